What follows belongs to an exercise in optimizing a design on an open flow for small area, a short achievable clock period and few clock cycles per item; a production flow would make more cautious choices.
Where RTL was checked, it was by simulation tests only, not by an equivalence proof against the original.
Runs are listed by start time; runs that overlapped did not see each other's results, and the first one shown may already differ from the original design.
The series may have gaps, and a smaller design here may also do less where the tests do not look.
The RTL of runs 1 to 17, 20, 21, 27, 29, 33, 38 and 39 was laid out without a check of its function.

`design/flow/config.mk`:
```
export PLATFORM = sky130hd
export DESIGN_NAME = multiplier
export DESIGN_NICKNAME = multiplier
export VERILOG_FILES = /design/flow/design.v
export SDC_FILE = /design/flow/constraint.sdc
export NUM_CORES = 4
export LEC_CHECK = 0
export CAP_MARGIN = 20
export CORE_MARGIN = 2
export CORE_UTILIZATION = 40
export SLEW_MARGIN = 20
```
`design/flow/constraint.sdc`:
```
create_clock -name core_clock -period 4.0 [get_ports {clk}]
set_input_delay 0.8000 -clock core_clock [delete_from_list [all_inputs] [get_ports {clk}]]
set_output_delay 0.8000 -clock core_clock [all_outputs]
set_load 0.01 [all_outputs]
```
`design/flow/design.v`:
```
module multiplier(
	input logic clk,
	input logic rst,
	input logic start_flag,
	input logic[15:0] a,
	input logic[15:0] b,
	output logic[31:0] result,
	output logic status
	);
	logic signed[15:0] sa, sb;
	logic[31:0] prod;
	logic done;
	assign sa = a;
	assign sb = b;
	always_ff @(posedge clk) begin
		prod <= sa * sb;
	end
	always_ff @(posedge clk or negedge rst) begin
		if(~rst) done <= 1'b0;
		else done <= start_flag;
	end
	assign result = prod;
	assign status = done;
endmodule
```
`design/flow/run.sh`:
```
#!/bin/bash
# synth_recipe.tcl (not shown) runs the flow's synth.tcl, then flattens the netlist and writes it again
# the make line also repeats each setting of config.mk as NAME=value (left out here)
make -C /OpenROAD-flow-scripts/flow DESIGN_CONFIG=/design/flow/config.mk WORK_HOME=/design/flow/orfs CLKGATE_MAP_FILE= SYNTH_SCRIPT=/design/flow/synth_recipe.tcl finish
```
==> results of run 1 <==
-- through the flow --
| stage | hold WS, ns | instances | cell area (um2) | TNS [ns] |
|---|---|---|---|---|
| global route | 0.6567 | 1738 | 14840 | -42.86 |
| detailed placement | 0.9537 | 1659 | 13070 | -62.73 |
| global placement | 0.9502 | 1659 | 13070 | -61.71 |
| CTS | 0.6501 | 1720 | 14260 | -38.82 |
| finish | 0.6531 | 1738 | 14840 | -39.41 |
| floorplan | 0.5044 | 1128 | 11050 | -32.96 |
-- area by class of cell --
class	instances	area, um2	share of cell area
Multi-Input combinational cell	767	9664	0.6514
Timing Repair Buffer	303	2843	0.1916
Inverter	292	1101	0.07422
Sequential cell	33	665.6	0.04487
Tap cell	335	419.2	0.02825
Clock buffer	5	125.1	0.008434
Clock inverter	3	17.52	0.001181
-- state kept, by name, summed over array words and instances (netlist names) --
name / cells
prod: 32
done: 1
-- worst max-delay path by stage --
stage                     start                to  cells after the start
after floorplan            a[3]  prod[28]$_DFF_P_                     21
after global placement     b[4]  prod[28]$_DFF_P_                     22
after detailed placement   b[4]  prod[30]$_DFF_P_                     21
after CTS                  a[5]  prod[30]$_DFF_P_                     20
after global routing      a[15]  prod[30]$_DFF_P_                     22
final                     a[15]  prod[30]$_DFF_P_                     22
-- metal layers --
metal  wire (um)  GRT usage  share of wire  vias up
li1            -          -              -     3849
met1       11190     0.2609           0.39     4333
met2       15990     0.4060           0.56      124
met3         828    0.02186          0.029       32
met4         512    0.03786          0.018        0
met5           0          0              0        -
-- cells by family after synthesis --
kind of cell	Yosys count	share of synthesized area
adder cells (fa/ha/maj)	344	0.5926
buffers and inverters	328	0.1176
AND/OR/NAND/NOR	311	0.1474
AO/OA/AOI/OAI	77	0.05049
XOR/XNOR	35	0.02897
flip-flops	33	0.06290
-- cell usage after synthesis, types with 3 or more instances --
master	instances
nand3_1	8
ha_1	82
clkbuf_1	31
o21bai_1	4
a21o_1	6
nand2b_1	4
xor2_1	4
a21oi_1	26
nor2_1	25
o21a_1	4
dfxtp_1	32
and2_1	123
nand2_1	132
o211ai_1	6
inv_1	292
o31ai_1	3
nor3_1	4
fa_1	262
o21ai_0	12
xnor2_1	31
-- what timing repair did --
item | 4_1_cts | 5_1_grt
setup endpoints to repair | 27 | 26
pin swaps | 131 | 148
buffers inserted | 57 | 34
cloned | 1 | 1
resized for setup | 304 | 154
==> flow_summary.ini, run 1 <==
[clock_tree]
cts_root_buf = clkbuf_16
cts_tree = built
clock_sinks = 33
path_clk_slew_ns = 0.06
h-tree-depth = 2
cts_hold_buf = 0
cts_buffers = 5
cts_buffer_depth = 2

[critical_path]
cp_num_buf_inv = 7
crit_path_frequent_cell = fa_1
cp-start-kind = input port
worstPathCellList = buf_6 > buf_8 > buf_4 > nand2_4 > inv_2 > fa_2 > buf_12 > fa_2 > fa_1 > fa_1 > fa_1 > inv_2 > fa_1 > inv_2 > ha_4 > and3_4 > and2_4 > nand3_4 > a2bb2oi_4 > o211a_1 > or3_4 > o211ai_1
worstSetupPathType = in2reg
crit_path_top_delay_cell = fa_2
arrival_ns = 6.28
critPathTopFamily = adder cells
cpPeakStageDelay_ns = 0.59
cp.required_ns = 4.20
cp_max_fo = 6
crit_path_end_kind = flip-flop

[sta]
setup_viol = 25
fmax_mhz = 164.4
period_minus_slack_ns = 6.081
grt_setup_unrepaired = yes
setup_ws_ns = -2.081
period_share = 1.520
relSlewSlack = 0.7018
tightest_slew_ns = 0.4439
finalMaxSlewViolations = 0
finalHoldViolCount = 0

[synthesis]
synthTopCellsByArea = fa_1 50%, inv_1 10%, ha_1 9.7%
ys_seq_area_frac = 0.06290
yosysWarningCount = 1
synth.distinct_cells = 50
async_reset_ff_frac = 0.03030
yosysTopAreaCellShare = 0.4956
synth_top_area_cell = fa_1
synth-edff-count = 0
syn_area_um2 = 10580
synth_seq_cells = 33
avgSynthCellArea_um2 = 9.382
synthCells = 1128
synth-main-ff-cell = dfxtp_1

[placed_design]
post-place-ws_ns = -2.926
place_congestion = 0.8380
dp_hpwl_mm = 22.88
portBuffers = 67

[drt]
num_vias = 8338
wire_per_inst_um = 16.41
firstDrtPassIters = 4
wl_mm = 28.53
drt_iter0_drc = 315
via_per_inst = 4.797
antenna_left = 0
drcViolationCount = 0

[run_status]
so_faults = setup timing
outcome = failed layout checks

[floorplanning]
rows = 59
die_w_um = 166.7
die_area_um2 = 27770
core_area_um2 = 25980
die_h_um = 166.7
pin_count = 68
initial_core_util = 0.4073

[layout]
final_nets = 1781
area_delta_synth_final_pct = 40.19
fill_cells = 2297
insertedDiodeCount = 0
post-route-util = 0.5709
drive_gt1_frac = 0.3500
layout_common_cells = 254 x inv_1, 239 x fa_1, 162 x buf_4
mostFrequentLayoutCell = inv_1

[hold_path]
hold_class = in2async

[global_routing]
grt_usage = 0.2125
antenna_found_initial = 0
grt_start_max_net_pins = 14
grt_pass1_vias = 9397
globalRouteOverflowTotal = 0
grt_pass1_wl_mm = 46.84

[flow_run]
drv_cap = 0
Power of run 1 is not shown: default switching activity piles up to over one toggle a cycle in this logic, so the estimate is an artifact.
==> run 2: changes to the inputs <==
==> design/flow/design.v (replaced) <==
module multiplier(
	input logic clk,
	input logic rst,
	input logic start_flag,
	input logic[15:0] a,
	input logic[15:0] b,
	output logic[31:0] result,
	output logic status
	);
	logic one1;
	logic two2;
	logic neg3;
	logic pp4;
	logic pp5;
	logic pp6;
	logic pp7;
	logic pp8;
	logic pp9;
	logic pp10;
	logic pp11;
	logic pp12;
	logic pp13;
	logic pp14;
	logic pp15;
	logic pp16;
	logic pp17;
	logic pp18;
	logic pp19;
	logic pp20;
	logic one21;
	logic two22;
	logic neg23;
	logic pp24;
	logic pp25;
	logic pp26;
	logic pp27;
	logic pp28;
	logic pp29;
	logic pp30;
	logic pp31;
	logic pp32;
	logic pp33;
	logic pp34;
	logic pp35;
	logic pp36;
	logic pp37;
	logic pp38;
	logic pp39;
	logic pp40;
	logic one41;
	logic two42;
	logic neg43;
	logic pp44;
	logic pp45;
	logic pp46;
	logic pp47;
	logic pp48;
	logic pp49;
	logic pp50;
	logic pp51;
	logic pp52;
	logic pp53;
	logic pp54;
	logic pp55;
	logic pp56;
	logic pp57;
	logic pp58;
	logic pp59;
	logic pp60;
	logic one61;
	logic two62;
	logic neg63;
	logic pp64;
	logic pp65;
	logic pp66;
	logic pp67;
	logic pp68;
	logic pp69;
	logic pp70;
	logic pp71;
	logic pp72;
	logic pp73;
	logic pp74;
	logic pp75;
	logic pp76;
	logic pp77;
	logic pp78;
	logic pp79;
	logic pp80;
	logic one81;
	logic two82;
	logic neg83;
	logic pp84;
	logic pp85;
	logic pp86;
	logic pp87;
	logic pp88;
	logic pp89;
	logic pp90;
	logic pp91;
	logic pp92;
	logic pp93;
	logic pp94;
	logic pp95;
	logic pp96;
	logic pp97;
	logic pp98;
	logic pp99;
	logic pp100;
	logic one101;
	logic two102;
	logic neg103;
	logic pp104;
	logic pp105;
	logic pp106;
	logic pp107;
	logic pp108;
	logic pp109;
	logic pp110;
	logic pp111;
	logic pp112;
	logic pp113;
	logic pp114;
	logic pp115;
	logic pp116;
	logic pp117;
	logic pp118;
	logic pp119;
	logic pp120;
	logic one121;
	logic two122;
	logic neg123;
	logic pp124;
	logic pp125;
	logic pp126;
	logic pp127;
	logic pp128;
	logic pp129;
	logic pp130;
	logic pp131;
	logic pp132;
	logic pp133;
	logic pp134;
	logic pp135;
	logic pp136;
	logic pp137;
	logic pp138;
	logic pp139;
	logic pp140;
	logic one141;
	logic two142;
	logic neg143;
	logic pp144;
	logic pp145;
	logic pp146;
	logic pp147;
	logic pp148;
	logic pp149;
	logic pp150;
	logic pp151;
	logic pp152;
	logic pp153;
	logic pp154;
	logic pp155;
	logic pp156;
	logic pp157;
	logic pp158;
	logic pp159;
	logic pp160;
	logic s161;
	logic c162;
	logic s163;
	logic c164;
	logic s165;
	logic c166;
	logic s167;
	logic c168;
	logic s169;
	logic c170;
	logic s171;
	logic c172;
	logic s173;
	logic c174;
	logic s175;
	logic c176;
	logic s177;
	logic c178;
	logic s179;
	logic c180;
	logic s181;
	logic c182;
	logic s183;
	logic c184;
	logic s185;
	logic c186;
	logic s187;
	logic c188;
	logic s189;
	logic c190;
	logic s191;
	logic c192;
	logic s193;
	logic c194;
	logic s195;
	logic c196;
	logic s197;
	logic c198;
	logic s199;
	logic c200;
	logic s201;
	logic c202;
	logic s203;
	logic c204;
	logic s205;
	logic c206;
	logic s207;
	logic c208;
	logic s209;
	logic c210;
	logic s211;
	logic c212;
	logic s213;
	logic c214;
	logic s215;
	logic c216;
	logic s217;
	logic c218;
	logic s219;
	logic c220;
	logic s221;
	logic c222;
	logic s223;
	logic c224;
	logic s225;
	logic c226;
	logic s227;
	logic c228;
	logic s229;
	logic c230;
	logic s231;
	logic c232;
	logic s233;
	logic c234;
	logic s235;
	logic c236;
	logic s237;
	logic c238;
	logic s239;
	logic c240;
	logic s241;
	logic c242;
	logic s243;
	logic c244;
	logic s245;
	logic c246;
	logic s247;
	logic c248;
	logic s249;
	logic c250;
	logic s251;
	logic c252;
	logic s253;
	logic c254;
	logic s255;
	logic c256;
	logic s257;
	logic c258;
	logic s259;
	logic c260;
	logic s261;
	logic c262;
	logic s263;
	logic c264;
	logic s265;
	logic c266;
	logic s267;
	logic c268;
	logic s269;
	logic c270;
	logic s271;
	logic c272;
	logic s273;
	logic c274;
	logic s275;
	logic c276;
	logic s277;
	logic c278;
	logic s279;
	logic c280;
	logic s281;
	logic c282;
	logic s283;
	logic c284;
	logic s285;
	logic c286;
	logic s287;
	logic c288;
	logic s289;
	logic c290;
	logic s291;
	logic c292;
	logic s293;
	logic c294;
	logic s295;
	logic c296;
	logic s297;
	logic c298;
	logic s299;
	logic c300;
	logic s301;
	logic c302;
	logic s303;
	logic c304;
	logic s305;
	logic c306;
	logic s307;
	logic c308;
	logic s309;
	logic c310;
	logic s311;
	logic c312;
	logic s313;
	logic c314;
	logic s315;
	logic c316;
	logic s317;
	logic c318;
	logic s319;
	logic c320;
	logic s321;
	logic c322;
	logic s323;
	logic c324;
	logic s325;
	logic c326;
	logic s327;
	logic c328;
	logic s329;
	logic c330;
	logic s331;
	logic c332;
	logic s333;
	logic c334;
	logic s335;
	logic c336;
	logic s337;
	logic c338;
	logic s339;
	logic c340;
	logic s341;
	logic c342;
	logic s343;
	logic c344;
	logic s345;
	logic c346;
	logic s347;
	logic c348;
	logic s349;
	logic c350;
	logic s351;
	logic c352;
	logic s353;
	logic c354;
	logic s355;
	logic c356;
	logic s357;
	logic c358;
	logic s359;
	logic c360;
	logic s361;
	logic c362;
	logic s363;
	logic c364;
	logic s365;
	logic c366;
	logic s367;
	logic c368;
	logic s369;
	logic c370;
	logic s371;
	logic c372;
	logic s373;
	logic c374;
	logic s375;
	logic c376;
	logic s377;
	logic c378;
	logic s379;
	logic c380;
	logic s381;
	logic c382;
	logic s383;
	logic c384;
	assign one1 = b[0];
	assign two2 = b[1] & ~b[0];
	assign neg3 = b[1];
	assign pp4 = ((one1 & a[0])) ^ neg3;
	assign pp5 = ((one1 & a[1]) | (two2 & a[0])) ^ neg3;
	assign pp6 = ((one1 & a[2]) | (two2 & a[1])) ^ neg3;
	assign pp7 = ((one1 & a[3]) | (two2 & a[2])) ^ neg3;
	assign pp8 = ((one1 & a[4]) | (two2 & a[3])) ^ neg3;
	assign pp9 = ((one1 & a[5]) | (two2 & a[4])) ^ neg3;
	assign pp10 = ((one1 & a[6]) | (two2 & a[5])) ^ neg3;
	assign pp11 = ((one1 & a[7]) | (two2 & a[6])) ^ neg3;
	assign pp12 = ((one1 & a[8]) | (two2 & a[7])) ^ neg3;
	assign pp13 = ((one1 & a[9]) | (two2 & a[8])) ^ neg3;
	assign pp14 = ((one1 & a[10]) | (two2 & a[9])) ^ neg3;
	assign pp15 = ((one1 & a[11]) | (two2 & a[10])) ^ neg3;
	assign pp16 = ((one1 & a[12]) | (two2 & a[11])) ^ neg3;
	assign pp17 = ((one1 & a[13]) | (two2 & a[12])) ^ neg3;
	assign pp18 = ((one1 & a[14]) | (two2 & a[13])) ^ neg3;
	assign pp19 = ((one1 & a[15]) | (two2 & a[14])) ^ neg3;
	assign pp20 = ~((one1 | two2) & a[15]) ^ neg3;
	assign one21 = b[2] ^ b[1];
	assign two22 = (b[3] & ~b[2] & ~b[1]) | (~b[3] & b[2] & b[1]);
	assign neg23 = b[3];
	assign pp24 = ((one21 & a[0])) ^ neg23;
	assign pp25 = ((one21 & a[1]) | (two22 & a[0])) ^ neg23;
	assign pp26 = ((one21 & a[2]) | (two22 & a[1])) ^ neg23;
	assign pp27 = ((one21 & a[3]) | (two22 & a[2])) ^ neg23;
	assign pp28 = ((one21 & a[4]) | (two22 & a[3])) ^ neg23;
	assign pp29 = ((one21 & a[5]) | (two22 & a[4])) ^ neg23;
	assign pp30 = ((one21 & a[6]) | (two22 & a[5])) ^ neg23;
	assign pp31 = ((one21 & a[7]) | (two22 & a[6])) ^ neg23;
	assign pp32 = ((one21 & a[8]) | (two22 & a[7])) ^ neg23;
	assign pp33 = ((one21 & a[9]) | (two22 & a[8])) ^ neg23;
	assign pp34 = ((one21 & a[10]) | (two22 & a[9])) ^ neg23;
	assign pp35 = ((one21 & a[11]) | (two22 & a[10])) ^ neg23;
	assign pp36 = ((one21 & a[12]) | (two22 & a[11])) ^ neg23;
	assign pp37 = ((one21 & a[13]) | (two22 & a[12])) ^ neg23;
	assign pp38 = ((one21 & a[14]) | (two22 & a[13])) ^ neg23;
	assign pp39 = ((one21 & a[15]) | (two22 & a[14])) ^ neg23;
	assign pp40 = ~((one21 | two22) & a[15]) ^ neg23;
	assign one41 = b[4] ^ b[3];
	assign two42 = (b[5] & ~b[4] & ~b[3]) | (~b[5] & b[4] & b[3]);
	assign neg43 = b[5];
	assign pp44 = ((one41 & a[0])) ^ neg43;
	assign pp45 = ((one41 & a[1]) | (two42 & a[0])) ^ neg43;
	assign pp46 = ((one41 & a[2]) | (two42 & a[1])) ^ neg43;
	assign pp47 = ((one41 & a[3]) | (two42 & a[2])) ^ neg43;
	assign pp48 = ((one41 & a[4]) | (two42 & a[3])) ^ neg43;
	assign pp49 = ((one41 & a[5]) | (two42 & a[4])) ^ neg43;
	assign pp50 = ((one41 & a[6]) | (two42 & a[5])) ^ neg43;
	assign pp51 = ((one41 & a[7]) | (two42 & a[6])) ^ neg43;
	assign pp52 = ((one41 & a[8]) | (two42 & a[7])) ^ neg43;
	assign pp53 = ((one41 & a[9]) | (two42 & a[8])) ^ neg43;
	assign pp54 = ((one41 & a[10]) | (two42 & a[9])) ^ neg43;
	assign pp55 = ((one41 & a[11]) | (two42 & a[10])) ^ neg43;
	assign pp56 = ((one41 & a[12]) | (two42 & a[11])) ^ neg43;
	assign pp57 = ((one41 & a[13]) | (two42 & a[12])) ^ neg43;
	assign pp58 = ((one41 & a[14]) | (two42 & a[13])) ^ neg43;
	assign pp59 = ((one41 & a[15]) | (two42 & a[14])) ^ neg43;
	assign pp60 = ~((one41 | two42) & a[15]) ^ neg43;
	assign one61 = b[6] ^ b[5];
	assign two62 = (b[7] & ~b[6] & ~b[5]) | (~b[7] & b[6] & b[5]);
	assign neg63 = b[7];
	assign pp64 = ((one61 & a[0])) ^ neg63;
	assign pp65 = ((one61 & a[1]) | (two62 & a[0])) ^ neg63;
	assign pp66 = ((one61 & a[2]) | (two62 & a[1])) ^ neg63;
	assign pp67 = ((one61 & a[3]) | (two62 & a[2])) ^ neg63;
	assign pp68 = ((one61 & a[4]) | (two62 & a[3])) ^ neg63;
	assign pp69 = ((one61 & a[5]) | (two62 & a[4])) ^ neg63;
	assign pp70 = ((one61 & a[6]) | (two62 & a[5])) ^ neg63;
	assign pp71 = ((one61 & a[7]) | (two62 & a[6])) ^ neg63;
	assign pp72 = ((one61 & a[8]) | (two62 & a[7])) ^ neg63;
	assign pp73 = ((one61 & a[9]) | (two62 & a[8])) ^ neg63;
	assign pp74 = ((one61 & a[10]) | (two62 & a[9])) ^ neg63;
	assign pp75 = ((one61 & a[11]) | (two62 & a[10])) ^ neg63;
	assign pp76 = ((one61 & a[12]) | (two62 & a[11])) ^ neg63;
	assign pp77 = ((one61 & a[13]) | (two62 & a[12])) ^ neg63;
	assign pp78 = ((one61 & a[14]) | (two62 & a[13])) ^ neg63;
	assign pp79 = ((one61 & a[15]) | (two62 & a[14])) ^ neg63;
	assign pp80 = ~((one61 | two62) & a[15]) ^ neg63;
	assign one81 = b[8] ^ b[7];
	assign two82 = (b[9] & ~b[8] & ~b[7]) | (~b[9] & b[8] & b[7]);
	assign neg83 = b[9];
	assign pp84 = ((one81 & a[0])) ^ neg83;
	assign pp85 = ((one81 & a[1]) | (two82 & a[0])) ^ neg83;
	assign pp86 = ((one81 & a[2]) | (two82 & a[1])) ^ neg83;
	assign pp87 = ((one81 & a[3]) | (two82 & a[2])) ^ neg83;
	assign pp88 = ((one81 & a[4]) | (two82 & a[3])) ^ neg83;
	assign pp89 = ((one81 & a[5]) | (two82 & a[4])) ^ neg83;
	assign pp90 = ((one81 & a[6]) | (two82 & a[5])) ^ neg83;
	assign pp91 = ((one81 & a[7]) | (two82 & a[6])) ^ neg83;
	assign pp92 = ((one81 & a[8]) | (two82 & a[7])) ^ neg83;
	assign pp93 = ((one81 & a[9]) | (two82 & a[8])) ^ neg83;
	assign pp94 = ((one81 & a[10]) | (two82 & a[9])) ^ neg83;
	assign pp95 = ((one81 & a[11]) | (two82 & a[10])) ^ neg83;
	assign pp96 = ((one81 & a[12]) | (two82 & a[11])) ^ neg83;
	assign pp97 = ((one81 & a[13]) | (two82 & a[12])) ^ neg83;
	assign pp98 = ((one81 & a[14]) | (two82 & a[13])) ^ neg83;
	assign pp99 = ((one81 & a[15]) | (two82 & a[14])) ^ neg83;
	assign pp100 = ~((one81 | two82) & a[15]) ^ neg83;
	assign one101 = b[10] ^ b[9];
	assign two102 = (b[11] & ~b[10] & ~b[9]) | (~b[11] & b[10] & b[9]);
	assign neg103 = b[11];
	assign pp104 = ((one101 & a[0])) ^ neg103;
	assign pp105 = ((one101 & a[1]) | (two102 & a[0])) ^ neg103;
	assign pp106 = ((one101 & a[2]) | (two102 & a[1])) ^ neg103;
	assign pp107 = ((one101 & a[3]) | (two102 & a[2])) ^ neg103;
	assign pp108 = ((one101 & a[4]) | (two102 & a[3])) ^ neg103;
	assign pp109 = ((one101 & a[5]) | (two102 & a[4])) ^ neg103;
	assign pp110 = ((one101 & a[6]) | (two102 & a[5])) ^ neg103;
	assign pp111 = ((one101 & a[7]) | (two102 & a[6])) ^ neg103;
	assign pp112 = ((one101 & a[8]) | (two102 & a[7])) ^ neg103;
	assign pp113 = ((one101 & a[9]) | (two102 & a[8])) ^ neg103;
	assign pp114 = ((one101 & a[10]) | (two102 & a[9])) ^ neg103;
	assign pp115 = ((one101 & a[11]) | (two102 & a[10])) ^ neg103;
	assign pp116 = ((one101 & a[12]) | (two102 & a[11])) ^ neg103;
	assign pp117 = ((one101 & a[13]) | (two102 & a[12])) ^ neg103;
	assign pp118 = ((one101 & a[14]) | (two102 & a[13])) ^ neg103;
	assign pp119 = ((one101 & a[15]) | (two102 & a[14])) ^ neg103;
	assign pp120 = ~((one101 | two102) & a[15]) ^ neg103;
	assign one121 = b[12] ^ b[11];
	assign two122 = (b[13] & ~b[12] & ~b[11]) | (~b[13] & b[12] & b[11]);
	assign neg123 = b[13];
	assign pp124 = ((one121 & a[0])) ^ neg123;
	assign pp125 = ((one121 & a[1]) | (two122 & a[0])) ^ neg123;
	assign pp126 = ((one121 & a[2]) | (two122 & a[1])) ^ neg123;
	assign pp127 = ((one121 & a[3]) | (two122 & a[2])) ^ neg123;
	assign pp128 = ((one121 & a[4]) | (two122 & a[3])) ^ neg123;
	assign pp129 = ((one121 & a[5]) | (two122 & a[4])) ^ neg123;
	assign pp130 = ((one121 & a[6]) | (two122 & a[5])) ^ neg123;
	assign pp131 = ((one121 & a[7]) | (two122 & a[6])) ^ neg123;
	assign pp132 = ((one121 & a[8]) | (two122 & a[7])) ^ neg123;
	assign pp133 = ((one121 & a[9]) | (two122 & a[8])) ^ neg123;
	assign pp134 = ((one121 & a[10]) | (two122 & a[9])) ^ neg123;
	assign pp135 = ((one121 & a[11]) | (two122 & a[10])) ^ neg123;
	assign pp136 = ((one121 & a[12]) | (two122 & a[11])) ^ neg123;
	assign pp137 = ((one121 & a[13]) | (two122 & a[12])) ^ neg123;
	assign pp138 = ((one121 & a[14]) | (two122 & a[13])) ^ neg123;
	assign pp139 = ((one121 & a[15]) | (two122 & a[14])) ^ neg123;
	assign pp140 = ~((one121 | two122) & a[15]) ^ neg123;
	assign one141 = b[14] ^ b[13];
	assign two142 = (b[15] & ~b[14] & ~b[13]) | (~b[15] & b[14] & b[13]);
	assign neg143 = b[15];
	assign pp144 = ((one141 & a[0])) ^ neg143;
	assign pp145 = ((one141 & a[1]) | (two142 & a[0])) ^ neg143;
	assign pp146 = ((one141 & a[2]) | (two142 & a[1])) ^ neg143;
	assign pp147 = ((one141 & a[3]) | (two142 & a[2])) ^ neg143;
	assign pp148 = ((one141 & a[4]) | (two142 & a[3])) ^ neg143;
	assign pp149 = ((one141 & a[5]) | (two142 & a[4])) ^ neg143;
	assign pp150 = ((one141 & a[6]) | (two142 & a[5])) ^ neg143;
	assign pp151 = ((one141 & a[7]) | (two142 & a[6])) ^ neg143;
	assign pp152 = ((one141 & a[8]) | (two142 & a[7])) ^ neg143;
	assign pp153 = ((one141 & a[9]) | (two142 & a[8])) ^ neg143;
	assign pp154 = ((one141 & a[10]) | (two142 & a[9])) ^ neg143;
	assign pp155 = ((one141 & a[11]) | (two142 & a[10])) ^ neg143;
	assign pp156 = ((one141 & a[12]) | (two142 & a[11])) ^ neg143;
	assign pp157 = ((one141 & a[13]) | (two142 & a[12])) ^ neg143;
	assign pp158 = ((one141 & a[14]) | (two142 & a[13])) ^ neg143;
	assign pp159 = ((one141 & a[15]) | (two142 & a[14])) ^ neg143;
	assign pp160 = ~((one141 | two142) & a[15]) ^ neg143;
	assign s161 = neg23 ^ pp6;
	assign c162 = neg23 & pp6;
	assign s163 = pp7 ^ pp25;
	assign c164 = pp7 & pp25;
	assign s165 = neg43 ^ pp8 ^ pp26;
	assign c166 = (neg43 & pp8) | (neg43 & pp26) | (pp8 & pp26);
	assign s167 = pp44 ^ c164;
	assign c168 = pp44 & c164;
	assign s169 = pp9 ^ pp27 ^ pp45;
	assign c170 = (pp9 & pp27) | (pp9 & pp45) | (pp27 & pp45);
	assign s171 = c168 ^ c166;
	assign c172 = c168 & c166;
	assign s173 = neg63 ^ pp10 ^ pp28;
	assign c174 = (neg63 & pp10) | (neg63 & pp28) | (pp10 & pp28);
	assign s175 = pp46 ^ pp64 ^ c170;
	assign c176 = (pp46 & pp64) | (pp46 & c170) | (pp64 & c170);
	assign s177 = s173 ^ c172;
	assign c178 = s173 & c172;
	assign s179 = pp11 ^ pp29 ^ pp47;
	assign c180 = (pp11 & pp29) | (pp11 & pp47) | (pp29 & pp47);
	assign s181 = pp65 ^ c174 ^ s179;
	assign c182 = (pp65 & c174) | (pp65 & s179) | (c174 & s179);
	assign s183 = c176 ^ c178;
	assign c184 = c176 & c178;
	assign s185 = neg83 ^ pp12 ^ pp30;
	assign c186 = (neg83 & pp12) | (neg83 & pp30) | (pp12 & pp30);
	assign s187 = pp48 ^ pp66 ^ pp84;
	assign c188 = (pp48 & pp66) | (pp48 & pp84) | (pp66 & pp84);
	assign s189 = c180 ^ s185 ^ s187;
	assign c190 = (c180 & s185) | (c180 & s187) | (s185 & s187);
	assign s191 = c182 ^ c184;
	assign c192 = c182 & c184;
	assign s193 = pp13 ^ pp31 ^ pp49;
	assign c194 = (pp13 & pp31) | (pp13 & pp49) | (pp31 & pp49);
	assign s195 = pp67 ^ pp85 ^ c186;
	assign c196 = (pp67 & pp85) | (pp67 & c186) | (pp85 & c186);
	assign s197 = c188 ^ s193 ^ c190;
	assign c198 = (c188 & s193) | (c188 & c190) | (s193 & c190);
	assign s199 = s195 ^ c192;
	assign c200 = s195 & c192;
	assign s201 = neg103 ^ pp14 ^ pp32;
	assign c202 = (neg103 & pp14) | (neg103 & pp32) | (pp14 & pp32);
	assign s203 = pp50 ^ pp68 ^ pp86;
	assign c204 = (pp50 & pp68) | (pp50 & pp86) | (pp68 & pp86);
	assign s205 = pp104 ^ c194 ^ s201;
	assign c206 = (pp104 & c194) | (pp104 & s201) | (c194 & s201);
	assign s207 = s203 ^ c196 ^ s205;
	assign c208 = (s203 & c196) | (s203 & s205) | (c196 & s205);
	assign s209 = c198 ^ c200;
	assign c210 = c198 & c200;
	assign s211 = pp15 ^ pp33 ^ pp51;
	assign c212 = (pp15 & pp33) | (pp15 & pp51) | (pp33 & pp51);
	assign s213 = pp69 ^ pp87 ^ pp105;
	assign c214 = (pp69 & pp87) | (pp69 & pp105) | (pp87 & pp105);
	assign s215 = c202 ^ c204 ^ s211;
	assign c216 = (c202 & c204) | (c202 & s211) | (c204 & s211);
	assign s217 = s213 ^ c206 ^ s215;
	assign c218 = (s213 & c206) | (s213 & s215) | (c206 & s215);
	assign s219 = c208 ^ s217;
	assign c220 = c208 & s217;
	assign s221 = neg123 ^ pp16 ^ pp34;
	assign c222 = (neg123 & pp16) | (neg123 & pp34) | (pp16 & pp34);
	assign s223 = pp52 ^ pp70 ^ pp88;
	assign c224 = (pp52 & pp70) | (pp52 & pp88) | (pp70 & pp88);
	assign s225 = pp106 ^ pp124 ^ c212;
	assign c226 = (pp106 & pp124) | (pp106 & c212) | (pp124 & c212);
	assign s227 = c214 ^ s221 ^ s223;
	assign c228 = (c214 & s221) | (c214 & s223) | (s221 & s223);
	assign s229 = c216 ^ s225 ^ s227;
	assign c230 = (c216 & s225) | (c216 & s227) | (s225 & s227);
	assign s231 = c218 ^ s229;
	assign c232 = c218 & s229;
	assign s233 = pp17 ^ pp35 ^ pp53;
	assign c234 = (pp17 & pp35) | (pp17 & pp53) | (pp35 & pp53);
	assign s235 = pp71 ^ pp89 ^ pp107;
	assign c236 = (pp71 & pp89) | (pp71 & pp107) | (pp89 & pp107);
	assign s237 = pp125 ^ c222 ^ c224;
	assign c238 = (pp125 & c222) | (pp125 & c224) | (c222 & c224);
	assign s239 = s233 ^ s235 ^ c226;
	assign c240 = (s233 & s235) | (s233 & c226) | (s235 & c226);
	assign s241 = c228 ^ s237 ^ s239;
	assign c242 = (c228 & s237) | (c228 & s239) | (s237 & s239);
	assign s243 = c230 ^ c232;
	assign c244 = c230 & c232;
	assign s245 = neg143 ^ pp18 ^ pp36;
	assign c246 = (neg143 & pp18) | (neg143 & pp36) | (pp18 & pp36);
	assign s247 = pp54 ^ pp72 ^ pp90;
	assign c248 = (pp54 & pp72) | (pp54 & pp90) | (pp72 & pp90);
	assign s249 = pp108 ^ pp126 ^ pp144;
	assign c250 = (pp108 & pp126) | (pp108 & pp144) | (pp126 & pp144);
	assign s251 = c234 ^ c236 ^ s245;
	assign c252 = (c234 & c236) | (c234 & s245) | (c236 & s245);
	assign s253 = s247 ^ s249 ^ c238;
	assign c254 = (s247 & s249) | (s247 & c238) | (s249 & c238);
	assign s255 = s251 ^ c240 ^ s253;
	assign c256 = (s251 & c240) | (s251 & s253) | (c240 & s253);
	assign s257 = c242 ^ s255;
	assign c258 = c242 & s255;
	assign s259 = pp19 ^ pp37 ^ pp55;
	assign c260 = (pp19 & pp37) | (pp19 & pp55) | (pp37 & pp55);
	assign s261 = pp73 ^ pp91 ^ pp109;
	assign c262 = (pp73 & pp91) | (pp73 & pp109) | (pp91 & pp109);
	assign s263 = pp127 ^ pp145 ^ c246;
	assign c264 = (pp127 & pp145) | (pp127 & c246) | (pp145 & c246);
	assign s265 = c248 ^ c250 ^ s259;
	assign c266 = (c248 & c250) | (c248 & s259) | (c250 & s259);
	assign s267 = s261 ^ c252 ^ s263;
	assign c268 = (s261 & c252) | (s261 & s263) | (c252 & s263);
	assign s269 = s265 ^ c254 ^ s267;
	assign c270 = (s265 & c254) | (s265 & s267) | (c254 & s267);
	assign s271 = c256 ^ s269;
	assign c272 = c256 & s269;
	assign s273 = ~(pp20 ^ pp38);
	assign c274 = pp20 | pp38;
	assign s275 = pp56 ^ pp74 ^ pp92;
	assign c276 = (pp56 & pp74) | (pp56 & pp92) | (pp74 & pp92);
	assign s277 = pp110 ^ pp128 ^ pp146;
	assign c278 = (pp110 & pp128) | (pp110 & pp146) | (pp128 & pp146);
	assign s279 = c260 ^ c262 ^ s273;
	assign c280 = (c260 & c262) | (c260 & s273) | (c262 & s273);
	assign s281 = s275 ^ s277 ^ c264;
	assign c282 = (s275 & s277) | (s275 & c264) | (s277 & c264);
	assign s283 = c266 ^ s279 ^ c268;
	assign c284 = (c266 & s279) | (c266 & c268) | (s279 & c268);
	assign s285 = s281 ^ c270 ^ s283;
	assign c286 = (s281 & c270) | (s281 & s283) | (c270 & s283);
	assign s287 = ~(pp39 ^ pp57);
	assign c288 = pp39 | pp57;
	assign s289 = pp75 ^ pp93 ^ pp111;
	assign c290 = (pp75 & pp93) | (pp75 & pp111) | (pp93 & pp111);
	assign s291 = pp129 ^ pp147 ^ c274;
	assign c292 = (pp129 & pp147) | (pp129 & c274) | (pp147 & c274);
	assign s293 = c276 ^ c278 ^ s287;
	assign c294 = (c276 & c278) | (c276 & s287) | (c278 & s287);
	assign s295 = s289 ^ c280 ^ s291;
	assign c296 = (s289 & c280) | (s289 & s291) | (c280 & s291);
	assign s297 = s293 ^ c282 ^ s295;
	assign c298 = (s293 & c282) | (s293 & s295) | (c282 & s295);
	assign s299 = c284 ^ s297;
	assign c300 = c284 & s297;
	assign s301 = pp40 ^ pp58 ^ pp76;
	assign c302 = (pp40 & pp58) | (pp40 & pp76) | (pp58 & pp76);
	assign s303 = pp94 ^ pp112 ^ pp130;
	assign c304 = (pp94 & pp112) | (pp94 & pp130) | (pp112 & pp130);
	assign s305 = pp148 ^ c288 ^ c290;
	assign c306 = (pp148 & c288) | (pp148 & c290) | (c288 & c290);
	assign s307 = s301 ^ s303 ^ c292;
	assign c308 = (s301 & s303) | (s301 & c292) | (s303 & c292);
	assign s309 = c294 ^ s305 ^ c296;
	assign c310 = (c294 & s305) | (c294 & c296) | (s305 & c296);
	assign s311 = s307 ^ c298 ^ s309;
	assign c312 = (s307 & c298) | (s307 & s309) | (c298 & s309);
	assign s313 = ~(pp59 ^ pp77);
	assign c314 = pp59 | pp77;
	assign s315 = pp95 ^ pp113 ^ pp131;
	assign c316 = (pp95 & pp113) | (pp95 & pp131) | (pp113 & pp131);
	assign s317 = pp149 ^ c302 ^ c304;
	assign c318 = (pp149 & c302) | (pp149 & c304) | (c302 & c304);
	assign s319 = s313 ^ s315 ^ c306;
	assign c320 = (s313 & s315) | (s313 & c306) | (s315 & c306);
	assign s321 = s317 ^ c308 ^ s319;
	assign c322 = (s317 & c308) | (s317 & s319) | (c308 & s319);
	assign s323 = c310 ^ s321;
	assign c324 = c310 & s321;
	assign s325 = pp60 ^ pp78 ^ pp96;
	assign c326 = (pp60 & pp78) | (pp60 & pp96) | (pp78 & pp96);
	assign s327 = pp114 ^ pp132 ^ pp150;
	assign c328 = (pp114 & pp132) | (pp114 & pp150) | (pp132 & pp150);
	assign s329 = c314 ^ c316 ^ s325;
	assign c330 = (c314 & c316) | (c314 & s325) | (c316 & s325);
	assign s331 = s327 ^ c318 ^ s329;
	assign c332 = (s327 & c318) | (s327 & s329) | (c318 & s329);
	assign s333 = c320 ^ s331 ^ c322;
	assign c334 = (c320 & s331) | (c320 & c322) | (s331 & c322);
	assign s335 = ~(pp79 ^ pp97);
	assign c336 = pp79 | pp97;
	assign s337 = pp115 ^ pp133 ^ pp151;
	assign c338 = (pp115 & pp133) | (pp115 & pp151) | (pp133 & pp151);
	assign s339 = c326 ^ c328 ^ s335;
	assign c340 = (c326 & c328) | (c326 & s335) | (c328 & s335);
	assign s341 = s337 ^ c330 ^ s339;
	assign c342 = (s337 & c330) | (s337 & s339) | (c330 & s339);
	assign s343 = c332 ^ s341;
	assign c344 = c332 & s341;
	assign s345 = pp80 ^ pp98 ^ pp116;
	assign c346 = (pp80 & pp98) | (pp80 & pp116) | (pp98 & pp116);
	assign s347 = pp134 ^ pp152 ^ c336;
	assign c348 = (pp134 & pp152) | (pp134 & c336) | (pp152 & c336);
	assign s349 = c338 ^ s345 ^ c340;
	assign c350 = (c338 & s345) | (c338 & c340) | (s345 & c340);
	assign s351 = s347 ^ c342 ^ s349;
	assign c352 = (s347 & c342) | (s347 & s349) | (c342 & s349);
	assign s353 = ~(pp99 ^ pp117);
	assign c354 = pp99 | pp117;
	assign s355 = pp135 ^ pp153 ^ c346;
	assign c356 = (pp135 & pp153) | (pp135 & c346) | (pp153 & c346);
	assign s357 = s353 ^ c348 ^ s355;
	assign c358 = (s353 & c348) | (s353 & s355) | (c348 & s355);
	assign s359 = c350 ^ s357;
	assign c360 = c350 & s357;
	assign s361 = pp100 ^ pp118 ^ pp136;
	assign c362 = (pp100 & pp118) | (pp100 & pp136) | (pp118 & pp136);
	assign s363 = pp154 ^ c354 ^ s361;
	assign c364 = (pp154 & c354) | (pp154 & s361) | (c354 & s361);
	assign s365 = c356 ^ s363 ^ c358;
	assign c366 = (c356 & s363) | (c356 & c358) | (s363 & c358);
	assign s367 = ~(pp119 ^ pp137);
	assign c368 = pp119 | pp137;
	assign s369 = pp155 ^ c362 ^ s367;
	assign c370 = (pp155 & c362) | (pp155 & s367) | (c362 & s367);
	assign s371 = c364 ^ s369;
	assign c372 = c364 & s369;
	assign s373 = pp120 ^ pp138 ^ pp156;
	assign c374 = (pp120 & pp138) | (pp120 & pp156) | (pp138 & pp156);
	assign s375 = c368 ^ s373 ^ c370;
	assign c376 = (c368 & s373) | (c368 & c370) | (s373 & c370);
	assign s377 = ~(pp139 ^ pp157);
	assign c378 = pp139 | pp157;
	assign s379 = c374 ^ s377;
	assign c380 = c374 & s377;
	assign s381 = pp140 ^ pp158 ^ c378;
	assign c382 = (pp140 & pp158) | (pp140 & c378) | (pp158 & c378);
	assign s383 = ~pp159;
	assign c384 = pp159;
	logic[31:0] rs, rc;
	assign rs = {1'b1, pp160, c382, c380, c376, c372, c366, c360, c352, c344, c334, c324, c312, c300, c286, c272, c258, c244, s241, c220, c210, s207, s197, s189, s181, s175, s169, s165, c162, pp24, pp5, pp4};
	assign rc = {1'b0, c384, s383, s381, s379, s375, s371, s365, s359, s351, s343, s333, s323, s311, s299, s285, s271, s257, s243, s231, s219, s209, s199, s191, s183, s177, s171, s167, s163, s161, 1'b0, neg3};
	logic[31:0] hs_q, hc_q;
	logic done;
	always_ff @(posedge clk) begin
		hs_q <= rs[31:0];
		hc_q <= rc[31:0];
	end
	always_ff @(posedge clk or negedge rst) begin
		if(~rst) done <= 1'b0;
		else done <= start_flag;
	end
	logic[32:0] hi;
	assign hi = {hs_q, 1'b0} + {hc_q, 1'b0};
	assign result = hi[32:1];
	assign status = done;
endmodule
==> flow_summary.ini, run 2 <==
[run_status]
outcome = no timing/DRC/antenna violations

[clock_tree]
cts_buffer_depth = 2
path_clk_slew_ns = 0.06
cts_root_buf = clkbuf_16
cts_buffers = 9
cts_tree = built
clock_sinks = 62
cts_hold_buf = 0
h-tree-depth = 3

[hold_path]
hold_class = in2async

[sta]
period_minus_slack_ns = 3.869
fmax_mhz = 258.5
holdWs_ns = 0.6179
period_share = 0.9672
finalMaxSlewViolations = 0
finalHoldViolCount = 0
setup_viol = 0
relSlewSlack = 0.7214
grt_setup_unrepaired = yes
tightest_slew_ns = 0.4151

[global_routing]
antenna_found_initial = 0
grt_pass1_wl_mm = 52.63
globalRouteOverflowTotal = 0
grt_start_max_net_pins = 47
grt_pass1_vias = 10003
grt_usage = 0.2280

[layout]
largest_registers = hs_q: 31 flops, hc_q: 30 flops, done: 1 flops
mostFrequentLayoutCell = buf_4
fill_cells = 2523
multi_input_area_um2 = 8476
layout_common_cells = 195 x buf_4, 168 x nand2_1, 157 x a21oi_1
final_nets = 1772
seq_area_um2 = 1246
largest-register = hs_q
largest_reg_flops = 31
insertedDiodeCount = 0
area_delta_synth_final_pct = 25.47
drive_gt1_frac = 0.1781

[placed_design]
place_congestion = 0.8966
portBuffers = 67
dp_hpwl_mm = 25.55

[synthesis]
syn_area_um2 = 10640
synth-edff-count = 0
yosysWarningCount = 1
synthCells = 1470
synth-main-ff-cell = dfxtp_1
ys_seq_area_frac = 0.1171
ys_top_cells_by_count = 168 x nand2_1, 162 x a21oi_1, 126 x clkbuf_1, 103 x nor2_1, 103 x o21ai_0
yosysTopAreaCellShare = 0.1581
synth_top_area_cell = fa_1
synth_seq_cells = 62
async_reset_ff_frac = 0.01613
avgSynthCellArea_um2 = 7.237
yosysMostFrequentCell = nand2_1
synth.distinct_cells = 64
synthTopCellsByArea = fa_1 16%, dfxtp_1 11%, a21oi_1 7.6%

[floorplanning]
die_h_um = 167.1
die_area_um2 = 27910
initial_core_util = 0.4082
pin_count = 68
die_w_um = 167.1
core_area_um2 = 26060
rows = 59

[drt]
firstDrtPassIters = 5
drcViolationCount = 0
num_vias = 10975
wire_per_inst_um = 16.74
via_per_inst = 5.672
wl_mm = 32.40
drt_iter0_drc = 999
antenna_left = 0

[critical_path]
worstSetupPathType = in2reg
cp-start-kind = input port
critical_path.startpoint = a[10]
arrival_ns = 4.07
cp.required_ns = 4.20
crit_path_end_kind = flip-flop
cp_max_fo = 9

[flow_run]
drv_cap = 0
[run 2: critical path: stages]
cell and delay [ns]:
clkdlybuf4s50_1 0.39, buf_4 0.17, buf_4 0.17, maj3_1 0.36, o22ai_2 0.18, a21oi_2 0.08, fa_1 0.56, inv_1 0.06
fa_1 0.42, fa_1 0.41, inv_1 0.07, fa_1 0.40
[run 2: metrics by stage]
| step | setup slack, ns | cell area (um2) | instances | utilization | TNS (ns) |
|---|---|---|---|---|---|
| after floorplan | -0.02470 | 10670 | 1470 | - | -0.02470 |
| after global placement | -0.4466 | 12790 | 1913 | 0.4909 | -6.986 |
| after detailed placement | -0.4655 | 12790 | 1913 | 0.4909 | -7.824 |
| after CTS | 0.003401 | 13150 | 1929 | 0.5044 | 0 |
| after global routing | -0.01018 | 13350 | 1935 | 0.5122 | -0.01865 |
| final | 0.1311 | 13350 | 1935 | 0.5122 | 0 |
[run 2: final timing paths]
check	endpoint	slack (ns)	depth (start not counted)
max	hc_q[20]$_DFF_P_	0.13	12
min	done$_DFF_PN0_	0.62	1
max in group asynchronous	done$_DFF_PN0_	3.28	1
min in group core_clock	done$_DFF_PN0_	0.92	1
[run 2: layout make-up]
cell class              instances  share of cell area
well taps                     335             0.03141
repair buffers                280              0.1859
clock buffers                  11             0.01894
inverters                     103             0.02925
flip-flops and latches         62             0.09337
clock inverters                 5            0.006094
multi-input cells            1139              0.6350
[run 2: layer usage]
layer  GRT usage  routed length (um)  vias to the layer above
met5           0                   0                        -
met3     0.01545                1669                       34
met4     0.06109                 647                        0
li1            -                   -                     5406
met1      0.3414               15690                     5169
met2      0.3543               14390                      366
[run 2: kinds of logic (layout without fill, tap and decap cells)]
family | Yosys count | count (layout) | share of synthesized area
AND/OR/NAND/NOR | 375 | 375 | 0.1560
flip-flops | 62 | 62 | 0.1171
XOR/XNOR | 57 | 57 | 0.04693
adder cells (fa/ha/maj) | 188 | 188 | 0.2696
AO/OA/AOI/OAI | 519 | 519 | 0.3124
buffers and inverters | 269 | 399 | 0.09798
[run 2: timing repair]
item / in CTS / in global routing
gates cloned: 0 / 1
pin swaps: 2 / 10
endpoints found under the setup margin: 13 / 24
gates resized for setup: 10 / 52
setup buffers: 0 / 5
Power of run 2 is not shown: the default activity estimate is doubtful for this run.
==> run 3: changes to the inputs <==
--- a/design/flow/design.v
+++ b/design/flow/design.v
@@ -778,18 +778,24 @@
 	logic[31:0] rs, rc;
 	assign rs = {1'b1, pp160, c382, c380, c376, c372, c366, c360, c352, c344, c334, c324, c312, c300, c286, c272, c258, c244, s241, c220, c210, s207, s197, s189, s181, s175, s169, s165, c162, pp24, pp5, pp4};
 	assign rc = {1'b0, c384, s383, s381, s379, s375, s371, s365, s359, s351, s343, s333, s323, s311, s299, s285, s271, s257, s243, s231, s219, s209, s199, s191, s183, s177, s171, s167, s163, s161, 1'b0, neg3};
-	logic[31:0] hs_q, hc_q;
+	logic[23:0] hs_q, hc_q;
+	logic[8:0] lo;
+	logic[7:0] lo_q;
+	logic cin_q;
+	assign lo = {1'b0, rs[7:0]} + {1'b0, rc[7:0]};
 	logic done;
 	always_ff @(posedge clk) begin
-		hs_q <= rs[31:0];
-		hc_q <= rc[31:0];
+		hs_q <= rs[31:8];
+		hc_q <= rc[31:8];
+		lo_q <= lo[7:0];
+		cin_q <= lo[8];
 	end
 	always_ff @(posedge clk or negedge rst) begin
 		if(~rst) done <= 1'b0;
 		else done <= start_flag;
 	end
-	logic[32:0] hi;
-	assign hi = {hs_q, 1'b0} + {hc_q, 1'b0};
-	assign result = hi[32:1];
+	logic[24:0] hi;
+	assign hi = {hs_q, 1'b1} + {hc_q, cin_q};
+	assign result = {hi[24:1], lo_q};
 	assign status = done;
 endmodule
==> flow_summary.ini, run 3 <==
[critical_path]
cp-start-kind = input port
crit_path_end_kind = flip-flop
cp_max_fo = 4
critical_path.startpoint = b[4]
cp.required_ns = 4.18
worstSetupPathType = in2reg
arrival_ns = 4.10
setup.worst_path.end = hc_q[5]$_DFF_P_

[sta]
period_minus_slack_ns = 3.923
grt_setup_unrepaired = yes
tightest_slew_ns = 0.5415
fmax_mhz = 254.9
finalHoldViolCount = 0
period_share = 0.9809
relSlewSlack = 0.6381
setup_viol = 0
finalMaxSlewViolations = 0

[global_routing]
grt_pass1_vias = 9299
grt_usage = 0.2366
antenna_found_initial = 0
grt_start_max_net_pins = 34
grt_pass1_wl_mm = 50.25
globalRouteOverflowTotal = 0

[placed_design]
portBuffers = 67
dpl_cell_area_um2 = 12170
place_congestion = 0.8869
dp_hpwl_mm = 25.04

[layout]
largest_registers = hc_q: 23 flops, hs_q: 23 flops, lo_q: 8 flops
area_delta_synth_final_pct = 25.39
fill_cells = 2369
insertedDiodeCount = 0
layout_common_cells = 190 x buf_4, 152 x a21oi_1, 132 x nand2_1
mostFrequentLayoutCell = buf_4
final_nets = 1666
final_area_um2 = 12560
drive_gt1_frac = 0.1948

[floorplanning]
initial_core_util = 0.4093
rows = 57
pin_count = 68
die_h_um = 162.2
die_w_um = 162.2
core_area_um2 = 24460
die_area_um2 = 26320

[synthesis]
async_reset_ff_frac = 0.01786
synth_seq_cells = 56
avgSynthCellArea_um2 = 7.352
synth_top_area_cell = fa_1
synth.distinct_cells = 61
synth-main-ff-cell = dfxtp_1
muxShareOfSynthArea = 0.002124
synth_compound_area_frac = 0.3173
ys_top_cells_by_count = 160 x a21oi_1, 132 x nand2_1, 118 x clkbuf_1, 113 x inv_1, 88 x nor2_1
synthTopCellsByArea = fa_1 17%, dfxtp_1 11%, a21oi_1 8.0%
yosysWarningCount = 1
syn_area_um2 = 10010
synthXorXnorAreaFrac = 0.04811
synthCells = 1362
yosys.area_share.simple = 0.1359
yosysTopAreaCellShare = 0.1699
synth-adder-area-share = 0.2814
yosysMostFrequentCell = a21oi_1
synth_top_family_by_area = compound AO/OA/AOI/OAI gates
ys_seq_area_frac = 0.1125
synth-edff-count = 0

[drt]
drt_iter0_drc = 1111
via_per_inst = 5.724
wl_mm = 31.29
antenna_left = 0
drcViolationCount = 0
num_vias = 10378
wire_per_inst_um = 17.26
firstDrtPassIters = 5

[clock_tree]
clock_sinks = 56
h-tree-depth = 2
cts_buffers = 5
cts_tree = built
cts_buffer_depth = 2
path_clk_slew_ns = 0.07
cts_root_buf = clkbuf_16

[flow_run]
drv_cap = 0

[run_status]
outcome = no timing/DRC/antenna violations

[hold_path]
hold_class = in2async
==> run 3: cell count changes in the layout (fill, tap and decap cells not counted), sizes merged, moves of 7 or more <==
cell           previous run  this run
clkbuf                   14         7
o22ai                    42        55
nor2                    104        89
o21ai                   110        65
nand2                   168       132
o211ai                   16         4
inv                     101       113
maj3                     46        39
clkdlybuf4s50            41        51
a22oi                    34        43
dlymetal6s2s             15         7
==> run 3: per-stage QoR <==
stage	instances	hold slack, ns	worst slack, ns	util	setup TNS, ns
finish	1813	0.6358	0.07658	0.5133	0
global route	1813	0.6382	-0.01896	0.5133	-0.03076
CTS	1814	0.6294	0.0007572	0.5063	0
detailed placement	1805	0.9512	-0.5299	0.4976	-8.059
global placement	1805	0.9485	-0.4338	0.4976	-6.857
floorplan	1362	0.5044	0.004008	-	0
==> run 3: worst min path at each step <==
stage / startpoint / endpoint / slack (ns) / cells past startpoint
floorplan: rst / done$_DFF_PN0_ / 0.50 / 0
global placement: rst / done$_DFF_PN0_ / 0.95 / 1
detailed placement: rst / done$_DFF_PN0_ / 0.95 / 1
CTS: rst / done$_DFF_PN0_ / 0.63 / 1
global route: rst / done$_DFF_PN0_ / 0.64 / 1
finish: rst / done$_DFF_PN0_ / 0.64 / 1
==> run 3: critical path, cell delays in order <==
cell             delay, ns
clkdlybuf4s50_1       0.52
clkinv_1              0.13
buf_4                 0.17
o311a_1               0.31
o22ai_2               0.18
fa_1                  0.46
fa_1                  0.52
fa_1                  0.54
inv_1                 0.04
ha_1                  0.17
ha_1                  0.27
==> run 3: cell families (layout without fill, tap and decap cells) <==
logic type / after synthesis / after routing
muxes: 2 / 2
AOI/OAI and AO/OA: 487 / 487
DFF: 56 / 56
adders and majority gates: 182 / 182
and+or+nand+nor: 310 / 310
xor gates and xnor gates: 55 / 55
buffers and inverters: 270 / 397
==> run 3: timing repair <==
action / 4_1_cts / 5_1_grt
setup buffers: 2 / 0
endpoints found under the setup margin: 13 / 22
hold buffers: 0 / 0
pin swaps: 8 / 12
gates resized for setup: 26 / 48
==> run 3: metal layers <==
layer  vias up  GRT usage  share of wire
li1       5052          -              -
met1      4893     0.3606           0.48
met2       410     0.3632           0.43
met3        23    0.02400          0.074
met4         0    0.04505          0.013
met5         -          0              0
==> run 3: area by class of cell <==
class / count / area (um2) / share of cell area
flip-flops and latches: 56 / 1126 / 0.08969
clock buffers: 6 / 128.9 / 0.01026
well taps: 324 / 405.4 / 0.03229
repair buffers: 274 / 2374 / 0.1890
clock inverters: 2 / 16.27 / 0.001295
multi-input cells: 1036 / 8074 / 0.6430
inverters: 115 / 431.7 / 0.03438
Power of run 3 is not shown: the default activity estimate is doubtful for this run.
==> run 4: changes to the inputs <==
--- a/design/flow/design.v
+++ b/design/flow/design.v
@@ -778,24 +778,18 @@
 	logic[31:0] rs, rc;
 	assign rs = {1'b1, pp160, c382, c380, c376, c372, c366, c360, c352, c344, c334, c324, c312, c300, c286, c272, c258, c244, s241, c220, c210, s207, s197, s189, s181, s175, s169, s165, c162, pp24, pp5, pp4};
 	assign rc = {1'b0, c384, s383, s381, s379, s375, s371, s365, s359, s351, s343, s333, s323, s311, s299, s285, s271, s257, s243, s231, s219, s209, s199, s191, s183, s177, s171, s167, s163, s161, 1'b0, neg3};
-	logic[23:0] hs_q, hc_q;
-	logic[8:0] lo;
-	logic[7:0] lo_q;
-	logic cin_q;
-	assign lo = {1'b0, rs[7:0]} + {1'b0, rc[7:0]};
+	logic[31:0] hs_q, hc_q;
 	logic done;
 	always_ff @(posedge clk) begin
-		hs_q <= rs[31:8];
-		hc_q <= rc[31:8];
-		lo_q <= lo[7:0];
-		cin_q <= lo[8];
+		hs_q <= rs[31:0];
+		hc_q <= rc[31:0];
 	end
 	always_ff @(posedge clk or negedge rst) begin
 		if(~rst) done <= 1'b0;
 		else done <= start_flag;
 	end
-	logic[24:0] hi;
-	assign hi = {hs_q, 1'b1} + {hc_q, cin_q};
-	assign result = {hi[24:1], lo_q};
+	logic[32:0] hi;
+	assign hi = {hs_q, 1'b0} + {hc_q, 1'b0};
+	assign result = hi[32:1];
 	assign status = done;
 endmodule
--- a/design/flow/config.mk
+++ b/design/flow/config.mk
@@ -5,6 +5,7 @@
 export SDC_FILE = /design/flow/constraint.sdc
 export NUM_CORES = 4
 export LEC_CHECK = 0
+export ABC_CLOCK_PERIOD_IN_PS = 2500
 export CAP_MARGIN = 20
 export CORE_MARGIN = 2
 export CORE_UTILIZATION = 40
==> flow_summary.ini, run 4 <==
[critical_path]
worstPathCellList = clkdlybuf4s50_1 > buf_4 > buf_4 > maj3_1 > o22ai_2 > a21oi_2 > fa_1 > inv_1 > fa_1 > fa_1 > inv_1 > fa_1
cp-start-kind = input port
crit_path_top_delay_cell = fa_1
cp_num_buf_inv = 5
worstSetupPathType = in2reg
cpPeakStageDelay_ns = 0.56
cp_max_fo = 9
crit_path_frequent_cell = fa_1
arrival_ns = 4.07
cp.required_ns = 4.20
critPathTopFamily = adder cells
crit_path_end_kind = flip-flop

[clock_tree]
clock_sinks = 62
cts_root_buf = clkbuf_16
path_clk_slew_ns = 0.06
cts_buffers = 9
h-tree-depth = 3
cts_tree = built
cts_buffer_depth = 2
cts_hold_buf = 0

[layout]
post-route-util = 0.5122
drive_gt1_frac = 0.1781
largest_reg_flops = 31
multi_input_area_um2 = 8476
area_delta_synth_final_pct = 25.47
mostFrequentLayoutCell = buf_4
largest_registers = hs_q: 31 flops, hc_q: 30 flops, done: 1 flops
final_area_um2 = 13350
insertedDiodeCount = 0
seq_area_um2 = 1246
fill_cells = 2523
final_nets = 1772
largest-register = hs_q
layout_common_cells = 195 x buf_4, 168 x nand2_1, 157 x a21oi_1

[sta]
period_share = 0.9672
tightest_slew_ns = 0.4151
grt_setup_unrepaired = yes
finalSetupTns_ns = 0
relSlewSlack = 0.7214
period_minus_slack_ns = 3.869
setup_viol = 0
finalMaxSlewViolations = 0
fmax_mhz = 258.5
finalHoldViolCount = 0
setup_ws_ns = 0.1311

[drt]
antenna_left = 0
wl_mm = 32.40
via_per_inst = 5.672
wire_per_inst_um = 16.74
drt_iter0_drc = 999
drcViolationCount = 0
firstDrtPassIters = 5
num_vias = 10975

[synthesis]
ys_seq_area_frac = 0.1171
synth-edff-count = 0
synth_top_area_cell = fa_1
async_reset_ff_frac = 0.01613
yosysTopAreaCellShare = 0.1581
synth_seq_cells = 62
synth.distinct_cells = 64
syn_area_um2 = 10640
ys_top_cells_by_count = 168 x nand2_1, 162 x a21oi_1, 126 x clkbuf_1, 103 x nor2_1, 103 x o21ai_0
yosysWarningCount = 1
synth-main-ff-cell = dfxtp_1
yosysMostFrequentCell = nand2_1
synthCells = 1470
synthTopCellsByArea = fa_1 16%, dfxtp_1 11%, a21oi_1 7.6%
avgSynthCellArea_um2 = 7.237

[global_routing]
met2_usage = 0.3543
busiest_layer = met2
globalRouteOverflowTotal = 0
grt.met3_usage = 0.01545
grt_usage = 0.2280
antenna_found_initial = 0
globalRouteMet1Util = 0.3414
grt_start_max_net_pins = 47
grt_pass1_vias = 10003
grt_pass1_wl_mm = 52.63

[run_status]
outcome = no timing/DRC/antenna violations

[floorplanning]
die_w_um = 167.1
rows = 59
die_area_um2 = 27910
core_area_um2 = 26060
die_h_um = 167.1
pin_count = 68
initial_core_util = 0.4082

[placed_design]
dp_hpwl_mm = 25.55
post-place-ws_ns = -0.4655
portBuffers = 67
place_congestion = 0.8966
dpl_cell_area_um2 = 12790

[hold_path]
hold_class = in2async

[flow_run]
drv_cap = 0
[run 4: changes by cell type after synthesis, sizes merged, moves of 7 or more]
cell,previous run,this run
a22oi,43,34
clkbuf,118,127
inv,113,100
maj3,39,46
nand2,132,168
nor2,89,104
o211ai,4,16
o21ai,65,110
o22ai,55,42
[run 4: worst max-delay path by stage]
stage / start / endpoint / slack [ns] / depth (start not counted)
4_1_cts: a[9] / hc_q[20]$_DFF_P_ / 0.003 / 13
3_3_place_gp: b[2] / hc_q[16]$_DFF_P_ / -0.45 / 12
2_1_floorplan: b[9] / hc_q[18]$_DFF_P_ / -0.02 / 11
6_report: a[10] / hc_q[20]$_DFF_P_ / 0.13 / 12
3_5_place_dp: b[2] / hc_q[16]$_DFF_P_ / -0.47 / 12
5_1_grt: a[14] / hc_q[18]$_DFF_P_ / -0.01 / 13
[run 4: what timing repair did]
item	in CTS	in global routing
gates cloned	0	1
pin swaps	2	10
endpoints found under the setup margin	13	24
gates resized for setup	10	52
setup buffers	0	5
[run 4: logic make-up (layout without fill, tap and decap cells)]
family                     count (synthesis)  after routing  synth area share
AOI/OAI and AO/OA                        519            519            0.3124
buffers and inverters                    269            399           0.09798
and+or+nand+nor                          375            375            0.1560
xor gates and xnor gates                  57             57           0.04693
adders and majority gates                188            188            0.2696
DFF                                       62             62            0.1171
[run 4: through the flow]
stage               hold slack (ns)  instances
floorplan                    0.5044       1470
global placement             0.9493       1913
detailed placement           0.9539       1913
CTS                          0.6115       1929
global route                 0.6112       1935
finish                       0.6179       1935
[run 4: final cells by class]
| cell class | count | share of cell area |
|---|---|---|
| clock buffers | 11 | 0.01894 |
| clock inverters | 5 | 0.006094 |
| inverters | 103 | 0.02925 |
| multi-input cells | 1139 | 0.6350 |
| flip-flops and latches | 62 | 0.09337 |
| well taps | 335 | 0.03141 |
| repair buffers | 280 | 0.1859 |
[run 4: metal layers]
layer  vias up  share of wire
li1       5406              -
met1      5169           0.48
met2       366           0.44
met3        34          0.052
met4         0          0.020
met5         -              0
Power of run 4 is not shown: the default activity estimate is doubtful for this run.
==> run 5: changes to the inputs <==
--- a/design/flow/config.mk
+++ b/design/flow/config.mk
@@ -5,7 +5,7 @@
 export SDC_FILE = /design/flow/constraint.sdc
 export NUM_CORES = 4
 export LEC_CHECK = 0
-export ABC_CLOCK_PERIOD_IN_PS = 2500
+export ABC_AREA = 1
 export CAP_MARGIN = 20
 export CORE_MARGIN = 2
 export CORE_UTILIZATION = 40
==> flow_summary.ini, run 5 <==
[sta]
period_share = 0.9813
finalSetupTns_ns = 0
finalHoldViolCount = 0
setup_ws_ns = 0.07469
relSlewSlack = 0.6512
setup_viol = 0
tightest_slew_ns = 0.5227
fmax_mhz = 254.8
period_minus_slack_ns = 3.925
finalMaxSlewViolations = 0
grt_setup_unrepaired = yes

[critical_path]
crit_path_end_kind = flip-flop
cp.required_ns = 4.18
cp-start-kind = input port
crit_path_frequent_cell = fa_1
cpPeakStageDelay_ns = 0.54
worstSetupPathType = in2reg
arrival_ns = 4.11
worstPathCellList = clkdlybuf4s50_1 > nand2_2 > inv_1 > o21ai_4 > buf_6 > o22ai_2 > xor2_1 > fa_1 > inv_1 > fa_1 > fa_1 > fa_1
cp_max_fo = 6
crit_path_top_delay_cell = fa_1

[run_status]
outcome = no timing/DRC/antenna violations

[placed_design]
post-place-ws_ns = -0.4612
dp_hpwl_mm = 20.27
place_congestion = 0.9070
dp.cells = 1543
portBuffers = 67

[floorplanning]
die_w_um = 151.2
initial_core_util = 0.4098
pin_count = 68
die_h_um = 151.2
die_area_um2 = 22860
rows = 53
core_area_um2 = 21150

[drt]
drt_iter0_drc = 448
drcViolationCount = 0
antenna_left = 0
via_per_inst = 4.886
wl_mm = 23.65
wire_per_inst_um = 15.17
firstDrtPassIters = 5
num_vias = 7617

[synthesis]
synth-main-ff-cell = dfxtp_1
yosysMostFrequentCell = nand2_1
synthCells = 1119
synth_top_area_cell = fa_1
synth_seq_cells = 62
syn_area_um2 = 8668
synth.distinct_cells = 34
avgSynthCellArea_um2 = 7.746
ys_seq_area_frac = 0.1438
yosysWarningCount = 1
async_reset_ff_frac = 0.01613
ys_top_cells_by_count = 240 x nand2_1, 217 x inv_1, 143 x xor2_1, 84 x fa_1, 79 x o22ai_1
synthTopCellsByArea = fa_1 19%, xor2_1 14%, dfxtp_1 14%
synth-edff-count = 0
yosysTopAreaCellShare = 0.1940

[global_routing]
grt_start_max_net_pins = 14
grt_usage = 0.2128
grt_pass1_wl_mm = 37.95
globalRouteOverflowTotal = 0
grt_pass1_vias = 7421
antenna_found_initial = 0

[layout]
area_delta_synth_final_pct = 26.89
insertedDiodeCount = 0
largest_registers = hs_q: 31 flops, hc_q: 30 flops, done: 1 flops
largest-register = hs_q
final_nets = 1457
multi_input_area_um2 = 6565
largest_reg_flops = 31
layout.cells.non_filler = 1559
mostFrequentLayoutCell = nand2_1
seq_area_um2 = 1246
fill_cells = 2028
drive_gt1_frac = 0.1893
layout_common_cells = 232 x nand2_1, 215 x inv_1, 134 x xor2_1

[clock_tree]
clock_sinks = 62
cts_buffers = 9
cts_root_buf = clkbuf_16
path_clk_slew_ns = 0.06
cts_buffer_depth = 2
h-tree-depth = 3
cts_tree = built

[flow_run]
drv_cap = 0

[hold_path]
hold_class = in2async
==> run 5: cell families after synthesis <==
family	synth area share
xor+xnor	0.1445
buf+inv	0.1277
fa+ha+maj	0.2777
compound gates	0.1478
flops	0.1438
simple gates	0.1585
==> run 5: final timing paths <==
path | slack, ns | from | end | depth (start not counted)
max in group asynchronous | 3.30 | rst | done$_DFF_PN0_ | 1
worst max-delay path | 0.07 | b[6] | hs_q[21]$_DFF_P_ | 12
worst min-delay path | 0.61 | rst | done$_DFF_PN0_ | 1
min in group core_clock | 0.91 | start_flag | done$_DFF_PN0_ | 1
==> run 5: layer usage <==
layer,vias up,global-route usage,part of all wire
met5,-,0,0
met1,3533,0.2922,0.46
met4,0,0.06589,0.026
li1,3836,-,-
met3,37,0.01386,0.043
met2,211,0.3590,0.47
==> run 5: what timing repair did <==
| action | 4_1_cts | 5_1_grt |
|---|---|---|
| pin swaps | 8 | 21 |
| resized for setup | 18 | 47 |
| setup endpoints to repair | 7 | 18 |
| hold buffers | 0 | 0 |
| buffers inserted | 0 | 1 |
==> run 5: critical path: cells and delay by family <==
| kind | cells | cell delay (ns) |
|---|---|---|
| AOI/OAI and AO/OA | 2 | 0.34 |
| xor gates and xnor gates | 1 | 0.18 |
| adders and majority gates | 4 | 1.94 |
| buffers and inverters | 4 | 0.74 |
| and+or+nand+nor | 1 | 0.10 |
==> run 5: final cells by class <==
| cell class | count | share of cell area |
|---|---|---|
| tap | 275 | 0.03128 |
| clock buffer | 11 | 0.02207 |
| inverter | 222 | 0.07576 |
| clock inverter | 4 | 0.004323 |
| timing repair buffer | 195 | 0.1564 |
| multi-input combinational | 790 | 0.5969 |
| sequential | 62 | 0.1133 |
==> run 5: stage by stage <==
stage / utilization / hold WS [ns] / instance area, um2
after floorplan: - / 0.5044 / 8675
after global placement: 0.4929 / 0.9491 / 10430
after detailed placement: 0.4929 / 0.9514 / 10430
after CTS: 0.5103 / 0.5949 / 10790
after global routing: 0.5200 / 0.6105 / 11000
final: 0.5200 / 0.6083 / 11000
Power of run 5 is not shown: the default activity estimate is doubtful for this run.
==> run 6: changes to the inputs <==
==> design/flow/design.v (replaced) <==
module multiplier(
	input logic clk,
	input logic rst,
	input logic start_flag,
	input logic[15:0] a,
	input logic[15:0] b,
	output logic[31:0] result,
	output logic status
	);
	localparam n = 16;
	typedef enum logic [2:0] {IDLE, CHECK, SHIFT, COUNT_CHECK, DONE} state_t;
	logic[15:0] M;
	logic[15:0] Q;
	logic[16:0] regA;	 
	logic c0;
	logic[7:0] counter;
	state_t state;
	logic[34:0] organizer;
	assign organizer = {regA[16], regA, Q, c0};
	always@(posedge clk or negedge rst) begin
		if(~rst) begin
			state <= IDLE;
			M <= 0;
			Q <= 0;
			regA <= 0;
			c0 <= 0;
			counter <= 0;
		end
		else begin
			case(state)
				IDLE, DONE: begin
					if(start_flag) begin
						counter <= n;
						M <= a;
						Q <= b;
						regA <= 0;
						c0 <= 0;
						state <= CHECK;
					end
					else begin
						state <= IDLE;
					end
				end
				CHECK: begin
					if({Q[0], c0} == 2'b10) begin
						regA <= regA - {M[15], M};
					end
					else if({Q[0], c0} == 2'b01) begin
						regA <= regA + {M[15], M};
					end
					state <= SHIFT;
				end
				SHIFT: begin
					{regA, Q, c0} <= organizer[34:1];
					counter <= counter - 1;
					state <= COUNT_CHECK;
				end
				COUNT_CHECK: begin
					if(counter == 0) begin
						state <= DONE;
					end
					else begin
						state <= CHECK;
					end
				end
				default: begin
					state <= IDLE;
				end
			endcase
		end
	end
	assign status = (state == DONE);
	assign result = {regA[15:0], Q};
endmodule
--- a/design/flow/config.mk
+++ b/design/flow/config.mk
@@ -5,7 +5,6 @@
 export SDC_FILE = /design/flow/constraint.sdc
 export NUM_CORES = 4
 export LEC_CHECK = 0
-export ABC_AREA = 1
 export CAP_MARGIN = 20
 export CORE_MARGIN = 2
 export CORE_UTILIZATION = 40
==> flow_summary.ini, run 6 <==
[critical_path]
reg2reg_slack_ns = 0.63
cp-start-kind = flip-flop
crit_path_end_kind = flip-flop
worstSetupPathType = reg2reg
rr_startpoint = c0$_DFFE_PN0P_
reg2reg_to = regA[13]$_DFFE_PN0P_
cp_max_fo = 17
arrival_ns = 3.66
reg2reg_depth = 12
cp.required_ns = 4.28

[clock_tree]
post_cts_buffers = 0
clock_sinks = 61
cts_hold_buf = 0
cts_buffer_depth = 2
path_clk_slew_ns = 0.07
cts_root_buf = clkbuf_8
post_cts_resized = 0
clkLatencyLatePin_ns = 0.35
cts_buffers = 9
cts_tree = built
h-tree-depth = 3

[synthesis]
synth_seq_cells = 61
yosysWarningCount = 1
synth_top_area_cell = dfrtp_1
synth-adder-area-share = 0.06634
synth-main-ff-cell = dfrtp_1
yosys.area_share.simple = 0.2058
muxShareOfSynthArea = 0.002899
synth_top_family_by_area = simple AND/OR/NAND/NOR gates
synthXorXnorAreaFrac = 0.05411
synth.distinct_cells = 55
synthTopCellsByArea = dfrtp_1 39%, nand2_1 8.9%, buf_4 6.2%
ys_seq_area_frac = 0.3929
synth_compound_area_frac = 0.1865
synthCells = 459
async_reset_ff_frac = 1.000
ys_top_cells_by_count = 92 x nand2_1, 61 x dfrtp_1, 42 x nor2_1, 32 x buf_4, 24 x o21ai_0
yosysTopAreaCellShare = 0.3929
syn_area_um2 = 3885
avgSynthCellArea_um2 = 8.464
synth-edff-count = 0
yosysMostFrequentCell = nand2_1

[layout]
largest-register = regA
layout_common_cells = 92 x nand2_1, 66 x clkdlybuf4s50_1, 61 x dfrtp_1
largest_reg_flops = 17
drive_gt1_frac = 0.05400
fill_cells = 923
mostFrequentLayoutCell = nand2_1
area_delta_synth_final_pct = 19.71
final_area_um2 = 4651
insertedDiodeCount = 0
final_nets = 550
largest_registers = regA: 17 flops, M: 16 flops, Q: 16 flops
layout.cells.non_filler = 629

[floorplanning]
initial_core_util = 0.4165
die_w_um = 102.6
rows = 35
die_area_um2 = 10520
core_area_um2 = 9328
die_h_um = 102.6
pin_count = 68

[drt]
met2_wirelength_mm = 3.849
num_vias = 3262
wl_mm = 9.151
via_per_inst = 5.186
antenna_left = 0
drcViolationCount = 0
drt-met1-wl_mm = 4.703
wire_per_inst_um = 14.55
drt_iter0_drc = 169
top_layer = met4
wl_met3_um = 395
firstDrtPassIters = 5

[placed_design]
dp_hpwl_mm = 6.876
dp.cells = 613
place_congestion = 0.8595
portBuffers = 67
dpl_cell_area_um2 = 4458

[global_routing]
grt_start_max_net_pins = 30
grt_pass1_vias = 2980
grt_pass1_wl_mm = 14.86
globalRouteOverflowTotal = 0
grt_usage = 0.1812
antenna_found_initial = 0

[sta]
finalMaxSlewViolations = 0
period_minus_slack_ns = 3.372
tightest_slew_ns = 0.8659
finalSetupTns_ns = 0
setup_viol = 0
finalHoldViolCount = 0
fmax_mhz = 296.6
grt_setup_unrepaired = no
finClkSkew_ns = 0.01227
period_share = 0.8430
relSlewSlack = 0.4206

[hold_path]
hold_class = in2async

[flow_run]
drv_cap = 0

[run_status]
outcome = no timing/DRC/antenna violations
## run 6: cell types whose count changed in the layout (fill, tap and decap cells not counted), sizes merged, moves of 18 or more
cell	change
dfrtp	+60
ha	-39
a22oi	+18
nand3	-18
nand2	-153
o22ai	-118
xor2	-141
fa	-83
inv	-209
dfxtp	-61
xnor2	+22
buf	-120
## run 6: area by class of cell
cell class	count	area, um2	area share
flip-flops and latches	61	1526	0.3282
inverters	13	48.80	0.01049
clock inverters	4	47.55	0.01022
clock buffers	12	145.1	0.03121
well taps	129	161.4	0.03471
multi-input cells	336	2003	0.4307
repair buffers	74	718.2	0.1544
## run 6: per-layer routing
| metal | global-route usage | vias to the layer above |
|---|---|---|
| li1 | - | 1646 |
| met1 | 0.2738 | 1514 |
| met2 | 0.2589 | 87 |
| met3 | 0.02983 | 15 |
| met4 | 0.06974 | 0 |
| met5 | 0 | - |
## run 6: kinds of logic after synthesis
family / after synthesis
adders and majority gates: 20
AOI/OAI and AO/OA: 110
muxes: 1
buffers and inverters: 62
xor gates and xnor gates: 24
DFF: 61
and+or+nand+nor: 181
## run 6: how the worst max path moves through the flow
stage / start / to / slack [ns] / depth (start not counted)
6_report: c0$_DFFE_PN0P_ / regA[13]$_DFFE_PN0P_ / 0.63 / 12
5_1_grt: c0$_DFFE_PN0P_ / regA[13]$_DFFE_PN0P_ / 0.32 / 12
4_1_cts: c0$_DFFE_PN0P_ / regA[13]$_DFFE_PN0P_ / 0.64 / 12
3_5_place_dp: c0$_DFFE_PN0P_ / regA[13]$_DFFE_PN0P_ / 0.65 / 12
3_3_place_gp: c0$_DFFE_PN0P_ / regA[16]$_DFFE_PN0P_ / 0.76 / 12
2_1_floorplan: M[4]$_DFFE_PN0P_ / regA[14]$_DFFE_PN0P_ / 1.12 / 13
## run 6: through the flow
step           hold WS, ns    util  worst slack [ns]
2_1_floorplan       0.4507       -             1.122
3_3_place_gp        0.4644  0.4779            0.7624
3_5_place_dp        0.4775  0.4779            0.6541
4_1_cts             0.3066  0.4986            0.6418
5_1_grt             0.3137  0.4986            0.3226
6_report            0.3045  0.4986            0.6280
## run 6: critical path, cell delays in order, from the launching register on
cell and delay, ns:
dfrtp_1 0.39, inv_1 0.06, ha_1 0.49, mux2_2 0.43
inv_1 0.07, ha_1 0.12, nor2b_1 0.16, o2111ai_1 0.14
a311oi_1 0.39, nor2_1 0.14, o21ai_0 0.41, nor4b_1 0.32
o22a_1 0.19
Power of run 6 is not shown: the default activity estimate is doubtful for this run.
==> run 7: too many edits to list; what changed since run 6 <==
design/flow/design.v: 74 -> 1116 lines; modules unchanged: 0
  multiplier: edited, 74 -> 1105 lines, shown in part
  mult_fa: new, 4 lines, not shown
  mult_pp: new, 3 lines
  mult_ha: new, 4 lines
==> module multiplier, changes in run 7, first 19 of 1163 lines <==
@@ -7,68 +7,1099 @@
 	output logic[31:0] result,
 	output logic status
 	);
-	localparam n = 16;
-	typedef enum logic [2:0] {IDLE, CHECK, SHIFT, COUNT_CHECK, DONE} state_t;
-	logic[15:0] M;
-	logic[15:0] Q;
-	logic[16:0] regA;	 
-	logic c0;
-	logic[7:0] counter;
-	state_t state;
-	logic[34:0] organizer;
-	assign organizer = {regA[16], regA, Q, c0};
-	always@(posedge clk or negedge rst) begin
-		if(~rst) begin
-			state <= IDLE;
-			M <= 0;
-			Q <= 0;
==> module mult_pp as of run 7 <==
module mult_pp(input logic one, input logic two, input logic y0, input logic y1, output logic p);
	assign p = ~((one & y0) | (two & y1));
endmodule
==> module mult_ha as of run 7 <==
module mult_ha(input logic x, input logic y, output logic s, output logic c);
	assign s = x ^ y;
	assign c = x & y;
endmodule
--- a/design/flow/config.mk
+++ b/design/flow/config.mk
@@ -9,3 +9,4 @@
 export CORE_MARGIN = 2
 export CORE_UTILIZATION = 40
 export SLEW_MARGIN = 20
+export SYNTH_HIERARCHICAL = 1
==> flow_summary.ini, run 7 <==
[floorplanning]
initial_core_util = 0.4105
die_w_um = 148.8
die_h_um = 148.8
core_area_um2 = 20430
die_area_um2 = 22140
pin_count = 68
rows = 52

[run_status]
outcome = failed layout checks
so_faults = setup timing

[layout]
largest-register = lo_q
mostFrequentLayoutCell = xnor2_1
insertedDiodeCount = 0
largest_reg_flops = 6
area_delta_synth_final_pct = 25.71
layout_common_cells = 147 x xnor2_1, 128 x a22oi_2, 111 x buf_4
drive_gt1_frac = 0.3308
layout.cells.non_filler = 1201
final_nets = 1110
post-route-util = 0.5160

[clock_tree]
cts_root_buf = clkbuf_16
path_clk_slew_ns = 0.06
cts_buffers = 9
clock_sinks = 79
h-tree-depth = 3
cts_tree = built
cts_buffer_depth = 2

[synthesis]
muxShareOfSynthArea = 0.001194
yosys.area_share.simple = 0.05148
synthTopCellsByArea = fa_1 21%, a22oi_2 19%, dfxtp_1 19%
synth_top_area_cell = fa_1
synth_compound_area_frac = 0.2596
ys_seq_area_frac = 0.1892
synth.distinct_cells = 52
avgSynthCellArea_um2 = 10.93
synth-adder-area-share = 0.3002
async_reset_ff_frac = 0.01266
synth-main-ff-cell = dfxtp_1
synthCells = 767
synthXorXnorAreaFrac = 0.1598
yosysMostFrequentCell = xnor2_1
ys_top_cells_by_count = 147 x xnor2_1, 128 x a22oi_2, 87 x fa_1, 78 x dfxtp_1, 62 x ha_1
yosysTopAreaCellShare = 0.2077
yosysWarningCount = 7
syn_area_um2 = 8386
synth_seq_cells = 79
synth_top_family_by_area = adder cells
synth-edff-count = 0

[sta]
period_share = 1.050
setup_viol = 4
setup_ws_ns = -0.1988
fmax_mhz = 238.2
period_minus_slack_ns = 4.199
tightest_slew_ns = 0.4470
finalHoldViolCount = 0
grt_setup_unrepaired = yes
relSlewSlack = 0.7020
finalMaxSlewViolations = 0

[drt]
wl_mm = 21.52
drt_iter0_drc = 449
wire_per_inst_um = 17.92
via_per_inst = 5.147
num_vias = 6181
firstDrtPassIters = 4
drcViolationCount = 0
antenna_left = 0

[critical_path]
worstPathCellList = fa_1 > ha_2 > inv_2 > fa_2 > nor2b_2 > o211ai_1 > a211o_1 > a21oi_4 > a41o_1 > buf_4 > buf_4 > a311o_1 > o311ai_1 > buf_2
cp.required_ns = 3.20
cpPeakStageDelay_ns = 0.53
crit_path_frequent_cell = buf_4
arrival_ns = 3.40
cp-start-kind = flip-flop
cp_max_fo = 2
worstSetupPathType = reg2out
crit_path_end_kind = output pin
crit_path_top_delay_cell = fa_1

[global_routing]
grt_usage = 0.2041
grt_pass1_wl_mm = 34.78
grt_pass1_vias = 6377
grt_start_max_net_pins = 21
globalRouteOverflowTotal = 0
antenna_found_initial = 0

[hold_path]
hold_class = in2async

[placed_design]
post-place-ws_ns = -0.3503
dp.cells = 1176
place_congestion = 0.9061
portBuffers = 67
dp_hpwl_mm = 18.00

[flow_run]
drv_cap = 0
-- run 7: layout make-up --
type                            count  area, um2
Fill cell                        1876       9888
Clock inverter                      5      81.33
Tap cell                          270      337.8
Sequential cell                    79       1589
Timing Repair Buffer              183       1531
Inverter                           49      183.9
Multi-Input combinational cell    604       6575
Clock buffer                       11      242.7
-- run 7: what timing repair did --
item | in CTS | in global routing
gates resized for setup | 57 | 16
setup endpoints to repair | 17 | 15
buffers inserted | 7 | 2
pin swaps | 11 | 11
hold buffers | 0 | 0
-- run 7: logic make-up (layout without fill, tap and decap cells) --
group           Yosys count  count (layout)
mux                       1               1
compound gates          214             214
fa+ha+maj               149             149
xor+xnor                153             153
buf+inv                  84             248
flops                    79              79
simple gates             87              87
-- run 7: critical path: cells and delay by family (launching register included) --
family	cells	cell delay (ns)
adder cells (fa/ha/maj)	3	1.06
buffers and inverters	4	0.41
AND/OR/NAND/NOR	1	0.14
flip-flops	1	0.32
AO/OA/AOI/OAI	6	1.11
-- run 7: path summary, 6_finish.rpt --
| path | cells past startpoint | from | end | slack, ns |
|---|---|---|---|---|
| max in group asynchronous | 1 | rst | done$_DFF_PN0_ | 3.31 |
| min | 1 | rst | done$_DFF_PN0_ | 0.59 |
| max | 14 | q6_1$_DFF_P_ | result[28] | -0.20 |
| min in group core_clock | 1 | start_flag | done$_DFF_PN0_ | 0.89 |
-- run 7: Yosys stat by module (local to each module, per instance) --
module | times used | cells inside | flip-flops and latches | cell area, um2
mult_fa | 86 | 1 | 0 | 20.02
mult_ha | 18 | 1 | 0 | 12.51
mult_pp | 128 | 1 | 0 | 12.51
multiplier | 1 | 535 | 79 | 4837
-- run 7: per-stage QoR --
stage / cell area (um2) / setup TNS (ns) / hold WS [ns]
floorplan: 8424 / 0 / 0.5044
global placement: 10140 / -1.094 / 0.9486
detailed placement: 10140 / -1.181 / 0.9501
CTS: 10510 / -1.086 / 0.5813
global route: 10540 / -1.503 / 0.5896
finish: 10540 / -0.6225 / 0.5931
-- run 7: metal layers --
| layer | share of wire | GRT usage | vias up |
|---|---|---|---|
| met5 | 0 | 0 | - |
| met4 | 0.011 | 0.05000 | 0 |
| met3 | 0.051 | 0.03914 | 14 |
| met2 | 0.44 | 0.3100 | 133 |
| met1 | 0.50 | 0.3002 | 3013 |
| li1 | - | - | 3021 |
Power of run 7 is not shown: the default activity estimate is doubtful for this run.
--- run 8: outline of the changes from run 7 ---
design/flow/design.v: 1116 -> 1090 lines; modules unchanged: 3
  multiplier: edited, 1105 -> 1079 lines, not shown
==> flow_summary.ini, run 8 <==
[layout]
post-route-util = 0.5451
fill_cells = 1784
seq_area_um2 = 1246
area_delta_synth_final_pct = 34.42
layout.cells.non_filler = 1253
layout_common_cells = 157 x buf_4, 139 x xnor2_1, 128 x a22oi_2
mostFrequentLayoutCell = buf_4
final_nets = 1162
drive_gt1_frac = 0.3835
insertedDiodeCount = 0
multi_input_area_um2 = 6884

[floorplanning]
core_area_um2 = 20100
initial_core_util = 0.4055
die_h_um = 146.8
die_area_um2 = 21540
rows = 52
die_w_um = 146.8
pin_count = 68

[placed_design]
place_congestion = 0.8733
dp_hpwl_mm = 18.94
portBuffers = 67
dp.cells = 1227

[drt]
via_per_inst = 5.178
wl_mm = 22.21
antenna_left = 0
wire_per_inst_um = 17.73
drt_iter0_drc = 416
drcViolationCount = 0
firstDrtPassIters = 5
num_vias = 6488

[critical_path]
worstPathCellList = clkdlybuf4s50_1 > inv_1 > ha_4 > a22oi_2 > fa_1 > fa_2 > fa_2 > fa_1 > fa_1
worst-path-stages = 9
cp.required_ns = 4.20
cp-start-kind = input port
crit_path_end_kind = flip-flop
arrival_ns = 4.12
crit_path_top_delay_cell = fa_1
crit_path_frequent_cell = fa_1
cpPeakStageDelay_ns = 0.54
cp_max_fo = 6
critPathTopFamily = adder cells
worstSetupPathType = in2reg
cp_num_buf_inv = 2

[clock_tree]
cts_tree = built
cts_root_buf = clkbuf_16
clock_sinks = 62
cts_hold_buf = 0
cts_buffers = 9
path_clk_slew_ns = 0.06
cts_buffer_depth = 2
h-tree-depth = 3

[global_routing]
grt_start_max_net_pins = 21
antenna_found_initial = 0
grt_usage = 0.2097
grt_pass1_wl_mm = 35.43
grt_pass1_vias = 6418
globalRouteOverflowTotal = 0

[hold_path]
hold_class = in2async

[sta]
tightest_slew_ns = 0.4080
period_minus_slack_ns = 3.915
relSlewSlack = 0.7252
finalHoldViolCount = 0
finalMaxSlewViolations = 0
period_share = 0.9789
fmax_mhz = 255.4
setup_viol = 0

[synthesis]
synthTopCellsByArea = fa_1 21%, a22oi_2 20%, xnor2_1 16%
synth-edff-count = 0
synth-main-ff-cell = dfxtp_1
ys_top_cells_by_count = 146 x xnor2_1, 128 x a22oi_2, 84 x fa_1, 65 x ha_1, 61 x dfxtp_1
async_reset_ff_frac = 0.01613
synthCells = 767
yosysWarningCount = 7
synth_seq_cells = 62
yosysMostFrequentCell = xnor2_1
synth_top_area_cell = fa_1
ys_seq_area_frac = 0.1529
yosysTopAreaCellShare = 0.2063
syn_area_um2 = 8153
avgSynthCellArea_um2 = 10.63
synth.distinct_cells = 56

[run_status]
outcome = no timing/DRC/antenna violations

[flow_run]
drv_cap = 0
==> run 8: final timing paths <==
check                            from              to  slack, ns
max in group asynchronous         rst  done$_DFF_PN0_       3.29
min in group core_clock    start_flag  done$_DFF_PN0_       0.91
hold / removal                    rst  done$_DFF_PN0_       0.61
setup / recovery                 b[8]   q16_1$_DFF_P_       0.08
==> run 8: routing by layer <==
layer	track usage	share of wire	up-vias	wire, um
met1	0.3127	0.50	3153	11090
met2	0.3183	0.43	145	9655
met5	0	0	-	0
li1	-	-	3166	-
met3	0.03137	0.050	24	1101
met4	0.05388	0.016	0	365
==> run 8: kinds of logic (layout without fill, tap and decap cells) <==
logic type	count (synthesis)	count (layout)	share of synthesized area
adders and majority gates	149	149	0.3060
DFF	62	62	0.1529
and+or+nand+nor	83	83	0.05095
buffers and inverters	82	298	0.03791
xor gates and xnor gates	155	155	0.1665
AOI/OAI and AO/OA	236	236	0.2858
==> run 8: cell type report <==
type / count / share of cell area
clock inverter: 6 / 0.005708
timing repair buffer: 235 / 0.1846
multi-input combinational: 623 / 0.6282
clock buffer: 10 / 0.02089
inverter: 47 / 0.01610
sequential: 62 / 0.1137
tap: 270 / 0.03083
==> run 8: modules after synthesis, one instance, submodules excluded <==
module | flip-flops and latches | cells inside | area (um2) | copies in the design
mult_ha | 0 | 1 | 12.51 | 20
mult_fa | 0 | 1 | 20.02 | 84
mult_pp | 0 | 1 | 12.51 | 128
multiplier | 62 | 535 | 4619 | 1
==> run 8: repair_timing <==
item,CTS,global route
hold endpoints to repair,0,0
pin swaps,5,13
setup endpoints to repair,17,17
resized for setup,30,25
buffers inserted,4,6
==> run 8: through the flow <==
step,cell area (um2),worst slack (ns),setup TNS (ns),hold slack (ns)
after floorplan,8323,-0.04125,-0.04125,0.5044
after global placement,10390,-0.4649,-6.696,0.9489
after detailed placement,10390,-0.5513,-7.747,0.9506
after CTS,10840,0.0003126,0,0.5990
after global routing,10960,-0.006116,-0.006116,0.6072
final,10960,0.08450,0,0.6094
Power of run 8 is not shown: the default activity estimate is doubtful for this run.
==> run 9: changes to the inputs <==
--- a/design/flow/config.mk
+++ b/design/flow/config.mk
@@ -8,5 +8,6 @@
 export CAP_MARGIN = 20
 export CORE_MARGIN = 2
 export CORE_UTILIZATION = 40
+export GPL_TIMING_DRIVEN = 0
 export SLEW_MARGIN = 20
 export SYNTH_HIERARCHICAL = 1
==> flow_summary.ini, run 9 <==
[critical_path]
cp_max_fo = 5
arrival_ns = 4.14
crit_path_end_kind = flip-flop
worstSetupPathType = in2reg
cp-start-kind = input port
cp.required_ns = 4.20

[run_status]
outcome = no timing/DRC/antenna violations

[layout]
multi_input_area_um2 = 7064
insertedDiodeCount = 0
seq_area_um2 = 1246
layout_common_cells = 129 x xnor2_1, 128 x a22oi_2, 68 x fa_1
final_area_um2 = 10470
mostFrequentLayoutCell = xnor2_1
final_nets = 1073
area_delta_synth_final_pct = 28.41
drive_gt1_frac = 0.3415
fill_cells = 1782

[synthesis]
synth_top_area_cell = fa_1
async_reset_ff_frac = 0.01613
yosysTopAreaCellShare = 0.2063
avgSynthCellArea_um2 = 10.63
synth.distinct_cells = 56
yosysWarningCount = 7
synth_seq_cells = 62
ys_top_cells_by_count = 146 x xnor2_1, 128 x a22oi_2, 84 x fa_1, 65 x ha_1, 61 x dfxtp_1
ys_seq_area_frac = 0.1529
synth-edff-count = 0
synthCells = 767
synthTopCellsByArea = fa_1 21%, a22oi_2 20%, xnor2_1 16%
syn_area_um2 = 8153
synth-main-ff-cell = dfxtp_1
yosysMostFrequentCell = xnor2_1

[sta]
period_minus_slack_ns = 3.944
holdWs_ns = 0.6187
grt_setup_unrepaired = yes
relSlewSlack = 0.2949
tightest_slew_ns = 1.058
finalMaxSlewViolations = 0
setup_viol = 0
finalHoldViolCount = 0
period_share = 0.9860
fmax_mhz = 253.6

[floorplanning]
core_area_um2 = 20100
die_w_um = 146.8
pin_count = 68
die_h_um = 146.8
die_area_um2 = 21540
initial_core_util = 0.4055
rows = 52

[flow_run]
drv_cap = 0

[drt]
num_vias = 6206
drt_iter0_drc = 326
antenna_left = 0
drcViolationCount = 0
via_per_inst = 5.336
wire_per_inst_um = 18.70
firstDrtPassIters = 5
wl_mm = 21.75

[placed_design]
portBuffers = 49
dpl_cell_area_um2 = 9163
dp_hpwl_mm = 16.65
place_congestion = 0.8311

[global_routing]
grt_pass1_wl_mm = 34.35
grt_start_max_net_pins = 19
grt_pass1_vias = 6231
globalRouteOverflowTotal = 0
antenna_found_initial = 0
grt_usage = 0.2040

[clock_tree]
h-tree-depth = 3
cts_buffers = 9
path_clk_slew_ns = 0.05
cts_tree = built
cts_root_buf = clkbuf_16
cts_hold_buf = 0
cts_buffer_depth = 2
clock_sinks = 62

[hold_path]
hold_class = in2async
run 9: cell counts after synthesis:
No cell type changed its count.
run 9: modules after synthesis (local to each module, per instance):
module	flip-flops and latches	cells inside
mult_fa	0	1
mult_pp	0	1
mult_ha	0	1
multiplier	62	535
run 9: repair_timing:
action                     CTS  global route
buffers inserted            31            29
setup endpoints to repair   40            25
gates resized for setup     77            40
pin swaps                   15            21
gates cloned                 1             0
run 9: metrics by stage:
step	TNS (ns)	instances	utilization	setup WS, ns
6_report	0	1163	0.5207	0.05615
5_1_grt	-0.05135	1163	0.5207	-0.03101
4_1_cts	0	1134	0.5027	0.005059
3_5_place_dp	-25.40	1087	0.4558	-1.232
3_3_place_gp	-25.13	1086	0.4552	-1.209
2_1_floorplan	-0.04125	767	-	-0.04125
run 9: cells by family after synthesis:
group,count (synthesis),synth area share
adder cells (fa/ha/maj),149,0.3060
AO/OA/AOI/OAI,236,0.2858
buffers and inverters,82,0.03791
XOR/XNOR,155,0.1665
AND/OR/NAND/NOR,83,0.05095
flip-flops,62,0.1529
run 9: routing by layer:
| layer | vias to the layer above | track usage | part of all wire |
|---|---|---|---|
| met4 | 0 | 0.04563 | 0.016 |
| met3 | 22 | 0.03913 | 0.067 |
| met2 | 182 | 0.3127 | 0.43 |
| met1 | 3016 | 0.2989 | 0.48 |
| met5 | - | 0 | 0 |
| li1 | 2986 | - | - |
run 9: area by class of cell:
class | count | share of cell area
tap | 270 | 0.03227
clock inverter | 4 | 0.004542
sequential | 62 | 0.1190
multi-input combinational | 623 | 0.6748
buffer | 35 | 0.02845
clock buffer | 11 | 0.02319
inverter | 47 | 0.01685
timing repair buffer | 111 | 0.1009
run 9: path summary, 6_finish.rpt:
check	slack, ns	cells past startpoint	endpoint	start
max	0.06	10	q19_1$_DFF_P_	b[7]
max in group asynchronous	3.29	1	done$_DFF_PN0_	rst
min	0.62	1	done$_DFF_PN0_	rst
min in group core_clock	0.89	3	q0_0$_DFF_P_	b[1]
run 9: critical path, stage by stage:
cell and delay [ns]:
clkdlybuf4s50_1 0.53, inv_2 0.10, ha_4 0.35, buf_12 0.12
a22oi_2 0.08, fa_2 0.40, fa_1 0.42, fa_2 0.58
fa_2 0.44, ha_1 0.31
Power of run 9 is not shown: the default activity estimate is doubtful for this run.
--- run 10: outline of the changes from run 9 ---
design/flow/design.v: 1090 -> 1183 lines; modules unchanged: 0
  multiplier: edited, 1079 -> 1183 lines, not shown
  removed: mult_fa, mult_pp, mult_ha
--- a/design/flow/config.mk
+++ b/design/flow/config.mk
@@ -10,4 +10,3 @@
 export CORE_UTILIZATION = 40
 export GPL_TIMING_DRIVEN = 0
 export SLEW_MARGIN = 20
-export SYNTH_HIERARCHICAL = 1
==> flow_summary.ini, run 10 <==
[run_status]
outcome = no timing/DRC/antenna violations

[placed_design]
portBuffers = 47
post-place-ws_ns = -1.284
dp_hpwl_mm = 25.78
dpl_cell_area_um2 = 9982
place_congestion = 1.009

[floorplanning]
die_w_um = 152.7
core_area_um2 = 21760
pin_count = 68
die_h_um = 152.7
initial_core_util = 0.4065
rows = 54
die_area_um2 = 23310

[synthesis]
synthTopCellsByArea = fa_1 19%, dfxtp_1 14%, ha_1 9.2%
yosysTopAreaCellShare = 0.1902
synth_top_area_cell = fa_1
synth.distinct_cells = 58
avgSynthCellArea_um2 = 7.882
async_reset_ff_frac = 0.01613
ys_seq_area_frac = 0.1409
yosysWarningCount = 1
yosysMostFrequentCell = nor2_1
synthCells = 1122
ys_top_cells_by_count = 138 x nor2_1, 112 x inv_1, 107 x o22ai_1, 106 x clkbuf_1, 84 x fa_1
synth-main-ff-cell = dfxtp_1
syn_area_um2 = 8843
synth-edff-count = 0
synth_seq_cells = 62

[clock_tree]
clock_sinks = 62
path_clk_slew_ns = 0.05
cts_buffer_depth = 2
cts_root_buf = clkbuf_16
cts_hold_buf = 0
cts_tree = built
h-tree-depth = 3
cts_buffers = 9

[drt]
firstDrtPassIters = 6
wire_per_inst_um = 23.71
wl_mm = 35.04
antenna_left = 0
via_per_inst = 6.332
drt_iter0_drc = 1288
num_vias = 9359
drcViolationCount = 0

[layout]
insertedDiodeCount = 0
final_area_um2 = 10910
seq_area_um2 = 1246
final_nets = 1377
layout_common_cells = 133 x nor2_1, 103 x o22ai_1, 96 x inv_1
fill_cells = 2152
multi_input_area_um2 = 7128
mostFrequentLayoutCell = nor2_1
area_delta_synth_final_pct = 23.33
drive_gt1_frac = 0.1669

[critical_path]
worstSetupPathType = in2reg
cp_max_fo = 10
crit_path_frequent_cell = fa_1
cp-start-kind = input port
critical_path.startpoint = b[11]
cp.required_ns = 4.20
crit_path_top_delay_cell = fa_1
worstPathCellList = buf_4 > inv_8 > clkbuf_8 > ha_1 > clkbuf_8 > inv_2 > buf_6 > o22ai_1 > nor2_1 > nor2_1 > fa_1 > inv_1 > fa_1 > fa_1 > fa_1
cpPeakStageDelay_ns = 0.56
critPathTopFamily = adder cells
cp_num_buf_inv = 7
arrival_ns = 4.13
crit_path_end_kind = flip-flop

[global_routing]
grt_usage = 0.2926
grt_pass1_vias = 9042
antenna_found_initial = 0
globalRouteOverflowTotal = 0
grt_pass1_wl_mm = 52.81
grt_start_max_net_pins = 17

[sta]
setup_ws_ns = 0.06710
holdWs_ns = 0.6104
setup_viol = 0
finalHoldViolCount = 0
relSlewSlack = 0.3531
fmax_mhz = 254.3
period_minus_slack_ns = 3.933
finalMaxSlewViolations = 0
period_share = 0.9832
tightest_slew_ns = 0.9703

[hold_path]
hold_class = in2async

[flow_run]
drv_cap = 0
[run 10: per-stage QoR]
stage                      TNS, ns  instances    util
after detailed placement    -34.98       1449  0.4588
after CTS                        0       1470  0.4884
final                            0       1478  0.5013
after global placement      -33.98       1449  0.4588
after floorplan            -0.5727       1122       -
after global routing      -0.03502       1478  0.5013
[run 10: layout make-up]
| type | instances | area share |
|---|---|---|
| Sequential cell | 62 | 0.1143 |
| Tap cell | 280 | 0.03212 |
| Buffer | 110 | 0.06826 |
| Clock buffer | 9 | 0.02065 |
| Timing Repair Buffer | 68 | 0.05724 |
| Multi-Input combinational cell | 825 | 0.6536 |
| Clock inverter | 7 | 0.006768 |
| Inverter | 117 | 0.04715 |
[run 10: logic make-up (layout without fill, tap and decap cells)]
kind of cell             after synthesis  after routing  share of synthesized area
AO/OA/AOI/OAI                        405            405                     0.3212
XOR/XNOR                              49             49                    0.04853
buffers and inverters                235            311                     0.1003
adder cells (fa/ha/maj)              149            149                     0.2821
flip-flops                            62             62                     0.1409
AND/OR/NAND/NOR                      222            222                     0.1070
[run 10: layer usage]
layer,vias up,share of wire,global-route usage
li1,4200,-,-
met1,4367,0.40,0.3961
met2,652,0.41,0.4367
met3,140,0.13,0.06911
met4,0,0.057,0.1477
met5,-,0,0
[run 10: how the worst max path moves through the flow]
stage	to	slack, ns	depth (start not counted)
3_5_place_dp	q18_1$_DFF_P_	-1.28	15
6_report	q20_1$_DFF_P_	0.07	15
3_3_place_gp	q18_1$_DFF_P_	-1.27	15
2_1_floorplan	q18_1$_DFF_P_	-0.11	14
5_1_grt	q14_1$_DFF_P_	-0.02	15
4_1_cts	q16_1$_DFF_P_	0.0001	15
[run 10: timing repair]
item,4_1_cts,5_1_grt
gates resized for setup,124,93
buffers inserted,8,13
pin swaps,18,29
endpoints found under the setup margin,43,26
Power of run 10 is not shown: the default activity estimate is doubtful for this run.
==> run 11: changes to the inputs <==
==> design/flow/design.v: back to that of run 8 <==
==> design/flow/flow/run.sh (new file) <==
#!/bin/bash
set -euo pipefail
cd "$(dirname "$0")/.."
export BUFFER_PORTS_ARGS="-buffer_cell sky130_fd_sc_hd__buf_2"
bash standard.sh > make.log 2>&1
==> design/flow/standard.sh (new file) <==
#!/bin/bash
# synth_recipe.tcl (not shown) runs the flow's synth.tcl, then flattens the netlist and writes it again
# the make line also repeats each setting of config.mk as NAME=value (left out here)
make -C /OpenROAD-flow-scripts/flow DESIGN_CONFIG=/design/flow/config.mk WORK_HOME=/design/flow/orfs CLKGATE_MAP_FILE= SYNTH_SCRIPT=/design/flow/synth_recipe.tcl "${@:-finish}"
--- a/design/flow/config.mk
+++ b/design/flow/config.mk
@@ -10,3 +10,4 @@
 export CORE_UTILIZATION = 40
 export GPL_TIMING_DRIVEN = 0
 export SLEW_MARGIN = 20
+export SYNTH_HIERARCHICAL = 1
removed: design/flow/run.sh
==> flow_summary.ini, run 11 <==
[run_status]
outcome = no timing/DRC/antenna violations

[clock_tree]
clock_sinks = 62
cts_buffers = 9
h-tree-depth = 3
cts_root_buf = clkbuf_16
cts_tree = built
cts_buffer_depth = 2
path_clk_slew_ns = 0.05

[sta]
setup_ws_ns = 0.05300
finalMaxSlewViolations = 0
finalHoldViolCount = 0
fmax_mhz = 253.4
grt_setup_unrepaired = yes
period_minus_slack_ns = 3.947
relSlewSlack = 0.4220
tightest_slew_ns = 0.8670
setup_viol = 0
period_share = 0.9868
holdWs_ns = 0.2436

[global_routing]
antenna_found_initial = 0
grt_start_max_net_pins = 19
grt_usage = 0.1956
grt_pass1_vias = 6126
globalRouteOverflowTotal = 0
grt_pass1_wl_mm = 33.32

[layout]
area_delta_synth_final_pct = 17.57
mostFrequentLayoutCell = xnor2_1
drive_gt1_frac = 0.3337
insertedDiodeCount = 0
final_area_um2 = 9585
layout_common_cells = 134 x xnor2_1, 128 x a22oi_2, 82 x fa_1
final_nets = 1037

[critical_path]
arrival_ns = 4.14
cp_max_fo = 10
worstSetupPathType = in2reg
worstPathCellList = buf_2 > clkbuf_4 > clkbuf_8 > xnor2_1 > a22oi_2 > fa_1 > fa_1 > fa_1 > fa_1 > fa_1
cp.required_ns = 4.19
crit_path_frequent_cell = fa_1
cp-start-kind = input port
crit_path_end_kind = flip-flop
cpPeakStageDelay_ns = 0.54
crit_path_top_delay_cell = fa_1
critical_path.startpoint = b[9]

[placed_design]
dp_hpwl_mm = 16.70
place_congestion = 0.8581
portBuffers = 49
post-place-ws_ns = -0.5704
dpl_cell_area_um2 = 8917

[synthesis]
synth-edff-count = 0
synth_seq_cells = 62
ys_top_cells_by_count = 146 x xnor2_1, 128 x a22oi_2, 84 x fa_1, 65 x ha_1, 61 x dfxtp_1
synth-main-ff-cell = dfxtp_1
synthTopCellsByArea = fa_1 21%, a22oi_2 20%, xnor2_1 16%
syn_area_um2 = 8153
avgSynthCellArea_um2 = 10.63
synth_top_area_cell = fa_1
synth.distinct_cells = 56
yosysMostFrequentCell = xnor2_1
yosysTopAreaCellShare = 0.2063
ys_seq_area_frac = 0.1529
synthCells = 767
async_reset_ff_frac = 0.01613
yosysWarningCount = 7

[drt]
drt_iter0_drc = 360
num_vias = 5972
wl_mm = 20.62
wire_per_inst_um = 18.30
firstDrtPassIters = 7
drcViolationCount = 0
antenna_left = 0
via_per_inst = 5.299

[floorplanning]
initial_core_util = 0.4055
core_area_um2 = 20100
die_area_um2 = 21540
pin_count = 68
die_h_um = 146.8
rows = 52
die_w_um = 146.8

[hold_path]
hold_class = in2async

[flow_run]
drv_cap = 0
==> run 11: area by class of cell <==
type,instances,area [um2]
fillers,1899,10520
multi-input cells,623,6868
flip-flops and latches,62,1246
repair buffers,75,456.7
well taps,270,337.8
clock buffers,11,242.7
plain buffers,35,210.2
inverters,47,176.4
clock inverters,4,47.55
==> run 11: worst max-delay path: cells and delay by family <==
kind                       cells  cell delay, ns
buffers and inverters          3            0.56
xor gates and xnor gates       1            0.29
adders and majority gates      5            2.38
AOI/OAI and AO/OA              1            0.10
==> run 11: repair_timing <==
item | in CTS | in global routing
endpoints found under the setup margin | 11 | 9
buffers inserted | 14 | 11
gates resized for setup | 19 | 18
pin swaps | 5 | 1
hold buffers | 0 | 0
==> run 11: cell families (layout without fill, tap and decap cells) <==
group,Yosys count,count (layout),share of synthesized area
AO/OA/AOI/OAI,236,236,0.2858
XOR/XNOR,155,155,0.1665
adder cells (fa/ha/maj),149,149,0.3060
AND/OR/NAND/NOR,83,83,0.05095
buffers and inverters,82,172,0.03791
flip-flops,62,62,0.1529
==> run 11: stage by stage <==
stage           TNS, ns    util  instances
2_1_floorplan  -0.04125       -        767
3_3_place_gp     -7.020  0.4430       1086
3_5_place_dp     -7.357  0.4436       1087
4_1_cts               0  0.4697       1116
5_1_grt         -0.1030  0.4768       1127
6_report              0  0.4768       1127
==> run 11: worst max-delay path by stage <==
stage / endpoint / slack, ns / cells past startpoint
floorplan: q16_1$_DFF_P_ / -0.04 / 10
global placement: q16_1$_DFF_P_ / -0.53 / 11
detailed placement: q16_1$_DFF_P_ / -0.57 / 11
CTS: q18_1$_DFF_P_ / 0.01 / 9
global route: q20_1$_DFF_P_ / -0.04 / 10
finish: q16_1$_DFF_P_ / 0.05 / 10
==> run 11: layer usage <==
| layer | global-route usage | routed length, um | vias to the layer above |
|---|---|---|---|
| met5 | 0 | 0 | - |
| met4 | 0.05000 | 264 | 0 |
| met3 | 0.03043 | 1072 | 20 |
| met2 | 0.2958 | 8819 | 153 |
| met1 | 0.2921 | 10470 | 2883 |
| li1 | - | - | 2916 |
==> run 11: per-module statistics from Yosys, one instance, submodules excluded <==
module	cell area [um2]	copies in the design
multiplier	4619	1
mult_ha	12.51	20
mult_pp	12.51	128
mult_fa	20.02	84
Power of run 11 is not shown: the default activity estimate is doubtful for this run.
==> run 12: too many edits to list; what changed since run 11 <==
design/flow/design.v: 1090 -> 1090 lines; modules unchanged: 3
  multiplier: edited, 1079 -> 1079 lines, shown in part
==> module multiplier, changes in run 12, first 15 of 362 lines <==
@@ -885,188 +885,188 @@
 	mult_pp u_pp294 (.one(one260), .two(two261), .y0(y277), .y1(y276), .p(pp294));
 	mult_pp u_pp295 (.one(one260), .two(two261), .y0(y278), .y1(y277), .p(pp295));
 	assign pp296 = (one260 | two261) & y278;
-	mult_ha u_s297 (.x(cb40), .y(pp23), .s(s297), .c(c298));
-	mult_ha u_s299 (.x(pp24), .y(pp59), .s(s299), .c(c300));
-	mult_fa u_s301 (.x(cb77), .y(pp25), .z(pp60), .s(s301), .c(c302));
-	mult_ha u_s303 (.x(pp95), .y(c300), .s(s303), .c(c304));
-	mult_fa u_s305 (.x(pp26), .y(pp61), .z(pp96), .s(s305), .c(c306));
-	mult_ha u_s307 (.x(c304), .y(c302), .s(s307), .c(c308));
-	mult_fa u_s309 (.x(cb114), .y(pp27), .z(pp62), .s(s309), .c(c310));
-	mult_fa u_s311 (.x(pp97), .y(pp132), .z(c306), .s(s311), .c(c312));
-	mult_ha u_s313 (.x(s309), .y(c308), .s(s313), .c(c314));
-	mult_fa u_s315 (.x(pp28), .y(pp63), .z(pp98), .s(s315), .c(c316));
-	mult_fa u_s317 (.x(pp133), .y(c310), .z(s315), .s(s317), .c(c318));
==> flow_summary.ini, run 12 <==
[floorplanning]
core_area_um2 = 20300
die_h_um = 148.2
initial_core_util = 0.4099
pin_count = 68
die_w_um = 148.2
die_area_um2 = 21970
rows = 52

[critical_path]
critical_path.startpoint = b[7]
cp_max_fo = 10
arrival_ns = 4.10
critPathTopFamily = adder cells
cpPeakStageDelay_ns = 0.58
cp-start-kind = input port
cp.required_ns = 4.19
crit_path_top_delay_cell = fa_1
cp_num_buf_inv = 6
crit_path_frequent_cell = fa_1
crit_path_end_kind = flip-flop
worstPathCellList = buf_2 > buf_4 > buf_6 > inv_1 > ha_4 > clkbuf_4 > buf_4 > a22oi_2 > ha_1 > fa_1 > fa_1 > fa_1
worstSetupPathType = in2reg

[sta]
finalHoldViolCount = 0
tightest_slew_ns = 0.8628
setup_ws_ns = 0.09065
holdWs_ns = 0.2410
grt_setup_unrepaired = no
finalMaxSlewViolations = 0
fmax_mhz = 255.8
period_minus_slack_ns = 3.909
relSlewSlack = 0.4248
period_share = 0.9773
setup_viol = 0

[drt]
drcViolationCount = 0
wire_per_inst_um = 17.91
wl_mm = 20.76
num_vias = 6259
antenna_left = 0
via_per_inst = 5.400
drt_iter0_drc = 298
firstDrtPassIters = 4

[global_routing]
antenna_found_initial = 0
grt_pass1_vias = 6153
grt_start_max_net_pins = 19
grt_usage = 0.1909
globalRouteOverflowTotal = 0
grt_pass1_wl_mm = 33.27

[clock_tree]
clock_sinks = 62
cts_root_buf = clkbuf_16
cts_tree = built
cts_hold_buf = 0
path_clk_slew_ns = 0.05
h-tree-depth = 3
cts_buffers = 9
cts_buffer_depth = 2

[placed_design]
dp_hpwl_mm = 17.18
dp.cells = 1127
portBuffers = 50
post-place-ws_ns = -0.5005
place_congestion = 0.9007

[synthesis]
avgSynthCellArea_um2 = 10.31
synth-edff-count = 0
synth.distinct_cells = 57
ys_seq_area_frac = 0.1498
synth_top_area_cell = fa_1
synth-main-ff-cell = dfxtp_1
synthCells = 807
yosysTopAreaCellShare = 0.2093
synth_seq_cells = 62
yosysMostFrequentCell = xnor2_1
syn_area_um2 = 8320
async_reset_ff_frac = 0.01613
ys_top_cells_by_count = 139 x xnor2_1, 128 x a22oi_2, 87 x fa_1, 61 x dfxtp_1, 59 x ha_1
synthTopCellsByArea = fa_1 21%, a22oi_2 19%, dfxtp_1 15%
yosysWarningCount = 7

[layout]
layout.cells.non_filler = 1159
post-route-util = 0.4716
layout_common_cells = 139 x xnor2_1, 128 x a22oi_2, 87 x fa_1
drive_gt1_frac = 0.2891
area_delta_synth_final_pct = 15.07
insertedDiodeCount = 0
final_nets = 1065
mostFrequentLayoutCell = xnor2_1

[flow_run]
drv_cap = 0

[hold_path]
hold_class = in2async

[run_status]
outcome = no timing/DRC/antenna violations
==> run 12: changes by cell type in the layout (fill, tap and decap cells not counted), sizes merged, moves of 5 or more <==
cell | before | now
xnor2 | 146 | 139
ha | 65 | 59
nor3 | 3 | 10
o21ai | 25 | 30
a21o | 15 | 8
nor2 | 13 | 30
buf | 86 | 80
==> run 12: what timing repair did <==
item	CTS	global route
hold endpoints to repair	0	0
gates resized for setup	11	9
pin swaps	2	2
buffers inserted	4	12
cloned	0	0
setup endpoints to repair	17	14
==> run 12: layout make-up <==
class / count / area, um2
Clock inverter: 3 / 90.09
Fill cell: 1973 / 10730
Multi-Input combinational cell: 660 / 6904
Timing Repair Buffer: 66 / 370.4
Buffer: 38 / 188.9
Inverter: 47 / 176.4
Clock buffer: 13 / 260.3
Tap cell: 270 / 337.8
Sequential cell: 62 / 1246
==> run 12: logic make-up after synthesis <==
| logic type | after synthesis | share of synthesized area |
|---|---|---|
| muxes | 1 | 0.001203 |
| and+or+nand+nor | 117 | 0.06752 |
| buffers and inverters | 85 | 0.03895 |
| AOI/OAI and AO/OA | 247 | 0.2877 |
| DFF | 62 | 0.1498 |
| xor gates and xnor gates | 149 | 0.1568 |
| adders and majority gates | 146 | 0.2980 |
==> run 12: Yosys stat by module, one instance, submodules excluded <==
module      cell area, um2  flip-flops and latches
mult_ha              12.51                       0
mult_fa              20.02                       0
multiplier            4765                      62
mult_pp              12.51                       0
==> run 12: per-layer routing <==
layer / global-route usage / wire, um / vias up
li1: - / - / 3061
met1: 0.2920 / 10780 / 3051
met2: 0.2875 / 8770 / 133
met3: 0.02454 / 957 / 14
met4: 0.04143 / 243 / 0
met5: 0 / 0 / -
==> run 12: worst max-delay path by stage <==
stage                         end  slack [ns]  cells past startpoint
CTS                 q17_1$_DFF_P_       0.005                     10
detailed placement  q17_1$_DFF_P_       -0.50                     10
global route        q16_1$_DFF_P_       0.003                      9
global placement    q17_1$_DFF_P_       -0.48                     10
floorplan           q17_1$_DFF_P_       0.001                      8
finish              q14_1$_DFF_P_        0.09                     12
==> run 12: metrics by stage <==
| step | TNS, ns | area (um2) |
|---|---|---|
| floorplan | 0 | 8439 |
| global placement | -7.726 | 9027 |
| detailed placement | -8.189 | 9027 |
| CTS | 0 | 9460 |
| global route | 0 | 9574 |
| finish | 0 | 9574 |
Power of run 12 is not shown: the default activity estimate is doubtful for this run.
--- run 13: outline of the changes from run 12 ---
design/flow/design.v: 1090 -> 1466 lines; modules unchanged: 3
  multiplier: edited, 1079 -> 1431 lines, not shown
  mult_and2: new, 3 lines
  mult_enc: new, 5 lines, not shown
  mult_fa1: new, 4 lines, not shown
  mult_gc: new, 3 lines, not shown
  mult_pps: new, 3 lines
  mult_xor: new, 3 lines
  mult_y: new, 3 lines
==> module mult_and2 as of run 13 <==
module mult_and2(input logic a, input logic b, output logic y);
	assign y = a & b;
endmodule
==> module mult_pps as of run 13 <==
module mult_pps(input logic one, input logic two, input logic y0, output logic p);
	assign p = (one | two) & y0;
endmodule
==> module mult_xor as of run 13 <==
module mult_xor(input logic a, input logic b, output logic y);
	assign y = a ^ b;
endmodule
==> module mult_y as of run 13 <==
module mult_y(input logic a, input logic n, output logic y);
	assign y = ~(a ^ n);
endmodule
==> flow_summary.ini, run 13 <==
[run_status]
outcome = no timing/DRC/antenna violations

[global_routing]
grt_usage = 0.1885
grt_pass1_wl_mm = 30.42
antenna_found_initial = 0
globalRouteOverflowTotal = 0
grt_pass1_vias = 5818
grt_start_max_net_pins = 24

[layout]
multi_input_area_um2 = 6392
final_nets = 959
area_delta_synth_final_pct = 15.60
layout_common_cells = 128 x xnor2_1, 128 x a22oi_2, 87 x fa_1
drive_gt1_frac = 0.3461
fill_cells = 1819
seq_area_um2 = 1246
insertedDiodeCount = 0

[synthesis]
async_reset_ff_frac = 0.01613
avgSynthCellArea_um2 = 11.58
synthTopCellsByArea = fa_1 22%, a22oi_2 20%, dfxtp_1 15%
yosysTopAreaCellShare = 0.2195
synth.distinct_cells = 17
synth-edff-count = 0
ys_top_cells_by_count = 128 x a22oi_2, 128 x xnor2_1, 87 x fa_1, 61 x dfxtp_1, 59 x ha_1
syn_area_um2 = 7934
synth_seq_cells = 62
synth_top_area_cell = fa_1
synthCells = 685
yosysWarningCount = 7
synth-main-ff-cell = dfxtp_1
ys_seq_area_frac = 0.1571

[drt]
antenna_left = 0
drcViolationCount = 0
firstDrtPassIters = 4
wire_per_inst_um = 17.46
num_vias = 5429
via_per_inst = 5.180
wl_mm = 18.30
drt_iter0_drc = 210

[critical_path]
cp_max_fo = 5
worstSetupPathType = reg2out
cp-start-kind = flip-flop
crit_path_end_kind = output pin
cp.required_ns = 3.20
arrival_ns = 3.05

[placed_design]
dp_hpwl_mm = 14.35
portBuffers = 67
post-place-ws_ns = -0.7462
place_congestion = 0.8625

[floorplanning]
die_w_um = 144.8
core_area_um2 = 19460
pin_count = 68
die_h_um = 144.8
die_area_um2 = 20980
rows = 51
initial_core_util = 0.4077

[clock_tree]
cts_root_buf = clkbuf_16
path_clk_slew_ns = 0.06
cts_tree = built
clock_sinks = 62
cts_buffer_depth = 2
cts_hold_buf = 0
cts_buffers = 9
h-tree-depth = 3

[sta]
setup_viol = 0
finalMaxSlewViolations = 0
relSlewSlack = 0.4444
tightest_slew_ns = 0.8334
fmax_mhz = 259.8
period_share = 0.9624
grt_setup_unrepaired = no
setup_ws_ns = 0.1504
finalHoldViolCount = 0
period_minus_slack_ns = 3.850

[flow_run]
drv_cap = 0

[hold_path]
hold_class = in2async
run 13: cell types whose count changed in the layout (fill, tap and decap cells not counted), sizes merged, moves of 6 or more:
| cell | previous run | this run |
|---|---|---|
| xor2 | 10 | 30 |
| o21ai | 30 | 0 |
| xnor2 | 139 | 128 |
| nand3 | 14 | 0 |
| buf | 80 | 111 |
| and2 | 2 | 23 |
| clkbuf | 37 | 9 |
| nor3 | 10 | 0 |
| nand2b | 2 | 8 |
| nor2 | 30 | 0 |
| nand2 | 31 | 8 |
| a21oi | 31 | 0 |
| a21o | 8 | 51 |
run 13: per-layer routing:
| metal | global-route usage | part of all wire |
|---|---|---|
| met1 | 0.2541 | 0.46 |
| met2 | 0.3103 | 0.49 |
| met3 | 0.02336 | 0.036 |
| met4 | 0.07052 | 0.014 |
| met5 | 0 | 0 |
run 13: metrics by stage:
| step | hold slack (ns) | util | std cells | TNS, ns | area, um2 |
|---|---|---|---|---|---|
| floorplan | 0.5044 | - | 687 | 0 | 7941 |
| detailed placement | 0.5761 | 0.4431 | 1019 | -14.83 | 8623 |
| global route | 0.2072 | 0.4712 | 1048 | 0 | 9171 |
| CTS | 0.1972 | 0.4686 | 1044 | -0.001489 | 9120 |
| finish | 0.2094 | 0.4712 | 1048 | 0 | 9171 |
| global placement | 0.5744 | 0.4423 | 1019 | -13.07 | 8608 |
run 13: final timing paths:
check	from	to	slack (ns)
hold / removal	rst	done$_DFF_PN0_	0.21
max in group asynchronous	rst	done$_DFF_PN0_	3.71
setup / recovery	q3_1$_DFF_P_	result[30]	0.15
min in group core_clock	start_flag	done$_DFF_PN0_	0.55
run 13: Yosys stat by module, one instance, submodules excluded, excerpt:
module | cells | area (um2)
mult_ha | 1 | 12.51
mult_fa | 1 | 20.02
mult_and2 | 1 | 6.256
mult_fa1 | 5 | 27.53
mult_gc | 1 | 7.507
multiplier | 107 | 1531
mult_enc | 7 | 48.80
mult_xor | 1 | 8.758
run 13: worst max-delay path: stages, from the launching register on:
cell and delay (ns):
dfxtp_1 0.30, ha_1 0.32, and2_1 0.17, a21o_1 0.24, a21o_1 0.25, a21o_1 0.27
a21o_2 0.28, a21o_1 0.23, a21o_1 0.20, xor2_1 0.16, buf_4 0.13, buf_2 0.13
run 13: cells by family after synthesis:
| group | count (synthesis) | share of synthesized area |
|---|---|---|
| adder cells (fa/ha/maj) | 146 | 0.3126 |
| buffers and inverters | 76 | 0.05062 |
| AO/OA/AOI/OAI | 195 | 0.2703 |
| AND/OR/NAND/NOR | 47 | 0.03454 |
| other | 1 | 0.0004727 |
| flip-flops | 62 | 0.1571 |
| XOR/XNOR | 158 | 0.1744 |
run 13: timing repair:
item | in CTS | in global routing
setup buffers | 9 | 4
gates resized for setup | 20 | 3
pin swaps | 3 | 1
gates cloned | 0 | 0
endpoints found under the setup margin | 20 | 8
run 13: final cells by class:
| type | count | share of cell area |
|---|---|---|
| Clock inverter | 7 | 0.01078 |
| Buffer | 31 | 0.02538 |
| Clock buffer | 9 | 0.02456 |
| Multi-Input combinational cell | 549 | 0.6970 |
| Tap cell | 265 | 0.03615 |
| Sequential cell | 62 | 0.1359 |
| Timing Repair Buffer | 80 | 0.05184 |
| Inverter | 45 | 0.01842 |
Power of run 13 is not shown: the default activity estimate is doubtful for this run.
## Run 14: large edit since run 13, in outline
design/flow/design.v: 1466 -> 1558 lines; modules unchanged: 10
  multiplier: edited, 1431 -> 1523 lines, shown in part
==> module multiplier, changes in run 14, first 57 of 398 lines <==
@@ -699,36 +699,82 @@
 	logic pp21208;
 	logic pg1211;
 	logic pp21212;
-	logic sum1215;
-	logic sum1217;
-	logic sum1219;
-	logic sum1221;
-	logic sum1223;
-	logic sum1225;
-	logic sum1227;
-	logic sum1229;
-	logic sum1231;
-	logic sum1233;
-	logic sum1235;
-	logic sum1237;
-	logic sum1239;
-	logic sum1241;
-	logic sum1243;
-	logic sum1245;
-	logic sum1247;
-	logic sum1249;
-	logic sum1251;
-	logic sum1253;
-	logic sum1255;
-	logic sum1257;
-	logic sum1259;
-	logic sum1261;
-	logic sum1263;
-	logic sum1265;
-	logic sum1267;
-	logic sum1269;
-	logic sum1271;
-	logic sum1273;
+	logic pg1215;
+	logic pp21216;
+	logic pg1219;
+	logic pp21220;
+	logic pg1223;
+	logic pp21224;
+	logic pg1227;
+	logic pp21228;
+	logic pg1231;
+	logic pp21232;
+	logic pg1235;
+	logic pp21236;
+	logic pg1239;
+	logic pp21240;
+	logic pg1243;
+	logic pp21244;
+	logic pg1247;
+	logic pp21248;
+	logic pg1251;
+	logic pp21252;
+	logic pg1255;
+	logic pp21256;
+	logic pg1259;
==> flow_summary.ini, run 14 <==
[run_status]
outcome = no timing/DRC/antenna violations

[layout]
final_nets = 1010
area_delta_synth_final_pct = 15.53
drive_gt1_frac = 0.3309
seq_area_um2 = 1246
final_area_um2 = 9532
multi_input_area_um2 = 6709
layout_common_cells = 128 x xnor2_1, 128 x a22oi_2, 87 x fa_1
fill_cells = 1922
insertedDiodeCount = 0

[drt]
via_per_inst = 5.178
drt_iter0_drc = 218
wl_mm = 19.61
antenna_left = 0
num_vias = 5716
wire_per_inst_um = 17.76
drcViolationCount = 0
firstDrtPassIters = 4

[sta]
setup_viol = 0
relSlewSlack = 0.4249
grt_setup_unrepaired = no
period_share = 0.9722
finalMaxSlewViolations = 0
period_minus_slack_ns = 3.889
finalHoldViolCount = 0
fmax_mhz = 257.1
tightest_slew_ns = 0.8627

[synthesis]
async_reset_ff_frac = 0.01613
ys_top_cells_by_count = 128 x a22oi_2, 128 x xnor2_1, 87 x fa_1, 74 x a21o_1, 61 x dfxtp_1
yosysTopAreaCellShare = 0.2111
syn_area_um2 = 8250
synthCells = 731
synth.distinct_cells = 17
ys_seq_area_frac = 0.1510
synth-edff-count = 0
synth-main-ff-cell = dfxtp_1
synth_top_area_cell = fa_1
avgSynthCellArea_um2 = 11.29
synth_seq_cells = 62
yosysWarningCount = 7
synthTopCellsByArea = fa_1 21%, a22oi_2 19%, dfxtp_1 15%

[global_routing]
globalRouteOverflowTotal = 0
grt_pass1_vias = 6061
grt_usage = 0.1908
antenna_found_initial = 0
grt_pass1_wl_mm = 32.59
grt_start_max_net_pins = 24

[placed_design]
dpl_cell_area_um2 = 8954
dp_hpwl_mm = 15.09
place_congestion = 0.8351
portBuffers = 67

[floorplanning]
rows = 52
die_area_um2 = 21790
core_area_um2 = 20230
initial_core_util = 0.4077
pin_count = 68
die_h_um = 147.6
die_w_um = 147.6

[clock_tree]
h-tree-depth = 3
clock_sinks = 62
cts_hold_buf = 0
path_clk_slew_ns = 0.06
cts_buffer_depth = 2
cts_buffers = 9
cts_root_buf = clkbuf_16
cts_tree = built

[critical_path]
crit_path_end_kind = flip-flop
crit_path_top_delay_cell = o22ai_4
cp_max_fo = 23
cp-start-kind = input port
critPathTopFamily = adder cells
arrival_ns = 4.11
cp.required_ns = 4.22
worstSetupPathType = in2reg
worstPathCellList = buf_4 > nand2_1 > o22ai_4 > a22oi_2 > fa_1 > fa_1 > fa_1 > fa_1
cpPeakStageDelay_ns = 0.67
cp_num_buf_inv = 1
crit_path_frequent_cell = fa_1

[flow_run]
drv_cap = 0

[hold_path]
hold_class = in2async
==> run 14: routing by layer <==
metal / track usage / routed length, um / vias to the layer above
li1: - / - / 2760
met3: 0.02593 / 529 / 22
met5: 0 / 0 / -
met4: 0.05433 / 370 / 0
met1: 0.2520 / 9141 / 2836
met2: 0.3274 / 9570 / 98
==> run 14: repair_timing <==
item / CTS / global route
gates resized for setup: 19 / 3
cloned: 0 / 0
setup endpoints to repair: 21 / 17
setup buffers: 8 / 10
pin swaps: 4 / 1
==> run 14: layout make-up <==
type | instances | share of cell area
Multi-Input combinational cell | 595 | 0.7039
Sequential cell | 62 | 0.1307
Timing Repair Buffer | 85 | 0.05382
Tap cell | 270 | 0.03544
Buffer | 31 | 0.02442
Clock buffer | 9 | 0.02363
Inverter | 45 | 0.01772
Clock inverter | 7 | 0.01037
==> run 14: worst paths after layout <==
path,start,endpoint,slack [ns],depth (start not counted)
max,b[9],q18_1$_DFF_P_,0.11,8
min,rst,done$_DFF_PN0_,0.22,1
max in group asynchronous,rst,done$_DFF_PN0_,3.69,1
min in group core_clock,start_flag,done$_DFF_PN0_,0.57,1
==> run 14: cell families after synthesis <==
| group | Yosys count | share of synthesized area |
|---|---|---|
| AOI/OAI and AO/OA | 218 | 0.2809 |
| xor gates and xnor gates | 158 | 0.1677 |
| adders and majority gates | 146 | 0.3006 |
| buffers and inverters | 76 | 0.04868 |
| DFF | 62 | 0.1510 |
| other | 1 | 0.0004545 |
| and+or+nand+nor | 70 | 0.05065 |
==> run 14: modules after synthesis (local to each module, per instance) <==
module / area, um2 / flops+latches / cells / times used
multiplier: 1531 / 62 / 107 / 1
mult_enc: 48.80 / 0 / 7 / 8
mult_fa1: 27.53 / 0 / 5 / 4
mult_fa: 20.02 / 0 / 1 / 87
mult_ha: 12.51 / 0 / 1 / 47
mult_pp: 12.51 / 0 / 1 / 128
mult_xor: 8.758 / 0 / 1 / 30
mult_y: 8.758 / 0 / 1 / 128
mult_gc: 7.507 / 0 / 1 / 74
mult_pps: 7.507 / 0 / 1 / 8
mult_and2: 6.256 / 0 / 1 / 46
==> run 14: through the flow <==
stage                     std cells  hold WS, ns  TNS [ns]  utilization  setup WS (ns)
after floorplan                 733       0.5044         0            -         0.1820
after global placement         1070       0.5742    -13.79       0.4414        -0.7125
after detailed placement       1070       0.5757    -15.01       0.4425        -0.7732
after CTS                      1094       0.2111         0       0.4657        0.05570
after global routing           1104       0.2081         0       0.4711       0.001493
final                          1104       0.2234         0       0.4711         0.1111
Power of run 14 is not shown: the default activity estimate is doubtful for this run.
--- run 15: outline of the changes from run 14 ---
design/flow/design.v: 1558 -> 1486 lines; modules unchanged: 9
  multiplier: edited, 1523 -> 1447 lines, not shown
  mult_cb: new, 3 lines
  mult_one: new, 3 lines
  mult_two: new, 3 lines
  removed: mult_enc
==> module mult_cb as of run 15 <==
module mult_cb(input logic b1, input logic b0, input logic bm, output logic cb);
	assign cb = b1 | ~(b0 | bm);
endmodule
==> module mult_one as of run 15 <==
module mult_one(input logic b0, input logic bm, output logic one);
	assign one = b0 ^ bm;
endmodule
==> module mult_two as of run 15 <==
module mult_two(input logic b1, input logic b0, input logic bm, output logic two);
	assign two = (b1 & ~b0 & ~bm) | (~b1 & b0 & bm);
endmodule
==> flow_summary.ini, run 15 <==
[sta]
period_minus_slack_ns = 3.851
tightest_slew_ns = 0.7924
finalSetupTns_ns = 0
period_share = 0.9627
relSlewSlack = 0.4717
fmax_mhz = 259.7
setup_viol = 0
finalMaxSlewViolations = 0
finalHoldViolCount = 0
grt_setup_unrepaired = no
holdWs_ns = 0.2133

[critical_path]
arrival_ns = 3.05
worstSetupPathType = reg2out
critPathTopFamily = compound AO/OA/AOI/OAI gates
cpPeakStageDelay_ns = 0.32
cp-start-kind = flip-flop
cp_max_fo = 5
cp_num_buf_inv = 2
crit_path_top_delay_cell = ha_1
crit_path_frequent_cell = a21o_1
crit_path_end_kind = output pin
cp.required_ns = 3.20
worstPathCellList = ha_1 > a21o_1 > a21o_1 > a21o_1 > a21o_2 > a21o_2 > a21o_1 > a21o_1 > xor2_1 > buf_4 > buf_2

[synthesis]
synth-edff-count = 0
synth_top_area_cell = fa_1
ys_top_cells_by_count = 128 x a22oi_2, 128 x xnor2_1, 87 x fa_1, 61 x dfxtp_1
ys_seq_area_frac = 0.1587
async_reset_ff_frac = 0.01613
avgSynthCellArea_um2 = 11.74
yosysWarningCount = 7
synth-main-ff-cell = dfxtp_1
synthCells = 669
syn_area_um2 = 7854
synthTopCellsByArea = fa_1 22%, a22oi_2 20%, dfxtp_1 16%
synth_seq_cells = 62
yosysTopAreaCellShare = 0.2218
synth.distinct_cells = 17

[hold_path]
hold_class = in2async

[drt]
wire_per_inst_um = 17.41
drt_iter0_drc = 182
firstDrtPassIters = 4
num_vias = 5457
via_per_inst = 5.134
antenna_left = 0
drcViolationCount = 0
wl_mm = 18.51

[global_routing]
globalRouteOverflowTotal = 0
met2_usage = 0.3073
busiest_layer = met2
grt_usage = 0.1896
grt_start_max_net_pins = 25
grt.met3_usage = 0.02914
grt_pass1_vias = 5833
globalRouteMet1Util = 0.2549
antenna_found_initial = 0
grt_pass1_wl_mm = 30.28

[layout]
final_nets = 966
drive_gt1_frac = 0.3797
layout.cells.non_filler = 1063
area_delta_synth_final_pct = 20.46
fill_cells = 1756
final_area_um2 = 9460
layout_common_cells = 128 x xnor2_1, 128 x a22oi_2, 87 x fa_1
insertedDiodeCount = 0

[flow_run]
drv_cap = 0

[floorplanning]
die_area_um2 = 20770
die_w_um = 144.1
core_area_um2 = 19330
rows = 51
pin_count = 68
die_h_um = 144.1
initial_core_util = 0.4062

[clock_tree]
cts_tree = built
cts_buffers = 9
clock_sinks = 62
cts_buffer_depth = 2
path_clk_slew_ns = 0.06
cts_root_buf = clkbuf_16
h-tree-depth = 3

[placed_design]
dp.cells = 1004
dp_hpwl_mm = 14.48
place_congestion = 0.8866
portBuffers = 67
dpl_cell_area_um2 = 8633

[run_status]
outcome = no timing/DRC/antenna violations
[run 15: logic make-up after synthesis]
logic type,count (synthesis),synth area share
AOI/OAI and AO/OA,203,0.2807
xor gates and xnor gates,166,0.1851
adders and majority gates,138,0.3030
buffers and inverters,60,0.04349
DFF,62,0.1587
other,1,0.0004775
and+or+nand+nor,39,0.02852
[run 15: worst max path at each step]
| stage | startpoint | to | depth (start not counted) |
|---|---|---|---|
| after floorplan | b[2] | q16_1$_DFF_P_ | 7 |
| after global placement | b[13] | q17_1$_DFF_P_ | 7 |
| after detailed placement | b[11] | q18_1$_DFF_P_ | 8 |
| after CTS | b[15] | q17_1$_DFF_P_ | 8 |
| after global routing | b[7] | q17_1$_DFF_P_ | 8 |
| final | q3_1$_DFF_P_ | result[30] | 11 |
[run 15: per-stage QoR]
stage,utilization,setup slack [ns]
after floorplan,-,0.1820
after global placement,0.4444,-0.7377
after detailed placement,0.4465,-0.8195
after CTS,0.4778,0.01522
after global routing,0.4893,0.01632
final,0.4893,0.1491
[run 15: layout make-up]
cell class	instances	area, um2	area share
multi-input combinational	550	6490	0.6860
tap	265	331.6	0.03505
clock inverter	7	65.06	0.006877
timing repair buffer	110	760.7	0.08041
clock buffer	9	225.2	0.02381
buffer	31	232.7	0.02460
sequential	62	1246	0.1317
inverter	29	108.9	0.01151
[run 15: repair_timing]
item,CTS,global route
gates resized for setup,16,4
hold buffers,0,0
pin swaps,8,3
buffers inserted,19,24
endpoints found under the hold margin,0,0
cloned,0,0
endpoints found under the setup margin,21,14
[run 15: modules after synthesis (local to each module, per instance), excerpt]
| module | times used | cells |
|---|---|---|
| mult_cb | 8 | 1 |
| mult_fa1 | 4 | 5 |
| mult_ha | 47 | 1 |
| mult_one | 8 | 1 |
| mult_pp | 128 | 1 |
| mult_pps | 8 | 1 |
| mult_two | 8 | 3 |
| mult_xor | 30 | 1 |
| mult_y | 128 | 1 |
| multiplier | 1 | 107 |
[run 15: layer usage]
layer / vias up / wire, um
met5: - / 0
met4: 0 / 374
met3: 25 / 691
met2: 91 / 8889
met1: 2737 / 8550
li1: 2604 / -
Power of run 15 is not shown: the default activity estimate is doubtful for this run.
--- run 16: outline of the changes from run 15 ---
design/flow/design.v: 1486 -> 1578 lines; modules unchanged: 12
  multiplier: edited, 1447 -> 1539 lines, shown in part
==> module multiplier, changes in run 16, first 57 of 398 lines <==
@@ -699,36 +699,82 @@
 	logic pp21224;
 	logic pg1227;
 	logic pp21228;
-	logic sum1231;
-	logic sum1233;
-	logic sum1235;
-	logic sum1237;
-	logic sum1239;
-	logic sum1241;
-	logic sum1243;
-	logic sum1245;
-	logic sum1247;
-	logic sum1249;
-	logic sum1251;
-	logic sum1253;
-	logic sum1255;
-	logic sum1257;
-	logic sum1259;
-	logic sum1261;
-	logic sum1263;
-	logic sum1265;
-	logic sum1267;
-	logic sum1269;
-	logic sum1271;
-	logic sum1273;
-	logic sum1275;
-	logic sum1277;
-	logic sum1279;
-	logic sum1281;
-	logic sum1283;
-	logic sum1285;
-	logic sum1287;
-	logic sum1289;
+	logic pg1231;
+	logic pp21232;
+	logic pg1235;
+	logic pp21236;
+	logic pg1239;
+	logic pp21240;
+	logic pg1243;
+	logic pp21244;
+	logic pg1247;
+	logic pp21248;
+	logic pg1251;
+	logic pp21252;
+	logic pg1255;
+	logic pp21256;
+	logic pg1259;
+	logic pp21260;
+	logic pg1263;
+	logic pp21264;
+	logic pg1267;
+	logic pp21268;
+	logic pg1271;
+	logic pp21272;
+	logic pg1275;
==> flow_summary.ini, run 16 <==
[drt]
wire_per_inst_um = 17.87
num_vias = 5775
drt_iter0_drc = 253
firstDrtPassIters = 4
antenna_left = 0
drcViolationCount = 0
wl_mm = 19.90
via_per_inst = 5.184

[sta]
relSlewSlack = 0.2904
fmax_mhz = 258.0
setup_viol = 0
tightest_slew_ns = 1.064
finalMaxSlewViolations = 0
period_share = 0.9691
period_minus_slack_ns = 3.876
setup_ws_ns = 0.1235
finalHoldViolCount = 0

[global_routing]
antenna_found_initial = 0
globalRouteOverflowTotal = 0
grt_pass1_vias = 5999
grt_usage = 0.1909
grt_pass1_wl_mm = 32.31
grt_start_max_net_pins = 25

[synthesis]
synthTopCellsByArea = fa_1 21%, a22oi_2 20%, dfxtp_1 15%
synth-adder-area-share = 0.2913
yosysTopAreaCellShare = 0.2132
synth_top_family_by_area = adder cells
synthCells = 715
yosysWarningCount = 7
synth-main-ff-cell = dfxtp_1
yosys.area_share.simple = 0.04502
syn_area_um2 = 8170
synthXorXnorAreaFrac = 0.1779
ys_seq_area_frac = 0.1525
async_reset_ff_frac = 0.01613
ys_top_cells_by_count = 128 x a22oi_2, 128 x xnor2_1, 87 x fa_1, 74 x a21o_1, 61 x dfxtp_1
synth_top_area_cell = fa_1
avgSynthCellArea_um2 = 11.43
synth_compound_area_frac = 0.2910
synth_seq_cells = 62
synth-edff-count = 0
muxShareOfSynthArea = 0
synth.distinct_cells = 17

[critical_path]
crit_path_top_delay_cell = fa_1
worstSetupPathType = in2reg
crit_path_frequent_cell = fa_1
cp.required_ns = 4.22
cp_num_buf_inv = 1
arrival_ns = 4.10
worstPathCellList = buf_4 > nand2b_1 > o22ai_4 > a22oi_2 > fa_1 > fa_1 > fa_1 > fa_1
cp-start-kind = input port
crit_path_end_kind = flip-flop
critPathTopFamily = adder cells
cp_max_fo = 24
cpPeakStageDelay_ns = 0.60

[layout]
insertedDiodeCount = 0
drive_gt1_frac = 0.3578
layout_common_cells = 128 x xnor2_1, 128 x a22oi_2, 87 x fa_1
area_delta_synth_final_pct = 20.34
multi_input_area_um2 = 6794
final_nets = 1012
layout.cells.non_filler = 1114
fill_cells = 1875
seq_area_um2 = 1246
post-route-util = 0.4875

[clock_tree]
clock_sinks = 62
cts_buffer_depth = 2
cts_root_buf = clkbuf_16
cts_tree = built
h-tree-depth = 3
cts_buffers = 9
path_clk_slew_ns = 0.06
cts_hold_buf = 0

[placed_design]
dp_hpwl_mm = 14.78
post-place-ws_ns = -0.7655
place_congestion = 0.7951
dp.cells = 1055
portBuffers = 67

[floorplanning]
die_h_um = 146.9
die_w_um = 146.9
pin_count = 68
die_area_um2 = 21590
initial_core_util = 0.4051
core_area_um2 = 20170
rows = 52

[run_status]
outcome = no timing/DRC/antenna violations

[hold_path]
hold_class = in2async

[flow_run]
drv_cap = 0
[run 16: layout make-up]
class	count	area share
multi-input cells	596	0.6910
flip-flops and latches	62	0.1268
repair buffers	110	0.08170
well taps	270	0.03436
clock buffers	10	0.02431
plain buffers	31	0.02367
inverters	29	0.01107
clock inverters	6	0.007126
[run 16: Yosys stat by module (local to each module, per instance), excerpt]
module	cell area, um2	flops+latches	times used	cells
mult_and2	6.256	0	46	1
mult_fa	20.02	0	87	1
mult_fa1	27.53	0	4	5
mult_gc	7.507	0	74	1
mult_ha	12.51	0	47	1
mult_one	8.758	0	8	1
mult_xor	8.758	0	30	1
mult_y	8.758	0	128	1
multiplier	1531	62	1	107
[run 16: cell families (layout without fill, tap and decap cells)]
| family | after synthesis | after routing |
|---|---|---|
| AO/OA/AOI/OAI | 226 | 226 |
| XOR/XNOR | 166 | 166 |
| adder cells (fa/ha/maj) | 138 | 138 |
| buffers and inverters | 60 | 186 |
| flip-flops | 62 | 62 |
| other | 1 | 4 |
| AND/OR/NAND/NOR | 62 | 62 |
[run 16: layer usage]
| layer | GRT usage | wire length [um] |
|---|---|---|
| met4 | 0.04471 | 255 |
| met1 | 0.2605 | 9311 |
| met5 | 0 | 0 |
| met3 | 0.02764 | 729 |
| met2 | 0.3221 | 9608 |
[run 16: what timing repair did]
item,in CTS,in global routing
gates resized for setup,11,1
pin swaps,8,3
buffers inserted,18,25
endpoints found under the setup margin,20,17
[run 16: path summary, 6_finish.rpt]
kind,from,endpoint,depth (start not counted)
min in group core_clock,start_flag,done$_DFF_PN0_,1
min,rst,done$_DFF_PN0_,1
max,b[1],q15_1$_DFF_P_,8
max in group asynchronous,rst,done$_DFF_PN0_,1
[run 16: metrics by stage]
stage               setup TNS [ns]  hold slack (ns)  instance area (um2)
detailed placement          -15.42           0.5765                 8986
floorplan                        0           0.5044                 8242
global placement            -14.72           0.5743                 8915
global route             -0.008189           0.2092                 9832
finish                           0           0.2170                 9832
CTS                              0           0.2007                 9593
Power of run 16 is not shown: the default activity estimate is doubtful for this run.
## Run 17: large edit since run 16, in outline
design/flow/design.v: 1578 -> 1568 lines; modules unchanged: 7
  multiplier: edited, 1539 -> 1527 lines, not shown
  mult_cb: edited, 3 -> 3 lines
  mult_or2: new, 3 lines
  mult_pp: edited, 3 -> 3 lines, not shown
  mult_pps: edited, 3 -> 3 lines, not shown
  mult_xnor: new, 3 lines
  mult_y: edited, 3 -> 3 lines
  removed: mult_fa1
==> module mult_cb as of run 17 <==
module mult_cb(input logic b1, input logic b0, input logic bm, output logic cb);
	assign cb = b1 & ~(b0 & bm);
endmodule
==> module mult_or2 as of run 17 <==
module mult_or2(input logic a, input logic b, output logic y);
	assign y = a | b;
endmodule
==> module mult_xnor as of run 17 <==
module mult_xnor(input logic a, input logic b, output logic y);
	assign y = ~(a ^ b);
endmodule
==> module mult_y as of run 17 <==
module mult_y(input logic a, input logic n, output logic y);
	assign y = a ^ n;
endmodule
==> flow_summary.ini, run 17 <==
[drt]
drcViolationCount = 0
via_per_inst = 5.507
wire_per_inst_um = 17.89
num_vias = 5595
wl_mm = 18.18
firstDrtPassIters = 5
antenna_left = 0
drt_iter0_drc = 243

[synthesis]
synthXorXnorAreaFrac = 0.1954
synthCells = 695
synth_compound_area_frac = 0.2502
ys_top_cells_by_count = 166 x xor2_1, 128 x a22o_1, 87 x fa_1, 74 x a21o_1, 61 x dfxtp_1
synth-edff-count = 0
synth_top_area_cell = fa_1
yosysWarningCount = 7
yosysTopAreaCellShare = 0.2286
yosysMostFrequentCell = xor2_1
yosys.area_share.simple = 0.05156
synth-adder-area-share = 0.3057
synth_top_family_by_area = adder cells
synth-main-ff-cell = dfxtp_1
syn_area_um2 = 7620
async_reset_ff_frac = 0.01613
synth.distinct_cells = 18
muxShareOfSynthArea = 0
avgSynthCellArea_um2 = 10.96
synthTopCellsByArea = fa_1 23%, xor2_1 19%, dfxtp_1 16%
synth_seq_cells = 62
ys_seq_area_frac = 0.1635

[global_routing]
busiest_layer = met2
globalRouteOverflowTotal = 0
grt_start_max_net_pins = 25
grt_usage = 0.1893
antenna_found_initial = 0
grt.met3_usage = 0.03499
met2_usage = 0.3107
grt_pass1_vias = 5916
globalRouteMet1Util = 0.2530
grt_pass1_wl_mm = 30.30

[sta]
period_minus_slack_ns = 3.830
setup_viol = 0
fmax_mhz = 261.1
period_share = 0.9576
setup_ws_ns = 0.1696
finalHoldViolCount = 0
finalMaxSlewViolations = 0
grt_setup_unrepaired = no
tightest_slew_ns = 0.7303
relSlewSlack = 0.5127

[critical_path]
crit_path_frequent_cell = fa_1
worstSetupPathType = in2reg
crit_path_end_kind = flip-flop
cp_max_fo = 24
arrival_ns = 4.04
cp.required_ns = 4.21
cpPeakStageDelay_ns = 0.59
crit_path_top_delay_cell = fa_1
worstPathCellList = clkbuf_4 > xor2_1 > buf_4 > a22o_1 > fa_1 > fa_1 > fa_1 > fa_1
cp_num_buf_inv = 2
critPathTopFamily = adder cells
cp-start-kind = input port

[layout]
layout.cells.non_filler = 1016
area_delta_synth_final_pct = 14.89
layout_common_cells = 159 x xor2_1, 128 x a22o_1, 87 x fa_1
insertedDiodeCount = 0
drive_gt1_frac = 0.1752
final_nets = 946
fill_cells = 1742
mostFrequentLayoutCell = xor2_1

[clock_tree]
cts_tree = built
clock_sinks = 62
cts_hold_buf = 0
cts_buffer_depth = 2
cts_root_buf = clkbuf_16
h-tree-depth = 3
cts_buffers = 9
path_clk_slew_ns = 0.05

[flow_run]
drv_cap = 0

[placed_design]
place_congestion = 0.8778
post-place-ws_ns = -0.6652
portBuffers = 67
dp_hpwl_mm = 14.54
dp.cells = 1000

[floorplanning]
rows = 50
die_w_um = 142.0
die_h_um = 142.0
initial_core_util = 0.4074
die_area_um2 = 20170
pin_count = 68
core_area_um2 = 18710

[run_status]
outcome = no timing/DRC/antenna violations

[hold_path]
hold_class = in2async
==> run 17: cell types whose count changed in the layout (fill, tap and decap cells not counted), sizes merged, moves of 25 or more <==
cell / previous run / this run
a22oi: 128 / 0
buf: 141 / 95
inv: 30 / 5
xnor2: 128 / 4
xor2: 38 / 166
a22o: 0 / 128
==> run 17: timing repair <==
| action | CTS | global route |
|---|---|---|
| resized for setup | 18 | 5 |
| setup endpoints to repair | 19 | 16 |
| buffers inserted | 0 | 0 |
==> run 17: routing by layer <==
layer / routed length [um] / up-vias
met4: 310 / 0
li1: - / 2633
met1: 8378 / 2817
met3: 852 / 23
met2: 8634 / 122
met5: 0 / -
==> run 17: cell type report <==
cell class / instances / area, um2 / share of cell area
repair buffers: 68 / 362.8 / 0.04145
flip-flops and latches: 62 / 1246 / 0.1423
clock inverters: 3 / 17.52 / 0.002001
inverters: 5 / 18.77 / 0.002144
clock buffers: 13 / 270.3 / 0.03087
multi-input cells: 600 / 6314 / 0.7212
plain buffers: 31 / 232.7 / 0.02658
well taps: 234 / 292.8 / 0.03344
==> run 17: cell families (layout without fill, tap and decap cells) <==
logic type	Yosys count	in the layout
AOI/OAI and AO/OA	226	226
and+or+nand+nor	66	66
other	1	4
DFF	62	62
xor gates and xnor gates	170	170
buffers and inverters	36	120
adders and majority gates	134	134
==> run 17: how the worst max path moves through the flow <==
stage	startpoint	to	slack (ns)	depth (start not counted)
CTS	b[3]	q17_1$_DFF_P_	0.03	7
floorplan	b[1]	q15_1$_DFF_P_	0.26	6
detailed placement	b[3]	q17_1$_DFF_P_	-0.67	7
global route	b[5]	q18_1$_DFF_P_	0.04	8
finish	b[5]	q18_1$_DFF_P_	0.17	8
global placement	b[13]	q17_1$_DFF_P_	-0.77	7
==> run 17: per-stage QoR <==
| stage | TNS, ns | area (um2) | hold slack (ns) | util |
|---|---|---|---|---|
| floorplan | 0 | 7631 | 0.5044 | - |
| global placement | -14.53 | 8259 | 0.5743 | 0.4415 |
| detailed placement | -11.28 | 8304 | 0.5749 | 0.4439 |
| CTS | 0 | 8726 | 0.2091 | 0.4665 |
| global route | 0 | 8755 | 0.2148 | 0.4680 |
| finish | 0 | 8755 | 0.2199 | 0.4680 |
==> run 17: Yosys stat by module, one instance, submodules excluded, excerpt <==
module | copies in the design | cell area, um2
mult_two | 8 | 22.52
mult_fa | 87 | 20.02
mult_xor | 30 | 8.758
mult_one | 8 | 8.758
mult_pp | 128 | 8.758
mult_xnor | 4 | 8.758
mult_gc | 74 | 7.507
mult_pps | 8 | 5.005
Power of run 17 is not shown: the default activity estimate is doubtful for this run.
==> run 18: too many edits to list; what changed since run 17 <==
design/flow/design.v: 1568 -> 1476 lines; modules unchanged: 13
  multiplier: edited, 1527 -> 1435 lines, shown in part
==> module multiplier, changes in run 18, first 58 of 398 lines <==
@@ -691,82 +691,36 @@
 	logic pp21220;
 	logic pg1223;
 	logic pp21224;
-	logic pg1227;
-	logic pp21228;
-	logic pg1231;
-	logic pp21232;
-	logic pg1235;
-	logic pp21236;
-	logic pg1239;
-	logic pp21240;
-	logic pg1243;
-	logic pp21244;
-	logic pg1247;
-	logic pp21248;
-	logic pg1251;
-	logic pp21252;
-	logic pg1255;
-	logic pp21256;
-	logic pg1259;
-	logic pp21260;
-	logic pg1263;
-	logic pp21264;
-	logic pg1267;
-	logic pp21268;
-	logic pg1271;
-	logic pp21272;
-	logic pg1275;
-	logic pp21276;
-	logic pg1279;
-	logic pp21280;
-	logic pg1283;
-	logic pp21284;
-	logic pg1287;
-	logic pp21288;
-	logic pg1291;
-	logic pp21292;
-	logic pg1295;
-	logic pp21296;
-	logic pg1299;
-	logic pp21300;
-	logic pg1303;
-	logic pp21304;
-	logic pg1307;
-	logic pp21308;
-	logic pg1311;
-	logic pp21312;
-	logic pg1315;
-	logic pp21316;
-	logic sum1319;
-	logic sum1321;
-	logic sum1323;
-	logic sum1325;
-	logic sum1327;
-	logic sum1329;
-	logic sum1331;
-	logic sum1333;
==> flow_summary.ini, run 18 <==
[synthesis]
synth_compound_area_frac = 0.2375
synthTopCellsByArea = fa_1 24%, xor2_1 20%, dfxtp_1 17%
synth_seq_cells = 62
muxShareOfSynthArea = 0
synth_top_area_cell = fa_1
synth-edff-count = 0
yosysTopAreaCellShare = 0.2385
synth.distinct_cells = 18
synth-adder-area-share = 0.3190
synth-main-ff-cell = dfxtp_1
ys_seq_area_frac = 0.1706
yosys.area_share.simple = 0.03409
ys_top_cells_by_count = 166 x xor2_1, 128 x a22o_1, 87 x fa_1, 61 x dfxtp_1, 51 x a21o_1
avgSynthCellArea_um2 = 11.25
synthXorXnorAreaFrac = 0.2039
synth_top_family_by_area = adder cells
yosysWarningCount = 7
synthCells = 649
async_reset_ff_frac = 0.01613
yosysMostFrequentCell = xor2_1
syn_area_um2 = 7303

[layout]
drive_gt1_frac = 0.1848
mostFrequentLayoutCell = xor2_1
final_area_um2 = 8418
layout_common_cells = 158 x xor2_1, 128 x a22o_1, 87 x fa_1
final_nets = 900
area_delta_synth_final_pct = 15.26
insertedDiodeCount = 0
layout.cells.non_filler = 965
post-route-util = 0.4686

[placed_design]
dp.cells = 949
dp_hpwl_mm = 13.50
dpl_cell_area_um2 = 7993
portBuffers = 67
place_congestion = 0.8635

[critical_path]
crit_path_top_delay_cell = ha_1
arrival_ns = 3.05
cp-start-kind = flip-flop
cp_max_fo = 5
worstPathCellList = ha_1 > a21o_1 > a21o_1 > a21o_1 > a21o_1 > a21o_2 > a21o_1 > a21o_1 > xor2_1 > buf_4 > buf_2
cpPeakStageDelay_ns = 0.33
cp.required_ns = 3.20
crit_path_end_kind = output pin
worstSetupPathType = reg2out
crit_path_frequent_cell = a21o_1

[sta]
finalHoldViolCount = 0
setup_viol = 0
fmax_mhz = 259.8
grt_setup_unrepaired = no
tightest_slew_ns = 0.7435
period_share = 0.9621
finalMaxSlewViolations = 0
relSlewSlack = 0.5039
period_minus_slack_ns = 3.849

[hold_path]
hold_class = in2async

[clock_tree]
cts_root_buf = clkbuf_16
cts_buffer_depth = 2
h-tree-depth = 3
post_cts_buffers = 0
cts_hold_buf = 0
path_clk_slew_ns = 0.05
clock_sinks = 62
cts_buffers = 9
cts_tree = built

[drt]
antenna_left = 0
wire_per_inst_um = 17.81
drcViolationCount = 0
drt_iter0_drc = 252
firstDrtPassIters = 4
wl_mm = 17.19
via_per_inst = 5.518
num_vias = 5325

[floorplanning]
die_w_um = 139.1
rows = 49
pin_count = 68
die_h_um = 139.1
die_area_um2 = 19350
core_area_um2 = 17960
initial_core_util = 0.4066

[global_routing]
grt_pass1_vias = 5640
globalRouteOverflowTotal = 0
grt_start_max_net_pins = 25
grt_pass1_wl_mm = 28.75
grt_usage = 0.1842
antenna_found_initial = 0

[flow_run]
drv_cap = 0

[run_status]
outcome = no timing/DRC/antenna violations
run 18: cell families (layout without fill, tap and decap cells):
kind of cell               count (synthesis)  in the layout
adders and majority gates                134            134
xor gates and xnor gates                 170            170
AOI/OAI and AO/OA                        203            203
buffers and inverters                     36            120
other                                      1              4
and+or+nand+nor                           43             43
DFF                                       62             62
run 18: critical path, delay by kind of cell (launching register included):
kind	cells	cell delay, ns
buffers and inverters	2	0.25
AOI/OAI and AO/OA	7	1.66
adders and majority gates	1	0.33
DFF	1	0.30
xor gates and xnor gates	1	0.17
run 18: layout make-up:
class	count	area, um2
multi-input combinational	554	5995
timing repair buffer	68	366.6
tap	229	286.5
sequential	62	1246
clock inverter	1	5.005
clock buffer	15	267.8
inverter	5	18.77
buffer	31	232.7
fill	1667	9545
run 18: Yosys stat by module, one instance, submodules excluded, a selection:
module / cells / times used / flops+latches
mult_two: 3 / 8 / 0
mult_or2: 1 / 4 / 0
mult_one: 1 / 8 / 0
mult_ha: 1 / 47 / 0
mult_and2: 1 / 23 / 0
mult_cb: 1 / 8 / 0
run 18: repair_timing:
item,CTS,global route
setup endpoints to repair,19,19
gates cloned,0,0
gates resized for setup,12,11
pin swaps,0,0
run 18: worst paths after layout:
check	from	endpoint	slack (ns)
min in group core_clock	start_flag	done$_DFF_PN0_	0.56
worst min-delay path	rst	done$_DFF_PN0_	0.22
worst max-delay path	q3_1$_DFF_P_	result[30]	0.15
max in group asynchronous	rst	done$_DFF_PN0_	3.70
run 18: per-layer routing:
layer  vias to the layer above  global-route usage  wire length, um
li1                       2465                   -                -
met1                      2694              0.2457             7841
met2                       142              0.2930             8176
met3                        24             0.04178              878
met4                         0             0.06964              289
met5                         -                   0                0
run 18: through the flow:
stage / hold slack (ns) / setup WS (ns) / TNS, ns
2_1_floorplan: 0.5044 / 0.2576 / 0
3_5_place_dp: 0.5757 / -0.6954 / -12.32
3_3_place_gp: 0.5739 / -0.8778 / -16.51
4_1_cts: 0.2077 / 0.001383 / 0
5_1_grt: 0.2029 / 0.002421 / 0
6_report: 0.2223 / 0.1514 / 0
Testbench counts for the RTL of run 18, summed over its fixed seeds: cycles 1,608, items 1,600.
Power of run 18 is not shown: the default activity estimate is doubtful for this run.
==> run 19: changes to the inputs <==
--- a/design/flow/config.mk
+++ b/design/flow/config.mk
@@ -9,5 +9,6 @@
 export CORE_MARGIN = 2
 export CORE_UTILIZATION = 40
 export GPL_TIMING_DRIVEN = 0
+export SETUP_SLACK_MARGIN = 0.6
 export SLEW_MARGIN = 20
 export SYNTH_HIERARCHICAL = 1
==> flow_summary.ini, run 19 <==
[run_status]
outcome = no timing/DRC/antenna violations

[critical_path]
critical_path.startpoint = q7_1$_DFF_P_
cp.required_ns = 3.20
cpPeakStageDelay_ns = 0.37
worst-path-stages = 12
arrival_ns = 2.77
crit_path_end_kind = output pin
crit_path_top_delay_cell = dfxtp_1
critPathTopFamily = compound AO/OA/AOI/OAI gates
worstPathCellList = ha_4 > and2_1 > a21o_1 > a21o_1 > a21o_4 > buf_6 > a21o_1 > a21o_1 > a21o_1 > xor2_1 > buf_4 > buf_6
worstSetupPathType = reg2out
cp_num_buf_inv = 3
crit_path_frequent_cell = a21o_1
cp-start-kind = flip-flop
cp_max_fo = 3
setup.worst_path.end = result[23]

[clock_tree]
path_clk_slew_ns = 0.06
cts_buffers = 9
clock_sinks = 62
cts_hold_buf = 0
cts_buffer_depth = 2
cts_tree = built
cts_root_buf = clkbuf_16
h-tree-depth = 3

[synthesis]
syn_area_um2 = 7303
synth_compound_area_frac = 0.2375
yosysTopAreaCellShare = 0.2385
yosysMostFrequentCell = xor2_1
synthCells = 649
ys_top_cells_by_count = 166 x xor2_1, 128 x a22o_1, 87 x fa_1, 61 x dfxtp_1, 51 x a21o_1
yosys.area_share.simple = 0.03409
synth_top_area_cell = fa_1
synth.distinct_cells = 18
synth-main-ff-cell = dfxtp_1
avgSynthCellArea_um2 = 11.25
ys_seq_area_frac = 0.1706
synth-edff-count = 0
async_reset_ff_frac = 0.01613
synth_top_family_by_area = adder cells
synth-adder-area-share = 0.3190
synth_seq_cells = 62
yosysWarningCount = 7
synthTopCellsByArea = fa_1 24%, xor2_1 20%, dfxtp_1 17%
muxShareOfSynthArea = 0
synthXorXnorAreaFrac = 0.2039

[drt]
wl_mm = 19.15
drcViolationCount = 0
antenna_left = 0
wire_per_inst_um = 18.79
drt_iter0_drc = 283
via_per_inst = 5.575
num_vias = 5681
firstDrtPassIters = 5

[placed_design]
place_congestion = 0.8779
post-place-ws_ns = -0.3477
dpl_cell_area_um2 = 8139
dp_hpwl_mm = 13.67
portBuffers = 67

[sta]
finalHoldViolCount = 0
period_share = 0.8931
finalMaxSlewViolations = 0
setup_ws_ns = 0.4277
setup_viol = 0
grt_setup_unrepaired = yes
period_minus_slack_ns = 3.572
holdWs_ns = 0.2224
fmax_mhz = 279.9

[floorplanning]
rows = 49
die_w_um = 139.1
die_area_um2 = 19350
core_area_um2 = 17960
pin_count = 68
initial_core_util = 0.4066
die_h_um = 139.1

[layout]
final_nets = 954
layout_common_cells = 156 x xor2_1, 128 x a22o_1, 79 x fa_1
area_delta_synth_final_pct = 27.03
final_area_um2 = 9278
insertedDiodeCount = 0
mostFrequentLayoutCell = xor2_1
drive_gt1_frac = 0.2823
post-route-util = 0.5165
fill_cells = 1606

[global_routing]
antenna_found_initial = 0
grt_start_max_net_pins = 25
grt_usage = 0.1975
grt_pass1_vias = 5962
globalRouteOverflowTotal = 0
grt_pass1_wl_mm = 30.71

[flow_run]
drv_cap = 0

[hold_path]
hold_class = in2async
-- run 19: per-module statistics from Yosys (local to each module, per instance), a selection --
module	cells inside	copies in the design
mult_pps	1	8
mult_two	3	8
multiplier	99	1
mult_ha	1	47
mult_xnor	1	4
mult_y	1	128
mult_one	1	8
mult_and2	1	23
-- run 19: timing repair --
item                                    in CTS  in global routing
pin swaps                                   28                 18
cloned                                       0                  2
buffers inserted                            49                  4
gates resized for setup                     33                 35
endpoints found under the setup margin      41                 30
-- run 19: kinds of logic after synthesis --
| group | after synthesis |
|---|---|
| compound gates | 203 |
| xor+xnor | 170 |
| flops | 62 |
| buf+inv | 36 |
| fa+ha+maj | 134 |
| simple gates | 43 |
| other cells | 1 |
-- run 19: final cells by class --
cell class,count,area [um2],area share
inverter,5,18.77,0.002023
tap,229,286.5,0.03088
buffer,31,232.7,0.02508
sequential,62,1249,0.1346
multi-input combinational,556,6252,0.6739
clock inverter,6,61.31,0.006608
timing repair buffer,120,938.4,0.1011
clock buffer,10,239.0,0.02576
-- run 19: routing by layer --
metal  vias up  share of wire  GRT usage
li1       2584              -          -
met1      2901           0.45     0.2640
met2       159           0.47     0.3306
met3        37          0.048    0.03246
met4         0          0.025    0.05954
met5         -              0          0
-- run 19: worst min-delay path by stage --
stage	start	to	slack (ns)
floorplan	rst	done$_DFF_PN0_	0.50
CTS	rst	done$_DFF_PN0_	0.21
global placement	rst	done$_DFF_PN0_	0.57
global route	rst	done$_DFF_PN0_	0.22
finish	rst	done$_DFF_PN0_	0.22
detailed placement	rst	done$_DFF_PN0_	0.58
-- run 19: through the flow --
step / setup TNS (ns) / std cells
floorplan: 0 / 652
global route: 0 / 1019
global placement: -4.509 / 948
CTS: 0 / 1013
detailed placement: -5.573 / 948
finish: 0 / 1019
Power of run 19 is not shown: the default activity estimate is doubtful for this run.
==> run 20: too many edits to list; what changed since run 19 <==
design/flow/design.v: 1476 -> 1465 lines; modules unchanged: 11
  multiplier: edited, 1435 -> 1403 lines, not shown
  mult_and001: new, 3 lines
  mult_and011: new, 3 lines, not shown
  mult_and100: new, 3 lines, not shown
  mult_and110: new, 3 lines, not shown
  mult_g0101: new, 3 lines, not shown
  mult_g0111: new, 3 lines, not shown
  mult_g1000: new, 3 lines, not shown
  mult_g1010: new, 3 lines, not shown
  mult_nand2: new, 3 lines
  removed: mult_and2, mult_gc
==> module mult_and001 as of run 20 <==
module mult_and001(input logic a, input logic b, output logic y);
	assign y = ~(a & b);
endmodule
==> module mult_nand2 as of run 20 <==
module mult_nand2(input logic a, input logic b, output logic y);
	assign y = ~(a & b);
endmodule
--- a/design/flow/config.mk
+++ b/design/flow/config.mk
@@ -9,6 +9,5 @@
 export CORE_MARGIN = 2
 export CORE_UTILIZATION = 40
 export GPL_TIMING_DRIVEN = 0
-export SETUP_SLACK_MARGIN = 0.6
 export SLEW_MARGIN = 20
 export SYNTH_HIERARCHICAL = 1
==> flow_summary.ini, run 20 <==
[synthesis]
syn_area_um2 = 7478
synth_seq_cells = 62
yosysMostFrequentCell = xor2_1
ys_top_cells_by_count = 184 x xor2_1, 128 x a22o_1, 87 x fa_1, 61 x dfxtp_1, 54 x nand2_1
synth-edff-count = 0
yosysTopAreaCellShare = 0.2329
async_reset_ff_frac = 0.01613
ys_seq_area_frac = 0.1666
synth.distinct_cells = 21
synth-main-ff-cell = dfxtp_1
avgSynthCellArea_um2 = 10.39
synth_top_area_cell = fa_1
synthTopCellsByArea = fa_1 23%, xor2_1 22%, dfxtp_1 16%
synthCells = 720
yosysWarningCount = 7

[sta]
period_minus_slack_ns = 3.797
finalMaxSlewViolations = 0
finalSetupTns_ns = 0
grt_setup_unrepaired = no
finalHoldViolCount = 0
tightest_slew_ns = 0.7143
setup_viol = 0
relSlewSlack = 0.5234
period_share = 0.9492
fmax_mhz = 263.4

[floorplanning]
die_area_um2 = 19810
die_w_um = 140.7
pin_count = 68
die_h_um = 140.7
rows = 50
core_area_um2 = 18520
initial_core_util = 0.4039

[run_status]
outcome = no timing/DRC/antenna violations

[clock_tree]
cts_buffer_depth = 2
path_clk_slew_ns = 0.05
cts_tree = built
clock_sinks = 62
cts_buffers = 9
h-tree-depth = 3
cts_root_buf = clkbuf_16

[layout]
layout_common_cells = 176 x xor2_1, 128 x a22o_1, 87 x fa_1
insertedDiodeCount = 0
final_nets = 943
mostFrequentLayoutCell = xor2_1
drive_gt1_frac = 0.2237
area_delta_synth_final_pct = 15.99
fill_cells = 1777

[global_routing]
grt_pass1_vias = 5475
grt_usage = 0.1749
globalRouteOverflowTotal = 0
antenna_found_initial = 0
grt_pass1_wl_mm = 27.72
grt_start_max_net_pins = 25

[placed_design]
portBuffers = 67
place_congestion = 0.8314
dp_hpwl_mm = 13.11

[drt]
antenna_left = 0
drcViolationCount = 0
wl_met3_um = 834
wire_per_inst_um = 15.82
via_per_inst = 5.119
wl_mm = 16.50
met2_wirelength_mm = 7.448
num_vias = 5339
top_layer = met4
drt_iter0_drc = 238
drt-met1-wl_mm = 8.103
firstDrtPassIters = 5

[critical_path]
cp_max_fo = 24
crit_path_top_delay_cell = fa_1
worstPathCellList = clkbuf_4 > nand2b_1 > o22ai_4 > a22o_1 > fa_1 > fa_1 > fa_1 > fa_1
arrival_ns = 4.01
worstSetupPathType = in2reg
crit_path_frequent_cell = fa_1
cp.required_ns = 4.21
cpPeakStageDelay_ns = 0.58
critPathTopFamily = adder cells
cp-start-kind = input port
cp_num_buf_inv = 1
crit_path_end_kind = flip-flop

[flow_run]
drv_cap = 0

[hold_path]
hold_class = in2async
run 20: final timing paths:
check                           start        endpoint  slack (ns)  cells past startpoint
min in group core_clock    start_flag  done$_DFF_PN0_        0.57                      1
worst min-delay path              rst  done$_DFF_PN0_        0.22                      1
max in group asynchronous         rst  done$_DFF_PN0_        3.69                      1
worst max-delay path             b[3]   q15_1$_DFF_P_        0.20                      8
run 20: cells by family after synthesis:
group / share of synthesized area
DFF: 0.1666
AOI/OAI and AO/OA: 0.2421
adders and majority gates: 0.2613
xor gates and xnor gates: 0.2342
and+or+nand+nor: 0.04099
buffers and inverters: 0.05421
other: 0.0005014
run 20: stage by stage:
stage | area, um2 | hold slack [ns] | setup slack (ns) | utilization | cells
after CTS | 8591 | 0.2099 | 0.002246 | 0.4639 | 1040
after global routing | 8675 | 0.2068 | 0.05820 | 0.4684 | 1043
final | 8675 | 0.2229 | 0.2033 | 0.4684 | 1043
after floorplan | 7490 | 0.5044 | 0.2576 | - | 723
after detailed placement | 8155 | 0.5756 | -0.6640 | 0.4404 | 1024
after global placement | 8118 | 0.5739 | -0.8490 | 0.4384 | 1024
run 20: timing repair:
action | 4_1_cts | 5_1_grt
buffers inserted | 0 | 3
hold buffers | 0 | 0
pin swaps | 0 | 1
resized for setup | 17 | 10
endpoints found under the setup margin | 20 | 21
run 20: per-module statistics from Yosys, one instance, submodules excluded, a selection:
| module | area (um2) | flip-flops and latches | cells inside | times used |
|---|---|---|---|---|
| mult_or2 | 6.256 | 0 | 1 | 4 |
| mult_cb | 11.26 | 0 | 1 | 8 |
| mult_ha | 12.51 | 0 | 1 | 17 |
| mult_and011 | 6.256 | 0 | 1 | 1 |
| mult_pps | 5.005 | 0 | 1 | 8 |
| mult_y | 8.758 | 0 | 1 | 128 |
| mult_g1010 | 12.51 | 0 | 2 | 30 |
| mult_xor | 8.758 | 0 | 1 | 48 |
| mult_g0101 | 12.51 | 0 | 2 | 11 |
| mult_and001 | 3.754 | 0 | 1 | 16 |
| mult_and110 | 3.754 | 0 | 1 | 6 |
| mult_xnor | 8.758 | 0 | 1 | 16 |
| mult_one | 8.758 | 0 | 1 | 8 |
| multiplier | 1501 | 62 | 99 | 1 |
| mult_nand2 | 3.754 | 0 | 1 | 30 |
| mult_two | 22.52 | 0 | 3 | 8 |
run 20: layer usage:
layer | track usage | up-vias
met5 | 0 | -
met4 | 0.04316 | 0
met3 | 0.03736 | 5
met2 | 0.2786 | 103
met1 | 0.2440 | 2615
li1 | - | 2616
run 20: layout make-up:
cell class / count / area, um2 / share of cell area
sequential: 62 / 1246 / 0.1437
inverter: 46 / 172.7 / 0.01990
clock buffer: 13 / 260.3 / 0.03000
timing repair buffer: 70 / 375.4 / 0.04327
clock inverter: 3 / 42.54 / 0.004904
multi-input combinational: 584 / 6052 / 0.6977
buffer: 31 / 232.7 / 0.02683
tap: 234 / 292.8 / 0.03375
Power of run 20 is not shown: the default activity estimate is doubtful for this run.
--- run 21: outline of the changes from run 20 ---
design/flow/design.v: 1465 -> 1557 lines; modules unchanged: 20
  multiplier: edited, 1403 -> 1495 lines, shown in part
==> module multiplier, changes in run 21, first 60 of 417 lines <==
@@ -609,20 +609,20 @@
 	logic pa1087;
 	logic pg1089;
 	logic pg1091;
-	logic pa1093;
-	logic pg1095;
-	logic pa1097;
-	logic pg1099;
-	logic pa1101;
-	logic pg1103;
-	logic pa1105;
-	logic pg1107;
-	logic pa1109;
-	logic pg1111;
-	logic pa1113;
-	logic pg1115;
-	logic pa1117;
-	logic pg1119;
+	logic pg1093;
+	logic pa1095;
+	logic pg1097;
+	logic pa1099;
+	logic pg1101;
+	logic pa1103;
+	logic pg1105;
+	logic pa1107;
+	logic pg1109;
+	logic pa1111;
+	logic pg1113;
+	logic pa1115;
+	logic pg1117;
+	logic pa1119;
 	logic pg1121;
 	logic pa1123;
 	logic pg1125;
@@ -630,66 +630,112 @@
 	logic pg1129;
 	logic pa1131;
 	logic pg1133;
-	logic pg1135;
-	logic pa1137;
-	logic pg1139;
+	logic pa1135;
+	logic pg1137;
+	logic pa1139;
 	logic pg1141;
-	logic pg1143;
+	logic pa1143;
 	logic pg1145;
-	logic pg1147;
+	logic pa1147;
 	logic pg1149;
 	logic pg1151;
 	logic pg1153;
 	logic pg1155;
 	logic pg1157;
-	logic pg1159;
+	logic pa1159;
 	logic pg1161;
-	logic pg1163;
==> flow_summary.ini, run 21 <==
[global_routing]
antenna_found_initial = 0
grt_start_max_net_pins = 25
globalRouteOverflowTotal = 0
grt_pass1_wl_mm = 29.30
grt_pass1_vias = 5645
grt_usage = 0.1811

[synthesis]
synth-main-ff-cell = dfxtp_1
synthCells = 767
synthXorXnorAreaFrac = 0.2220
yosysTopAreaCellShare = 0.2208
yosysWarningCount = 7
async_reset_ff_frac = 0.01613
ys_top_cells_by_count = 180 x xor2_1, 128 x a22o_1, 87 x fa_1, 61 x dfxtp_1, 57 x nand2_1
synth_top_family_by_area = compound AO/OA/AOI/OAI gates
synth-edff-count = 0
synthTopCellsByArea = fa_1 22%, xor2_1 20%, dfxtp_1 15%
yosysMostFrequentCell = xor2_1
synth_top_area_cell = fa_1
synth-adder-area-share = 0.2477
ys_seq_area_frac = 0.1580
syn_area_um2 = 7889
synth.distinct_cells = 22
yosys.area_share.simple = 0.06090
muxShareOfSynthArea = 0
avgSynthCellArea_um2 = 10.29
synth_seq_cells = 62
synth_compound_area_frac = 0.2585

[critical_path]
cp-start-kind = input port
critPathTopFamily = adder cells
crit_path_frequent_cell = fa_1
cp_max_fo = 20
cp.required_ns = 4.22
cp_num_buf_inv = 1
cpPeakStageDelay_ns = 0.57
worstPathCellList = buf_2 > nand2b_1 > o22ai_4 > a22o_1 > fa_1 > fa_1 > fa_1 > fa_1
crit_path_top_delay_cell = fa_1
crit_path_end_kind = flip-flop
arrival_ns = 4.08
worstSetupPathType = in2reg

[floorplanning]
core_area_um2 = 19400
die_area_um2 = 20860
initial_core_util = 0.4067
rows = 51
die_w_um = 144.4
die_h_um = 144.4
pin_count = 68

[run_status]
outcome = no timing/DRC/antenna violations

[clock_tree]
post_cts_buffers = 0
cts_root_buf = clkbuf_16
cts_buffer_depth = 2
h-tree-depth = 3
clock_sinks = 62
cts_buffers = 9
cts_tree = built
path_clk_slew_ns = 0.05

[drt]
wl_mm = 17.81
num_vias = 5723
via_per_inst = 5.110
wire_per_inst_um = 15.90
antenna_left = 0
drcViolationCount = 0
firstDrtPassIters = 5
drt_iter0_drc = 237

[placed_design]
place_congestion = 0.8326
portBuffers = 67
dp_hpwl_mm = 14.33
post-place-ws_ns = -0.6178

[sta]
finalMaxSlewViolations = 0
period_share = 0.9664
grt_setup_unrepaired = no
finalHoldViolCount = 0
setup_ws_ns = 0.1344
fmax_mhz = 258.7
setup_viol = 0
relSlewSlack = 0.5057
period_minus_slack_ns = 3.866
tightest_slew_ns = 0.7408

[layout]
final_nets = 989
fill_cells = 1921
area_delta_synth_final_pct = 15.42
insertedDiodeCount = 0
mostFrequentLayoutCell = xor2_1
post-route-util = 0.4694
drive_gt1_frac = 0.2211
layout_common_cells = 172 x xor2_1, 128 x a22o_1, 87 x fa_1

[hold_path]
hold_class = in2async

[flow_run]
drv_cap = 0
-- run 21: final timing paths --
check / startpoint / to / cells after the start
min: rst / done$_DFF_PN0_ / 1
max: b[15] / q17_1$_DFF_P_ / 8
max in group asynchronous: rst / done$_DFF_PN0_ / 1
min in group core_clock: start_flag / done$_DFF_PN0_ / 1
-- run 21: per-module statistics from Yosys (local to each module, per instance), a selection --
| module | area [um2] | flops+latches | copies in the design | cells |
|---|---|---|---|---|
| mult_xnor | 8.758 | 0 | 20 | 1 |
| mult_g0101 | 12.51 | 0 | 13 | 2 |
| mult_g1010 | 12.51 | 0 | 29 | 2 |
| mult_g1000 | 10.01 | 0 | 15 | 1 |
| mult_cb | 11.26 | 0 | 8 | 1 |
| mult_fa | 20.02 | 0 | 87 | 1 |
| mult_and110 | 3.754 | 0 | 9 | 1 |
| mult_and011 | 6.256 | 0 | 12 | 1 |
| mult_ha | 12.51 | 0 | 17 | 1 |
| mult_or2 | 6.256 | 0 | 4 | 1 |
| multiplier | 1505 | 62 | 1 | 99 |
| mult_and100 | 13.76 | 0 | 6 | 1 |
| mult_pp | 8.758 | 0 | 128 | 1 |
| mult_g0111 | 10.01 | 0 | 17 | 1 |
| mult_pps | 5.005 | 0 | 8 | 1 |
| mult_y | 8.758 | 0 | 128 | 1 |
-- run 21: cell families after synthesis --
family                     after synthesis
xor gates and xnor gates               200
buffers and inverters                   78
other                                    1
adders and majority gates              104
DFF                                     62
and+or+nand+nor                         96
AOI/OAI and AO/OA                      226
-- run 21: metal layers --
layer | global-route usage | part of all wire | vias up | wire length [um]
met4 | 0.05365 | 0.016 | 0 | 280
met3 | 0.02748 | 0.049 | 23 | 864
met1 | 0.2521 | 0.48 | 2795 | 8490
met5 | 0 | 0 | - | 0
li1 | - | - | 2785 | -
met2 | 0.2921 | 0.46 | 120 | 8174
-- run 21: area by class of cell --
type,instances,area [um2],area share
Buffer,32,240.2,0.02638
Clock buffer,14,294.0,0.03229
Sequential cell,62,1246,0.1369
Multi-Input combinational cell,630,6432,0.7065
Timing Repair Buffer,69,375.4,0.04123
Tap cell,265,331.6,0.03642
Clock inverter,2,12.51,0.001374
Inverter,46,172.7,0.01896
-- run 21: what timing repair did --
action                                  4_1_cts  5_1_grt
hold buffers                                  0        0
gates resized for setup                      13       10
endpoints found under the setup margin       19       20
-- run 21: stage by stage --
| stage | cell area [um2] | cells | setup TNS [ns] | hold WS (ns) |
|---|---|---|---|---|
| floorplan | 7900 | 770 | 0 | 0.5044 |
| global placement | 8567 | 1102 | -18.08 | 0.5747 |
| detailed placement | 8635 | 1104 | -10.94 | 0.5754 |
| CTS | 9036 | 1120 | 0 | 0.2058 |
| global route | 9105 | 1120 | 0 | 0.2061 |
| finish | 9105 | 1120 | 0 | 0.2200 |
Power of run 21 is not shown: the default activity estimate is doubtful for this run.
==> run 22: changes to the inputs <==
==> design/flow/design.v: back to that of run 18 <==
--- a/design/flow/config.mk
+++ b/design/flow/config.mk
@@ -9,5 +9,6 @@
 export CORE_MARGIN = 2
 export CORE_UTILIZATION = 40
 export GPL_TIMING_DRIVEN = 0
+export SETUP_SLACK_MARGIN = 0.3
 export SLEW_MARGIN = 20
 export SYNTH_HIERARCHICAL = 1
==> flow_summary.ini, run 22 <==
[floorplanning]
initial_core_util = 0.4066
die_h_um = 139.1
die_area_um2 = 19350
core_area_um2 = 17960
rows = 49
die_w_um = 139.1
pin_count = 68

[drt]
firstDrtPassIters = 6
wl_mm = 18.02
wire_per_inst_um = 18.06
via_per_inst = 5.403
num_vias = 5392
antenna_left = 0
drcViolationCount = 0
drt_iter0_drc = 323

[layout]
final_nets = 933
fill_cells = 1633
layout_common_cells = 158 x xor2_1, 128 x a22o_1, 87 x fa_1
layout.cells.non_filler = 998
mostFrequentLayoutCell = xor2_1
seq_area_um2 = 1249
multi_input_area_um2 = 6123
drive_gt1_frac = 0.2380
area_delta_synth_final_pct = 21.81
insertedDiodeCount = 0

[placed_design]
place_congestion = 0.8511
dp.cells = 948
dp_hpwl_mm = 13.72
post-place-ws_ns = -0.5070
portBuffers = 67

[synthesis]
synthCells = 649
yosysMostFrequentCell = xor2_1
ys_top_cells_by_count = 166 x xor2_1, 128 x a22o_1, 87 x fa_1, 61 x dfxtp_1, 51 x a21o_1
ys_seq_area_frac = 0.1706
yosysWarningCount = 7
avgSynthCellArea_um2 = 11.25
synth-main-ff-cell = dfxtp_1
synth.distinct_cells = 18
async_reset_ff_frac = 0.01613
synth-edff-count = 0
synthTopCellsByArea = fa_1 24%, xor2_1 20%, dfxtp_1 17%
yosysTopAreaCellShare = 0.2385
synth_seq_cells = 62
synth_top_area_cell = fa_1
syn_area_um2 = 7303

[sta]
grt_setup_unrepaired = yes
finalHoldViolCount = 0
period_share = 0.9038
finalSetupTns_ns = 0
holdWs_ns = 0.2245
setup_viol = 0
fmax_mhz = 276.6
period_minus_slack_ns = 3.615
tightest_slew_ns = 0.7582
setup_ws_ns = 0.3849
relSlewSlack = 0.4941
finalMaxSlewViolations = 0

[critical_path]
crit_path_frequent_cell = fa_1
cp.required_ns = 4.21
arrival_ns = 3.83
cpPeakStageDelay_ns = 0.58
cp-start-kind = input port
crit_path_top_delay_cell = fa_1
worstSetupPathType = in2reg
critical_path.startpoint = b[3]
crit_path_end_kind = flip-flop
worstPathCellList = buf_4 > nand2b_1 > o22ai_4 > a22o_1 > fa_1 > fa_1 > fa_1 > fa_1
cp_max_fo = 24

[clock_tree]
cts_root_buf = clkbuf_16
cts_buffers = 9
h-tree-depth = 3
clock_sinks = 62
cts_tree = built
cts_hold_buf = 0
cts_buffer_depth = 2
path_clk_slew_ns = 0.05

[global_routing]
grt_pass1_wl_mm = 29.14
grt_pass1_vias = 5676
antenna_found_initial = 0
grt_start_max_net_pins = 25
globalRouteOverflowTotal = 0
grt_usage = 0.1875

[hold_path]
hold_class = in2async

[flow_run]
drv_cap = 0

[run_status]
outcome = no timing/DRC/antenna violations
## run 22: Yosys stat by module, one instance, submodules excluded, excerpt
| module | flip-flops and latches | cell area [um2] |
|---|---|---|
| mult_one | 0 | 8.758 |
| mult_fa | 0 | 20.02 |
| mult_or2 | 0 | 6.256 |
| mult_y | 0 | 8.758 |
| mult_pps | 0 | 5.005 |
| mult_cb | 0 | 11.26 |
| mult_xor | 0 | 8.758 |
| mult_ha | 0 | 12.51 |
| mult_pp | 0 | 8.758 |
| mult_gc | 0 | 7.507 |
| mult_and2 | 0 | 6.256 |
| mult_two | 0 | 22.52 |
| multiplier | 62 | 1501 |
## run 22: through the flow
step                area [um2]    util
global route              8896  0.4952
floorplan                 7367       -
CTS                       8682  0.4833
global placement          7989  0.4447
detailed placement        7996  0.4451
finish                    8896  0.4952
## run 22: per-layer routing
layer,share of wire,track usage,vias to the layer above
li1,-,-,2541
met1,0.46,0.2472,2702
met2,0.48,0.3150,128
met3,0.044,0.03488,21
met4,0.014,0.05582,0
met5,0,0,-
## run 22: logic make-up (layout without fill, tap and decap cells)
group,after synthesis,after routing,synth area share
AND/OR/NAND/NOR,43,43,0.03409
flip-flops,62,62,0.1706
adder cells (fa/ha/maj),134,134,0.3190
buffers and inverters,36,153,0.03444
AO/OA/AOI/OAI,203,203,0.2375
other,1,4,0.0005135
XOR/XNOR,170,170,0.2039
## run 22: path summary, 6_finish.rpt
path,end,slack (ns),cells after the start
worst min-delay path,done$_DFF_PN0_,0.22,1
max in group asynchronous,done$_DFF_PN0_,3.69,1
min in group core_clock,done$_DFF_PN0_,0.57,1
worst max-delay path,q15_1$_DFF_P_,0.38,8
## run 22: final cells by class
| type | instances | share of cell area |
|---|---|---|
| repair buffers | 101 | 0.07679 |
| well taps | 229 | 0.03221 |
| inverters | 5 | 0.002110 |
| plain buffers | 31 | 0.02616 |
| multi-input cells | 554 | 0.6883 |
| flip-flops and latches | 62 | 0.1404 |
| clock inverters | 3 | 0.004782 |
| clock buffers | 13 | 0.02925 |
## run 22: what timing repair did
action,CTS,global route
buffers inserted,18,16
resized for setup,33,6
pin swaps,18,15
endpoints found under the hold margin,0,0
setup endpoints to repair,29,16
gates cloned,0,0
## run 22: critical path: cells and delay by family
kind / cells / cell delay [ns]
adders and majority gates: 4 / 1.96
AOI/OAI and AO/OA: 2 / 0.53
buffers and inverters: 1 / 0.35
and+or+nand+nor: 1 / 0.16
Testbench counts for the RTL of run 22, summed over its fixed seeds: cycles 1,608, items 1,600.
Power of run 22 is not shown: the default activity estimate is doubtful for this run.
==> run 23: changes to the inputs <==
--- a/design/flow/config.mk
+++ b/design/flow/config.mk
@@ -8,6 +8,7 @@
 export CAP_MARGIN = 20
 export CORE_MARGIN = 2
 export CORE_UTILIZATION = 40
+export CTS_BUF_LIST = sky130_fd_sc_hd__clkbuf_2 sky130_fd_sc_hd__clkbuf_4
 export GPL_TIMING_DRIVEN = 0
 export SETUP_SLACK_MARGIN = 0.3
 export SLEW_MARGIN = 20
==> flow_summary.ini, run 23 <==
[drt]
via_per_inst = 5.487
num_vias = 5421
antenna_left = 0
firstDrtPassIters = 5
drcViolationCount = 0
wire_per_inst_um = 18.03
drt_iter0_drc = 344
wl_mm = 17.82

[synthesis]
yosysMostFrequentCell = xor2_1
synthCells = 649
yosysTopAreaCellShare = 0.2385
yosysWarningCount = 7
ys_seq_area_frac = 0.1706
ys_top_cells_by_count = 166 x xor2_1, 128 x a22o_1, 87 x fa_1, 61 x dfxtp_1, 51 x a21o_1
synth_top_area_cell = fa_1
avgSynthCellArea_um2 = 11.25
synth-main-ff-cell = dfxtp_1
yosys.area_share.simple = 0.03409
synthTopCellsByArea = fa_1 24%, xor2_1 20%, dfxtp_1 17%
synthXorXnorAreaFrac = 0.2039
synth_compound_area_frac = 0.2375
muxShareOfSynthArea = 0
async_reset_ff_frac = 0.01613
synth_top_family_by_area = adder cells
synth.distinct_cells = 18
synth-adder-area-share = 0.3190
syn_area_um2 = 7303
synth_seq_cells = 62
synth-edff-count = 0

[layout]
area_delta_synth_final_pct = 18.45
final_area_um2 = 8651
layout_common_cells = 158 x xor2_1, 128 x a22o_1, 87 x fa_1
seq_area_um2 = 1250
fill_cells = 1657
mostFrequentLayoutCell = xor2_1
post-route-util = 0.4816
multi_input_area_um2 = 6123
final_nets = 922
drive_gt1_frac = 0.2282

[sta]
period_minus_slack_ns = 3.717
finalMaxSlewViolations = 0
finalHoldViolCount = 0
relSlewSlack = 0.4901
setup_ws_ns = 0.2829
holdWs_ns = 0.1015
tightest_slew_ns = 0.7642
setup_viol = 0
fmax_mhz = 269.0
grt_setup_unrepaired = yes
period_share = 0.9293

[critical_path]
arrival_ns = 2.92
cp_max_fo = 4
cp.required_ns = 3.20
cp-start-kind = flip-flop
crit_path_end_kind = output pin
critical_path.startpoint = q3_0$_DFF_P_
worstSetupPathType = reg2out

[flow_run]
drv_cap = 0

[clock_tree]
cts_buffers = 9
cts_tree = built
cts_root_buf = clkbuf_4
clock_sinks = 62
cts_hold_buf = 0
h-tree-depth = 3
path_clk_slew_ns = 0.12
cts_buffer_depth = 2

[placed_design]
portBuffers = 67
place_congestion = 0.8511
dp_hpwl_mm = 13.72
post-place-ws_ns = -0.5070
dpl_cell_area_um2 = 7996

[global_routing]
grt_pass1_vias = 5625
grt_usage = 0.1864
globalRouteOverflowTotal = 0
grt_start_max_net_pins = 25
antenna_found_initial = 1
grt_pass1_wl_mm = 28.85

[floorplanning]
pin_count = 68
die_w_um = 139.1
initial_core_util = 0.4066
rows = 49
die_h_um = 139.1
die_area_um2 = 19350
core_area_um2 = 17960

[run_status]
outcome = no timing/DRC/antenna violations

[hold_path]
hold_class = in2async
==> run 23: cell counts after synthesis <==
Identical to the previous run, type by type.
==> run 23: cells by family after synthesis <==
kind of cell / count (synthesis)
AND/OR/NAND/NOR: 43
buffers and inverters: 36
adder cells (fa/ha/maj): 134
XOR/XNOR: 170
other: 1
AO/OA/AOI/OAI: 203
flip-flops: 62
==> run 23: cell type report <==
type | instances | share of cell area
clock buffer | 11 | 0.009546
sequential | 62 | 0.1445
buffer | 31 | 0.02690
timing repair buffer | 90 | 0.06986
antenna | 1 | 0.0002893
clock inverter | 5 | 0.005785
multi-input combinational | 554 | 0.7078
inverter | 5 | 0.002170
tap | 229 | 0.03312
==> run 23: routing by layer <==
metal  track usage  vias to the layer above  wire length (um)
met5             0                        -                 0
met4       0.06167                        0               246
met3       0.03349                       16              1036
met2        0.3085                      142              8491
met1        0.2478                     2734              8041
li1              -                     2529                 -
==> run 23: what timing repair did <==
| item | 4_1_cts | 5_1_grt |
|---|---|---|
| hold endpoints to repair | 0 | 0 |
| pin swaps | 15 | 13 |
| endpoints found under the setup margin | 30 | 15 |
| setup buffers | 10 | 13 |
| gates resized for setup | 39 | 7 |
==> run 23: per-stage QoR <==
stage / TNS, ns / instances
2_1_floorplan: 0 / 652
3_3_place_gp: -11.73 / 948
3_5_place_dp: -7.887 / 948
4_1_cts: 0 / 974
5_1_grt: 0 / 988
6_report: 0 / 988
==> run 23: worst max-delay path: stages (launching register included) <==
cell and delay, ns:
dfxtp_2 0.35, ha_4 0.23, and2_1 0.15, a21o_1 0.21, a21o_4 0.23, a21o_4 0.22, a21o_4 0.23, a21o_4 0.22
a21o_1 0.18, xor2_1 0.17, buf_4 0.14, buf_6 0.11
==> run 23: worst max-delay path by stage <==
stage                    end  slack, ns  cells past startpoint
4_1_cts           result[30]       0.19                     11
2_1_floorplan  q17_1$_DFF_P_       0.31                      6
6_report          result[30]       0.28                     11
3_3_place_gp   q17_1$_DFF_P_      -0.75                      7
5_1_grt           result[30]       0.15                     11
3_5_place_dp   q18_1$_DFF_P_      -0.51                      8
==> run 23: modules after synthesis, one instance, submodules excluded <==
module | flip-flops and latches | cells inside
mult_one | 0 | 1
mult_two | 0 | 3
mult_pps | 0 | 1
mult_gc | 0 | 1
mult_xor | 0 | 1
mult_or2 | 0 | 1
mult_pp | 0 | 1
multiplier | 62 | 99
mult_cb | 0 | 1
mult_y | 0 | 1
mult_xnor | 0 | 1
mult_fa | 0 | 1
mult_ha | 0 | 1
mult_and2 | 0 | 1
Power of run 23 is not shown: the default activity estimate is doubtful for this run.
==> run 24: changes to the inputs <==
--- a/design/flow/config.mk
+++ b/design/flow/config.mk
@@ -7,8 +7,7 @@
 export LEC_CHECK = 0
 export CAP_MARGIN = 20
 export CORE_MARGIN = 2
-export CORE_UTILIZATION = 40
-export CTS_BUF_LIST = sky130_fd_sc_hd__clkbuf_2 sky130_fd_sc_hd__clkbuf_4
+export CORE_UTILIZATION = 70
 export GPL_TIMING_DRIVEN = 0
 export SETUP_SLACK_MARGIN = 0.3
 export SLEW_MARGIN = 20
==> flow_summary.ini, run 24 <==
[run_status]
outcome = no timing/DRC/antenna violations

[clock_tree]
clock_sinks = 62
cts_buffer_depth = 2
h-tree-depth = 3
cts_buffers = 9
cts_root_buf = clkbuf_8
cts_hold_buf = 0
path_clk_slew_ns = 0.07
cts_tree = built

[synthesis]
ys_top_cells_by_count = 166 x xor2_1, 128 x a22o_1, 87 x fa_1, 61 x dfxtp_1, 51 x a21o_1
yosysMostFrequentCell = xor2_1
synth_top_family_by_area = adder cells
ys_seq_area_frac = 0.1706
synth-edff-count = 0
synth.distinct_cells = 18
muxShareOfSynthArea = 0
synthXorXnorAreaFrac = 0.2039
synthCells = 649
synth_top_area_cell = fa_1
synth-main-ff-cell = dfxtp_1
avgSynthCellArea_um2 = 11.25
yosysTopAreaCellShare = 0.2385
synth_seq_cells = 62
synth_compound_area_frac = 0.2375
synth-adder-area-share = 0.3190
syn_area_um2 = 7303
yosysWarningCount = 7
yosys.area_share.simple = 0.03409
synthTopCellsByArea = fa_1 24%, xor2_1 20%, dfxtp_1 17%
async_reset_ff_frac = 0.01613

[sta]
finalHoldViolCount = 0
finalMaxSlewViolations = 0
tightest_slew_ns = 0.8251
setup_viol = 0
fmax_mhz = 274.2
relSlewSlack = 0.4495
period_share = 0.9118
period_minus_slack_ns = 3.647
grt_setup_unrepaired = yes

[critical_path]
cp-start-kind = flip-flop
worstPathCellList = ha_4 > a21o_1 > a21o_1 > a21o_4 > a21o_4 > a21o_4 > a21o_1 > a21o_1 > xor2_1 > buf_4 > buf_6
arrival_ns = 2.85
crit_path_end_kind = output pin
critPathTopFamily = compound AO/OA/AOI/OAI gates
cp_num_buf_inv = 2
crit_path_frequent_cell = a21o_1
cp.required_ns = 3.20
cp_max_fo = 5
worstSetupPathType = reg2out
cpPeakStageDelay_ns = 0.38
critical_path.startpoint = q5_1$_DFF_P_
crit_path_top_delay_cell = dfxtp_1

[global_routing]
grt_usage = 0.3149
grt_pass1_vias = 5627
grt_pass1_wl_mm = 27.61
globalRouteOverflowTotal = 0
grt_start_max_net_pins = 25
antenna_found_initial = 0

[drt]
drt-met1-wl_mm = 7.387
top_layer = met4
antenna_left = 0
met2_wirelength_mm = 8.690
wl_met3_mm = 1.295
num_vias = 5616
via_per_inst = 6.240
wl_mm = 17.67
drt_iter0_drc = 418
firstDrtPassIters = 5
wire_per_inst_um = 19.63
drcViolationCount = 0

[layout]
insertedDiodeCount = 0
final_nets = 929
area_delta_synth_final_pct = 17.53
drive_gt1_frac = 0.2343
mostFrequentLayoutCell = xor2_1
layout_common_cells = 158 x xor2_1, 128 x a22o_1, 87 x fa_1
fill_cells = 591
post-route-util = 0.8389

[floorplanning]
die_area_um2 = 11270
pin_count = 68
die_h_um = 106.1
rows = 37
initial_core_util = 0.7138
die_w_um = 106.1
core_area_um2 = 10230

[placed_design]
portBuffers = 67
dp_hpwl_mm = 12.49
place_congestion = 0.9538

[flow_run]
drv_cap = 0

[hold_path]
hold_class = in2async
run 24: cell counts after synthesis:
No cell type changed its count.
run 24: kinds of logic (layout without fill, tap and decap cells):
family                   Yosys count  count (layout)
AND/OR/NAND/NOR                   43              43
AO/OA/AOI/OAI                    203             203
adder cells (fa/ha/maj)          134             134
flip-flops                        62              62
buffers and inverters             36             148
XOR/XNOR                         170             170
other                              1               4
run 24: repair_timing:
action | in CTS | in global routing
gates resized for setup | 28 | 13
setup buffers | 8 | 22
setup endpoints to repair | 26 | 18
pin swaps | 6 | 19
run 24: layout make-up:
| class | instances | area (um2) | share of cell area |
|---|---|---|---|
| clock buffer | 13 | 148.9 | 0.01735 |
| timing repair buffer | 97 | 611.8 | 0.07128 |
| sequential | 62 | 1250 | 0.1456 |
| multi-input combinational | 554 | 6141 | 0.7155 |
| clock inverter | 2 | 10.01 | 0.001166 |
| buffer | 31 | 232.7 | 0.02711 |
| tap | 136 | 170.2 | 0.01983 |
| inverter | 5 | 18.77 | 0.002187 |
run 24: modules after synthesis, one instance, submodules excluded:
module,copies in the design,flip-flops and latches
multiplier,1,62
mult_pps,8,0
mult_y,128,0
mult_xnor,4,0
mult_gc,51,0
mult_two,8,0
mult_and2,23,0
mult_cb,8,0
mult_xor,30,0
mult_one,8,0
mult_fa,87,0
mult_or2,4,0
mult_pp,128,0
mult_ha,47,0
run 24: metrics by stage:
stage               setup WS (ns)  area [um2]  hold WS (ns)  cells  TNS, ns
finish                     0.3526        8583        0.2016    900        0
global route               0.2800        8583        0.1937    900        0
CTS                        0.3017        8280        0.1946    878        0
detailed placement        -0.4689        7880        0.5766    855   -7.218
global placement          -0.7548        7873        0.5738    855   -12.04
floorplan                  0.3113        7367        0.5044    652        0
run 24: layer usage:
layer	track usage	vias up
met4	0.1053	0
met5	0	-
met3	0.04721	25
li1	-	2534
met2	0.5298	257
met1	0.4188	2800
run 24: path summary, 6_finish.rpt:
check,slack [ns],to,cells after the start
max in group asynchronous,3.72,done$_DFF_PN0_,1
setup / recovery,0.35,result[30],11
hold / removal,0.20,done$_DFF_PN0_,1
min in group core_clock,0.55,done$_DFF_PN0_,1
Power of run 24 is not shown: the default activity estimate is doubtful for this run.
==> run 25: changes to the inputs <==
--- a/design/flow/config.mk
+++ b/design/flow/config.mk
@@ -9,6 +9,5 @@
 export CORE_MARGIN = 2
 export CORE_UTILIZATION = 70
 export GPL_TIMING_DRIVEN = 0
-export SETUP_SLACK_MARGIN = 0.3
 export SLEW_MARGIN = 20
 export SYNTH_HIERARCHICAL = 1
==> flow_summary.ini, run 25 <==
[run_status]
outcome = no timing/DRC/antenna violations

[synthesis]
synth-edff-count = 0
synthTopCellsByArea = fa_1 24%, xor2_1 20%, dfxtp_1 17%
ys_top_cells_by_count = 166 x xor2_1, 128 x a22o_1, 87 x fa_1, 61 x dfxtp_1, 51 x a21o_1
yosysMostFrequentCell = xor2_1
synth.distinct_cells = 18
synthCells = 649
yosysTopAreaCellShare = 0.2385
synth_seq_cells = 62
syn_area_um2 = 7303
ys_seq_area_frac = 0.1706
avgSynthCellArea_um2 = 11.25
async_reset_ff_frac = 0.01613
synth-main-ff-cell = dfxtp_1
yosysWarningCount = 7
synth_top_area_cell = fa_1

[drt]
antenna_left = 0
drcViolationCount = 0
top_layer = met4
wl_mm = 16.29
drt-met1-wl_mm = 6.957
via_per_inst = 6.203
firstDrtPassIters = 5
num_vias = 5397
drt_iter0_drc = 377
met2_wirelength_mm = 7.839
wire_per_inst_um = 18.73
wl_met3_mm = 1.129

[global_routing]
grt_pass1_wl_mm = 26.99
globalRouteOverflowTotal = 0
grt_pass1_vias = 5555
grt_start_max_net_pins = 25
grt_usage = 0.3066
antenna_found_initial = 0

[sta]
fmax_mhz = 258.9
period_minus_slack_ns = 3.863
finalMaxSlewViolations = 0
finalHoldViolCount = 0
period_share = 0.9657
grt_setup_unrepaired = no
tightest_slew_ns = 0.7648
relSlewSlack = 0.4897
setup_viol = 0

[placed_design]
portBuffers = 67
dp.cells = 855
place_congestion = 0.9160
dp_hpwl_mm = 12.52

[clock_tree]
cts_hold_buf = 0
cts_buffers = 9
cts_root_buf = clkbuf_8
clock_sinks = 62
cts_tree = built
path_clk_slew_ns = 0.07
cts_buffer_depth = 2
h-tree-depth = 3

[floorplanning]
rows = 37
die_w_um = 106.1
core_area_um2 = 10230
initial_core_util = 0.7138
die_area_um2 = 11270
die_h_um = 106.1
pin_count = 68

[critical_path]
arrival_ns = 3.06
cp_max_fo = 5
worstSetupPathType = reg2out
cp-start-kind = flip-flop
crit_path_end_kind = output pin
cp.required_ns = 3.20

[hold_path]
hold_class = in2async

[layout]
drive_gt1_frac = 0.1826
layout.cells.non_filler = 870
mostFrequentLayoutCell = xor2_1
area_delta_synth_final_pct = 12.25
insertedDiodeCount = 0
final_nets = 899
layout_common_cells = 158 x xor2_1, 128 x a22o_1, 87 x fa_1
post-route-util = 0.8013

[flow_run]
drv_cap = 0
## run 25: path summary, 6_finish.rpt
path / start / endpoint / slack, ns / depth (start not counted)
worst max-delay path: q3_1$_DFF_P_ / result[30] / 0.14 / 11
max in group asynchronous: rst / done$_DFF_PN0_ / 3.71 / 1
worst min-delay path: rst / done$_DFF_PN0_ / 0.21 / 1
min in group core_clock: start_flag / done$_DFF_PN0_ / 0.55 / 1
## run 25: logic make-up after synthesis
logic type      share of synthesized area
flops                              0.1706
buf+inv                           0.03444
fa+ha+maj                          0.3190
xor+xnor                           0.2039
other cells                     0.0005135
compound gates                     0.2375
simple gates                      0.03409
## run 25: layout make-up
cell class	count	area (um2)
fillers	680	2033
well taps	136	170.2
plain buffers	31	232.7
multi-input cells	554	6016
clock buffers	13	148.9
clock inverters	2	10.01
repair buffers	67	355.3
flip-flops and latches	62	1246
inverters	5	18.77
## run 25: what timing repair did
action                     in CTS  in global routing
buffers inserted                0                  0
setup endpoints to repair      18                 20
gates resized for setup        12                 12
pin swaps                       0                  0
## run 25: critical path, stage by stage (launching register included)
cell	delay, ns
dfxtp_1	0.31
ha_1	0.33
and2_1	0.17
a21o_1	0.22
a21o_1	0.27
a21o_1	0.28
a21o_1	0.28
a21o_1	0.23
a21o_1	0.20
xor2_1	0.16
buf_4	0.12
buf_2	0.12
## run 25: metrics by stage
stage	area [um2]	setup WS (ns)	hold WS, ns	setup TNS (ns)
floorplan	7315	0.2576	0.5044	0
global placement	7820	-0.7605	0.5743	-13.91
detailed placement	7865	-0.6892	0.5762	-11.97
CTS	8129	-0.01950	0.2016	-0.01950
global route	8198	0.01418	0.1980	0
finish	8198	0.1372	0.2074	0
## run 25: routing by layer
layer	up-vias	GRT usage
met5	-	0
met4	0	0.1081
met3	38	0.06499
met2	191	0.4986
met1	2691	0.4077
li1	2477	-
## run 25: per-module statistics from Yosys, one instance, submodules excluded
| module | times used | cell area (um2) | flops+latches | cells |
|---|---|---|---|---|
| mult_xor | 30 | 8.758 | 0 | 1 |
| mult_ha | 47 | 12.51 | 0 | 1 |
| mult_pp | 128 | 8.758 | 0 | 1 |
| mult_and2 | 23 | 6.256 | 0 | 1 |
| mult_y | 128 | 8.758 | 0 | 1 |
| mult_xnor | 4 | 8.758 | 0 | 1 |
| mult_or2 | 4 | 6.256 | 0 | 1 |
| multiplier | 1 | 1501 | 62 | 99 |
| mult_cb | 8 | 11.26 | 0 | 1 |
| mult_two | 8 | 22.52 | 0 | 3 |
| mult_one | 8 | 8.758 | 0 | 1 |
| mult_pps | 8 | 5.005 | 0 | 1 |
| mult_gc | 51 | 7.507 | 0 | 1 |
| mult_fa | 87 | 20.02 | 0 | 1 |
Power of run 25 is not shown: the default activity estimate is doubtful for this run.
==> run 26: changes to the inputs <==
--- a/design/flow/config.mk
+++ b/design/flow/config.mk
@@ -8,6 +8,7 @@
 export CAP_MARGIN = 20
 export CORE_MARGIN = 2
 export CORE_UTILIZATION = 70
-export GPL_TIMING_DRIVEN = 0
+export GPL_TIMING_DRIVEN = 1
+export SETUP_SLACK_MARGIN = 0.3
 export SLEW_MARGIN = 20
 export SYNTH_HIERARCHICAL = 1
==> flow_summary.ini, run 26 <==
[run_status]
outcome = no timing/DRC/antenna violations

[synthesis]
synth.distinct_cells = 18
syn_area_um2 = 7303
muxShareOfSynthArea = 0
synth-adder-area-share = 0.3190
ys_top_cells_by_count = 166 x xor2_1, 128 x a22o_1, 87 x fa_1, 61 x dfxtp_1, 51 x a21o_1
synthCells = 649
synth_top_area_cell = fa_1
synth_top_family_by_area = adder cells
yosysMostFrequentCell = xor2_1
synthXorXnorAreaFrac = 0.2039
synth-main-ff-cell = dfxtp_1
yosysTopAreaCellShare = 0.2385
ys_seq_area_frac = 0.1706
synthTopCellsByArea = fa_1 24%, xor2_1 20%, dfxtp_1 17%
synth_compound_area_frac = 0.2375
avgSynthCellArea_um2 = 11.25
yosysWarningCount = 7
synth-edff-count = 0
async_reset_ff_frac = 0.01613
yosys.area_share.simple = 0.03409
synth_seq_cells = 62

[clock_tree]
path_clk_slew_ns = 0.07
h-tree-depth = 3
cts_root_buf = clkbuf_8
cts_buffer_depth = 2
cts_tree = built
cts_buffers = 9
cts_hold_buf = 0
clock_sinks = 62

[sta]
setup_viol = 0
finalMaxSlewViolations = 0
grt_setup_unrepaired = yes
finalSetupTns_ns = 0
period_minus_slack_ns = 3.645
relSlewSlack = 0.6372
fmax_mhz = 274.4
tightest_slew_ns = 0.5437
period_share = 0.9112
finalHoldViolCount = 0

[drt]
wire_per_inst_um = 20.45
num_vias = 5520
firstDrtPassIters = 4
antenna_left = 0
drcViolationCount = 0
via_per_inst = 6.230
wl_mm = 18.12
drt_iter0_drc = 418

[critical_path]
cp_max_fo = 5
cp.required_ns = 3.20
cp-start-kind = flip-flop
crit_path_end_kind = output pin
arrival_ns = 2.84
worstSetupPathType = reg2out

[global_routing]
grt_pass1_wl_mm = 28.88
globalRouteOverflowTotal = 0
grt_usage = 0.3342
grt_start_max_net_pins = 22
antenna_found_initial = 0
grt_pass1_vias = 5708

[layout]
final_nets = 914
area_delta_synth_final_pct = 13.04
drive_gt1_frac = 0.2053
insertedDiodeCount = 0
layout_common_cells = 159 x xor2_1, 128 x a22o_1, 87 x fa_1
seq_area_um2 = 1246
fill_cells = 680
mostFrequentLayoutCell = xor2_1
multi_input_area_um2 = 5912
final_area_um2 = 8255

[placed_design]
place_congestion = 0.9443
dp_hpwl_mm = 14.42
portBuffers = 67
dpl_cell_area_um2 = 7968

[hold_path]
hold_class = in2async

[flow_run]
drv_cap = 0

[floorplanning]
core_area_um2 = 10230
pin_count = 68
die_w_um = 106.1
die_area_um2 = 11270
rows = 37
die_h_um = 106.1
initial_core_util = 0.7138
run 26: cell count changes in the layout (fill, tap and decap cells not counted), sizes merged:
cell,before,now
buf,90,113
bufinv,0,2
clkbuf,21,12
run 26: metrics by stage:
stage / setup WS, ns / util / hold slack [ns] / cells
final: 0.3552 / 0.8069 / 0.2000 / 886
after global routing: 0.2357 / 0.8069 / 0.1904 / 886
after CTS: 0.3159 / 0.8014 / 0.1883 / 882
after detailed placement: 0.02683 / 0.7788 / 0.5787 / 866
after global placement: 0.1063 / 0.7788 / 0.5746 / 866
after floorplan: 0.3113 / - / 0.5044 / 652
run 26: cell families (layout without fill, tap and decap cells):
logic type	count (synthesis)	count (layout)
AOI/OAI and AO/OA	203	203
xor gates and xnor gates	170	170
adders and majority gates	134	134
buffers and inverters	36	134
DFF	62	62
other	1	4
and+or+nand+nor	43	43
run 26: critical path, cell delays in order, from the launching register on:
cell,delay (ns)
dfxtp_1,0.31
ha_1,0.34
and2_1,0.20
a21o_1,0.20
a21o_4,0.22
a21o_4,0.24
a21o_4,0.24
a21o_1,0.22
a21o_1,0.20
a21o_1,0.16
inv_1,0.04
buf_2,0.11
run 26: layout make-up:
class | count | share of cell area
multi-input cells | 554 | 0.7161
clock buffers | 12 | 0.01758
clock inverters | 4 | 0.008487
inverters | 5 | 0.002273
flip-flops and latches | 62 | 0.1510
well taps | 136 | 0.02061
repair buffers | 113 | 0.08396
run 26: modules after synthesis, one instance, submodules excluded:
module      cells  flops+latches
mult_and2       1              0
mult_xor        1              0
mult_fa         1              0
mult_xnor       1              0
mult_pp         1              0
mult_or2        1              0
mult_cb         1              0
mult_one        1              0
mult_ha         1              0
multiplier     99             62
mult_pps        1              0
mult_two        3              0
mult_gc         1              0
mult_y          1              0
run 26: timing repair:
| item | in CTS | in global routing |
|---|---|---|
| pin swaps | 0 | 3 |
| gates resized for setup | 4 | 3 |
| setup endpoints to repair | 4 | 6 |
| setup buffers | 0 | 4 |
run 26: final timing paths:
| kind | startpoint | end | cells past startpoint |
|---|---|---|---|
| worst max-delay path | q7_1$_DFF_P_ | result[31] | 11 |
| worst min-delay path | rst | done$_DFF_PN0_ | 1 |
| max in group asynchronous | rst | done$_DFF_PN0_ | 1 |
| min in group core_clock | start_flag | done$_DFF_PN0_ | 1 |
run 26: per-layer routing:
metal / vias up / track usage / wire (um)
li1: 2492 / - / -
met1: 2755 / 0.4518 / 7894
met2: 244 / 0.5549 / 8731
met3: 29 / 0.05518 / 1187
met4: 0 / 0.1006 / 301
met5: - / 0 / 0
Power of run 26 is not shown: the default activity estimate is doubtful for this run.
==> run 27: too many edits to list; what changed since run 26 <==
design/flow/design.v: 1476 -> 1413 lines; modules unchanged: 11
  multiplier: edited, 1435 -> 1369 lines, not shown
  mult_and000: new, 3 lines
  mult_g0000: new, 3 lines
  mult_two0: new, 3 lines
  removed: mult_and2, mult_gc
==> module mult_and000 as of run 27 <==
module mult_and000(input logic a, input logic b, output logic y);
	assign y = (a & b);
endmodule
==> module mult_g0000 as of run 27 <==
module mult_g0000(input logic gh, input logic ph, input logic gl, output logic g);
	assign g = (gh | (ph & gl));
endmodule
==> module mult_two0 as of run 27 <==
module mult_two0(input logic b1, input logic b0, output logic two);
	assign two = b1 & ~b0;
endmodule
==> flow_summary.ini, run 27 <==
[global_routing]
grt_usage = 0.3275
grt_pass1_vias = 5542
grt_pass1_wl_mm = 28.08
antenna_found_initial = 0
grt_start_max_net_pins = 22
globalRouteOverflowTotal = 0

[synthesis]
synth-main-ff-cell = dfxtp_1
async_reset_ff_frac = 0.01613
yosysMostFrequentCell = xor2_1
syn_area_um2 = 7271
synthCells = 644
ys_top_cells_by_count = 165 x xor2_1, 128 x a22o_1, 87 x fa_1, 61 x dfxtp_1, 51 x a21o_1
yosysTopAreaCellShare = 0.2395
avgSynthCellArea_um2 = 11.29
ys_seq_area_frac = 0.1714
synth.distinct_cells = 18
yosysWarningCount = 7
synth-edff-count = 0
synth_seq_cells = 62
synth_top_area_cell = fa_1
synthTopCellsByArea = fa_1 24%, xor2_1 20%, dfxtp_1 17%

[hold_path]
hold_class = in2async

[drt]
via_per_inst = 6.292
wl_met3_um = 983
antenna_left = 0
drt_iter0_drc = 409
wl_mm = 17.71
drcViolationCount = 0
drt-met1-wl_mm = 7.896
num_vias = 5499
top_layer = met4
wire_per_inst_um = 20.27
met2_wirelength_mm = 8.413
firstDrtPassIters = 5

[clock_tree]
cts_tree = built
cts_buffer_depth = 2
path_clk_slew_ns = 0.08
clock_sinks = 62
cts_buffers = 9
h-tree-depth = 3
cts_root_buf = clkbuf_8
cts_hold_buf = 0

[layout]
post-route-util = 0.8048
insertedDiodeCount = 0
area_delta_synth_final_pct = 12.73
layout_common_cells = 159 x xor2_1, 128 x a22o_1, 87 x fa_1
drive_gt1_frac = 0.2033
mostFrequentLayoutCell = xor2_1
final_nets = 902

[sta]
grt_setup_unrepaired = yes
finalMaxSlewViolations = 0
finalSetupTns_ns = 0
relSlewSlack = 0.6491
period_minus_slack_ns = 3.599
fmax_mhz = 277.9
tightest_slew_ns = 0.5259
period_share = 0.8997
finalHoldViolCount = 0
setup_viol = 0

[critical_path]
worstSetupPathType = reg2out
crit_path_end_kind = output pin
cp_max_fo = 5
arrival_ns = 2.80
cp-start-kind = flip-flop
cp.required_ns = 3.20

[floorplanning]
die_h_um = 105.9
initial_core_util = 0.7139
pin_count = 68
die_area_um2 = 11220
rows = 37
die_w_um = 105.9
core_area_um2 = 10180

[placed_design]
dp_hpwl_mm = 14.03
place_congestion = 0.9509
portBuffers = 67

[run_status]
outcome = no timing/DRC/antenna violations

[flow_run]
drv_cap = 0
-- run 27: cell types whose count changed after synthesis, sizes merged --
cell | before | now
nor2b | 0 | 1
conb | 1 | 0
nand2 | 8 | 7
a21boi | 8 | 7
o22ai | 8 | 7
nand2b | 8 | 7
xor2 | 166 | 165
-- run 27: repair_timing --
action / CTS / global route
buffers inserted: 0 / 3
endpoints found under the setup margin: 4 / 6
gates resized for setup: 3 / 4
pin swaps: 0 / 3
-- run 27: final cells by class --
cell class,instances,area (um2)
clock buffer,12,155.1
fill,664,1988
timing repair buffer,109,663.1
tap,136,170.2
clock inverter,4,70.07
inverter,5,18.77
multi-input combinational,546,5873
sequential,62,1246
-- run 27: modules after synthesis, one instance, submodules excluded, a selection --
module,flops+latches,times used,cells inside
multiplier,62,1,98
mult_two,0,7,3
mult_fa,0,87,1
mult_two0,0,1,1
mult_ha,0,47,1
mult_cb,0,7,1
mult_one,0,7,1
mult_xnor,0,4,1
mult_y,0,128,1
mult_and000,0,23,1
mult_or2,0,4,1
mult_pps,0,8,1
-- run 27: logic make-up (layout without fill, tap and decap cells) --
family | count (synthesis) | in the layout | share of synthesized area
AO/OA/AOI/OAI | 201 | 201 | 0.2352
XOR/XNOR | 169 | 169 | 0.2036
adder cells (fa/ha/maj) | 134 | 134 | 0.3204
buffers and inverters | 36 | 130 | 0.03459
flip-flops | 62 | 62 | 0.1714
AND/OR/NAND/NOR | 42 | 42 | 0.03476
-- run 27: worst max-delay path by stage --
stage                            start  depth (start not counted)             to
final                     q7_1$_DFF_P_                         11     result[31]
after global routing      q7_1$_DFF_P_                         11     result[31]
after CTS                 q3_1$_DFF_P_                         11     result[31]
after detailed placement          b[4]                          8  q16_1$_DFF_P_
after global placement            b[4]                          8  q16_1$_DFF_P_
after floorplan                  b[11]                          6  q17_1$_DFF_P_
-- run 27: critical path, stage by stage, from the launching register on --
cell and delay (ns):
dfxtp_1 0.31, ha_1 0.33, and2_1 0.19, a21o_1 0.18, a21o_4 0.22, a21o_4 0.24
a21o_4 0.24, a21o_1 0.23, a21o_1 0.19, a21o_1 0.15, inv_1 0.04, buf_2 0.11
-- run 27: layer usage --
| layer | global-route usage | vias to the layer above |
|---|---|---|
| met5 | 0 | - |
| met4 | 0.1015 | 0 |
| met3 | 0.04905 | 41 |
| met2 | 0.5392 | 203 |
| met1 | 0.4510 | 2783 |
| li1 | - | 2472 |
-- run 27: per-stage QoR --
stage	hold slack [ns]	cells	cell area [um2]	worst slack, ns
2_1_floorplan	0.5044	644	7316	0.3113
3_3_place_gp	0.5746	855	7894	0.09912
3_5_place_dp	0.5749	855	7894	0.03979
4_1_cts	0.1799	871	8135	0.3039
5_1_grt	0.1773	874	8197	0.2897
6_report	0.1899	874	8197	0.4012
Power of run 27 is not shown: the default activity estimate is doubtful for this run.
--- run 28: outline of the changes from run 27 ---
design/flow/design.v: 1413 -> 1376 lines; modules unchanged: 14
  multiplier: edited, 1369 -> 1332 lines, shown in part
==> module multiplier, changes in run 28, first 60 of 528 lines <==
@@ -577,128 +577,110 @@
 	logic c996;
 	logic s998;
 	logic c999;
-	logic pa1001;
-	logic pa1003;
-	logic pg1005;
-	logic pa1007;
-	logic pg1009;
-	logic pa1011;
-	logic pg1013;
-	logic pa1015;
-	logic pg1017;
-	logic pa1019;
-	logic pg1021;
-	logic pa1023;
-	logic pg1025;
-	logic pa1027;
-	logic pg1029;
-	logic pa1031;
-	logic pg1033;
-	logic pa1035;
-	logic pg1037;
-	logic pa1039;
-	logic pg1041;
-	logic pa1043;
-	logic pg1045;
-	logic pa1047;
-	logic pg1049;
-	logic pa1051;
-	logic pg1053;
-	logic pa1055;
-	logic pg1057;
-	logic pg1059;
-	logic pa1061;
-	logic pg1063;
-	logic pa1065;
-	logic pg1067;
-	logic pa1069;
-	logic pg1071;
-	logic pa1073;
-	logic pg1075;
-	logic pa1077;
-	logic pg1079;
-	logic pa1081;
-	logic pg1083;
-	logic pa1085;
-	logic pg1087;
-	logic pg1089;
-	logic pa1091;
-	logic pg1093;
-	logic pa1095;
-	logic pg1097;
-	logic pa1099;
-	logic pg1101;
-	logic pg1103;
-	logic pa1105;
-	logic pg1107;
-	logic pg1109;
-	logic pg1111;
==> flow_summary.ini, run 28 <==
[layout]
area_delta_synth_final_pct = 11.03
mostFrequentLayoutCell = xor2_1
final_nets = 875
drive_gt1_frac = 0.1915
layout_common_cells = 154 x xor2_1, 128 x a22o_1, 91 x fa_1
final_area_um2 = 7896
insertedDiodeCount = 0
post-route-util = 0.8042

[synthesis]
synthCells = 625
synth_compound_area_frac = 0.2331
synth_top_area_cell = fa_1
synth-edff-count = 0
avgSynthCellArea_um2 = 11.38
synth.distinct_cells = 18
yosys.area_share.simple = 0.03202
yosysMostFrequentCell = xor2_1
ys_top_cells_by_count = 160 x xor2_1, 128 x a22o_1, 91 x fa_1, 57 x dfxtp_1
synth_top_family_by_area = adder cells
ys_seq_area_frac = 0.1640
synth-main-ff-cell = dfxtp_1
yosysTopAreaCellShare = 0.2562
synthTopCellsByArea = fa_1 26%, xor2_1 20%, dfxtp_1 16%
muxShareOfSynthArea = 0
syn_area_um2 = 7112
synthXorXnorAreaFrac = 0.2020
synth-adder-area-share = 0.3336
async_reset_ff_frac = 0.01724
synth_seq_cells = 58
yosysWarningCount = 7

[clock_tree]
cts_root_buf = clkbuf_8
cts_buffer_depth = 2
cts_hold_buf = 0
path_clk_slew_ns = 0.07
cts_tree = built
post_cts_resized = 0
h-tree-depth = 3
cts_buffers = 9
clock_sinks = 58
post_cts_buffers = 0

[sta]
setup_ws_ns = 0.4508
finalSetupTns_ns = 0
relSlewSlack = 0.6256
tightest_slew_ns = 0.5611
fmax_mhz = 281.8
period_share = 0.8873
setup_viol = 0
grt_setup_unrepaired = no
finalHoldViolCount = 0
period_minus_slack_ns = 3.549
finalMaxSlewViolations = 0

[drt]
antenna_left = 0
via_per_inst = 6.343
firstDrtPassIters = 5
num_vias = 5347
drcViolationCount = 0
wire_per_inst_um = 20.81
drt_iter0_drc = 373
wl_mm = 17.54

[hold_path]
hold_class = in2async

[critical_path]
worstSetupPathType = in2reg
cp.required_ns = 4.23
setup.worst_path.end = q15_1$_DFF_P_
crit_path_end_kind = flip-flop
arrival_ns = 3.78
worstPathCellList = buf_2 > nand2_1 > o22ai_2 > a22o_1 > fa_1 > fa_1 > fa_1 > fa_1
cp_max_fo = 11
crit_path_frequent_cell = fa_1
critical_path.startpoint = b[1]
cp-start-kind = input port
crit_path_top_delay_cell = fa_1
cpPeakStageDelay_ns = 0.59

[global_routing]
antenna_found_initial = 0
grt_pass1_wl_mm = 28.92
grt_pass1_vias = 5758
grt_usage = 0.3366
grt_start_max_net_pins = 18
globalRouteOverflowTotal = 0

[flow_run]
drv_cap = 0

[placed_design]
portBuffers = 67
place_congestion = 0.9143
dp_hpwl_mm = 13.71
post-place-ws_ns = 0.1104
dpl_cell_area_um2 = 7674

[floorplanning]
die_h_um = 104.8
pin_count = 68
rows = 36
initial_core_util = 0.7243
core_area_um2 = 9819
die_w_um = 104.8
die_area_um2 = 10980

[run_status]
outcome = no timing/DRC/antenna violations
-- run 28: worst min path at each step --
stage / slack [ns] / cells past startpoint / end
finish: 0.19 / 1 / done$_DFF_PN0_
global route: 0.20 / 1 / done$_DFF_PN0_
CTS: 0.20 / 1 / done$_DFF_PN0_
detailed placement: 0.58 / 1 / done$_DFF_PN0_
global placement: 0.57 / 1 / done$_DFF_PN0_
floorplan: 0.50 / 0 / done$_DFF_PN0_
-- run 28: layout make-up --
type / count / area [um2]
clock buffer: 14 / 172.7
clock inverter: 2 / 35.03
fill: 644 / 1923
inverter: 5 / 18.77
multi-input combinational: 531 / 5754
sequential: 58 / 1166
tap: 133 / 166.4
timing repair buffer: 100 / 583.1
-- run 28: cell families (layout without fill, tap and decap cells) --
kind of cell             count (synthesis)  after routing
buffers and inverters                   36            121
flip-flops                              58             58
adder cells (fa/ha/maj)                135            135
AND/OR/NAND/NOR                         38             38
XOR/XNOR                               164            164
AO/OA/AOI/OAI                          194            194
-- run 28: critical path: cells and delay by family --
| kind | cells | cell delay (ns) |
|---|---|---|
| adders and majority gates | 4 | 1.96 |
| and+or+nand+nor | 1 | 0.11 |
| buffers and inverters | 1 | 0.25 |
| AOI/OAI and AO/OA | 2 | 0.66 |
-- run 28: per-layer routing --
layer  vias up  wire length [um]  GRT usage
met1      2717              7765     0.4483
met2       216              8424     0.5719
li1       2385                 -          -
met4         0               278     0.1029
met5         -                 0          0
met3        29              1076    0.04741
-- run 28: metrics by stage --
step	hold WS, ns	std cells
3_5_place_dp	0.5756	827
3_3_place_gp	0.5744	827
5_1_grt	0.1986	843
6_report	0.1946	843
2_1_floorplan	0.5044	625
4_1_cts	0.1988	843
-- run 28: Yosys stat by module, one instance, submodules excluded, excerpt --
module,cells inside,times used,cell area (um2),flip-flops and latches
mult_two,3,7,22.52,0
mult_fa,1,91,20.02,0
mult_two0,1,1,13.76,0
mult_ha,1,44,12.51,0
mult_cb,1,7,11.26,0
mult_xnor,1,4,8.758,0
mult_y,1,128,8.758,0
mult_pp,1,128,8.758,0
mult_xor,1,25,8.758,0
mult_and000,1,19,6.256,0
mult_pps,1,8,5.005,0
Testbench counts for the RTL of run 28, summed over its fixed seeds: cycles 1,608, items 1,600.
Power of run 28 is not shown: the default activity estimate is doubtful for this run.
==> run 29: changes to the inputs <==
--- a/design/flow/design.v
+++ b/design/flow/design.v
@@ -603,27 +603,27 @@
 	logic pg1046;
 	logic pa1048;
 	logic pg1050;
-	logic pg1052;
-	logic pa1054;
-	logic pg1056;
-	logic pa1058;
-	logic pg1060;
-	logic pa1062;
-	logic pg1064;
-	logic pa1066;
-	logic pg1068;
-	logic pa1070;
-	logic pg1072;
-	logic pa1074;
-	logic pg1076;
-	logic pa1078;
-	logic pg1080;
-	logic pa1082;
+	logic pa1052;
+	logic pg1054;
+	logic pa1056;
+	logic pg1058;
+	logic pa1060;
+	logic pg1062;
+	logic pa1064;
+	logic pg1066;
+	logic pa1068;
+	logic pg1070;
+	logic pa1072;
+	logic pg1074;
+	logic pa1076;
+	logic pg1078;
+	logic pa1080;
+	logic pg1082;
 	logic pg1084;
 	logic pa1086;
 	logic pg1088;
 	logic pg1090;
-	logic pa1092;
+	logic pg1092;
 	logic pg1094;
 	logic pg1096;
 	logic pg1098;
@@ -645,10 +645,10 @@
 	logic pg1130;
 	logic pg1132;
 	logic pg1134;
-	logic pg1136;
-	logic pg1138;
-	logic pg1140;
-	logic pg1142;
+	logic sum1136;
+	logic sum1138;
+	logic sum1140;
+	logic sum1142;
 	logic sum1144;
 	logic sum1146;
 	logic sum1148;
@@ -668,23 +668,15 @@
 	logic sum1176;
 	logic sum1178;
 	logic sum1180;
-	logic sum1182;
-	logic sum1184;
-	logic sum1186;
-	logic sum1188;
-	logic sum1190;
-	logic sum1192;
 	logic q0_0;
 	logic q1_0;
 	logic q2_0;
 	logic q3_0;
 	logic q4_0;
 	logic q5_0;
-	logic q6_c;
 	logic q6_0;
-	logic q6_1;
 	logic q7_0;
-	logic q7_1;
+	logic q8_c;
 	logic q8_0;
 	logic q8_1;
 	logic q9_0;
@@ -1144,8 +1136,8 @@
 	mult_fa u922 (.x(c829), .y(s831), .z(c918), .s(s920), .c(c921));
 	mult_fa u925 (.x(c832), .y(s834), .z(c921), .s(s923), .c(c924));
 	mult_fa u928 (.x(c835), .y(s837), .z(c924), .s(s926), .c(c927));
-	mult_ha u931 (.x(q6_0), .y(q6_1), .s(s929), .c(c930));
-	mult_ha u934 (.x(q7_0), .y(q7_1), .s(s932), .c(c933));
+	mult_fa u931 (.x(c838), .y(s840), .z(c927), .s(s929), .c(c930));
+	mult_fa u934 (.x(c841), .y(s843), .z(c930), .s(s932), .c(c933));
 	mult_ha u937 (.x(q8_0), .y(q8_1), .s(s935), .c(c936));
 	mult_ha u940 (.x(q9_0), .y(q9_1), .s(s938), .c(c939));
 	mult_ha u943 (.x(q10_0), .y(q10_1), .s(s941), .c(c942));
@@ -1169,101 +1161,95 @@
 	mult_ha u997 (.x(q28_0), .y(q28_1), .s(s995), .c(c996));
 	mult_ha u1000 (.x(q29_0), .y(q29_1), .s(s998), .c(c999));
 	mult_ha u1003 (.x(q30_0), .y(q30_1), .s(s1001), .c(c1002));
-	mult_and000 u1005 (.a(s932), .b(s929), .y(pa1004));
-	mult_g0000 u1007 (.gh(c933), .ph(s932), .gl(c930), .g(pg1006));
-	mult_and000 u1009 (.a(s938), .b(s935), .y(pa1008));
-	mult_g0000 u1011 (.gh(c939), .ph(s938), .gl(c936), .g(pg1010));
-	mult_and000 u1013 (.a(s944), .b(s941), .y(pa1012));
-	mult_g0000 u1015 (.gh(c945), .ph(s944), .gl(c942), .g(pg1014));
-	mult_and000 u1017 (.a(s950), .b(s947), .y(pa1016));
-	mult_g0000 u1019 (.gh(c951), .ph(s950), .gl(c948), .g(pg1018));
-	mult_and000 u1021 (.a(s956), .b(s953), .y(pa1020));
-	mult_g0000 u1023 (.gh(c957), .ph(s956), .gl(c954), .g(pg1022));
-	mult_and000 u1025 (.a(s962), .b(s959), .y(pa1024));
-	mult_g0000 u1027 (.gh(c963), .ph(s962), .gl(c960), .g(pg1026));
-	mult_and000 u1029 (.a(s968), .b(s965), .y(pa1028));
-	mult_g0000 u1031 (.gh(c969), .ph(s968), .gl(c966), .g(pg1030));
-	mult_and000 u1033 (.a(s974), .b(s971), .y(pa1032));
-	mult_g0000 u1035 (.gh(c975), .ph(s974), .gl(c972), .g(pg1034));
-	mult_and000 u1037 (.a(s980), .b(s977), .y(pa1036));
-	mult_g0000 u1039 (.gh(c981), .ph(s980), .gl(c978), .g(pg1038));
-	mult_and000 u1041 (.a(s986), .b(s983), .y(pa1040));
-	mult_g0000 u1043 (.gh(c987), .ph(s986), .gl(c984), .g(pg1042));
-	mult_and000 u1045 (.a(s992), .b(s989), .y(pa1044));
-	mult_g0000 u1047 (.gh(c993), .ph(s992), .gl(c990), .g(pg1046));
-	mult_and000 u1049 (.a(s998), .b(s995), .y(pa1048));
-	mult_g0000 u1051 (.gh(c999), .ph(s998), .gl(c996), .g(pg1050));
-	mult_g0000 u1053 (.gh(pg1006), .ph(pa1004), .gl(q6_c), .g(pg1052));
-	mult_and000 u1055 (.a(pa1012), .b(pa1008), .y(pa1054));
-	mult_g0000 u1057 (.gh(pg1014), .ph(pa1012), .gl(pg1010), .g(pg1056));
-	mult_and000 u1059 (.a(pa1020), .b(pa1016), .y(pa1058));
-	mult_g0000 u1061 (.gh(pg1022), .ph(pa1020), .gl(pg1018), .g(pg1060));
-	mult_and000 u1063 (.a(pa1028), .b(pa1024), .y(pa1062));
-	mult_g0000 u1065 (.gh(pg1030), .ph(pa1028), .gl(pg1026), .g(pg1064));
-	mult_and000 u1067 (.a(pa1036), .b(pa1032), .y(pa1066));
-	mult_g0000 u1069 (.gh(pg1038), .ph(pa1036), .gl(pg1034), .g(pg1068));
-	mult_and000 u1071 (.a(pa1044), .b(pa1040), .y(pa1070));
-	mult_g0000 u1073 (.gh(pg1046), .ph(pa1044), .gl(pg1042), .g(pg1072));
-	mult_and000 u1075 (.a(s1001), .b(pa1048), .y(pa1074));
-	mult_g0000 u1077 (.gh(c1002), .ph(s1001), .gl(pg1050), .g(pg1076));
-	mult_and000 u1079 (.a(pa1058), .b(pa1054), .y(pa1078));
-	mult_g0000 u1081 (.gh(pg1060), .ph(pa1058), .gl(pg1056), .g(pg1080));
-	mult_and000 u1083 (.a(pa1066), .b(pa1062), .y(pa1082));
-	mult_g0000 u1085 (.gh(pg1068), .ph(pa1066), .gl(pg1064), .g(pg1084));
-	mult_and000 u1087 (.a(pa1074), .b(pa1070), .y(pa1086));
-	mult_g0000 u1089 (.gh(pg1076), .ph(pa1074), .gl(pg1072), .g(pg1088));
-	mult_g0000 u1091 (.gh(pg1080), .ph(pa1078), .gl(pg1052), .g(pg1090));
-	mult_and000 u1093 (.a(pa1086), .b(pa1082), .y(pa1092));
-	mult_g0000 u1095 (.gh(pg1088), .ph(pa1086), .gl(pg1084), .g(pg1094));
-	mult_g0000 u1097 (.gh(pg1094), .ph(pa1092), .gl(pg1090), .g(pg1096));
-	mult_g0000 u1099 (.gh(pg1084), .ph(pa1082), .gl(pg1090), .g(pg1098));
-	mult_g0000 u1101 (.gh(pg1056), .ph(pa1054), .gl(pg1052), .g(pg1100));
-	mult_g0000 u1103 (.gh(pg1064), .ph(pa1062), .gl(pg1090), .g(pg1102));
-	mult_g0000 u1105 (.gh(pg1072), .ph(pa1070), .gl(pg1098), .g(pg1104));
-	mult_g0000 u1107 (.gh(pg1010), .ph(pa1008), .gl(pg1052), .g(pg1106));
-	mult_g0000 u1109 (.gh(pg1018), .ph(pa1016), .gl(pg1100), .g(pg1108));
-	mult_g0000 u1111 (.gh(pg1026), .ph(pa1024), .gl(pg1090), .g(pg1110));
-	mult_g0000 u1113 (.gh(pg1034), .ph(pa1032), .gl(pg1102), .g(pg1112));
-	mult_g0000 u1115 (.gh(pg1042), .ph(pa1040), .gl(pg1098), .g(pg1114));
-	mult_g0000 u1117 (.gh(pg1050), .ph(pa1048), .gl(pg1104), .g(pg1116));
-	mult_g0000 u1119 (.gh(c930), .ph(s929), .gl(q6_c), .g(pg1118));
-	mult_g0000 u1121 (.gh(c936), .ph(s935), .gl(pg1052), .g(pg1120));
-	mult_g0000 u1123 (.gh(c942), .ph(s941), .gl(pg1106), .g(pg1122));
-	mult_g0000 u1125 (.gh(c948), .ph(s947), .gl(pg1100), .g(pg1124));
-	mult_g0000 u1127 (.gh(c954), .ph(s953), .gl(pg1108), .g(pg1126));
-	mult_g0000 u1129 (.gh(c960), .ph(s959), .gl(pg1090), .g(pg1128));
-	mult_g0000 u1131 (.gh(c966), .ph(s965), .gl(pg1110), .g(pg1130));
-	mult_g0000 u1133 (.gh(c972), .ph(s971), .gl(pg1102), .g(pg1132));
-	mult_g0000 u1135 (.gh(c978), .ph(s977), .gl(pg1112), .g(pg1134));
-	mult_g0000 u1137 (.gh(c984), .ph(s983), .gl(pg1098), .g(pg1136));
-	mult_g0000 u1139 (.gh(c990), .ph(s989), .gl(pg1114), .g(pg1138));
-	mult_g0000 u1141 (.gh(c996), .ph(s995), .gl(pg1104), .g(pg1140));
-	mult_g0000 u1143 (.gh(c1002), .ph(s1001), .gl(pg1116), .g(pg1142));
-	mult_xor u1145 (.a(s929), .b(q6_c), .y(sum1144));
-	mult_xor u1147 (.a(s932), .b(pg1118), .y(sum1146));
-	mult_xor u1149 (.a(s935), .b(pg1052), .y(sum1148));
-	mult_xor u1151 (.a(s938), .b(pg1120), .y(sum1150));
-	mult_xor u1153 (.a(s941), .b(pg1106), .y(sum1152));
-	mult_xor u1155 (.a(s944), .b(pg1122), .y(sum1154));
-	mult_xor u1157 (.a(s947), .b(pg1100), .y(sum1156));
-	mult_xor u1159 (.a(s950), .b(pg1124), .y(sum1158));
-	mult_xor u1161 (.a(s953), .b(pg1108), .y(sum1160));
-	mult_xor u1163 (.a(s956), .b(pg1126), .y(sum1162));
-	mult_xor u1165 (.a(s959), .b(pg1090), .y(sum1164));
-	mult_xor u1167 (.a(s962), .b(pg1128), .y(sum1166));
-	mult_xor u1169 (.a(s965), .b(pg1110), .y(sum1168));
-	mult_xor u1171 (.a(s968), .b(pg1130), .y(sum1170));
-	mult_xor u1173 (.a(s971), .b(pg1102), .y(sum1172));
-	mult_xor u1175 (.a(s974), .b(pg1132), .y(sum1174));
-	mult_xor u1177 (.a(s977), .b(pg1112), .y(sum1176));
-	mult_xor u1179 (.a(s980), .b(pg1134), .y(sum1178));
-	mult_xor u1181 (.a(s983), .b(pg1098), .y(sum1180));
-	mult_xor u1183 (.a(s986), .b(pg1136), .y(sum1182));
-	mult_xor u1185 (.a(s989), .b(pg1114), .y(sum1184));
-	mult_xor u1187 (.a(s992), .b(pg1138), .y(sum1186));
-	mult_xor u1189 (.a(s995), .b(pg1104), .y(sum1188));
-	mult_xor u1191 (.a(s998), .b(pg1140), .y(sum1190));
-	mult_xor u1193 (.a(s1001), .b(pg1116), .y(sum1192));
+	mult_and000 u1005 (.a(s938), .b(s935), .y(pa1004));
+	mult_g0000 u1007 (.gh(c939), .ph(s938), .gl(c936), .g(pg1006));
+	mult_and000 u1009 (.a(s944), .b(s941), .y(pa1008));
+	mult_g0000 u1011 (.gh(c945), .ph(s944), .gl(c942), .g(pg1010));
+	mult_and000 u1013 (.a(s950), .b(s947), .y(pa1012));
+	mult_g0000 u1015 (.gh(c951), .ph(s950), .gl(c948), .g(pg1014));
+	mult_and000 u1017 (.a(s956), .b(s953), .y(pa1016));
+	mult_g0000 u1019 (.gh(c957), .ph(s956), .gl(c954), .g(pg1018));
+	mult_and000 u1021 (.a(s962), .b(s959), .y(pa1020));
+	mult_g0000 u1023 (.gh(c963), .ph(s962), .gl(c960), .g(pg1022));
+	mult_and000 u1025 (.a(s968), .b(s965), .y(pa1024));
+	mult_g0000 u1027 (.gh(c969), .ph(s968), .gl(c966), .g(pg1026));
+	mult_and000 u1029 (.a(s974), .b(s971), .y(pa1028));
+	mult_g0000 u1031 (.gh(c975), .ph(s974), .gl(c972), .g(pg1030));
+	mult_and000 u1033 (.a(s980), .b(s977), .y(pa1032));
+	mult_g0000 u1035 (.gh(c981), .ph(s980), .gl(c978), .g(pg1034));
+	mult_and000 u1037 (.a(s986), .b(s983), .y(pa1036));
+	mult_g0000 u1039 (.gh(c987), .ph(s986), .gl(c984), .g(pg1038));
+	mult_and000 u1041 (.a(s992), .b(s989), .y(pa1040));
+	mult_g0000 u1043 (.gh(c993), .ph(s992), .gl(c990), .g(pg1042));
+	mult_and000 u1045 (.a(s998), .b(s995), .y(pa1044));
+	mult_g0000 u1047 (.gh(c999), .ph(s998), .gl(c996), .g(pg1046));
+	mult_and000 u1049 (.a(pa1008), .b(pa1004), .y(pa1048));
+	mult_g0000 u1051 (.gh(pg1010), .ph(pa1008), .gl(pg1006), .g(pg1050));
+	mult_and000 u1053 (.a(pa1016), .b(pa1012), .y(pa1052));
+	mult_g0000 u1055 (.gh(pg1018), .ph(pa1016), .gl(pg1014), .g(pg1054));
+	mult_and000 u1057 (.a(pa1024), .b(pa1020), .y(pa1056));
+	mult_g0000 u1059 (.gh(pg1026), .ph(pa1024), .gl(pg1022), .g(pg1058));
+	mult_and000 u1061 (.a(pa1032), .b(pa1028), .y(pa1060));
+	mult_g0000 u1063 (.gh(pg1034), .ph(pa1032), .gl(pg1030), .g(pg1062));
+	mult_and000 u1065 (.a(pa1040), .b(pa1036), .y(pa1064));
+	mult_g0000 u1067 (.gh(pg1042), .ph(pa1040), .gl(pg1038), .g(pg1066));
+	mult_and000 u1069 (.a(s1001), .b(pa1044), .y(pa1068));
+	mult_g0000 u1071 (.gh(c1002), .ph(s1001), .gl(pg1046), .g(pg1070));
+	mult_and000 u1073 (.a(pa1052), .b(pa1048), .y(pa1072));
+	mult_g0000 u1075 (.gh(pg1054), .ph(pa1052), .gl(pg1050), .g(pg1074));
+	mult_and000 u1077 (.a(pa1060), .b(pa1056), .y(pa1076));
+	mult_g0000 u1079 (.gh(pg1062), .ph(pa1060), .gl(pg1058), .g(pg1078));
+	mult_and000 u1081 (.a(pa1068), .b(pa1064), .y(pa1080));
+	mult_g0000 u1083 (.gh(pg1070), .ph(pa1068), .gl(pg1066), .g(pg1082));
+	mult_g0000 u1085 (.gh(pg1074), .ph(pa1072), .gl(q8_c), .g(pg1084));
+	mult_and000 u1087 (.a(pa1080), .b(pa1076), .y(pa1086));
+	mult_g0000 u1089 (.gh(pg1082), .ph(pa1080), .gl(pg1078), .g(pg1088));
+	mult_g0000 u1091 (.gh(pg1088), .ph(pa1086), .gl(pg1084), .g(pg1090));
+	mult_g0000 u1093 (.gh(pg1078), .ph(pa1076), .gl(pg1084), .g(pg1092));
+	mult_g0000 u1095 (.gh(pg1050), .ph(pa1048), .gl(q8_c), .g(pg1094));
+	mult_g0000 u1097 (.gh(pg1058), .ph(pa1056), .gl(pg1084), .g(pg1096));
+	mult_g0000 u1099 (.gh(pg1066), .ph(pa1064), .gl(pg1092), .g(pg1098));
+	mult_g0000 u1101 (.gh(pg1006), .ph(pa1004), .gl(q8_c), .g(pg1100));
+	mult_g0000 u1103 (.gh(pg1014), .ph(pa1012), .gl(pg1094), .g(pg1102));
+	mult_g0000 u1105 (.gh(pg1022), .ph(pa1020), .gl(pg1084), .g(pg1104));
+	mult_g0000 u1107 (.gh(pg1030), .ph(pa1028), .gl(pg1096), .g(pg1106));
+	mult_g0000 u1109 (.gh(pg1038), .ph(pa1036), .gl(pg1092), .g(pg1108));
+	mult_g0000 u1111 (.gh(pg1046), .ph(pa1044), .gl(pg1098), .g(pg1110));
+	mult_g0000 u1113 (.gh(c936), .ph(s935), .gl(q8_c), .g(pg1112));
+	mult_g0000 u1115 (.gh(c942), .ph(s941), .gl(pg1100), .g(pg1114));
+	mult_g0000 u1117 (.gh(c948), .ph(s947), .gl(pg1094), .g(pg1116));
+	mult_g0000 u1119 (.gh(c954), .ph(s953), .gl(pg1102), .g(pg1118));
+	mult_g0000 u1121 (.gh(c960), .ph(s959), .gl(pg1084), .g(pg1120));
+	mult_g0000 u1123 (.gh(c966), .ph(s965), .gl(pg1104), .g(pg1122));
+	mult_g0000 u1125 (.gh(c972), .ph(s971), .gl(pg1096), .g(pg1124));
+	mult_g0000 u1127 (.gh(c978), .ph(s977), .gl(pg1106), .g(pg1126));
+	mult_g0000 u1129 (.gh(c984), .ph(s983), .gl(pg1092), .g(pg1128));
+	mult_g0000 u1131 (.gh(c990), .ph(s989), .gl(pg1108), .g(pg1130));
+	mult_g0000 u1133 (.gh(c996), .ph(s995), .gl(pg1098), .g(pg1132));
+	mult_g0000 u1135 (.gh(c1002), .ph(s1001), .gl(pg1110), .g(pg1134));
+	mult_xor u1137 (.a(s935), .b(q8_c), .y(sum1136));
+	mult_xor u1139 (.a(s938), .b(pg1112), .y(sum1138));
+	mult_xor u1141 (.a(s941), .b(pg1100), .y(sum1140));
+	mult_xor u1143 (.a(s944), .b(pg1114), .y(sum1142));
+	mult_xor u1145 (.a(s947), .b(pg1094), .y(sum1144));
+	mult_xor u1147 (.a(s950), .b(pg1116), .y(sum1146));
+	mult_xor u1149 (.a(s953), .b(pg1102), .y(sum1148));
+	mult_xor u1151 (.a(s956), .b(pg1118), .y(sum1150));
+	mult_xor u1153 (.a(s959), .b(pg1084), .y(sum1152));
+	mult_xor u1155 (.a(s962), .b(pg1120), .y(sum1154));
+	mult_xor u1157 (.a(s965), .b(pg1104), .y(sum1156));
+	mult_xor u1159 (.a(s968), .b(pg1122), .y(sum1158));
+	mult_xor u1161 (.a(s971), .b(pg1096), .y(sum1160));
+	mult_xor u1163 (.a(s974), .b(pg1124), .y(sum1162));
+	mult_xor u1165 (.a(s977), .b(pg1106), .y(sum1164));
+	mult_xor u1167 (.a(s980), .b(pg1126), .y(sum1166));
+	mult_xor u1169 (.a(s983), .b(pg1092), .y(sum1168));
+	mult_xor u1171 (.a(s986), .b(pg1128), .y(sum1170));
+	mult_xor u1173 (.a(s989), .b(pg1108), .y(sum1172));
+	mult_xor u1175 (.a(s992), .b(pg1130), .y(sum1174));
+	mult_xor u1177 (.a(s995), .b(pg1098), .y(sum1176));
+	mult_xor u1179 (.a(s998), .b(pg1132), .y(sum1178));
+	mult_xor u1181 (.a(s1001), .b(pg1110), .y(sum1180));
 	always_ff @(posedge clk) begin
 		q0_0 <= s911;
 		q1_0 <= s914;
@@ -1271,11 +1257,9 @@
 		q3_0 <= s920;
 		q4_0 <= s923;
 		q5_0 <= s926;
-		q6_c <= c927;
-		q6_0 <= c838;
-		q6_1 <= s840;
-		q7_0 <= c841;
-		q7_1 <= s843;
+		q6_0 <= s929;
+		q7_0 <= s932;
+		q8_c <= c933;
 		q8_0 <= c844;
 		q8_1 <= s846;
 		q9_0 <= c847;
@@ -1327,7 +1311,7 @@
 		if(~rst) done <= 1'b0;
 		else done <= start_flag;
 	end
-	assign result = {~pg1142, sum1192, sum1190, sum1188, sum1186, sum1184, sum1182, sum1180, sum1178, sum1176, sum1174, sum1172, sum1170, sum1168, sum1166, sum1164, sum1162, sum1160, sum1158, sum1156, sum1154, sum1152, sum1150, sum1148, sum1146, sum1144, q5_0, q4_0, q3_0, q2_0, q1_0, q0_0};
+	assign result = {~pg1134, sum1180, sum1178, sum1176, sum1174, sum1172, sum1170, sum1168, sum1166, sum1164, sum1162, sum1160, sum1158, sum1156, sum1154, sum1152, sum1150, sum1148, sum1146, sum1144, sum1142, sum1140, sum1138, sum1136, q7_0, q6_0, q5_0, q4_0, q3_0, q2_0, q1_0, q0_0};
 	assign status = done;
 endmodule
 module mult_and000(input logic a, input logic b, output logic y);
==> flow_summary.ini, run 29 <==
[sta]
setup_ws_ns = 0.2866
relSlewSlack = 0.5857
finalMaxSlewViolations = 0
tightest_slew_ns = 0.6214
fmax_mhz = 269.3
period_minus_slack_ns = 3.713
setup_viol = 0
grt_setup_unrepaired = yes
finalHoldViolCount = 0
holdWs_ns = 0.2369
period_share = 0.9284

[hold_path]
hold_class = in2async

[drt]
drcViolationCount = 0
num_vias = 5238
drt_iter0_drc = 489
antenna_left = 0
wl_mm = 17.08
firstDrtPassIters = 5
wire_per_inst_um = 20.40
via_per_inst = 6.258

[critical_path]
cp_max_fo = 6
crit_path_end_kind = flip-flop
worstSetupPathType = in2reg
cp-start-kind = input port
cp.required_ns = 4.21
arrival_ns = 3.93

[global_routing]
met2_usage = 0.5602
grt.met3_usage = 0.04261
grt_pass1_wl_mm = 28.06
grt_start_max_net_pins = 18
globalRouteMet1Util = 0.4406
busiest_layer = met2
antenna_found_initial = 0
grt_usage = 0.3267
globalRouteOverflowTotal = 0
grt_pass1_vias = 5515

[synthesis]
synth.distinct_cells = 18
syn_area_um2 = 7041
synthXorXnorAreaFrac = 0.2015
synthCells = 617
muxShareOfSynthArea = 0
async_reset_ff_frac = 0.01786
yosysTopAreaCellShare = 0.2644
synth_seq_cells = 56
synth-edff-count = 0
yosysMostFrequentCell = xor2_1
synth_top_area_cell = fa_1
synth_compound_area_frac = 0.2323
synth-adder-area-share = 0.3391
yosysWarningCount = 7
synth-main-ff-cell = dfxtp_1
synthTopCellsByArea = fa_1 26%, xor2_1 20%, a22o_1 16%
avgSynthCellArea_um2 = 11.41
yosys.area_share.simple = 0.03146
ys_top_cells_by_count = 158 x xor2_1, 128 x a22o_1, 93 x fa_1, 55 x dfxtp_1, 42 x ha_1
ys_seq_area_frac = 0.1599
synth_top_family_by_area = adder cells

[layout]
mostFrequentLayoutCell = xor2_1
insertedDiodeCount = 0
layout_common_cells = 152 x xor2_1, 128 x a22o_1, 88 x fa_1
final_nets = 873
drive_gt1_frac = 0.2074
fill_cells = 678
area_delta_synth_final_pct = 11.20
final_area_um2 = 7829

[placed_design]
dpl_cell_area_um2 = 7715
dp_hpwl_mm = 14.05
portBuffers = 67
post-place-ws_ns = -0.2047
place_congestion = 0.9158

[clock_tree]
post_cts_buffers = 0
cts_root_buf = clkbuf_8
post_cts_resized = 1
path_clk_slew_ns = 0.10
h-tree-depth = 2
cts_buffers = 5
cts_tree = built
clock_sinks = 56
cts_hold_buf = 0
cts_buffer_depth = 2

[floorplanning]
initial_core_util = 0.7203
die_h_um = 104.3
die_area_um2 = 10880
die_w_um = 104.3
core_area_um2 = 9774
pin_count = 68
rows = 36

[flow_run]
drv_cap = 0

[run_status]
outcome = no timing/DRC/antenna violations
[run 29: cell count changes after synthesis]
cell / previous run / this run
a21o_1: 44 / 41
and2_1: 19 / 18
dfxtp_1: 57 / 55
fa_1: 91 / 93
ha_1: 44 / 42
xor2_1: 160 / 158
[run 29: logic make-up after synthesis]
| group | after synthesis |
|---|---|
| compound gates | 191 |
| xor+xnor | 162 |
| fa+ha+maj | 135 |
| buf+inv | 36 |
| flops | 56 |
| simple gates | 37 |
[run 29: final timing paths]
path / depth (start not counted) / end / from
max: 11 / q7_0$_DFF_P_ / b[1]
min: 1 / done$_DFF_PN0_ / rst
max in group asynchronous: 1 / done$_DFF_PN0_ / rst
min in group core_clock: 1 / done$_DFF_PN0_ / start_flag
[run 29: area by class of cell]
type / count / area [um2] / area share
clock buffer: 7 / 86.33 / 0.01103
clock inverter: 1 / 7.507 / 0.0009589
inverter: 5 / 18.77 / 0.002397
multi-input combinational: 525 / 5746 / 0.7339
sequential: 56 / 1126 / 0.1438
tap: 133 / 166.4 / 0.02126
timing repair buffer: 110 / 678.2 / 0.08662
[run 29: metrics by stage]
stage,setup TNS (ns),cells,util
6_report,0,837,0.8009
5_1_grt,0,837,0.8009
4_1_cts,0,837,0.8001
2_1_floorplan,0,617,-
3_5_place_dp,-1.042,829,0.7893
3_3_place_gp,-0.02907,829,0.7893
[run 29: layer usage]
| layer | vias to the layer above | share of wire |
|---|---|---|
| li1 | 2355 | - |
| met1 | 2592 | 0.42 |
| met2 | 249 | 0.48 |
| met3 | 42 | 0.077 |
| met4 | 0 | 0.018 |
| met5 | - | 0 |
[run 29: modules after synthesis, one instance, submodules excluded, excerpt]
module / flops+latches / cells inside / times used
mult_two0: 0 / 1 / 1
mult_ha: 0 / 1 / 42
mult_cb: 0 / 1 / 7
mult_xor: 0 / 1 / 23
mult_y: 0 / 1 / 128
mult_one: 0 / 1 / 7
mult_and000: 0 / 1 / 18
mult_or2: 0 / 1 / 4
mult_pps: 0 / 1 / 8
[run 29: critical path, stage by stage]
cell    delay, ns
buf_2        0.14
xor2_1       0.19
a22o_1       0.25
ha_2         0.19
ha_2         0.18
fa_2         0.34
fa_2         0.35
fa_2         0.36
fa_2         0.35
fa_2         0.34
fa_1         0.43
Power of run 29 is not shown: the default activity estimate is doubtful for this run.
==> run 30: changes to the inputs <==
==> design/flow/design.v: back to that of run 28 <==
--- a/design/flow/config.mk
+++ b/design/flow/config.mk
@@ -7,7 +7,7 @@
 export LEC_CHECK = 0
 export CAP_MARGIN = 20
 export CORE_MARGIN = 2
-export CORE_UTILIZATION = 70
+export CORE_UTILIZATION = 80
 export GPL_TIMING_DRIVEN = 1
 export SETUP_SLACK_MARGIN = 0.3
 export SLEW_MARGIN = 20
==> flow_summary.ini, run 30 <==
[run_status]
outcome = no timing/DRC/antenna violations

[clock_tree]
cts_buffers = 9
cts_hold_buf = 0
cts_root_buf = clkbuf_8
h-tree-depth = 3
cts_buffer_depth = 2
cts_tree = built
path_clk_slew_ns = 0.07
clock_sinks = 58

[synthesis]
syn_area_um2 = 7112
synthCells = 625
synthXorXnorAreaFrac = 0.2020
synth_top_area_cell = fa_1
synth-edff-count = 0
async_reset_ff_frac = 0.01724
ys_top_cells_by_count = 160 x xor2_1, 128 x a22o_1, 91 x fa_1, 57 x dfxtp_1
muxShareOfSynthArea = 0
synth-main-ff-cell = dfxtp_1
yosysWarningCount = 7
synth-adder-area-share = 0.3336
synthTopCellsByArea = fa_1 26%, xor2_1 20%, dfxtp_1 16%
avgSynthCellArea_um2 = 11.38
synth_compound_area_frac = 0.2331
yosysTopAreaCellShare = 0.2562
yosys.area_share.simple = 0.03202
yosysMostFrequentCell = xor2_1
synth.distinct_cells = 18
synth_top_family_by_area = adder cells
synth_seq_cells = 58
ys_seq_area_frac = 0.1640

[sta]
grt_setup_unrepaired = no
holdWs_ns = 0.2034
finalHoldViolCount = 0
period_minus_slack_ns = 3.629
finalMaxSlewViolations = 0
period_share = 0.9071
relSlewSlack = 0.6285
setup_viol = 0
tightest_slew_ns = 0.5568
fmax_mhz = 275.6
finalSetupTns_ns = 0

[drt]
wire_per_inst_um = 24.60
drcViolationCount = 0
num_vias = 5766
drt_iter0_drc = 761
via_per_inst = 7.006
firstDrtPassIters = 5
antenna_left = 0
wl_mm = 20.24

[layout]
layout_common_cells = 154 x xor2_1, 128 x a22o_1, 91 x fa_1
final_nets = 880
mostFrequentLayoutCell = xor2_1
drive_gt1_frac = 0.1986
final_area_um2 = 7903
insertedDiodeCount = 0
area_delta_synth_final_pct = 11.12

[floorplanning]
initial_core_util = 0.8195
rows = 34
die_h_um = 98.29
die_w_um = 98.29
die_area_um2 = 9660
pin_count = 68
core_area_um2 = 8678

[global_routing]
grt_usage = 0.4168
grt_pass1_wl_mm = 30.92
grt_start_max_net_pins = 18
grt_pass1_vias = 5953
globalRouteOverflowTotal = 0
antenna_found_initial = 0

[critical_path]
worstPathCellList = ha_1 > a21o_1 > a21o_1 > a21o_1 > a21o_4 > a21o_4 > a21o_1 > a21o_1 > a21o_1 > inv_1 > buf_2
cp_max_fo = 5
crit_path_end_kind = output pin
crit_path_top_delay_cell = ha_1
arrival_ns = 2.83
worstSetupPathType = reg2out
crit_path_frequent_cell = a21o_1
cpPeakStageDelay_ns = 0.36
cp-start-kind = flip-flop
cp.required_ns = 3.20

[placed_design]
portBuffers = 67
dp_hpwl_mm = 14.68
place_congestion = 0.9637
dpl_cell_area_um2 = 7680

[hold_path]
hold_class = in2async

[flow_run]
drv_cap = 0
==> run 30: worst max-delay path by stage <==
| stage | start | to | slack, ns | cells past startpoint |
|---|---|---|---|---|
| global placement | b[11] | q16_1$_DFF_P_ | 0.27 | 8 |
| detailed placement | b[11] | q17_1$_DFF_P_ | 0.12 | 8 |
| global route | q9_1$_DFF_P_ | result[27] | 0.30 | 10 |
| finish | q9_1$_DFF_P_ | result[31] | 0.37 | 11 |
| CTS | q9_1$_DFF_P_ | result[30] | 0.33 | 10 |
| floorplan | b[11] | q17_1$_DFF_P_ | 0.31 | 6 |
==> run 30: final cells by class <==
| type | count | area (um2) |
|---|---|---|
| Inverter | 5 | 18.77 |
| Multi-Input combinational cell | 531 | 5754 |
| Clock buffer | 14 | 172.7 |
| Clock inverter | 2 | 35.03 |
| Timing Repair Buffer | 105 | 620.6 |
| Fill cell | 331 | 775.7 |
| Sequential cell | 58 | 1166 |
| Tap cell | 108 | 135.1 |
==> run 30: Yosys stat by module (local to each module, per instance) <==
| module | copies in the design | cells inside |
|---|---|---|
| multiplier | 1 | 94 |
| mult_ha | 44 | 1 |
| mult_or2 | 4 | 1 |
| mult_one | 7 | 1 |
| mult_g0000 | 44 | 1 |
| mult_and000 | 19 | 1 |
| mult_cb | 7 | 1 |
| mult_xor | 25 | 1 |
| mult_fa | 91 | 1 |
| mult_two | 7 | 3 |
| mult_two0 | 1 | 1 |
| mult_pps | 8 | 1 |
| mult_xnor | 4 | 1 |
| mult_pp | 128 | 1 |
| mult_y | 128 | 1 |
==> run 30: what timing repair did <==
item,CTS,global route
resized for setup,1,1
cloned,0,0
endpoints found under the setup margin,1,3
setup buffers,0,0
==> run 30: through the flow <==
step,worst slack [ns],util,cells
floorplan,0.3113,-,625
global placement,0.2731,0.8849,807
CTS,0.3265,0.9097,823
detailed placement,0.1183,0.8849,807
global route,0.3038,0.9106,823
finish,0.3714,0.9106,823
==> run 30: per-layer routing <==
metal / vias to the layer above / routed length, um / global-route usage
li1: 2389 / - / -
met1: 2822 / 7547 / 0.5251
met2: 442 / 9818 / 0.7023
met3: 113 / 1838 / 0.07802
met4: 0 / 1037 / 0.1876
met5: - / 0 / 0
==> run 30: critical path, delay by kind of cell, from the launching register on <==
family                   cells  cell delay [ns]
buffers and inverters        2             0.15
AO/OA/AOI/OAI                8             1.65
adder cells (fa/ha/maj)      1             0.36
flip-flops                   1             0.30
==> run 30: kinds of logic after synthesis <==
logic type	after synthesis
adder cells (fa/ha/maj)	135
XOR/XNOR	164
AO/OA/AOI/OAI	194
AND/OR/NAND/NOR	38
buffers and inverters	36
flip-flops	58
Testbench counts for the RTL of run 30, summed over its fixed seeds: cycles 1,608, items 1,600.
Power of run 30 is not shown: the default activity estimate is doubtful for this run.
==> run 31: changes to the inputs <==
--- a/design/flow/config.mk
+++ b/design/flow/config.mk
@@ -7,8 +7,8 @@
 export LEC_CHECK = 0
 export CAP_MARGIN = 20
 export CORE_MARGIN = 2
-export CORE_UTILIZATION = 80
+export CORE_UTILIZATION = 70
 export GPL_TIMING_DRIVEN = 1
-export SETUP_SLACK_MARGIN = 0.3
+export SETUP_SLACK_MARGIN = 0.5
 export SLEW_MARGIN = 20
 export SYNTH_HIERARCHICAL = 1
==> flow_summary.ini, run 31 <==
[global_routing]
grt_usage = 0.3414
globalRouteOverflowTotal = 0
grt_pass1_vias = 5906
grt_pass1_wl_mm = 29.36
antenna_found_initial = 0
grt_start_max_net_pins = 18

[clock_tree]
h-tree-depth = 3
cts_buffers = 9
cts_buffer_depth = 2
cts_root_buf = clkbuf_8
cts_tree = built
path_clk_slew_ns = 0.06
cts_hold_buf = 0
clock_sinks = 58

[layout]
post-route-util = 0.8391
final_nets = 887
layout_common_cells = 152 x xor2_1, 128 x a22o_1, 91 x fa_1
insertedDiodeCount = 0
mostFrequentLayoutCell = xor2_1
drive_gt1_frac = 0.2327
fill_cells = 585
area_delta_synth_final_pct = 15.85

[sta]
setup_viol = 0
relSlewSlack = 0.7286
finalHoldViolCount = 0
finalMaxSlewViolations = 0
period_minus_slack_ns = 3.452
fmax_mhz = 289.7
tightest_slew_ns = 0.4042
finalSetupTns_ns = 0
holdWs_ns = 0.2062
setup_ws_ns = 0.5482
grt_setup_unrepaired = yes
period_share = 0.8630

[floorplanning]
initial_core_util = 0.7243
die_area_um2 = 10980
die_w_um = 104.8
die_h_um = 104.8
core_area_um2 = 9819
pin_count = 68
rows = 36

[critical_path]
cp-start-kind = input port
cpPeakStageDelay_ns = 0.58
crit_path_frequent_cell = fa_1
worstSetupPathType = in2reg
crit_path_top_delay_cell = fa_1
crit_path_end_kind = flip-flop
cp_num_buf_inv = 2
cp_max_fo = 10
worstPathCellList = clkbuf_4 > buf_4 > xor2_1 > a22o_1 > fa_1 > fa_1 > fa_1 > fa_1
critPathTopFamily = adder cells
arrival_ns = 3.69
cp.required_ns = 4.24

[synthesis]
synth-edff-count = 0
ys_seq_area_frac = 0.1640
synthTopCellsByArea = fa_1 26%, xor2_1 20%, dfxtp_1 16%
syn_area_um2 = 7112
synthCells = 625
synth_seq_cells = 58
yosysMostFrequentCell = xor2_1
avgSynthCellArea_um2 = 11.38
synth_top_area_cell = fa_1
yosysWarningCount = 7
async_reset_ff_frac = 0.01724
synth.distinct_cells = 18
ys_top_cells_by_count = 160 x xor2_1, 128 x a22o_1, 91 x fa_1, 57 x dfxtp_1
synth-main-ff-cell = dfxtp_1
yosysTopAreaCellShare = 0.2562

[flow_run]
drv_cap = 0

[placed_design]
place_congestion = 0.9894
post-place-ws_ns = 0.1458
portBuffers = 67
dp_hpwl_mm = 13.95

[drt]
antenna_left = 0
wl_mm = 18.17
num_vias = 5527
drcViolationCount = 0
firstDrtPassIters = 5
drt_iter0_drc = 465
wire_per_inst_um = 21.25
via_per_inst = 6.464

[run_status]
outcome = no timing/DRC/antenna violations

[hold_path]
hold_class = in2async
[run 31: cell count changes in the layout (fill, tap and decap cells not counted), moves of 7 or more]
cell / previous run / this run
ha_1: 44 / 35
ha_4: 0 / 9
o22ai_2: 7 / 0
o22ai_4: 0 / 7
[run 31: layout make-up]
type                    instances  area, um2  share of cell area
clock buffers                  13      148.9             0.01807
clock inverters                 3      40.04            0.004860
inverters                       5      18.77            0.002278
multi-input cells             531       5992              0.7273
flip-flops and latches         58       1174              0.1424
well taps                     133      166.4             0.02020
repair buffers                112      699.4             0.08489
[run 31: repair_timing]
item,4_1_cts,5_1_grt
pin swaps,7,7
gates resized for setup,15,21
setup endpoints to repair,4,22
buffers inserted,3,7
[run 31: worst max path at each step]
stage	startpoint	to	slack, ns	cells past startpoint
2_1_floorplan	b[1]	q15_1$_DFF_P_	0.51	6
3_3_place_gp	b[7]	q17_1$_DFF_P_	0.24	8
3_5_place_dp	b[5]	q17_1$_DFF_P_	0.15	8
4_1_cts	q11_0$_DFF_P_	result[31]	0.50	11
5_1_grt	q11_0$_DFF_P_	result[23]	0.45	11
6_report	b[7]	q17_1$_DFF_P_	0.55	8
[run 31: cell families after synthesis]
family | count (synthesis) | synth area share
XOR/XNOR | 164 | 0.2020
AO/OA/AOI/OAI | 194 | 0.2331
adder cells (fa/ha/maj) | 135 | 0.3336
buffers and inverters | 36 | 0.03536
flip-flops | 58 | 0.1640
AND/OR/NAND/NOR | 38 | 0.03202
[run 31: per-stage QoR]
stage	cells	instance area, um2
floorplan	625	7217
global placement	829	7749
detailed placement	829	7749
CTS	848	8077
global route	855	8239
finish	855	8239
[run 31: per-module statistics from Yosys, one instance, submodules excluded, excerpt]
| module | cell area (um2) | copies in the design | flops+latches | cells inside |
|---|---|---|---|---|
| mult_cb | 11.26 | 7 | 0 | 1 |
| mult_or2 | 6.256 | 4 | 0 | 1 |
| mult_and000 | 6.256 | 19 | 0 | 1 |
| mult_ha | 12.51 | 44 | 0 | 1 |
| mult_g0000 | 7.507 | 44 | 0 | 1 |
| mult_y | 8.758 | 128 | 0 | 1 |
| mult_xor | 8.758 | 25 | 0 | 1 |
| mult_one | 8.758 | 7 | 0 | 1 |
| mult_two0 | 13.76 | 1 | 0 | 1 |
[run 31: layer usage]
metal  vias up  share of wire  track usage
met3        47          0.076      0.07611
li1       2412              -            -
met2       287           0.48       0.5552
met4         0          0.023       0.1133
met5         -              0            0
met1      2781           0.42       0.4545
Power of run 31 is not shown: the default activity estimate is doubtful for this run.
==> run 32: changes to the inputs <==
--- a/design/flow/config.mk
+++ b/design/flow/config.mk
@@ -8,7 +8,9 @@
 export CAP_MARGIN = 20
 export CORE_MARGIN = 2
 export CORE_UTILIZATION = 70
+export CTS_BUF_LIST = sky130_fd_sc_hd__clkbuf_4 sky130_fd_sc_hd__clkbuf_8
+export CTS_CLUSTER_SIZE = 30
 export GPL_TIMING_DRIVEN = 1
-export SETUP_SLACK_MARGIN = 0.5
+export SETUP_SLACK_MARGIN = 0.3
 export SLEW_MARGIN = 20
 export SYNTH_HIERARCHICAL = 1
==> flow_summary.ini, run 32 <==
[floorplanning]
core_area_um2 = 9819
die_h_um = 104.8
rows = 36
initial_core_util = 0.7243
pin_count = 68
die_area_um2 = 10980
die_w_um = 104.8

[sta]
setup_viol = 0
tightest_slew_ns = 0.5701
finalSetupTns_ns = 0
fmax_mhz = 277.5
period_minus_slack_ns = 3.603
grt_setup_unrepaired = no
finalMaxSlewViolations = 0
finalHoldViolCount = 0
period_share = 0.9008
relSlewSlack = 0.6196

[clock_tree]
clock_sinks = 58
cts_buffers = 9
cts_tree = built
post_cts_buffers = 0
cts_root_buf = clkbuf_8
h-tree-depth = 3
path_clk_slew_ns = 0.07
cts_buffer_depth = 2

[placed_design]
place_congestion = 0.9143
portBuffers = 67
dp.cells = 827
dpl_cell_area_um2 = 7674
dp_hpwl_mm = 13.71

[critical_path]
cp_max_fo = 16
cp-start-kind = input port
crit_path_end_kind = flip-flop
crit_path_top_delay_cell = fa_1
worstPathCellList = buf_2 > nand2b_1 > o22ai_2 > a22o_1 > fa_1 > fa_1 > fa_1 > fa_1
cpPeakStageDelay_ns = 0.58
cp.required_ns = 4.23
crit_path_frequent_cell = fa_1
arrival_ns = 3.83
worstSetupPathType = in2reg

[synthesis]
synth_compound_area_frac = 0.2331
synth_top_family_by_area = adder cells
muxShareOfSynthArea = 0
async_reset_ff_frac = 0.01724
syn_area_um2 = 7112
avgSynthCellArea_um2 = 11.38
synth-main-ff-cell = dfxtp_1
synthTopCellsByArea = fa_1 26%, xor2_1 20%, dfxtp_1 16%
synthXorXnorAreaFrac = 0.2020
yosysMostFrequentCell = xor2_1
synth-edff-count = 0
synthCells = 625
synth_seq_cells = 58
synth-adder-area-share = 0.3336
ys_top_cells_by_count = 160 x xor2_1, 128 x a22o_1, 91 x fa_1, 57 x dfxtp_1
yosysTopAreaCellShare = 0.2562
synth.distinct_cells = 18
synth_top_area_cell = fa_1
yosys.area_share.simple = 0.03202
yosysWarningCount = 7
ys_seq_area_frac = 0.1640

[global_routing]
grt_start_max_net_pins = 18
globalRouteOverflowTotal = 0
grt_pass1_wl_mm = 28.90
antenna_found_initial = 0
grt_usage = 0.3357
grt_pass1_vias = 5754

[layout]
fill_cells = 645
layout.cells.non_filler = 843
insertedDiodeCount = 0
area_delta_synth_final_pct = 11.03
drive_gt1_frac = 0.1944
final_nets = 875
layout_common_cells = 154 x xor2_1, 128 x a22o_1, 91 x fa_1
mostFrequentLayoutCell = xor2_1
final_area_um2 = 7896

[drt]
wl_mm = 17.54
wire_per_inst_um = 20.81
firstDrtPassIters = 5
drt_iter0_drc = 419
num_vias = 5333
via_per_inst = 6.326
antenna_left = 0
drcViolationCount = 0

[hold_path]
hold_class = in2async

[flow_run]
drv_cap = 0

[run_status]
outcome = no timing/DRC/antenna violations
run 32: kinds of logic (layout without fill, tap and decap cells):
group | count (synthesis) | after routing
flip-flops | 58 | 58
buffers and inverters | 36 | 121
AND/OR/NAND/NOR | 38 | 38
XOR/XNOR | 164 | 164
adder cells (fa/ha/maj) | 135 | 135
AO/OA/AOI/OAI | 194 | 194
run 32: routing by layer:
metal  global-route usage  part of all wire
met1               0.4458              0.44
met4               0.1010             0.016
met2               0.5742              0.48
met3              0.04554             0.060
met5                    0                 0
run 32: per-stage QoR:
stage                 util  setup WS (ns)  hold WS (ns)
floorplan                -         0.3113        0.5044
global placement    0.7815         0.1861        0.5744
detailed placement  0.7815         0.1104        0.5756
CTS                 0.8034         0.4224        0.1997
global route        0.8042         0.3030        0.2025
finish              0.8042         0.3967        0.2097
run 32: timing repair:
item | in CTS | in global routing
resized for setup | 0 | 2
setup endpoints to repair | 0 | 1
hold buffers | 0 | 0
run 32: layout make-up:
| cell class | instances | area, um2 | share of cell area |
|---|---|---|---|
| clock buffers | 14 | 180.2 | 0.02282 |
| flip-flops and latches | 58 | 1166 | 0.1477 |
| repair buffers | 100 | 583.1 | 0.07384 |
| clock inverters | 2 | 35.03 | 0.004437 |
| multi-input cells | 531 | 5747 | 0.7278 |
| inverters | 5 | 18.77 | 0.002377 |
| well taps | 133 | 166.4 | 0.02107 |
run 32: worst paths after layout:
path | depth (start not counted) | startpoint | end
worst max-delay path | 8 | b[13] | q17_1$_DFF_P_
min in group core_clock | 1 | start_flag | done$_DFF_PN0_
worst min-delay path | 1 | rst | done$_DFF_PN0_
max in group asynchronous | 1 | rst | done$_DFF_PN0_
run 32: critical path: cells and delay by family:
family | cells | cell delay [ns]
AOI/OAI and AO/OA | 2 | 0.67
adders and majority gates | 4 | 1.86
buffers and inverters | 1 | 0.37
and+or+nand+nor | 1 | 0.13
run 32: Yosys stat by module (local to each module, per instance), excerpt:
module	copies in the design	flip-flops and latches	cell area, um2	cells
mult_xor	25	0	8.758	1
mult_y	128	0	8.758	1
mult_xnor	4	0	8.758	1
mult_one	7	0	8.758	1
mult_pp	128	0	8.758	1
mult_fa	91	0	20.02	1
mult_cb	7	0	11.26	1
multiplier	1	58	1418	94
Power of run 32 is not shown: the default activity estimate is doubtful for this run.
==> run 33: changes to the inputs <==
--- a/design/flow/design.v
+++ b/design/flow/design.v
@@ -604,76 +604,120 @@
 	logic pa1048;
 	logic pg1050;
 	logic pg1052;
-	logic pa1054;
-	logic pg1056;
-	logic pa1058;
-	logic pg1060;
-	logic pa1062;
-	logic pg1064;
-	logic pa1066;
-	logic pg1068;
-	logic pa1070;
-	logic pg1072;
-	logic pa1074;
-	logic pg1076;
-	logic pa1078;
-	logic pg1080;
-	logic pa1082;
-	logic pg1084;
-	logic pa1086;
-	logic pg1088;
+	logic pg1054;
+	logic pa1056;
+	logic pg1058;
+	logic pa1060;
+	logic pg1062;
+	logic pa1064;
+	logic pg1066;
+	logic pa1068;
+	logic pg1070;
+	logic pa1072;
+	logic pg1074;
+	logic pa1076;
+	logic pg1078;
+	logic pa1080;
+	logic pg1082;
+	logic pa1084;
+	logic pg1086;
+	logic pa1088;
 	logic pg1090;
 	logic pa1092;
 	logic pg1094;
-	logic pg1096;
+	logic pa1096;
 	logic pg1098;
-	logic pg1100;
+	logic pa1100;
 	logic pg1102;
-	logic pg1104;
+	logic pa1104;
 	logic pg1106;
-	logic pg1108;
+	logic pa1108;
 	logic pg1110;
-	logic pg1112;
+	logic pa1112;
 	logic pg1114;
-	logic pg1116;
+	logic pa1116;
 	logic pg1118;
-	logic pg1120;
+	logic pa1120;
 	logic pg1122;
-	logic pg1124;
+	logic pa1124;
 	logic pg1126;
-	logic pg1128;
+	logic pa1128;
 	logic pg1130;
-	logic pg1132;
+	logic pa1132;
 	logic pg1134;
-	logic pg1136;
+	logic pa1136;
 	logic pg1138;
-	logic pg1140;
+	logic pa1140;
 	logic pg1142;
-	logic sum1144;
-	logic sum1146;
-	logic sum1148;
-	logic sum1150;
-	logic sum1152;
-	logic sum1154;
-	logic sum1156;
-	logic sum1158;
-	logic sum1160;
-	logic sum1162;
-	logic sum1164;
-	logic sum1166;
-	logic sum1168;
-	logic sum1170;
-	logic sum1172;
-	logic sum1174;
-	logic sum1176;
-	logic sum1178;
-	logic sum1180;
-	logic sum1182;
-	logic sum1184;
-	logic sum1186;
-	logic sum1188;
-	logic sum1190;
-	logic sum1192;
+	logic pa1144;
+	logic pg1146;
+	logic pa1148;
+	logic pg1150;
+	logic pg1152;
+	logic pg1154;
+	logic pg1156;
+	logic pg1158;
+	logic pg1160;
+	logic pg1162;
+	logic pg1164;
+	logic pg1166;
+	logic pa1168;
+	logic pg1170;
+	logic pa1172;
+	logic pg1174;
+	logic pa1176;
+	logic pg1178;
+	logic pa1180;
+	logic pg1182;
+	logic pa1184;
+	logic pg1186;
+	logic pa1188;
+	logic pg1190;
+	logic pa1192;
+	logic pg1194;
+	logic pa1196;
+	logic pg1198;
+	logic pg1200;
+	logic pg1202;
+	logic pg1204;
+	logic pg1206;
+	logic pg1208;
+	logic pg1210;
+	logic pg1212;
+	logic pg1214;
+	logic pg1216;
+	logic pg1218;
+	logic pg1220;
+	logic pg1222;
+	logic pg1224;
+	logic pg1226;
+	logic pg1228;
+	logic pg1230;
+	logic sum1232;
+	logic sum1234;
+	logic sum1236;
+	logic sum1238;
+	logic sum1240;
+	logic sum1242;
+	logic sum1244;
+	logic sum1246;
+	logic sum1248;
+	logic sum1250;
+	logic sum1252;
+	logic sum1254;
+	logic sum1256;
+	logic sum1258;
+	logic sum1260;
+	logic sum1262;
+	logic sum1264;
+	logic sum1266;
+	logic sum1268;
+	logic sum1270;
+	logic sum1272;
+	logic sum1274;
+	logic sum1276;
+	logic sum1278;
+	logic sum1280;
 	logic q0_0;
 	logic q1_0;
 	logic q2_0;
@@ -1193,77 +1237,121 @@
 	mult_g0000 u1047 (.gh(c993), .ph(s992), .gl(c990), .g(pg1046));
 	mult_and000 u1049 (.a(s998), .b(s995), .y(pa1048));
 	mult_g0000 u1051 (.gh(c999), .ph(s998), .gl(c996), .g(pg1050));
-	mult_g0000 u1053 (.gh(pg1006), .ph(pa1004), .gl(q6_c), .g(pg1052));
-	mult_and000 u1055 (.a(pa1012), .b(pa1008), .y(pa1054));
-	mult_g0000 u1057 (.gh(pg1014), .ph(pa1012), .gl(pg1010), .g(pg1056));
-	mult_and000 u1059 (.a(pa1020), .b(pa1016), .y(pa1058));
-	mult_g0000 u1061 (.gh(pg1022), .ph(pa1020), .gl(pg1018), .g(pg1060));
-	mult_and000 u1063 (.a(pa1028), .b(pa1024), .y(pa1062));
-	mult_g0000 u1065 (.gh(pg1030), .ph(pa1028), .gl(pg1026), .g(pg1064));
-	mult_and000 u1067 (.a(pa1036), .b(pa1032), .y(pa1066));
-	mult_g0000 u1069 (.gh(pg1038), .ph(pa1036), .gl(pg1034), .g(pg1068));
-	mult_and000 u1071 (.a(pa1044), .b(pa1040), .y(pa1070));
-	mult_g0000 u1073 (.gh(pg1046), .ph(pa1044), .gl(pg1042), .g(pg1072));
-	mult_and000 u1075 (.a(s1001), .b(pa1048), .y(pa1074));
-	mult_g0000 u1077 (.gh(c1002), .ph(s1001), .gl(pg1050), .g(pg1076));
-	mult_and000 u1079 (.a(pa1058), .b(pa1054), .y(pa1078));
-	mult_g0000 u1081 (.gh(pg1060), .ph(pa1058), .gl(pg1056), .g(pg1080));
-	mult_and000 u1083 (.a(pa1066), .b(pa1062), .y(pa1082));
-	mult_g0000 u1085 (.gh(pg1068), .ph(pa1066), .gl(pg1064), .g(pg1084));
-	mult_and000 u1087 (.a(pa1074), .b(pa1070), .y(pa1086));
-	mult_g0000 u1089 (.gh(pg1076), .ph(pa1074), .gl(pg1072), .g(pg1088));
-	mult_g0000 u1091 (.gh(pg1080), .ph(pa1078), .gl(pg1052), .g(pg1090));
-	mult_and000 u1093 (.a(pa1086), .b(pa1082), .y(pa1092));
-	mult_g0000 u1095 (.gh(pg1088), .ph(pa1086), .gl(pg1084), .g(pg1094));
-	mult_g0000 u1097 (.gh(pg1094), .ph(pa1092), .gl(pg1090), .g(pg1096));
-	mult_g0000 u1099 (.gh(pg1084), .ph(pa1082), .gl(pg1090), .g(pg1098));
-	mult_g0000 u1101 (.gh(pg1056), .ph(pa1054), .gl(pg1052), .g(pg1100));
-	mult_g0000 u1103 (.gh(pg1064), .ph(pa1062), .gl(pg1090), .g(pg1102));
-	mult_g0000 u1105 (.gh(pg1072), .ph(pa1070), .gl(pg1098), .g(pg1104));
-	mult_g0000 u1107 (.gh(pg1010), .ph(pa1008), .gl(pg1052), .g(pg1106));
-	mult_g0000 u1109 (.gh(pg1018), .ph(pa1016), .gl(pg1100), .g(pg1108));
-	mult_g0000 u1111 (.gh(pg1026), .ph(pa1024), .gl(pg1090), .g(pg1110));
-	mult_g0000 u1113 (.gh(pg1034), .ph(pa1032), .gl(pg1102), .g(pg1112));
-	mult_g0000 u1115 (.gh(pg1042), .ph(pa1040), .gl(pg1098), .g(pg1114));
-	mult_g0000 u1117 (.gh(pg1050), .ph(pa1048), .gl(pg1104), .g(pg1116));
-	mult_g0000 u1119 (.gh(c930), .ph(s929), .gl(q6_c), .g(pg1118));
-	mult_g0000 u1121 (.gh(c936), .ph(s935), .gl(pg1052), .g(pg1120));
-	mult_g0000 u1123 (.gh(c942), .ph(s941), .gl(pg1106), .g(pg1122));
-	mult_g0000 u1125 (.gh(c948), .ph(s947), .gl(pg1100), .g(pg1124));
-	mult_g0000 u1127 (.gh(c954), .ph(s953), .gl(pg1108), .g(pg1126));
-	mult_g0000 u1129 (.gh(c960), .ph(s959), .gl(pg1090), .g(pg1128));
-	mult_g0000 u1131 (.gh(c966), .ph(s965), .gl(pg1110), .g(pg1130));
-	mult_g0000 u1133 (.gh(c972), .ph(s971), .gl(pg1102), .g(pg1132));
-	mult_g0000 u1135 (.gh(c978), .ph(s977), .gl(pg1112), .g(pg1134));
-	mult_g0000 u1137 (.gh(c984), .ph(s983), .gl(pg1098), .g(pg1136));
-	mult_g0000 u1139 (.gh(c990), .ph(s989), .gl(pg1114), .g(pg1138));
-	mult_g0000 u1141 (.gh(c996), .ph(s995), .gl(pg1104), .g(pg1140));
-	mult_g0000 u1143 (.gh(c1002), .ph(s1001), .gl(pg1116), .g(pg1142));
-	mult_xor u1145 (.a(s929), .b(q6_c), .y(sum1144));
-	mult_xor u1147 (.a(s932), .b(pg1118), .y(sum1146));
-	mult_xor u1149 (.a(s935), .b(pg1052), .y(sum1148));
-	mult_xor u1151 (.a(s938), .b(pg1120), .y(sum1150));
-	mult_xor u1153 (.a(s941), .b(pg1106), .y(sum1152));
-	mult_xor u1155 (.a(s944), .b(pg1122), .y(sum1154));
-	mult_xor u1157 (.a(s947), .b(pg1100), .y(sum1156));
-	mult_xor u1159 (.a(s950), .b(pg1124), .y(sum1158));
-	mult_xor u1161 (.a(s953), .b(pg1108), .y(sum1160));
-	mult_xor u1163 (.a(s956), .b(pg1126), .y(sum1162));
-	mult_xor u1165 (.a(s959), .b(pg1090), .y(sum1164));
-	mult_xor u1167 (.a(s962), .b(pg1128), .y(sum1166));
-	mult_xor u1169 (.a(s965), .b(pg1110), .y(sum1168));
-	mult_xor u1171 (.a(s968), .b(pg1130), .y(sum1170));
-	mult_xor u1173 (.a(s971), .b(pg1102), .y(sum1172));
-	mult_xor u1175 (.a(s974), .b(pg1132), .y(sum1174));
-	mult_xor u1177 (.a(s977), .b(pg1112), .y(sum1176));
-	mult_xor u1179 (.a(s980), .b(pg1134), .y(sum1178));
-	mult_xor u1181 (.a(s983), .b(pg1098), .y(sum1180));
-	mult_xor u1183 (.a(s986), .b(pg1136), .y(sum1182));
-	mult_xor u1185 (.a(s989), .b(pg1114), .y(sum1184));
-	mult_xor u1187 (.a(s992), .b(pg1138), .y(sum1186));
-	mult_xor u1189 (.a(s995), .b(pg1104), .y(sum1188));
-	mult_xor u1191 (.a(s998), .b(pg1140), .y(sum1190));
-	mult_xor u1193 (.a(s1001), .b(pg1116), .y(sum1192));
+	mult_g0000 u1053 (.gh(c930), .ph(s929), .gl(q6_c), .g(pg1052));
+	mult_g0000 u1055 (.gh(pg1006), .ph(pa1004), .gl(q6_c), .g(pg1054));
+	mult_and000 u1057 (.a(s941), .b(pa1008), .y(pa1056));
+	mult_g0000 u1059 (.gh(c942), .ph(s941), .gl(pg1010), .g(pg1058));
+	mult_and000 u1061 (.a(pa1012), .b(pa1008), .y(pa1060));
+	mult_g0000 u1063 (.gh(pg1014), .ph(pa1012), .gl(pg1010), .g(pg1062));
+	mult_and000 u1065 (.a(s953), .b(pa1016), .y(pa1064));
+	mult_g0000 u1067 (.gh(c954), .ph(s953), .gl(pg1018), .g(pg1066));
+	mult_and000 u1069 (.a(pa1020), .b(pa1016), .y(pa1068));
+	mult_g0000 u1071 (.gh(pg1022), .ph(pa1020), .gl(pg1018), .g(pg1070));
+	mult_and000 u1073 (.a(s965), .b(pa1024), .y(pa1072));
+	mult_g0000 u1075 (.gh(c966), .ph(s965), .gl(pg1026), .g(pg1074));
+	mult_and000 u1077 (.a(pa1028), .b(pa1024), .y(pa1076));
+	mult_g0000 u1079 (.gh(pg1030), .ph(pa1028), .gl(pg1026), .g(pg1078));
+	mult_and000 u1081 (.a(s977), .b(pa1032), .y(pa1080));
+	mult_g0000 u1083 (.gh(c978), .ph(s977), .gl(pg1034), .g(pg1082));
+	mult_and000 u1085 (.a(pa1036), .b(pa1032), .y(pa1084));
+	mult_g0000 u1087 (.gh(pg1038), .ph(pa1036), .gl(pg1034), .g(pg1086));
+	mult_and000 u1089 (.a(s989), .b(pa1040), .y(pa1088));
+	mult_g0000 u1091 (.gh(c990), .ph(s989), .gl(pg1042), .g(pg1090));
+	mult_and000 u1093 (.a(pa1044), .b(pa1040), .y(pa1092));
+	mult_g0000 u1095 (.gh(pg1046), .ph(pa1044), .gl(pg1042), .g(pg1094));
+	mult_and000 u1097 (.a(s1001), .b(pa1048), .y(pa1096));
+	mult_g0000 u1099 (.gh(c1002), .ph(s1001), .gl(pg1050), .g(pg1098));
+	mult_and000 u1101 (.a(s1001), .b(pa1048), .y(pa1100));
+	mult_g0000 u1103 (.gh(c1002), .ph(s1001), .gl(pg1050), .g(pg1102));
+	mult_and000 u1105 (.a(s947), .b(pa1060), .y(pa1104));
+	mult_g0000 u1107 (.gh(c948), .ph(s947), .gl(pg1062), .g(pg1106));
+	mult_and000 u1109 (.a(pa1016), .b(pa1060), .y(pa1108));
+	mult_g0000 u1111 (.gh(pg1018), .ph(pa1016), .gl(pg1062), .g(pg1110));
+	mult_and000 u1113 (.a(pa1064), .b(pa1060), .y(pa1112));
+	mult_g0000 u1115 (.gh(pg1066), .ph(pa1064), .gl(pg1062), .g(pg1114));
+	mult_and000 u1117 (.a(pa1068), .b(pa1060), .y(pa1116));
+	mult_g0000 u1119 (.gh(pg1070), .ph(pa1068), .gl(pg1062), .g(pg1118));
+	mult_and000 u1121 (.a(s971), .b(pa1076), .y(pa1120));
+	mult_g0000 u1123 (.gh(c972), .ph(s971), .gl(pg1078), .g(pg1122));
+	mult_and000 u1125 (.a(pa1032), .b(pa1076), .y(pa1124));
+	mult_g0000 u1127 (.gh(pg1034), .ph(pa1032), .gl(pg1078), .g(pg1126));
+	mult_and000 u1129 (.a(pa1080), .b(pa1076), .y(pa1128));
+	mult_g0000 u1131 (.gh(pg1082), .ph(pa1080), .gl(pg1078), .g(pg1130));
+	mult_and000 u1133 (.a(pa1084), .b(pa1076), .y(pa1132));
+	mult_g0000 u1135 (.gh(pg1086), .ph(pa1084), .gl(pg1078), .g(pg1134));
+	mult_and000 u1137 (.a(s995), .b(pa1092), .y(pa1136));
+	mult_g0000 u1139 (.gh(c996), .ph(s995), .gl(pg1094), .g(pg1138));
+	mult_and000 u1141 (.a(pa1048), .b(pa1092), .y(pa1140));
+	mult_g0000 u1143 (.gh(pg1050), .ph(pa1048), .gl(pg1094), .g(pg1142));
+	mult_and000 u1145 (.a(pa1096), .b(pa1092), .y(pa1144));
+	mult_g0000 u1147 (.gh(pg1098), .ph(pa1096), .gl(pg1094), .g(pg1146));
+	mult_and000 u1149 (.a(pa1100), .b(pa1092), .y(pa1148));
+	mult_g0000 u1151 (.gh(pg1102), .ph(pa1100), .gl(pg1094), .g(pg1150));
+	mult_g0000 u1153 (.gh(c936), .ph(s935), .gl(pg1054), .g(pg1152));
+	mult_g0000 u1155 (.gh(pg1010), .ph(pa1008), .gl(pg1054), .g(pg1154));
+	mult_g0000 u1157 (.gh(pg1058), .ph(pa1056), .gl(pg1054), .g(pg1156));
+	mult_g0000 u1159 (.gh(pg1062), .ph(pa1060), .gl(pg1054), .g(pg1158));
+	mult_g0000 u1161 (.gh(pg1106), .ph(pa1104), .gl(pg1054), .g(pg1160));
+	mult_g0000 u1163 (.gh(pg1110), .ph(pa1108), .gl(pg1054), .g(pg1162));
+	mult_g0000 u1165 (.gh(pg1114), .ph(pa1112), .gl(pg1054), .g(pg1164));
+	mult_g0000 u1167 (.gh(pg1118), .ph(pa1116), .gl(pg1054), .g(pg1166));
+	mult_and000 u1169 (.a(s983), .b(pa1132), .y(pa1168));
+	mult_g0000 u1171 (.gh(c984), .ph(s983), .gl(pg1134), .g(pg1170));
+	mult_and000 u1173 (.a(pa1040), .b(pa1132), .y(pa1172));
+	mult_g0000 u1175 (.gh(pg1042), .ph(pa1040), .gl(pg1134), .g(pg1174));
+	mult_and000 u1177 (.a(pa1088), .b(pa1132), .y(pa1176));
+	mult_g0000 u1179 (.gh(pg1090), .ph(pa1088), .gl(pg1134), .g(pg1178));
+	mult_and000 u1181 (.a(pa1092), .b(pa1132), .y(pa1180));
+	mult_g0000 u1183 (.gh(pg1094), .ph(pa1092), .gl(pg1134), .g(pg1182));
+	mult_and000 u1185 (.a(pa1136), .b(pa1132), .y(pa1184));
+	mult_g0000 u1187 (.gh(pg1138), .ph(pa1136), .gl(pg1134), .g(pg1186));
+	mult_and000 u1189 (.a(pa1140), .b(pa1132), .y(pa1188));
+	mult_g0000 u1191 (.gh(pg1142), .ph(pa1140), .gl(pg1134), .g(pg1190));
+	mult_and000 u1193 (.a(pa1144), .b(pa1132), .y(pa1192));
+	mult_g0000 u1195 (.gh(pg1146), .ph(pa1144), .gl(pg1134), .g(pg1194));
+	mult_and000 u1197 (.a(pa1148), .b(pa1132), .y(pa1196));
+	mult_g0000 u1199 (.gh(pg1150), .ph(pa1148), .gl(pg1134), .g(pg1198));
+	mult_g0000 u1201 (.gh(c960), .ph(s959), .gl(pg1166), .g(pg1200));
+	mult_g0000 u1203 (.gh(pg1026), .ph(pa1024), .gl(pg1166), .g(pg1202));
+	mult_g0000 u1205 (.gh(pg1074), .ph(pa1072), .gl(pg1166), .g(pg1204));
+	mult_g0000 u1207 (.gh(pg1078), .ph(pa1076), .gl(pg1166), .g(pg1206));
+	mult_g0000 u1209 (.gh(pg1122), .ph(pa1120), .gl(pg1166), .g(pg1208));
+	mult_g0000 u1211 (.gh(pg1126), .ph(pa1124), .gl(pg1166), .g(pg1210));
+	mult_g0000 u1213 (.gh(pg1130), .ph(pa1128), .gl(pg1166), .g(pg1212));
+	mult_g0000 u1215 (.gh(pg1134), .ph(pa1132), .gl(pg1166), .g(pg1214));
+	mult_g0000 u1217 (.gh(pg1170), .ph(pa1168), .gl(pg1166), .g(pg1216));
+	mult_g0000 u1219 (.gh(pg1174), .ph(pa1172), .gl(pg1166), .g(pg1218));
+	mult_g0000 u1221 (.gh(pg1178), .ph(pa1176), .gl(pg1166), .g(pg1220));
+	mult_g0000 u1223 (.gh(pg1182), .ph(pa1180), .gl(pg1166), .g(pg1222));
+	mult_g0000 u1225 (.gh(pg1186), .ph(pa1184), .gl(pg1166), .g(pg1224));
+	mult_g0000 u1227 (.gh(pg1190), .ph(pa1188), .gl(pg1166), .g(pg1226));
+	mult_g0000 u1229 (.gh(pg1194), .ph(pa1192), .gl(pg1166), .g(pg1228));
+	mult_g0000 u1231 (.gh(pg1198), .ph(pa1196), .gl(pg1166), .g(pg1230));
+	mult_xor u1233 (.a(s929), .b(q6_c), .y(sum1232));
+	mult_xor u1235 (.a(s932), .b(pg1052), .y(sum1234));
+	mult_xor u1237 (.a(s935), .b(pg1054), .y(sum1236));
+	mult_xor u1239 (.a(s938), .b(pg1152), .y(sum1238));
+	mult_xor u1241 (.a(s941), .b(pg1154), .y(sum1240));
+	mult_xor u1243 (.a(s944), .b(pg1156), .y(sum1242));
+	mult_xor u1245 (.a(s947), .b(pg1158), .y(sum1244));
+	mult_xor u1247 (.a(s950), .b(pg1160), .y(sum1246));
+	mult_xor u1249 (.a(s953), .b(pg1162), .y(sum1248));
+	mult_xor u1251 (.a(s956), .b(pg1164), .y(sum1250));
+	mult_xor u1253 (.a(s959), .b(pg1166), .y(sum1252));
+	mult_xor u1255 (.a(s962), .b(pg1200), .y(sum1254));
+	mult_xor u1257 (.a(s965), .b(pg1202), .y(sum1256));
+	mult_xor u1259 (.a(s968), .b(pg1204), .y(sum1258));
+	mult_xor u1261 (.a(s971), .b(pg1206), .y(sum1260));
+	mult_xor u1263 (.a(s974), .b(pg1208), .y(sum1262));
+	mult_xor u1265 (.a(s977), .b(pg1210), .y(sum1264));
+	mult_xor u1267 (.a(s980), .b(pg1212), .y(sum1266));
+	mult_xor u1269 (.a(s983), .b(pg1214), .y(sum1268));
+	mult_xor u1271 (.a(s986), .b(pg1216), .y(sum1270));
+	mult_xor u1273 (.a(s989), .b(pg1218), .y(sum1272));
+	mult_xor u1275 (.a(s992), .b(pg1220), .y(sum1274));
+	mult_xor u1277 (.a(s995), .b(pg1222), .y(sum1276));
+	mult_xor u1279 (.a(s998), .b(pg1224), .y(sum1278));
+	mult_xor u1281 (.a(s1001), .b(pg1226), .y(sum1280));
 	always_ff @(posedge clk) begin
 		q0_0 <= s911;
 		q1_0 <= s914;
@@ -1327,7 +1415,7 @@
 		if(~rst) done <= 1'b0;
 		else done <= start_flag;
 	end
-	assign result = {~pg1142, sum1192, sum1190, sum1188, sum1186, sum1184, sum1182, sum1180, sum1178, sum1176, sum1174, sum1172, sum1170, sum1168, sum1166, sum1164, sum1162, sum1160, sum1158, sum1156, sum1154, sum1152, sum1150, sum1148, sum1146, sum1144, q5_0, q4_0, q3_0, q2_0, q1_0, q0_0};
+	assign result = {~pg1228, sum1280, sum1278, sum1276, sum1274, sum1272, sum1270, sum1268, sum1266, sum1264, sum1262, sum1260, sum1258, sum1256, sum1254, sum1252, sum1250, sum1248, sum1246, sum1244, sum1242, sum1240, sum1238, sum1236, sum1234, sum1232, q5_0, q4_0, q3_0, q2_0, q1_0, q0_0};
 	assign status = done;
 endmodule
 module mult_and000(input logic a, input logic b, output logic y);
--- a/design/flow/config.mk
+++ b/design/flow/config.mk
@@ -8,8 +8,6 @@
 export CAP_MARGIN = 20
 export CORE_MARGIN = 2
 export CORE_UTILIZATION = 70
-export CTS_BUF_LIST = sky130_fd_sc_hd__clkbuf_4 sky130_fd_sc_hd__clkbuf_8
-export CTS_CLUSTER_SIZE = 30
 export GPL_TIMING_DRIVEN = 1
 export SETUP_SLACK_MARGIN = 0.3
 export SLEW_MARGIN = 20
==> flow_summary.ini, run 33 <==
[synthesis]
ys_seq_area_frac = 0.1573
yosysTopAreaCellShare = 0.2457
avgSynthCellArea_um2 = 11.08
synth_seq_cells = 58
yosysWarningCount = 7
synth.distinct_cells = 18
synth-main-ff-cell = dfxtp_1
async_reset_ff_frac = 0.01724
synth_top_area_cell = fa_1
syn_area_um2 = 7415
synthCells = 669
synth-edff-count = 0
synthTopCellsByArea = fa_1 25%, xor2_1 19%, dfxtp_1 15%
ys_top_cells_by_count = 160 x xor2_1, 128 x a22o_1, 91 x fa_1, 66 x a21o_1, 57 x dfxtp_1
yosysMostFrequentCell = xor2_1

[placed_design]
place_congestion = 0.9325
post-place-ws_ns = 0.1346
dp_hpwl_mm = 15.11
dp.cells = 882
portBuffers = 67

[clock_tree]
cts_buffers = 9
clock_sinks = 58
post_cts_resized = 0
post_cts_buffers = 0
h-tree-depth = 3
cts_buffer_depth = 2
cts_hold_buf = 0
cts_tree = built
path_clk_slew_ns = 0.07
cts_root_buf = clkbuf_8

[sta]
finalHoldViolCount = 0
fmax_mhz = 284.9
grt_setup_unrepaired = no
period_share = 0.8776
finalSetupTns_ns = 0
setup_ws_ns = 0.4898
tightest_slew_ns = 0.6962
finalMaxSlewViolations = 0
setup_viol = 0
period_minus_slack_ns = 3.510
relSlewSlack = 0.5359

[global_routing]
grt_usage = 0.3492
grt_pass1_wl_mm = 30.26
antenna_found_initial = 0
globalRouteOverflowTotal = 0
grt_start_max_net_pins = 18
grt_pass1_vias = 5958

[layout]
final_nets = 927
fill_cells = 692
insertedDiodeCount = 0
mostFrequentLayoutCell = xor2_1
layout_common_cells = 154 x xor2_1, 128 x a22o_1, 91 x fa_1
layout.cells.non_filler = 897
area_delta_synth_final_pct = 11.19
drive_gt1_frac = 0.1879

[hold_path]
hold_class = in2async

[floorplanning]
die_h_um = 106.9
die_w_um = 106.9
pin_count = 68
core_area_um2 = 10320
initial_core_util = 0.7182
rows = 37
die_area_um2 = 11430

[drt]
antenna_left = 0
wl_mm = 18.71
num_vias = 5693
via_per_inst = 6.347
drt-met1-wl_mm = 8.174
met2_wirelength_mm = 8.779
drt_iter0_drc = 487
wl_met3_mm = 1.300
top_layer = met4
wire_per_inst_um = 20.86
firstDrtPassIters = 5
drcViolationCount = 0

[critical_path]
cp.required_ns = 4.23
worstSetupPathType = in2reg
arrival_ns = 3.74
crit_path_end_kind = flip-flop
cp_max_fo = 15
cp-start-kind = input port

[run_status]
outcome = no timing/DRC/antenna violations

[flow_run]
drv_cap = 0
## run 33: how the worst max path moves through the flow
stage	from	to	slack, ns	cells after the start
CTS	b[1]	q15_1$_DFF_P_	0.50	8
floorplan	b[11]	q17_1$_DFF_P_	0.31	6
detailed placement	b[1]	q15_1$_DFF_P_	0.13	8
global placement	b[1]	q15_1$_DFF_P_	0.17	8
finish	b[1]	q15_1$_DFF_P_	0.49	8
global route	b[1]	q15_1$_DFF_P_	0.34	8
## run 33: modules after synthesis, one instance, submodules excluded, a selection
module	cells	flops+latches
multiplier	94	58
mult_two	3	0
mult_fa	1	0
mult_ha	1	0
mult_cb	1	0
mult_pp	1	0
mult_one	1	0
mult_xor	1	0
mult_y	1	0
mult_xnor	1	0
mult_g0000	1	0
mult_or2	1	0
mult_and000	1	0
## run 33: cells by family (layout without fill, tap and decap cells)
| family | after synthesis | after routing | synth area share |
|---|---|---|---|
| AO/OA/AOI/OAI | 216 | 216 | 0.2459 |
| XOR/XNOR | 164 | 164 | 0.1937 |
| adder cells (fa/ha/maj) | 135 | 135 | 0.3199 |
| buffers and inverters | 36 | 128 | 0.03392 |
| flip-flops | 58 | 58 | 0.1573 |
| AND/OR/NAND/NOR | 60 | 60 | 0.04927 |
## run 33: per-stage QoR
step	instance area, um2	hold slack [ns]	util
finish	8244	0.2014	0.7986
global route	8244	0.1912	0.7986
CTS	8244	0.1890	0.7986
detailed placement	8040	0.5749	0.7788
global placement	8040	0.5745	0.7788
floorplan	7460	0.5044	-
## run 33: area by class of cell
cell class,count,area [um2],area share
multi-input cells,575,6042,0.7329
clock inverters,2,35.03,0.004250
clock buffers,13,168.9,0.02049
repair buffers,108,643.1,0.07801
well taps,136,170.2,0.02064
flip-flops and latches,58,1166,0.1414
inverters,5,18.77,0.002277
## run 33: critical path: stages
cell,delay (ns)
buf_2,0.32
buf_4,0.27
xor2_1,0.11
a22o_1,0.25
fa_1,0.52
fa_1,0.49
fa_1,0.58
fa_1,0.41
## run 33: metal layers
| metal | up-vias | track usage |
|---|---|---|
| li1 | 2556 | - |
| met1 | 2827 | 0.4674 |
| met2 | 261 | 0.5696 |
| met3 | 49 | 0.06748 |
| met4 | 0 | 0.1234 |
| met5 | - | 0 |
Power of run 33 is not shown: the default activity estimate is doubtful for this run.
==> run 34: changes to the inputs <==
==> design/flow/design.v: back to that of run 28 <==
--- a/design/flow/config.mk
+++ b/design/flow/config.mk
@@ -9,6 +9,6 @@
 export CORE_MARGIN = 2
 export CORE_UTILIZATION = 70
 export GPL_TIMING_DRIVEN = 1
-export SETUP_SLACK_MARGIN = 0.3
+export SETUP_SLACK_MARGIN = 0.2
 export SLEW_MARGIN = 20
 export SYNTH_HIERARCHICAL = 1
==> flow_summary.ini, run 34 <==
[synthesis]
synthCells = 625
ys_top_cells_by_count = 160 x xor2_1, 128 x a22o_1, 91 x fa_1, 57 x dfxtp_1
avgSynthCellArea_um2 = 11.38
yosysTopAreaCellShare = 0.2562
yosysMostFrequentCell = xor2_1
synth_seq_cells = 58
async_reset_ff_frac = 0.01724
synth-edff-count = 0
ys_seq_area_frac = 0.1640
synth_top_area_cell = fa_1
yosysWarningCount = 7
synth.distinct_cells = 18
syn_area_um2 = 7112
synth-main-ff-cell = dfxtp_1
synthTopCellsByArea = fa_1 26%, xor2_1 20%, dfxtp_1 16%

[placed_design]
place_congestion = 0.9347
portBuffers = 67
dp_hpwl_mm = 13.99
post-place-ws_ns = -0.08906

[floorplanning]
initial_core_util = 0.7243
die_area_um2 = 10980
die_h_um = 104.8
pin_count = 68
die_w_um = 104.8
rows = 36
core_area_um2 = 9819

[sta]
finalMaxSlewViolations = 0
finalHoldViolCount = 0
holdWs_ns = 0.1996
grt_setup_unrepaired = no
period_share = 0.9368
tightest_slew_ns = 1.049
fmax_mhz = 266.9
relSlewSlack = 0.2986
period_minus_slack_ns = 3.747
setup_viol = 0
setup_ws_ns = 0.2526

[layout]
area_delta_synth_final_pct = 10.70
insertedDiodeCount = 0
layout_common_cells = 160 x xor2_1, 128 x a22o_1, 91 x fa_1
fill_cells = 656
mostFrequentLayoutCell = xor2_1
drive_gt1_frac = 0.1868
final_nets = 877

[clock_tree]
cts_buffers = 9
post_cts_resized = 0
post_cts_buffers = 0
cts_tree = built
path_clk_slew_ns = 0.07
cts_hold_buf = 0
cts_root_buf = clkbuf_8
cts_buffer_depth = 2
clock_sinks = 58
h-tree-depth = 3

[drt]
wire_per_inst_um = 20.88
drt_iter0_drc = 406
wl_mm = 17.65
drcViolationCount = 0
antenna_left = 0
via_per_inst = 6.381
firstDrtPassIters = 5
num_vias = 5392

[critical_path]
crit_path_end_kind = flip-flop
worstPathCellList = buf_2 > xor2_1 > a22o_1 > fa_1 > fa_1 > fa_1 > fa_1
cpPeakStageDelay_ns = 0.83
cp-start-kind = input port
crit_path_top_delay_cell = xor2_1
arrival_ns = 3.98
worstSetupPathType = in2reg
cp_max_fo = 12
crit_path_frequent_cell = fa_1
cp.required_ns = 4.23

[global_routing]
grt_pass1_wl_mm = 28.61
grt_pass1_vias = 5594
grt_usage = 0.3374
globalRouteOverflowTotal = 0
grt_start_max_net_pins = 19
antenna_found_initial = 0

[flow_run]
drv_cap = 0

[run_status]
outcome = no timing/DRC/antenna violations

[hold_path]
hold_class = in2async
[run 34: critical path, delay by kind of cell]
kind | cells | cell delay [ns]
buffers and inverters | 1 | 0.12
adder cells (fa/ha/maj) | 4 | 1.93
XOR/XNOR | 1 | 0.83
AO/OA/AOI/OAI | 1 | 0.30
[run 34: worst paths after layout]
check / start / endpoint / cells after the start / slack (ns)
max: b[8] / q17_1$_DFF_P_ / 7 / 0.25
max in group asynchronous: rst / done$_DFF_PN0_ / 1 / 3.72
min in group core_clock: start_flag / done$_DFF_PN0_ / 1 / 0.54
min: rst / done$_DFF_PN0_ / 1 / 0.20
[run 34: layer usage]
| layer | GRT usage | wire (um) | up-vias |
|---|---|---|---|
| met5 | 0 | 0 | - |
| met4 | 0.1333 | 530 | 0 |
| met3 | 0.05427 | 1021 | 45 |
| met2 | 0.5622 | 8488 | 228 |
| met1 | 0.4412 | 7606 | 2722 |
| li1 | - | - | 2397 |
[run 34: stage by stage]
step	cell area [um2]	std cells	util	setup TNS (ns)
2_1_floorplan	7112	625	-	0
3_3_place_gp	7669	829	0.7810	0
3_5_place_dp	7669	829	0.7810	-0.2419
4_1_cts	7873	845	0.8017	0
5_1_grt	7873	845	0.8017	0
6_report	7873	845	0.8017	0
[run 34: final cells by class]
class                           instances  area [um2]  area share
Clock buffer                           11       151.4     0.01923
Clock inverter                          5       52.55    0.006675
Inverter                                5       18.77    0.002384
Multi-Input combinational cell        531        5694      0.7233
Sequential cell                        58        1166      0.1481
Tap cell                              133       166.4     0.02114
Timing Repair Buffer                  102       623.1     0.07915
[run 34: cells by family (layout without fill, tap and decap cells)]
logic type	after synthesis	count (layout)	share of synthesized area
AND/OR/NAND/NOR	38	38	0.03202
adder cells (fa/ha/maj)	135	135	0.3336
AO/OA/AOI/OAI	194	194	0.2331
XOR/XNOR	164	164	0.2020
buffers and inverters	36	123	0.03536
flip-flops	58	58	0.1640
[run 34: Yosys stat by module, one instance, submodules excluded, excerpt]
module	copies in the design	cells inside	flip-flops and latches
mult_and000	19	1	0
mult_fa	91	1	0
mult_ha	44	1	0
mult_or2	4	1	0
mult_two0	1	1	0
mult_xnor	4	1	0
mult_xor	25	1	0
multiplier	1	94	58
Testbench counts for the RTL of run 34, summed over its fixed seeds: cycles 1,608, items 1,600.
Power of run 34 is not shown: the default activity estimate is doubtful for this run.
==> run 35: changes to the inputs <==
--- a/design/flow/config.mk
+++ b/design/flow/config.mk
@@ -9,6 +9,6 @@
 export CORE_MARGIN = 2
 export CORE_UTILIZATION = 70
 export GPL_TIMING_DRIVEN = 1
-export SETUP_SLACK_MARGIN = 0.2
+export SETUP_SLACK_MARGIN = 0.4
 export SLEW_MARGIN = 20
 export SYNTH_HIERARCHICAL = 1
==> flow_summary.ini, run 35 <==
[layout]
mostFrequentLayoutCell = xor2_1
insertedDiodeCount = 0
layout_common_cells = 153 x xor2_1, 128 x a22o_1, 91 x fa_1
final_nets = 878
drive_gt1_frac = 0.2076
area_delta_synth_final_pct = 11.65

[synthesis]
yosysMostFrequentCell = xor2_1
ys_top_cells_by_count = 160 x xor2_1, 128 x a22o_1, 91 x fa_1, 57 x dfxtp_1
synthCells = 625
synth.distinct_cells = 18
synth_seq_cells = 58
synth-edff-count = 0
ys_seq_area_frac = 0.1640
avgSynthCellArea_um2 = 11.38
async_reset_ff_frac = 0.01724
syn_area_um2 = 7112
synth-main-ff-cell = dfxtp_1
synthTopCellsByArea = fa_1 26%, xor2_1 20%, dfxtp_1 16%
yosysTopAreaCellShare = 0.2562
synth_top_area_cell = fa_1
yosysWarningCount = 7

[drt]
antenna_left = 0
met2_wirelength_mm = 8.251
wl_met3_mm = 1.179
drcViolationCount = 0
drt-met1-wl_mm = 7.389
wl_mm = 17.25
wire_per_inst_um = 20.39
drt_iter0_drc = 366
via_per_inst = 6.262
top_layer = met4
firstDrtPassIters = 5
num_vias = 5298

[floorplanning]
initial_core_util = 0.7243
die_h_um = 104.8
rows = 36
core_area_um2 = 9819
pin_count = 68
die_w_um = 104.8
die_area_um2 = 10980

[sta]
period_share = 0.8718
setup_viol = 0
relSlewSlack = 0.6495
finalSetupTns_ns = 0
fmax_mhz = 286.8
finalMaxSlewViolations = 0
finalHoldViolCount = 0
grt_setup_unrepaired = no
period_minus_slack_ns = 3.487
tightest_slew_ns = 0.5253

[flow_run]
drv_cap = 0

[global_routing]
antenna_found_initial = 0
grt_usage = 0.3221
grt_pass1_vias = 5592
grt_pass1_wl_mm = 27.41
grt_start_max_net_pins = 18
globalRouteOverflowTotal = 0

[clock_tree]
h-tree-depth = 3
cts_buffer_depth = 2
cts_buffers = 9
cts_tree = built
cts_root_buf = clkbuf_8
clock_sinks = 58
cts_hold_buf = 0
path_clk_slew_ns = 0.06

[placed_design]
place_congestion = 0.9463
portBuffers = 67
dp_hpwl_mm = 13.89

[critical_path]
worstSetupPathType = in2reg
cp_max_fo = 17
crit_path_end_kind = flip-flop
arrival_ns = 3.71
cp-start-kind = input port
cp.required_ns = 4.23

[hold_path]
hold_class = in2async

[run_status]
outcome = no timing/DRC/antenna violations
==> run 35: Yosys stat by module (local to each module, per instance) <==
module / copies in the design / cells / cell area, um2
mult_fa: 91 / 1 / 20.02
mult_xor: 25 / 1 / 8.758
mult_or2: 4 / 1 / 6.256
mult_xnor: 4 / 1 / 8.758
mult_pps: 8 / 1 / 5.005
mult_two0: 1 / 1 / 13.76
mult_y: 128 / 1 / 8.758
mult_two: 7 / 3 / 22.52
multiplier: 1 / 94 / 1418
mult_g0000: 44 / 1 / 7.507
mult_cb: 7 / 1 / 11.26
mult_ha: 44 / 1 / 12.51
mult_one: 7 / 1 / 8.758
mult_pp: 128 / 1 / 8.758
mult_and000: 19 / 1 / 6.256
==> run 35: layout make-up <==
class                   instances  area [um2]
well taps                     133       166.4
fillers                       654        1879
clock buffers                  10       137.6
flip-flops and latches         58        1166
clock inverters                 6       32.53
inverters                       5       18.77
multi-input cells             531        5813
repair buffers                103       605.6
==> run 35: timing repair <==
item	CTS	global route
endpoints found under the hold margin	0	0
gates resized for setup	0	9
buffers inserted	0	1
endpoints found under the setup margin	0	4
==> run 35: worst max-delay path by stage <==
stage | start | to | cells past startpoint
after detailed placement | b[1] | q5_0$_DFF_P_ | 9
after CTS | q9_1$_DFF_P_ | result[31] | 11
after global routing | q15_1$_DFF_P_ | result[30] | 10
final | b[7] | q15_1$_DFF_P_ | 8
after global placement | b[7] | q17_1$_DFF_P_ | 8
after floorplan | b[2] | q15_1$_DFF_P_ | 7
==> run 35: cell families after synthesis <==
| group | after synthesis | synth area share |
|---|---|---|
| flops | 58 | 0.1640 |
| buf+inv | 36 | 0.03536 |
| xor+xnor | 164 | 0.2020 |
| compound gates | 194 | 0.2331 |
| simple gates | 38 | 0.03202 |
| fa+ha+maj | 135 | 0.3336 |
==> run 35: metrics by stage <==
stage / instances / setup slack [ns] / area [um2] / hold WS [ns] / util
2_1_floorplan: 625 / 0.4237 / 7164 / 0.5044 / -
3_3_place_gp: 829 / 0.2276 / 7696 / 0.5742 / 0.7838
3_5_place_dp: 829 / 0.1378 / 7696 / 0.5756 / 0.7838
4_1_cts: 845 / 0.4206 / 7866 / 0.2011 / 0.8011
5_1_grt: 846 / 0.4074 / 7940 / 0.2010 / 0.8086
6_report: 846 / 0.5130 / 7940 / 0.2082 / 0.8086
==> run 35: routing by layer <==
metal	vias to the layer above	track usage
met1	2636	0.4101
met3	44	0.06613
met5	-	0
met4	0	0.1305
met2	223	0.5380
li1	2395	-
==> run 35: worst max-delay path, cell delays in order <==
cell and delay [ns]:
buf_2 0.20, buf_4 0.31, xor2_1 0.14, a22o_1 0.26, fa_1 0.52, fa_1 0.48, fa_1 0.59, fa_1 0.42
Power of run 35 is not shown: the default activity estimate is doubtful for this run.
==> run 36: changes to the inputs <==
--- a/design/flow/config.mk
+++ b/design/flow/config.mk
@@ -8,6 +8,7 @@
 export CAP_MARGIN = 20
 export CORE_MARGIN = 2
 export CORE_UTILIZATION = 70
+export GPL_ROUTABILITY_DRIVEN = 0
 export GPL_TIMING_DRIVEN = 1
 export SETUP_SLACK_MARGIN = 0.4
 export SLEW_MARGIN = 20
==> flow_summary.ini, run 36 <==
[synthesis]
synth-edff-count = 0
synth_top_area_cell = fa_1
synthCells = 625
synth-main-ff-cell = dfxtp_1
synth_seq_cells = 58
syn_area_um2 = 7112
synth.distinct_cells = 18
yosysTopAreaCellShare = 0.2562
ys_seq_area_frac = 0.1640
async_reset_ff_frac = 0.01724
synthTopCellsByArea = fa_1 26%, xor2_1 20%, dfxtp_1 16%
yosysWarningCount = 7
ys_top_cells_by_count = 160 x xor2_1, 128 x a22o_1, 91 x fa_1, 57 x dfxtp_1
yosysMostFrequentCell = xor2_1
avgSynthCellArea_um2 = 11.38

[critical_path]
cp_max_fo = 5
worstSetupPathType = reg2out
cp-start-kind = flip-flop
cp.required_ns = 3.20
arrival_ns = 2.71
crit_path_end_kind = output pin

[run_status]
outcome = no timing/DRC/antenna violations

[floorplanning]
rows = 36
die_h_um = 104.8
die_w_um = 104.8
die_area_um2 = 10980
core_area_um2 = 9819
pin_count = 68
initial_core_util = 0.7243

[global_routing]
antenna_found_initial = 0
grt_start_max_net_pins = 17
globalRouteOverflowTotal = 0
grt_pass1_vias = 5666
grt_pass1_wl_mm = 28.37
grt_usage = 0.3286

[hold_path]
hold_class = in2async

[drt]
wire_per_inst_um = 20.46
drt_iter0_drc = 458
antenna_left = 0
via_per_inst = 6.344
firstDrtPassIters = 5
drcViolationCount = 0
num_vias = 5386
wl_mm = 17.37

[clock_tree]
cts_buffers = 9
cts_tree = built
clock_sinks = 58
h-tree-depth = 3
cts_root_buf = clkbuf_8
cts_buffer_depth = 2
cts_hold_buf = 0
path_clk_slew_ns = 0.06

[layout]
area_delta_synth_final_pct = 12.63
layout_common_cells = 153 x xor2_1, 128 x a22o_1, 91 x fa_1
final_nets = 881
post-route-util = 0.8157
insertedDiodeCount = 0
mostFrequentLayoutCell = xor2_1
drive_gt1_frac = 0.2081
final_area_um2 = 8010

[sta]
finalMaxSlewViolations = 0
tightest_slew_ns = 0.5058
period_minus_slack_ns = 3.509
grt_setup_unrepaired = yes
setup_viol = 0
period_share = 0.8771
finalSetupTns_ns = 0
fmax_mhz = 285.0
relSlewSlack = 0.6625
finalHoldViolCount = 0

[placed_design]
dp_hpwl_mm = 13.75
dpl_cell_area_um2 = 7719
portBuffers = 67

[flow_run]
drv_cap = 0
## run 36: critical path, stage by stage, from the launching register on
cell and delay [ns]:
dfxtp_1 0.30, ha_1 0.33, and2_1 0.17, and2_1 0.17, and2_1 0.16, a21o_4 0.24
a21o_4 0.24, a21o_1 0.22, a21o_1 0.19, a21o_1 0.17, inv_1 0.05, buf_2 0.12
## run 36: routing by layer
layer	wire (um)	track usage	share of wire
met5	0	0	0
met4	340	0.1038	0.020
met3	1245	0.06238	0.072
met2	8475	0.5515	0.49
met1	7306	0.4317	0.42
## run 36: final timing paths
check                               from        endpoint  cells after the start
setup / recovery           q14_1$_DFF_P_      result[31]                     11
hold / removal                       rst  done$_DFF_PN0_                      1
max in group asynchronous            rst  done$_DFF_PN0_                      1
min in group core_clock       start_flag  done$_DFF_PN0_                      1
## run 36: cell type report
class                      count  area [um2]
multi-input combinational    531        5833
fill                         650        1809
sequential                    58        1166
timing repair buffer         106       628.1
tap                          133       166.4
clock buffer                  14       162.7
clock inverter                 2       35.03
inverter                       5       18.77
## run 36: logic make-up after synthesis
group / after synthesis / synth area share
and+or+nand+nor: 38 / 0.03202
DFF: 58 / 0.1640
buffers and inverters: 36 / 0.03536
adders and majority gates: 135 / 0.3336
AOI/OAI and AO/OA: 194 / 0.2331
xor gates and xnor gates: 164 / 0.2020
## run 36: per-stage QoR
stage	setup slack, ns	std cells	hold slack [ns]
CTS	0.4019	848	0.2086
floorplan	0.4237	625	0.5044
global route	0.3856	849	0.2069
global placement	0.2397	832	0.5746
detailed placement	0.1615	832	0.5758
finish	0.4915	849	0.2214
## run 36: per-module statistics from Yosys (local to each module, per instance), a selection
module / cells inside / area (um2) / flip-flops and latches / copies in the design
mult_cb: 1 / 11.26 / 0 / 7
mult_g0000: 1 / 7.507 / 0 / 44
mult_fa: 1 / 20.02 / 0 / 91
mult_xnor: 1 / 8.758 / 0 / 4
mult_two0: 1 / 13.76 / 0 / 1
mult_or2: 1 / 6.256 / 0 / 4
mult_two: 3 / 22.52 / 0 / 7
mult_ha: 1 / 12.51 / 0 / 44
mult_y: 1 / 8.758 / 0 / 128
## run 36: what timing repair did
item                       in CTS  in global routing
gates resized for setup         2                  8
setup endpoints to repair       2                  6
buffers inserted                0                  1
pin swaps                       0                  1
Power of run 36 is not shown: the default activity estimate is doubtful for this run.
==> run 37: changes to the inputs <==
--- a/design/flow/config.mk
+++ b/design/flow/config.mk
@@ -8,8 +8,8 @@
 export CAP_MARGIN = 20
 export CORE_MARGIN = 2
 export CORE_UTILIZATION = 70
-export GPL_ROUTABILITY_DRIVEN = 0
 export GPL_TIMING_DRIVEN = 1
+export PLACE_DENSITY = 0.8
 export SETUP_SLACK_MARGIN = 0.4
 export SLEW_MARGIN = 20
 export SYNTH_HIERARCHICAL = 1
==> flow_summary.ini, run 37 <==
[layout]
seq_area_um2 = 1166
layout.cells.non_filler = 846
multi_input_area_um2 = 5813
insertedDiodeCount = 0
layout_common_cells = 153 x xor2_1, 128 x a22o_1, 91 x fa_1
final_nets = 878
area_delta_synth_final_pct = 11.65
fill_cells = 654
drive_gt1_frac = 0.2076
mostFrequentLayoutCell = xor2_1

[global_routing]
grt_usage = 0.3221
grt_pass1_wl_mm = 27.41
grt_start_max_net_pins = 18
grt_pass1_vias = 5592
globalRouteOverflowTotal = 0
antenna_found_initial = 0

[sta]
relSlewSlack = 0.6495
finalHoldViolCount = 0
fmax_mhz = 286.8
finalMaxSlewViolations = 0
finalSetupTns_ns = 0
setup_viol = 0
period_minus_slack_ns = 3.487
tightest_slew_ns = 0.5253
setup_ws_ns = 0.5130
grt_setup_unrepaired = no
period_share = 0.8718

[drt]
via_per_inst = 6.262
num_vias = 5298
drt_iter0_drc = 366
antenna_left = 0
firstDrtPassIters = 5
wire_per_inst_um = 20.39
wl_mm = 17.25
drcViolationCount = 0

[clock_tree]
cts_root_buf = clkbuf_8
cts_buffers = 9
h-tree-depth = 3
clock_sinks = 58
cts_buffer_depth = 2
cts_hold_buf = 0
path_clk_slew_ns = 0.06
cts_tree = built

[floorplanning]
initial_core_util = 0.7243
die_area_um2 = 10980
die_w_um = 104.8
core_area_um2 = 9819
rows = 36
die_h_um = 104.8
pin_count = 68

[placed_design]
dp.cells = 829
post-place-ws_ns = 0.1378
place_congestion = 0.9463
portBuffers = 67
dp_hpwl_mm = 13.89

[synthesis]
synthCells = 625
synth-main-ff-cell = dfxtp_1
yosysWarningCount = 7
avgSynthCellArea_um2 = 11.38
synth_top_area_cell = fa_1
ys_seq_area_frac = 0.1640
syn_area_um2 = 7112
synth.distinct_cells = 18
ys_top_cells_by_count = 160 x xor2_1, 128 x a22o_1, 91 x fa_1, 57 x dfxtp_1
yosysTopAreaCellShare = 0.2562
async_reset_ff_frac = 0.01724
synth-edff-count = 0
synth_seq_cells = 58
synthTopCellsByArea = fa_1 26%, xor2_1 20%, dfxtp_1 16%
yosysMostFrequentCell = xor2_1

[critical_path]
crit_path_end_kind = flip-flop
cp-start-kind = input port
worstSetupPathType = in2reg
arrival_ns = 3.71
cp.required_ns = 4.23
cp_max_fo = 17

[hold_path]
hold_class = in2async

[flow_run]
drv_cap = 0

[run_status]
outcome = no timing/DRC/antenna violations
## run 37: cell counts after synthesis
Identical to the previous run, type by type.
## run 37: worst max path at each step
stage | start | end | slack (ns) | cells past startpoint
2_1_floorplan | b[2] | q15_1$_DFF_P_ | 0.42 | 7
3_3_place_gp | b[7] | q17_1$_DFF_P_ | 0.23 | 8
3_5_place_dp | b[1] | q5_0$_DFF_P_ | 0.14 | 9
4_1_cts | q9_1$_DFF_P_ | result[31] | 0.42 | 11
5_1_grt | q15_1$_DFF_P_ | result[30] | 0.41 | 10
6_report | b[7] | q15_1$_DFF_P_ | 0.51 | 8
## run 37: routing by layer
metal	GRT usage	share of wire	up-vias
met1	0.4101	0.43	2636
met2	0.5380	0.48	223
met4	0.1305	0.025	0
met5	0	0	-
li1	-	-	2395
met3	0.06613	0.068	44
## run 37: layout make-up
cell class	count	area share
clock buffers	10	0.01733
clock inverters	6	0.004097
inverters	5	0.002364
multi-input cells	531	0.7321
flip-flops and latches	58	0.1469
well taps	133	0.02096
repair buffers	103	0.07627
## run 37: cell families after synthesis
| family | count (synthesis) | share of synthesized area |
|---|---|---|
| AOI/OAI and AO/OA | 194 | 0.2331 |
| xor gates and xnor gates | 164 | 0.2020 |
| adders and majority gates | 135 | 0.3336 |
| DFF | 58 | 0.1640 |
| and+or+nand+nor | 38 | 0.03202 |
| buffers and inverters | 36 | 0.03536 |
## run 37: through the flow
step | utilization | hold WS (ns) | instance area, um2
global placement | 0.7838 | 0.5742 | 7696
global route | 0.8086 | 0.2010 | 7940
detailed placement | 0.7838 | 0.5756 | 7696
finish | 0.8086 | 0.2082 | 7940
CTS | 0.8011 | 0.2011 | 7866
floorplan | - | 0.5044 | 7164
## run 37: Yosys stat by module, one instance, submodules excluded, a selection
module | area (um2) | cells inside | flops+latches | copies in the design
multiplier | 1418 | 94 | 58 | 1
mult_two | 22.52 | 3 | 0 | 7
mult_two0 | 13.76 | 1 | 0 | 1
mult_one | 8.758 | 1 | 0 | 7
mult_pp | 8.758 | 1 | 0 | 128
mult_xnor | 8.758 | 1 | 0 | 4
mult_g0000 | 7.507 | 1 | 0 | 44
## run 37: worst max-delay path: stages
cell and delay (ns):
buf_2 0.20, buf_4 0.31, xor2_1 0.14, a22o_1 0.26, fa_1 0.52, fa_1 0.48
fa_1 0.59, fa_1 0.42
## run 37: timing repair
action / 4_1_cts / 5_1_grt
endpoints found under the setup margin: 0 / 4
gates resized for setup: 0 / 9
endpoints found under the hold margin: 0 / 0
setup buffers: 0 / 1
Power of run 37 is not shown: the default activity estimate is doubtful for this run.
==> run 38: changes to the inputs <==
--- a/design/flow/design.v
+++ b/design/flow/design.v
@@ -579,52 +579,52 @@
 	logic c999;
 	logic s1001;
 	logic c1002;
-	logic pa1004;
-	logic pg1006;
-	logic pa1008;
-	logic pg1010;
-	logic pa1012;
-	logic pg1014;
-	logic pa1016;
-	logic pg1018;
-	logic pa1020;
-	logic pg1022;
-	logic pa1024;
-	logic pg1026;
-	logic pa1028;
-	logic pg1030;
-	logic pa1032;
-	logic pg1034;
-	logic pa1036;
-	logic pg1038;
-	logic pa1040;
-	logic pg1042;
-	logic pa1044;
-	logic pg1046;
-	logic pa1048;
-	logic pg1050;
+	logic pg1004;
+	logic pa1006;
+	logic pg1008;
+	logic pa1010;
+	logic pg1012;
+	logic pa1014;
+	logic pg1016;
+	logic pa1018;
+	logic pg1020;
+	logic pa1022;
+	logic pg1024;
+	logic pa1026;
+	logic pg1028;
+	logic pa1030;
+	logic pg1032;
+	logic pa1034;
+	logic pg1036;
+	logic pa1038;
+	logic pg1040;
+	logic pa1042;
+	logic pg1044;
+	logic pa1046;
+	logic pg1048;
+	logic pa1050;
 	logic pg1052;
-	logic pa1054;
-	logic pg1056;
-	logic pa1058;
-	logic pg1060;
-	logic pa1062;
-	logic pg1064;
-	logic pa1066;
-	logic pg1068;
-	logic pa1070;
-	logic pg1072;
-	logic pa1074;
-	logic pg1076;
-	logic pa1078;
-	logic pg1080;
-	logic pa1082;
-	logic pg1084;
-	logic pa1086;
-	logic pg1088;
+	logic pg1054;
+	logic pa1056;
+	logic pg1058;
+	logic pa1060;
+	logic pg1062;
+	logic pa1064;
+	logic pg1066;
+	logic pa1068;
+	logic pg1070;
+	logic pa1072;
+	logic pg1074;
+	logic pa1076;
+	logic pg1078;
+	logic pa1080;
+	logic pg1082;
+	logic pa1084;
+	logic pg1086;
+	logic pa1088;
 	logic pg1090;
-	logic pa1092;
-	logic pg1094;
+	logic pg1092;
+	logic pa1094;
 	logic pg1096;
 	logic pg1098;
 	logic pg1100;
@@ -649,7 +649,7 @@
 	logic pg1138;
 	logic pg1140;
 	logic pg1142;
-	logic sum1144;
+	logic pg1144;
 	logic sum1146;
 	logic sum1148;
 	logic sum1150;
@@ -674,13 +674,16 @@
 	logic sum1188;
 	logic sum1190;
 	logic sum1192;
+	logic sum1194;
+	logic sum1196;
 	logic q0_0;
 	logic q1_0;
 	logic q2_0;
 	logic q3_0;
 	logic q4_0;
+	logic q5_c;
 	logic q5_0;
-	logic q6_c;
+	logic q5_1;
 	logic q6_0;
 	logic q6_1;
 	logic q7_0;
@@ -1143,7 +1146,7 @@
 	mult_fa u919 (.x(s828), .y(pp109), .z(c915), .s(s917), .c(c918));
 	mult_fa u922 (.x(c829), .y(s831), .z(c918), .s(s920), .c(c921));
 	mult_fa u925 (.x(c832), .y(s834), .z(c921), .s(s923), .c(c924));
-	mult_fa u928 (.x(c835), .y(s837), .z(c924), .s(s926), .c(c927));
+	mult_ha u928 (.x(q5_0), .y(q5_1), .s(s926), .c(c927));
 	mult_ha u931 (.x(q6_0), .y(q6_1), .s(s929), .c(c930));
 	mult_ha u934 (.x(q7_0), .y(q7_1), .s(s932), .c(c933));
 	mult_ha u937 (.x(q8_0), .y(q8_1), .s(s935), .c(c936));
@@ -1169,109 +1172,112 @@
 	mult_ha u997 (.x(q28_0), .y(q28_1), .s(s995), .c(c996));
 	mult_ha u1000 (.x(q29_0), .y(q29_1), .s(s998), .c(c999));
 	mult_ha u1003 (.x(q30_0), .y(q30_1), .s(s1001), .c(c1002));
-	mult_and000 u1005 (.a(s932), .b(s929), .y(pa1004));
-	mult_g0000 u1007 (.gh(c933), .ph(s932), .gl(c930), .g(pg1006));
-	mult_and000 u1009 (.a(s938), .b(s935), .y(pa1008));
-	mult_g0000 u1011 (.gh(c939), .ph(s938), .gl(c936), .g(pg1010));
-	mult_and000 u1013 (.a(s944), .b(s941), .y(pa1012));
-	mult_g0000 u1015 (.gh(c945), .ph(s944), .gl(c942), .g(pg1014));
-	mult_and000 u1017 (.a(s950), .b(s947), .y(pa1016));
-	mult_g0000 u1019 (.gh(c951), .ph(s950), .gl(c948), .g(pg1018));
-	mult_and000 u1021 (.a(s956), .b(s953), .y(pa1020));
-	mult_g0000 u1023 (.gh(c957), .ph(s956), .gl(c954), .g(pg1022));
-	mult_and000 u1025 (.a(s962), .b(s959), .y(pa1024));
-	mult_g0000 u1027 (.gh(c963), .ph(s962), .gl(c960), .g(pg1026));
-	mult_and000 u1029 (.a(s968), .b(s965), .y(pa1028));
-	mult_g0000 u1031 (.gh(c969), .ph(s968), .gl(c966), .g(pg1030));
-	mult_and000 u1033 (.a(s974), .b(s971), .y(pa1032));
-	mult_g0000 u1035 (.gh(c975), .ph(s974), .gl(c972), .g(pg1034));
-	mult_and000 u1037 (.a(s980), .b(s977), .y(pa1036));
-	mult_g0000 u1039 (.gh(c981), .ph(s980), .gl(c978), .g(pg1038));
-	mult_and000 u1041 (.a(s986), .b(s983), .y(pa1040));
-	mult_g0000 u1043 (.gh(c987), .ph(s986), .gl(c984), .g(pg1042));
-	mult_and000 u1045 (.a(s992), .b(s989), .y(pa1044));
-	mult_g0000 u1047 (.gh(c993), .ph(s992), .gl(c990), .g(pg1046));
-	mult_and000 u1049 (.a(s998), .b(s995), .y(pa1048));
-	mult_g0000 u1051 (.gh(c999), .ph(s998), .gl(c996), .g(pg1050));
-	mult_g0000 u1053 (.gh(pg1006), .ph(pa1004), .gl(q6_c), .g(pg1052));
-	mult_and000 u1055 (.a(pa1012), .b(pa1008), .y(pa1054));
-	mult_g0000 u1057 (.gh(pg1014), .ph(pa1012), .gl(pg1010), .g(pg1056));
-	mult_and000 u1059 (.a(pa1020), .b(pa1016), .y(pa1058));
-	mult_g0000 u1061 (.gh(pg1022), .ph(pa1020), .gl(pg1018), .g(pg1060));
-	mult_and000 u1063 (.a(pa1028), .b(pa1024), .y(pa1062));
-	mult_g0000 u1065 (.gh(pg1030), .ph(pa1028), .gl(pg1026), .g(pg1064));
-	mult_and000 u1067 (.a(pa1036), .b(pa1032), .y(pa1066));
-	mult_g0000 u1069 (.gh(pg1038), .ph(pa1036), .gl(pg1034), .g(pg1068));
-	mult_and000 u1071 (.a(pa1044), .b(pa1040), .y(pa1070));
-	mult_g0000 u1073 (.gh(pg1046), .ph(pa1044), .gl(pg1042), .g(pg1072));
-	mult_and000 u1075 (.a(s1001), .b(pa1048), .y(pa1074));
-	mult_g0000 u1077 (.gh(c1002), .ph(s1001), .gl(pg1050), .g(pg1076));
-	mult_and000 u1079 (.a(pa1058), .b(pa1054), .y(pa1078));
-	mult_g0000 u1081 (.gh(pg1060), .ph(pa1058), .gl(pg1056), .g(pg1080));
-	mult_and000 u1083 (.a(pa1066), .b(pa1062), .y(pa1082));
-	mult_g0000 u1085 (.gh(pg1068), .ph(pa1066), .gl(pg1064), .g(pg1084));
-	mult_and000 u1087 (.a(pa1074), .b(pa1070), .y(pa1086));
-	mult_g0000 u1089 (.gh(pg1076), .ph(pa1074), .gl(pg1072), .g(pg1088));
-	mult_g0000 u1091 (.gh(pg1080), .ph(pa1078), .gl(pg1052), .g(pg1090));
-	mult_and000 u1093 (.a(pa1086), .b(pa1082), .y(pa1092));
-	mult_g0000 u1095 (.gh(pg1088), .ph(pa1086), .gl(pg1084), .g(pg1094));
-	mult_g0000 u1097 (.gh(pg1094), .ph(pa1092), .gl(pg1090), .g(pg1096));
-	mult_g0000 u1099 (.gh(pg1084), .ph(pa1082), .gl(pg1090), .g(pg1098));
-	mult_g0000 u1101 (.gh(pg1056), .ph(pa1054), .gl(pg1052), .g(pg1100));
-	mult_g0000 u1103 (.gh(pg1064), .ph(pa1062), .gl(pg1090), .g(pg1102));
-	mult_g0000 u1105 (.gh(pg1072), .ph(pa1070), .gl(pg1098), .g(pg1104));
-	mult_g0000 u1107 (.gh(pg1010), .ph(pa1008), .gl(pg1052), .g(pg1106));
-	mult_g0000 u1109 (.gh(pg1018), .ph(pa1016), .gl(pg1100), .g(pg1108));
-	mult_g0000 u1111 (.gh(pg1026), .ph(pa1024), .gl(pg1090), .g(pg1110));
-	mult_g0000 u1113 (.gh(pg1034), .ph(pa1032), .gl(pg1102), .g(pg1112));
-	mult_g0000 u1115 (.gh(pg1042), .ph(pa1040), .gl(pg1098), .g(pg1114));
-	mult_g0000 u1117 (.gh(pg1050), .ph(pa1048), .gl(pg1104), .g(pg1116));
-	mult_g0000 u1119 (.gh(c930), .ph(s929), .gl(q6_c), .g(pg1118));
-	mult_g0000 u1121 (.gh(c936), .ph(s935), .gl(pg1052), .g(pg1120));
-	mult_g0000 u1123 (.gh(c942), .ph(s941), .gl(pg1106), .g(pg1122));
-	mult_g0000 u1125 (.gh(c948), .ph(s947), .gl(pg1100), .g(pg1124));
-	mult_g0000 u1127 (.gh(c954), .ph(s953), .gl(pg1108), .g(pg1126));
-	mult_g0000 u1129 (.gh(c960), .ph(s959), .gl(pg1090), .g(pg1128));
-	mult_g0000 u1131 (.gh(c966), .ph(s965), .gl(pg1110), .g(pg1130));
-	mult_g0000 u1133 (.gh(c972), .ph(s971), .gl(pg1102), .g(pg1132));
-	mult_g0000 u1135 (.gh(c978), .ph(s977), .gl(pg1112), .g(pg1134));
-	mult_g0000 u1137 (.gh(c984), .ph(s983), .gl(pg1098), .g(pg1136));
-	mult_g0000 u1139 (.gh(c990), .ph(s989), .gl(pg1114), .g(pg1138));
-	mult_g0000 u1141 (.gh(c996), .ph(s995), .gl(pg1104), .g(pg1140));
-	mult_g0000 u1143 (.gh(c1002), .ph(s1001), .gl(pg1116), .g(pg1142));
-	mult_xor u1145 (.a(s929), .b(q6_c), .y(sum1144));
-	mult_xor u1147 (.a(s932), .b(pg1118), .y(sum1146));
-	mult_xor u1149 (.a(s935), .b(pg1052), .y(sum1148));
-	mult_xor u1151 (.a(s938), .b(pg1120), .y(sum1150));
-	mult_xor u1153 (.a(s941), .b(pg1106), .y(sum1152));
-	mult_xor u1155 (.a(s944), .b(pg1122), .y(sum1154));
-	mult_xor u1157 (.a(s947), .b(pg1100), .y(sum1156));
-	mult_xor u1159 (.a(s950), .b(pg1124), .y(sum1158));
-	mult_xor u1161 (.a(s953), .b(pg1108), .y(sum1160));
-	mult_xor u1163 (.a(s956), .b(pg1126), .y(sum1162));
-	mult_xor u1165 (.a(s959), .b(pg1090), .y(sum1164));
-	mult_xor u1167 (.a(s962), .b(pg1128), .y(sum1166));
-	mult_xor u1169 (.a(s965), .b(pg1110), .y(sum1168));
-	mult_xor u1171 (.a(s968), .b(pg1130), .y(sum1170));
-	mult_xor u1173 (.a(s971), .b(pg1102), .y(sum1172));
-	mult_xor u1175 (.a(s974), .b(pg1132), .y(sum1174));
-	mult_xor u1177 (.a(s977), .b(pg1112), .y(sum1176));
-	mult_xor u1179 (.a(s980), .b(pg1134), .y(sum1178));
-	mult_xor u1181 (.a(s983), .b(pg1098), .y(sum1180));
-	mult_xor u1183 (.a(s986), .b(pg1136), .y(sum1182));
-	mult_xor u1185 (.a(s989), .b(pg1114), .y(sum1184));
-	mult_xor u1187 (.a(s992), .b(pg1138), .y(sum1186));
-	mult_xor u1189 (.a(s995), .b(pg1104), .y(sum1188));
-	mult_xor u1191 (.a(s998), .b(pg1140), .y(sum1190));
-	mult_xor u1193 (.a(s1001), .b(pg1116), .y(sum1192));
+	mult_g0000 u1005 (.gh(c927), .ph(s926), .gl(q5_c), .g(pg1004));
+	mult_and000 u1007 (.a(s932), .b(s929), .y(pa1006));
+	mult_g0000 u1009 (.gh(c933), .ph(s932), .gl(c930), .g(pg1008));
+	mult_and000 u1011 (.a(s938), .b(s935), .y(pa1010));
+	mult_g0000 u1013 (.gh(c939), .ph(s938), .gl(c936), .g(pg1012));
+	mult_and000 u1015 (.a(s944), .b(s941), .y(pa1014));
+	mult_g0000 u1017 (.gh(c945), .ph(s944), .gl(c942), .g(pg1016));
+	mult_and000 u1019 (.a(s950), .b(s947), .y(pa1018));
+	mult_g0000 u1021 (.gh(c951), .ph(s950), .gl(c948), .g(pg1020));
+	mult_and000 u1023 (.a(s956), .b(s953), .y(pa1022));
+	mult_g0000 u1025 (.gh(c957), .ph(s956), .gl(c954), .g(pg1024));
+	mult_and000 u1027 (.a(s962), .b(s959), .y(pa1026));
+	mult_g0000 u1029 (.gh(c963), .ph(s962), .gl(c960), .g(pg1028));
+	mult_and000 u1031 (.a(s968), .b(s965), .y(pa1030));
+	mult_g0000 u1033 (.gh(c969), .ph(s968), .gl(c966), .g(pg1032));
+	mult_and000 u1035 (.a(s974), .b(s971), .y(pa1034));
+	mult_g0000 u1037 (.gh(c975), .ph(s974), .gl(c972), .g(pg1036));
+	mult_and000 u1039 (.a(s980), .b(s977), .y(pa1038));
+	mult_g0000 u1041 (.gh(c981), .ph(s980), .gl(c978), .g(pg1040));
+	mult_and000 u1043 (.a(s986), .b(s983), .y(pa1042));
+	mult_g0000 u1045 (.gh(c987), .ph(s986), .gl(c984), .g(pg1044));
+	mult_and000 u1047 (.a(s992), .b(s989), .y(pa1046));
+	mult_g0000 u1049 (.gh(c993), .ph(s992), .gl(c990), .g(pg1048));
+	mult_and000 u1051 (.a(s998), .b(s995), .y(pa1050));
+	mult_g0000 u1053 (.gh(c999), .ph(s998), .gl(c996), .g(pg1052));
+	mult_g0000 u1055 (.gh(pg1008), .ph(pa1006), .gl(pg1004), .g(pg1054));
+	mult_and000 u1057 (.a(pa1014), .b(pa1010), .y(pa1056));
+	mult_g0000 u1059 (.gh(pg1016), .ph(pa1014), .gl(pg1012), .g(pg1058));
+	mult_and000 u1061 (.a(pa1022), .b(pa1018), .y(pa1060));
+	mult_g0000 u1063 (.gh(pg1024), .ph(pa1022), .gl(pg1020), .g(pg1062));
+	mult_and000 u1065 (.a(pa1030), .b(pa1026), .y(pa1064));
+	mult_g0000 u1067 (.gh(pg1032), .ph(pa1030), .gl(pg1028), .g(pg1066));
+	mult_and000 u1069 (.a(pa1038), .b(pa1034), .y(pa1068));
+	mult_g0000 u1071 (.gh(pg1040), .ph(pa1038), .gl(pg1036), .g(pg1070));
+	mult_and000 u1073 (.a(pa1046), .b(pa1042), .y(pa1072));
+	mult_g0000 u1075 (.gh(pg1048), .ph(pa1046), .gl(pg1044), .g(pg1074));
+	mult_and000 u1077 (.a(s1001), .b(pa1050), .y(pa1076));
+	mult_g0000 u1079 (.gh(c1002), .ph(s1001), .gl(pg1052), .g(pg1078));
+	mult_and000 u1081 (.a(pa1060), .b(pa1056), .y(pa1080));
+	mult_g0000 u1083 (.gh(pg1062), .ph(pa1060), .gl(pg1058), .g(pg1082));
+	mult_and000 u1085 (.a(pa1068), .b(pa1064), .y(pa1084));
+	mult_g0000 u1087 (.gh(pg1070), .ph(pa1068), .gl(pg1066), .g(pg1086));
+	mult_and000 u1089 (.a(pa1076), .b(pa1072), .y(pa1088));
+	mult_g0000 u1091 (.gh(pg1078), .ph(pa1076), .gl(pg1074), .g(pg1090));
+	mult_g0000 u1093 (.gh(pg1082), .ph(pa1080), .gl(pg1054), .g(pg1092));
+	mult_and000 u1095 (.a(pa1088), .b(pa1084), .y(pa1094));
+	mult_g0000 u1097 (.gh(pg1090), .ph(pa1088), .gl(pg1086), .g(pg1096));
+	mult_g0000 u1099 (.gh(pg1096), .ph(pa1094), .gl(pg1092), .g(pg1098));
+	mult_g0000 u1101 (.gh(pg1086), .ph(pa1084), .gl(pg1092), .g(pg1100));
+	mult_g0000 u1103 (.gh(pg1058), .ph(pa1056), .gl(pg1054), .g(pg1102));
+	mult_g0000 u1105 (.gh(pg1066), .ph(pa1064), .gl(pg1092), .g(pg1104));
+	mult_g0000 u1107 (.gh(pg1074), .ph(pa1072), .gl(pg1100), .g(pg1106));
+	mult_g0000 u1109 (.gh(pg1012), .ph(pa1010), .gl(pg1054), .g(pg1108));
+	mult_g0000 u1111 (.gh(pg1020), .ph(pa1018), .gl(pg1102), .g(pg1110));
+	mult_g0000 u1113 (.gh(pg1028), .ph(pa1026), .gl(pg1092), .g(pg1112));
+	mult_g0000 u1115 (.gh(pg1036), .ph(pa1034), .gl(pg1104), .g(pg1114));
+	mult_g0000 u1117 (.gh(pg1044), .ph(pa1042), .gl(pg1100), .g(pg1116));
+	mult_g0000 u1119 (.gh(pg1052), .ph(pa1050), .gl(pg1106), .g(pg1118));
+	mult_g0000 u1121 (.gh(c930), .ph(s929), .gl(pg1004), .g(pg1120));
+	mult_g0000 u1123 (.gh(c936), .ph(s935), .gl(pg1054), .g(pg1122));
+	mult_g0000 u1125 (.gh(c942), .ph(s941), .gl(pg1108), .g(pg1124));
+	mult_g0000 u1127 (.gh(c948), .ph(s947), .gl(pg1102), .g(pg1126));
+	mult_g0000 u1129 (.gh(c954), .ph(s953), .gl(pg1110), .g(pg1128));
+	mult_g0000 u1131 (.gh(c960), .ph(s959), .gl(pg1092), .g(pg1130));
+	mult_g0000 u1133 (.gh(c966), .ph(s965), .gl(pg1112), .g(pg1132));
+	mult_g0000 u1135 (.gh(c972), .ph(s971), .gl(pg1104), .g(pg1134));
+	mult_g0000 u1137 (.gh(c978), .ph(s977), .gl(pg1114), .g(pg1136));
+	mult_g0000 u1139 (.gh(c984), .ph(s983), .gl(pg1100), .g(pg1138));
+	mult_g0000 u1141 (.gh(c990), .ph(s989), .gl(pg1116), .g(pg1140));
+	mult_g0000 u1143 (.gh(c996), .ph(s995), .gl(pg1106), .g(pg1142));
+	mult_g0000 u1145 (.gh(c1002), .ph(s1001), .gl(pg1118), .g(pg1144));
+	mult_xor u1147 (.a(s926), .b(q5_c), .y(sum1146));
+	mult_xor u1149 (.a(s929), .b(pg1004), .y(sum1148));
+	mult_xor u1151 (.a(s932), .b(pg1120), .y(sum1150));
+	mult_xor u1153 (.a(s935), .b(pg1054), .y(sum1152));
+	mult_xor u1155 (.a(s938), .b(pg1122), .y(sum1154));
+	mult_xor u1157 (.a(s941), .b(pg1108), .y(sum1156));
+	mult_xor u1159 (.a(s944), .b(pg1124), .y(sum1158));
+	mult_xor u1161 (.a(s947), .b(pg1102), .y(sum1160));
+	mult_xor u1163 (.a(s950), .b(pg1126), .y(sum1162));
+	mult_xor u1165 (.a(s953), .b(pg1110), .y(sum1164));
+	mult_xor u1167 (.a(s956), .b(pg1128), .y(sum1166));
+	mult_xor u1169 (.a(s959), .b(pg1092), .y(sum1168));
+	mult_xor u1171 (.a(s962), .b(pg1130), .y(sum1170));
+	mult_xor u1173 (.a(s965), .b(pg1112), .y(sum1172));
+	mult_xor u1175 (.a(s968), .b(pg1132), .y(sum1174));
+	mult_xor u1177 (.a(s971), .b(pg1104), .y(sum1176));
+	mult_xor u1179 (.a(s974), .b(pg1134), .y(sum1178));
+	mult_xor u1181 (.a(s977), .b(pg1114), .y(sum1180));
+	mult_xor u1183 (.a(s980), .b(pg1136), .y(sum1182));
+	mult_xor u1185 (.a(s983), .b(pg1100), .y(sum1184));
+	mult_xor u1187 (.a(s986), .b(pg1138), .y(sum1186));
+	mult_xor u1189 (.a(s989), .b(pg1116), .y(sum1188));
+	mult_xor u1191 (.a(s992), .b(pg1140), .y(sum1190));
+	mult_xor u1193 (.a(s995), .b(pg1106), .y(sum1192));
+	mult_xor u1195 (.a(s998), .b(pg1142), .y(sum1194));
+	mult_xor u1197 (.a(s1001), .b(pg1118), .y(sum1196));
 	always_ff @(posedge clk) begin
 		q0_0 <= s911;
 		q1_0 <= s914;
 		q2_0 <= s917;
 		q3_0 <= s920;
 		q4_0 <= s923;
-		q5_0 <= s926;
-		q6_c <= c927;
+		q5_c <= c924;
+		q5_0 <= c835;
+		q5_1 <= s837;
 		q6_0 <= c838;
 		q6_1 <= s840;
 		q7_0 <= c841;
@@ -1327,7 +1333,7 @@
 		if(~rst) done <= 1'b0;
 		else done <= start_flag;
 	end
-	assign result = {~pg1142, sum1192, sum1190, sum1188, sum1186, sum1184, sum1182, sum1180, sum1178, sum1176, sum1174, sum1172, sum1170, sum1168, sum1166, sum1164, sum1162, sum1160, sum1158, sum1156, sum1154, sum1152, sum1150, sum1148, sum1146, sum1144, q5_0, q4_0, q3_0, q2_0, q1_0, q0_0};
+	assign result = {~pg1144, sum1196, sum1194, sum1192, sum1190, sum1188, sum1186, sum1184, sum1182, sum1180, sum1178, sum1176, sum1174, sum1172, sum1170, sum1168, sum1166, sum1164, sum1162, sum1160, sum1158, sum1156, sum1154, sum1152, sum1150, sum1148, sum1146, q4_0, q3_0, q2_0, q1_0, q0_0};
 	assign status = done;
 endmodule
 module mult_and000(input logic a, input logic b, output logic y);
--- a/design/flow/config.mk
+++ b/design/flow/config.mk
@@ -9,7 +9,6 @@
 export CORE_MARGIN = 2
 export CORE_UTILIZATION = 70
 export GPL_TIMING_DRIVEN = 1
-export PLACE_DENSITY = 0.8
 export SETUP_SLACK_MARGIN = 0.4
 export SLEW_MARGIN = 20
 export SYNTH_HIERARCHICAL = 1
==> flow_summary.ini, run 38 <==
[global_routing]
grt_start_max_net_pins = 22
globalRouteOverflowTotal = 0
grt_pass1_vias = 5631
grt_pass1_wl_mm = 28.27
antenna_found_initial = 0
grt_usage = 0.3341

[drt]
antenna_left = 0
drcViolationCount = 0
firstDrtPassIters = 5
via_per_inst = 6.388
wire_per_inst_um = 20.82
drt_iter0_drc = 538
wl_mm = 17.74
num_vias = 5443

[sta]
holdWs_ns = 0.2070
fmax_mhz = 285.1
tightest_slew_ns = 0.5080
finalHoldViolCount = 0
relSlewSlack = 0.6611
setup_viol = 0
period_minus_slack_ns = 3.508
grt_setup_unrepaired = yes
period_share = 0.8769
finalMaxSlewViolations = 0
finalSetupTns_ns = 0

[critical_path]
worstSetupPathType = reg2out
cp-start-kind = flip-flop
cp.required_ns = 3.20
critical_path.startpoint = q13_1$_DFF_P_
crit_path_end_kind = output pin
arrival_ns = 2.71
cp_max_fo = 5

[clock_tree]
cts_hold_buf = 0
cts_root_buf = clkbuf_8
h-tree-depth = 3
cts_tree = built
path_clk_slew_ns = 0.06
clock_sinks = 59
cts_buffers = 9
cts_buffer_depth = 2

[placed_design]
portBuffers = 67
dp_hpwl_mm = 14.03
place_congestion = 0.9301

[synthesis]
syn_area_um2 = 7141
synthCells = 628
avgSynthCellArea_um2 = 11.37
synth-main-ff-cell = dfxtp_1
ys_seq_area_frac = 0.1661
async_reset_ff_frac = 0.01695
yosysWarningCount = 7
synth_seq_cells = 59
synth-edff-count = 0
synth.distinct_cells = 18
synthTopCellsByArea = fa_1 25%, xor2_1 20%, dfxtp_1 16%
yosysTopAreaCellShare = 0.2523
ys_top_cells_by_count = 161 x xor2_1, 128 x a22o_1, 90 x fa_1, 58 x dfxtp_1
synth_top_area_cell = fa_1
yosysMostFrequentCell = xor2_1

[layout]
area_delta_synth_final_pct = 13.16
drive_gt1_frac = 0.2058
post-route-util = 0.8229
layout_common_cells = 154 x xor2_1, 128 x a22o_1, 90 x fa_1
final_nets = 885
fill_cells = 614
mostFrequentLayoutCell = xor2_1
insertedDiodeCount = 0

[floorplanning]
rows = 36
core_area_um2 = 9819
die_w_um = 105
pin_count = 68
initial_core_util = 0.7272
die_h_um = 105
die_area_um2 = 11030

[run_status]
outcome = no timing/DRC/antenna violations

[flow_run]
drv_cap = 0

[hold_path]
hold_class = in2async
[run 38: per-stage QoR]
step	setup slack (ns)	std cells	area, um2
2_1_floorplan	0.4237	628	7193
3_3_place_gp	0.1160	836	7767
3_5_place_dp	0.001064	836	7767
4_1_cts	0.4177	851	7968
5_1_grt	0.3873	852	8080
6_report	0.4925	852	8080
[run 38: worst max path at each step]
stage | endpoint | slack, ns | depth (start not counted)
global route | result[31] | 0.39 | 11
CTS | result[31] | 0.42 | 11
floorplan | q15_1$_DFF_P_ | 0.42 | 7
finish | result[31] | 0.49 | 11
global placement | q16_1$_DFF_P_ | 0.12 | 8
detailed placement | q17_1$_DFF_P_ | 0.001 | 8
[run 38: layer usage]
metal | vias to the layer above | track usage | share of wire
met2 | 265 | 0.5492 | 0.47
li1 | 2411 | - | -
met3 | 55 | 0.03930 | 0.063
met1 | 2712 | 0.4501 | 0.43
met4 | 0 | 0.1381 | 0.034
met5 | - | 0 | 0
[run 38: cell families after synthesis]
kind of cell	share of synthesized area
flip-flops	0.1661
AND/OR/NAND/NOR	0.03189
buffers and inverters	0.03522
adder cells (fa/ha/maj)	0.3312
XOR/XNOR	0.2024
AO/OA/AOI/OAI	0.2332
[run 38: per-module statistics from Yosys (local to each module, per instance)]
| module | cell area [um2] | times used | flip-flops and latches |
|---|---|---|---|
| mult_and000 | 6.256 | 19 | 0 |
| mult_cb | 11.26 | 7 | 0 |
| mult_fa | 20.02 | 90 | 0 |
| mult_g0000 | 7.507 | 45 | 0 |
| mult_ha | 12.51 | 45 | 0 |
| mult_one | 8.758 | 7 | 0 |
| mult_or2 | 6.256 | 4 | 0 |
| mult_pp | 8.758 | 128 | 0 |
| mult_pps | 5.005 | 8 | 0 |
| mult_two | 22.52 | 7 | 0 |
| mult_two0 | 13.76 | 1 | 0 |
| mult_xnor | 8.758 | 4 | 0 |
| mult_xor | 8.758 | 26 | 0 |
| mult_y | 8.758 | 128 | 0 |
| multiplier | 1438 | 1 | 59 |
[run 38: area by class of cell]
cell class              count  area [um2]  share of cell area
flip-flops and latches     59        1186              0.1468
repair buffers            107       655.6             0.08114
inverters                   5       18.77            0.002323
well taps                 133       166.4             0.02059
clock inverters             3       40.04            0.004955
multi-input cells         533        5868              0.7262
clock buffers              12       145.1             0.01796
[run 38: critical path: stages (launching register included)]
cell and delay [ns]:
dfxtp_1 0.30, ha_1 0.33, a21o_1 0.21, a21o_1 0.17, a21o_1 0.17, a21o_4 0.22
a21o_4 0.24, a21o_1 0.22, a21o_1 0.19, a21o_1 0.15, inv_1 0.04, buf_2 0.11
[run 38: timing repair]
action,4_1_cts,5_1_grt
endpoints found under the setup margin,2,9
gates resized for setup,2,13
buffers inserted,0,1
pin swaps,0,2
endpoints found under the hold margin,0,0
Power of run 38 is not shown: the default activity estimate is doubtful for this run.
==> run 39: changes to the inputs <==
--- a/design/flow/design.v
+++ b/design/flow/design.v
@@ -604,27 +604,27 @@
 	logic pg1048;
 	logic pa1050;
 	logic pg1052;
-	logic pg1054;
-	logic pa1056;
-	logic pg1058;
-	logic pa1060;
-	logic pg1062;
-	logic pa1064;
-	logic pg1066;
-	logic pa1068;
-	logic pg1070;
-	logic pa1072;
-	logic pg1074;
-	logic pa1076;
-	logic pg1078;
-	logic pa1080;
-	logic pg1082;
-	logic pa1084;
+	logic pa1054;
+	logic pg1056;
+	logic pa1058;
+	logic pg1060;
+	logic pa1062;
+	logic pg1064;
+	logic pa1066;
+	logic pg1068;
+	logic pa1070;
+	logic pg1072;
+	logic pa1074;
+	logic pg1076;
+	logic pa1078;
+	logic pg1080;
+	logic pa1082;
+	logic pg1084;
 	logic pg1086;
 	logic pa1088;
 	logic pg1090;
 	logic pg1092;
-	logic pa1094;
+	logic pg1094;
 	logic pg1096;
 	logic pg1098;
 	logic pg1100;
@@ -646,10 +646,10 @@
 	logic pg1132;
 	logic pg1134;
 	logic pg1136;
-	logic pg1138;
-	logic pg1140;
-	logic pg1142;
-	logic pg1144;
+	logic sum1138;
+	logic sum1140;
+	logic sum1142;
+	logic sum1144;
 	logic sum1146;
 	logic sum1148;
 	logic sum1150;
@@ -670,22 +670,14 @@
 	logic sum1180;
 	logic sum1182;
 	logic sum1184;
-	logic sum1186;
-	logic sum1188;
-	logic sum1190;
-	logic sum1192;
-	logic sum1194;
-	logic sum1196;
 	logic q0_0;
 	logic q1_0;
 	logic q2_0;
 	logic q3_0;
 	logic q4_0;
-	logic q5_c;
 	logic q5_0;
-	logic q5_1;
 	logic q6_0;
-	logic q6_1;
+	logic q7_c;
 	logic q7_0;
 	logic q7_1;
 	logic q8_0;
@@ -1146,8 +1138,8 @@
 	mult_fa u919 (.x(s828), .y(pp109), .z(c915), .s(s917), .c(c918));
 	mult_fa u922 (.x(c829), .y(s831), .z(c918), .s(s920), .c(c921));
 	mult_fa u925 (.x(c832), .y(s834), .z(c921), .s(s923), .c(c924));
-	mult_ha u928 (.x(q5_0), .y(q5_1), .s(s926), .c(c927));
-	mult_ha u931 (.x(q6_0), .y(q6_1), .s(s929), .c(c930));
+	mult_fa u928 (.x(c835), .y(s837), .z(c924), .s(s926), .c(c927));
+	mult_fa u931 (.x(c838), .y(s840), .z(c927), .s(s929), .c(c930));
 	mult_ha u934 (.x(q7_0), .y(q7_1), .s(s932), .c(c933));
 	mult_ha u937 (.x(q8_0), .y(q8_1), .s(s935), .c(c936));
 	mult_ha u940 (.x(q9_0), .y(q9_1), .s(s938), .c(c939));
@@ -1172,114 +1164,106 @@
 	mult_ha u997 (.x(q28_0), .y(q28_1), .s(s995), .c(c996));
 	mult_ha u1000 (.x(q29_0), .y(q29_1), .s(s998), .c(c999));
 	mult_ha u1003 (.x(q30_0), .y(q30_1), .s(s1001), .c(c1002));
-	mult_g0000 u1005 (.gh(c927), .ph(s926), .gl(q5_c), .g(pg1004));
-	mult_and000 u1007 (.a(s932), .b(s929), .y(pa1006));
-	mult_g0000 u1009 (.gh(c933), .ph(s932), .gl(c930), .g(pg1008));
-	mult_and000 u1011 (.a(s938), .b(s935), .y(pa1010));
-	mult_g0000 u1013 (.gh(c939), .ph(s938), .gl(c936), .g(pg1012));
-	mult_and000 u1015 (.a(s944), .b(s941), .y(pa1014));
-	mult_g0000 u1017 (.gh(c945), .ph(s944), .gl(c942), .g(pg1016));
-	mult_and000 u1019 (.a(s950), .b(s947), .y(pa1018));
-	mult_g0000 u1021 (.gh(c951), .ph(s950), .gl(c948), .g(pg1020));
-	mult_and000 u1023 (.a(s956), .b(s953), .y(pa1022));
-	mult_g0000 u1025 (.gh(c957), .ph(s956), .gl(c954), .g(pg1024));
-	mult_and000 u1027 (.a(s962), .b(s959), .y(pa1026));
-	mult_g0000 u1029 (.gh(c963), .ph(s962), .gl(c960), .g(pg1028));
-	mult_and000 u1031 (.a(s968), .b(s965), .y(pa1030));
-	mult_g0000 u1033 (.gh(c969), .ph(s968), .gl(c966), .g(pg1032));
-	mult_and000 u1035 (.a(s974), .b(s971), .y(pa1034));
-	mult_g0000 u1037 (.gh(c975), .ph(s974), .gl(c972), .g(pg1036));
-	mult_and000 u1039 (.a(s980), .b(s977), .y(pa1038));
-	mult_g0000 u1041 (.gh(c981), .ph(s980), .gl(c978), .g(pg1040));
-	mult_and000 u1043 (.a(s986), .b(s983), .y(pa1042));
-	mult_g0000 u1045 (.gh(c987), .ph(s986), .gl(c984), .g(pg1044));
-	mult_and000 u1047 (.a(s992), .b(s989), .y(pa1046));
-	mult_g0000 u1049 (.gh(c993), .ph(s992), .gl(c990), .g(pg1048));
-	mult_and000 u1051 (.a(s998), .b(s995), .y(pa1050));
-	mult_g0000 u1053 (.gh(c999), .ph(s998), .gl(c996), .g(pg1052));
-	mult_g0000 u1055 (.gh(pg1008), .ph(pa1006), .gl(pg1004), .g(pg1054));
-	mult_and000 u1057 (.a(pa1014), .b(pa1010), .y(pa1056));
-	mult_g0000 u1059 (.gh(pg1016), .ph(pa1014), .gl(pg1012), .g(pg1058));
-	mult_and000 u1061 (.a(pa1022), .b(pa1018), .y(pa1060));
-	mult_g0000 u1063 (.gh(pg1024), .ph(pa1022), .gl(pg1020), .g(pg1062));
-	mult_and000 u1065 (.a(pa1030), .b(pa1026), .y(pa1064));
-	mult_g0000 u1067 (.gh(pg1032), .ph(pa1030), .gl(pg1028), .g(pg1066));
-	mult_and000 u1069 (.a(pa1038), .b(pa1034), .y(pa1068));
-	mult_g0000 u1071 (.gh(pg1040), .ph(pa1038), .gl(pg1036), .g(pg1070));
-	mult_and000 u1073 (.a(pa1046), .b(pa1042), .y(pa1072));
-	mult_g0000 u1075 (.gh(pg1048), .ph(pa1046), .gl(pg1044), .g(pg1074));
-	mult_and000 u1077 (.a(s1001), .b(pa1050), .y(pa1076));
-	mult_g0000 u1079 (.gh(c1002), .ph(s1001), .gl(pg1052), .g(pg1078));
-	mult_and000 u1081 (.a(pa1060), .b(pa1056), .y(pa1080));
-	mult_g0000 u1083 (.gh(pg1062), .ph(pa1060), .gl(pg1058), .g(pg1082));
-	mult_and000 u1085 (.a(pa1068), .b(pa1064), .y(pa1084));
-	mult_g0000 u1087 (.gh(pg1070), .ph(pa1068), .gl(pg1066), .g(pg1086));
-	mult_and000 u1089 (.a(pa1076), .b(pa1072), .y(pa1088));
-	mult_g0000 u1091 (.gh(pg1078), .ph(pa1076), .gl(pg1074), .g(pg1090));
-	mult_g0000 u1093 (.gh(pg1082), .ph(pa1080), .gl(pg1054), .g(pg1092));
-	mult_and000 u1095 (.a(pa1088), .b(pa1084), .y(pa1094));
-	mult_g0000 u1097 (.gh(pg1090), .ph(pa1088), .gl(pg1086), .g(pg1096));
-	mult_g0000 u1099 (.gh(pg1096), .ph(pa1094), .gl(pg1092), .g(pg1098));
-	mult_g0000 u1101 (.gh(pg1086), .ph(pa1084), .gl(pg1092), .g(pg1100));
-	mult_g0000 u1103 (.gh(pg1058), .ph(pa1056), .gl(pg1054), .g(pg1102));
-	mult_g0000 u1105 (.gh(pg1066), .ph(pa1064), .gl(pg1092), .g(pg1104));
-	mult_g0000 u1107 (.gh(pg1074), .ph(pa1072), .gl(pg1100), .g(pg1106));
-	mult_g0000 u1109 (.gh(pg1012), .ph(pa1010), .gl(pg1054), .g(pg1108));
-	mult_g0000 u1111 (.gh(pg1020), .ph(pa1018), .gl(pg1102), .g(pg1110));
-	mult_g0000 u1113 (.gh(pg1028), .ph(pa1026), .gl(pg1092), .g(pg1112));
-	mult_g0000 u1115 (.gh(pg1036), .ph(pa1034), .gl(pg1104), .g(pg1114));
-	mult_g0000 u1117 (.gh(pg1044), .ph(pa1042), .gl(pg1100), .g(pg1116));
-	mult_g0000 u1119 (.gh(pg1052), .ph(pa1050), .gl(pg1106), .g(pg1118));
-	mult_g0000 u1121 (.gh(c930), .ph(s929), .gl(pg1004), .g(pg1120));
-	mult_g0000 u1123 (.gh(c936), .ph(s935), .gl(pg1054), .g(pg1122));
-	mult_g0000 u1125 (.gh(c942), .ph(s941), .gl(pg1108), .g(pg1124));
-	mult_g0000 u1127 (.gh(c948), .ph(s947), .gl(pg1102), .g(pg1126));
-	mult_g0000 u1129 (.gh(c954), .ph(s953), .gl(pg1110), .g(pg1128));
-	mult_g0000 u1131 (.gh(c960), .ph(s959), .gl(pg1092), .g(pg1130));
-	mult_g0000 u1133 (.gh(c966), .ph(s965), .gl(pg1112), .g(pg1132));
-	mult_g0000 u1135 (.gh(c972), .ph(s971), .gl(pg1104), .g(pg1134));
-	mult_g0000 u1137 (.gh(c978), .ph(s977), .gl(pg1114), .g(pg1136));
-	mult_g0000 u1139 (.gh(c984), .ph(s983), .gl(pg1100), .g(pg1138));
-	mult_g0000 u1141 (.gh(c990), .ph(s989), .gl(pg1116), .g(pg1140));
-	mult_g0000 u1143 (.gh(c996), .ph(s995), .gl(pg1106), .g(pg1142));
-	mult_g0000 u1145 (.gh(c1002), .ph(s1001), .gl(pg1118), .g(pg1144));
-	mult_xor u1147 (.a(s926), .b(q5_c), .y(sum1146));
-	mult_xor u1149 (.a(s929), .b(pg1004), .y(sum1148));
-	mult_xor u1151 (.a(s932), .b(pg1120), .y(sum1150));
-	mult_xor u1153 (.a(s935), .b(pg1054), .y(sum1152));
-	mult_xor u1155 (.a(s938), .b(pg1122), .y(sum1154));
-	mult_xor u1157 (.a(s941), .b(pg1108), .y(sum1156));
-	mult_xor u1159 (.a(s944), .b(pg1124), .y(sum1158));
-	mult_xor u1161 (.a(s947), .b(pg1102), .y(sum1160));
-	mult_xor u1163 (.a(s950), .b(pg1126), .y(sum1162));
-	mult_xor u1165 (.a(s953), .b(pg1110), .y(sum1164));
-	mult_xor u1167 (.a(s956), .b(pg1128), .y(sum1166));
-	mult_xor u1169 (.a(s959), .b(pg1092), .y(sum1168));
-	mult_xor u1171 (.a(s962), .b(pg1130), .y(sum1170));
-	mult_xor u1173 (.a(s965), .b(pg1112), .y(sum1172));
-	mult_xor u1175 (.a(s968), .b(pg1132), .y(sum1174));
-	mult_xor u1177 (.a(s971), .b(pg1104), .y(sum1176));
-	mult_xor u1179 (.a(s974), .b(pg1134), .y(sum1178));
-	mult_xor u1181 (.a(s977), .b(pg1114), .y(sum1180));
-	mult_xor u1183 (.a(s980), .b(pg1136), .y(sum1182));
-	mult_xor u1185 (.a(s983), .b(pg1100), .y(sum1184));
-	mult_xor u1187 (.a(s986), .b(pg1138), .y(sum1186));
-	mult_xor u1189 (.a(s989), .b(pg1116), .y(sum1188));
-	mult_xor u1191 (.a(s992), .b(pg1140), .y(sum1190));
-	mult_xor u1193 (.a(s995), .b(pg1106), .y(sum1192));
-	mult_xor u1195 (.a(s998), .b(pg1142), .y(sum1194));
-	mult_xor u1197 (.a(s1001), .b(pg1118), .y(sum1196));
+	mult_g0000 u1005 (.gh(c933), .ph(s932), .gl(q7_c), .g(pg1004));
+	mult_and000 u1007 (.a(s938), .b(s935), .y(pa1006));
+	mult_g0000 u1009 (.gh(c939), .ph(s938), .gl(c936), .g(pg1008));
+	mult_and000 u1011 (.a(s944), .b(s941), .y(pa1010));
+	mult_g0000 u1013 (.gh(c945), .ph(s944), .gl(c942), .g(pg1012));
+	mult_and000 u1015 (.a(s950), .b(s947), .y(pa1014));
+	mult_g0000 u1017 (.gh(c951), .ph(s950), .gl(c948), .g(pg1016));
+	mult_and000 u1019 (.a(s956), .b(s953), .y(pa1018));
+	mult_g0000 u1021 (.gh(c957), .ph(s956), .gl(c954), .g(pg1020));
+	mult_and000 u1023 (.a(s962), .b(s959), .y(pa1022));
+	mult_g0000 u1025 (.gh(c963), .ph(s962), .gl(c960), .g(pg1024));
+	mult_and000 u1027 (.a(s968), .b(s965), .y(pa1026));
+	mult_g0000 u1029 (.gh(c969), .ph(s968), .gl(c966), .g(pg1028));
+	mult_and000 u1031 (.a(s974), .b(s971), .y(pa1030));
+	mult_g0000 u1033 (.gh(c975), .ph(s974), .gl(c972), .g(pg1032));
+	mult_and000 u1035 (.a(s980), .b(s977), .y(pa1034));
+	mult_g0000 u1037 (.gh(c981), .ph(s980), .gl(c978), .g(pg1036));
+	mult_and000 u1039 (.a(s986), .b(s983), .y(pa1038));
+	mult_g0000 u1041 (.gh(c987), .ph(s986), .gl(c984), .g(pg1040));
+	mult_and000 u1043 (.a(s992), .b(s989), .y(pa1042));
+	mult_g0000 u1045 (.gh(c993), .ph(s992), .gl(c990), .g(pg1044));
+	mult_and000 u1047 (.a(s998), .b(s995), .y(pa1046));
+	mult_g0000 u1049 (.gh(c999), .ph(s998), .gl(c996), .g(pg1048));
+	mult_and000 u1051 (.a(pa1010), .b(pa1006), .y(pa1050));
+	mult_g0000 u1053 (.gh(pg1012), .ph(pa1010), .gl(pg1008), .g(pg1052));
+	mult_and000 u1055 (.a(pa1018), .b(pa1014), .y(pa1054));
+	mult_g0000 u1057 (.gh(pg1020), .ph(pa1018), .gl(pg1016), .g(pg1056));
+	mult_and000 u1059 (.a(pa1026), .b(pa1022), .y(pa1058));
+	mult_g0000 u1061 (.gh(pg1028), .ph(pa1026), .gl(pg1024), .g(pg1060));
+	mult_and000 u1063 (.a(pa1034), .b(pa1030), .y(pa1062));
+	mult_g0000 u1065 (.gh(pg1036), .ph(pa1034), .gl(pg1032), .g(pg1064));
+	mult_and000 u1067 (.a(pa1042), .b(pa1038), .y(pa1066));
+	mult_g0000 u1069 (.gh(pg1044), .ph(pa1042), .gl(pg1040), .g(pg1068));
+	mult_and000 u1071 (.a(s1001), .b(pa1046), .y(pa1070));
+	mult_g0000 u1073 (.gh(c1002), .ph(s1001), .gl(pg1048), .g(pg1072));
+	mult_and000 u1075 (.a(pa1054), .b(pa1050), .y(pa1074));
+	mult_g0000 u1077 (.gh(pg1056), .ph(pa1054), .gl(pg1052), .g(pg1076));
+	mult_and000 u1079 (.a(pa1062), .b(pa1058), .y(pa1078));
+	mult_g0000 u1081 (.gh(pg1064), .ph(pa1062), .gl(pg1060), .g(pg1080));
+	mult_and000 u1083 (.a(pa1070), .b(pa1066), .y(pa1082));
+	mult_g0000 u1085 (.gh(pg1072), .ph(pa1070), .gl(pg1068), .g(pg1084));
+	mult_g0000 u1087 (.gh(pg1076), .ph(pa1074), .gl(pg1004), .g(pg1086));
+	mult_and000 u1089 (.a(pa1082), .b(pa1078), .y(pa1088));
+	mult_g0000 u1091 (.gh(pg1084), .ph(pa1082), .gl(pg1080), .g(pg1090));
+	mult_g0000 u1093 (.gh(pg1090), .ph(pa1088), .gl(pg1086), .g(pg1092));
+	mult_g0000 u1095 (.gh(pg1080), .ph(pa1078), .gl(pg1086), .g(pg1094));
+	mult_g0000 u1097 (.gh(pg1052), .ph(pa1050), .gl(pg1004), .g(pg1096));
+	mult_g0000 u1099 (.gh(pg1060), .ph(pa1058), .gl(pg1086), .g(pg1098));
+	mult_g0000 u1101 (.gh(pg1068), .ph(pa1066), .gl(pg1094), .g(pg1100));
+	mult_g0000 u1103 (.gh(pg1008), .ph(pa1006), .gl(pg1004), .g(pg1102));
+	mult_g0000 u1105 (.gh(pg1016), .ph(pa1014), .gl(pg1096), .g(pg1104));
+	mult_g0000 u1107 (.gh(pg1024), .ph(pa1022), .gl(pg1086), .g(pg1106));
+	mult_g0000 u1109 (.gh(pg1032), .ph(pa1030), .gl(pg1098), .g(pg1108));
+	mult_g0000 u1111 (.gh(pg1040), .ph(pa1038), .gl(pg1094), .g(pg1110));
+	mult_g0000 u1113 (.gh(pg1048), .ph(pa1046), .gl(pg1100), .g(pg1112));
+	mult_g0000 u1115 (.gh(c936), .ph(s935), .gl(pg1004), .g(pg1114));
+	mult_g0000 u1117 (.gh(c942), .ph(s941), .gl(pg1102), .g(pg1116));
+	mult_g0000 u1119 (.gh(c948), .ph(s947), .gl(pg1096), .g(pg1118));
+	mult_g0000 u1121 (.gh(c954), .ph(s953), .gl(pg1104), .g(pg1120));
+	mult_g0000 u1123 (.gh(c960), .ph(s959), .gl(pg1086), .g(pg1122));
+	mult_g0000 u1125 (.gh(c966), .ph(s965), .gl(pg1106), .g(pg1124));
+	mult_g0000 u1127 (.gh(c972), .ph(s971), .gl(pg1098), .g(pg1126));
+	mult_g0000 u1129 (.gh(c978), .ph(s977), .gl(pg1108), .g(pg1128));
+	mult_g0000 u1131 (.gh(c984), .ph(s983), .gl(pg1094), .g(pg1130));
+	mult_g0000 u1133 (.gh(c990), .ph(s989), .gl(pg1110), .g(pg1132));
+	mult_g0000 u1135 (.gh(c996), .ph(s995), .gl(pg1100), .g(pg1134));
+	mult_g0000 u1137 (.gh(c1002), .ph(s1001), .gl(pg1112), .g(pg1136));
+	mult_xor u1139 (.a(s932), .b(q7_c), .y(sum1138));
+	mult_xor u1141 (.a(s935), .b(pg1004), .y(sum1140));
+	mult_xor u1143 (.a(s938), .b(pg1114), .y(sum1142));
+	mult_xor u1145 (.a(s941), .b(pg1102), .y(sum1144));
+	mult_xor u1147 (.a(s944), .b(pg1116), .y(sum1146));
+	mult_xor u1149 (.a(s947), .b(pg1096), .y(sum1148));
+	mult_xor u1151 (.a(s950), .b(pg1118), .y(sum1150));
+	mult_xor u1153 (.a(s953), .b(pg1104), .y(sum1152));
+	mult_xor u1155 (.a(s956), .b(pg1120), .y(sum1154));
+	mult_xor u1157 (.a(s959), .b(pg1086), .y(sum1156));
+	mult_xor u1159 (.a(s962), .b(pg1122), .y(sum1158));
+	mult_xor u1161 (.a(s965), .b(pg1106), .y(sum1160));
+	mult_xor u1163 (.a(s968), .b(pg1124), .y(sum1162));
+	mult_xor u1165 (.a(s971), .b(pg1098), .y(sum1164));
+	mult_xor u1167 (.a(s974), .b(pg1126), .y(sum1166));
+	mult_xor u1169 (.a(s977), .b(pg1108), .y(sum1168));
+	mult_xor u1171 (.a(s980), .b(pg1128), .y(sum1170));
+	mult_xor u1173 (.a(s983), .b(pg1094), .y(sum1172));
+	mult_xor u1175 (.a(s986), .b(pg1130), .y(sum1174));
+	mult_xor u1177 (.a(s989), .b(pg1110), .y(sum1176));
+	mult_xor u1179 (.a(s992), .b(pg1132), .y(sum1178));
+	mult_xor u1181 (.a(s995), .b(pg1100), .y(sum1180));
+	mult_xor u1183 (.a(s998), .b(pg1134), .y(sum1182));
+	mult_xor u1185 (.a(s1001), .b(pg1112), .y(sum1184));
 	always_ff @(posedge clk) begin
 		q0_0 <= s911;
 		q1_0 <= s914;
 		q2_0 <= s917;
 		q3_0 <= s920;
 		q4_0 <= s923;
-		q5_c <= c924;
-		q5_0 <= c835;
-		q5_1 <= s837;
-		q6_0 <= c838;
-		q6_1 <= s840;
+		q5_0 <= s926;
+		q6_0 <= s929;
+		q7_c <= c930;
 		q7_0 <= c841;
 		q7_1 <= s843;
 		q8_0 <= c844;
@@ -1333,7 +1317,7 @@
 		if(~rst) done <= 1'b0;
 		else done <= start_flag;
 	end
-	assign result = {~pg1144, sum1196, sum1194, sum1192, sum1190, sum1188, sum1186, sum1184, sum1182, sum1180, sum1178, sum1176, sum1174, sum1172, sum1170, sum1168, sum1166, sum1164, sum1162, sum1160, sum1158, sum1156, sum1154, sum1152, sum1150, sum1148, sum1146, q4_0, q3_0, q2_0, q1_0, q0_0};
+	assign result = {~pg1136, sum1184, sum1182, sum1180, sum1178, sum1176, sum1174, sum1172, sum1170, sum1168, sum1166, sum1164, sum1162, sum1160, sum1158, sum1156, sum1154, sum1152, sum1150, sum1148, sum1146, sum1144, sum1142, sum1140, sum1138, q6_0, q5_0, q4_0, q3_0, q2_0, q1_0, q0_0};
 	assign status = done;
 endmodule
 module mult_and000(input logic a, input logic b, output logic y);
==> flow_summary.ini, run 39 <==
[run_status]
outcome = no timing/DRC/antenna violations

[critical_path]
arrival_ns = 3.74
worstSetupPathType = in2reg
cp.required_ns = 4.22
critical_path.startpoint = b[10]
cp_max_fo = 10
cp-start-kind = input port
crit_path_end_kind = flip-flop

[sta]
finalHoldViolCount = 0
fmax_mhz = 283.7
finalSetupTns_ns = 0
setup_ws_ns = 0.4752
setup_viol = 0
holdWs_ns = 0.2238
period_minus_slack_ns = 3.525
relSlewSlack = 0.6334
grt_setup_unrepaired = no
period_share = 0.8812
tightest_slew_ns = 0.5494
finalMaxSlewViolations = 0

[global_routing]
grt_pass1_vias = 5629
antenna_found_initial = 0
grt_pass1_wl_mm = 28.39
grt_usage = 0.3335
globalRouteOverflowTotal = 0
grt_start_max_net_pins = 17

[synthesis]
ys_top_cells_by_count = 159 x xor2_1, 128 x a22o_1, 92 x fa_1, 56 x dfxtp_1, 43 x ha_1
avgSynthCellArea_um2 = 11.40
synth-main-ff-cell = dfxtp_1
syn_area_um2 = 7069
yosysTopAreaCellShare = 0.2605
synthTopCellsByArea = fa_1 26%, xor2_1 20%, a22o_1 16%
synth_top_family_by_area = adder cells
synthCells = 620
yosys.area_share.simple = 0.03133
ys_seq_area_frac = 0.1621
synth_compound_area_frac = 0.2324
synth-adder-area-share = 0.3366
synth_top_area_cell = fa_1
async_reset_ff_frac = 0.01754
yosysMostFrequentCell = xor2_1
synth-edff-count = 0
synth_seq_cells = 57
synth.distinct_cells = 18
synthXorXnorAreaFrac = 0.2019
muxShareOfSynthArea = 0
yosysWarningCount = 7

[clock_tree]
h-tree-depth = 3
cts_buffer_depth = 2
cts_root_buf = clkbuf_8
cts_hold_buf = 0
path_clk_slew_ns = 0.06
cts_tree = built
clock_sinks = 57
cts_buffers = 9

[drt]
wl_mm = 17.59
wire_per_inst_um = 20.84
via_per_inst = 6.376
drt_iter0_drc = 465
antenna_left = 0
firstDrtPassIters = 4
drcViolationCount = 0
num_vias = 5381

[floorplanning]
die_area_um2 = 10920
core_area_um2 = 9774
die_h_um = 104.5
pin_count = 68
rows = 36
initial_core_util = 0.7232
die_w_um = 104.5

[layout]
fill_cells = 634
final_area_um2 = 7915
area_delta_synth_final_pct = 11.96
drive_gt1_frac = 0.2068
layout_common_cells = 152 x xor2_1, 128 x a22o_1, 88 x fa_1
insertedDiodeCount = 0
final_nets = 876
mostFrequentLayoutCell = xor2_1

[placed_design]
dpl_cell_area_um2 = 7684
dp_hpwl_mm = 14.06
place_congestion = 0.9622
post-place-ws_ns = -0.004206
portBuffers = 67

[hold_path]
hold_class = in2async

[flow_run]
drv_cap = 0
[run 39: cell types whose count changed in the layout (fill, tap and decap cells not counted), sizes merged]
cell,previous run,this run
fa,90,92
dfxtp,58,56
buf,107,104
and2,19,18
clkinvlp,0,1
ha,45,43
xor2,161,159
clkinv,2,1
bufinv,1,0
clkbuf,12,16
a21o,45,42
[run 39: area by class of cell]
cell class | count | area (um2) | share of cell area
clock inverters | 2 | 12.51 | 0.001581
well taps | 133 | 166.4 | 0.02102
clock buffers | 14 | 162.7 | 0.02055
flip-flops and latches | 57 | 1146 | 0.1448
multi-input cells | 527 | 5772 | 0.7292
repair buffers | 106 | 636.9 | 0.08046
inverters | 5 | 18.77 | 0.002371
[run 39: worst max-delay path: stages]
cell,delay (ns)
buf_2,0.15
nand2b_1,0.17
o22ai_2,0.44
a22o_1,0.23
fa_1,0.47
fa_1,0.47
fa_1,0.59
fa_1,0.42
[run 39: metrics by stage]
stage	instances	util
after floorplan	620	-
after global placement	827	0.7861
after detailed placement	827	0.7861
after CTS	843	0.8050
after global routing	844	0.8098
final	844	0.8098
[run 39: per-module statistics from Yosys, one instance, submodules excluded]
module / flip-flops and latches / cell area (um2)
multiplier: 57 / 1398
mult_two: 0 / 22.52
mult_fa: 0 / 20.02
mult_two0: 0 / 13.76
mult_ha: 0 / 12.51
mult_cb: 0 / 11.26
mult_one: 0 / 8.758
mult_pp: 0 / 8.758
mult_xnor: 0 / 8.758
mult_xor: 0 / 8.758
mult_y: 0 / 8.758
mult_g0000: 0 / 7.507
mult_and000: 0 / 6.256
mult_or2: 0 / 6.256
mult_pps: 0 / 5.005
[run 39: cells by family after synthesis]
kind of cell | Yosys count
DFF | 57
buffers and inverters | 36
and+or+nand+nor | 37
adders and majority gates | 135
xor gates and xnor gates | 163
AOI/OAI and AO/OA | 192
[run 39: per-layer routing]
| metal | global-route usage | part of all wire | vias to the layer above |
|---|---|---|---|
| met2 | 0.5644 | 0.49 | 258 |
| met3 | 0.04637 | 0.072 | 29 |
| met4 | 0.09749 | 0.013 | 0 |
| li1 | - | - | 2377 |
| met5 | 0 | 0 | - |
| met1 | 0.4482 | 0.42 | 2717 |
[run 39: what timing repair did]
action	CTS	global route
buffers inserted	0	1
endpoints found under the setup margin	3	8
pin swaps	0	6
resized for setup	2	8
[run 39: path summary, 6_finish.rpt]
| kind | slack, ns | endpoint | depth (start not counted) |
|---|---|---|---|
| max in group asynchronous | 3.69 | done$_DFF_PN0_ | 1 |
| min in group core_clock | 0.57 | done$_DFF_PN0_ | 1 |
| hold / removal | 0.22 | done$_DFF_PN0_ | 1 |
| setup / recovery | 0.48 | q16_1$_DFF_P_ | 8 |
Power of run 39 is not shown: the default activity estimate is doubtful for this run.
==> run 40: changes to the inputs <==
==> design/flow/design.v: back to that of run 28 <==
==> design/flow/flow/run.sh (replaced) <==
#!/bin/bash
set -euo pipefail
cd "$(dirname "$0")/.."
export BUFFER_PORTS_ARGS="-buffer_cell sky130_fd_sc_hd__buf_1"
bash standard.sh > make.log 2>&1
--- a/design/flow/config.mk
+++ b/design/flow/config.mk
@@ -9,6 +9,6 @@
 export CORE_MARGIN = 2
 export CORE_UTILIZATION = 70
 export GPL_TIMING_DRIVEN = 1
-export SETUP_SLACK_MARGIN = 0.4
+export SETUP_SLACK_MARGIN = 0.3
 export SLEW_MARGIN = 20
 export SYNTH_HIERARCHICAL = 1
==> flow_summary.ini, run 40 <==
[run_status]
outcome = no timing/DRC/antenna violations

[floorplanning]
core_area_um2 = 9819
rows = 36
initial_core_util = 0.7243
pin_count = 68
die_area_um2 = 10980
die_w_um = 104.8
die_h_um = 104.8

[synthesis]
synthCells = 625
syn_area_um2 = 7112
ys_seq_area_frac = 0.1640
synthTopCellsByArea = fa_1 26%, xor2_1 20%, dfxtp_1 16%
synth_top_area_cell = fa_1
synth_seq_cells = 58
yosysMostFrequentCell = xor2_1
synth.distinct_cells = 18
yosysTopAreaCellShare = 0.2562
ys_top_cells_by_count = 160 x xor2_1, 128 x a22o_1, 91 x fa_1, 57 x dfxtp_1
synth-main-ff-cell = dfxtp_1
yosysWarningCount = 7
avgSynthCellArea_um2 = 11.38
synth-edff-count = 0
async_reset_ff_frac = 0.01724

[clock_tree]
cts_tree = built
cts_buffer_depth = 2
cts_root_buf = clkbuf_8
h-tree-depth = 3
cts_buffers = 9
path_clk_slew_ns = 0.06
clock_sinks = 58

[critical_path]
crit_path_frequent_cell = fa_1
arrival_ns = 3.84
crit_path_end_kind = flip-flop
cp_max_fo = 24
cp-start-kind = input port
worstSetupPathType = in2reg
critPathTopFamily = adder cells
worstPathCellList = buf_1 > buf_12 > nand2b_1 > o22ai_2 > a22o_1 > fa_1 > fa_1 > fa_1 > fa_1
cpPeakStageDelay_ns = 0.59
cp_num_buf_inv = 2
cp.required_ns = 4.23
crit_path_top_delay_cell = fa_1

[layout]
final_area_um2 = 8011
mostFrequentLayoutCell = xor2_1
fill_cells = 630
area_delta_synth_final_pct = 12.65
layout.cells.non_filler = 860
insertedDiodeCount = 0
layout_common_cells = 154 x xor2_1, 128 x a22o_1, 91 x fa_1
drive_gt1_frac = 0.1252
final_nets = 892

[sta]
relSlewSlack = 0.5115
setup_ws_ns = 0.3931
grt_setup_unrepaired = yes
period_share = 0.9017
setup_viol = 0
finalMaxSlewViolations = 0
tightest_slew_ns = 0.7327
fmax_mhz = 277.2
finalHoldViolCount = 0
period_minus_slack_ns = 3.607

[placed_design]
place_congestion = 0.9795
portBuffers = 67
post-place-ws_ns = -0.05978
dp_hpwl_mm = 14.39
dpl_cell_area_um2 = 7755
dp.cells = 844

[drt]
firstDrtPassIters = 5
drcViolationCount = 0
antenna_left = 0
wl_mm = 17.75
via_per_inst = 6.335
wire_per_inst_um = 20.63
drt_iter0_drc = 515
num_vias = 5448

[hold_path]
hold_class = in2async

[global_routing]
grt_start_max_net_pins = 25
grt_usage = 0.3391
grt_pass1_wl_mm = 28.92
grt_pass1_vias = 5711
antenna_found_initial = 0
globalRouteOverflowTotal = 0

[flow_run]
drv_cap = 0
## run 40: final cells by class
class | count | area, um2 | share of cell area
well taps | 133 | 166.4 | 0.02077
inverters | 5 | 18.77 | 0.002343
clock inverters | 5 | 53.80 | 0.006716
clock buffers | 11 | 141.4 | 0.01765
multi-input cells | 531 | 5793 | 0.7231
repair buffers | 117 | 671.9 | 0.08387
flip-flops and latches | 58 | 1166 | 0.1456
## run 40: per-module statistics from Yosys (local to each module, per instance), excerpt
module	area [um2]	times used	flops+latches	cells
mult_or2	6.256	4	0	1
mult_ha	12.51	44	0	1
mult_one	8.758	7	0	1
mult_pps	5.005	8	0	1
mult_two0	13.76	1	0	1
multiplier	1418	1	58	94
mult_xor	8.758	25	0	1
mult_y	8.758	128	0	1
## run 40: final timing paths
check,start,endpoint,slack [ns],cells after the start
worst max-delay path,b[11],q18_1$_DFF_P_,0.39,9
worst min-delay path,rst,done$_DFF_PN0_,0.19,1
max in group asynchronous,rst,done$_DFF_PN0_,3.71,1
min in group core_clock,start_flag,done$_DFF_PN0_,0.54,1
## run 40: per-stage QoR
step	hold slack (ns)	utilization	setup TNS [ns]
floorplan	0.5044	-	0
global placement	0.5627	0.7898	0
detailed placement	0.5643	0.7898	-0.1010
CTS	0.1845	0.8096	0
global route	0.1949	0.8159	0
finish	0.1942	0.8159	0
## run 40: logic make-up after synthesis
group                      share of synthesized area
xor gates and xnor gates                      0.2020
and+or+nand+nor                              0.03202
DFF                                           0.1640
AOI/OAI and AO/OA                             0.2331
adders and majority gates                     0.3336
buffers and inverters                        0.03536
## run 40: routing by layer
layer	share of wire	GRT usage
met3	0.073	0.04055
met4	0.025	0.1324
met1	0.43	0.4602
met5	0	0
met2	0.47	0.5580
## run 40: what timing repair did
action,4_1_cts,5_1_grt
resized for setup,0,12
hold buffers,0,0
endpoints found under the setup margin,0,21
setup buffers,0,0
Testbench counts for the RTL of run 40, summed over its fixed seeds: cycles 1,608, items 1,600.
Power of run 40 is not shown: the default activity estimate is doubtful for this run.
==> run 41: changes to the inputs <==
--- a/design/flow/config.mk
+++ b/design/flow/config.mk
@@ -9,6 +9,6 @@
 export CORE_MARGIN = 2
 export CORE_UTILIZATION = 70
 export GPL_TIMING_DRIVEN = 1
-export SETUP_SLACK_MARGIN = 0.3
+export SETUP_SLACK_MARGIN = 0.4
 export SLEW_MARGIN = 20
 export SYNTH_HIERARCHICAL = 1
==> flow_summary.ini, run 41 <==
[clock_tree]
cts_hold_buf = 0
cts_root_buf = clkbuf_8
path_clk_slew_ns = 0.07
cts_buffers = 9
clock_sinks = 58
cts_buffer_depth = 2
cts_tree = built
h-tree-depth = 3

[layout]
final_nets = 897
layout.cells.non_filler = 865
mostFrequentLayoutCell = xor2_1
layout_common_cells = 153 x xor2_1, 128 x a22o_1, 91 x fa_1
drive_gt1_frac = 0.1489
area_delta_synth_final_pct = 15.22
insertedDiodeCount = 0
post-route-util = 0.8345

[sta]
period_minus_slack_ns = 3.523
grt_setup_unrepaired = no
finalSetupTns_ns = 0
finalHoldViolCount = 0
finalMaxSlewViolations = 0
holdWs_ns = 0.1938
relSlewSlack = 0.5913
fmax_mhz = 283.8
period_share = 0.8808
tightest_slew_ns = 0.6130
setup_viol = 0

[global_routing]
globalRouteOverflowTotal = 0
grt_pass1_vias = 5710
globalRouteMet1Util = 0.4531
antenna_found_initial = 0
grt_start_max_net_pins = 25
grt_usage = 0.3357
grt.met3_usage = 0.06925
grt_pass1_wl_mm = 28.70
busiest_layer = met2
met2_usage = 0.5464

[placed_design]
place_congestion = 0.9665
dp.cells = 842
portBuffers = 67
dp_hpwl_mm = 13.86

[synthesis]
async_reset_ff_frac = 0.01724
syn_area_um2 = 7112
yosysMostFrequentCell = xor2_1
synthTopCellsByArea = fa_1 26%, xor2_1 20%, dfxtp_1 16%
avgSynthCellArea_um2 = 11.38
synth-edff-count = 0
yosysWarningCount = 7
synth_top_area_cell = fa_1
synth_seq_cells = 58
synthCells = 625
synth.distinct_cells = 18
ys_seq_area_frac = 0.1640
synth-main-ff-cell = dfxtp_1
ys_top_cells_by_count = 160 x xor2_1, 128 x a22o_1, 91 x fa_1, 57 x dfxtp_1
yosysTopAreaCellShare = 0.2562

[flow_run]
drv_cap = 0

[critical_path]
crit_path_top_delay_cell = ha_1
cp.required_ns = 3.20
critPathTopFamily = compound AO/OA/AOI/OAI gates
cp_max_fo = 5
arrival_ns = 2.72
worstPathCellList = ha_1 > and2_1 > and2_1 > and2_1 > a21o_4 > a21o_4 > a21o_1 > a21o_1 > a21o_1 > inv_1 > buf_1
worstSetupPathType = reg2out
crit_path_end_kind = output pin
cpPeakStageDelay_ns = 0.34
cp-start-kind = flip-flop
cp_num_buf_inv = 2

[floorplanning]
pin_count = 68
initial_core_util = 0.7243
die_area_um2 = 10980
die_h_um = 104.8
die_w_um = 104.8
core_area_um2 = 9819
rows = 36

[drt]
drcViolationCount = 0
firstDrtPassIters = 5
num_vias = 5492
wire_per_inst_um = 20.99
drt_iter0_drc = 454
antenna_left = 0
wl_mm = 18.16
via_per_inst = 6.349

[hold_path]
hold_class = in2async

[run_status]
outcome = no timing/DRC/antenna violations
==> run 41: cell counts after synthesis <==
Identical to the previous run, type by type.
==> run 41: path summary, 6_finish.rpt <==
path                                  end          start  depth (start not counted)  slack [ns]
min in group core_clock    done$_DFF_PN0_     start_flag                          1        0.54
worst max-delay path           result[31]  q15_1$_DFF_P_                         11        0.48
worst min-delay path       done$_DFF_PN0_            rst                          1        0.19
max in group asynchronous  done$_DFF_PN0_            rst                          1        3.71
==> run 41: layout make-up <==
class | count | area (um2)
inverters | 5 | 18.77
repair buffers | 122 | 753.2
fillers | 579 | 1625
well taps | 133 | 166.4
clock buffers | 11 | 151.4
multi-input cells | 531 | 5886
flip-flops and latches | 58 | 1166
clock inverters | 5 | 52.55
==> run 41: routing by layer <==
layer	routed length, um	part of all wire
met5	0	0
met4	382	0.021
met3	1611	0.089
met2	8676	0.48
met1	7489	0.41
==> run 41: cell families after synthesis <==
group	Yosys count	share of synthesized area
AO/OA/AOI/OAI	194	0.2331
XOR/XNOR	164	0.2020
adder cells (fa/ha/maj)	135	0.3336
buffers and inverters	36	0.03536
flip-flops	58	0.1640
AND/OR/NAND/NOR	38	0.03202
==> run 41: metrics by stage <==
stage	area, um2	setup WS (ns)
2_1_floorplan	7164	0.4237
3_3_place_gp	7772	-0.01729
3_5_place_dp	7772	-0.1004
4_1_cts	8050	0.4063
5_1_grt	8194	0.4021
6_report	8194	0.4767
==> run 41: timing repair <==
item | CTS | global route
setup endpoints to repair | 16 | 23
resized for setup | 10 | 15
hold endpoints to repair | 0 | 0
pin swaps | 2 | 3
setup buffers | 1 | 6
==> run 41: per-module statistics from Yosys, one instance, submodules excluded, a selection <==
| module | flops+latches | cell area, um2 | cells | copies in the design |
|---|---|---|---|---|
| mult_and000 | 0 | 6.256 | 1 | 19 |
| mult_cb | 0 | 11.26 | 1 | 7 |
| mult_ha | 0 | 12.51 | 1 | 44 |
| mult_one | 0 | 8.758 | 1 | 7 |
| mult_or2 | 0 | 6.256 | 1 | 4 |
| mult_pp | 0 | 8.758 | 1 | 128 |
| mult_two | 0 | 22.52 | 3 | 7 |
| mult_two0 | 0 | 13.76 | 1 | 1 |
| mult_xnor | 0 | 8.758 | 1 | 4 |
| mult_xor | 0 | 8.758 | 1 | 25 |
| mult_y | 0 | 8.758 | 1 | 128 |
| multiplier | 58 | 1418 | 94 | 1 |
Power of run 41 is not shown: the default activity estimate is doubtful for this run.

-- re-timing with driven ports --
No port has a modelled driver above. Below, the same layouts with a new extraction and two added sets of constraints. Step 1: set_driving_cell puts a clkbuf_16 on clk and a buf_2 on each other input, an assumption about the parent block. Step 2 times the ports against the registers' clock, not the clock port: input delays grow and output delays shrink by t, the midpoint of the rising clock arrivals with the driver on. Slacks: ideal / step 1 / step 2; pairs: ideal / step 1.
run	shift t [ns]	setup WS [ns]	hold slack, ns	worst slew at a driven data input, ns	cell pins on the clock port's net
run 1	0.319	-2.081 / -2.077 / -2.396	0.653 / 0.637 / 0.956	0.17	1
run 2	0.359	0.131 / 0.103 / -0.210	0.618 / 0.601 / 0.961	0.04	1
run 3	0.338	0.077 / 0.097 / -0.241	0.636 / 0.617 / 0.954	0.05	1
run 4	0.359	0.131 / 0.103 / -0.210	0.618 / 0.601 / 0.961	0.04	1
run 5	0.357	0.075 / 0.091 / -0.266	0.608 / 0.596 / 0.953	0.04	1
run 6	0.372	0.628 / 0.628 / 0.628	0.305 / 0.297 / 0.481	0.04	1
run 7	0.387	-0.199 / -0.242 / -0.025	0.593 / 0.575 / 0.961	0.04	1
run 8	0.365	0.085 / 0.089 / -0.269	0.609 / 0.592 / 0.957	0.08	1
run 9	0.353	0.056 / 0.067 / -0.286	0.619 / 0.606 / 0.959	0.04	1
run 10	0.363	0.067 / 0.079 / -0.284	0.610 / 0.594 / 0.957	0.08	1
run 11	0.356	0.053 / 0.067 / -0.289	0.244 / 0.228 / 0.584	0.03	1
run 12	0.355	0.091 / 0.107 / -0.249	0.241 / 0.225 / 0.581	0.03	1
run 13	0.392	0.150 / 0.108 / -0.228	0.209 / 0.190 / 0.582	0.04	1
run 14	0.380	0.111 / 0.114 / -0.265	0.223 / 0.201 / 0.581	0.05	1
run 15	0.390	0.149 / 0.104 / -0.215	0.213 / 0.193 / 0.583	0.05	1
run 16	0.385	0.124 / 0.105 / -0.280	0.217 / 0.194 / 0.579	0.06	1
run 17	0.384	0.170 / 0.180 / -0.203	0.220 / 0.201 / 0.584	0.04	1
run 18	0.381	0.151 / 0.107 / -0.206	0.222 / 0.199 / 0.580	0.05	1
run 19	0.382	0.428 / 0.385 / 0.253	0.222 / 0.201 / 0.582	0.07	1
run 20	0.378	0.203 / 0.176 / -0.161	0.223 / 0.202 / 0.580	0.05	1
run 21	0.385	0.134 / 0.158 / -0.227	0.220 / 0.198 / 0.583	0.05	1
run 22	0.379	0.385 / 0.376 / 0.026	0.224 / 0.205 / 0.584	0.06	1
run 23	0.486	0.283 / 0.246 / -0.110	0.101 / 0.088 / 0.574	0.05	1
run 24	0.392	0.353 / 0.315 / 0.004	0.202 / 0.187 / 0.578	0.05	1
run 25	0.386	0.137 / 0.100 / -0.217	0.207 / 0.194 / 0.580	0.04	1
run 26	0.390	0.355 / 0.322 / 0.111	0.200 / 0.188 / 0.578	0.05	1
run 27	0.391	0.401 / 0.368 / 0.078	0.190 / 0.180 / 0.570	0.03	1
run 28	0.398	0.451 / 0.429 / 0.067	0.195 / 0.184 / 0.581	0.04	1
run 29	0.348	0.287 / 0.300 / -0.047	0.237 / 0.225 / 0.572	0.04	1
run 30	0.385	0.371 / 0.338 / 0.028	0.203 / 0.192 / 0.576	0.05	1
run 31	0.395	0.548 / 0.521 / 0.167	0.206 / 0.194 / 0.589	0.04	1
run 32	0.388	0.397 / 0.411 / 0.023	0.210 / 0.198 / 0.586	0.04	1
run 33	0.387	0.490 / 0.495 / 0.109	0.201 / 0.191 / 0.578	0.04	1
run 34	0.392	0.253 / 0.267 / -0.125	0.200 / 0.187 / 0.579	0.04	1
run 35	0.394	0.513 / 0.477 / 0.137	0.208 / 0.195 / 0.589	0.03	1
run 36	0.381	0.491 / 0.456 / 0.126	0.221 / 0.210 / 0.591	0.04	1
run 37	0.394	0.513 / 0.477 / 0.137	0.208 / 0.195 / 0.589	0.03	1
run 38	0.390	0.492 / 0.457 / 0.138	0.207 / 0.192 / 0.582	0.04	1
run 39	0.377	0.475 / 0.466 / 0.109	0.224 / 0.211 / 0.588	0.04	1
run 40	0.386	0.393 / 0.394 / 0.008	0.194 / 0.186 / 0.572	0.04	1
run 41	0.387	0.477 / 0.442 / 0.113	0.194 / 0.191 / 0.578	0.04	1
With both steps, setup timing fails in 21 of these runs, where it was met with ideal ports. For run 16, which loses most, drivers alone change the setup slack by -0.019 ns; drivers and shift together by -0.404 ns.
